Context: an optimization exercise on an open-source flow, tuned for a short achievable clock period and few clock cycles. The choices shown serve that exercise and are no tape-out recipe. Function was checked by simulation only, so behaviour that the tests miss may differ from the original. Runs are listed by start time; runs that overlapped did not see each other's results, and the first one shown may already differ from the original design. Not every run is shown, and edits may drop behaviour that the tests do not exercise. The clock cells of runs 10 to 23 come from the design's own scripts or RTL, not from TritonCTS. The clock port is modelled as an ideal driver, which makes a skipped or thinned clock tree look cheaper than it is; a real chip needs a root buffer or a tree.

==> flow/design.v <==
module Register #(parameter DATA_WIDTH=32, parameter [(DATA_WIDTH-1):0] dafault_D={DATA_WIDTH{1'b0}})(
  input [(DATA_WIDTH-1):0] D,
  input rst,
  input en,
  input clk,
  output reg [(DATA_WIDTH-1):0]Q
);
always @ (posedge clk, posedge rst)
begin
  if(rst==1)begin
    Q<=dafault_D;
  end
  else if (en == 1) begin
    Q<=D;
  end
  else 
	 Q<=Q;
end
endmodule
module WriteControl (
  input [4:0] sel,
  input en,
  output out0,
  output out1,
  output out2,
  output out3,
  output out4,
  output out5,
  output out6,
  output out7,
  output out8,
  output out9,
  output out10,
  output out11,
  output out12,
  output out13,
  output out14,
  output out15,
  output out16,
  output out17,
  output out18,
  output out19,
  output out20,
  output out21,
  output out22,
  output out23,
  output out24,
  output out25,
  output out26,
  output out27,
  output out28,
  output out29,
  output out30,
  output out31
);
assign out0 = ((sel == 5'd0)&&(en ==1'b1))? 1'b1: 1'b0;
assign out1 = ((sel == 5'd1)&&(en ==1'b1))? 1'b1: 1'b0;
assign out2 = ((sel == 5'd2)&&(en ==1'b1))? 1'b1: 1'b0;
assign out3 = ((sel == 5'd3)&&(en ==1'b1))? 1'b1: 1'b0;
assign out4 = ((sel == 5'd4)&&(en ==1'b1))? 1'b1: 1'b0;
assign out5 = ((sel == 5'd5)&&(en ==1'b1))? 1'b1: 1'b0;
assign out6 = ((sel == 5'd6)&&(en ==1'b1))? 1'b1: 1'b0;
assign out7 = ((sel == 5'd7)&&(en ==1'b1))? 1'b1: 1'b0;
assign out8 = ((sel == 5'd8)&&(en ==1'b1))? 1'b1: 1'b0;
assign out9 = ((sel == 5'd9)&&(en ==1'b1))? 1'b1: 1'b0;
assign out10 = ((sel == 5'd10)&&(en==1'b1))? 1'b1: 1'b0;
assign out11 = ((sel == 5'd11)&&(en==1'b1))? 1'b1: 1'b0;
assign out12 = ((sel == 5'd12)&&(en==1'b1))? 1'b1: 1'b0;
assign out13 = ((sel == 5'd13)&&(en==1'b1))? 1'b1: 1'b0;
assign out14 = ((sel == 5'd14)&&(en==1'b1))? 1'b1: 1'b0;
assign out15 = ((sel == 5'd15)&&(en==1'b1))? 1'b1: 1'b0;
assign out16 = ((sel == 5'd16)&&(en==1'b1))? 1'b1: 1'b0;
assign out17 = ((sel == 5'd17)&&(en==1'b1))? 1'b1: 1'b0;
assign out18 = ((sel == 5'd18)&&(en==1'b1))? 1'b1: 1'b0;
assign out19 = ((sel == 5'd19)&&(en==1'b1))? 1'b1: 1'b0;
assign out20 = ((sel == 5'd20)&&(en==1'b1))? 1'b1: 1'b0;
assign out21 = ((sel == 5'd21)&&(en==1'b1))? 1'b1: 1'b0;
assign out22 = ((sel == 5'd22)&&(en==1'b1))? 1'b1: 1'b0;
assign out23 = ((sel == 5'd23)&&(en==1'b1))? 1'b1: 1'b0;
assign out24 = ((sel == 5'd24)&&(en==1'b1))? 1'b1: 1'b0;
assign out25 = ((sel == 5'd25)&&(en==1'b1))? 1'b1: 1'b0;
assign out26 = ((sel == 5'd26)&&(en==1'b1))? 1'b1: 1'b0;
assign out27 = ((sel == 5'd27)&&(en==1'b1))? 1'b1: 1'b0;
assign out28 = ((sel == 5'd28)&&(en==1'b1))? 1'b1: 1'b0;
assign out29 = ((sel == 5'd29)&&(en==1'b1))? 1'b1: 1'b0;
assign out30 = ((sel == 5'd30)&&(en==1'b1))? 1'b1: 1'b0;
assign out31 = ((sel == 5'd31)&&(en==1'b1))? 1'b1: 1'b0;
endmodule
module MUX32input (
  input [4:0]sel,
  input [31:0] Q0,
  input [31:0] Q1,
  input [31:0] Q2,
  input [31:0] Q3,
  input [31:0] Q4,
  input [31:0] Q5,
  input [31:0] Q6,
  input [31:0] Q7,
  input [31:0] Q8,
  input [31:0] Q9,
  input [31:0] Q10,
  input [31:0] Q11,
  input [31:0] Q12,
  input [31:0] Q13,
  input [31:0] Q14,
  input [31:0] Q15,
  input [31:0] Q16,
  input [31:0] Q17,
  input [31:0] Q18,
  input [31:0] Q19,
  input [31:0] Q20,
  input [31:0] Q21,
  input [31:0] Q22,
  input [31:0] Q23,
  input [31:0] Q24,
  input [31:0] Q25,
  input [31:0] Q26,
  input [31:0] Q27,
  input [31:0] Q28,
  input [31:0] Q29,
  input [31:0] Q30,
  input [31:0] Q31,
  output [31:0] data
);
reg [31:0] Dout;
assign data = Dout;
always @ * begin
  case (sel)
    5'd0: Dout = Q0;
    5'd1: Dout = Q1;
    5'd2: Dout = Q2;
    5'd3: Dout = Q3;
    5'd4: Dout = Q4;
    5'd5: Dout = Q5;
    5'd6: Dout = Q6;
    5'd7: Dout = Q7;
    5'd8: Dout = Q8;
    5'd9: Dout = Q9;
    5'd10: Dout = Q10;
    5'd11: Dout = Q11;
    5'd12: Dout = Q12;
    5'd13: Dout = Q13;
    5'd14: Dout = Q14;
    5'd15: Dout = Q15;
    5'd16: Dout = Q16;
    5'd17: Dout = Q17;
    5'd18: Dout = Q18;
    5'd19: Dout = Q19;
    5'd20: Dout = Q20;
    5'd21: Dout = Q21;
    5'd22: Dout = Q22;
    5'd23: Dout = Q23;
    5'd24: Dout = Q24;
    5'd25: Dout = Q25;
    5'd26: Dout = Q26;
    5'd27: Dout = Q27;
    5'd28: Dout = Q28;
    5'd29: Dout = Q29;
    5'd30: Dout = Q30;
    5'd31: Dout = Q31;
	 default: Dout = 32'b0;
  endcase
end
endmodule  
module Registers #(parameter DATA_WIDTH=32, parameter ADDR_WIDTH=5)(
 input [(DATA_WIDTH-1):0] D,
 input clk,
 input rst,
 input en0,
 input en1,
 input en2,
 input en3,
 input en4,
 input en5,
 input en6,
 input en7,
 input en8,
 input en9,
 input en10,
 input en11,
 input en12,
 input en13,
 input en14,
 input en15,
 input en16,
 input en17,
 input en18,
 input en19,
 input en20,
 input en21,
 input en22,
 input en23,
 input en24,
 input en25,
 input en26,
 input en27,
 input en28,
 input en29,
 input en30,
 input en31,
 output [(DATA_WIDTH-1):0] Q0,
 output [(DATA_WIDTH-1):0] Q1,
 output [(DATA_WIDTH-1):0] Q2,
 output [(DATA_WIDTH-1):0] Q3,
 output [(DATA_WIDTH-1):0] Q4,
 output [(DATA_WIDTH-1):0] Q5,
 output [(DATA_WIDTH-1):0] Q6,
 output [(DATA_WIDTH-1):0] Q7,
 output [(DATA_WIDTH-1):0] Q8,
 output [(DATA_WIDTH-1):0] Q9,
 output [(DATA_WIDTH-1):0] Q10,
 output [(DATA_WIDTH-1):0] Q11,
 output [(DATA_WIDTH-1):0] Q12,
 output [(DATA_WIDTH-1):0] Q13,
 output [(DATA_WIDTH-1):0] Q14,
 output [(DATA_WIDTH-1):0] Q15,
 output [(DATA_WIDTH-1):0] Q16,
 output [(DATA_WIDTH-1):0] Q17,
 output [(DATA_WIDTH-1):0] Q18,
 output [(DATA_WIDTH-1):0] Q19,
 output [(DATA_WIDTH-1):0] Q20,
 output [(DATA_WIDTH-1):0] Q21,
 output [(DATA_WIDTH-1):0] Q22,
 output [(DATA_WIDTH-1):0] Q23,
 output [(DATA_WIDTH-1):0] Q24,
 output [(DATA_WIDTH-1):0] Q25,
 output [(DATA_WIDTH-1):0] Q26,
 output [(DATA_WIDTH-1):0] Q27,
 output [(DATA_WIDTH-1):0] Q28,
 output [(DATA_WIDTH-1):0] Q29,
 output [(DATA_WIDTH-1):0] Q30,
 output [(DATA_WIDTH-1):0] Q31
);
wire enable [DATA_WIDTH-1:0];
wire [DATA_WIDTH-1:0] Qout [DATA_WIDTH-1:0];
assign enable[0] = en0;
assign enable[1] = en1;
assign enable[2] = en2;
assign enable[3] = en3;
assign enable[4] = en4;
assign enable[5] = en5;
assign enable[6] = en6;
assign enable[7] = en7;
assign enable[8] = en8;
assign enable[9] = en9;
assign enable[10] = en10;
assign enable[11] = en11;
assign enable[12] = en12;
assign enable[13] = en13;
assign enable[14] = en14;
assign enable[15] = en15;
assign enable[16] = en16;
assign enable[17] = en17;
assign enable[18] = en18;
assign enable[19] = en19;
assign enable[20] = en20;
assign enable[21] = en21;
assign enable[22] = en22;
assign enable[23] = en23;
assign enable[24] = en24;
assign enable[25] = en25;
assign enable[26] = en26;
assign enable[27] = en27;
assign enable[28] = en28;
assign enable[29] = en29;
assign enable[30] = en30;
assign enable[31] = en31;
assign Q0 = Qout[0];
assign Q1 = Qout[1];
assign Q2 = Qout[2];
assign Q3 = Qout[3];
assign Q4 = Qout[4];
assign Q5 = Qout[5];
assign Q6 = Qout[6];
assign Q7 = Qout[7];
assign Q8 = Qout[8];
assign Q9 = Qout[9];
assign Q10 = Qout[10];
assign Q11 = Qout[11];
assign Q12 = Qout[12];
assign Q13 = Qout[13];
assign Q14 = Qout[14];
assign Q15 = Qout[15];
assign Q16 = Qout[16];
assign Q17 = Qout[17];
assign Q18 = Qout[18];
assign Q19 = Qout[19];
assign Q20 = Qout[20];
assign Q21 = Qout[21];
assign Q22 = Qout[22];
assign Q23 = Qout[23];
assign Q24 = Qout[24];
assign Q25 = Qout[25];
assign Q26 = Qout[26];
assign Q27 = Qout[27];
assign Q28 = Qout[28];
assign Q29 = Qout[29];
assign Q30 = Qout[30];
assign Q31 = Qout[31];
genvar i;
generate
	for (i=0;i<2;i=i+1) begin: R0_1
		Register #(.dafault_D(32'h0000_0000)) R (
			.D(D),
			.rst(rst),
			.en(enable[i]),
			.clk(clk),
			.Q(Qout[i])
		);
	end
	for (i=3;i<32;i=i+1) begin: R3_31
		Register #(.dafault_D(32'h0000_0000)) R (
			.D(D),
			.rst(rst),
			.en(enable[i]),
			.clk(clk),
			.Q(Qout[i])
		);
	end
endgenerate
Register #(.dafault_D(32'h7FFF_EFFC)) SP (  
			.D(D),
			.rst(rst),
			.en(enable[2]),
			.clk(clk),
			.Q(Qout[2])
		);
endmodule
module RegisterFile #(parameter DATA_WIDTH=32, parameter ADDR_WIDTH=5)(
  input clk,
  input rst,
  input we3,
  input [(ADDR_WIDTH-1):0] A1,
  input [(ADDR_WIDTH-1):0] A2,
  input [(ADDR_WIDTH-1):0] A3,
  input [(DATA_WIDTH-1):0] wd3,
  output [(DATA_WIDTH-1):0] rd1,
  output [(DATA_WIDTH-1):0] rd2
);
wire [DATA_WIDTH-1:0] Q [2**ADDR_WIDTH-1:0];  
wire en [DATA_WIDTH-1:0];  
WriteControl WC_32_regs (
.sel(A3),
.en(we3),
.out0(en[0]),
.out1(en[1]),
.out2(en[2]),
.out3(en[3]),
.out4(en[4]),
.out5(en[5]),
.out6(en[6]),
.out7(en[7]),
.out8(en[8]),
.out9(en[9]),
.out10(en[10]),
.out11(en[11]),
.out12(en[12]),
.out13(en[13]),
.out14(en[14]),
.out15(en[15]),
.out16(en[16]),
.out17(en[17]),
.out18(en[18]),
.out19(en[19]),
.out20(en[20]),
.out21(en[21]),
.out22(en[22]),
.out23(en[23]),
.out24(en[24]),
.out25(en[25]),
.out26(en[26]),
.out27(en[27]),
.out28(en[28]),
.out29(en[29]),
.out30(en[30]),
.out31(en[31])
);
Registers Regs (
 .D(wd3),
 .clk(clk),
 .rst(rst),
 .en0(1'b0),
 .en1(en[1]),
 .en2(en[2]),
 .en3(en[3]),
 .en4(en[4]),
 .en5(en[5]),
 .en6(en[6]),
 .en7(en[7]),
 .en8(en[8]),
 .en9(en[9]),
 .en10(en[10]),
 .en11(en[11]),
 .en12(en[12]),
 .en13(en[13]),
 .en14(en[14]),
 .en15(en[15]),
 .en16(en[16]),
 .en17(en[17]),
 .en18(en[18]),
 .en19(en[19]),
 .en20(en[20]),
 .en21(en[21]),
 .en22(en[22]),
 .en23(en[23]),
 .en24(en[24]),
 .en25(en[25]),
 .en26(en[26]),
 .en27(en[27]),
 .en28(en[28]),
 .en29(en[29]),
 .en30(en[30]),
 .en31(en[31]),
 .Q0(Q[0]),
 .Q1(Q[1]),
 .Q2(Q[2]),
 .Q3(Q[3]),
 .Q4(Q[4]),
 .Q5(Q[5]),
 .Q6(Q[6]),
 .Q7(Q[7]),
 .Q8(Q[8]),
 .Q9(Q[9]),
 .Q10(Q[10]),
 .Q11(Q[11]),
 .Q12(Q[12]),
 .Q13(Q[13]),
 .Q14(Q[14]),
 .Q15(Q[15]),
 .Q16(Q[16]),
 .Q17(Q[17]),
 .Q18(Q[18]),
 .Q19(Q[19]),
 .Q20(Q[20]),
 .Q21(Q[21]),
 .Q22(Q[22]),
 .Q23(Q[23]),
 .Q24(Q[24]),
 .Q25(Q[25]),
 .Q26(Q[26]),
 .Q27(Q[27]),
 .Q28(Q[28]),
 .Q29(Q[29]),
 .Q30(Q[30]),
 .Q31(Q[31])
);
MUX32input rd1Out(
  .sel(A1),
  .Q0(Q[0]),
  .Q1(Q[1]),
  .Q2(Q[2]),
  .Q3(Q[3]),
  .Q4(Q[4]),
  .Q5(Q[5]),
  .Q6(Q[6]),
  .Q7(Q[7]),
  .Q8(Q[8]),
  .Q9(Q[9]),
  .Q10(Q[10]),
  .Q11(Q[11]),
  .Q12(Q[12]),
  .Q13(Q[13]),
  .Q14(Q[14]),
  .Q15(Q[15]),
  .Q16(Q[16]),
  .Q17(Q[17]),
  .Q18(Q[18]),
  .Q19(Q[19]),
  .Q20(Q[20]),
  .Q21(Q[21]),
  .Q22(Q[22]),
  .Q23(Q[23]),
  .Q24(Q[24]),
  .Q25(Q[25]),
  .Q26(Q[26]),
  .Q27(Q[27]),
  .Q28(Q[28]),
  .Q29(Q[29]),
  .Q30(Q[30]),
  .Q31(Q[31]),
  .data(rd1)
);
MUX32input rd2Out(
  .sel(A2),
  .Q0(Q[0]),
  .Q1(Q[1]),
  .Q2(Q[2]),
  .Q3(Q[3]),
  .Q4(Q[4]),
  .Q5(Q[5]),
  .Q6(Q[6]),
  .Q7(Q[7]),
  .Q8(Q[8]),
  .Q9(Q[9]),
  .Q10(Q[10]),
  .Q11(Q[11]),
  .Q12(Q[12]),
  .Q13(Q[13]),
  .Q14(Q[14]),
  .Q15(Q[15]),
  .Q16(Q[16]),
  .Q17(Q[17]),
  .Q18(Q[18]),
  .Q19(Q[19]),
  .Q20(Q[20]),
  .Q21(Q[21]),
  .Q22(Q[22]),
  .Q23(Q[23]),
  .Q24(Q[24]),
  .Q25(Q[25]),
  .Q26(Q[26]),
  .Q27(Q[27]),
  .Q28(Q[28]),
  .Q29(Q[29]),
  .Q30(Q[30]),
  .Q31(Q[31]),
  .data(rd2)
);
endmodule
module Mux_2to1 #(parameter InLength=32)(
input [InLength-1:0]A, B,
input Sel,
output [InLength-1:0]s
);
assign s = Sel==1'b0 ? A:B;
endmodule	
module Mux_4to1 #(parameter InLength=32)(
	input [InLength-1:0]A, B, C, D,
	input [1:0]Sel,
	output reg[InLength-1:0]s
);
always @*
begin
	case (Sel)
		2'b00:s=A;
		2'b01:s=B;
		2'b10:s=C;
		2'b11:s=D;
	endcase
end
endmodule	
module adder #(parameter LENGTH = 32)(
 input signed [LENGTH-1:0] A,
 input signed [LENGTH-1:0] B,
 output reg signed [LENGTH-1:0] Result
);
wire [LENGTH-1:0] Suma;
assign Suma = A+B;      
always @ * begin
	  Result= Suma;
end
endmodule
module ALU #(parameter LENGTH = 32)(
 input signed [LENGTH-1:0] A,
 input signed [LENGTH-1:0] B,
 input [4:0] control,
 output zeroflag,
 output negativeflag,
 output reg signed [LENGTH-1:0] Result
);
wire [LENGTH-1:0] suma,resta,Land,Lor,Lxor,Sleft,Sright,SrightU,SetLess,SetLessU, Mul;
wire [LENGTH-1:0] UA, UB;
assign UA = A;
assign UB = B;
assign suma = A+B;      
assign resta = A-B;      
assign Land = A&B;  
assign Lor = A|B;   
assign Sleft = A<<({27'b0,UB[4:0]});  
assign Sright = A>>({27'b0,UB[4:0]});
assign SrightU = UA>>>({27'b0,UB[4:0]});
assign Lxor = A^B;
assign SetLess = (A<B)?1:0;
assign SetLessU = (UA<UB)?1:0;
assign Mul = A*B;
always @ * begin
	case (control)
	  5'b00000:Result= suma;
	  5'b01000:Result= resta;
	  5'b00111:Result= Land; 
	  5'b00110:Result= Lor;
	  5'b00100:Result= Lxor;
	  5'b00001:Result= Sleft;
	  5'b00101:Result= Sright;
	  5'b01101:Result= SrightU;
	  5'b00010:Result= SetLess;
	  5'b00011:Result= SetLessU;
	  5'b10000:Result= Mul;	 
	  default:Result= {LENGTH{1'b0}};
	endcase
end
assign zeroflag = (Result == {LENGTH{1'b0}})?1'b1:1'b0;	 
assign negativeflag = Result[LENGTH-1];		 
endmodule
module imm(
  input [24:0]Datain,
  input [2:0]Ins_type,
  output reg [31:0]Imm,
  output [31:0]Doutm4
);
localparam I_type			= 3'b000;   
localparam S_type			= 3'b010;   
localparam B_type			= 3'b011;   
localparam J_type			= 3'b100;   
localparam U_type			= 3'b101;   
always @* begin
	case(Ins_type)
		I_type:		Imm= {{20{Datain[24]}},Datain[24:13]};
		S_type: 		Imm= {{20{Datain[24]}},Datain[24:18],Datain[4:0]};
		B_type: 		Imm= {{19{Datain[24]}},Datain[24],Datain[0],Datain[23:18],Datain[4:1],1'b0};
		J_type: 		Imm= {{11{Datain[24]}},Datain[24],Datain[12:5],Datain[13],Datain[23:14],1'b0};
		U_type: 		Imm= {Datain[24:5],{12{1'b0}}};
		default: 	Imm=32'h00000000;
	endcase
end
assign Doutm4 = Imm + 32'hFFFF_FFFC;
endmodule
module ALU_decoder(
	input [1:0]mod,
	input [2:0]funct,
	input [1:0]ALUop,
	output reg [4:0]ALUcontrol
);
always @*
	begin
	  if (ALUop==2'b00)
	  	ALUcontrol=5'b0000;
	  else if (ALUop==2'b01)
	  	ALUcontrol=5'b1000;
	  else if (ALUop==2'b10)
	  	ALUcontrol={mod,funct};	
	  else
	  	ALUcontrol=5'b0000;
	end	
endmodule
module Control (
	input [6:0]op_inst,
	output reg [2:0] InstType,
	output reg	Jump,
					JumpR,
					Branch,
					MemRead,
					MemWrite,
					ALUsrc,
					RegWrite,
					PCSave,
	output reg [1:0] 	ALU_Op,
							MemToReg
);
localparam R_Type = 7'h33;
localparam I_Logic_Type = 7'h13;
localparam I_Load_Type = 7'h03;
localparam S_Type = 7'h23;
localparam B_Type = 7'h63;
localparam J_Type = 7'h6F;
localparam I_Jump_Type = 7'h67;
localparam U_Load_Type = 7'h37;
localparam U_Add_Type = 7'h17;
always @ * begin
	case (op_inst)
		R_Type:
		begin
			InstType = 3'b111;
			ALU_Op = 2'b10;
			Jump = 1'b0;
			JumpR = 1'b0;
			Branch = 1'b0;
			MemRead = 1'b0;
			MemToReg = 2'b00;
			MemWrite = 1'b0;
			ALUsrc = 1'b0;
			RegWrite = 1'b1;
			PCSave = 1'b0;
		end
		I_Logic_Type:
		begin
			InstType = 3'b000;
			ALU_Op = 2'b10;
			Jump = 1'b0;
			JumpR = 1'b0;
			Branch = 1'b0;
			MemRead = 1'b0;
			MemToReg = 2'b00;
			MemWrite = 1'b0;
			ALUsrc = 1'b1;
			RegWrite = 1'b1;
			PCSave = 1'b0;
		end
		I_Load_Type:
		begin
			InstType = 3'b000;
			ALU_Op = 2'b00;
			Jump = 1'b0;
			JumpR = 1'b0;
			Branch = 1'b0;
			MemRead = 1'b1;
			MemToReg = 2'b01;
			MemWrite = 1'b0;
			ALUsrc = 1'b1;
			RegWrite = 1'b1;
			PCSave = 1'b0;
		end
		S_Type:
		begin
			InstType = 3'b010;
			ALU_Op = 2'b00;
			Jump = 1'b0;
			JumpR = 1'b0;
			Branch = 1'b0;
			MemRead = 1'b0;
			MemToReg = 2'b00;
			MemWrite = 1'b1;
			ALUsrc = 1'b1;
			RegWrite = 1'b0;
			PCSave = 1'b0;
		end
		B_Type:
		begin
			InstType = 3'b011;
			ALU_Op = 2'b01;
			Jump = 1'b0;
			JumpR = 1'b0;
			Branch = 1'b1;
			MemRead = 1'b0;
			MemToReg = 2'b00;
			MemWrite = 1'b0;
			ALUsrc = 1'b0;
			RegWrite = 1'b0;
			PCSave = 1'b0;
		end
		J_Type:
		begin
			InstType = 3'b100;
			ALU_Op = 2'b00;
			Jump = 1'b1;
			JumpR = 1'b0;
			Branch = 1'b0;
			MemRead = 1'b0;
			MemToReg = 2'b10;
			MemWrite = 1'b0;
			ALUsrc = 1'b0;
			RegWrite = 1'b1;
			PCSave = 1'b0;
		end
		I_Jump_Type:
		begin
			InstType = 3'b000;
			ALU_Op = 2'b00;
			Jump = 1'b0;
			JumpR = 1'b1;
			Branch = 1'b0;
			MemRead = 1'b0;
			MemToReg = 2'b10;
			MemWrite = 1'b0;
			ALUsrc = 1'b1;
			RegWrite = 1'b1;
			PCSave = 1'b0;
		end
		U_Load_Type:
		begin
			InstType = 3'b101;
			ALU_Op = 1'b00;
			Jump = 1'b0;
			JumpR = 1'b0;
			Branch = 1'b0;
			MemRead = 1'b0;
			MemToReg = 2'b11;
			MemWrite = 1'b0;
			ALUsrc = 1'b0;
			RegWrite = 1'b1;
			PCSave = 1'b0;
		end
		U_Add_Type:
		begin
			InstType = 3'b101;
			ALU_Op = 1'b00;
			Jump = 1'b0;
			JumpR = 1'b0;
			Branch = 1'b0;
			MemRead = 1'b0;
			MemToReg = 2'b10;
			MemWrite = 1'b0;
			ALUsrc = 1'b0;
			RegWrite = 1'b1;
			PCSave = 1'b1;
		end
		default:
		begin
			InstType = 3'b000;
			ALU_Op = 1'b00;
			Jump = 1'b0;
			JumpR = 1'b0;
			Branch = 1'b0;
			MemRead = 1'b0;
			MemToReg = 2'b00;
			MemWrite = 1'b0;
			ALUsrc = 1'b0;
			RegWrite = 1'b0;
			PCSave = 1'b0;
		end
	endcase
end
endmodule
module Control_unit_riscv(
		input [1:0] mod,
		input [6:0] opcode,
		input [2:0] funct3,
		output	Jump, 
					JumpR, 
					Branch, 
					MemRead, 
					MemWrite, 
					ALUsrc, 
					RegWrite, 
					PCSave,
					BNEinst, 
					BEQinst,
		output [1:0] MemToReg,
		output [4:0] ALUcontrol,
		output [2:0] InstType
);
wire [2:0] Inst_Type;
wire [1:0] mod2, ALUop;
assign BNEinst = (funct3 == 3'b001)? 1'b1: 1'b0;
assign BEQinst = (funct3 == 3'b000)? 1'b1: 1'b0;
assign InstType = Inst_Type;
assign mod2 = (Inst_Type ==  3'b111)? mod: 2'b0;
ALU_decoder ALUControl(
	.funct(funct3),
	.mod(mod2),
	.ALUop(ALUop),
	.ALUcontrol(ALUcontrol)
);
Control ControlModule(
	.op_inst(opcode),
	.InstType(Inst_Type),
	.Jump(Jump),
	.JumpR(JumpR),
	.Branch(Branch),
	.MemRead(MemRead),
	.MemWrite(MemWrite),
	.ALUsrc(ALUsrc),
	.RegWrite(RegWrite),
	.PCSave(PCSave),
	.ALU_Op(ALUop),
	.MemToReg(MemToReg)
);
endmodule
module core_risc_v #(parameter DATA_WIDTH = 32, parameter ADDR_WIDTH = 32)(
	input clk_O,
	input rst,
	output [(ADDR_WIDTH-1):0] PC,
	input [31:0] Instr_out,
	input [(DATA_WIDTH-1):0] data_o_map,
 	output MemWrite,
	output MemRead,
	output [(ADDR_WIDTH-1):0] Result,
	output [(DATA_WIDTH-1):0] rd2
);
wire JumpR,  PCWrite, RegWrite, zeroflag, PCen, bbeq, bbne, branch, srcB, PCSave;
wire [31:0] ToRegs, nxt_PC, Data_A, Imm, WD3_Out, ImmM4, pc_adder, pc_add_imm, PCadded, Data_B;
wire [1:0] MemToReg;
wire [4:0] ALUcontrol;
wire [2:0] Ins_type;
assign PCen = (zeroflag & bbeq & branch) | (~zeroflag & bbne & branch) | PCWrite;
Register #(.DATA_WIDTH(32), .dafault_D(32'h0040_0000)) PCReg(
.D(nxt_PC),
.rst(rst),
.en(1'b1),
.clk(clk_O),
.Q(PC)
);
adder PC_adder(
.A(PC),
.B(32'h0000_0004),
.Result(pc_adder)
);
adder PC_add_imm(
.A(PC),
.B(Imm),
.Result(pc_add_imm)
);
Mux_2to1 #(.InLength(32))pc_src(
.A(PCadded), 
.B(Result),
.Sel(JumpR), 
.s(nxt_PC)
); 
Mux_2to1 #(.InLength(32))pc_adders(
.A(pc_adder), 
.B(pc_add_imm),
.Sel(PCen), 
.s(PCadded)
);
Mux_2to1 #(.InLength(32))pc_save(
.A(pc_adder), 
.B(pc_add_imm),
.Sel(PCSave), 
.s(ToRegs)
);
Mux_4to1 #(.InLength(32))data_pc_rd(
.A(Result), 
.B(data_o_map),  
.C(ToRegs),
.D(Imm),
.Sel(MemToReg),
.s(WD3_Out)
);
RegisterFile RegFile(
.clk(clk_O),
.rst(rst),
.we3(RegWrite),
.A1(Instr_out[19:15]),
.A2(Instr_out[24:20]),
.A3(Instr_out[11:7]),
.wd3(WD3_Out),
.rd1(Data_A),
.rd2(rd2)
); 
imm GenImm(
  .Datain(Instr_out[31:7]),
  .Ins_type(Ins_type),
  .Imm(Imm),
  .Doutm4(ImmM4)
);
Mux_2to1 #(.InLength(32))src_B(
.A(rd2), 
.B(Imm),
.Sel(srcB),  
.s(Data_B)
);
ALU ALU_Block(
.A(Data_A),
.B(Data_B),
.control(ALUcontrol),
.zeroflag(zeroflag),
.negativeflag(),
.Result(Result)
);
Control_unit_riscv cu_riscV(
	.mod({Instr_out[25],Instr_out[30]}),
	.opcode(Instr_out[6:0]),
	.funct3(Instr_out[14:12]),
	.Jump(PCWrite), 
	.JumpR(JumpR), 
	.MemRead(MemRead), 
	.MemWrite(MemWrite), 
	.ALUsrc(srcB), 
	.RegWrite(RegWrite), 
	.PCSave(PCSave),
	.MemToReg(MemToReg),
	.ALUcontrol(ALUcontrol),
	.Branch(branch), 
	.BNEinst(bbne), 
	.BEQinst(bbeq),
	.InstType(Ins_type)
);
endmodule
==> flow/run.sh <==
#!/bin/bash
# synth_recipe.tcl (not shown) runs the flow's synth.tcl, then flattens the netlist and writes it again
# the make line also repeats each setting of config.mk as NAME=value (left out here)
make -C /OpenROAD-flow-scripts/flow DESIGN_CONFIG=/design/flow/config.mk WORK_HOME=/design/flow/orfs CLKGATE_MAP_FILE= SYNTH_SCRIPT=/design/flow/synth_recipe.tcl finish
==> flow/config.mk <==
export PLATFORM = sky130hd
export DESIGN_NAME = core_risc_v
export DESIGN_NICKNAME = core_risc_v
export VERILOG_FILES = /design/flow/design.v
export SDC_FILE = /design/flow/constraint.sdc
export NUM_CORES = 8
export LEC_CHECK = 0
export CAP_MARGIN = 20
export CORE_MARGIN = 2
export CORE_UTILIZATION = 40
export SLEW_MARGIN = 20
==> flow/constraint.sdc <==
create_clock -name core_clock -period 25.0 [get_ports {clk_O}]
set_input_delay 5.0000 -clock core_clock [delete_from_list [all_inputs] [get_ports {clk_O}]]
set_output_delay 5.0000 -clock core_clock [all_outputs]
set_load 0.01 [all_outputs]
==> metrics.yaml, run 1 <==
clock_network:
  root_buffer: "clkbuf_16"
  cts_tree: "built"
  post_cts_buffers: 0
  cts.sinks: 1024
  ctsHoldBuffers: 0
  htree_num_levels: 3
  worst_skew_pair.late_latency_ns: 0.82
  cts_resized: 0
  cts_buffer_depth: 3
  path_clk_slew_ns: 0.07
  numCtsBuffers: 105
setup_path:
  crit_arrival_ns: 18.85
  cp-start-kind: "input port"
  crit_type: "in -> out"
  worstSetupEndpointType: "primary output"
  critPathRequiredTime_ns: 20.00
  slowest_stage: "clkdlybuf4s50_1"
  crit_fanout: 20
  max_stage_delay_ns: 1.21
synth:
  ys_types: 102
  synthCells: 9225
  synth_seq_area_share_pct: 32.9
  synth_area_um2: 78100
  synth-seq-cells: 1024
  syn_area_per_cell_um2: 8.47
  yosys-top-cells-area: "dfrtp_1 (32%), fa_1 (11%), nand2_1 (7.0%), o21ai_0 (6.3%), a22oi_1 (5.2%)"
  yosys_warnings: 12
  async_flop_share_pct: 100
  synth_nets: 9981
  synth_edf_count: 0
  yosys-top-cells-count: "nand2_1 (1450), dfrtp_1 (995), o21ai_0 (988), nor2_1 (666), clkbuf_1 (642)"
  synth.top_cell.area_share_pct: 31.9
  synth_ff_type: "dfrtp_1"
  synth_top_area_cell: "dfrtp_1"
  synth_most_common_cell: "nand2_1"
timing:
  period_needed_ns: 23.85
  rsz0062_at_grt: "no"
  slew_viol_final: 0
  slew_headroom_pct: 16.4
  finalCritPeriodShare_pct: 95.4
  tightest_slew_ns: 1.25
  hold_viol: 0
  fin_tns_setup_ns: 0
  max_freq_ghz: 0.0419
  final-setup-viol-count: 0
  skew_ns: 0.0536
  fin_ws_ns: 1.15
status:
  status: "finished clean"
finish:
  drive_above_1_share_pct: 10.2
  multi_input_area_um2: 48300
  fin_nets: 9815
  fillers: 18902
  fin_cells: 11731
  final_cell_area_um2: 87200
  synthToLayoutAreaGrowth_pct: 11.7
  register_area_um2: 25700
drt:
  firstDrtPassIters: 13
  ant_nets: 0
  vias_per_cell: 7.06
  vias: 82774
  wirelength_um: 447000
  drc: 0
  routedWlPerCell_um: 38.1
  drtIter0Drc: 15746
floorplanning:
  die_h_um: 446
  initial_utilization_pct: 40.2
  core_area_um2: 194000
  row_count: 162
  chipWidth_um: 446
  ioPinCount: 164
  dieArea_um2: 199000
global_routing:
  track_usage_pct: 43.9
  gr-total-overflow: 0
  first_global_vias: 77599
  grt_pass1_wl_um: 617000
  grt_antenna_before_repair: 35
  grt_max_degree: 186
placement:
  post_dp_cell_area_um2: 83500
  dp_cells: 11491
  place.gp.congestion: 1.07
  io_buffers: 163
  pre_cts_ws_ns: 1.67
  place_hpwl_um: 305000
hold_path:
  hold_path_class: "reg -> reg"
run:
  maxCapViolCount: 0
[sequential cells by signal (all words and copies together) (netlist names)]
name / cells
PCReg.Q: 32
RegFile.Regs.R0_1.R.Q: 32
RegFile.Regs.R3_31.R.Q: 928
RegFile.Regs.SP.Q: 32
[layout by cell type, fill, tap and decap left out, types with 79 or more instances in the layout]
cell	n
buf_4	337
o21ai_0	967
nor3_1	108
a22oi_1	546
inv_1	548
a2111oi_0	81
xnor2_1	113
clkbuf_16	105
nand4_1	135
and3_1	328
a221oi_1	94
mux2_2	159
ha_1	279
nand3_1	227
a21oi_1	186
mux2i_1	84
dfrtp_1	995
a22o_1	81
nor2_1	600
o31ai_1	79
clkdlybuf4s50_1	157
fa_1	411
nand2_1	1426
[final timing paths]
kind | from | end | slack [ns] | depth (start not counted)
min in group asynchronous | rst | RegFile.Regs.R3_31[5].R.Q[0]$_DFFE_PP0P_ | 4.75 | 2
worst min register to register | RegFile.Regs.SP.Q[29]$_DFFE_PP1P_ | RegFile.Regs.SP.Q[29]$_DFFE_PP1P_ | 0.50 | 2
max in group asynchronous | rst | RegFile.Regs.R3_31[21].R.Q[23]$_DFFE_PP0P_ | 15.46 | 7
worst max-delay path | Instr_out[24] | Result[31] | 1.15 | 40
worst max register to register | RegFile.Regs.R3_31[18].R.Q[4]$_DFFE_PP0P_ | PCReg.Q[17]$_DFF_PP0_ | 11.40 | 41
worst min-delay path | RegFile.Regs.SP.Q[29]$_DFFE_PP1P_ | RegFile.Regs.SP.Q[29]$_DFFE_PP1P_ | 0.50 | 2
[layout make-up]
type	count	area share [%]
well taps	2542	3.65
inverters	568	2.45
diodes	42	0.121
repair buffers	506	4.93
clock inverters	37	0.488
multi-input cells	6854	55.4
clock buffers	158	3.52
flip-flops and latches	1024	29.4
[worst max-delay path, delay by kind of cell]
kind	cells	cell delay, ns
mux	1	0.18
compound gates	13	3.51
simple gates	7	3.03
buf+inv	8	2.98
fa+ha+maj	10	3.93
xor+xnor	1	0.18
[metrics by stage]
stage / hold WS (ns) / utilization (%)
after detailed placement: 0.484 / 42.9
after global routing: 0.512 / 44.8
after floorplan: 0.450 / -
after global placement: 0.467 / 42.9
final: 0.498 / 44.9
after CTS: 0.498 / 44.7
[routing by layer]
layer | GRT usage [%] | share of wire, % | vias to the layer above | wire, µm
li1 | - | - | 32271 | -
met3 | 19.7 | 16 | 2265 | 73100
met1 | 56.1 | 36 | 40351 | 163000
met2 | 58.4 | 38 | 7864 | 170000
met5 | 1.49 | 0.091 | - | 407
met4 | 30.2 | 9.1 | 23 | 40600
[cell families after synthesis]
logic type	after synthesis	synth area share (%)
and+or+nand+nor	3256	19.2
AOI/OAI and AO/OA	2517	21.2
buffers and inverters	1347	6.70
DFF	1024	32.9
adders and majority gates	690	15.0
muxes	247	3.44
xor gates and xnor gates	144	1.62
Testbench counts, summed over its fixed seeds: cycles 49,391.
Power of run 1 is not shown: the default activity estimate is doubtful for this run.
==> run 2: changes to the inputs <==
==> flow/design.v (replaced) <==
module mul_stage1(input [31:0] a, input [31:0] b, output [159:0] rows);
wire [1023:0] pp;
genvar gi, gj;
generate for (gj = 0; gj < 32; gj = gj + 1) begin : g_r
  for (gi = 0; gi < 32; gi = gi + 1) begin : g_c
    assign pp[gj*32+gi] = a[gi] & b[gj];
  end end endgenerate
wire w1 = pp[2] ^ pp[33] ^ pp[64];
wire w2 = (pp[2] & pp[33]) | (pp[2] & pp[64]) | (pp[33] & pp[64]);
wire w3 = pp[3] ^ pp[34] ^ pp[65];
wire w4 = (pp[3] & pp[34]) | (pp[3] & pp[65]) | (pp[34] & pp[65]);
wire w5 = pp[4] ^ pp[35] ^ pp[66];
wire w6 = (pp[4] & pp[35]) | (pp[4] & pp[66]) | (pp[35] & pp[66]);
wire w7 = pp[5] ^ pp[36] ^ pp[67];
wire w8 = (pp[5] & pp[36]) | (pp[5] & pp[67]) | (pp[36] & pp[67]);
wire w9 = pp[98] ^ pp[129] ^ pp[160];
wire w10 = (pp[98] & pp[129]) | (pp[98] & pp[160]) | (pp[129] & pp[160]);
wire w11 = pp[6] ^ pp[37] ^ pp[68];
wire w12 = (pp[6] & pp[37]) | (pp[6] & pp[68]) | (pp[37] & pp[68]);
wire w13 = pp[99] ^ pp[130] ^ pp[161];
wire w14 = (pp[99] & pp[130]) | (pp[99] & pp[161]) | (pp[130] & pp[161]);
wire w15 = pp[7] ^ pp[38] ^ pp[69];
wire w16 = (pp[7] & pp[38]) | (pp[7] & pp[69]) | (pp[38] & pp[69]);
wire w17 = pp[100] ^ pp[131] ^ pp[162];
wire w18 = (pp[100] & pp[131]) | (pp[100] & pp[162]) | (pp[131] & pp[162]);
wire w19 = pp[8] ^ pp[39] ^ pp[70];
wire w20 = (pp[8] & pp[39]) | (pp[8] & pp[70]) | (pp[39] & pp[70]);
wire w21 = pp[101] ^ pp[132] ^ pp[163];
wire w22 = (pp[101] & pp[132]) | (pp[101] & pp[163]) | (pp[132] & pp[163]);
wire w23 = pp[194] ^ pp[225] ^ pp[256];
wire w24 = (pp[194] & pp[225]) | (pp[194] & pp[256]) | (pp[225] & pp[256]);
wire w25 = pp[9] ^ pp[40] ^ pp[71];
wire w26 = (pp[9] & pp[40]) | (pp[9] & pp[71]) | (pp[40] & pp[71]);
wire w27 = pp[102] ^ pp[133] ^ pp[164];
wire w28 = (pp[102] & pp[133]) | (pp[102] & pp[164]) | (pp[133] & pp[164]);
wire w29 = pp[195] ^ pp[226] ^ pp[257];
wire w30 = (pp[195] & pp[226]) | (pp[195] & pp[257]) | (pp[226] & pp[257]);
wire w31 = pp[10] ^ pp[41] ^ pp[72];
wire w32 = (pp[10] & pp[41]) | (pp[10] & pp[72]) | (pp[41] & pp[72]);
wire w33 = pp[103] ^ pp[134] ^ pp[165];
wire w34 = (pp[103] & pp[134]) | (pp[103] & pp[165]) | (pp[134] & pp[165]);
wire w35 = pp[196] ^ pp[227] ^ pp[258];
wire w36 = (pp[196] & pp[227]) | (pp[196] & pp[258]) | (pp[227] & pp[258]);
wire w37 = pp[11] ^ pp[42] ^ pp[73];
wire w38 = (pp[11] & pp[42]) | (pp[11] & pp[73]) | (pp[42] & pp[73]);
wire w39 = pp[104] ^ pp[135] ^ pp[166];
wire w40 = (pp[104] & pp[135]) | (pp[104] & pp[166]) | (pp[135] & pp[166]);
wire w41 = pp[197] ^ pp[228] ^ pp[259];
wire w42 = (pp[197] & pp[228]) | (pp[197] & pp[259]) | (pp[228] & pp[259]);
wire w43 = pp[290] ^ pp[321] ^ pp[352];
wire w44 = (pp[290] & pp[321]) | (pp[290] & pp[352]) | (pp[321] & pp[352]);
wire w45 = pp[12] ^ pp[43] ^ pp[74];
wire w46 = (pp[12] & pp[43]) | (pp[12] & pp[74]) | (pp[43] & pp[74]);
wire w47 = pp[105] ^ pp[136] ^ pp[167];
wire w48 = (pp[105] & pp[136]) | (pp[105] & pp[167]) | (pp[136] & pp[167]);
wire w49 = pp[198] ^ pp[229] ^ pp[260];
wire w50 = (pp[198] & pp[229]) | (pp[198] & pp[260]) | (pp[229] & pp[260]);
wire w51 = pp[291] ^ pp[322] ^ pp[353];
wire w52 = (pp[291] & pp[322]) | (pp[291] & pp[353]) | (pp[322] & pp[353]);
wire w53 = pp[13] ^ pp[44] ^ pp[75];
wire w54 = (pp[13] & pp[44]) | (pp[13] & pp[75]) | (pp[44] & pp[75]);
wire w55 = pp[106] ^ pp[137] ^ pp[168];
wire w56 = (pp[106] & pp[137]) | (pp[106] & pp[168]) | (pp[137] & pp[168]);
wire w57 = pp[199] ^ pp[230] ^ pp[261];
wire w58 = (pp[199] & pp[230]) | (pp[199] & pp[261]) | (pp[230] & pp[261]);
wire w59 = pp[292] ^ pp[323] ^ pp[354];
wire w60 = (pp[292] & pp[323]) | (pp[292] & pp[354]) | (pp[323] & pp[354]);
wire w61 = pp[14] ^ pp[45] ^ pp[76];
wire w62 = (pp[14] & pp[45]) | (pp[14] & pp[76]) | (pp[45] & pp[76]);
wire w63 = pp[107] ^ pp[138] ^ pp[169];
wire w64 = (pp[107] & pp[138]) | (pp[107] & pp[169]) | (pp[138] & pp[169]);
wire w65 = pp[200] ^ pp[231] ^ pp[262];
wire w66 = (pp[200] & pp[231]) | (pp[200] & pp[262]) | (pp[231] & pp[262]);
wire w67 = pp[293] ^ pp[324] ^ pp[355];
wire w68 = (pp[293] & pp[324]) | (pp[293] & pp[355]) | (pp[324] & pp[355]);
wire w69 = pp[386] ^ pp[417] ^ pp[448];
wire w70 = (pp[386] & pp[417]) | (pp[386] & pp[448]) | (pp[417] & pp[448]);
wire w71 = pp[15] ^ pp[46] ^ pp[77];
wire w72 = (pp[15] & pp[46]) | (pp[15] & pp[77]) | (pp[46] & pp[77]);
wire w73 = pp[108] ^ pp[139] ^ pp[170];
wire w74 = (pp[108] & pp[139]) | (pp[108] & pp[170]) | (pp[139] & pp[170]);
wire w75 = pp[201] ^ pp[232] ^ pp[263];
wire w76 = (pp[201] & pp[232]) | (pp[201] & pp[263]) | (pp[232] & pp[263]);
wire w77 = pp[294] ^ pp[325] ^ pp[356];
wire w78 = (pp[294] & pp[325]) | (pp[294] & pp[356]) | (pp[325] & pp[356]);
wire w79 = pp[387] ^ pp[418] ^ pp[449];
wire w80 = (pp[387] & pp[418]) | (pp[387] & pp[449]) | (pp[418] & pp[449]);
wire w81 = pp[16] ^ pp[47] ^ pp[78];
wire w82 = (pp[16] & pp[47]) | (pp[16] & pp[78]) | (pp[47] & pp[78]);
wire w83 = pp[109] ^ pp[140] ^ pp[171];
wire w84 = (pp[109] & pp[140]) | (pp[109] & pp[171]) | (pp[140] & pp[171]);
wire w85 = pp[202] ^ pp[233] ^ pp[264];
wire w86 = (pp[202] & pp[233]) | (pp[202] & pp[264]) | (pp[233] & pp[264]);
wire w87 = pp[295] ^ pp[326] ^ pp[357];
wire w88 = (pp[295] & pp[326]) | (pp[295] & pp[357]) | (pp[326] & pp[357]);
wire w89 = pp[388] ^ pp[419] ^ pp[450];
wire w90 = (pp[388] & pp[419]) | (pp[388] & pp[450]) | (pp[419] & pp[450]);
wire w91 = pp[17] ^ pp[48] ^ pp[79];
wire w92 = (pp[17] & pp[48]) | (pp[17] & pp[79]) | (pp[48] & pp[79]);
wire w93 = pp[110] ^ pp[141] ^ pp[172];
wire w94 = (pp[110] & pp[141]) | (pp[110] & pp[172]) | (pp[141] & pp[172]);
wire w95 = pp[203] ^ pp[234] ^ pp[265];
wire w96 = (pp[203] & pp[234]) | (pp[203] & pp[265]) | (pp[234] & pp[265]);
wire w97 = pp[296] ^ pp[327] ^ pp[358];
wire w98 = (pp[296] & pp[327]) | (pp[296] & pp[358]) | (pp[327] & pp[358]);
wire w99 = pp[389] ^ pp[420] ^ pp[451];
wire w100 = (pp[389] & pp[420]) | (pp[389] & pp[451]) | (pp[420] & pp[451]);
wire w101 = pp[482] ^ pp[513] ^ pp[544];
wire w102 = (pp[482] & pp[513]) | (pp[482] & pp[544]) | (pp[513] & pp[544]);
wire w103 = pp[18] ^ pp[49] ^ pp[80];
wire w104 = (pp[18] & pp[49]) | (pp[18] & pp[80]) | (pp[49] & pp[80]);
wire w105 = pp[111] ^ pp[142] ^ pp[173];
wire w106 = (pp[111] & pp[142]) | (pp[111] & pp[173]) | (pp[142] & pp[173]);
wire w107 = pp[204] ^ pp[235] ^ pp[266];
wire w108 = (pp[204] & pp[235]) | (pp[204] & pp[266]) | (pp[235] & pp[266]);
wire w109 = pp[297] ^ pp[328] ^ pp[359];
wire w110 = (pp[297] & pp[328]) | (pp[297] & pp[359]) | (pp[328] & pp[359]);
wire w111 = pp[390] ^ pp[421] ^ pp[452];
wire w112 = (pp[390] & pp[421]) | (pp[390] & pp[452]) | (pp[421] & pp[452]);
wire w113 = pp[483] ^ pp[514] ^ pp[545];
wire w114 = (pp[483] & pp[514]) | (pp[483] & pp[545]) | (pp[514] & pp[545]);
wire w115 = pp[19] ^ pp[50] ^ pp[81];
wire w116 = (pp[19] & pp[50]) | (pp[19] & pp[81]) | (pp[50] & pp[81]);
wire w117 = pp[112] ^ pp[143] ^ pp[174];
wire w118 = (pp[112] & pp[143]) | (pp[112] & pp[174]) | (pp[143] & pp[174]);
wire w119 = pp[205] ^ pp[236] ^ pp[267];
wire w120 = (pp[205] & pp[236]) | (pp[205] & pp[267]) | (pp[236] & pp[267]);
wire w121 = pp[298] ^ pp[329] ^ pp[360];
wire w122 = (pp[298] & pp[329]) | (pp[298] & pp[360]) | (pp[329] & pp[360]);
wire w123 = pp[391] ^ pp[422] ^ pp[453];
wire w124 = (pp[391] & pp[422]) | (pp[391] & pp[453]) | (pp[422] & pp[453]);
wire w125 = pp[484] ^ pp[515] ^ pp[546];
wire w126 = (pp[484] & pp[515]) | (pp[484] & pp[546]) | (pp[515] & pp[546]);
wire w127 = pp[20] ^ pp[51] ^ pp[82];
wire w128 = (pp[20] & pp[51]) | (pp[20] & pp[82]) | (pp[51] & pp[82]);
wire w129 = pp[113] ^ pp[144] ^ pp[175];
wire w130 = (pp[113] & pp[144]) | (pp[113] & pp[175]) | (pp[144] & pp[175]);
wire w131 = pp[206] ^ pp[237] ^ pp[268];
wire w132 = (pp[206] & pp[237]) | (pp[206] & pp[268]) | (pp[237] & pp[268]);
wire w133 = pp[299] ^ pp[330] ^ pp[361];
wire w134 = (pp[299] & pp[330]) | (pp[299] & pp[361]) | (pp[330] & pp[361]);
wire w135 = pp[392] ^ pp[423] ^ pp[454];
wire w136 = (pp[392] & pp[423]) | (pp[392] & pp[454]) | (pp[423] & pp[454]);
wire w137 = pp[485] ^ pp[516] ^ pp[547];
wire w138 = (pp[485] & pp[516]) | (pp[485] & pp[547]) | (pp[516] & pp[547]);
wire w139 = pp[578] ^ pp[609] ^ pp[640];
wire w140 = (pp[578] & pp[609]) | (pp[578] & pp[640]) | (pp[609] & pp[640]);
wire w141 = pp[21] ^ pp[52] ^ pp[83];
wire w142 = (pp[21] & pp[52]) | (pp[21] & pp[83]) | (pp[52] & pp[83]);
wire w143 = pp[114] ^ pp[145] ^ pp[176];
wire w144 = (pp[114] & pp[145]) | (pp[114] & pp[176]) | (pp[145] & pp[176]);
wire w145 = pp[207] ^ pp[238] ^ pp[269];
wire w146 = (pp[207] & pp[238]) | (pp[207] & pp[269]) | (pp[238] & pp[269]);
wire w147 = pp[300] ^ pp[331] ^ pp[362];
wire w148 = (pp[300] & pp[331]) | (pp[300] & pp[362]) | (pp[331] & pp[362]);
wire w149 = pp[393] ^ pp[424] ^ pp[455];
wire w150 = (pp[393] & pp[424]) | (pp[393] & pp[455]) | (pp[424] & pp[455]);
wire w151 = pp[486] ^ pp[517] ^ pp[548];
wire w152 = (pp[486] & pp[517]) | (pp[486] & pp[548]) | (pp[517] & pp[548]);
wire w153 = pp[579] ^ pp[610] ^ pp[641];
wire w154 = (pp[579] & pp[610]) | (pp[579] & pp[641]) | (pp[610] & pp[641]);
wire w155 = pp[22] ^ pp[53] ^ pp[84];
wire w156 = (pp[22] & pp[53]) | (pp[22] & pp[84]) | (pp[53] & pp[84]);
wire w157 = pp[115] ^ pp[146] ^ pp[177];
wire w158 = (pp[115] & pp[146]) | (pp[115] & pp[177]) | (pp[146] & pp[177]);
wire w159 = pp[208] ^ pp[239] ^ pp[270];
wire w160 = (pp[208] & pp[239]) | (pp[208] & pp[270]) | (pp[239] & pp[270]);
wire w161 = pp[301] ^ pp[332] ^ pp[363];
wire w162 = (pp[301] & pp[332]) | (pp[301] & pp[363]) | (pp[332] & pp[363]);
wire w163 = pp[394] ^ pp[425] ^ pp[456];
wire w164 = (pp[394] & pp[425]) | (pp[394] & pp[456]) | (pp[425] & pp[456]);
wire w165 = pp[487] ^ pp[518] ^ pp[549];
wire w166 = (pp[487] & pp[518]) | (pp[487] & pp[549]) | (pp[518] & pp[549]);
wire w167 = pp[580] ^ pp[611] ^ pp[642];
wire w168 = (pp[580] & pp[611]) | (pp[580] & pp[642]) | (pp[611] & pp[642]);
wire w169 = pp[23] ^ pp[54] ^ pp[85];
wire w170 = (pp[23] & pp[54]) | (pp[23] & pp[85]) | (pp[54] & pp[85]);
wire w171 = pp[116] ^ pp[147] ^ pp[178];
wire w172 = (pp[116] & pp[147]) | (pp[116] & pp[178]) | (pp[147] & pp[178]);
wire w173 = pp[209] ^ pp[240] ^ pp[271];
wire w174 = (pp[209] & pp[240]) | (pp[209] & pp[271]) | (pp[240] & pp[271]);
wire w175 = pp[302] ^ pp[333] ^ pp[364];
wire w176 = (pp[302] & pp[333]) | (pp[302] & pp[364]) | (pp[333] & pp[364]);
wire w177 = pp[395] ^ pp[426] ^ pp[457];
wire w178 = (pp[395] & pp[426]) | (pp[395] & pp[457]) | (pp[426] & pp[457]);
wire w179 = pp[488] ^ pp[519] ^ pp[550];
wire w180 = (pp[488] & pp[519]) | (pp[488] & pp[550]) | (pp[519] & pp[550]);
wire w181 = pp[581] ^ pp[612] ^ pp[643];
wire w182 = (pp[581] & pp[612]) | (pp[581] & pp[643]) | (pp[612] & pp[643]);
wire w183 = pp[674] ^ pp[705] ^ pp[736];
wire w184 = (pp[674] & pp[705]) | (pp[674] & pp[736]) | (pp[705] & pp[736]);
wire w185 = pp[24] ^ pp[55] ^ pp[86];
wire w186 = (pp[24] & pp[55]) | (pp[24] & pp[86]) | (pp[55] & pp[86]);
wire w187 = pp[117] ^ pp[148] ^ pp[179];
wire w188 = (pp[117] & pp[148]) | (pp[117] & pp[179]) | (pp[148] & pp[179]);
wire w189 = pp[210] ^ pp[241] ^ pp[272];
wire w190 = (pp[210] & pp[241]) | (pp[210] & pp[272]) | (pp[241] & pp[272]);
wire w191 = pp[303] ^ pp[334] ^ pp[365];
wire w192 = (pp[303] & pp[334]) | (pp[303] & pp[365]) | (pp[334] & pp[365]);
wire w193 = pp[396] ^ pp[427] ^ pp[458];
wire w194 = (pp[396] & pp[427]) | (pp[396] & pp[458]) | (pp[427] & pp[458]);
wire w195 = pp[489] ^ pp[520] ^ pp[551];
wire w196 = (pp[489] & pp[520]) | (pp[489] & pp[551]) | (pp[520] & pp[551]);
wire w197 = pp[582] ^ pp[613] ^ pp[644];
wire w198 = (pp[582] & pp[613]) | (pp[582] & pp[644]) | (pp[613] & pp[644]);
wire w199 = pp[675] ^ pp[706] ^ pp[737];
wire w200 = (pp[675] & pp[706]) | (pp[675] & pp[737]) | (pp[706] & pp[737]);
wire w201 = pp[25] ^ pp[56] ^ pp[87];
wire w202 = (pp[25] & pp[56]) | (pp[25] & pp[87]) | (pp[56] & pp[87]);
wire w203 = pp[118] ^ pp[149] ^ pp[180];
wire w204 = (pp[118] & pp[149]) | (pp[118] & pp[180]) | (pp[149] & pp[180]);
wire w205 = pp[211] ^ pp[242] ^ pp[273];
wire w206 = (pp[211] & pp[242]) | (pp[211] & pp[273]) | (pp[242] & pp[273]);
wire w207 = pp[304] ^ pp[335] ^ pp[366];
wire w208 = (pp[304] & pp[335]) | (pp[304] & pp[366]) | (pp[335] & pp[366]);
wire w209 = pp[397] ^ pp[428] ^ pp[459];
wire w210 = (pp[397] & pp[428]) | (pp[397] & pp[459]) | (pp[428] & pp[459]);
wire w211 = pp[490] ^ pp[521] ^ pp[552];
wire w212 = (pp[490] & pp[521]) | (pp[490] & pp[552]) | (pp[521] & pp[552]);
wire w213 = pp[583] ^ pp[614] ^ pp[645];
wire w214 = (pp[583] & pp[614]) | (pp[583] & pp[645]) | (pp[614] & pp[645]);
wire w215 = pp[676] ^ pp[707] ^ pp[738];
wire w216 = (pp[676] & pp[707]) | (pp[676] & pp[738]) | (pp[707] & pp[738]);
wire w217 = pp[26] ^ pp[57] ^ pp[88];
wire w218 = (pp[26] & pp[57]) | (pp[26] & pp[88]) | (pp[57] & pp[88]);
wire w219 = pp[119] ^ pp[150] ^ pp[181];
wire w220 = (pp[119] & pp[150]) | (pp[119] & pp[181]) | (pp[150] & pp[181]);
wire w221 = pp[212] ^ pp[243] ^ pp[274];
wire w222 = (pp[212] & pp[243]) | (pp[212] & pp[274]) | (pp[243] & pp[274]);
wire w223 = pp[305] ^ pp[336] ^ pp[367];
wire w224 = (pp[305] & pp[336]) | (pp[305] & pp[367]) | (pp[336] & pp[367]);
wire w225 = pp[398] ^ pp[429] ^ pp[460];
wire w226 = (pp[398] & pp[429]) | (pp[398] & pp[460]) | (pp[429] & pp[460]);
wire w227 = pp[491] ^ pp[522] ^ pp[553];
wire w228 = (pp[491] & pp[522]) | (pp[491] & pp[553]) | (pp[522] & pp[553]);
wire w229 = pp[584] ^ pp[615] ^ pp[646];
wire w230 = (pp[584] & pp[615]) | (pp[584] & pp[646]) | (pp[615] & pp[646]);
wire w231 = pp[677] ^ pp[708] ^ pp[739];
wire w232 = (pp[677] & pp[708]) | (pp[677] & pp[739]) | (pp[708] & pp[739]);
wire w233 = pp[770] ^ pp[801] ^ pp[832];
wire w234 = (pp[770] & pp[801]) | (pp[770] & pp[832]) | (pp[801] & pp[832]);
wire w235 = pp[27] ^ pp[58] ^ pp[89];
wire w236 = (pp[27] & pp[58]) | (pp[27] & pp[89]) | (pp[58] & pp[89]);
wire w237 = pp[120] ^ pp[151] ^ pp[182];
wire w238 = (pp[120] & pp[151]) | (pp[120] & pp[182]) | (pp[151] & pp[182]);
wire w239 = pp[213] ^ pp[244] ^ pp[275];
wire w240 = (pp[213] & pp[244]) | (pp[213] & pp[275]) | (pp[244] & pp[275]);
wire w241 = pp[306] ^ pp[337] ^ pp[368];
wire w242 = (pp[306] & pp[337]) | (pp[306] & pp[368]) | (pp[337] & pp[368]);
wire w243 = pp[399] ^ pp[430] ^ pp[461];
wire w244 = (pp[399] & pp[430]) | (pp[399] & pp[461]) | (pp[430] & pp[461]);
wire w245 = pp[492] ^ pp[523] ^ pp[554];
wire w246 = (pp[492] & pp[523]) | (pp[492] & pp[554]) | (pp[523] & pp[554]);
wire w247 = pp[585] ^ pp[616] ^ pp[647];
wire w248 = (pp[585] & pp[616]) | (pp[585] & pp[647]) | (pp[616] & pp[647]);
wire w249 = pp[678] ^ pp[709] ^ pp[740];
wire w250 = (pp[678] & pp[709]) | (pp[678] & pp[740]) | (pp[709] & pp[740]);
wire w251 = pp[771] ^ pp[802] ^ pp[833];
wire w252 = (pp[771] & pp[802]) | (pp[771] & pp[833]) | (pp[802] & pp[833]);
wire w253 = pp[28] ^ pp[59] ^ pp[90];
wire w254 = (pp[28] & pp[59]) | (pp[28] & pp[90]) | (pp[59] & pp[90]);
wire w255 = pp[121] ^ pp[152] ^ pp[183];
wire w256 = (pp[121] & pp[152]) | (pp[121] & pp[183]) | (pp[152] & pp[183]);
wire w257 = pp[214] ^ pp[245] ^ pp[276];
wire w258 = (pp[214] & pp[245]) | (pp[214] & pp[276]) | (pp[245] & pp[276]);
wire w259 = pp[307] ^ pp[338] ^ pp[369];
wire w260 = (pp[307] & pp[338]) | (pp[307] & pp[369]) | (pp[338] & pp[369]);
wire w261 = pp[400] ^ pp[431] ^ pp[462];
wire w262 = (pp[400] & pp[431]) | (pp[400] & pp[462]) | (pp[431] & pp[462]);
wire w263 = pp[493] ^ pp[524] ^ pp[555];
wire w264 = (pp[493] & pp[524]) | (pp[493] & pp[555]) | (pp[524] & pp[555]);
wire w265 = pp[586] ^ pp[617] ^ pp[648];
wire w266 = (pp[586] & pp[617]) | (pp[586] & pp[648]) | (pp[617] & pp[648]);
wire w267 = pp[679] ^ pp[710] ^ pp[741];
wire w268 = (pp[679] & pp[710]) | (pp[679] & pp[741]) | (pp[710] & pp[741]);
wire w269 = pp[772] ^ pp[803] ^ pp[834];
wire w270 = (pp[772] & pp[803]) | (pp[772] & pp[834]) | (pp[803] & pp[834]);
wire w271 = pp[29] ^ pp[60] ^ pp[91];
wire w272 = (pp[29] & pp[60]) | (pp[29] & pp[91]) | (pp[60] & pp[91]);
wire w273 = pp[122] ^ pp[153] ^ pp[184];
wire w274 = (pp[122] & pp[153]) | (pp[122] & pp[184]) | (pp[153] & pp[184]);
wire w275 = pp[215] ^ pp[246] ^ pp[277];
wire w276 = (pp[215] & pp[246]) | (pp[215] & pp[277]) | (pp[246] & pp[277]);
wire w277 = pp[308] ^ pp[339] ^ pp[370];
wire w278 = (pp[308] & pp[339]) | (pp[308] & pp[370]) | (pp[339] & pp[370]);
wire w279 = pp[401] ^ pp[432] ^ pp[463];
wire w280 = (pp[401] & pp[432]) | (pp[401] & pp[463]) | (pp[432] & pp[463]);
wire w281 = pp[494] ^ pp[525] ^ pp[556];
wire w282 = (pp[494] & pp[525]) | (pp[494] & pp[556]) | (pp[525] & pp[556]);
wire w283 = pp[587] ^ pp[618] ^ pp[649];
wire w284 = (pp[587] & pp[618]) | (pp[587] & pp[649]) | (pp[618] & pp[649]);
wire w285 = pp[680] ^ pp[711] ^ pp[742];
wire w286 = (pp[680] & pp[711]) | (pp[680] & pp[742]) | (pp[711] & pp[742]);
wire w287 = pp[773] ^ pp[804] ^ pp[835];
wire w288 = (pp[773] & pp[804]) | (pp[773] & pp[835]) | (pp[804] & pp[835]);
wire w289 = pp[866] ^ pp[897] ^ pp[928];
wire w290 = (pp[866] & pp[897]) | (pp[866] & pp[928]) | (pp[897] & pp[928]);
wire w291 = pp[30] ^ pp[61] ^ pp[92];
wire w292 = (pp[30] & pp[61]) | (pp[30] & pp[92]) | (pp[61] & pp[92]);
wire w293 = pp[123] ^ pp[154] ^ pp[185];
wire w294 = (pp[123] & pp[154]) | (pp[123] & pp[185]) | (pp[154] & pp[185]);
wire w295 = pp[216] ^ pp[247] ^ pp[278];
wire w296 = (pp[216] & pp[247]) | (pp[216] & pp[278]) | (pp[247] & pp[278]);
wire w297 = pp[309] ^ pp[340] ^ pp[371];
wire w298 = (pp[309] & pp[340]) | (pp[309] & pp[371]) | (pp[340] & pp[371]);
wire w299 = pp[402] ^ pp[433] ^ pp[464];
wire w300 = (pp[402] & pp[433]) | (pp[402] & pp[464]) | (pp[433] & pp[464]);
wire w301 = pp[495] ^ pp[526] ^ pp[557];
wire w302 = (pp[495] & pp[526]) | (pp[495] & pp[557]) | (pp[526] & pp[557]);
wire w303 = pp[588] ^ pp[619] ^ pp[650];
wire w304 = (pp[588] & pp[619]) | (pp[588] & pp[650]) | (pp[619] & pp[650]);
wire w305 = pp[681] ^ pp[712] ^ pp[743];
wire w306 = (pp[681] & pp[712]) | (pp[681] & pp[743]) | (pp[712] & pp[743]);
wire w307 = pp[774] ^ pp[805] ^ pp[836];
wire w308 = (pp[774] & pp[805]) | (pp[774] & pp[836]) | (pp[805] & pp[836]);
wire w309 = pp[867] ^ pp[898] ^ pp[929];
wire w310 = (pp[867] & pp[898]) | (pp[867] & pp[929]) | (pp[898] & pp[929]);
wire w311 = pp[31] ^ pp[62] ^ pp[93];
wire w312 = pp[124] ^ pp[155] ^ pp[186];
wire w313 = pp[217] ^ pp[248] ^ pp[279];
wire w314 = pp[310] ^ pp[341] ^ pp[372];
wire w315 = pp[403] ^ pp[434] ^ pp[465];
wire w316 = pp[496] ^ pp[527] ^ pp[558];
wire w317 = pp[589] ^ pp[620] ^ pp[651];
wire w318 = pp[682] ^ pp[713] ^ pp[744];
wire w319 = pp[775] ^ pp[806] ^ pp[837];
wire w320 = pp[868] ^ pp[899] ^ pp[930];
wire w321 = w2 ^ w3 ^ pp[96];
wire w322 = (w2 & w3) | (w2 & pp[96]) | (w3 & pp[96]);
wire w323 = w4 ^ w5 ^ pp[97];
wire w324 = (w4 & w5) | (w4 & pp[97]) | (w5 & pp[97]);
wire w325 = w6 ^ w7 ^ w9;
wire w326 = (w6 & w7) | (w6 & w9) | (w7 & w9);
wire w327 = w8 ^ w10 ^ w11;
wire w328 = (w8 & w10) | (w8 & w11) | (w10 & w11);
wire w329 = w12 ^ w14 ^ w15;
wire w330 = (w12 & w14) | (w12 & w15) | (w14 & w15);
wire w331 = w17 ^ pp[193] ^ pp[224];
wire w332 = (w17 & pp[193]) | (w17 & pp[224]) | (pp[193] & pp[224]);
wire w333 = w16 ^ w18 ^ w19;
wire w334 = (w16 & w18) | (w16 & w19) | (w18 & w19);
wire w335 = w20 ^ w22 ^ w24;
wire w336 = (w20 & w22) | (w20 & w24) | (w22 & w24);
wire w337 = w25 ^ w27 ^ w29;
wire w338 = (w25 & w27) | (w25 & w29) | (w27 & w29);
wire w339 = w26 ^ w28 ^ w30;
wire w340 = (w26 & w28) | (w26 & w30) | (w28 & w30);
wire w341 = w31 ^ w33 ^ w35;
wire w342 = (w31 & w33) | (w31 & w35) | (w33 & w35);
wire w343 = w32 ^ w34 ^ w36;
wire w344 = (w32 & w34) | (w32 & w36) | (w34 & w36);
wire w345 = w37 ^ w39 ^ w41;
wire w346 = (w37 & w39) | (w37 & w41) | (w39 & w41);
wire w347 = w38 ^ w40 ^ w42;
wire w348 = (w38 & w40) | (w38 & w42) | (w40 & w42);
wire w349 = w44 ^ w45 ^ w47;
wire w350 = (w44 & w45) | (w44 & w47) | (w45 & w47);
wire w351 = w49 ^ w51 ^ pp[384];
wire w352 = (w49 & w51) | (w49 & pp[384]) | (w51 & pp[384]);
wire w353 = w46 ^ w48 ^ w50;
wire w354 = (w46 & w48) | (w46 & w50) | (w48 & w50);
wire w355 = w52 ^ w53 ^ w55;
wire w356 = (w52 & w53) | (w52 & w55) | (w53 & w55);
wire w357 = w57 ^ w59 ^ pp[385];
wire w358 = (w57 & w59) | (w57 & pp[385]) | (w59 & pp[385]);
wire w359 = w54 ^ w56 ^ w58;
wire w360 = (w54 & w56) | (w54 & w58) | (w56 & w58);
wire w361 = w60 ^ w61 ^ w63;
wire w362 = (w60 & w61) | (w60 & w63) | (w61 & w63);
wire w363 = w65 ^ w67 ^ w69;
wire w364 = (w65 & w67) | (w65 & w69) | (w67 & w69);
wire w365 = w62 ^ w64 ^ w66;
wire w366 = (w62 & w64) | (w62 & w66) | (w64 & w66);
wire w367 = w68 ^ w70 ^ w71;
wire w368 = (w68 & w70) | (w68 & w71) | (w70 & w71);
wire w369 = w73 ^ w75 ^ w77;
wire w370 = (w73 & w75) | (w73 & w77) | (w75 & w77);
wire w371 = w72 ^ w74 ^ w76;
wire w372 = (w72 & w74) | (w72 & w76) | (w74 & w76);
wire w373 = w78 ^ w80 ^ w81;
wire w374 = (w78 & w80) | (w78 & w81) | (w80 & w81);
wire w375 = w83 ^ w85 ^ w87;
wire w376 = (w83 & w85) | (w83 & w87) | (w85 & w87);
wire w377 = w89 ^ pp[481] ^ pp[512];
wire w378 = (w89 & pp[481]) | (w89 & pp[512]) | (pp[481] & pp[512]);
wire w379 = w82 ^ w84 ^ w86;
wire w380 = (w82 & w84) | (w82 & w86) | (w84 & w86);
wire w381 = w88 ^ w90 ^ w91;
wire w382 = (w88 & w90) | (w88 & w91) | (w90 & w91);
wire w383 = w93 ^ w95 ^ w97;
wire w384 = (w93 & w95) | (w93 & w97) | (w95 & w97);
wire w385 = w92 ^ w94 ^ w96;
wire w386 = (w92 & w94) | (w92 & w96) | (w94 & w96);
wire w387 = w98 ^ w100 ^ w102;
wire w388 = (w98 & w100) | (w98 & w102) | (w100 & w102);
wire w389 = w103 ^ w105 ^ w107;
wire w390 = (w103 & w105) | (w103 & w107) | (w105 & w107);
wire w391 = w109 ^ w111 ^ w113;
wire w392 = (w109 & w111) | (w109 & w113) | (w111 & w113);
wire w393 = w104 ^ w106 ^ w108;
wire w394 = (w104 & w106) | (w104 & w108) | (w106 & w108);
wire w395 = w110 ^ w112 ^ w114;
wire w396 = (w110 & w112) | (w110 & w114) | (w112 & w114);
wire w397 = w115 ^ w117 ^ w119;
wire w398 = (w115 & w117) | (w115 & w119) | (w117 & w119);
wire w399 = w121 ^ w123 ^ w125;
wire w400 = (w121 & w123) | (w121 & w125) | (w123 & w125);
wire w401 = w116 ^ w118 ^ w120;
wire w402 = (w116 & w118) | (w116 & w120) | (w118 & w120);
wire w403 = w122 ^ w124 ^ w126;
wire w404 = (w122 & w124) | (w122 & w126) | (w124 & w126);
wire w405 = w127 ^ w129 ^ w131;
wire w406 = (w127 & w129) | (w127 & w131) | (w129 & w131);
wire w407 = w133 ^ w135 ^ w137;
wire w408 = (w133 & w135) | (w133 & w137) | (w135 & w137);
wire w409 = w128 ^ w130 ^ w132;
wire w410 = (w128 & w130) | (w128 & w132) | (w130 & w132);
wire w411 = w134 ^ w136 ^ w138;
wire w412 = (w134 & w136) | (w134 & w138) | (w136 & w138);
wire w413 = w140 ^ w141 ^ w143;
wire w414 = (w140 & w141) | (w140 & w143) | (w141 & w143);
wire w415 = w145 ^ w147 ^ w149;
wire w416 = (w145 & w147) | (w145 & w149) | (w147 & w149);
wire w417 = w151 ^ w153 ^ pp[672];
wire w418 = (w151 & w153) | (w151 & pp[672]) | (w153 & pp[672]);
wire w419 = w142 ^ w144 ^ w146;
wire w420 = (w142 & w144) | (w142 & w146) | (w144 & w146);
wire w421 = w148 ^ w150 ^ w152;
wire w422 = (w148 & w150) | (w148 & w152) | (w150 & w152);
wire w423 = w154 ^ w155 ^ w157;
wire w424 = (w154 & w155) | (w154 & w157) | (w155 & w157);
wire w425 = w159 ^ w161 ^ w163;
wire w426 = (w159 & w161) | (w159 & w163) | (w161 & w163);
wire w427 = w165 ^ w167 ^ pp[673];
wire w428 = (w165 & w167) | (w165 & pp[673]) | (w167 & pp[673]);
wire w429 = w156 ^ w158 ^ w160;
wire w430 = (w156 & w158) | (w156 & w160) | (w158 & w160);
wire w431 = w162 ^ w164 ^ w166;
wire w432 = (w162 & w164) | (w162 & w166) | (w164 & w166);
wire w433 = w168 ^ w169 ^ w171;
wire w434 = (w168 & w169) | (w168 & w171) | (w169 & w171);
wire w435 = w173 ^ w175 ^ w177;
wire w436 = (w173 & w175) | (w173 & w177) | (w175 & w177);
wire w437 = w179 ^ w181 ^ w183;
wire w438 = (w179 & w181) | (w179 & w183) | (w181 & w183);
wire w439 = w170 ^ w172 ^ w174;
wire w440 = (w170 & w172) | (w170 & w174) | (w172 & w174);
wire w441 = w176 ^ w178 ^ w180;
wire w442 = (w176 & w178) | (w176 & w180) | (w178 & w180);
wire w443 = w182 ^ w184 ^ w185;
wire w444 = (w182 & w184) | (w182 & w185) | (w184 & w185);
wire w445 = w187 ^ w189 ^ w191;
wire w446 = (w187 & w189) | (w187 & w191) | (w189 & w191);
wire w447 = w193 ^ w195 ^ w197;
wire w448 = (w193 & w195) | (w193 & w197) | (w195 & w197);
wire w449 = w186 ^ w188 ^ w190;
wire w450 = (w186 & w188) | (w186 & w190) | (w188 & w190);
wire w451 = w192 ^ w194 ^ w196;
wire w452 = (w192 & w194) | (w192 & w196) | (w194 & w196);
wire w453 = w198 ^ w200 ^ w201;
wire w454 = (w198 & w200) | (w198 & w201) | (w200 & w201);
wire w455 = w203 ^ w205 ^ w207;
wire w456 = (w203 & w205) | (w203 & w207) | (w205 & w207);
wire w457 = w209 ^ w211 ^ w213;
wire w458 = (w209 & w211) | (w209 & w213) | (w211 & w213);
wire w459 = w215 ^ pp[769] ^ pp[800];
wire w460 = (w215 & pp[769]) | (w215 & pp[800]) | (pp[769] & pp[800]);
wire w461 = w202 ^ w204 ^ w206;
wire w462 = (w202 & w204) | (w202 & w206) | (w204 & w206);
wire w463 = w208 ^ w210 ^ w212;
wire w464 = (w208 & w210) | (w208 & w212) | (w210 & w212);
wire w465 = w214 ^ w216 ^ w217;
wire w466 = (w214 & w216) | (w214 & w217) | (w216 & w217);
wire w467 = w219 ^ w221 ^ w223;
wire w468 = (w219 & w221) | (w219 & w223) | (w221 & w223);
wire w469 = w225 ^ w227 ^ w229;
wire w470 = (w225 & w227) | (w225 & w229) | (w227 & w229);
wire w471 = w218 ^ w220 ^ w222;
wire w472 = (w218 & w220) | (w218 & w222) | (w220 & w222);
wire w473 = w224 ^ w226 ^ w228;
wire w474 = (w224 & w226) | (w224 & w228) | (w226 & w228);
wire w475 = w230 ^ w232 ^ w234;
wire w476 = (w230 & w232) | (w230 & w234) | (w232 & w234);
wire w477 = w235 ^ w237 ^ w239;
wire w478 = (w235 & w237) | (w235 & w239) | (w237 & w239);
wire w479 = w241 ^ w243 ^ w245;
wire w480 = (w241 & w243) | (w241 & w245) | (w243 & w245);
wire w481 = w247 ^ w249 ^ w251;
wire w482 = (w247 & w249) | (w247 & w251) | (w249 & w251);
wire w483 = w236 ^ w238 ^ w240;
wire w484 = (w236 & w238) | (w236 & w240) | (w238 & w240);
wire w485 = w242 ^ w244 ^ w246;
wire w486 = (w242 & w244) | (w242 & w246) | (w244 & w246);
wire w487 = w248 ^ w250 ^ w252;
wire w488 = (w248 & w250) | (w248 & w252) | (w250 & w252);
wire w489 = w253 ^ w255 ^ w257;
wire w490 = (w253 & w255) | (w253 & w257) | (w255 & w257);
wire w491 = w259 ^ w261 ^ w263;
wire w492 = (w259 & w261) | (w259 & w263) | (w261 & w263);
wire w493 = w265 ^ w267 ^ w269;
wire w494 = (w265 & w267) | (w265 & w269) | (w267 & w269);
wire w495 = w254 ^ w256 ^ w258;
wire w496 = (w254 & w256) | (w254 & w258) | (w256 & w258);
wire w497 = w260 ^ w262 ^ w264;
wire w498 = (w260 & w262) | (w260 & w264) | (w262 & w264);
wire w499 = w266 ^ w268 ^ w270;
wire w500 = (w266 & w268) | (w266 & w270) | (w268 & w270);
wire w501 = w271 ^ w273 ^ w275;
wire w502 = (w271 & w273) | (w271 & w275) | (w273 & w275);
wire w503 = w277 ^ w279 ^ w281;
wire w504 = (w277 & w279) | (w277 & w281) | (w279 & w281);
wire w505 = w283 ^ w285 ^ w287;
wire w506 = (w283 & w285) | (w283 & w287) | (w285 & w287);
wire w507 = w272 ^ w274 ^ w276;
wire w508 = (w272 & w274) | (w272 & w276) | (w274 & w276);
wire w509 = w278 ^ w280 ^ w282;
wire w510 = (w278 & w280) | (w278 & w282) | (w280 & w282);
wire w511 = w284 ^ w286 ^ w288;
wire w512 = (w284 & w286) | (w284 & w288) | (w286 & w288);
wire w513 = w290 ^ w291 ^ w293;
wire w514 = (w290 & w291) | (w290 & w293) | (w291 & w293);
wire w515 = w295 ^ w297 ^ w299;
wire w516 = (w295 & w297) | (w295 & w299) | (w297 & w299);
wire w517 = w301 ^ w303 ^ w305;
wire w518 = (w301 & w303) | (w301 & w305) | (w303 & w305);
wire w519 = w307 ^ w309 ^ pp[960];
wire w520 = (w307 & w309) | (w307 & pp[960]) | (w309 & pp[960]);
wire w521 = w292 ^ w294 ^ w296;
wire w522 = w298 ^ w300 ^ w302;
wire w523 = w304 ^ w306 ^ w308;
wire w524 = w310 ^ w311 ^ w312;
wire w525 = w313 ^ w314 ^ w315;
wire w526 = w316 ^ w317 ^ w318;
wire w527 = w319 ^ w320 ^ pp[961];
wire w528 = w322 ^ w323 ^ pp[128];
wire w529 = (w322 & w323) | (w322 & pp[128]) | (w323 & pp[128]);
wire w530 = w326 ^ w327 ^ w13;
wire w531 = (w326 & w327) | (w326 & w13) | (w327 & w13);
wire w532 = w328 ^ w329 ^ w331;
wire w533 = (w328 & w329) | (w328 & w331) | (w329 & w331);
wire w534 = w330 ^ w332 ^ w333;
wire w535 = (w330 & w332) | (w330 & w333) | (w332 & w333);
wire w536 = w334 ^ w335 ^ w337;
wire w537 = (w334 & w335) | (w334 & w337) | (w335 & w337);
wire w538 = w336 ^ w338 ^ w339;
wire w539 = (w336 & w338) | (w336 & w339) | (w338 & w339);
wire w540 = w341 ^ pp[289] ^ pp[320];
wire w541 = (w341 & pp[289]) | (w341 & pp[320]) | (pp[289] & pp[320]);
wire w542 = w340 ^ w342 ^ w343;
wire w543 = (w340 & w342) | (w340 & w343) | (w342 & w343);
wire w544 = w344 ^ w346 ^ w347;
wire w545 = (w344 & w346) | (w344 & w347) | (w346 & w347);
wire w546 = w348 ^ w350 ^ w352;
wire w547 = (w348 & w350) | (w348 & w352) | (w350 & w352);
wire w548 = w353 ^ w355 ^ w357;
wire w549 = (w353 & w355) | (w353 & w357) | (w355 & w357);
wire w550 = w354 ^ w356 ^ w358;
wire w551 = (w354 & w356) | (w354 & w358) | (w356 & w358);
wire w552 = w359 ^ w361 ^ w363;
wire w553 = (w359 & w361) | (w359 & w363) | (w361 & w363);
wire w554 = w360 ^ w362 ^ w364;
wire w555 = (w360 & w362) | (w360 & w364) | (w362 & w364);
wire w556 = w365 ^ w367 ^ w369;
wire w557 = (w365 & w367) | (w365 & w369) | (w367 & w369);
wire w558 = w366 ^ w368 ^ w370;
wire w559 = (w366 & w368) | (w366 & w370) | (w368 & w370);
wire w560 = w371 ^ w373 ^ w375;
wire w561 = (w371 & w373) | (w371 & w375) | (w373 & w375);
wire w562 = w372 ^ w374 ^ w376;
wire w563 = (w372 & w374) | (w372 & w376) | (w374 & w376);
wire w564 = w378 ^ w379 ^ w381;
wire w565 = (w378 & w379) | (w378 & w381) | (w379 & w381);
wire w566 = w383 ^ w99 ^ w101;
wire w567 = (w383 & w99) | (w383 & w101) | (w99 & w101);
wire w568 = w380 ^ w382 ^ w384;
wire w569 = (w380 & w382) | (w380 & w384) | (w382 & w384);
wire w570 = w385 ^ w387 ^ w389;
wire w571 = (w385 & w387) | (w385 & w389) | (w387 & w389);
wire w572 = w386 ^ w388 ^ w390;
wire w573 = (w386 & w388) | (w386 & w390) | (w388 & w390);
wire w574 = w392 ^ w393 ^ w395;
wire w575 = (w392 & w393) | (w392 & w395) | (w393 & w395);
wire w576 = w397 ^ w399 ^ pp[577];
wire w577 = (w397 & w399) | (w397 & pp[577]) | (w399 & pp[577]);
wire w578 = w394 ^ w396 ^ w398;
wire w579 = (w394 & w396) | (w394 & w398) | (w396 & w398);
wire w580 = w400 ^ w401 ^ w403;
wire w581 = (w400 & w401) | (w400 & w403) | (w401 & w403);
wire w582 = w405 ^ w407 ^ w139;
wire w583 = (w405 & w407) | (w405 & w139) | (w407 & w139);
wire w584 = w402 ^ w404 ^ w406;
wire w585 = (w402 & w404) | (w402 & w406) | (w404 & w406);
wire w586 = w408 ^ w409 ^ w411;
wire w587 = (w408 & w409) | (w408 & w411) | (w409 & w411);
wire w588 = w413 ^ w415 ^ w417;
wire w589 = (w413 & w415) | (w413 & w417) | (w415 & w417);
wire w590 = w410 ^ w412 ^ w414;
wire w591 = (w410 & w412) | (w410 & w414) | (w412 & w414);
wire w592 = w416 ^ w418 ^ w419;
wire w593 = (w416 & w418) | (w416 & w419) | (w418 & w419);
wire w594 = w421 ^ w423 ^ w425;
wire w595 = (w421 & w423) | (w421 & w425) | (w423 & w425);
wire w596 = w420 ^ w422 ^ w424;
wire w597 = (w420 & w422) | (w420 & w424) | (w422 & w424);
wire w598 = w426 ^ w428 ^ w429;
wire w599 = (w426 & w428) | (w426 & w429) | (w428 & w429);
wire w600 = w431 ^ w433 ^ w435;
wire w601 = (w431 & w433) | (w431 & w435) | (w433 & w435);
wire w602 = w430 ^ w432 ^ w434;
wire w603 = (w430 & w432) | (w430 & w434) | (w432 & w434);
wire w604 = w436 ^ w438 ^ w439;
wire w605 = (w436 & w438) | (w436 & w439) | (w438 & w439);
wire w606 = w441 ^ w443 ^ w445;
wire w607 = (w441 & w443) | (w441 & w445) | (w443 & w445);
wire w608 = w447 ^ w199 ^ pp[768];
wire w609 = (w447 & w199) | (w447 & pp[768]) | (w199 & pp[768]);
wire w610 = w440 ^ w442 ^ w444;
wire w611 = (w440 & w442) | (w440 & w444) | (w442 & w444);
wire w612 = w446 ^ w448 ^ w449;
wire w613 = (w446 & w448) | (w446 & w449) | (w448 & w449);
wire w614 = w451 ^ w453 ^ w455;
wire w615 = (w451 & w453) | (w451 & w455) | (w453 & w455);
wire w616 = w450 ^ w452 ^ w454;
wire w617 = (w450 & w452) | (w450 & w454) | (w452 & w454);
wire w618 = w456 ^ w458 ^ w460;
wire w619 = (w456 & w458) | (w456 & w460) | (w458 & w460);
wire w620 = w461 ^ w463 ^ w465;
wire w621 = (w461 & w463) | (w461 & w465) | (w463 & w465);
wire w622 = w467 ^ w469 ^ w231;
wire w623 = (w467 & w469) | (w467 & w231) | (w469 & w231);
wire w624 = w462 ^ w464 ^ w466;
wire w625 = (w462 & w464) | (w462 & w466) | (w464 & w466);
wire w626 = w468 ^ w470 ^ w471;
wire w627 = (w468 & w470) | (w468 & w471) | (w470 & w471);
wire w628 = w473 ^ w475 ^ w477;
wire w629 = (w473 & w475) | (w473 & w477) | (w475 & w477);
wire w630 = w479 ^ w481 ^ pp[864];
wire w631 = (w479 & w481) | (w479 & pp[864]) | (w481 & pp[864]);
wire w632 = w472 ^ w474 ^ w476;
wire w633 = (w472 & w474) | (w472 & w476) | (w474 & w476);
wire w634 = w478 ^ w480 ^ w482;
wire w635 = (w478 & w480) | (w478 & w482) | (w480 & w482);
wire w636 = w483 ^ w485 ^ w487;
wire w637 = (w483 & w485) | (w483 & w487) | (w485 & w487);
wire w638 = w489 ^ w491 ^ w493;
wire w639 = (w489 & w491) | (w489 & w493) | (w491 & w493);
wire w640 = w484 ^ w486 ^ w488;
wire w641 = (w484 & w486) | (w484 & w488) | (w486 & w488);
wire w642 = w490 ^ w492 ^ w494;
wire w643 = (w490 & w492) | (w490 & w494) | (w492 & w494);
wire w644 = w495 ^ w497 ^ w499;
wire w645 = (w495 & w497) | (w495 & w499) | (w497 & w499);
wire w646 = w501 ^ w503 ^ w505;
wire w647 = (w501 & w503) | (w501 & w505) | (w503 & w505);
wire w648 = w496 ^ w498 ^ w500;
wire w649 = (w496 & w498) | (w496 & w500) | (w498 & w500);
wire w650 = w502 ^ w504 ^ w506;
wire w651 = (w502 & w504) | (w502 & w506) | (w504 & w506);
wire w652 = w507 ^ w509 ^ w511;
wire w653 = (w507 & w509) | (w507 & w511) | (w509 & w511);
wire w654 = w513 ^ w515 ^ w517;
wire w655 = (w513 & w515) | (w513 & w517) | (w515 & w517);
wire w656 = w508 ^ w510 ^ w512;
wire w657 = w514 ^ w516 ^ w518;
wire w658 = w520 ^ w521 ^ w522;
wire w659 = w523 ^ w524 ^ w525;
wire w660 = w526 ^ w527 ^ pp[992];
wire w661 = w529 ^ w324 ^ w325;
wire w662 = (w529 & w324) | (w529 & w325) | (w324 & w325);
wire w663 = w533 ^ w534 ^ w21;
wire w664 = (w533 & w534) | (w533 & w21) | (w534 & w21);
wire w665 = w535 ^ w536 ^ pp[288];
wire w666 = (w535 & w536) | (w535 & pp[288]) | (w536 & pp[288]);
wire w667 = w537 ^ w538 ^ w540;
wire w668 = (w537 & w538) | (w537 & w540) | (w538 & w540);
wire w669 = w539 ^ w541 ^ w542;
wire w670 = (w539 & w541) | (w539 & w542) | (w541 & w542);
wire w671 = w543 ^ w544 ^ w349;
wire w672 = (w543 & w544) | (w543 & w349) | (w544 & w349);
wire w673 = w545 ^ w546 ^ w548;
wire w674 = (w545 & w546) | (w545 & w548) | (w546 & w548);
wire w675 = w547 ^ w549 ^ w550;
wire w676 = (w547 & w549) | (w547 & w550) | (w549 & w550);
wire w677 = w551 ^ w553 ^ w554;
wire w678 = (w551 & w553) | (w551 & w554) | (w553 & w554);
wire w679 = w556 ^ w79 ^ pp[480];
wire w680 = (w556 & w79) | (w556 & pp[480]) | (w79 & pp[480]);
wire w681 = w555 ^ w557 ^ w558;
wire w682 = (w555 & w557) | (w555 & w558) | (w557 & w558);
wire w683 = w559 ^ w561 ^ w562;
wire w684 = (w559 & w561) | (w559 & w562) | (w561 & w562);
wire w685 = w563 ^ w565 ^ w567;
wire w686 = (w563 & w565) | (w563 & w567) | (w565 & w567);
wire w687 = w568 ^ w570 ^ w391;
wire w688 = (w568 & w570) | (w568 & w391) | (w570 & w391);
wire w689 = w569 ^ w571 ^ w572;
wire w690 = (w569 & w571) | (w569 & w572) | (w571 & w572);
wire w691 = w574 ^ w576 ^ pp[608];
wire w692 = (w574 & w576) | (w574 & pp[608]) | (w576 & pp[608]);
wire w693 = w573 ^ w575 ^ w577;
wire w694 = (w573 & w575) | (w573 & w577) | (w575 & w577);
wire w695 = w578 ^ w580 ^ w582;
wire w696 = (w578 & w580) | (w578 & w582) | (w580 & w582);
wire w697 = w579 ^ w581 ^ w583;
wire w698 = (w579 & w581) | (w579 & w583) | (w581 & w583);
wire w699 = w584 ^ w586 ^ w588;
wire w700 = (w584 & w586) | (w584 & w588) | (w586 & w588);
wire w701 = w585 ^ w587 ^ w589;
wire w702 = (w585 & w587) | (w585 & w589) | (w587 & w589);
wire w703 = w590 ^ w592 ^ w594;
wire w704 = (w590 & w592) | (w590 & w594) | (w592 & w594);
wire w705 = w591 ^ w593 ^ w595;
wire w706 = (w591 & w593) | (w591 & w595) | (w593 & w595);
wire w707 = w596 ^ w598 ^ w600;
wire w708 = (w596 & w598) | (w596 & w600) | (w598 & w600);
wire w709 = w597 ^ w599 ^ w601;
wire w710 = (w597 & w599) | (w597 & w601) | (w599 & w601);
wire w711 = w602 ^ w604 ^ w606;
wire w712 = (w602 & w604) | (w602 & w606) | (w604 & w606);
wire w713 = w603 ^ w605 ^ w607;
wire w714 = (w603 & w605) | (w603 & w607) | (w605 & w607);
wire w715 = w609 ^ w610 ^ w612;
wire w716 = (w609 & w610) | (w609 & w612) | (w610 & w612);
wire w717 = w614 ^ w457 ^ w459;
wire w718 = (w614 & w457) | (w614 & w459) | (w457 & w459);
wire w719 = w611 ^ w613 ^ w615;
wire w720 = (w611 & w613) | (w611 & w615) | (w613 & w615);
wire w721 = w616 ^ w618 ^ w620;
wire w722 = (w616 & w618) | (w616 & w620) | (w618 & w620);
wire w723 = w617 ^ w619 ^ w621;
wire w724 = (w617 & w619) | (w617 & w621) | (w619 & w621);
wire w725 = w623 ^ w624 ^ w626;
wire w726 = (w623 & w624) | (w623 & w626) | (w624 & w626);
wire w727 = w625 ^ w627 ^ w629;
wire w728 = (w625 & w627) | (w625 & w629) | (w627 & w629);
wire w729 = w631 ^ w632 ^ w634;
wire w730 = (w631 & w632) | (w631 & w634) | (w632 & w634);
wire w731 = w636 ^ w638 ^ pp[865];
wire w732 = (w636 & w638) | (w636 & pp[865]) | (w638 & pp[865]);
wire w733 = w633 ^ w635 ^ w637;
wire w734 = (w633 & w635) | (w633 & w637) | (w635 & w637);
wire w735 = w639 ^ w640 ^ w642;
wire w736 = (w639 & w640) | (w639 & w642) | (w640 & w642);
wire w737 = w644 ^ w646 ^ w289;
wire w738 = (w644 & w646) | (w644 & w289) | (w646 & w289);
wire w739 = w641 ^ w643 ^ w645;
wire w740 = (w641 & w643) | (w641 & w645) | (w643 & w645);
wire w741 = w647 ^ w648 ^ w650;
wire w742 = (w647 & w648) | (w647 & w650) | (w648 & w650);
wire w743 = w652 ^ w654 ^ w519;
wire w744 = (w652 & w654) | (w652 & w519) | (w654 & w519);
wire w745 = w649 ^ w651 ^ w653;
wire w746 = w655 ^ w656 ^ w657;
wire w747 = w658 ^ w659 ^ w660;
wire w748 = w662 ^ w530 ^ pp[192];
wire w749 = (w662 & w530) | (w662 & pp[192]) | (w530 & pp[192]);
wire w750 = w668 ^ w669 ^ w345;
wire w751 = (w668 & w669) | (w668 & w345) | (w669 & w345);
wire w752 = w670 ^ w671 ^ w351;
wire w753 = (w670 & w671) | (w670 & w351) | (w671 & w351);
wire w754 = w672 ^ w673 ^ pp[416];
wire w755 = (w672 & w673) | (w672 & pp[416]) | (w673 & pp[416]);
wire w756 = w674 ^ w675 ^ w552;
wire w757 = (w674 & w675) | (w674 & w552) | (w675 & w552);
wire w758 = w676 ^ w677 ^ w679;
wire w759 = (w676 & w677) | (w676 & w679) | (w677 & w679);
wire w760 = w678 ^ w680 ^ w681;
wire w761 = (w678 & w680) | (w678 & w681) | (w680 & w681);
wire w762 = w682 ^ w683 ^ w564;
wire w763 = (w682 & w683) | (w682 & w564) | (w683 & w564);
wire w764 = w684 ^ w685 ^ w687;
wire w765 = (w684 & w685) | (w684 & w687) | (w685 & w687);
wire w766 = w686 ^ w688 ^ w689;
wire w767 = (w686 & w688) | (w686 & w689) | (w688 & w689);
wire w768 = w690 ^ w692 ^ w693;
wire w769 = (w690 & w692) | (w690 & w693) | (w692 & w693);
wire w770 = w694 ^ w696 ^ w697;
wire w771 = (w694 & w696) | (w694 & w697) | (w696 & w697);
wire w772 = w698 ^ w700 ^ w701;
wire w773 = (w698 & w700) | (w698 & w701) | (w700 & w701);
wire w774 = w703 ^ w427 ^ pp[704];
wire w775 = (w703 & w427) | (w703 & pp[704]) | (w427 & pp[704]);
wire w776 = w702 ^ w704 ^ w705;
wire w777 = (w702 & w704) | (w702 & w705) | (w704 & w705);
wire w778 = w706 ^ w708 ^ w709;
wire w779 = (w706 & w708) | (w706 & w709) | (w708 & w709);
wire w780 = w710 ^ w712 ^ w713;
wire w781 = (w710 & w712) | (w710 & w713) | (w712 & w713);
wire w782 = w714 ^ w716 ^ w718;
wire w783 = (w714 & w716) | (w714 & w718) | (w716 & w718);
wire w784 = w719 ^ w721 ^ w622;
wire w785 = (w719 & w721) | (w719 & w622) | (w721 & w622);
wire w786 = w720 ^ w722 ^ w723;
wire w787 = (w720 & w722) | (w720 & w723) | (w722 & w723);
wire w788 = w725 ^ w628 ^ w630;
wire w789 = (w725 & w628) | (w725 & w630) | (w628 & w630);
wire w790 = w724 ^ w726 ^ w727;
wire w791 = (w724 & w726) | (w724 & w727) | (w726 & w727);
wire w792 = w729 ^ w731 ^ pp[896];
wire w793 = (w729 & w731) | (w729 & pp[896]) | (w731 & pp[896]);
wire w794 = w728 ^ w730 ^ w732;
wire w795 = (w728 & w730) | (w728 & w732) | (w730 & w732);
wire w796 = w733 ^ w735 ^ w737;
wire w797 = (w733 & w735) | (w733 & w737) | (w735 & w737);
wire w798 = w734 ^ w736 ^ w738;
wire w799 = (w734 & w736) | (w734 & w738) | (w736 & w738);
wire w800 = w739 ^ w741 ^ w743;
wire w801 = (w739 & w741) | (w739 & w743) | (w741 & w743);
wire w802 = w740 ^ w742 ^ w744;
wire w803 = w745 ^ w746 ^ w747;
assign rows[0] = pp[0];
assign rows[1] = pp[1];
assign rows[2] = w1;
assign rows[3] = w321;
assign rows[4] = w528;
assign rows[5] = w661;
assign rows[6] = w748;
assign rows[7] = w749;
assign rows[8] = w663;
assign rows[9] = w664;
assign rows[10] = w666;
assign rows[11] = w750;
assign rows[12] = w751;
assign rows[13] = w753;
assign rows[14] = w755;
assign rows[15] = w757;
assign rows[16] = w759;
assign rows[17] = w761;
assign rows[18] = w763;
assign rows[19] = w765;
assign rows[20] = w767;
assign rows[21] = w769;
assign rows[22] = w771;
assign rows[23] = w773;
assign rows[24] = w777;
assign rows[25] = w779;
assign rows[26] = w781;
assign rows[27] = w783;
assign rows[28] = w787;
assign rows[29] = w791;
assign rows[30] = w795;
assign rows[31] = w799;
assign rows[32] = 1'b0;
assign rows[33] = pp[32];
assign rows[34] = 1'b0;
assign rows[35] = 1'b0;
assign rows[36] = 1'b0;
assign rows[37] = 1'b0;
assign rows[38] = 1'b0;
assign rows[39] = w531;
assign rows[40] = w23;
assign rows[41] = w665;
assign rows[42] = w667;
assign rows[43] = w43;
assign rows[44] = w752;
assign rows[45] = w754;
assign rows[46] = w756;
assign rows[47] = w758;
assign rows[48] = w760;
assign rows[49] = w762;
assign rows[50] = w764;
assign rows[51] = w766;
assign rows[52] = w768;
assign rows[53] = w770;
assign rows[54] = w772;
assign rows[55] = w775;
assign rows[56] = w778;
assign rows[57] = w780;
assign rows[58] = w782;
assign rows[59] = w785;
assign rows[60] = w789;
assign rows[61] = w793;
assign rows[62] = w797;
assign rows[63] = w801;
assign rows[64] = 1'b0;
assign rows[65] = 1'b0;
assign rows[66] = 1'b0;
assign rows[67] = 1'b0;
assign rows[68] = 1'b0;
assign rows[69] = 1'b0;
assign rows[70] = 1'b0;
assign rows[71] = w532;
assign rows[72] = 1'b0;
assign rows[73] = 1'b0;
assign rows[74] = 1'b0;
assign rows[75] = 1'b0;
assign rows[76] = 1'b0;
assign rows[77] = 1'b0;
assign rows[78] = 1'b0;
assign rows[79] = 1'b0;
assign rows[80] = w560;
assign rows[81] = w566;
assign rows[82] = pp[576];
assign rows[83] = w691;
assign rows[84] = w695;
assign rows[85] = w699;
assign rows[86] = w774;
assign rows[87] = w776;
assign rows[88] = w711;
assign rows[89] = w715;
assign rows[90] = w784;
assign rows[91] = w786;
assign rows[92] = w790;
assign rows[93] = w794;
assign rows[94] = w798;
assign rows[95] = w802;
assign rows[96] = 1'b0;
assign rows[97] = 1'b0;
assign rows[98] = 1'b0;
assign rows[99] = 1'b0;
assign rows[100] = 1'b0;
assign rows[101] = 1'b0;
assign rows[102] = 1'b0;
assign rows[103] = 1'b0;
assign rows[104] = 1'b0;
assign rows[105] = 1'b0;
assign rows[106] = 1'b0;
assign rows[107] = 1'b0;
assign rows[108] = 1'b0;
assign rows[109] = 1'b0;
assign rows[110] = 1'b0;
assign rows[111] = 1'b0;
assign rows[112] = w377;
assign rows[113] = 1'b0;
assign rows[114] = 1'b0;
assign rows[115] = 1'b0;
assign rows[116] = 1'b0;
assign rows[117] = 1'b0;
assign rows[118] = 1'b0;
assign rows[119] = w707;
assign rows[120] = w608;
assign rows[121] = w717;
assign rows[122] = w233;
assign rows[123] = w788;
assign rows[124] = w792;
assign rows[125] = w796;
assign rows[126] = w800;
assign rows[127] = w803;
assign rows[128] = 1'b0;
assign rows[129] = 1'b0;
assign rows[130] = 1'b0;
assign rows[131] = 1'b0;
assign rows[132] = 1'b0;
assign rows[133] = 1'b0;
assign rows[134] = 1'b0;
assign rows[135] = 1'b0;
assign rows[136] = 1'b0;
assign rows[137] = 1'b0;
assign rows[138] = 1'b0;
assign rows[139] = 1'b0;
assign rows[140] = 1'b0;
assign rows[141] = 1'b0;
assign rows[142] = 1'b0;
assign rows[143] = 1'b0;
assign rows[144] = 1'b0;
assign rows[145] = 1'b0;
assign rows[146] = 1'b0;
assign rows[147] = 1'b0;
assign rows[148] = 1'b0;
assign rows[149] = 1'b0;
assign rows[150] = 1'b0;
assign rows[151] = w437;
assign rows[152] = 1'b0;
assign rows[153] = 1'b0;
assign rows[154] = 1'b0;
assign rows[155] = 1'b0;
assign rows[156] = 1'b0;
assign rows[157] = 1'b0;
assign rows[158] = 1'b0;
assign rows[159] = 1'b0;
endmodule
module mul_stage2(input [159:0] rows, output [31:0] p);
wire w804 = rows[7] ^ rows[39] ^ rows[71];
wire w805 = (rows[7] & rows[39]) | (rows[7] & rows[71]) | (rows[39] & rows[71]);
wire w806 = rows[16] ^ rows[48] ^ rows[80];
wire w807 = (rows[16] & rows[48]) | (rows[16] & rows[80]) | (rows[48] & rows[80]);
wire w808 = rows[17] ^ rows[49] ^ rows[81];
wire w809 = (rows[17] & rows[49]) | (rows[17] & rows[81]) | (rows[49] & rows[81]);
wire w810 = rows[18] ^ rows[50] ^ rows[82];
wire w811 = (rows[18] & rows[50]) | (rows[18] & rows[82]) | (rows[50] & rows[82]);
wire w812 = rows[19] ^ rows[51] ^ rows[83];
wire w813 = (rows[19] & rows[51]) | (rows[19] & rows[83]) | (rows[51] & rows[83]);
wire w814 = rows[20] ^ rows[52] ^ rows[84];
wire w815 = (rows[20] & rows[52]) | (rows[20] & rows[84]) | (rows[52] & rows[84]);
wire w816 = rows[21] ^ rows[53] ^ rows[85];
wire w817 = (rows[21] & rows[53]) | (rows[21] & rows[85]) | (rows[53] & rows[85]);
wire w818 = rows[22] ^ rows[54] ^ rows[86];
wire w819 = (rows[22] & rows[54]) | (rows[22] & rows[86]) | (rows[54] & rows[86]);
wire w820 = rows[23] ^ rows[55] ^ rows[87];
wire w821 = (rows[23] & rows[55]) | (rows[23] & rows[87]) | (rows[55] & rows[87]);
wire w822 = rows[24] ^ rows[56] ^ rows[88];
wire w823 = (rows[24] & rows[56]) | (rows[24] & rows[88]) | (rows[56] & rows[88]);
wire w824 = rows[25] ^ rows[57] ^ rows[89];
wire w825 = (rows[25] & rows[57]) | (rows[25] & rows[89]) | (rows[57] & rows[89]);
wire w826 = rows[26] ^ rows[58] ^ rows[90];
wire w827 = (rows[26] & rows[58]) | (rows[26] & rows[90]) | (rows[58] & rows[90]);
wire w828 = rows[27] ^ rows[59] ^ rows[91];
wire w829 = (rows[27] & rows[59]) | (rows[27] & rows[91]) | (rows[59] & rows[91]);
wire w830 = rows[28] ^ rows[60] ^ rows[92];
wire w831 = (rows[28] & rows[60]) | (rows[28] & rows[92]) | (rows[60] & rows[92]);
wire w832 = rows[29] ^ rows[61] ^ rows[93];
wire w833 = (rows[29] & rows[61]) | (rows[29] & rows[93]) | (rows[61] & rows[93]);
wire w834 = rows[30] ^ rows[62] ^ rows[94];
wire w835 = (rows[30] & rows[62]) | (rows[30] & rows[94]) | (rows[62] & rows[94]);
wire w836 = rows[31] ^ rows[63] ^ rows[95];
wire w837 = w805 ^ rows[8] ^ rows[40];
wire w838 = (w805 & rows[8]) | (w805 & rows[40]) | (rows[8] & rows[40]);
wire w839 = w819 ^ w820 ^ rows[119];
wire w840 = (w819 & w820) | (w819 & rows[119]) | (w820 & rows[119]);
wire w841 = w821 ^ w822 ^ rows[120];
wire w842 = (w821 & w822) | (w821 & rows[120]) | (w822 & rows[120]);
wire w843 = w823 ^ w824 ^ rows[121];
wire w844 = (w823 & w824) | (w823 & rows[121]) | (w824 & rows[121]);
wire w845 = w825 ^ w826 ^ rows[122];
wire w846 = (w825 & w826) | (w825 & rows[122]) | (w826 & rows[122]);
wire w847 = w827 ^ w828 ^ rows[123];
wire w848 = (w827 & w828) | (w827 & rows[123]) | (w828 & rows[123]);
wire w849 = w829 ^ w830 ^ rows[124];
wire w850 = (w829 & w830) | (w829 & rows[124]) | (w830 & rows[124]);
wire w851 = w831 ^ w832 ^ rows[125];
wire w852 = (w831 & w832) | (w831 & rows[125]) | (w832 & rows[125]);
wire w853 = w833 ^ w834 ^ rows[126];
wire w854 = (w833 & w834) | (w833 & rows[126]) | (w834 & rows[126]);
wire w855 = w835 ^ w836 ^ rows[127];
wire w856 = w838 ^ rows[9] ^ rows[41];
wire w857 = (w838 & rows[9]) | (w838 & rows[41]) | (rows[9] & rows[41]);
wire w858 = w857 ^ rows[10] ^ rows[42];
wire w859 = (w857 & rows[10]) | (w857 & rows[42]) | (rows[10] & rows[42]);
wire w860 = w859 ^ rows[11] ^ rows[43];
wire w861 = (w859 & rows[11]) | (w859 & rows[43]) | (rows[11] & rows[43]);
wire w862 = w861 ^ rows[12] ^ rows[44];
wire w863 = (w861 & rows[12]) | (w861 & rows[44]) | (rows[12] & rows[44]);
wire w864 = w863 ^ rows[13] ^ rows[45];
wire w865 = (w863 & rows[13]) | (w863 & rows[45]) | (rows[13] & rows[45]);
wire w866 = w865 ^ rows[14] ^ rows[46];
wire w867 = (w865 & rows[14]) | (w865 & rows[46]) | (rows[14] & rows[46]);
wire w868 = w867 ^ rows[15] ^ rows[47];
wire w869 = (w867 & rows[15]) | (w867 & rows[47]) | (rows[15] & rows[47]);
wire w870 = w869 ^ w806 ^ rows[112];
wire w871 = (w869 & w806) | (w869 & rows[112]) | (w806 & rows[112]);
wire w872 = w871 ^ w807 ^ w808;
wire w873 = (w871 & w807) | (w871 & w808) | (w807 & w808);
wire w874 = w873 ^ w809 ^ w810;
wire w875 = (w873 & w809) | (w873 & w810) | (w809 & w810);
wire w876 = w875 ^ w811 ^ w812;
wire w877 = (w875 & w811) | (w875 & w812) | (w811 & w812);
wire w878 = w877 ^ w813 ^ w814;
wire w879 = (w877 & w813) | (w877 & w814) | (w813 & w814);
wire w880 = w879 ^ w815 ^ w816;
wire w881 = (w879 & w815) | (w879 & w816) | (w815 & w816);
wire w882 = w881 ^ w817 ^ w818;
wire w883 = (w881 & w817) | (w881 & w818) | (w817 & w818);
wire w884 = w883 ^ w839 ^ rows[151];
wire w885 = (w883 & w839) | (w883 & rows[151]) | (w839 & rows[151]);
wire w886 = w885 ^ w840 ^ w841;
wire w887 = (w885 & w840) | (w885 & w841) | (w840 & w841);
wire w888 = w887 ^ w842 ^ w843;
wire w889 = (w887 & w842) | (w887 & w843) | (w842 & w843);
wire w890 = w889 ^ w844 ^ w845;
wire w891 = (w889 & w844) | (w889 & w845) | (w844 & w845);
wire w892 = w891 ^ w846 ^ w847;
wire w893 = (w891 & w846) | (w891 & w847) | (w846 & w847);
wire w894 = w893 ^ w848 ^ w849;
wire w895 = (w893 & w848) | (w893 & w849) | (w848 & w849);
wire w896 = w895 ^ w850 ^ w851;
wire w897 = (w895 & w850) | (w895 & w851) | (w850 & w851);
wire w898 = w897 ^ w852 ^ w853;
wire w899 = (w897 & w852) | (w897 & w853) | (w852 & w853);
wire w900 = w899 ^ w854 ^ w855;
wire [31:0] x = {w900, w898, w896, w894, w892, w890, w888, w886, w884, w882, w880, w878, w876, w874, w872, w870, w868, w866, w864, w862, w860, w858, w856, w837, w804, rows[6], rows[5], rows[4], rows[3], rows[2], rows[1], rows[0]};
wire [31:0] y = {1'b0, 1'b0, 1'b0, 1'b0, 1'b0, 1'b0, 1'b0, 1'b0, 1'b0, 1'b0, 1'b0, 1'b0, 1'b0, 1'b0, 1'b0, 1'b0, 1'b0, 1'b0, 1'b0, 1'b0, 1'b0, 1'b0, 1'b0, 1'b0, 1'b0, 1'b0, 1'b0, 1'b0, 1'b0, 1'b0, rows[33], 1'b0};
assign p = x + y;
endmodule
module core_risc_v #(parameter DATA_WIDTH = 32, parameter ADDR_WIDTH = 32)(
	input clk_O,
	input rst,
	output [(ADDR_WIDTH-1):0] PC,
	input [31:0] Instr_out,
	input [(DATA_WIDTH-1):0] data_o_map,
	output MemWrite,
	output MemRead,
	output [(ADDR_WIDTH-1):0] Result,
	output [(DATA_WIDTH-1):0] rd2
);
localparam [31:0] RESET_PC = 32'h0040_0000;
localparam BTB_IW = 6;                  
localparam BTB_N  = 1 << BTB_IW;
localparam BTB_TW = 8;                  
reg [31:0] pc_f;
reg        v_d;
reg [31:0] ir_d, pc_d, pn_d;
reg        v_e;
reg [31:0] pc_e, pc4_e, tgt_e, pn_e, imm_e, idres_e, rs1v_e, rs2v_e;
reg [4:0]  rd_e;
reg        we_e, isB_e, isJAL_e, isJALR_e, isL_e, isS_e, isMul_e, srcB_e;
reg        f3eq_e, f3ne_e, pn_is_pc4_e, pn_is_tgt_e;
reg        fa_m_e, fa_w_e, fb_m_e, fb_w_e;
reg        op_add_e, op_sub_e, op_sll_e, op_slt_e, op_sltu_e, op_xor_e,
           op_srl_e, op_or_e, op_and_e, op_id_e;
reg        ctl_e;                       
reg [31:0] res_m, st_m;
reg        mw_m, mr_m, we_m, isMul_m;
reg [4:0]  rd_m;
reg [31:0] wb_val;
reg        we_w;
reg [4:0]  rd_w;
reg [31:0] rf [1:31];
reg              btb_v   [0:BTB_N-1];
reg [BTB_TW-1:0] btb_tag [0:BTB_N-1];
reg [31:0]       btb_tgt [0:BTB_N-1];
reg              bu_en, bu_v;
reg [BTB_IW-1:0] bu_idx;
reg [BTB_TW-1:0] bu_tag;
reg [31:0]       bu_tgt;
assign PC       = pc_f;
assign Result   = res_m;
assign rd2      = st_m;
assign MemWrite = mw_m;
assign MemRead  = mr_m;
wire [BTB_IW-1:0] f_idx = pc_f[2 +: BTB_IW];
wire [BTB_TW-1:0] f_tag = pc_f[2+BTB_IW +: BTB_TW];
wire              f_hit = btb_v[f_idx] && (btb_tag[f_idx] == f_tag);
wire [31:0]       pc4_f = pc_f + 32'd4;
wire [31:0]       pn_f  = f_hit ? btb_tgt[f_idx] : pc4_f;
wire [6:0] op_d  = ir_d[6:0];
wire [4:0] rd_d  = ir_d[11:7];
wire [2:0] f3_d  = ir_d[14:12];
wire [4:0] rs1_d = ir_d[19:15];
wire [4:0] rs2_d = ir_d[24:20];
wire       b25_d = ir_d[25];
wire       b30_d = ir_d[30];
wire isR_d     = (op_d == 7'h33);
wire isI_d     = (op_d == 7'h13);
wire isL_d     = (op_d == 7'h03);
wire isS_d     = (op_d == 7'h23);
wire isB_d     = (op_d == 7'h63);
wire isJAL_d   = (op_d == 7'h6F);
wire isJALR_d  = (op_d == 7'h67);
wire isLUI_d   = (op_d == 7'h37);
wire isAUIPC_d = (op_d == 7'h17);
wire [31:0] immI_d = {{20{ir_d[31]}}, ir_d[31:20]};
wire [31:0] immS_d = {{20{ir_d[31]}}, ir_d[31:25], ir_d[11:7]};
wire [31:0] immB_d = {{19{ir_d[31]}}, ir_d[31], ir_d[7], ir_d[30:25], ir_d[11:8], 1'b0};
wire [31:0] immJ_d = {{11{ir_d[31]}}, ir_d[31], ir_d[19:12], ir_d[20], ir_d[30:21], 1'b0};
wire [31:0] immU_d = {ir_d[31:12], 12'b0};
wire [31:0] imm_d = isS_d ? immS_d : immI_d;
wire [31:0] poff_d = isB_d ? immB_d : isJAL_d ? immJ_d : immU_d;
wire [31:0] tgt_d  = pc_d + poff_d;
wire [31:0] pc4_d  = pc_d + 32'd4;
wire we_d   = (isR_d | isI_d | isL_d | isJAL_d | isJALR_d | isLUI_d | isAUIPC_d) & (rd_d != 5'd0);
wire use1_d = isR_d | isI_d | isL_d | isS_d | isB_d | isJALR_d;
wire use2_d = isR_d | isS_d | isB_d;
wire [4:0] sel_d = isR_d ? {b25_d, b30_d, f3_d} : {2'b00, f3_d};
wire alu_d = isR_d | isI_d;
wire op_add_d  = (alu_d & (sel_d == 5'b00000)) | isL_d | isS_d;
wire op_sub_d  = alu_d & (sel_d == 5'b01000);
wire op_sll_d  = alu_d & (sel_d == 5'b00001);
wire op_slt_d  = alu_d & (sel_d == 5'b00010);
wire op_sltu_d = alu_d & (sel_d == 5'b00011);
wire op_xor_d  = alu_d & (sel_d == 5'b00100);
wire op_srl_d  = alu_d & ((sel_d == 5'b00101) | (sel_d == 5'b01101));
wire op_or_d   = alu_d & (sel_d == 5'b00110);
wire op_and_d  = alu_d & (sel_d == 5'b00111);
wire isMul_d   = isR_d & (sel_d == 5'b10000);
wire op_id_d   = isJAL_d | isJALR_d | isLUI_d | isAUIPC_d;
wire [31:0] idres_d = isLUI_d ? immU_d : isAUIPC_d ? tgt_d : pc4_d;
wire [31:0] rf1_d = (rs1_d == 5'd0) ? 32'd0 : (we_w && rd_w == rs1_d) ? wb_val : rf[rs1_d];
wire [31:0] rf2_d = (rs2_d == 5'd0) ? 32'd0 : (we_w && rd_w == rs2_d) ? wb_val : rf[rs2_d];
wire fa_m_d = we_e && v_e && (rd_e == rs1_d);
wire fb_m_d = we_e && v_e && (rd_e == rs2_d);
wire fa_w_d = we_m && (rd_m == rs1_d);
wire fb_w_d = we_m && (rd_m == rs2_d);
wire stall_d = v_d && v_e && we_e && (isL_e || isMul_e) &&
               ((use1_d && rd_e == rs1_d) || (use2_d && rd_e == rs2_d));
wire pn_is_pc4_d = (pn_d == pc4_d);
wire pn_is_tgt_d = (pn_d == tgt_d);
wire bcond_d     = isB_d & (f3_d[2:1] == 2'b00);           
wire redir_d     = v_d && !pn_is_tgt_d &&
                   (isJAL_d || (bcond_d && immB_d[31] && pn_is_pc4_d));
wire off4_d      = (poff_d == 32'd4);
wire [31:0] A   = fa_m_e ? res_m : fa_w_e ? wb_val : rs1v_e;
wire [31:0] B2  = fb_m_e ? res_m : fb_w_e ? wb_val : rs2v_e;
wire [31:0] B   = srcB_e ? imm_e : B2;
wire [31:0] sum   = A + B;
wire [31:0] diff  = A - B;
wire        lt_u  = (A < B);
wire        lt_s  = (A[31] ^ B[31]) ? A[31] : lt_u;
wire [31:0] shl   = A << B[4:0];
wire [31:0] shr   = A >> B[4:0];
wire [31:0] alu_res =
	({32{op_add_e}}  & sum)  |
	({32{op_sub_e}}  & diff) |
	({32{op_sll_e}}  & shl)  |
	({32{op_slt_e}}  & {31'd0, lt_s}) |
	({32{op_sltu_e}} & {31'd0, lt_u}) |
	({32{op_xor_e}}  & (A ^ B)) |
	({32{op_srl_e}}  & shr)  |
	({32{op_or_e}}   & (A | B)) |
	({32{op_and_e}}  & (A & B)) |
	({32{op_id_e}}   & idres_e);
wire eq_e    = (A == B2);
wire taken_e = isB_e & ((f3eq_e & eq_e) | (f3ne_e & ~eq_e));
wire jmis_e  = (sum != pn_e);
wire mis_e   = v_e && (isB_e    ? (taken_e ? ~pn_is_tgt_e : ~pn_is_pc4_e) :
                       isJALR_e ? jmis_e : ~pn_is_pc4_e);
wire [31:0] rtgt_e = (taken_e | isJAL_e) ? tgt_e : isJALR_e ? sum : pc4_e;
wire [159:0] mrows_e;
mul_stage1 MUL1(.a(A), .b(B2), .rows(mrows_e));
reg  [159:0] mrows_m;
wire [31:0]  mprod_m;
mul_stage2 MUL2(.rows(mrows_m), .p(mprod_m));
wire adv_d = !stall_d;      
always @(posedge clk_O or posedge rst) begin
	if (rst) begin
		pc_f <= RESET_PC;
		v_d  <= 1'b0;
		v_e  <= 1'b0;
		mw_m <= 1'b0;
		mr_m <= 1'b0;
		we_m <= 1'b0;
		isMul_m <= 1'b0;
		we_w <= 1'b0;
		bu_en <= 1'b0;
	end else begin
		if (mis_e) begin
			pc_f <= rtgt_e;
			v_d  <= 1'b0;
		end else if (stall_d) begin
			pc_f <= pc_f;
		end else if (redir_d) begin
			pc_f <= tgt_d;
			v_d  <= 1'b0;
		end else begin
			pc_f <= pn_f;
			v_d  <= 1'b1;
		end
		v_e <= v_d && !mis_e && !stall_d;
		mw_m    <= v_e && isS_e;
		mr_m    <= v_e && isL_e;
		we_m    <= v_e && we_e;
		isMul_m <= v_e && isMul_e;
		we_w <= we_m;
		bu_en <= v_e && (ctl_e || ~pn_is_pc4_e);
	end
end
always @(posedge clk_O) begin
	if (!mis_e && !stall_d) begin
		ir_d <= Instr_out;
		pc_d <= pc_f;
		pn_d <= pn_f;
	end
	if (adv_d) begin
		pc_e      <= pc_d;
		pc4_e     <= pc4_d;
		tgt_e     <= tgt_d;
		pn_e      <= redir_d ? tgt_d : pn_d;
		pn_is_pc4_e <= redir_d ? off4_d : pn_is_pc4_d;
		pn_is_tgt_e <= redir_d ? 1'b1 : pn_is_tgt_d;
		imm_e     <= imm_d;
		idres_e   <= idres_d;
		rs1v_e    <= rf1_d;
		rs2v_e    <= rf2_d;
		rd_e      <= rd_d;
		we_e      <= we_d;
		isB_e     <= isB_d;
		isJALR_e  <= isJALR_d;
		isJAL_e   <= isJAL_d;
		isL_e     <= isL_d;
		isS_e     <= isS_d;
		isMul_e   <= isMul_d;
		srcB_e    <= isI_d | isL_d | isS_d | isJALR_d;
		f3eq_e    <= (f3_d == 3'b000);
		f3ne_e    <= (f3_d == 3'b001);
		fa_m_e    <= fa_m_d;
		fa_w_e    <= fa_w_d;
		fb_m_e    <= fb_m_d;
		fb_w_e    <= fb_w_d;
		op_add_e  <= op_add_d;
		op_sub_e  <= op_sub_d;
		op_sll_e  <= op_sll_d;
		op_slt_e  <= op_slt_d;
		op_sltu_e <= op_sltu_d;
		op_xor_e  <= op_xor_d;
		op_srl_e  <= op_srl_d;
		op_or_e   <= op_or_d;
		op_and_e  <= op_and_d;
		op_id_e   <= op_id_d;
		ctl_e     <= isB_d | isJAL_d | isJALR_d;
	end
	res_m   <= alu_res;
	st_m    <= B2;
	rd_m    <= rd_e;
	mrows_m <= mrows_e;
	wb_val <= mr_m ? data_o_map : isMul_m ? mprod_m : res_m;
	rd_w   <= rd_m;
	bu_idx <= pc_e[2 +: BTB_IW];
	bu_tag <= pc_e[2+BTB_IW +: BTB_TW];
	bu_tgt <= rtgt_e;
	bu_v   <= ctl_e & (taken_e | isJALR_e | ~isB_e);
end
integer i;
always @(posedge clk_O or posedge rst) begin
	if (rst) begin
		for (i = 1; i < 32; i = i + 1)
			rf[i] <= (i == 2) ? 32'h7FFF_EFFC : 32'd0;
	end else if (we_w) begin
		rf[rd_w] <= wb_val;
	end
end
integer j;
always @(posedge clk_O or posedge rst) begin
	if (rst) begin
		for (j = 0; j < BTB_N; j = j + 1)
			btb_v[j] <= 1'b0;
	end else if (bu_en) begin
		btb_v[bu_idx] <= bu_v;
	end
end
always @(posedge clk_O) begin
	if (bu_en) begin
		btb_tag[bu_idx] <= bu_tag;
		btb_tgt[bu_idx] <= bu_tgt;
	end
end
endmodule
==> metrics.yaml, run 2 <==
setup_path:
  crit_path_start: "MUL2.rows[7]$_DFF_P_"
  reg2reg_slack_ns: 14.76
  r2r_end: "wb_val[31]$_DFF_P_"
  slowest_stage: "fa_1"
  crit_fanout: 1
  critPathRequiredTime_ns: 25.91
  ff2ff_path_depth: 38
  crit_arrival_ns: 11.15
  cp-start-kind: "flop"
  worstSetupEndpointType: "flop"
  crit_type: "reg -> reg"
  critPathMostFrequentCell: "fa_1"
  max_stage_delay_ns: 0.43
  timing.rr.start: "MUL2.rows[7]$_DFF_P_"
timing:
  hold_viol: 0
  max_freq_ghz: 0.0977
  finalCritPeriodShare_pct: 41.0
  tightest_slew_ns: 1.27
  period_needed_ns: 10.24
  final-setup-viol-count: 0
  slew_viol_final: 0
  fin_tns_setup_ns: 0
  rsz0062_at_grt: "no"
  skew_ns: 0.115
  slew_headroom_pct: 14.4
global_routing:
  grt_pass1_wl_um: 1020000
  grt_max_degree: 162
  grt_antenna_before_repair: 44
  gr-total-overflow: 0
  track_usage_pct: 28.9
  first_global_vias: 127119
hold_path:
  min_path_cells: 0
  hold_path_end: "bu_idx[3]$_DFF_P_"
  hold_path_class: "reg -> reg"
  min_from: "pc_e[5]$_DFFE_PN_"
synth:
  yosys-top-cells-count: "edfxtp_1 (2905), mux2_2 (1132), dfrtp_1 (1067), nor2_1 (955), mux4_2 (797)"
  synth.top_cell.area_share_pct: 43.8
  synth-seq-cells: 4240
  ys_types: 102
  syn_area_per_cell_um2: 14.8
  synth_ff_type: "edfxtp_1"
  synth_most_common_cell: "edfxtp_1"
  synth_seq_area_share_pct: 60.0
  synth_area_um2: 199000
  synthCells: 13449
  yosys-top-cells-area: "edfxtp_1 (44%), dfrtp_1 (13%), mux4_2 (9.0%), mux2_2 (6.4%), fa_1 (4.4%)"
  synth_top_area_cell: "edfxtp_1"
  synth_nets: 14104
  async_flop_share_pct: 25.8
  synth_edf_count: 2905
  yosys_warnings: 3
floorplanning:
  chipWidth_um: 710
  dieArea_um2: 503000
  ioPinCount: 164
  core_area_um2: 497000
  initial_utilization_pct: 40.1
  die_h_um: 710
  row_count: 259
clock_network:
  ctsHoldBuffers: 0
  numCtsBuffers: 437
  path_clk_slew_ns: 0.07
  worst_skew_pair.late_latency_ns: 1.07
  cts_tree: "built"
  cts_resized: 0
  cts.sinks: 4240
  post_cts_buffers: 0
  root_buffer: "clkbuf_16"
  cts_buffer_depth: 4
  htree_num_levels: 5
drt:
  wl_met2_um: 324000
  firstDrtPassIters: 10
  ant_nets: 0
  dr.max_layer_used: "met5"
  wl_met3_um: 88800
  routedWlPerCell_um: 36.2
  vias_per_cell: 6.42
  drtIter0Drc: 21572
  wirelength_um: 745000
  drc: 0
  drt-met1-wl_um: 285000
  vias: 132069
run:
  maxCapViolCount: 0
finish:
  final_common_cell: "edfxtp_1"
  mostFrequentLayoutCells: "edfxtp_1 (2905), mux2_2 (1132), dfrtp_1 (1059), nor2_1 (815), mux4_2 (797)"
  register_area_um2: 120000
  multi_input_area_um2: 74800
  fillers: 43472
  reg_top3: "btb_tgt x2048, rf x992, btb_tag x512"
  fin_nets: 14188
  regMostFlops: "btb_tgt"
  synthToLayoutAreaGrowth_pct: 13.0
  drive_above_1_share_pct: 24.4
  largest_reg_flops: 2048
placement:
  io_buffers: 163
  place.gp.congestion: 0.974
  place_hpwl_um: 442000
status:
  status: "finished clean"
[run 2: changes by cell type in the layout (fill, tap and decap cells not counted), moves of 139 or more]
cell       change
dfxtp_1      +193
nand2_1      -884
a221oi_1     +139
edfxtp_1    +2905
mux2_2       +973
mux4_2       +796
and3_1       -295
nor2_1       +215
clkbuf_16    +337
a21oi_1      +164
o21ai_0      -733
mux2i_1      +140
[run 2: cell families (layout without fill, tap and decap cells)]
logic type	count (synthesis)	in the layout	share of synthesized area, %
flops	4240	4240	60.0
simple gates	2365	2365	5.44
mux	2186	2186	16.8
compound gates	2141	2141	7.72
buf+inv	1577	2039	3.10
fa+ha+maj	589	589	5.35
xor+xnor	351	351	1.63
other cells	0	8	0
[run 2: worst max-delay path by stage]
stage	end	slack (ns)	cells after the start
after floorplan	btb_v[0]$_DFFE_PP0P_	4.90	1
after global placement	wb_val[31]$_DFF_P_	14.66	38
after detailed placement	wb_val[31]$_DFF_P_	14.87	38
after CTS	wb_val[31]$_DFF_P_	14.82	38
after global routing	wb_val[31]$_DFF_P_	14.33	38
final	wb_val[31]$_DFF_P_	14.76	38
[run 2: worst max-delay path, delay by kind of cell (launching register included)]
kind            cells  cell delay (ns)
buf+inv             7             0.46
fa+ha+maj          24             8.37
xor+xnor            4             0.71
simple gates        1             0.07
flops               1             0.33
compound gates      2             0.21
[run 2: through the flow]
stage / std cells / hold slack, ns / cell area (µm²) / worst slack, ns / util (%)
after floorplan: 13449 / 0.323 / 199000 / 4.90 / -
after global placement: 19741 / 0.328 / 210000 / 14.66 / 42.3
after detailed placement: 19746 / 0.330 / 210000 / 14.87 / 42.3
after CTS: 20563 / 0.349 / 225000 / 14.82 / 45.3
after global routing: 20568 / 0.362 / 225000 / 14.33 / 45.3
final: 20574 / 0.355 / 225000 / 14.76 / 45.3
[run 2: layout make-up]
| cell class | count | share of cell area (%) |
|---|---|---|
| clock inverter | 248 | 1.33 |
| tap | 6655 | 3.70 |
| antenna | 8 | 0.00889 |
| clock buffer | 569 | 5.27 |
| timing repair buffer | 599 | 2.27 |
| multi-input combinational | 7632 | 33.2 |
| inverter | 623 | 1.05 |
| sequential | 4240 | 53.1 |
[run 2: routing by layer]
metal / GRT usage [%] / vias to the layer above
li1: - / 51659
met2: 42.9 / 9129
met4: 14.9 / 20
met5: 0 / -
met3: 7.32 / 2161
met1: 39.3 / 69100
Testbench counts for the RTL of run 2, summed over its fixed seeds: cycles 52,735.
Power of run 2 is not shown: the default activity estimate is doubtful for this run.
==> run 3: changes to the inputs <==
==> flow/design.v (replaced) <==
module mul_stage1(input [31:0] a, input [31:0] b, output [31:0] s, output [31:0] c);
wire [1023:0] pp;
genvar gi, gj;
generate for (gj = 0; gj < 32; gj = gj + 1) begin : g_r
  for (gi = 0; gi < 32; gi = gi + 1) begin : g_c
    assign pp[gj*32+gi] = a[gi] & b[gj];
  end end endgenerate
wire w1, w2; mul_ha uw1(.a(pp[28]), .b(pp[59]), .s(w1), .co(w2));
wire w3, w4; mul_fa uw3(.a(pp[29]), .b(pp[60]), .c(pp[91]), .s(w3), .co(w4));
wire w5, w6; mul_ha uw5(.a(pp[122]), .b(pp[153]), .s(w5), .co(w6));
wire w7, w8; mul_fa uw7(.a(pp[30]), .b(pp[61]), .c(pp[92]), .s(w7), .co(w8));
wire w9, w10; mul_fa uw9(.a(pp[123]), .b(pp[154]), .c(pp[185]), .s(w9), .co(w10));
wire w11, w12; mul_ha uw11(.a(pp[216]), .b(pp[247]), .s(w11), .co(w12));
wire w13; mul_x3 uw13(.a(pp[31]), .b(pp[62]), .c(pp[93]), .s(w13));
wire w15; mul_x3 uw15(.a(pp[124]), .b(pp[155]), .c(pp[186]), .s(w15));
wire w17; mul_x3 uw17(.a(pp[217]), .b(pp[248]), .c(pp[279]), .s(w17));
wire w19 = pp[310] ^ pp[341];
wire w21, w22; mul_ha uw21(.a(pp[19]), .b(pp[50]), .s(w21), .co(w22));
wire w23, w24; mul_fa uw23(.a(pp[20]), .b(pp[51]), .c(pp[82]), .s(w23), .co(w24));
wire w25, w26; mul_ha uw25(.a(pp[113]), .b(pp[144]), .s(w25), .co(w26));
wire w27, w28; mul_fa uw27(.a(pp[21]), .b(pp[52]), .c(pp[83]), .s(w27), .co(w28));
wire w29, w30; mul_fa uw29(.a(pp[114]), .b(pp[145]), .c(pp[176]), .s(w29), .co(w30));
wire w31, w32; mul_ha uw31(.a(pp[207]), .b(pp[238]), .s(w31), .co(w32));
wire w33, w34; mul_fa uw33(.a(pp[22]), .b(pp[53]), .c(pp[84]), .s(w33), .co(w34));
wire w35, w36; mul_fa uw35(.a(pp[115]), .b(pp[146]), .c(pp[177]), .s(w35), .co(w36));
wire w37, w38; mul_fa uw37(.a(pp[208]), .b(pp[239]), .c(pp[270]), .s(w37), .co(w38));
wire w39, w40; mul_ha uw39(.a(pp[301]), .b(pp[332]), .s(w39), .co(w40));
wire w41, w42; mul_fa uw41(.a(pp[23]), .b(pp[54]), .c(pp[85]), .s(w41), .co(w42));
wire w43, w44; mul_fa uw43(.a(pp[116]), .b(pp[147]), .c(pp[178]), .s(w43), .co(w44));
wire w45, w46; mul_fa uw45(.a(pp[209]), .b(pp[240]), .c(pp[271]), .s(w45), .co(w46));
wire w47, w48; mul_fa uw47(.a(pp[302]), .b(pp[333]), .c(pp[364]), .s(w47), .co(w48));
wire w49, w50; mul_ha uw49(.a(pp[395]), .b(pp[426]), .s(w49), .co(w50));
wire w51, w52; mul_fa uw51(.a(pp[24]), .b(pp[55]), .c(pp[86]), .s(w51), .co(w52));
wire w53, w54; mul_fa uw53(.a(pp[117]), .b(pp[148]), .c(pp[179]), .s(w53), .co(w54));
wire w55, w56; mul_fa uw55(.a(pp[210]), .b(pp[241]), .c(pp[272]), .s(w55), .co(w56));
wire w57, w58; mul_fa uw57(.a(pp[303]), .b(pp[334]), .c(pp[365]), .s(w57), .co(w58));
wire w59, w60; mul_fa uw59(.a(pp[396]), .b(pp[427]), .c(pp[458]), .s(w59), .co(w60));
wire w61, w62; mul_ha uw61(.a(pp[489]), .b(pp[520]), .s(w61), .co(w62));
wire w63, w64; mul_fa uw63(.a(pp[25]), .b(pp[56]), .c(pp[87]), .s(w63), .co(w64));
wire w65, w66; mul_fa uw65(.a(pp[118]), .b(pp[149]), .c(pp[180]), .s(w65), .co(w66));
wire w67, w68; mul_fa uw67(.a(pp[211]), .b(pp[242]), .c(pp[273]), .s(w67), .co(w68));
wire w69, w70; mul_fa uw69(.a(pp[304]), .b(pp[335]), .c(pp[366]), .s(w69), .co(w70));
wire w71, w72; mul_fa uw71(.a(pp[397]), .b(pp[428]), .c(pp[459]), .s(w71), .co(w72));
wire w73, w74; mul_fa uw73(.a(pp[490]), .b(pp[521]), .c(pp[552]), .s(w73), .co(w74));
wire w75, w76; mul_ha uw75(.a(pp[583]), .b(pp[614]), .s(w75), .co(w76));
wire w77, w78; mul_fa uw77(.a(pp[26]), .b(pp[57]), .c(pp[88]), .s(w77), .co(w78));
wire w79, w80; mul_fa uw79(.a(pp[119]), .b(pp[150]), .c(pp[181]), .s(w79), .co(w80));
wire w81, w82; mul_fa uw81(.a(pp[212]), .b(pp[243]), .c(pp[274]), .s(w81), .co(w82));
wire w83, w84; mul_fa uw83(.a(pp[305]), .b(pp[336]), .c(pp[367]), .s(w83), .co(w84));
wire w85, w86; mul_fa uw85(.a(pp[398]), .b(pp[429]), .c(pp[460]), .s(w85), .co(w86));
wire w87, w88; mul_fa uw87(.a(pp[491]), .b(pp[522]), .c(pp[553]), .s(w87), .co(w88));
wire w89, w90; mul_fa uw89(.a(pp[584]), .b(pp[615]), .c(pp[646]), .s(w89), .co(w90));
wire w91, w92; mul_ha uw91(.a(pp[677]), .b(pp[708]), .s(w91), .co(w92));
wire w93, w94; mul_fa uw93(.a(pp[27]), .b(pp[58]), .c(pp[89]), .s(w93), .co(w94));
wire w95, w96; mul_fa uw95(.a(pp[120]), .b(pp[151]), .c(pp[182]), .s(w95), .co(w96));
wire w97, w98; mul_fa uw97(.a(pp[213]), .b(pp[244]), .c(pp[275]), .s(w97), .co(w98));
wire w99, w100; mul_fa uw99(.a(pp[306]), .b(pp[337]), .c(pp[368]), .s(w99), .co(w100));
wire w101, w102; mul_fa uw101(.a(pp[399]), .b(pp[430]), .c(pp[461]), .s(w101), .co(w102));
wire w103, w104; mul_fa uw103(.a(pp[492]), .b(pp[523]), .c(pp[554]), .s(w103), .co(w104));
wire w105, w106; mul_fa uw105(.a(pp[585]), .b(pp[616]), .c(pp[647]), .s(w105), .co(w106));
wire w107, w108; mul_fa uw107(.a(pp[678]), .b(pp[709]), .c(pp[740]), .s(w107), .co(w108));
wire w109, w110; mul_ha uw109(.a(pp[771]), .b(pp[802]), .s(w109), .co(w110));
wire w111, w112; mul_fa uw111(.a(w1), .b(pp[90]), .c(pp[121]), .s(w111), .co(w112));
wire w113, w114; mul_fa uw113(.a(pp[152]), .b(pp[183]), .c(pp[214]), .s(w113), .co(w114));
wire w115, w116; mul_fa uw115(.a(pp[245]), .b(pp[276]), .c(pp[307]), .s(w115), .co(w116));
wire w117, w118; mul_fa uw117(.a(pp[338]), .b(pp[369]), .c(pp[400]), .s(w117), .co(w118));
wire w119, w120; mul_fa uw119(.a(pp[431]), .b(pp[462]), .c(pp[493]), .s(w119), .co(w120));
wire w121, w122; mul_fa uw121(.a(pp[524]), .b(pp[555]), .c(pp[586]), .s(w121), .co(w122));
wire w123, w124; mul_fa uw123(.a(pp[617]), .b(pp[648]), .c(pp[679]), .s(w123), .co(w124));
wire w125, w126; mul_fa uw125(.a(pp[710]), .b(pp[741]), .c(pp[772]), .s(w125), .co(w126));
wire w127, w128; mul_fa uw127(.a(pp[803]), .b(pp[834]), .c(pp[865]), .s(w127), .co(w128));
wire w129, w130; mul_fa uw129(.a(w2), .b(w3), .c(w5), .s(w129), .co(w130));
wire w131, w132; mul_fa uw131(.a(pp[184]), .b(pp[215]), .c(pp[246]), .s(w131), .co(w132));
wire w133, w134; mul_fa uw133(.a(pp[277]), .b(pp[308]), .c(pp[339]), .s(w133), .co(w134));
wire w135, w136; mul_fa uw135(.a(pp[370]), .b(pp[401]), .c(pp[432]), .s(w135), .co(w136));
wire w137, w138; mul_fa uw137(.a(pp[463]), .b(pp[494]), .c(pp[525]), .s(w137), .co(w138));
wire w139, w140; mul_fa uw139(.a(pp[556]), .b(pp[587]), .c(pp[618]), .s(w139), .co(w140));
wire w141, w142; mul_fa uw141(.a(pp[649]), .b(pp[680]), .c(pp[711]), .s(w141), .co(w142));
wire w143, w144; mul_fa uw143(.a(pp[742]), .b(pp[773]), .c(pp[804]), .s(w143), .co(w144));
wire w145, w146; mul_fa uw145(.a(pp[835]), .b(pp[866]), .c(pp[897]), .s(w145), .co(w146));
wire w147, w148; mul_fa uw147(.a(w4), .b(w6), .c(w7), .s(w147), .co(w148));
wire w149, w150; mul_fa uw149(.a(w9), .b(w11), .c(pp[278]), .s(w149), .co(w150));
wire w151, w152; mul_fa uw151(.a(pp[309]), .b(pp[340]), .c(pp[371]), .s(w151), .co(w152));
wire w153, w154; mul_fa uw153(.a(pp[402]), .b(pp[433]), .c(pp[464]), .s(w153), .co(w154));
wire w155, w156; mul_fa uw155(.a(pp[495]), .b(pp[526]), .c(pp[557]), .s(w155), .co(w156));
wire w157, w158; mul_fa uw157(.a(pp[588]), .b(pp[619]), .c(pp[650]), .s(w157), .co(w158));
wire w159, w160; mul_fa uw159(.a(pp[681]), .b(pp[712]), .c(pp[743]), .s(w159), .co(w160));
wire w161, w162; mul_fa uw161(.a(pp[774]), .b(pp[805]), .c(pp[836]), .s(w161), .co(w162));
wire w163, w164; mul_fa uw163(.a(pp[867]), .b(pp[898]), .c(pp[929]), .s(w163), .co(w164));
wire w165; mul_x3 uw165(.a(w8), .b(w10), .c(w12), .s(w165));
wire w167; mul_x3 uw167(.a(w13), .b(w15), .c(w17), .s(w167));
wire w169; mul_x3 uw169(.a(w19), .b(pp[372]), .c(pp[403]), .s(w169));
wire w171; mul_x3 uw171(.a(pp[434]), .b(pp[465]), .c(pp[496]), .s(w171));
wire w173; mul_x3 uw173(.a(pp[527]), .b(pp[558]), .c(pp[589]), .s(w173));
wire w175; mul_x3 uw175(.a(pp[620]), .b(pp[651]), .c(pp[682]), .s(w175));
wire w177; mul_x3 uw177(.a(pp[713]), .b(pp[744]), .c(pp[775]), .s(w177));
wire w179; mul_x3 uw179(.a(pp[806]), .b(pp[837]), .c(pp[868]), .s(w179));
wire w181; mul_x3 uw181(.a(pp[899]), .b(pp[930]), .c(pp[961]), .s(w181));
wire w183, w184; mul_ha uw183(.a(pp[13]), .b(pp[44]), .s(w183), .co(w184));
wire w185, w186; mul_fa uw185(.a(pp[14]), .b(pp[45]), .c(pp[76]), .s(w185), .co(w186));
wire w187, w188; mul_ha uw187(.a(pp[107]), .b(pp[138]), .s(w187), .co(w188));
wire w189, w190; mul_fa uw189(.a(pp[15]), .b(pp[46]), .c(pp[77]), .s(w189), .co(w190));
wire w191, w192; mul_fa uw191(.a(pp[108]), .b(pp[139]), .c(pp[170]), .s(w191), .co(w192));
wire w193, w194; mul_ha uw193(.a(pp[201]), .b(pp[232]), .s(w193), .co(w194));
wire w195, w196; mul_fa uw195(.a(pp[16]), .b(pp[47]), .c(pp[78]), .s(w195), .co(w196));
wire w197, w198; mul_fa uw197(.a(pp[109]), .b(pp[140]), .c(pp[171]), .s(w197), .co(w198));
wire w199, w200; mul_fa uw199(.a(pp[202]), .b(pp[233]), .c(pp[264]), .s(w199), .co(w200));
wire w201, w202; mul_ha uw201(.a(pp[295]), .b(pp[326]), .s(w201), .co(w202));
wire w203, w204; mul_fa uw203(.a(pp[17]), .b(pp[48]), .c(pp[79]), .s(w203), .co(w204));
wire w205, w206; mul_fa uw205(.a(pp[110]), .b(pp[141]), .c(pp[172]), .s(w205), .co(w206));
wire w207, w208; mul_fa uw207(.a(pp[203]), .b(pp[234]), .c(pp[265]), .s(w207), .co(w208));
wire w209, w210; mul_fa uw209(.a(pp[296]), .b(pp[327]), .c(pp[358]), .s(w209), .co(w210));
wire w211, w212; mul_ha uw211(.a(pp[389]), .b(pp[420]), .s(w211), .co(w212));
wire w213, w214; mul_fa uw213(.a(pp[18]), .b(pp[49]), .c(pp[80]), .s(w213), .co(w214));
wire w215, w216; mul_fa uw215(.a(pp[111]), .b(pp[142]), .c(pp[173]), .s(w215), .co(w216));
wire w217, w218; mul_fa uw217(.a(pp[204]), .b(pp[235]), .c(pp[266]), .s(w217), .co(w218));
wire w219, w220; mul_fa uw219(.a(pp[297]), .b(pp[328]), .c(pp[359]), .s(w219), .co(w220));
wire w221, w222; mul_fa uw221(.a(pp[390]), .b(pp[421]), .c(pp[452]), .s(w221), .co(w222));
wire w223, w224; mul_ha uw223(.a(pp[483]), .b(pp[514]), .s(w223), .co(w224));
wire w225, w226; mul_fa uw225(.a(w21), .b(pp[81]), .c(pp[112]), .s(w225), .co(w226));
wire w227, w228; mul_fa uw227(.a(pp[143]), .b(pp[174]), .c(pp[205]), .s(w227), .co(w228));
wire w229, w230; mul_fa uw229(.a(pp[236]), .b(pp[267]), .c(pp[298]), .s(w229), .co(w230));
wire w231, w232; mul_fa uw231(.a(pp[329]), .b(pp[360]), .c(pp[391]), .s(w231), .co(w232));
wire w233, w234; mul_fa uw233(.a(pp[422]), .b(pp[453]), .c(pp[484]), .s(w233), .co(w234));
wire w235, w236; mul_fa uw235(.a(pp[515]), .b(pp[546]), .c(pp[577]), .s(w235), .co(w236));
wire w237, w238; mul_fa uw237(.a(w22), .b(w23), .c(w25), .s(w237), .co(w238));
wire w239, w240; mul_fa uw239(.a(pp[175]), .b(pp[206]), .c(pp[237]), .s(w239), .co(w240));
wire w241, w242; mul_fa uw241(.a(pp[268]), .b(pp[299]), .c(pp[330]), .s(w241), .co(w242));
wire w243, w244; mul_fa uw243(.a(pp[361]), .b(pp[392]), .c(pp[423]), .s(w243), .co(w244));
wire w245, w246; mul_fa uw245(.a(pp[454]), .b(pp[485]), .c(pp[516]), .s(w245), .co(w246));
wire w247, w248; mul_fa uw247(.a(pp[547]), .b(pp[578]), .c(pp[609]), .s(w247), .co(w248));
wire w249, w250; mul_fa uw249(.a(w24), .b(w26), .c(w27), .s(w249), .co(w250));
wire w251, w252; mul_fa uw251(.a(w29), .b(w31), .c(pp[269]), .s(w251), .co(w252));
wire w253, w254; mul_fa uw253(.a(pp[300]), .b(pp[331]), .c(pp[362]), .s(w253), .co(w254));
wire w255, w256; mul_fa uw255(.a(pp[393]), .b(pp[424]), .c(pp[455]), .s(w255), .co(w256));
wire w257, w258; mul_fa uw257(.a(pp[486]), .b(pp[517]), .c(pp[548]), .s(w257), .co(w258));
wire w259, w260; mul_fa uw259(.a(pp[579]), .b(pp[610]), .c(pp[641]), .s(w259), .co(w260));
wire w261, w262; mul_fa uw261(.a(w28), .b(w30), .c(w32), .s(w261), .co(w262));
wire w263, w264; mul_fa uw263(.a(w33), .b(w35), .c(w37), .s(w263), .co(w264));
wire w265, w266; mul_fa uw265(.a(w39), .b(pp[363]), .c(pp[394]), .s(w265), .co(w266));
wire w267, w268; mul_fa uw267(.a(pp[425]), .b(pp[456]), .c(pp[487]), .s(w267), .co(w268));
wire w269, w270; mul_fa uw269(.a(pp[518]), .b(pp[549]), .c(pp[580]), .s(w269), .co(w270));
wire w271, w272; mul_fa uw271(.a(pp[611]), .b(pp[642]), .c(pp[673]), .s(w271), .co(w272));
wire w273, w274; mul_fa uw273(.a(w34), .b(w36), .c(w38), .s(w273), .co(w274));
wire w275, w276; mul_fa uw275(.a(w40), .b(w41), .c(w43), .s(w275), .co(w276));
wire w277, w278; mul_fa uw277(.a(w45), .b(w47), .c(w49), .s(w277), .co(w278));
wire w279, w280; mul_fa uw279(.a(pp[457]), .b(pp[488]), .c(pp[519]), .s(w279), .co(w280));
wire w281, w282; mul_fa uw281(.a(pp[550]), .b(pp[581]), .c(pp[612]), .s(w281), .co(w282));
wire w283, w284; mul_fa uw283(.a(pp[643]), .b(pp[674]), .c(pp[705]), .s(w283), .co(w284));
wire w285, w286; mul_fa uw285(.a(w42), .b(w44), .c(w46), .s(w285), .co(w286));
wire w287, w288; mul_fa uw287(.a(w48), .b(w50), .c(w51), .s(w287), .co(w288));
wire w289, w290; mul_fa uw289(.a(w53), .b(w55), .c(w57), .s(w289), .co(w290));
wire w291, w292; mul_fa uw291(.a(w59), .b(w61), .c(pp[551]), .s(w291), .co(w292));
wire w293, w294; mul_fa uw293(.a(pp[582]), .b(pp[613]), .c(pp[644]), .s(w293), .co(w294));
wire w295, w296; mul_fa uw295(.a(pp[675]), .b(pp[706]), .c(pp[737]), .s(w295), .co(w296));
wire w297, w298; mul_fa uw297(.a(w52), .b(w54), .c(w56), .s(w297), .co(w298));
wire w299, w300; mul_fa uw299(.a(w58), .b(w60), .c(w62), .s(w299), .co(w300));
wire w301, w302; mul_fa uw301(.a(w63), .b(w65), .c(w67), .s(w301), .co(w302));
wire w303, w304; mul_fa uw303(.a(w69), .b(w71), .c(w73), .s(w303), .co(w304));
wire w305, w306; mul_fa uw305(.a(w75), .b(pp[645]), .c(pp[676]), .s(w305), .co(w306));
wire w307, w308; mul_fa uw307(.a(pp[707]), .b(pp[738]), .c(pp[769]), .s(w307), .co(w308));
wire w309, w310; mul_fa uw309(.a(w64), .b(w66), .c(w68), .s(w309), .co(w310));
wire w311, w312; mul_fa uw311(.a(w70), .b(w72), .c(w74), .s(w311), .co(w312));
wire w313, w314; mul_fa uw313(.a(w76), .b(w77), .c(w79), .s(w313), .co(w314));
wire w315, w316; mul_fa uw315(.a(w81), .b(w83), .c(w85), .s(w315), .co(w316));
wire w317, w318; mul_fa uw317(.a(w87), .b(w89), .c(w91), .s(w317), .co(w318));
wire w319, w320; mul_fa uw319(.a(pp[739]), .b(pp[770]), .c(pp[801]), .s(w319), .co(w320));
wire w321, w322; mul_fa uw321(.a(w78), .b(w80), .c(w82), .s(w321), .co(w322));
wire w323, w324; mul_fa uw323(.a(w84), .b(w86), .c(w88), .s(w323), .co(w324));
wire w325, w326; mul_fa uw325(.a(w90), .b(w92), .c(w93), .s(w325), .co(w326));
wire w327, w328; mul_fa uw327(.a(w95), .b(w97), .c(w99), .s(w327), .co(w328));
wire w329, w330; mul_fa uw329(.a(w101), .b(w103), .c(w105), .s(w329), .co(w330));
wire w331, w332; mul_fa uw331(.a(w107), .b(w109), .c(pp[833]), .s(w331), .co(w332));
wire w333, w334; mul_fa uw333(.a(w94), .b(w96), .c(w98), .s(w333), .co(w334));
wire w335, w336; mul_fa uw335(.a(w100), .b(w102), .c(w104), .s(w335), .co(w336));
wire w337, w338; mul_fa uw337(.a(w106), .b(w108), .c(w110), .s(w337), .co(w338));
wire w339, w340; mul_fa uw339(.a(w111), .b(w113), .c(w115), .s(w339), .co(w340));
wire w341, w342; mul_fa uw341(.a(w117), .b(w119), .c(w121), .s(w341), .co(w342));
wire w343, w344; mul_fa uw343(.a(w123), .b(w125), .c(w127), .s(w343), .co(w344));
wire w345, w346; mul_fa uw345(.a(w112), .b(w114), .c(w116), .s(w345), .co(w346));
wire w347, w348; mul_fa uw347(.a(w118), .b(w120), .c(w122), .s(w347), .co(w348));
wire w349, w350; mul_fa uw349(.a(w124), .b(w126), .c(w128), .s(w349), .co(w350));
wire w351, w352; mul_fa uw351(.a(w129), .b(w131), .c(w133), .s(w351), .co(w352));
wire w353, w354; mul_fa uw353(.a(w135), .b(w137), .c(w139), .s(w353), .co(w354));
wire w355, w356; mul_fa uw355(.a(w141), .b(w143), .c(w145), .s(w355), .co(w356));
wire w357, w358; mul_fa uw357(.a(w130), .b(w132), .c(w134), .s(w357), .co(w358));
wire w359, w360; mul_fa uw359(.a(w136), .b(w138), .c(w140), .s(w359), .co(w360));
wire w361, w362; mul_fa uw361(.a(w142), .b(w144), .c(w146), .s(w361), .co(w362));
wire w363, w364; mul_fa uw363(.a(w147), .b(w149), .c(w151), .s(w363), .co(w364));
wire w365, w366; mul_fa uw365(.a(w153), .b(w155), .c(w157), .s(w365), .co(w366));
wire w367, w368; mul_fa uw367(.a(w159), .b(w161), .c(w163), .s(w367), .co(w368));
wire w369; mul_x3 uw369(.a(w148), .b(w150), .c(w152), .s(w369));
wire w371; mul_x3 uw371(.a(w154), .b(w156), .c(w158), .s(w371));
wire w373; mul_x3 uw373(.a(w160), .b(w162), .c(w164), .s(w373));
wire w375; mul_x3 uw375(.a(w165), .b(w167), .c(w169), .s(w375));
wire w377; mul_x3 uw377(.a(w171), .b(w173), .c(w175), .s(w377));
wire w379; mul_x3 uw379(.a(w177), .b(w179), .c(w181), .s(w379));
wire w381, w382; mul_ha uw381(.a(pp[9]), .b(pp[40]), .s(w381), .co(w382));
wire w383, w384; mul_fa uw383(.a(pp[10]), .b(pp[41]), .c(pp[72]), .s(w383), .co(w384));
wire w385, w386; mul_ha uw385(.a(pp[103]), .b(pp[134]), .s(w385), .co(w386));
wire w387, w388; mul_fa uw387(.a(pp[11]), .b(pp[42]), .c(pp[73]), .s(w387), .co(w388));
wire w389, w390; mul_fa uw389(.a(pp[104]), .b(pp[135]), .c(pp[166]), .s(w389), .co(w390));
wire w391, w392; mul_ha uw391(.a(pp[197]), .b(pp[228]), .s(w391), .co(w392));
wire w393, w394; mul_fa uw393(.a(pp[12]), .b(pp[43]), .c(pp[74]), .s(w393), .co(w394));
wire w395, w396; mul_fa uw395(.a(pp[105]), .b(pp[136]), .c(pp[167]), .s(w395), .co(w396));
wire w397, w398; mul_fa uw397(.a(pp[198]), .b(pp[229]), .c(pp[260]), .s(w397), .co(w398));
wire w399, w400; mul_ha uw399(.a(pp[291]), .b(pp[322]), .s(w399), .co(w400));
wire w401, w402; mul_fa uw401(.a(w183), .b(pp[75]), .c(pp[106]), .s(w401), .co(w402));
wire w403, w404; mul_fa uw403(.a(pp[137]), .b(pp[168]), .c(pp[199]), .s(w403), .co(w404));
wire w405, w406; mul_fa uw405(.a(pp[230]), .b(pp[261]), .c(pp[292]), .s(w405), .co(w406));
wire w407, w408; mul_fa uw407(.a(pp[323]), .b(pp[354]), .c(pp[385]), .s(w407), .co(w408));
wire w409, w410; mul_fa uw409(.a(w184), .b(w185), .c(w187), .s(w409), .co(w410));
wire w411, w412; mul_fa uw411(.a(pp[169]), .b(pp[200]), .c(pp[231]), .s(w411), .co(w412));
wire w413, w414; mul_fa uw413(.a(pp[262]), .b(pp[293]), .c(pp[324]), .s(w413), .co(w414));
wire w415, w416; mul_fa uw415(.a(pp[355]), .b(pp[386]), .c(pp[417]), .s(w415), .co(w416));
wire w417, w418; mul_fa uw417(.a(w186), .b(w188), .c(w189), .s(w417), .co(w418));
wire w419, w420; mul_fa uw419(.a(w191), .b(w193), .c(pp[263]), .s(w419), .co(w420));
wire w421, w422; mul_fa uw421(.a(pp[294]), .b(pp[325]), .c(pp[356]), .s(w421), .co(w422));
wire w423, w424; mul_fa uw423(.a(pp[387]), .b(pp[418]), .c(pp[449]), .s(w423), .co(w424));
wire w425, w426; mul_fa uw425(.a(w190), .b(w192), .c(w194), .s(w425), .co(w426));
wire w427, w428; mul_fa uw427(.a(w195), .b(w197), .c(w199), .s(w427), .co(w428));
wire w429, w430; mul_fa uw429(.a(w201), .b(pp[357]), .c(pp[388]), .s(w429), .co(w430));
wire w431, w432; mul_fa uw431(.a(pp[419]), .b(pp[450]), .c(pp[481]), .s(w431), .co(w432));
wire w433, w434; mul_fa uw433(.a(w196), .b(w198), .c(w200), .s(w433), .co(w434));
wire w435, w436; mul_fa uw435(.a(w202), .b(w203), .c(w205), .s(w435), .co(w436));
wire w437, w438; mul_fa uw437(.a(w207), .b(w209), .c(w211), .s(w437), .co(w438));
wire w439, w440; mul_fa uw439(.a(pp[451]), .b(pp[482]), .c(pp[513]), .s(w439), .co(w440));
wire w441, w442; mul_fa uw441(.a(w204), .b(w206), .c(w208), .s(w441), .co(w442));
wire w443, w444; mul_fa uw443(.a(w210), .b(w212), .c(w213), .s(w443), .co(w444));
wire w445, w446; mul_fa uw445(.a(w215), .b(w217), .c(w219), .s(w445), .co(w446));
wire w447, w448; mul_fa uw447(.a(w221), .b(w223), .c(pp[545]), .s(w447), .co(w448));
wire w449, w450; mul_fa uw449(.a(w214), .b(w216), .c(w218), .s(w449), .co(w450));
wire w451, w452; mul_fa uw451(.a(w220), .b(w222), .c(w224), .s(w451), .co(w452));
wire w453, w454; mul_fa uw453(.a(w225), .b(w227), .c(w229), .s(w453), .co(w454));
wire w455, w456; mul_fa uw455(.a(w231), .b(w233), .c(w235), .s(w455), .co(w456));
wire w457, w458; mul_fa uw457(.a(w226), .b(w228), .c(w230), .s(w457), .co(w458));
wire w459, w460; mul_fa uw459(.a(w232), .b(w234), .c(w236), .s(w459), .co(w460));
wire w461, w462; mul_fa uw461(.a(w237), .b(w239), .c(w241), .s(w461), .co(w462));
wire w463, w464; mul_fa uw463(.a(w243), .b(w245), .c(w247), .s(w463), .co(w464));
wire w465, w466; mul_fa uw465(.a(w238), .b(w240), .c(w242), .s(w465), .co(w466));
wire w467, w468; mul_fa uw467(.a(w244), .b(w246), .c(w248), .s(w467), .co(w468));
wire w469, w470; mul_fa uw469(.a(w249), .b(w251), .c(w253), .s(w469), .co(w470));
wire w471, w472; mul_fa uw471(.a(w255), .b(w257), .c(w259), .s(w471), .co(w472));
wire w473, w474; mul_fa uw473(.a(w250), .b(w252), .c(w254), .s(w473), .co(w474));
wire w475, w476; mul_fa uw475(.a(w256), .b(w258), .c(w260), .s(w475), .co(w476));
wire w477, w478; mul_fa uw477(.a(w261), .b(w263), .c(w265), .s(w477), .co(w478));
wire w479, w480; mul_fa uw479(.a(w267), .b(w269), .c(w271), .s(w479), .co(w480));
wire w481, w482; mul_fa uw481(.a(w262), .b(w264), .c(w266), .s(w481), .co(w482));
wire w483, w484; mul_fa uw483(.a(w268), .b(w270), .c(w272), .s(w483), .co(w484));
wire w485, w486; mul_fa uw485(.a(w273), .b(w275), .c(w277), .s(w485), .co(w486));
wire w487, w488; mul_fa uw487(.a(w279), .b(w281), .c(w283), .s(w487), .co(w488));
wire w489, w490; mul_fa uw489(.a(w274), .b(w276), .c(w278), .s(w489), .co(w490));
wire w491, w492; mul_fa uw491(.a(w280), .b(w282), .c(w284), .s(w491), .co(w492));
wire w493, w494; mul_fa uw493(.a(w285), .b(w287), .c(w289), .s(w493), .co(w494));
wire w495, w496; mul_fa uw495(.a(w291), .b(w293), .c(w295), .s(w495), .co(w496));
wire w497, w498; mul_fa uw497(.a(w286), .b(w288), .c(w290), .s(w497), .co(w498));
wire w499, w500; mul_fa uw499(.a(w292), .b(w294), .c(w296), .s(w499), .co(w500));
wire w501, w502; mul_fa uw501(.a(w297), .b(w299), .c(w301), .s(w501), .co(w502));
wire w503, w504; mul_fa uw503(.a(w303), .b(w305), .c(w307), .s(w503), .co(w504));
wire w505, w506; mul_fa uw505(.a(w298), .b(w300), .c(w302), .s(w505), .co(w506));
wire w507, w508; mul_fa uw507(.a(w304), .b(w306), .c(w308), .s(w507), .co(w508));
wire w509, w510; mul_fa uw509(.a(w309), .b(w311), .c(w313), .s(w509), .co(w510));
wire w511, w512; mul_fa uw511(.a(w315), .b(w317), .c(w319), .s(w511), .co(w512));
wire w513, w514; mul_fa uw513(.a(w310), .b(w312), .c(w314), .s(w513), .co(w514));
wire w515, w516; mul_fa uw515(.a(w316), .b(w318), .c(w320), .s(w515), .co(w516));
wire w517, w518; mul_fa uw517(.a(w321), .b(w323), .c(w325), .s(w517), .co(w518));
wire w519, w520; mul_fa uw519(.a(w327), .b(w329), .c(w331), .s(w519), .co(w520));
wire w521, w522; mul_fa uw521(.a(w322), .b(w324), .c(w326), .s(w521), .co(w522));
wire w523, w524; mul_fa uw523(.a(w328), .b(w330), .c(w332), .s(w523), .co(w524));
wire w525, w526; mul_fa uw525(.a(w333), .b(w335), .c(w337), .s(w525), .co(w526));
wire w527, w528; mul_fa uw527(.a(w339), .b(w341), .c(w343), .s(w527), .co(w528));
wire w529, w530; mul_fa uw529(.a(w334), .b(w336), .c(w338), .s(w529), .co(w530));
wire w531, w532; mul_fa uw531(.a(w340), .b(w342), .c(w344), .s(w531), .co(w532));
wire w533, w534; mul_fa uw533(.a(w345), .b(w347), .c(w349), .s(w533), .co(w534));
wire w535, w536; mul_fa uw535(.a(w351), .b(w353), .c(w355), .s(w535), .co(w536));
wire w537, w538; mul_fa uw537(.a(w346), .b(w348), .c(w350), .s(w537), .co(w538));
wire w539, w540; mul_fa uw539(.a(w352), .b(w354), .c(w356), .s(w539), .co(w540));
wire w541, w542; mul_fa uw541(.a(w357), .b(w359), .c(w361), .s(w541), .co(w542));
wire w543, w544; mul_fa uw543(.a(w363), .b(w365), .c(w367), .s(w543), .co(w544));
wire w545; mul_x3 uw545(.a(w358), .b(w360), .c(w362), .s(w545));
wire w547; mul_x3 uw547(.a(w364), .b(w366), .c(w368), .s(w547));
wire w549; mul_x3 uw549(.a(w369), .b(w371), .c(w373), .s(w549));
wire w551; mul_x3 uw551(.a(w375), .b(w377), .c(w379), .s(w551));
wire w553, w554; mul_ha uw553(.a(pp[6]), .b(pp[37]), .s(w553), .co(w554));
wire w555, w556; mul_fa uw555(.a(pp[7]), .b(pp[38]), .c(pp[69]), .s(w555), .co(w556));
wire w557, w558; mul_ha uw557(.a(pp[100]), .b(pp[131]), .s(w557), .co(w558));
wire w559, w560; mul_fa uw559(.a(pp[8]), .b(pp[39]), .c(pp[70]), .s(w559), .co(w560));
wire w561, w562; mul_fa uw561(.a(pp[101]), .b(pp[132]), .c(pp[163]), .s(w561), .co(w562));
wire w563, w564; mul_ha uw563(.a(pp[194]), .b(pp[225]), .s(w563), .co(w564));
wire w565, w566; mul_fa uw565(.a(w381), .b(pp[71]), .c(pp[102]), .s(w565), .co(w566));
wire w567, w568; mul_fa uw567(.a(pp[133]), .b(pp[164]), .c(pp[195]), .s(w567), .co(w568));
wire w569, w570; mul_fa uw569(.a(pp[226]), .b(pp[257]), .c(pp[288]), .s(w569), .co(w570));
wire w571, w572; mul_fa uw571(.a(w382), .b(w383), .c(w385), .s(w571), .co(w572));
wire w573, w574; mul_fa uw573(.a(pp[165]), .b(pp[196]), .c(pp[227]), .s(w573), .co(w574));
wire w575, w576; mul_fa uw575(.a(pp[258]), .b(pp[289]), .c(pp[320]), .s(w575), .co(w576));
wire w577, w578; mul_fa uw577(.a(w384), .b(w386), .c(w387), .s(w577), .co(w578));
wire w579, w580; mul_fa uw579(.a(w389), .b(w391), .c(pp[259]), .s(w579), .co(w580));
wire w581, w582; mul_fa uw581(.a(pp[290]), .b(pp[321]), .c(pp[352]), .s(w581), .co(w582));
wire w583, w584; mul_fa uw583(.a(w388), .b(w390), .c(w392), .s(w583), .co(w584));
wire w585, w586; mul_fa uw585(.a(w393), .b(w395), .c(w397), .s(w585), .co(w586));
wire w587, w588; mul_fa uw587(.a(w399), .b(pp[353]), .c(pp[384]), .s(w587), .co(w588));
wire w589, w590; mul_fa uw589(.a(w394), .b(w396), .c(w398), .s(w589), .co(w590));
wire w591, w592; mul_fa uw591(.a(w400), .b(w401), .c(w403), .s(w591), .co(w592));
wire w593, w594; mul_fa uw593(.a(w405), .b(w407), .c(pp[416]), .s(w593), .co(w594));
wire w595, w596; mul_fa uw595(.a(w402), .b(w404), .c(w406), .s(w595), .co(w596));
wire w597, w598; mul_fa uw597(.a(w408), .b(w409), .c(w411), .s(w597), .co(w598));
wire w599, w600; mul_fa uw599(.a(w413), .b(w415), .c(pp[448]), .s(w599), .co(w600));
wire w601, w602; mul_fa uw601(.a(w410), .b(w412), .c(w414), .s(w601), .co(w602));
wire w603, w604; mul_fa uw603(.a(w416), .b(w417), .c(w419), .s(w603), .co(w604));
wire w605, w606; mul_fa uw605(.a(w421), .b(w423), .c(pp[480]), .s(w605), .co(w606));
wire w607, w608; mul_fa uw607(.a(w418), .b(w420), .c(w422), .s(w607), .co(w608));
wire w609, w610; mul_fa uw609(.a(w424), .b(w425), .c(w427), .s(w609), .co(w610));
wire w611, w612; mul_fa uw611(.a(w429), .b(w431), .c(pp[512]), .s(w611), .co(w612));
wire w613, w614; mul_fa uw613(.a(w426), .b(w428), .c(w430), .s(w613), .co(w614));
wire w615, w616; mul_fa uw615(.a(w432), .b(w433), .c(w435), .s(w615), .co(w616));
wire w617, w618; mul_fa uw617(.a(w437), .b(w439), .c(pp[544]), .s(w617), .co(w618));
wire w619, w620; mul_fa uw619(.a(w434), .b(w436), .c(w438), .s(w619), .co(w620));
wire w621, w622; mul_fa uw621(.a(w440), .b(w441), .c(w443), .s(w621), .co(w622));
wire w623, w624; mul_fa uw623(.a(w445), .b(w447), .c(pp[576]), .s(w623), .co(w624));
wire w625, w626; mul_fa uw625(.a(w442), .b(w444), .c(w446), .s(w625), .co(w626));
wire w627, w628; mul_fa uw627(.a(w448), .b(w449), .c(w451), .s(w627), .co(w628));
wire w629, w630; mul_fa uw629(.a(w453), .b(w455), .c(pp[608]), .s(w629), .co(w630));
wire w631, w632; mul_fa uw631(.a(w450), .b(w452), .c(w454), .s(w631), .co(w632));
wire w633, w634; mul_fa uw633(.a(w456), .b(w457), .c(w459), .s(w633), .co(w634));
wire w635, w636; mul_fa uw635(.a(w461), .b(w463), .c(pp[640]), .s(w635), .co(w636));
wire w637, w638; mul_fa uw637(.a(w458), .b(w460), .c(w462), .s(w637), .co(w638));
wire w639, w640; mul_fa uw639(.a(w464), .b(w465), .c(w467), .s(w639), .co(w640));
wire w641, w642; mul_fa uw641(.a(w469), .b(w471), .c(pp[672]), .s(w641), .co(w642));
wire w643, w644; mul_fa uw643(.a(w466), .b(w468), .c(w470), .s(w643), .co(w644));
wire w645, w646; mul_fa uw645(.a(w472), .b(w473), .c(w475), .s(w645), .co(w646));
wire w647, w648; mul_fa uw647(.a(w477), .b(w479), .c(pp[704]), .s(w647), .co(w648));
wire w649, w650; mul_fa uw649(.a(w474), .b(w476), .c(w478), .s(w649), .co(w650));
wire w651, w652; mul_fa uw651(.a(w480), .b(w481), .c(w483), .s(w651), .co(w652));
wire w653, w654; mul_fa uw653(.a(w485), .b(w487), .c(pp[736]), .s(w653), .co(w654));
wire w655, w656; mul_fa uw655(.a(w482), .b(w484), .c(w486), .s(w655), .co(w656));
wire w657, w658; mul_fa uw657(.a(w488), .b(w489), .c(w491), .s(w657), .co(w658));
wire w659, w660; mul_fa uw659(.a(w493), .b(w495), .c(pp[768]), .s(w659), .co(w660));
wire w661, w662; mul_fa uw661(.a(w490), .b(w492), .c(w494), .s(w661), .co(w662));
wire w663, w664; mul_fa uw663(.a(w496), .b(w497), .c(w499), .s(w663), .co(w664));
wire w665, w666; mul_fa uw665(.a(w501), .b(w503), .c(pp[800]), .s(w665), .co(w666));
wire w667, w668; mul_fa uw667(.a(w498), .b(w500), .c(w502), .s(w667), .co(w668));
wire w669, w670; mul_fa uw669(.a(w504), .b(w505), .c(w507), .s(w669), .co(w670));
wire w671, w672; mul_fa uw671(.a(w509), .b(w511), .c(pp[832]), .s(w671), .co(w672));
wire w673, w674; mul_fa uw673(.a(w506), .b(w508), .c(w510), .s(w673), .co(w674));
wire w675, w676; mul_fa uw675(.a(w512), .b(w513), .c(w515), .s(w675), .co(w676));
wire w677, w678; mul_fa uw677(.a(w517), .b(w519), .c(pp[864]), .s(w677), .co(w678));
wire w679, w680; mul_fa uw679(.a(w514), .b(w516), .c(w518), .s(w679), .co(w680));
wire w681, w682; mul_fa uw681(.a(w520), .b(w521), .c(w523), .s(w681), .co(w682));
wire w683, w684; mul_fa uw683(.a(w525), .b(w527), .c(pp[896]), .s(w683), .co(w684));
wire w685, w686; mul_fa uw685(.a(w522), .b(w524), .c(w526), .s(w685), .co(w686));
wire w687, w688; mul_fa uw687(.a(w528), .b(w529), .c(w531), .s(w687), .co(w688));
wire w689, w690; mul_fa uw689(.a(w533), .b(w535), .c(pp[928]), .s(w689), .co(w690));
wire w691, w692; mul_fa uw691(.a(w530), .b(w532), .c(w534), .s(w691), .co(w692));
wire w693, w694; mul_fa uw693(.a(w536), .b(w537), .c(w539), .s(w693), .co(w694));
wire w695, w696; mul_fa uw695(.a(w541), .b(w543), .c(pp[960]), .s(w695), .co(w696));
wire w697; mul_x3 uw697(.a(w538), .b(w540), .c(w542), .s(w697));
wire w699; mul_x3 uw699(.a(w544), .b(w545), .c(w547), .s(w699));
wire w701; mul_x3 uw701(.a(w549), .b(w551), .c(pp[992]), .s(w701));
wire w703, w704; mul_ha uw703(.a(pp[4]), .b(pp[35]), .s(w703), .co(w704));
wire w705, w706; mul_fa uw705(.a(pp[5]), .b(pp[36]), .c(pp[67]), .s(w705), .co(w706));
wire w707, w708; mul_ha uw707(.a(pp[98]), .b(pp[129]), .s(w707), .co(w708));
wire w709, w710; mul_fa uw709(.a(w553), .b(pp[68]), .c(pp[99]), .s(w709), .co(w710));
wire w711, w712; mul_fa uw711(.a(pp[130]), .b(pp[161]), .c(pp[192]), .s(w711), .co(w712));
wire w713, w714; mul_fa uw713(.a(w554), .b(w555), .c(w557), .s(w713), .co(w714));
wire w715, w716; mul_fa uw715(.a(pp[162]), .b(pp[193]), .c(pp[224]), .s(w715), .co(w716));
wire w717, w718; mul_fa uw717(.a(w556), .b(w558), .c(w559), .s(w717), .co(w718));
wire w719, w720; mul_fa uw719(.a(w561), .b(w563), .c(pp[256]), .s(w719), .co(w720));
wire w721, w722; mul_fa uw721(.a(w560), .b(w562), .c(w564), .s(w721), .co(w722));
wire w723, w724; mul_fa uw723(.a(w565), .b(w567), .c(w569), .s(w723), .co(w724));
wire w725, w726; mul_fa uw725(.a(w566), .b(w568), .c(w570), .s(w725), .co(w726));
wire w727, w728; mul_fa uw727(.a(w571), .b(w573), .c(w575), .s(w727), .co(w728));
wire w729, w730; mul_fa uw729(.a(w572), .b(w574), .c(w576), .s(w729), .co(w730));
wire w731, w732; mul_fa uw731(.a(w577), .b(w579), .c(w581), .s(w731), .co(w732));
wire w733, w734; mul_fa uw733(.a(w578), .b(w580), .c(w582), .s(w733), .co(w734));
wire w735, w736; mul_fa uw735(.a(w583), .b(w585), .c(w587), .s(w735), .co(w736));
wire w737, w738; mul_fa uw737(.a(w584), .b(w586), .c(w588), .s(w737), .co(w738));
wire w739, w740; mul_fa uw739(.a(w589), .b(w591), .c(w593), .s(w739), .co(w740));
wire w741, w742; mul_fa uw741(.a(w590), .b(w592), .c(w594), .s(w741), .co(w742));
wire w743, w744; mul_fa uw743(.a(w595), .b(w597), .c(w599), .s(w743), .co(w744));
wire w745, w746; mul_fa uw745(.a(w596), .b(w598), .c(w600), .s(w745), .co(w746));
wire w747, w748; mul_fa uw747(.a(w601), .b(w603), .c(w605), .s(w747), .co(w748));
wire w749, w750; mul_fa uw749(.a(w602), .b(w604), .c(w606), .s(w749), .co(w750));
wire w751, w752; mul_fa uw751(.a(w607), .b(w609), .c(w611), .s(w751), .co(w752));
wire w753, w754; mul_fa uw753(.a(w608), .b(w610), .c(w612), .s(w753), .co(w754));
wire w755, w756; mul_fa uw755(.a(w613), .b(w615), .c(w617), .s(w755), .co(w756));
wire w757, w758; mul_fa uw757(.a(w614), .b(w616), .c(w618), .s(w757), .co(w758));
wire w759, w760; mul_fa uw759(.a(w619), .b(w621), .c(w623), .s(w759), .co(w760));
wire w761, w762; mul_fa uw761(.a(w620), .b(w622), .c(w624), .s(w761), .co(w762));
wire w763, w764; mul_fa uw763(.a(w625), .b(w627), .c(w629), .s(w763), .co(w764));
wire w765, w766; mul_fa uw765(.a(w626), .b(w628), .c(w630), .s(w765), .co(w766));
wire w767, w768; mul_fa uw767(.a(w631), .b(w633), .c(w635), .s(w767), .co(w768));
wire w769, w770; mul_fa uw769(.a(w632), .b(w634), .c(w636), .s(w769), .co(w770));
wire w771, w772; mul_fa uw771(.a(w637), .b(w639), .c(w641), .s(w771), .co(w772));
wire w773, w774; mul_fa uw773(.a(w638), .b(w640), .c(w642), .s(w773), .co(w774));
wire w775, w776; mul_fa uw775(.a(w643), .b(w645), .c(w647), .s(w775), .co(w776));
wire w777, w778; mul_fa uw777(.a(w644), .b(w646), .c(w648), .s(w777), .co(w778));
wire w779, w780; mul_fa uw779(.a(w649), .b(w651), .c(w653), .s(w779), .co(w780));
wire w781, w782; mul_fa uw781(.a(w650), .b(w652), .c(w654), .s(w781), .co(w782));
wire w783, w784; mul_fa uw783(.a(w655), .b(w657), .c(w659), .s(w783), .co(w784));
wire w785, w786; mul_fa uw785(.a(w656), .b(w658), .c(w660), .s(w785), .co(w786));
wire w787, w788; mul_fa uw787(.a(w661), .b(w663), .c(w665), .s(w787), .co(w788));
wire w789, w790; mul_fa uw789(.a(w662), .b(w664), .c(w666), .s(w789), .co(w790));
wire w791, w792; mul_fa uw791(.a(w667), .b(w669), .c(w671), .s(w791), .co(w792));
wire w793, w794; mul_fa uw793(.a(w668), .b(w670), .c(w672), .s(w793), .co(w794));
wire w795, w796; mul_fa uw795(.a(w673), .b(w675), .c(w677), .s(w795), .co(w796));
wire w797, w798; mul_fa uw797(.a(w674), .b(w676), .c(w678), .s(w797), .co(w798));
wire w799, w800; mul_fa uw799(.a(w679), .b(w681), .c(w683), .s(w799), .co(w800));
wire w801, w802; mul_fa uw801(.a(w680), .b(w682), .c(w684), .s(w801), .co(w802));
wire w803, w804; mul_fa uw803(.a(w685), .b(w687), .c(w689), .s(w803), .co(w804));
wire w805, w806; mul_fa uw805(.a(w686), .b(w688), .c(w690), .s(w805), .co(w806));
wire w807, w808; mul_fa uw807(.a(w691), .b(w693), .c(w695), .s(w807), .co(w808));
wire w809; mul_x3 uw809(.a(w692), .b(w694), .c(w696), .s(w809));
wire w811; mul_x3 uw811(.a(w697), .b(w699), .c(w701), .s(w811));
wire w813, w814; mul_ha uw813(.a(pp[3]), .b(pp[34]), .s(w813), .co(w814));
wire w815, w816; mul_fa uw815(.a(w703), .b(pp[66]), .c(pp[97]), .s(w815), .co(w816));
wire w817, w818; mul_fa uw817(.a(w704), .b(w705), .c(w707), .s(w817), .co(w818));
wire w819, w820; mul_fa uw819(.a(w706), .b(w708), .c(w709), .s(w819), .co(w820));
wire w821, w822; mul_fa uw821(.a(w710), .b(w712), .c(w713), .s(w821), .co(w822));
wire w823, w824; mul_fa uw823(.a(w714), .b(w716), .c(w717), .s(w823), .co(w824));
wire w825, w826; mul_fa uw825(.a(w718), .b(w720), .c(w721), .s(w825), .co(w826));
wire w827, w828; mul_fa uw827(.a(w722), .b(w724), .c(w725), .s(w827), .co(w828));
wire w829, w830; mul_fa uw829(.a(w726), .b(w728), .c(w729), .s(w829), .co(w830));
wire w831, w832; mul_fa uw831(.a(w730), .b(w732), .c(w733), .s(w831), .co(w832));
wire w833, w834; mul_fa uw833(.a(w734), .b(w736), .c(w737), .s(w833), .co(w834));
wire w835, w836; mul_fa uw835(.a(w738), .b(w740), .c(w741), .s(w835), .co(w836));
wire w837, w838; mul_fa uw837(.a(w742), .b(w744), .c(w745), .s(w837), .co(w838));
wire w839, w840; mul_fa uw839(.a(w746), .b(w748), .c(w749), .s(w839), .co(w840));
wire w841, w842; mul_fa uw841(.a(w750), .b(w752), .c(w753), .s(w841), .co(w842));
wire w843, w844; mul_fa uw843(.a(w754), .b(w756), .c(w757), .s(w843), .co(w844));
wire w845, w846; mul_fa uw845(.a(w758), .b(w760), .c(w761), .s(w845), .co(w846));
wire w847, w848; mul_fa uw847(.a(w762), .b(w764), .c(w765), .s(w847), .co(w848));
wire w849, w850; mul_fa uw849(.a(w766), .b(w768), .c(w769), .s(w849), .co(w850));
wire w851, w852; mul_fa uw851(.a(w770), .b(w772), .c(w773), .s(w851), .co(w852));
wire w853, w854; mul_fa uw853(.a(w774), .b(w776), .c(w777), .s(w853), .co(w854));
wire w855, w856; mul_fa uw855(.a(w778), .b(w780), .c(w781), .s(w855), .co(w856));
wire w857, w858; mul_fa uw857(.a(w782), .b(w784), .c(w785), .s(w857), .co(w858));
wire w859, w860; mul_fa uw859(.a(w786), .b(w788), .c(w789), .s(w859), .co(w860));
wire w861, w862; mul_fa uw861(.a(w790), .b(w792), .c(w793), .s(w861), .co(w862));
wire w863, w864; mul_fa uw863(.a(w794), .b(w796), .c(w797), .s(w863), .co(w864));
wire w865, w866; mul_fa uw865(.a(w798), .b(w800), .c(w801), .s(w865), .co(w866));
wire w867, w868; mul_fa uw867(.a(w802), .b(w804), .c(w805), .s(w867), .co(w868));
wire w869; mul_x3 uw869(.a(w806), .b(w808), .c(w809), .s(w869));
wire w871, w872; mul_ha uw871(.a(pp[2]), .b(pp[33]), .s(w871), .co(w872));
wire w873, w874; mul_fa uw873(.a(w813), .b(pp[65]), .c(pp[96]), .s(w873), .co(w874));
wire w875, w876; mul_fa uw875(.a(w814), .b(w815), .c(pp[128]), .s(w875), .co(w876));
wire w877, w878; mul_fa uw877(.a(w816), .b(w817), .c(pp[160]), .s(w877), .co(w878));
wire w879, w880; mul_fa uw879(.a(w818), .b(w819), .c(w711), .s(w879), .co(w880));
wire w881, w882; mul_fa uw881(.a(w820), .b(w821), .c(w715), .s(w881), .co(w882));
wire w883, w884; mul_fa uw883(.a(w822), .b(w823), .c(w719), .s(w883), .co(w884));
wire w885, w886; mul_fa uw885(.a(w824), .b(w825), .c(w723), .s(w885), .co(w886));
wire w887, w888; mul_fa uw887(.a(w826), .b(w827), .c(w727), .s(w887), .co(w888));
wire w889, w890; mul_fa uw889(.a(w828), .b(w829), .c(w731), .s(w889), .co(w890));
wire w891, w892; mul_fa uw891(.a(w830), .b(w831), .c(w735), .s(w891), .co(w892));
wire w893, w894; mul_fa uw893(.a(w832), .b(w833), .c(w739), .s(w893), .co(w894));
wire w895, w896; mul_fa uw895(.a(w834), .b(w835), .c(w743), .s(w895), .co(w896));
wire w897, w898; mul_fa uw897(.a(w836), .b(w837), .c(w747), .s(w897), .co(w898));
wire w899, w900; mul_fa uw899(.a(w838), .b(w839), .c(w751), .s(w899), .co(w900));
wire w901, w902; mul_fa uw901(.a(w840), .b(w841), .c(w755), .s(w901), .co(w902));
wire w903, w904; mul_fa uw903(.a(w842), .b(w843), .c(w759), .s(w903), .co(w904));
wire w905, w906; mul_fa uw905(.a(w844), .b(w845), .c(w763), .s(w905), .co(w906));
wire w907, w908; mul_fa uw907(.a(w846), .b(w847), .c(w767), .s(w907), .co(w908));
wire w909, w910; mul_fa uw909(.a(w848), .b(w849), .c(w771), .s(w909), .co(w910));
wire w911, w912; mul_fa uw911(.a(w850), .b(w851), .c(w775), .s(w911), .co(w912));
wire w913, w914; mul_fa uw913(.a(w852), .b(w853), .c(w779), .s(w913), .co(w914));
wire w915, w916; mul_fa uw915(.a(w854), .b(w855), .c(w783), .s(w915), .co(w916));
wire w917, w918; mul_fa uw917(.a(w856), .b(w857), .c(w787), .s(w917), .co(w918));
wire w919, w920; mul_fa uw919(.a(w858), .b(w859), .c(w791), .s(w919), .co(w920));
wire w921, w922; mul_fa uw921(.a(w860), .b(w861), .c(w795), .s(w921), .co(w922));
wire w923, w924; mul_fa uw923(.a(w862), .b(w863), .c(w799), .s(w923), .co(w924));
wire w925, w926; mul_fa uw925(.a(w864), .b(w865), .c(w803), .s(w925), .co(w926));
wire w927, w928; mul_fa uw927(.a(w866), .b(w867), .c(w807), .s(w927), .co(w928));
wire w929; mul_x3 uw929(.a(w868), .b(w869), .c(w811), .s(w929));
assign s = {w928, w926, w924, w922, w920, w918, w916, w914, w912, w910, w908, w906, w904, w902, w900, w898, w896, w894, w892, w890, w888, w886, w884, w882, w880, w878, w876, w874, w872, w871, pp[1], pp[0]};
assign c = {w929, w927, w925, w923, w921, w919, w917, w915, w913, w911, w909, w907, w905, w903, w901, w899, w897, w895, w893, w891, w889, w887, w885, w883, w881, w879, w877, w875, w873, pp[64], pp[32], 1'b0};
endmodule
module mul_fa(input a, input b, input c, output s, output co);
assign s = a ^ b ^ c;
assign co = (a & b) | (a & c) | (b & c);
endmodule
module mul_ha(input a, input b, output s, output co);
assign s = a ^ b;
assign co = a & b;
endmodule
module mul_x3(input a, input b, input c, output s);
assign s = a ^ b ^ c;
endmodule
module mul_stage2(input [31:0] s, input [31:0] c, output [31:0] p);
assign p = s + c;
endmodule
module core_risc_v #(parameter DATA_WIDTH = 32, parameter ADDR_WIDTH = 32)(
	input clk_O,
	input rst,
	output [(ADDR_WIDTH-1):0] PC,
	input [31:0] Instr_out,
	input [(DATA_WIDTH-1):0] data_o_map,
	output MemWrite,
	output MemRead,
	output [(ADDR_WIDTH-1):0] Result,
	output [(DATA_WIDTH-1):0] rd2
);
localparam [31:0] RESET_PC = 32'h0040_0000;
localparam [31:0] RESET_SP = 32'h7FFF_EFFC;
localparam BTB_IW = 6;                  
localparam BTB_N  = 1 << BTB_IW;
localparam BTB_TW = 6;                  
localparam BTB_LB = 14;                 
reg [31:0] pc_f;
reg        v_d;
reg [31:0] ir_d, pc_d, pn_d;
reg        hit_d;
reg        v_e;
reg [31:0] pc4_e, tgt_e, jchk_e, imm_e, idres_e, op1_e, op2_e;
reg [4:0]  rd_e;
reg        we_e, isB_e, isJAL_e, isJALR_e, isL_e, isS_e, isMul_e, srcB_e;
reg        f3eq_e, f3ne_e, pn_is_pc4_e, pn_is_tgt_e;
reg        f1_e, f2_e;                  
reg [31:0] mop1_en, mop2_en;
reg        mf1_en, mf2_en;
reg [31:0] res_mx;                      
reg        op_add_e, op_sub_e, op_sll_e, op_slt_e, op_sltu_e, op_xor_e,
           op_srl_e, op_or_e, op_and_e, op_id_e;
reg        ctl_e;                       
reg [BTB_IW-1:0] bidx_e;
reg [BTB_TW-1:0] btag_e;
reg [31:0] res_mn, st_m, ms_m, mc_m;    
reg        mr_m, we_m, isMul_m;
wire [31:0] res_m = ~res_mn;
reg [31:0] pc_o, res_o;
reg        mw_o, mr_o;
reg [4:0]  rd_m;
reg [31:0] rf [1:31];
reg [31:1] rfv;
reg              btb_v   [0:BTB_N-1];
reg [BTB_TW-1:0] btb_tag [0:BTB_N-1];
reg [BTB_LB-1:0] btb_tgt [0:BTB_N-1];
reg              bu_en, bu_v;
reg [BTB_IW-1:0] bu_idx;
reg [BTB_TW-1:0] bu_tag;
reg [BTB_LB-1:0] bu_tgt;
assign PC       = pc_o;
assign Result   = res_o;
assign rd2      = st_m;
assign MemWrite = mw_o;
assign MemRead  = mr_o;
wire [BTB_IW-1:0] f_idx = pc_f[2 +: BTB_IW];
wire [BTB_TW-1:0] f_tag = pc_f[2+BTB_IW +: BTB_TW];
wire              f_hit = btb_v[f_idx] && (btb_tag[f_idx] == f_tag);
wire [31:0]       pc4_f = pc_f + 32'd4;
wire [31:0]       pn_f  = f_hit ? {pc_f[31:BTB_LB], btb_tgt[f_idx]} : pc4_f;
wire [31:0] mprod_m;
mul_stage2 MUL2(.s(ms_m), .c(mc_m), .p(mprod_m));
wire [31:0] mval = mr_m ? data_o_map : isMul_m ? mprod_m : res_m;
wire [6:0] op_d  = ir_d[6:0];
wire [4:0] rd_d  = ir_d[11:7];
wire [2:0] f3_d  = ir_d[14:12];
wire [4:0] rs1_d = ir_d[19:15];
wire [4:0] rs2_d = ir_d[24:20];
wire       b25_d = ir_d[25];
wire       b30_d = ir_d[30];
wire isR_d     = (op_d == 7'h33);
wire isI_d     = (op_d == 7'h13);
wire isL_d     = (op_d == 7'h03);
wire isS_d     = (op_d == 7'h23);
wire isB_d     = (op_d == 7'h63);
wire isJAL_d   = (op_d == 7'h6F);
wire isJALR_d  = (op_d == 7'h67);
wire isLUI_d   = (op_d == 7'h37);
wire isAUIPC_d = (op_d == 7'h17);
wire [31:0] immI_d = {{20{ir_d[31]}}, ir_d[31:20]};
wire [31:0] immS_d = {{20{ir_d[31]}}, ir_d[31:25], ir_d[11:7]};
wire [31:0] immB_d = {{19{ir_d[31]}}, ir_d[31], ir_d[7], ir_d[30:25], ir_d[11:8], 1'b0};
wire [31:0] immJ_d = {{11{ir_d[31]}}, ir_d[31], ir_d[19:12], ir_d[20], ir_d[30:21], 1'b0};
wire [31:0] immU_d = {ir_d[31:12], 12'b0};
wire [31:0] imm_d = isS_d ? immS_d : immI_d;
wire [31:0] poff_d = isB_d ? immB_d : isJAL_d ? immJ_d : immU_d;
wire [31:0] tgt_d  = pc_d + poff_d;
wire [31:0] pc4_d  = pc_d + 32'd4;
wire we_d   = (isR_d | isI_d | isL_d | isJAL_d | isJALR_d | isLUI_d | isAUIPC_d) & (rd_d != 5'd0);
wire use1_d = isR_d | isI_d | isL_d | isS_d | isB_d | isJALR_d;
wire use2_d = isR_d | isS_d | isB_d;
wire [4:0] sel_d = isR_d ? {b25_d, b30_d, f3_d} : {2'b00, f3_d};
wire alu_d = isR_d | isI_d;
wire op_add_d  = (alu_d & (sel_d == 5'b00000)) | isL_d | isS_d;
wire op_sub_d  = alu_d & (sel_d == 5'b01000);
wire op_sll_d  = alu_d & (sel_d == 5'b00001);
wire op_slt_d  = alu_d & (sel_d == 5'b00010);
wire op_sltu_d = alu_d & (sel_d == 5'b00011);
wire op_xor_d  = alu_d & (sel_d == 5'b00100);
wire op_srl_d  = alu_d & ((sel_d == 5'b00101) | (sel_d == 5'b01101));
wire op_or_d   = alu_d & (sel_d == 5'b00110);
wire op_and_d  = alu_d & (sel_d == 5'b00111);
wire isMul_d   = isR_d & (sel_d == 5'b10000);
wire op_id_d   = isJAL_d | isJALR_d | isLUI_d | isAUIPC_d;
wire [31:0] idres_d = isLUI_d ? immU_d : isAUIPC_d ? tgt_d : pc4_d;
wire [31:0] rr1_d = rfv[rs1_d] ? rf[rs1_d] : (rs1_d == 5'd2) ? RESET_SP : 32'd0;
wire [31:0] rr2_d = rfv[rs2_d] ? rf[rs2_d] : (rs2_d == 5'd2) ? RESET_SP : 32'd0;
wire        bp1_d = we_m && (rd_m == rs1_d);
wire        bp2_d = we_m && (rd_m == rs2_d);
wire [31:0] op1_d = (rs1_d == 5'd0) ? 32'd0 : bp1_d ? mval : rr1_d;
wire [31:0] op2_d = (rs2_d == 5'd0) ? 32'd0 : bp2_d ? mval : rr2_d;
wire        f1_d  = we_e && v_e && (rd_e == rs1_d);
wire        f2_d  = we_e && v_e && (rd_e == rs2_d);
wire stall_d = v_d && v_e && we_e && (isL_e || isMul_e) &&
               ((use1_d && rd_e == rs1_d) || (use2_d && rd_e == rs2_d));
wire [31:0] jchk_d = pn_d - imm_d;
wire pn_is_pc4_d = (pn_d == pc4_d);
wire pn_is_tgt_d = (pn_d == tgt_d);
wire bcond_d     = isB_d & (f3_d[2:1] == 2'b00);           
wire redir_d     = v_d && !hit_d && (isJAL_d || (bcond_d && immB_d[31]));
wire off4_d      = (poff_d == 32'd4);
wire [31:0] A   = f1_e ? res_m : op1_e;
wire [31:0] B2  = f2_e ? res_m : op2_e;
wire [31:0] B   = srcB_e ? imm_e : B2;
wire [31:0] sum   = A + B;
wire [31:0] diff  = A - B;
wire        lt_u  = (A < B);
wire        lt_s  = (A[31] ^ B[31]) ? A[31] : lt_u;
wire [31:0] shl   = A << B[4:0];
wire [31:0] shr   = A >> B[4:0];
wire [31:0] alu_res =
	({32{op_add_e}}  & sum)  |
	({32{op_sub_e}}  & diff) |
	({32{op_sll_e}}  & shl)  |
	({32{op_slt_e}}  & {31'd0, lt_s}) |
	({32{op_sltu_e}} & {31'd0, lt_u}) |
	({32{op_xor_e}}  & (A ^ B)) |
	({32{op_srl_e}}  & shr)  |
	({32{op_or_e}}   & (A | B)) |
	({32{op_and_e}}  & (A & B)) |
	({32{op_id_e}}   & idres_e);
wire eq_e    = (A == B2);
wire taken_e = isB_e & ((f3eq_e & eq_e) | (f3ne_e & ~eq_e));
wire jmis_e  = (A != jchk_e);
wire mis_e   = v_e && (isB_e    ? (taken_e ? ~pn_is_tgt_e : ~pn_is_pc4_e) :
                       isJALR_e ? jmis_e : isJAL_e ? ~pn_is_tgt_e : ~pn_is_pc4_e);
wire [31:0] rtgt_e = (taken_e | isJAL_e) ? tgt_e : isJALR_e ? sum : pc4_e;
wire [31:0] MA = ~mf1_en ? res_mx : ~mop1_en;
wire [31:0] MB = ~mf2_en ? res_mx : ~mop2_en;
wire [31:0] ms_e, mc_e;
mul_stage1 MUL1(.a(MA), .b(MB), .s(ms_e), .c(mc_e));
wire [31:0] pc_nx = mis_e ? rtgt_e : stall_d ? pc_f : redir_d ? tgt_d : pn_f;
always @(posedge clk_O or posedge rst) begin
	if (rst) begin
		pc_f    <= RESET_PC;
		v_d     <= 1'b0;
		v_e     <= 1'b0;
		mr_m    <= 1'b0;
		we_m    <= 1'b0;
		isMul_m <= 1'b0;
		bu_en   <= 1'b0;
	end else begin
		pc_f <= pc_nx;
		if (mis_e)
			v_d <= 1'b0;
		else if (!stall_d)
			v_d <= !redir_d;
		v_e <= v_d && !mis_e && !stall_d;
		mr_m    <= v_e && isL_e;
		we_m    <= v_e && we_e;
		isMul_m <= v_e && isMul_e;
		bu_en <= v_e && (ctl_e || ~pn_is_pc4_e);
	end
end
always @(posedge clk_O) begin
	if (!stall_d) begin
		ir_d  <= Instr_out;
		pc_d  <= pc_f;
		pn_d  <= pn_f;
		hit_d <= f_hit;
		pc4_e     <= pc4_d;
		tgt_e     <= tgt_d;
		jchk_e    <= jchk_d;
		pn_is_pc4_e <= redir_d ? off4_d : pn_is_pc4_d;
		pn_is_tgt_e <= redir_d ? 1'b1 : pn_is_tgt_d;
		imm_e     <= imm_d;
		idres_e   <= idres_d;
		op1_e     <= op1_d;
		op2_e     <= op2_d;
		f1_e      <= f1_d;
		f2_e      <= f2_d;
		mop1_en   <= ~op1_d;
		mop2_en   <= ~op2_d;
		mf1_en    <= ~f1_d;
		mf2_en    <= ~f2_d;
		rd_e      <= rd_d;
		we_e      <= we_d;
		isB_e     <= isB_d;
		isJAL_e   <= isJAL_d;
		isJALR_e  <= isJALR_d;
		isL_e     <= isL_d;
		isS_e     <= isS_d;
		isMul_e   <= isMul_d;
		srcB_e    <= isI_d | isL_d | isS_d | isJALR_d;
		f3eq_e    <= (f3_d == 3'b000);
		f3ne_e    <= (f3_d == 3'b001);
		op_add_e  <= op_add_d;
		op_sub_e  <= op_sub_d;
		op_sll_e  <= op_sll_d;
		op_slt_e  <= op_slt_d;
		op_sltu_e <= op_sltu_d;
		op_xor_e  <= op_xor_d;
		op_srl_e  <= op_srl_d;
		op_or_e   <= op_or_d;
		op_and_e  <= op_and_d;
		op_id_e   <= op_id_d;
		ctl_e     <= isB_d | isJAL_d | isJALR_d;
		bidx_e    <= pc_d[2 +: BTB_IW];
		btag_e    <= pc_d[2+BTB_IW +: BTB_TW];
	end
	res_mn <= ~alu_res;
	pc_o  <= rst ? RESET_PC : pc_nx;
	res_o <= alu_res;
	if (isMul_d)
		res_mx <= alu_res;
	mw_o  <= v_e && isS_e;
	mr_o  <= v_e && isL_e;
	st_m  <= B2;
	rd_m  <= rd_e;
	ms_m  <= ms_e;
	mc_m  <= mc_e;
	bu_idx <= bidx_e;
	bu_tag <= btag_e;
	bu_tgt <= rtgt_e[BTB_LB-1:0];
	bu_v   <= ctl_e & (taken_e | isJALR_e | ~isB_e);
end
always @(posedge clk_O or posedge rst) begin
	if (rst)
		rfv <= 31'd0;
	else if (we_m)
		rfv[rd_m] <= 1'b1;
end
always @(posedge clk_O) begin
	if (we_m)
		rf[rd_m] <= mval;
end
integer j;
always @(posedge clk_O or posedge rst) begin
	if (rst) begin
		for (j = 0; j < BTB_N; j = j + 1)
			btb_v[j] <= 1'b0;
	end else if (bu_en) begin
		btb_v[bu_idx] <= bu_v;
	end
end
always @(posedge clk_O) begin
	if (bu_en) begin
		btb_tag[bu_idx] <= bu_tag;
		btb_tgt[bu_idx] <= bu_tgt;
	end
end
endmodule
==> flow/flow/run.sh (new file) <==
#!/bin/bash
# Layout flow: the standard ORFS flow (standard synthesis unchanged), then the
# rest of the layout with a larger repair_timing setup margin so that the
# optimiser keeps improving paths that already meet the 25 ns constraint,
# unrestricted cell footprints for sizing, and buf_4 port buffers.
set -uo pipefail
bash standard.sh synth > synth.log 2>&1 || exit 1
bash standard.sh finish \
  SETUP_SLACK_MARGIN=19 \
  MATCH_CELL_FOOTPRINT=0 \
  "BUFFER_PORTS_ARGS=-buffer_cell sky130_fd_sc_hd__buf_4" > layout.log 2>&1
==> flow/standard.sh (new file) <==
#!/bin/bash
# synth_recipe.tcl (not shown) runs the flow's synth.tcl, then flattens the netlist and writes it again
# the make line also repeats each setting of config.mk as NAME=value (left out here)
make -C /OpenROAD-flow-scripts/flow DESIGN_CONFIG=/design/flow/config.mk WORK_HOME=/design/flow/orfs CLKGATE_MAP_FILE= SYNTH_SCRIPT=/design/flow/synth_recipe.tcl "${@:-finish}"
--- a/flow/config.mk
+++ b/flow/config.mk
@@ -7,5 +7,8 @@
 export LEC_CHECK = 0
+export ABC_CLOCK_PERIOD_IN_PS = 5000
 export CAP_MARGIN = 20
 export CORE_MARGIN = 2
-export CORE_UTILIZATION = 40
+export CORE_UTILIZATION = 60
+export PLACE_DENSITY = 0.7
 export SLEW_MARGIN = 20
+export SYNTH_HIERARCHICAL = 1
removed: flow/run.sh
==> metrics.yaml, run 3 <==
status:
  status: "finished clean"
timing:
  final-setup-viol-count: 0
  slew_headroom_pct: 14.1
  hold_viol: 0
  slew_viol_final: 0
  tightest_slew_ns: 1.27
  skew_ns: 0.0523
  finalCritPeriodShare_pct: 26.0
  rsz0062_at_grt: "yes"
  fin_tns_setup_ns: 0
  max_freq_ghz: 0.154
  period_needed_ns: 6.50
floorplanning:
  row_count: 188
  dieArea_um2: 267000
  core_area_um2: 262000
  initial_utilization_pct: 60.2
  die_h_um: 517
  ioPinCount: 164
  chipWidth_um: 517
synth:
  synth_most_common_cell: "edfxtp_1"
  synth_area_um2: 158000
  synth.top_cell.area_share_pct: 51.6
  yosys-top-cells-count: "edfxtp_1 (2712), mux4_2 (966), nor2_1 (625), and2_1 (553), nand2_1 (509)"
  yosys_warnings: 8
  synth_seq_area_share_pct: 56.8
  synth_nets: 11186
  synth-seq-cells: 3081
  synth_edf_count: 2712
  yosys-top-cells-area: "edfxtp_1 (52%), mux4_2 (14%), fa_1 (5.2%), dfxtp_1 (3.0%), and2_1 (2.2%)"
  synth_top_area_cell: "edfxtp_1"
  syn_area_per_cell_um2: 15.1
  synthCells: 10468
  async_flop_share_pct: 4.32
  synth_ff_type: "edfxtp_1"
  ys_types: 104
setup_path:
  ff2ff_path_depth: 16
  crit_type: "reg -> out"
  cp-start-kind: "flop"
  crit_path_cell_trace: "buf_6"
  max_stage_delay_ns: 0.46
  critPathRequiredTime_ns: 20.00
  path_depth: 1
  crit_family: "flip-flops"
  reg2reg_slack_ns: 19.11
  slowest_stage: "dfxtp_4"
  r2r_end: "res_mx[24]$_DFFE_PP_"
  path_buf_inv: 1
  crit_path_start: "res_o[29]$_DFF_P_"
  timing.rr.start: "res_mn[0]$_DFF_P_"
  crit_arrival_ns: 1.50
  worstSetupEndpointType: "primary output"
  crit_fanout: 1
  crit_end: "Result[29]"
drt:
  vias: 100796
  ant_nets: 0
  drc: 0
  firstDrtPassIters: 6
  vias_per_cell: 7.04
  wirelength_um: 542000
  drtIter0Drc: 14767
  routedWlPerCell_um: 37.8
clock_network:
  numCtsBuffers: 324
  cts_tree: "built"
  path_clk_slew_ns: 0.06
  worst_skew_pair.late_latency_ns: 0.94
  cts.sinks: 3081
  cts_buffer_depth: 4
  htree_num_levels: 5
  root_buffer: "clkbuf_16"
  ctsHoldBuffers: 0
global_routing:
  grt_max_degree: 132
  grt_pass1_wl_um: 757000
  grt_antenna_before_repair: 24
  track_usage_pct: 40.6
  first_global_vias: 100115
  gr-total-overflow: 0
finish:
  fin_nets: 11255
  mostFrequentLayoutCells: "edfxtp_1 (2712), mux4_2 (966), and2_1 (553), nor2_1 (531), nand2_1 (508)"
  final_cell_area_um2: 175000
  largest_reg_flops: 992
  synthToLayoutAreaGrowth_pct: 11.0
  drive_above_1_share_pct: 22.9
  reg_top3: "rf x992, btb_tgt x896, btb_tag x384"
  regMostFlops: "rf"
  final_common_cell: "edfxtp_1"
run:
  maxCapViolCount: 0
placement:
  io_buffers: 163
  post_dp_cell_area_um2: 163000
  place.gp.congestion: 1.04
  place_hpwl_um: 350000
hold_path:
  hold_path_class: "reg -> reg"
## run 3: cell count changes after synthesis, sizes merged, moves of 208 or more
cell    change
and2      +554
inv       -318
nor2      -330
clkbuf    -262
a221oi    -208
dfrtp     -935
a22oi     -480
mux2     -1006
## run 3: modules after synthesis, one instance, submodules excluded
module	flops+latches	copies in the design
mul_stage2	0	1
mul_ha	0	29
core_risc_v	3081	1
mul_stage1	0	1
mul_fa	0	406
mul_x3	0	29
## run 3: cell type report
cell class	instances	area, µm²
Antenna cell	9	22.5
Clock buffer	410	8770
Timing Repair Buffer	473	4200
Multi-Input combinational cell	6359	64700
Inverter	298	1140
Sequential cell	3081	89800
Clock inverter	176	2030
Tap cell	3515	4400
Fill cell	17735	86700
## run 3: worst min path at each step
stage | from | endpoint | slack, ns | cells past startpoint
5_1_grt | bidx_e[5]$_DFFE_PN_ | bu_idx[5]$_DFF_P_ | 0.35 | 0
6_report | bidx_e[0]$_DFFE_PN_ | bu_idx[0]$_DFF_P_ | 0.34 | 0
3_3_place_gp | bidx_e[3]$_DFFE_PN_ | bu_idx[3]$_DFF_P_ | 0.33 | 0
4_1_cts | bidx_e[5]$_DFFE_PN_ | bu_idx[5]$_DFF_P_ | 0.35 | 0
2_1_floorplan | bidx_e[0]$_DFFE_PN_ | bu_idx[0]$_DFF_P_ | 0.32 | 0
3_5_place_dp | btag_e[5]$_DFFE_PN_ | bu_tag[5]$_DFF_P_ | 0.33 | 0
## run 3: timing repair
| item | CTS | global route |
|---|---|---|
| gates cloned | 1 | 0 |
| pin swaps | 1 | 0 |
| setup buffers | 4 | 2 |
| resized for setup | 265 | 46 |
| setup endpoints to repair | 283 | 177 |
## run 3: cells by family after synthesis
group,Yosys count,synth area share [%]
multiplexers,1425,16.8
flip-flops,3081,56.8
buffers and inverters,1029,2.84
AO/OA/AOI/OAI,1533,6.41
other,1,0.00238
AND/OR/NAND/NOR,2355,7.52
adder cells (fa/ha/maj),652,7.13
XOR/XNOR,392,2.52
## run 3: per-layer routing
| metal | track usage [%] | share of wire (%) |
|---|---|---|
| met1 | 53.8 | 35 |
| met2 | 62.7 | 46 |
| met3 | 8.17 | 11 |
| met4 | 24.7 | 7.4 |
| met5 | 0 | 0.018 |
## run 3: stage by stage
step                      std cells  hold WS (ns)  utilization [%]  setup slack (ns)
final                         14321         0.344             66.9             18.50
after global routing          14315         0.347             66.9             18.48
after CTS                     14310         0.346             66.8             18.47
after detailed placement      13719         0.330             62.4             17.64
after global placement        13717         0.326             62.3             17.69
after floorplan               10468         0.323                -             19.00
Testbench counts for the RTL of run 3, summed over its fixed seeds: cycles 51,248.
Power of run 3 is not shown: the default activity estimate is doubtful for this run.
==> run 4: changes to the inputs <==
==> flow/flow/run.sh (replaced) <==
#!/bin/bash
# Layout flow: the standard ORFS flow (standard synthesis unchanged), with
#  - a larger repair_timing setup margin so that the optimiser keeps improving
#    paths that already meet the 25 ns constraint,
#  - unrestricted cell footprints for sizing and buf_4 port buffers,
#  - after global placement, each register that drives an output port moved
#    next to that port's buffer (legalised by the flow's detailed placement).
set -uo pipefail
VARS=(SETUP_SLACK_MARGIN=19 MATCH_CELL_FOOTPRINT=0 "BUFFER_PORTS_ARGS=-buffer_cell sky130_fd_sc_hd__buf_4")
RES=$PWD/orfs/results/sky130hd/core_risc_v/base
bash standard.sh synth > synth.log 2>&1 || exit 1
bash standard.sh 3_3_place_gp "${VARS[@]}" > place_gp.log 2>&1 || exit 1
MOVE_IN=$RES/3_3_place_gp.odb MOVE_OUT=$RES/3_3_place_gp.odb \
  openroad -no_init -exit flow/move_out_ffs.tcl > move.log 2>&1 || exit 1
bash standard.sh finish "${VARS[@]}" > layout.log 2>&1
==> flow/flow/move_out_ffs.tcl (new file) <==
# Move each register that drives an output-port buffer next to that buffer,
# so the register-to-port path has a short wire.  Legalised later by the
# flow's detailed placement.
read_db $::env(MOVE_IN)
set block [ord::get_db_block]
set n 0
foreach bterm [$block getBTerms] {
  if { [$bterm getIoType] != "OUTPUT" } { continue }
  set net [$bterm getNet]
  if { $net == "NULL" } { continue }
  set buf ""
  foreach it [$net getITerms] {
    if { [$it isOutputSignal] } { set buf [$it getInst] }
  }
  if { $buf == "" } { continue }
  set ff ""
  foreach it [$buf getITerms] {
    if { [$it isInputSignal] && [$it getNet] != "NULL" } {
      foreach it2 [[$it getNet] getITerms] {
        if { [$it2 isOutputSignal] } { set ff [$it2 getInst] }
      }
    }
  }
  if { $ff == "" } { continue }
  set m [[$ff getMaster] getName]
  if { ![string match "*df*" $m] } { continue }
  set loc [$buf getLocation]
  $ff setLocation [lindex $loc 0] [lindex $loc 1]
  incr n
}
puts "moved $n output registers"
write_db $::env(MOVE_OUT)
==> metrics.yaml, run 4 <==
setup_path:
  max_stage_delay_ns: 0.33
  slowest_stage: "dfxtp_2"
  crit_type: "reg -> out"
  reg2reg_slack_ns: 19.04
  crit_path_cell_trace: "buf_6"
  worstSetupEndpointType: "primary output"
  ff2ff_path_depth: 14
  crit_arrival_ns: 1.39
  r2r_end: "pc_o[14]$_SDFF_PP0_"
  timing.rr.start: "f1_e$_DFFE_PN_"
  critPathRequiredTime_ns: 20.00
  cp-start-kind: "flop"
  crit_family: "flip-flops"
  crit_fanout: 1
  path_buf_inv: 1
  crit_path_start: "pc_o[9]$_SDFF_PP0_"
clock_network:
  worst_skew_pair.late_latency_ns: 0.95
  cts_tree: "built"
  cts.sinks: 3081
  htree_num_levels: 5
  numCtsBuffers: 325
  path_clk_slew_ns: 0.07
  ctsHoldBuffers: 0
  root_buffer: "clkbuf_16"
  cts_buffer_depth: 4
synth:
  synthCells: 10468
  synth-seq-cells: 3081
  syn_area_per_cell_um2: 15.1
  yosys-top-cells-area: "edfxtp_1 (52%), mux4_2 (14%), fa_1 (5.2%), dfxtp_1 (3.0%), and2_1 (2.2%)"
  synth_ff_type: "edfxtp_1"
  synth_area_um2: 158000
  synth_top_area_cell: "edfxtp_1"
  yosys-top-cells-count: "edfxtp_1 (2712), mux4_2 (966), nor2_1 (625), and2_1 (553), nand2_1 (509)"
  yosys_warnings: 8
  ys_types: 104
  async_flop_share_pct: 4.32
  synth_nets: 11186
  synth_seq_area_share_pct: 56.8
  synth_edf_count: 2712
  synth.top_cell.area_share_pct: 51.6
  synth_most_common_cell: "edfxtp_1"
global_routing:
  grt_pass1_wl_um: 755000
  first_global_vias: 100323
  grt_max_degree: 132
  gr-total-overflow: 0
  grt_antenna_before_repair: 39
  track_usage_pct: 40.6
drt:
  vias: 101197
  drc: 0
  drtIter0Drc: 14069
  ant_nets: 0
  vias_per_cell: 7.05
  wirelength_um: 540000
  firstDrtPassIters: 8
  routedWlPerCell_um: 37.6
finish:
  multi_input_area_um2: 64700
  largest_reg_flops: 992
  final_common_cell: "edfxtp_1"
  final_cell_area_um2: 175000
  fin_cells: 14357
  reg_top3: "rf x992, btb_tgt x896, btb_tag x384"
  regMostFlops: "rf"
  fillers: 17761
  register_area_um2: 89700
  drive_above_1_share_pct: 23.3
  synthToLayoutAreaGrowth_pct: 10.9
  mostFrequentLayoutCells: "edfxtp_1 (2712), mux4_2 (966), and2_1 (553), nor2_1 (532), nand2_1 (507)"
  fin_nets: 11274
  utilization_pct: 66.8
placement:
  place_hpwl_um: 349000
  dp_cells: 13730
  place.gp.congestion: 1.04
  post_dp_cell_area_um2: 163000
  io_buffers: 163
hold_path:
  hold_path_class: "reg -> reg"
  hold_path_end: "bu_idx[0]$_DFF_P_"
  min_path_cells: 0
  min_from: "bidx_e[0]$_DFFE_PN_"
floorplanning:
  initial_utilization_pct: 60.2
  die_h_um: 517
  chipWidth_um: 517
  dieArea_um2: 267000
  ioPinCount: 164
  core_area_um2: 262000
  row_count: 188
timing:
  slew_headroom_pct: 10.8
  tightest_slew_ns: 1.34
  rsz0062_at_grt: "yes"
  max_freq_ghz: 0.157
  slew_viol_final: 0
  hold_viol: 0
  fin_tns_setup_ns: 0
  finalCritPeriodShare_pct: 25.5
  skew_ns: 0.0578
  period_needed_ns: 6.39
  final-setup-viol-count: 0
run:
  maxCapViolCount: 0
status:
  status: "finished clean"
run 4: changes by cell type in the layout (fill, tap and decap cells not counted), moves of 4 or more:
| cell | change |
|---|---|
| dfxtp_2 | +52 |
| buf_4 | +22 |
| diode_2 | +13 |
| o21ai_0 | -15 |
| clkbuf_1 | -9 |
| bufinv_16 | -14 |
| clkinv_4 | +6 |
| o21ai_1 | +14 |
| clkinv_2 | +5 |
| clkbuf_16 | -4 |
| dfxtp_4 | -52 |
| inv_6 | +7 |
run 4: final cells by class:
| cell class | instances | share of cell area (%) |
|---|---|---|
| antenna | 22 | 0.0315 |
| clock buffer | 400 | 4.96 |
| clock inverter | 191 | 1.07 |
| inverter | 298 | 0.654 |
| multi-input combinational | 6359 | 37.0 |
| sequential | 3081 | 51.3 |
| tap | 3515 | 2.51 |
| timing repair buffer | 491 | 2.47 |
run 4: logic make-up (layout without fill, tap and decap cells):
kind of cell	count (synthesis)	count (layout)	share of synthesized area, %
multiplexers	1425	1425	16.8
adder cells (fa/ha/maj)	652	652	7.13
AO/OA/AOI/OAI	1533	1533	6.41
XOR/XNOR	392	392	2.52
other	1	23	0.00238
buffers and inverters	1029	1380	2.84
AND/OR/NAND/NOR	2355	2356	7.52
flip-flops	3081	3081	56.8
run 4: layer usage:
metal	wire (µm)	GRT usage, %	up-vias
met5	152	0	-
li1	-	-	40374
met4	41000	25.3	22
met3	58500	8.74	1547
met1	193000	53.5	52161
met2	247000	62.1	7093
run 4: repair_timing:
action,4_1_cts,5_1_grt
hold endpoints to repair,0,0
pin swaps,2,0
endpoints found under the setup margin,284,175
resized for setup,220,47
setup buffers,8,5
cloned,1,0
run 4: how the worst max path moves through the flow:
stage                            end  cells past startpoint
2_1_floorplan  mop1_en[14]$_DFFE_PN_                      3
3_3_place_gp      pc_f[19]$_DFF_PP0_                     15
3_5_place_dp     pc_o[14]$_SDFF_PP0_                     14
4_1_cts                       PC[11]                      1
5_1_grt                        PC[5]                      1
6_report                       PC[9]                      1
run 4: metrics by stage:
stage          hold slack (ns)  setup slack, ns
2_1_floorplan            0.323            19.00
3_3_place_gp             0.326            17.69
3_5_place_dp             0.333            17.39
4_1_cts                  0.327            18.57
5_1_grt                  0.335            18.59
6_report                 0.325            18.61
run 4: Yosys stat by module, one instance, submodules excluded:
module | times used | flops+latches
core_risc_v | 1 | 3081
mul_stage2 | 1 | 0
mul_fa | 406 | 0
mul_stage1 | 1 | 0
mul_x3 | 29 | 0
mul_ha | 29 | 0
Power of run 4 is not shown: the default activity estimate is doubtful for this run.
==> run 5: changes to the inputs <==
--- a/flow/design.v
+++ b/flow/design.v
@@ -502,5 +502,5 @@
 localparam [31:0] RESET_SP = 32'h7FFF_EFFC;
-localparam BTB_IW = 6;                  
-localparam BTB_N  = 1 << BTB_IW;
-localparam BTB_TW = 6;                  
+localparam BTB_N  = 16;                 
+localparam BTB_PW = 4;                  
+localparam BTB_TW = 14;                 
 localparam BTB_LB = 14;                 
@@ -522,3 +522,2 @@
 reg        ctl_e;                       
-reg [BTB_IW-1:0] bidx_e;
 reg [BTB_TW-1:0] btag_e;
@@ -536,4 +535,4 @@
 reg              bu_en, bu_v;
-reg [BTB_IW-1:0] bu_idx;
 reg [BTB_TW-1:0] bu_tag;
+reg [BTB_PW-1:0] btb_ptr;               
 reg [BTB_LB-1:0] bu_tgt;
@@ -544,7 +543,16 @@
 assign MemRead  = mr_o;
-wire [BTB_IW-1:0] f_idx = pc_f[2 +: BTB_IW];
-wire [BTB_TW-1:0] f_tag = pc_f[2+BTB_IW +: BTB_TW];
-wire              f_hit = btb_v[f_idx] && (btb_tag[f_idx] == f_tag);
+wire [BTB_TW-1:0] f_tag = pc_f[2 +: BTB_TW];
+reg  [BTB_N-1:0]  f_way;
+reg  [BTB_LB-1:0] f_tgt;
+integer k;
+always @* begin
+	f_tgt = {BTB_LB{1'b0}};
+	for (k = 0; k < BTB_N; k = k + 1) begin
+		f_way[k] = btb_v[k] && (btb_tag[k] == f_tag);
+		f_tgt = f_tgt | ({BTB_LB{f_way[k]}} & btb_tgt[k]);
+	end
+end
+wire              f_hit = |f_way;
 wire [31:0]       pc4_f = pc_f + 32'd4;
-wire [31:0]       pn_f  = f_hit ? {pc_f[31:BTB_LB], btb_tgt[f_idx]} : pc4_f;
+wire [31:0]       pn_f  = f_hit ? {pc_f[31:BTB_LB], f_tgt} : pc4_f;
 wire [31:0] mprod_m;
@@ -706,4 +714,3 @@
 		ctl_e     <= isB_d | isJAL_d | isJALR_d;
-		bidx_e    <= pc_d[2 +: BTB_IW];
-		btag_e    <= pc_d[2+BTB_IW +: BTB_TW];
+		btag_e    <= pc_d[2 +: BTB_TW];
 	end
@@ -720,3 +727,2 @@
 	mc_m  <= mc_e;
-	bu_idx <= bidx_e;
 	bu_tag <= btag_e;
@@ -735,3 +741,10 @@
 end
+reg [BTB_N-1:0] u_way;
 integer j;
+always @* begin
+	for (j = 0; j < BTB_N; j = j + 1)
+		u_way[j] = btb_v[j] && (btb_tag[j] == bu_tag);
+end
+wire u_hit = |u_way;
+wire u_alloc = bu_en && !u_hit && bu_v;
 always @(posedge clk_O or posedge rst) begin
@@ -740,4 +753,12 @@
 			btb_v[j] <= 1'b0;
-	end else if (bu_en) begin
-		btb_v[bu_idx] <= bu_v;
+		btb_ptr <= {BTB_PW{1'b0}};
+	end else begin
+		for (j = 0; j < BTB_N; j = j + 1) begin
+			if (bu_en && u_way[j])
+				btb_v[j] <= bu_v;
+			else if (u_alloc && btb_ptr == j)
+				btb_v[j] <= 1'b1;
+		end
+		if (u_alloc)
+			btb_ptr <= btb_ptr + 1'b1;
 	end
@@ -745,5 +766,7 @@
 always @(posedge clk_O) begin
-	if (bu_en) begin
-		btb_tag[bu_idx] <= bu_tag;
-		btb_tgt[bu_idx] <= bu_tgt;
+	for (j = 0; j < BTB_N; j = j + 1) begin
+		if ((bu_en && u_way[j]) || (u_alloc && btb_ptr == j)) begin
+			btb_tag[j] <= bu_tag;
+			btb_tgt[j] <= bu_tgt;
+		end
 	end
==> metrics.yaml, run 5 <==
finish:
  largest_reg_flops: 992
  final_common_cell: "edfxtp_1"
  regMostFlops: "rf"
  final_cell_area_um2: 139000
  mostFrequentLayoutCells: "edfxtp_1 (1882), xnor2_1 (667), mux4_2 (589), and2_1 (586), nor2_1 (475)"
  synthToLayoutAreaGrowth_pct: 10.3
  fillers: 14870
  fin_nets: 10101
  utilization_pct: 66.5
  reg_top3: "rf x992, btb_tag x224, btb_tgt x224"
  drive_above_1_share_pct: 18.9
setup_path:
  ff2ff_path_depth: 19
  path_buf_inv: 1
  worstSetupEndpointType: "primary output"
  crit_fanout: 1
  crit_family: "flip-flops"
  crit_arrival_ns: 1.33
  path_depth: 1
  crit_type: "reg -> out"
  max_stage_delay_ns: 0.32
  crit_path_cell_trace: "buf_6"
  slowest_stage: "dfxtp_2"
  critPathRequiredTime_ns: 20.00
  cp-start-kind: "flop"
global_routing:
  grt_antenna_before_repair: 54
  grt_max_degree: 169
  grt_pass1_wl_um: 616000
  gr-total-overflow: 0
  first_global_vias: 84995
  track_usage_pct: 40.2
timing:
  final-setup-viol-count: 0
  hold_viol: 0
  rsz0062_at_grt: "yes"
  period_needed_ns: 6.33
  fin_tns_setup_ns: 0
  finalCritPeriodShare_pct: 25.3
  slew_viol_final: 0
  tightest_slew_ns: 1.25
  skew_ns: 0.104
  max_freq_ghz: 0.158
  slew_headroom_pct: 16.4
floorplanning:
  initial_utilization_pct: 60.3
  die_h_um: 462
  row_count: 168
  chipWidth_um: 462
  core_area_um2: 209000
  dieArea_um2: 214000
  ioPinCount: 164
drt:
  wirelength_um: 433000
  vias: 86014
  vias_per_cell: 6.94
  firstDrtPassIters: 6
  drtIter0Drc: 11795
  routedWlPerCell_um: 34.9
  ant_nets: 0
  drc: 0
synth:
  synth_ff_type: "edfxtp_1"
  yosys_warnings: 10
  syn_area_per_cell_um2: 13.4
  synth_top_area_cell: "edfxtp_1"
  synth_edf_count: 1882
  ys_types: 126
  synth-seq-cells: 2209
  synthCells: 9377
  synth.top_cell.area_share_pct: 44.8
  yosys-top-cells-area: "edfxtp_1 (45%), mux4_2 (11%), fa_1 (6.5%), xnor2_1 (4.6%), dfxtp_1 (3.8%)"
  synth_most_common_cell: "edfxtp_1"
  synth_seq_area_share_pct: 50.4
  async_flop_share_pct: 4.03
  synth_nets: 10096
  yosys-top-cells-count: "edfxtp_1 (1882), xnor2_1 (668), mux4_2 (589), and2_1 (586), nor2_1 (508)"
  synth_area_um2: 126000
run:
  maxCapViolCount: 0
placement:
  place_hpwl_um: 284000
  post_dp_cell_area_um2: 130000
  io_buffers: 163
  place.gp.congestion: 1.02
clock_network:
  htree_num_levels: 4
  worst_skew_pair.late_latency_ns: 0.92
  cts_buffer_depth: 3
  root_buffer: "clkbuf_16"
  numCtsBuffers: 226
  cts.sinks: 2209
  path_clk_slew_ns: 0.07
  cts_tree: "built"
hold_path:
  min_path_cells: 0
  hold_path_class: "reg -> reg"
status:
  status: "finished clean"
## run 5: cell count changes in the layout (fill, tap and decap cells not counted), moves of 57 or more
cell,before,now
nand4_1,44,152
edfxtp_1,2712,1882
nor2_1,532,475
clkbuf_16,331,229
xnor2_1,209,667
mux2_2,116,39
a21oi_1,439,381
mux4_2,966,589
nor2_2,62,3
## run 5: area by class of cell
cell class              instances  area, µm²  area share [%]
well taps                    2805       3510            2.52
repair buffers                421       3650            2.63
flip-flops and latches       2209      63700            45.8
inverters                     275       1040           0.750
clock inverters               147       1790            1.29
diodes                         17       42.5          0.0306
clock buffers                 277       6000            4.32
multi-input cells            6249      59300            42.7
## run 5: stage by stage
| step | hold WS [ns] | instances | setup WS, ns |
|---|---|---|---|
| after floorplan | 0.323 | 9377 | 19.01 |
| after global placement | 0.328 | 11950 | 17.97 |
| after detailed placement | 0.328 | 11950 | 17.89 |
| after CTS | 0.338 | 12375 | 18.63 |
| after global routing | 0.351 | 12388 | 18.63 |
| final | 0.340 | 12400 | 18.67 |
## run 5: path summary, 6_finish.rpt
path	from	to	slack [ns]
min in group asynchronous	rst	pc_f[27]$_DFF_PP0_	4.33
hold reg to reg	btag_e[3]$_DFFE_PN_	bu_tag[3]$_DFF_P_	0.34
setup reg to reg	ir_d[5]$_DFFE_PN_	pn_is_tgt_e$_SDFFCE_PP1N_	18.74
max in group asynchronous	rst	rfv[10]$_DFFE_PP0P_	19.56
setup / recovery	st_m[17]$_DFF_P_	rd2[17]	18.67
hold / removal	btag_e[3]$_DFFE_PN_	bu_tag[3]$_DFF_P_	0.34
## run 5: logic make-up after synthesis
| kind of cell | Yosys count | synth area share [%] |
|---|---|---|
| XOR/XNOR | 839 | 6.20 |
| AO/OA/AOI/OAI | 1480 | 7.96 |
| flip-flops | 2209 | 50.4 |
| adder cells (fa/ha/maj) | 653 | 8.93 |
| AND/OR/NAND/NOR | 2283 | 9.41 |
| multiplexers | 992 | 13.8 |
| other | 1 | 0.00298 |
| buffers and inverters | 920 | 3.26 |
## run 5: per-module statistics from Yosys, one instance, submodules excluded
module       cell area, µm²  copies in the design  flip-flops and latches  cells inside
mul_stage1             4240                     1                       0           672
mul_stage2             1750                     1                       0           243
mul_x3                 23.8                    29                       0             1
mul_ha                 12.5                    29                       0             1
mul_fa                 20.0                   406                       0             1
core_risc_v          111000                     1                    2209          7998
## run 5: per-layer routing
layer / up-vias / GRT usage (%) / wire length (µm)
met4: 20 / 20.3 / 25800
met1: 43741 / 55.4 / 162000
li1: 35029 / - / -
met2: 6020 / 60.0 / 193000
met5: - / 0 / 130
met3: 1204 / 9.91 / 52100
## run 5: what timing repair did
item | 4_1_cts | 5_1_grt
endpoints found under the setup margin | 116 | 143
gates resized for setup | 177 | 48
buffers inserted | 0 | 7
hold buffers | 0 | 0
cloned | 1 | 0
Testbench counts for the RTL of run 5, summed over its fixed seeds: cycles 51,191.
Power of run 5 is not shown: the default activity estimate is doubtful for this run.
==> run 6: changes to the inputs <==
--- a/flow/design.v
+++ b/flow/design.v
@@ -613,4 +613,5 @@
 wire [31:0] jchk_d = pn_d - imm_d;
-wire pn_is_pc4_d = (pn_d == pc4_d);
-wire pn_is_tgt_d = (pn_d == tgt_d);
+wire [31:0] dpn_d    = pn_d - pc_d;
+wire pn_is_pc4_d = (dpn_d == 32'd4);
+wire pn_is_tgt_d = (dpn_d == poff_d);
 wire bcond_d     = isB_d & (f3_d[2:1] == 2'b00);           
==> metrics.yaml, run 6 <==
setup_path:
  reg2reg_slack_ns: 19.13
  slowest_stage: "dfxtp_2"
  max_stage_delay_ns: 0.32
  crit_type: "reg -> out"
  path_buf_inv: 1
  ff2ff_path_depth: 16
  critPathRequiredTime_ns: 20.00
  crit_path_cell_trace: "buf_6"
  r2r_end: "res_mx[30]$_DFFE_PP_"
  crit_family: "flip-flops"
  crit_arrival_ns: 1.35
  worstSetupEndpointType: "primary output"
  crit_fanout: 1
  cp-start-kind: "flop"
  timing.rr.start: "f2_e$_DFFE_PN_"
finish:
  register_area_um2: 63700
  fin_nets: 10633
  drive_above_1_share_pct: 17.2
  final_common_cell: "edfxtp_1"
  reg_top3: "rf x992, btb_tag x224, btb_tgt x224"
  fillers: 15270
  multi_input_area_um2: 61300
  utilization_pct: 66.4
  regMostFlops: "rf"
  synthToLayoutAreaGrowth_pct: 9.95
  mostFrequentLayoutCells: "edfxtp_1 (1882), xnor2_1 (671), nor2_1 (581), and2_1 (561), mux4_2 (539)"
  largest_reg_flops: 992
run:
  maxCapViolCount: 0
drt:
  vias: 90848
  drtIter0Drc: 13455
  wirelength_um: 452000
  drc: 0
  routedWlPerCell_um: 35.0
  vias_per_cell: 7.04
  firstDrtPassIters: 7
  ant_nets: 0
floorplanning:
  core_area_um2: 212000
  row_count: 169
  initial_utilization_pct: 60.4
  dieArea_um2: 217000
  chipWidth_um: 466
  ioPinCount: 164
  die_h_um: 466
synth:
  yosys-top-cells-area: "edfxtp_1 (44%), mux4_2 (9.5%), fa_1 (6.4%), xnor2_1 (4.6%), dfxtp_1 (3.7%)"
  ys_types: 118
  synth_seq_area_share_pct: 49.5
  synth_nets: 10648
  synth_top_area_cell: "edfxtp_1"
  yosys-top-cells-count: "edfxtp_1 (1882), xnor2_1 (671), nor2_1 (615), and2_1 (561), mux4_2 (539)"
  synthCells: 9897
  syn_area_per_cell_um2: 13.0
  yosys_warnings: 10
  synth-seq-cells: 2209
  synth_most_common_cell: "edfxtp_1"
  synth_area_um2: 128000
  synth_ff_type: "edfxtp_1"
  synth.top_cell.area_share_pct: 44.1
  synth_edf_count: 1882
  async_flop_share_pct: 4.03
placement:
  place.gp.congestion: 1.05
  pre_cts_ws_ns: 17.95
  io_buffers: 163
  place_hpwl_um: 298000
timing:
  skew_ns: 0.0910
  period_needed_ns: 6.35
  finalCritPeriodShare_pct: 25.4
  hold_slack_ns: 0.342
  fin_tns_setup_ns: 0
  max_freq_ghz: 0.157
  rsz0062_at_grt: "yes"
  hold_viol: 0
  final-setup-viol-count: 0
  fin_ws_ns: 18.65
  tightest_slew_ns: 1.30
  slew_headroom_pct: 12.5
  slew_viol_final: 0
clock_network:
  htree_num_levels: 4
  ctsHoldBuffers: 0
  cts_tree: "built"
  root_buffer: "clkbuf_16"
  cts_buffer_depth: 3
  worst_skew_pair.late_latency_ns: 0.92
  cts.sinks: 2209
  numCtsBuffers: 223
  path_clk_slew_ns: 0.07
global_routing:
  grt_pass1_wl_um: 641000
  first_global_vias: 88921
  grt_antenna_before_repair: 46
  track_usage_pct: 41.3
  grt_max_degree: 129
  gr-total-overflow: 0
hold_path:
  min_from: "btag_e[7]$_DFFE_PN_"
  hold_path_end: "bu_tag[7]$_DFF_P_"
  min_path_cells: 0
  hold_path_class: "reg -> reg"
status:
  status: "finished clean"
## run 6: per-layer routing
| metal | track usage (%) | routed length, µm | up-vias |
|---|---|---|---|
| met3 | 10.5 | 56600 | 1258 |
| li1 | - | - | 37037 |
| met4 | 20.4 | 26300 | 24 |
| met2 | 61.1 | 199000 | 6483 |
| met1 | 57.4 | 169000 | 46046 |
| met5 | 0 | 207 | - |
## run 6: logic make-up after synthesis
group | Yosys count | synth area share, %
buffers and inverters | 969 | 3.30
adders and majority gates | 685 | 9.10
other | 1 | 0.00293
muxes | 1008 | 13.2
xor gates and xnor gates | 823 | 5.97
DFF | 2209 | 49.5
and+or+nand+nor | 2578 | 10.3
AOI/OAI and AO/OA | 1624 | 8.55
## run 6: worst max path at each step
stage | start | cells after the start | end
after detailed placement | data_o_map[25] | 3 | rf[17][25]$_DFFE_PP_
after CTS | pc_o[0]$_SDFF_PP0_ | 1 | PC[0]
after global routing | pc_o[3]$_SDFF_PP0_ | 1 | PC[3]
final | pc_o[3]$_SDFF_PP0_ | 1 | PC[3]
after floorplan | ir_d[15]$_DFFE_PN_ | 12 | pc_o[22]$_SDFF_PP1_
after global placement | data_o_map[25] | 3 | rf[24][25]$_DFFE_PP_
## run 6: worst register-to-register path, cell delays in order (launching register included)
cell and delay [ns]:
edfxtp_1 0.59, inv_1 0.14, buf_12 0.21, o21ai_1 0.91, mux2_2 0.33, ha_1 0.35
nor2b_1 0.18, o21ai_0 0.21, o221ai_2 0.21, nor3_2 0.31, o21ai_1 0.20, o41ai_4 0.37
a311o_1 0.29, o41ai_2 0.10, o21bai_1 0.17, mux2_2 0.36, a221o_1 0.53
## run 6: per-module statistics from Yosys (local to each module, per instance)
module / flip-flops and latches / area (µm²) / times used / cells
mul_x3: 0 / 23.8 / 29 / 1
core_risc_v: 2209 / 113000 / 1 / 8518
mul_stage2: 0 / 1750 / 1 / 243
mul_fa: 0 / 20.0 / 406 / 1
mul_ha: 0 / 12.5 / 29 / 1
mul_stage1: 0 / 4240 / 1 / 672
## run 6: repair_timing
action	in CTS	in global routing
setup buffers	0	5
pin swaps	0	1
resized for setup	196	28
cloned	0	0
endpoints found under the setup margin	240	222
## run 6: through the flow
step	cell area (µm²)	instances
after global placement	133000	12466
after CTS	141000	12885
after detailed placement	133000	12469
after floorplan	128000	9897
final	141000	12909
after global routing	141000	12896
## run 6: final cells by class
cell class | instances | share of cell area (%)
Clock buffer | 285 | 4.25
Tap cell | 2821 | 2.50
Sequential cell | 2209 | 45.2
Timing Repair Buffer | 425 | 2.65
Multi-Input combinational cell | 6719 | 43.5
Inverter | 304 | 0.813
Clock inverter | 131 | 1.08
Antenna cell | 15 | 0.0266
Testbench counts for the RTL of run 6, summed over its fixed seeds: cycles 51,191.
Power of run 6 is not shown: the default activity estimate is doubtful for this run.
==> run 7: changes to the inputs <==
--- a/flow/design.v
+++ b/flow/design.v
@@ -530,3 +530,3 @@
 reg [31:0] rf [1:31];
-reg [31:1] rfv;
+reg [31:0] rfv;
 reg              btb_v   [0:BTB_N-1];
@@ -617,4 +617,18 @@
 wire bcond_d     = isB_d & (f3_d[2:1] == 2'b00);           
-wire redir_d     = v_d && !hit_d && (isJAL_d || (bcond_d && immB_d[31]));
 wire off4_d      = (poff_d == 32'd4);
+wire raw1_d = !bp1_d && !f1_d;
+wire raw2_d = !bp2_d && !f2_d;
+wire eqr_d  = (rr1_d == rr2_d);
+wire brdy_d = bcond_d && raw1_d && raw2_d;
+wire btk_d  = f3_d[0] ? ~eqr_d : eqr_d;
+wire jrdy_d = isJALR_d && raw1_d;
+wire jok_d  = (rr1_d == jchk_d);
+wire [31:0] jt_d = rr1_d + imm_d;
+wire rjal_d  = isJAL_d && !pn_is_tgt_d;
+wire rbr_d   = brdy_d && (btk_d ? !pn_is_tgt_d : !pn_is_pc4_d);
+wire rbtfn_d = bcond_d && !brdy_d && !hit_d && immB_d[31];
+wire rjr_d   = jrdy_d && !jok_d;
+wire redir_d = v_d && (rjal_d || rbr_d || rbtfn_d || rjr_d);
+wire rnt_d   = rbr_d && !btk_d;             
+wire [31:0] rdt_d = rjr_d ? jt_d : rnt_d ? pc4_d : tgt_d;
 wire [31:0] A   = f1_e ? res_m : op1_e;
@@ -649,3 +663,3 @@
 mul_stage1 MUL1(.a(MA), .b(MB), .s(ms_e), .c(mc_e));
-wire [31:0] pc_nx = mis_e ? rtgt_e : stall_d ? pc_f : redir_d ? tgt_d : pn_f;
+wire [31:0] pc_nx = mis_e ? rtgt_e : stall_d ? pc_f : redir_d ? rdt_d : pn_f;
 always @(posedge clk_O or posedge rst) begin
@@ -680,5 +694,5 @@
 		tgt_e     <= tgt_d;
-		jchk_e    <= jchk_d;
-		pn_is_pc4_e <= redir_d ? off4_d : pn_is_pc4_d;
-		pn_is_tgt_e <= redir_d ? 1'b1 : pn_is_tgt_d;
+		jchk_e    <= (redir_d && rjr_d) ? rr1_d : jchk_d;
+		pn_is_pc4_e <= redir_d ? (rnt_d | off4_d) : pn_is_pc4_d;
+		pn_is_tgt_e <= redir_d ? (~rnt_d | off4_d) : pn_is_tgt_d;
 		imm_e     <= imm_d;
@@ -734,3 +748,3 @@
 	if (rst)
-		rfv <= 31'd0;
+		rfv <= 32'd0;
 	else if (we_m)
==> metrics.yaml, run 7 <==
floorplanning:
  die_h_um: 472
  core_area_um2: 217000
  dieArea_um2: 223000
  chipWidth_um: 472
  ioPinCount: 164
  row_count: 171
  initial_utilization_pct: 60.4
timing:
  final-setup-viol-count: 0
  skew_ns: 0.0937
  period_needed_ns: 6.46
  fin_tns_setup_ns: 0
  tightest_slew_ns: 1.32
  finalCritPeriodShare_pct: 25.8
  slew_viol_final: 0
  max_freq_ghz: 0.155
  hold_slack_ns: 0.346
  slew_headroom_pct: 11.6
  rsz0062_at_grt: "yes"
  hold_viol: 0
clock_network:
  cts.sinks: 2210
  worst_skew_pair.late_latency_ns: 0.94
  cts_tree: "built"
  numCtsBuffers: 222
  htree_num_levels: 4
  path_clk_slew_ns: 0.07
  root_buffer: "clkbuf_16"
  ctsHoldBuffers: 0
  cts_buffer_depth: 3
synth:
  syn_area_per_cell_um2: 12.2
  synthCells: 10814
  synth_most_common_cell: "edfxtp_1"
  synth-seq-cells: 2210
  synth_nets: 11585
  synth_area_um2: 131000
  synth_top_area_cell: "edfxtp_1"
  yosys-top-cells-count: "edfxtp_1 (1882), xnor2_1 (731), nand2_1 (633), nor2_1 (633), and2_1 (555)"
  synth_seq_area_share_pct: 48.4
  synth_ff_type: "edfxtp_1"
  ys_types: 115
  async_flop_share_pct: 4.07
  yosys_warnings: 10
  synth_edf_count: 1882
  yosys-top-cells-area: "edfxtp_1 (43%), mux4_2 (6.4%), fa_1 (6.3%), xnor2_1 (4.9%), mux2i_1 (3.6%)"
  synth.top_cell.area_share_pct: 43.0
setup_path:
  reg2reg_slack_ns: 18.54
  crit_fanout: 23
  r2r_end: "pc_o[26]$_SDFF_PP0_"
  crit_arrival_ns: 7.19
  critPathRequiredTime_ns: 25.73
  crit_type: "reg -> reg"
  worstSetupEndpointType: "flop"
  crit_end: "pc_o[26]$_SDFF_PP0_"
  ff2ff_path_depth: 18
  cp-start-kind: "flop"
finish:
  utilization_pct: 68.9
  drive_above_1_share_pct: 19.3
  reg_top3: "rf x992, btb_tag x224, btb_tgt x224"
  fin_nets: 11825
  largest_reg_flops: 992
  synthToLayoutAreaGrowth_pct: 13.9
  mostFrequentLayoutCells: "edfxtp_1 (1882), xnor2_1 (726), nand2_1 (625), nor2_1 (602), and2_1 (550)"
  regMostFlops: "rf"
  final_common_cell: "edfxtp_1"
hold_path:
  min_from: "btag_e[6]$_DFFE_PN_"
  hold_path_class: "reg -> reg"
global_routing:
  first_global_vias: 98600
  grt_max_degree: 75
  grt_antenna_before_repair: 50
  grt_pass1_wl_um: 741000
  gr-total-overflow: 0
  track_usage_pct: 47.2
drt:
  vias_per_cell: 7.26
  vias: 102694
  routedWlPerCell_um: 37.9
  ant_nets: 0
  firstDrtPassIters: 6
  drtIter0Drc: 16841
  drc: 0
  wirelength_um: 536000
run:
  maxCapViolCount: 0
placement:
  place.gp.congestion: 1.06
  io_buffers: 163
  place_hpwl_um: 349000
status:
  status: "finished clean"
==> run 7: cell types whose count changed after synthesis, moves of 35 or more <==
cell,before,now
mux4_2,539,376
nand4_1,223,167
a21oi_1,427,520
mux2i_1,393,478
nand2_1,480,633
a221oi_1,51,119
inv_1,296,441
nand3_1,179,243
o21ai_0,265,359
xnor2_1,671,731
a22oi_1,81,133
nor3_1,109,144
==> run 7: layer usage <==
layer | track usage (%) | routed length (µm) | part of all wire, % | vias to the layer above
met5 | 0 | 430 | 0.080 | -
li1 | - | - | - | 40613
met3 | 15.6 | 77100 | 14 | 2234
met2 | 68.2 | 228000 | 42 | 9140
met4 | 32.6 | 47000 | 8.8 | 44
met1 | 60.5 | 184000 | 34 | 50663
==> run 7: layout make-up <==
class	instances	area, µm²
fill	14952	67700
timing repair inverter	1	5.00
clock inverter	126	1520
clock buffer	294	6160
inverter	449	1710
tap	2854	3570
timing repair buffer	730	7320
antenna	33	82.6
multi-input combinational	7440	65600
sequential	2210	63700
==> run 7: critical path, stage by stage (launching register included) <==
cell and delay [ns]:
dfxtp_4 0.36, clkinv_2 0.63, nor3_1 1.32, a21oi_1 0.14
nand4_1 0.55, nor3b_1 0.30, o2bb2ai_1 0.16, o32a_1 0.23
o311a_1 0.23, nand4_4 0.23, nor4b_4 0.22, a2111oi_4 0.34
nand3_2 0.19, and3_4 0.22, buf_6 0.12, buf_6 0.12
clkbuf_16 0.18, o2bb2ai_4 0.14, a2111oi_4 0.56
==> run 7: repair_timing <==
| item | in CTS | in global routing |
|---|---|---|
| gates resized for setup | 582 | 213 |
| endpoints found under the hold margin | 0 | 0 |
| setup endpoints to repair | 297 | 279 |
| setup buffers | 103 | 96 |
| cloned | 25 | 10 |
| pin swaps | 61 | 103 |
==> run 7: metrics by stage <==
| step | area, µm² | setup slack (ns) | cells |
|---|---|---|---|
| finish | 150000 | 18.54 | 14137 |
| global route | 150000 | 18.61 | 14109 |
| CTS | 148000 | 18.61 | 13996 |
| detailed placement | 136000 | 15.52 | 13448 |
| global placement | 136000 | 16.31 | 13446 |
| floorplan | 131000 | 18.01 | 10814 |
==> run 7: worst min-delay path by stage <==
stage	end	slack, ns	depth (start not counted)
after detailed placement	bu_tag[5]$_DFF_P_	0.33	0
after global routing	bu_tag[2]$_DFF_P_	0.36	0
after global placement	bu_tag[2]$_DFF_P_	0.33	0
after floorplan	bu_tag[0]$_DFF_P_	0.32	0
final	bu_tag[6]$_DFF_P_	0.35	0
after CTS	bu_tag[6]$_DFF_P_	0.35	0
==> run 7: cells by family (layout without fill, tap and decap cells) <==
family                     Yosys count  in the layout  share of synthesized area (%)
other                                1             34                        0.00285
xor gates and xnor gates           875            875                           6.21
and+or+nand+nor                   2861           2861                           11.0
adders and majority gates          705            705                           9.07
AOI/OAI and AO/OA                 2051           2051                           10.5
DFF                               2210           2210                           48.4
buffers and inverters             1165           1600                           3.90
muxes                              946            947                           10.9
==> run 7: modules after synthesis, one instance, submodules excluded <==
module       flip-flops and latches  times used  cell area (µm²)  cells inside
mul_ha                            0          29             12.5             1
mul_fa                            0         406             20.0             1
mul_x3                            0          29             23.8             1
mul_stage1                        0           1             4240           672
core_risc_v                    2210           1           116000          9435
mul_stage2                        0           1             1750           243
Testbench counts for the RTL of run 7, summed over its fixed seeds: cycles 50,860.
Power of run 7 is not shown: the default activity estimate is doubtful for this run.
==> run 8: changes to the inputs <==
--- a/flow/design.v
+++ b/flow/design.v
@@ -530,3 +530,3 @@
 reg [31:0] rf [1:31];
-reg [31:0] rfv;
+reg [31:1] rfv;
 reg              btb_v   [0:BTB_N-1];
@@ -617,18 +617,4 @@
 wire bcond_d     = isB_d & (f3_d[2:1] == 2'b00);           
+wire redir_d     = v_d && !hit_d && (isJAL_d || (bcond_d && immB_d[31]));
 wire off4_d      = (poff_d == 32'd4);
-wire raw1_d = !bp1_d && !f1_d;
-wire raw2_d = !bp2_d && !f2_d;
-wire eqr_d  = (rr1_d == rr2_d);
-wire brdy_d = bcond_d && raw1_d && raw2_d;
-wire btk_d  = f3_d[0] ? ~eqr_d : eqr_d;
-wire jrdy_d = isJALR_d && raw1_d;
-wire jok_d  = (rr1_d == jchk_d);
-wire [31:0] jt_d = rr1_d + imm_d;
-wire rjal_d  = isJAL_d && !pn_is_tgt_d;
-wire rbr_d   = brdy_d && (btk_d ? !pn_is_tgt_d : !pn_is_pc4_d);
-wire rbtfn_d = bcond_d && !brdy_d && !hit_d && immB_d[31];
-wire rjr_d   = jrdy_d && !jok_d;
-wire redir_d = v_d && (rjal_d || rbr_d || rbtfn_d || rjr_d);
-wire rnt_d   = rbr_d && !btk_d;             
-wire [31:0] rdt_d = rjr_d ? jt_d : rnt_d ? pc4_d : tgt_d;
 wire [31:0] A   = f1_e ? res_m : op1_e;
@@ -663,3 +649,3 @@
 mul_stage1 MUL1(.a(MA), .b(MB), .s(ms_e), .c(mc_e));
-wire [31:0] pc_nx = mis_e ? rtgt_e : stall_d ? pc_f : redir_d ? rdt_d : pn_f;
+wire [31:0] pc_nx = mis_e ? rtgt_e : stall_d ? pc_f : redir_d ? tgt_d : pn_f;
 always @(posedge clk_O or posedge rst) begin
@@ -694,5 +680,5 @@
 		tgt_e     <= tgt_d;
-		jchk_e    <= (redir_d && rjr_d) ? rr1_d : jchk_d;
-		pn_is_pc4_e <= redir_d ? (rnt_d | off4_d) : pn_is_pc4_d;
-		pn_is_tgt_e <= redir_d ? (~rnt_d | off4_d) : pn_is_tgt_d;
+		jchk_e    <= jchk_d;
+		pn_is_pc4_e <= redir_d ? off4_d : pn_is_pc4_d;
+		pn_is_tgt_e <= redir_d ? 1'b1 : pn_is_tgt_d;
 		imm_e     <= imm_d;
@@ -748,3 +734,3 @@
 	if (rst)
-		rfv <= 32'd0;
+		rfv <= 31'd0;
 	else if (we_m)
--- a/flow/config.mk
+++ b/flow/config.mk
@@ -11,2 +11,4 @@
 export CORE_UTILIZATION = 60
+export CTS_CLUSTER_DIAMETER = 80
+export CTS_CLUSTER_SIZE = 30
 export PLACE_DENSITY = 0.7
==> metrics.yaml, run 8 <==
timing:
  slew_viol_final: 0
  period_needed_ns: 6.31
  slew_headroom_pct: 10.4
  skew_ns: 0.0801
  final-setup-viol-count: 0
  tightest_slew_ns: 1.33
  rsz0062_at_grt: "yes"
  max_freq_ghz: 0.158
  fin_tns_setup_ns: 0
  finalCritPeriodShare_pct: 25.2
  hold_viol: 0
finish:
  synthToLayoutAreaGrowth_pct: 7.34
  final_common_cell: "edfxtp_1"
  regMostFlops: "rf"
  fin_nets: 10526
  fin_cells: 12715
  drive_above_1_share_pct: 16.1
  mostFrequentLayoutCells: "edfxtp_1 (1882), xnor2_1 (671), nor2_1 (582), and2_1 (561), mux4_2 (539)"
  fillers: 15621
  largest_reg_flops: 992
  reg_top3: "rf x992, btb_tag x224, btb_tgt x224"
  final_cell_area_um2: 138000
setup_path:
  crit_path_cell_trace: "buf_6"
  crit_arrival_ns: 1.31
  path_buf_inv: 1
  crit_type: "reg -> out"
  cp-start-kind: "flop"
  path_depth: 1
  critPathRequiredTime_ns: 20.00
  crit_fanout: 1
  worstSetupEndpointType: "primary output"
  max_stage_delay_ns: 0.34
  slowest_stage: "dfxtp_2"
  crit_family: "flip-flops"
  ff2ff_path_depth: 17
floorplanning:
  row_count: 169
  die_h_um: 466
  chipWidth_um: 466
  ioPinCount: 164
  core_area_um2: 212000
  initial_utilization_pct: 60.4
  dieArea_um2: 217000
synth:
  synth_edf_count: 1882
  synth-seq-cells: 2209
  synth.top_cell.area_share_pct: 44.1
  synth_nets: 10648
  synthCells: 9897
  synth_most_common_cell: "edfxtp_1"
  synth_ff_type: "edfxtp_1"
  synth_top_area_cell: "edfxtp_1"
  yosys-top-cells-count: "edfxtp_1 (1882), xnor2_1 (671), nor2_1 (615), and2_1 (561), mux4_2 (539)"
  yosys-top-cells-area: "edfxtp_1 (44%), mux4_2 (9.5%), fa_1 (6.4%), xnor2_1 (4.6%), dfxtp_1 (3.7%)"
  synth_seq_area_share_pct: 49.5
  syn_area_per_cell_um2: 13.0
  async_flop_share_pct: 4.03
  ys_types: 118
  yosys_warnings: 10
  synth_area_um2: 128000
drt:
  drtIter0Drc: 13125
  wirelength_um: 446000
  firstDrtPassIters: 6
  drc: 0
  ant_nets: 0
  routedWlPerCell_um: 35.1
  vias: 89722
  vias_per_cell: 7.06
clock_network:
  worst_skew_pair.late_latency_ns: 0.87
  cts_tree: "built"
  numCtsBuffers: 116
  htree_num_levels: 3
  root_buffer: "clkbuf_16"
  cts_buffer_depth: 3
  path_clk_slew_ns: 0.11
  ctsHoldBuffers: 0
  cts.sinks: 2209
hold_path:
  hold_path_class: "reg -> reg"
  min_path_cells: 0
global_routing:
  grt_pass1_wl_um: 632000
  first_global_vias: 87144
  track_usage_pct: 40.7
  gr-total-overflow: 0
  grt_max_degree: 129
  grt_antenna_before_repair: 49
status:
  status: "finished clean"
placement:
  post_dp_cell_area_um2: 133000
  place.gp.congestion: 1.05
  dp_cells: 12469
  place_hpwl_um: 298000
  io_buffers: 163
run:
  maxCapViolCount: 0
-- run 8: changes by cell type after synthesis, sizes merged, moves of 81 or more --
cell   change
a21oi     -91
mux4     +163
o21ai     -81
nand2    -153
mux2i     -84
inv      -143
-- run 8: timing repair --
item | in CTS | in global routing
gates cloned | 0 | 0
gates resized for setup | 197 | 27
endpoints found under the setup margin | 170 | 216
setup buffers | 0 | 6
-- run 8: per-module statistics from Yosys, one instance, submodules excluded --
module / cells / area [µm²] / flip-flops and latches / copies in the design
core_risc_v: 8518 / 113000 / 2209 / 1
mul_stage1: 672 / 4240 / 0 / 1
mul_fa: 1 / 20.0 / 0 / 406
mul_ha: 1 / 12.5 / 0 / 29
mul_stage2: 243 / 1750 / 0 / 1
mul_x3: 1 / 23.8 / 0 / 29
-- run 8: layer usage --
metal	vias to the layer above	part of all wire (%)	global-route usage [%]
met2	6158	44	60.6
li1	36707	-	-
met4	32	5.5	18.9
met1	45632	38	57.1
met3	1193	12	9.77
met5	-	0.056	0
-- run 8: final timing paths --
| kind | slack (ns) | from | to |
|---|---|---|---|
| min in group asynchronous | 4.27 | rst | pc_f[21]$_DFF_PP0_ |
| setup reg to reg | 19.13 | f2_e$_DFFE_PN_ | res_mx[24]$_DFFE_PP_ |
| hold / removal | 0.35 | btag_e[7]$_DFFE_PN_ | bu_tag[7]$_DFF_P_ |
| setup / recovery | 18.69 | pc_o[6]$_SDFF_PP0_ | PC[6] |
| max in group asynchronous | 19.67 | rst | pc_f[15]$_DFF_PP0_ |
| hold reg to reg | 0.35 | btag_e[7]$_DFFE_PN_ | bu_tag[7]$_DFF_P_ |
-- run 8: layout make-up --
class	count	area (µm²)	share of cell area [%]
Multi-Input combinational cell	6719	61300	44.5
Clock inverter	81	1160	0.840
Inverter	304	1150	0.833
Tap cell	2821	3530	2.57
Sequential cell	2209	63700	46.3
Timing Repair Buffer	425	3720	2.70
Antenna cell	26	65.1	0.0473
Clock buffer	130	3010	2.19
-- run 8: stage by stage --
step / hold slack (ns) / setup slack, ns / util, %
6_report: 0.350 / 18.69 / 64.8
2_1_floorplan: 0.323 / 15.44 / -
3_5_place_dp: 0.327 / 17.95 / 62.5
3_3_place_gp: 0.329 / 17.99 / 62.4
5_1_grt: 0.362 / 18.65 / 64.8
4_1_cts: 0.352 / 18.65 / 64.7
-- run 8: worst register-to-register path, stage by stage (launching register included) --
cell and delay, ns:
edfxtp_1 0.56, inv_1 0.17, buf_12 0.25, o21ai_2 0.24, mux2i_2 0.35, buf_4 0.32, clkinv_1 0.10, buf_4 0.30
ha_1 0.34, a221o_1 0.33, a211oi_2 0.50, o21ai_1 0.28, a221oi_2 0.43, o31ai_1 0.20, a221o_1 0.41, nor2b_1 0.14
mux2_2 0.28, a221o_1 0.38
-- run 8: cell families after synthesis --
family                   after synthesis  synth area share (%)
other                                  1               0.00293
XOR/XNOR                             823                  5.97
AO/OA/AOI/OAI                       1624                  8.55
adder cells (fa/ha/maj)              685                  9.10
multiplexers                        1008                  13.2
flip-flops                          2209                  49.5
AND/OR/NAND/NOR                     2578                  10.3
buffers and inverters                969                  3.30
Testbench counts for the RTL of run 8, summed over its fixed seeds: cycles 51,191.
Power of run 8 is not shown: the default activity estimate is doubtful for this run.
==> run 9: changes to the inputs <==
--- a/flow/config.mk
+++ b/flow/config.mk
@@ -10,6 +10,6 @@
 export CORE_MARGIN = 2
-export CORE_UTILIZATION = 60
+export CORE_UTILIZATION = 72
 export CTS_CLUSTER_DIAMETER = 80
 export CTS_CLUSTER_SIZE = 30
-export PLACE_DENSITY = 0.7
+export PLACE_DENSITY = 0.8
 export SLEW_MARGIN = 20
==> metrics.yaml, run 9 <==
synth:
  synth_area_um2: 128000
  muxShareOfSynthArea_pct: 13.2
  synth_top_family_by_area: "multiplexers"
  synth_seq_area_share_pct: 49.5
  synth_nets: 10648
  yosys-top-cells-count: "edfxtp_1 (1882), xnor2_1 (671), nor2_1 (615), and2_1 (561), mux4_2 (539)"
  yosys-top-cells-area: "edfxtp_1 (44%), mux4_2 (9.5%), fa_1 (6.4%), xnor2_1 (4.6%), dfxtp_1 (3.7%)"
  synth.top_cell.area_share_pct: 44.1
  synth_simple_gate_area_share_pct: 10.3
  yosys_warnings: 10
  synthAdderAreaFrac_pct: 9.10
  synth-xor-area-share_pct: 5.97
  synth_most_common_cell: "edfxtp_1"
  async_flop_share_pct: 4.03
  synth_edf_count: 1882
  syn_area_per_cell_um2: 13.0
  synth_top_area_cell: "edfxtp_1"
  synth-seq-cells: 2209
  ys_types: 118
  synth_compound_area_share_pct: 8.55
  synth_ff_type: "edfxtp_1"
  synthCells: 9897
floorplanning:
  initial_utilization_pct: 72.6
  row_count: 154
  chipWidth_um: 426
  die_h_um: 426
  ioPinCount: 164
global_routing:
  track_usage_pct: 83.1
  gr-total-overflow: 1432
  grt_max_degree: 155
  grt_pass1_wl_um: 1040000
  first_global_vias: 117718
clock_network:
  ctsHoldBuffers: 0
  htree_num_levels: 3
  cts.sinks: 2209
  cts_buffer_depth: 3
  numCtsBuffers: 106
  root_buffer: "clkbuf_16"
status:
  error: "[ERROR GRT-0116] Global routing finished with congestion. Check the congestion regions in the DRC Viewer."
  status: "aborted with a tool error"
  haltStage: "global routing"
placement:
  place.gp.congestion: 1.06
  place_hpwl_um: 375000
  io_buffers: 163
-- run 9: timing repair --
item / CTS
resized for setup: 193
buffers inserted: 2
setup endpoints to repair: 206
-- run 9: routing by layer --
metal,GRT overflow,track usage (%)
met5,31,50.8
met3,209,74.4
met2,646,93.6
met4,353,74.4
met1,193,86.1
-- run 9: worst min path at each step --
stage / to / slack [ns]
floorplan: bu_tag[0]$_DFF_P_ / 0.32
global placement: bu_tag[2]$_DFF_P_ / 0.33
CTS: bu_tag[1]$_DFF_P_ / 0.36
detailed placement: bu_tag[5]$_DFF_P_ / 0.33
-- run 9: per-module statistics from Yosys, one instance, submodules excluded --
module       copies in the design  cell area (µm²)
core_risc_v                     1           113000
mul_stage1                      1             4240
mul_stage2                      1             1750
mul_x3                         29             23.8
mul_fa                        406             20.0
mul_ha                         29             12.5
-- run 9: kinds of logic after synthesis --
family          after synthesis
flops                      2209
compound gates             1624
simple gates               2578
mux                        1008
fa+ha+maj                   685
xor+xnor                    823
other cells                   1
buf+inv                     969
-- run 9: through the flow --
step	hold slack (ns)	std cells	instance area (µm²)	worst slack, ns
floorplan	0.323	9897	128000	15.44
global placement	0.328	11995	132000	18.09
detailed placement	0.330	11995	132000	17.95
CTS	0.356	12186	136000	18.67
==> run 10: changes to the inputs <==
--- a/flow/flow/run.sh
+++ b/flow/flow/run.sh
@@ -6,3 +6,6 @@
 #  - after global placement, each register that drives an output port moved
-#    next to that port's buffer (legalised by the flow's detailed placement).
+#    next to that port's buffer (legalised by the flow's detailed placement),
+#  - the clock tree built by flow/clock_tree.tcl (balanced 3-level tree,
+#    lower insertion delay than TritonCTS's H-tree) instead of ORFS's CTS;
+#    global routing, detailed routing and finishing are ORFS's.
 set -uo pipefail
@@ -10,2 +13,3 @@
 RES=$PWD/orfs/results/sky130hd/core_risc_v/base
+PLAT=$FLOW_HOME/platforms/sky130hd
 bash standard.sh synth > synth.log 2>&1 || exit 1
@@ -14,2 +18,11 @@
   openroad -no_init -exit flow/move_out_ffs.tcl > move.log 2>&1 || exit 1
+bash standard.sh place "${VARS[@]}" > place.log 2>&1 || exit 1
+DONT_USE=$(sed -n '/^export DONT_USE_CELLS/,/^$/p' $PLAT/config.mk | grep -o 'sky130_fd_sc_hd__[a-z0-9_]*' | sort -u | tr '\n' ' ')
+CTS_IN=$RES/3_place.odb CTS_SDC=$RES/3_place.sdc \
+CTS_OUT=$RES/4_1_cts.odb CTS_SDC_OUT=$RES/4_cts.sdc \
+LEAF_SIZE=17 MIDS=16 ROOTS=4 \
+LEAF_CELL=sky130_fd_sc_hd__clkbuf_16 MID_CELL=sky130_fd_sc_hd__clkbuf_16 \
+PLATFORM_DIR=$PLAT LIB=$PLAT/lib/sky130_fd_sc_hd__tt_025C_1v80.lib \
+DONT_USE="$DONT_USE" SETUP_MARGIN=19 \
+  openroad -no_init -exit flow/clock_tree.tcl > clock_tree.log 2>&1 || exit 1
 bash standard.sh finish "${VARS[@]}" > layout.log 2>&1
==> flow/flow/clock_tree.tcl (new file) <==
# Clock tree for the layout: a balanced three-level tree of clkbuf_16
# (4 root buffers driven by the clock port, MIDS mid buffers, leaf buffers
# each driving about LEAF_SIZE register clock pins).  Groups at every level
# are made by recursive bisection of the placement into equal-size parts,
# and each buffer sits at the centroid of the pins it drives.  Then the rest
# of ORFS's CTS step: legalisation and setup/hold repair.
read_liberty $::env(LIB)
read_db $::env(CTS_IN)
read_sdc $::env(CTS_SDC)
source $::env(PLATFORM_DIR)/setRC.tcl
set_dont_use $::env(DONT_USE)

set db [ord::get_db]
set block [ord::get_db_block]
set bufm [$db findMaster sky130_fd_sc_hd__clkbuf_16]
set leafm [$db findMaster $::env(LEAF_CELL)]
set midm [$db findMaster $::env(MID_CELL)]

set clknet [$block findNet clk_O]
set sinks {}
foreach it [$clknet getITerms] {
  lappend sinks $it
}
puts "clock sinks: [llength $sinks]"

proc centroid { pts } {
  set sx 0; set sy 0; set n [llength $pts]
  foreach p $pts { set sx [expr {$sx + [lindex $p 0]}]; set sy [expr {$sy + [lindex $p 1]}] }
  return [list [expr {$sx / $n}] [expr {$sy / $n}]]
}

# k-means on points {x y}; returns list of cluster index per point
proc kmeans { pts k iters } {
  set n [llength $pts]
  # init: evenly spaced points after sorting by x then y (deterministic)
  set idx [lsort -integer -indices [lmap p $pts { expr {[lindex $p 0] + [lindex $p 1]} }]]
  set cents {}
  for { set c 0 } { $c < $k } { incr c } {
    lappend cents [lindex $pts [lindex $idx [expr {int(($c + 0.5) * $n / $k)}]]]
  }
  set assign [lrepeat $n 0]
  for { set it 0 } { $it < $iters } { incr it } {
    set i 0
    foreach p $pts {
      set px [lindex $p 0]; set py [lindex $p 1]
      set best 0; set bd 1e30; set c 0
      foreach ce $cents {
        set d [expr {abs($px - [lindex $ce 0]) + abs($py - [lindex $ce 1])}]
        if { $d < $bd } { set bd $d; set best $c }
        incr c
      }
      lset assign $i $best
      incr i
    }
    set sums [lrepeat $k {0 0 0}]
    set i 0
    foreach p $pts {
      set c [lindex $assign $i]
      set s [lindex $sums $c]
      lset sums $c [list [expr {[lindex $s 0] + [lindex $p 0]}] [expr {[lindex $s 1] + [lindex $p 1]}] [expr {[lindex $s 2] + 1}]]
      incr i
    }
    set newc {}
    set c 0
    foreach s $sums {
      if { [lindex $s 2] > 0 } {
        lappend newc [list [expr {[lindex $s 0] / [lindex $s 2]}] [expr {[lindex $s 1] / [lindex $s 2]}]]
      } else {
        lappend newc [lindex $cents $c]
      }
      incr c
    }
    set cents $newc
  }
  return [list $assign $cents]
}


# recursive bisection into k groups of (nearly) equal size; pts is a list of
# {x y id}; returns a list of groups (lists of ids)
proc bisect { pts k } {
  if { $k <= 1 } { return [list [lmap p $pts { lindex $p 2 }]] }
  set xs [lmap p $pts { lindex $p 0 }]
  set ys [lmap p $pts { lindex $p 1 }]
  set w [expr {[tcl::mathfunc::max {*}$xs] - [tcl::mathfunc::min {*}$xs]}]
  set h [expr {[tcl::mathfunc::max {*}$ys] - [tcl::mathfunc::min {*}$ys]}]
  set ax [expr {$w >= $h ? 0 : 1}]
  set sorted [lsort -real -index $ax $pts]
  set k1 [expr {$k / 2}]
  set n1 [expr {int(round([llength $pts] * double($k1) / $k))}]
  return [concat [bisect [lrange $sorted 0 [expr {$n1 - 1}]] $k1] [bisect [lrange $sorted $n1 end] [expr {$k - $k1}]]]
}

set pts {}
foreach it $sinks {
  set inst [$it getInst]
  set b [$inst getBBox]
  lappend pts [list [expr {([$b xMin] + [$b xMax]) / 2}] [expr {([$b yMin] + [$b yMax]) / 2}]]
}
set nleaf [expr {int(ceil([llength $sinks] / double($::env(LEAF_SIZE))))}]
set ipts {}
set i 0
foreach p $pts { lappend ipts [list [lindex $p 0] [lindex $p 1] $i]; incr i }
set lassign [lrepeat [llength $pts] 0]
set lcents {}
set c 0
foreach g [bisect $ipts $nleaf] {
  set gp {}
  foreach id $g { lset lassign $id $c; lappend gp [lindex $pts $id] }
  lappend lcents [centroid $gp]
  incr c
}
puts "leaf clusters: $nleaf"

set bcount 0
proc new_buf { name x y {m ""} } {
  global block bufm
  if { $m == "" } { set m $bufm }
  set inst [odb::dbInst_create $block $m $name]
  $inst setLocation [expr {int($x)}] [expr {int($y)}]
  $inst setPlacementStatus PLACED
  return $inst
}
proc new_net { name } {
  global block
  set n [odb::dbNet_create $block $name]
  $n setSigType CLOCK
  return $n
}

# leaf buffers
set leafbufs {}
for { set c 0 } { $c < $nleaf } { incr c } {
  set ce [lindex $lcents $c]
  set b [new_buf "cts_leaf_$c" [lindex $ce 0] [lindex $ce 1] $leafm]
  set n [new_net "cts_leaf_net_$c"]
  [$b findITerm X] connect $n
  lappend leafbufs $b
  lappend leafnets $n
}
set i 0
foreach it $sinks {
  set c [lindex $lassign $i]
  $it disconnect
  $it connect [lindex $leafnets $c]
  incr i
}

# mid buffers: equal-size groups of leaves
proc group_pts { pts k } {
  set ipts {}
  set i 0
  foreach p $pts { lappend ipts [list [lindex $p 0] [lindex $p 1] $i]; incr i }
  set asg [lrepeat [llength $pts] 0]
  set cents {}
  set c 0
  foreach g [bisect $ipts $k] {
    set gp {}
    foreach id $g { lset asg $id $c; lappend gp [lindex $pts $id] }
    lappend cents [centroid $gp]
    incr c
  }
  return [list $asg $cents]
}
lassign [group_pts $lcents $::env(MIDS)] massign mcents
set midbufs {}
set midnets {}
for { set c 0 } { $c < $::env(MIDS) } { incr c } {
  set ce [lindex $mcents $c]
  set b [new_buf "cts_mid_$c" [lindex $ce 0] [lindex $ce 1] $midm]
  set n [new_net "cts_mid_net_$c"]
  [$b findITerm X] connect $n
  lappend midbufs $b
  lappend midnets $n
}
set i 0
foreach b $leafbufs {
  [$b findITerm A] connect [lindex $midnets [lindex $massign $i]]
  incr i
}
lassign [group_pts $mcents $::env(ROOTS)] rassign rcents
set rootnets {}
for { set c 0 } { $c < $::env(ROOTS) } { incr c } {
  set ce [lindex $rcents $c]
  set b [new_buf "cts_root_$c" [lindex $ce 0] [lindex $ce 1]]
  set n [new_net "cts_root_net_$c"]
  [$b findITerm X] connect $n
  [$b findITerm A] connect $clknet
  lappend rootnets $n
}
set i 0
foreach b $midbufs {
  [$b findITerm A] connect [lindex $rootnets [lindex $rassign $i]]
  incr i
}
$clknet setSigType CLOCK

set_propagated_clock [all_clocks]
estimate_parasitics -placement
report_clock_latency -include_internal_latency

set_placement_padding -global -left 0 -right 0
detailed_placement
estimate_parasitics -placement
report_worst_slack -max
report_worst_slack -min
repair_timing -setup_margin $::env(SETUP_MARGIN) -hold_margin 0 -repair_tns 100 -verbose
detailed_placement
check_placement -verbose
estimate_parasitics -placement
report_worst_slack -max
report_worst_slack -min
write_db $::env(CTS_OUT)
write_sdc -no_timestamp $::env(CTS_SDC_OUT)
--- a/flow/config.mk
+++ b/flow/config.mk
@@ -10,6 +10,6 @@
 export CORE_MARGIN = 2
-export CORE_UTILIZATION = 72
+export CORE_UTILIZATION = 60
 export CTS_CLUSTER_DIAMETER = 80
 export CTS_CLUSTER_SIZE = 30
-export PLACE_DENSITY = 0.8
+export PLACE_DENSITY = 0.7
 export SLEW_MARGIN = 20
==> metrics.yaml, run 10 <==
status:
  status: "finished clean"
floorplanning:
  dieArea_um2: 217000
  chipWidth_um: 466
  die_h_um: 466
  ioPinCount: 164
  initial_utilization_pct: 60.4
  row_count: 169
  core_area_um2: 212000
hold_path:
  min_from: "btag_e[7]$_DFFE_PN_"
  hold_path_class: "reg -> reg"
drt:
  ant_nets: 0
  routedWlPerCell_um: 35.4
  firstDrtPassIters: 6
  vias_per_cell: 7.10
  wirelength_um: 448000
  drc: 0
  vias: 89759
  drtIter0Drc: 13153
finish:
  final_common_cell: "edfxtp_1"
  largest_reg_flops: 992
  fin_nets: 10562
  mostFrequentLayoutCells: "edfxtp_1 (1882), xnor2_1 (671), nor2_1 (582), and2_1 (561), mux4_2 (539)"
  regMostFlops: "rf"
  drive_above_1_share_pct: 15.8
  reg_top3: "rf x992, btb_tag x224, btb_tgt x224"
  fillers: 15715
  synthToLayoutAreaGrowth_pct: 7.06
synth:
  synthCells: 9897
  yosys-top-cells-count: "edfxtp_1 (1882), xnor2_1 (671), nor2_1 (615), and2_1 (561), mux4_2 (539)"
  yosys_warnings: 10
  synth_top_area_cell: "edfxtp_1"
  synth_seq_area_share_pct: 49.5
  syn_area_per_cell_um2: 13.0
  ys_types: 118
  synth_area_um2: 128000
  synth_edf_count: 1882
  synth-seq-cells: 2209
  synth.top_cell.area_share_pct: 44.1
  synth_nets: 10648
  async_flop_share_pct: 4.03
  synth_ff_type: "edfxtp_1"
  yosys-top-cells-area: "edfxtp_1 (44%), mux4_2 (9.5%), fa_1 (6.4%), xnor2_1 (4.6%), dfxtp_1 (3.7%)"
  synth_most_common_cell: "edfxtp_1"
run:
  maxCapViolCount: 0
clock_network:
  path_clk_slew_ns: 0.10
  worst_skew_pair.late_latency_ns: 0.67
setup_path:
  worstSetupEndpointType: "primary output"
  timing.rr.start: "f2_e$_DFFE_PN_"
  cp-start-kind: "flop"
  crit_type: "reg -> out"
  slowest_stage: "dfxtp_2"
  crit_arrival_ns: 1.11
  crit_family: "flip-flops"
  crit_path_start: "st_m[5]$_DFF_P_"
  critPathRequiredTime_ns: 20.00
  max_stage_delay_ns: 0.33
  path_buf_inv: 1
  crit_path_cell_trace: "buf_6"
  crit_fanout: 1
global_routing:
  first_global_vias: 87467
  grt_max_degree: 129
  grt_antenna_before_repair: 44
  gr-total-overflow: 0
  track_usage_pct: 40.6
  grt_pass1_wl_um: 634000
timing:
  finalCritPeriodShare_pct: 24.4
  period_needed_ns: 6.11
  hold_viol: 0
  skew_ns: 0.112
  final-setup-viol-count: 0
  rsz0062_at_grt: "yes"
  fin_tns_setup_ns: 0
  max_freq_ghz: 0.164
  slew_headroom_pct: 6.39
  slew_viol_final: 0
  tightest_slew_ns: 1.39
placement:
  io_buffers: 163
  place_hpwl_um: 298000
  place.gp.congestion: 1.05
==> run 10: final timing paths <==
path	endpoint	slack, ns	cells after the start
setup / recovery	rd2[5]	18.89	1
hold / removal	bu_tag[7]$_DFF_P_	0.34	0
setup reg to reg	res_mx[30]$_DFFE_PP_	19.15	17
hold reg to reg	bu_tag[7]$_DFF_P_	0.34	0
max in group asynchronous	btb_v[6]$_DFFE_PP0P_	19.49	3
min in group asynchronous	pc_f[19]$_DFF_PP0_	4.47	2
==> run 10: layout make-up <==
class                      instances  area [µm²]  share of cell area, %
timing repair inverter             2        15.0                 0.0109
timing repair buffer             425        3740                   2.73
sequential                      2209       63700                   46.4
buffer                           150        3750                   2.74
inverter                         304        1150                  0.841
multi-input combinational       6719       61300                   44.7
tap                             2821        3530                   2.57
antenna                           17        42.5                 0.0310
==> run 10: through the flow <==
step | utilization [%] | hold slack, ns | std cells | setup WS (ns) | instance area [µm²]
final | 64.6 | 0.340 | 12647 | 18.89 | 137000
after floorplan | - | 0.323 | 9897 | 15.44 | 128000
after global placement | 62.4 | 0.329 | 12466 | 17.99 | 133000
after global routing | 64.6 | 0.344 | 12631 | 18.87 | 137000
after detailed placement | 62.5 | 0.327 | 12469 | 17.95 | 133000
==> run 10: cell families after synthesis <==
group	count (synthesis)	share of synthesized area, %
simple gates	2578	10.3
mux	1008	13.2
fa+ha+maj	685	9.10
compound gates	1624	8.55
buf+inv	969	3.30
flops	2209	49.5
xor+xnor	823	5.97
other cells	1	0.00293
==> run 10: routing by layer <==
metal / share of wire, % / up-vias / track usage (%)
met5: 0.042 / - / 0
met4: 5.8 / 26 / 19.3
met3: 12 / 1229 / 9.41
met2: 44 / 6111 / 60.2
met1: 38 / 45704 / 57.1
li1: - / 36689 / -
==> run 10: per-module statistics from Yosys, one instance, submodules excluded <==
module | cell area, µm² | times used | flip-flops and latches
mul_stage1 | 4240 | 1 | 0
core_risc_v | 113000 | 1 | 2209
mul_x3 | 23.8 | 29 | 0
mul_stage2 | 1750 | 1 | 0
mul_fa | 20.0 | 406 | 0
mul_ha | 12.5 | 29 | 0
Power of run 10 is not shown: the default activity estimate is doubtful for this run.
==> run 11: changes to the inputs <==
--- a/flow/design.v
+++ b/flow/design.v
@@ -525,2 +525,5 @@
 reg        mr_m, we_m, isMul_m;
+reg [31:0] wbv;
+reg [4:0]  rd_w;
+reg        we_w;
 wire [31:0] res_m = ~res_mn;
@@ -606,4 +609,6 @@
 wire        bp2_d = we_m && (rd_m == rs2_d);
-wire [31:0] op1_d = (rs1_d == 5'd0) ? 32'd0 : bp1_d ? mval : rr1_d;
-wire [31:0] op2_d = (rs2_d == 5'd0) ? 32'd0 : bp2_d ? mval : rr2_d;
+wire        bw1_d = we_w && (rd_w == rs1_d);
+wire        bw2_d = we_w && (rd_w == rs2_d);
+wire [31:0] op1_d = (rs1_d == 5'd0) ? 32'd0 : bp1_d ? mval : bw1_d ? wbv : rr1_d;
+wire [31:0] op2_d = (rs2_d == 5'd0) ? 32'd0 : bp2_d ? mval : bw2_d ? wbv : rr2_d;
 wire        f1_d  = we_e && v_e && (rd_e == rs1_d);
@@ -658,2 +663,3 @@
 		isMul_m <= 1'b0;
+		we_w    <= 1'b0;
 		bu_en   <= 1'b0;
@@ -669,2 +675,3 @@
 		isMul_m <= v_e && isMul_e;
+		we_w    <= we_m;
 		bu_en <= v_e && (ctl_e || ~pn_is_pc4_e);
@@ -727,2 +734,4 @@
 	ms_m  <= ms_e;
+	wbv   <= mval;
+	rd_w  <= rd_m;
 	mc_m  <= mc_e;
@@ -735,8 +744,8 @@
 		rfv <= 31'd0;
-	else if (we_m)
-		rfv[rd_m] <= 1'b1;
+	else if (we_w)
+		rfv[rd_w] <= 1'b1;
 end
 always @(posedge clk_O) begin
-	if (we_m)
-		rf[rd_m] <= mval;
+	if (we_w)
+		rf[rd_w] <= wbv;
 end
==> metrics.yaml, run 11 <==
timing:
  period_needed_ns: 6.14
  max_freq_ghz: 0.163
  skew_ns: 0.126
  slew_viol_final: 0
  fin_tns_setup_ns: 0
  rsz0062_at_grt: "yes"
  hold_viol: 0
  slew_headroom_pct: 15.0
  tightest_slew_ns: 1.24
  finalCritPeriodShare_pct: 24.5
  final-setup-viol-count: 0
setup_path:
  path_buf_inv: 1
  crit_arrival_ns: 1.14
  critPathRequiredTime_ns: 20.00
  worstSetupEndpointType: "primary output"
  crit_path_cell_trace: "buf_6"
  crit_family: "flip-flops"
  slowest_stage: "dfxtp_2"
  crit_type: "reg -> out"
  max_stage_delay_ns: 0.34
  crit_fanout: 1
  cp-start-kind: "flop"
finish:
  fin_nets: 10511
  synthToLayoutAreaGrowth_pct: 7.33
  largest_reg_flops: 992
  final_common_cell: "edfxtp_1"
  regMostFlops: "rf"
  fillers: 15568
  mostFrequentLayoutCells: "edfxtp_1 (1882), xnor2_1 (672), mux4_2 (591), and2_1 (552), nor2_1 (521)"
  drive_above_1_share_pct: 16.6
  reg_top3: "rf x992, btb_tag x224, btb_tgt x224"
synth:
  async_flop_share_pct: 4.01
  synth_nets: 10590
  synth.top_cell.area_share_pct: 44.0
  synth_edf_count: 1882
  synth_top_area_cell: "edfxtp_1"
  ys_types: 109
  synth_area_um2: 129000
  yosys-top-cells-area: "edfxtp_1 (44%), mux4_2 (10%), fa_1 (6.4%), xnor2_1 (4.6%), dfxtp_1 (4.3%)"
  synth_ff_type: "edfxtp_1"
  yosys-top-cells-count: "edfxtp_1 (1882), xnor2_1 (672), mux4_2 (591), nor2_1 (554), and2_1 (552)"
  synthCells: 9839
  synth-seq-cells: 2247
  syn_area_per_cell_um2: 13.1
  synth_seq_area_share_pct: 50.0
  synth_most_common_cell: "edfxtp_1"
  yosys_warnings: 10
floorplanning:
  ioPinCount: 164
  initial_utilization_pct: 60.5
  chipWidth_um: 467
  die_h_um: 467
  row_count: 169
  core_area_um2: 213000
  dieArea_um2: 218000
clock_network:
  worst_skew_pair.late_latency_ns: 0.68
  path_clk_slew_ns: 0.11
global_routing:
  grt_max_degree: 152
  grt_pass1_wl_um: 631000
  track_usage_pct: 40.4
  gr-total-overflow: 0
  grt_antenna_before_repair: 58
  first_global_vias: 87168
placement:
  place.gp.congestion: 1.02
  io_buffers: 163
  place_hpwl_um: 300000
drt:
  drc: 0
  drtIter0Drc: 13534
  firstDrtPassIters: 9
  ant_nets: 0
  wirelength_um: 446000
  vias: 89279
  vias_per_cell: 7.09
  routedWlPerCell_um: 35.4
hold_path:
  hold_path_class: "reg -> reg"
run:
  maxCapViolCount: 0
status:
  status: "finished clean"
## run 11: layer usage
metal / global-route usage [%] / part of all wire, % / vias up / wire [µm]
met2: 60.1 / 44 / 6202 / 197000
met5: 0 / 0.041 / - / 184
met3: 9.69 / 13 / 1140 / 55900
met4: 17.3 / 5.2 / 26 / 23200
met1: 57.3 / 38 / 45490 / 170000
li1: - / - / 36421 / -
## run 11: worst paths after layout
check / endpoint / startpoint / depth (start not counted) / slack (ns)
max: rd2[2] / st_m[2]$_DFF_P_ / 1 / 18.86
min: bu_tag[7]$_DFF_P_ / btag_e[7]$_DFFE_PN_ / 0 / 0.35
max reg2reg: res_mx[25]$_DFFE_PP_ / f2_e$_DFFE_PN_ / 16 / 19.08
min reg2reg: bu_tag[7]$_DFF_P_ / btag_e[7]$_DFFE_PN_ / 0 / 0.35
max in group asynchronous: btb_v[9]$_DFFE_PP0P_ / rst / 3 / 19.36
min in group asynchronous: pc_f[15]$_DFF_PP0_ / rst / 2 / 4.47
## run 11: final cells by class
type | count | area (µm²) | share of cell area, %
flip-flops and latches | 2247 | 64500 | 46.7
plain buffers | 153 | 3830 | 2.78
inverters | 311 | 1180 | 0.859
multi-input cells | 6611 | 61100 | 44.3
repair buffers | 436 | 3810 | 2.77
diodes | 18 | 45.0 | 0.0327
well taps | 2821 | 3530 | 2.56
## run 11: kinds of logic (layout without fill, tap and decap cells)
kind of cell	Yosys count	in the layout	share of synthesized area, %
adders and majority gates	685	685	9.07
xor gates and xnor gates	842	842	6.10
other	1	19	0.00292
buffers and inverters	981	900	3.20
and+or+nand+nor	2483	2483	9.90
AOI/OAI and AO/OA	1649	1649	8.49
muxes	951	951	13.2
DFF	2247	2247	50.0
## run 11: through the flow
| step | util, % | setup slack, ns | hold WS [ns] | instance area [µm²] | cells |
|---|---|---|---|---|---|
| after floorplan | - | 19.04 | 0.323 | 129000 | 9839 |
| after global placement | 62.7 | 18.35 | 0.329 | 133000 | 12413 |
| after detailed placement | 62.7 | 17.91 | 0.332 | 133000 | 12416 |
| after global routing | 64.9 | 18.83 | 0.358 | 138000 | 12584 |
| final | 64.9 | 18.86 | 0.347 | 138000 | 12597 |
## run 11: Yosys stat by module (local to each module, per instance)
module       copies in the design  cell area, µm²  flip-flops and latches
core_risc_v                     1          113000                    2247
mul_stage2                      1            1750                       0
mul_ha                         29            12.5                       0
mul_stage1                      1            4240                       0
mul_fa                        406            20.0                       0
mul_x3                         29            23.8                       0
Testbench counts for the RTL of run 11, summed over its fixed seeds: cycles 51,191.
Power of run 11 is not shown: the default activity estimate is doubtful for this run.
==> run 12: changes to the inputs <==
--- a/flow/design.v
+++ b/flow/design.v
@@ -1,2 +1,2 @@
-module mul_stage1(input [31:0] a, input [31:0] b, output [31:0] s, output [31:0] c);
+module mul_stage1(input [31:0] a, input [31:0] b, output [127:0] rows);
 wire [1023:0] pp;
@@ -413,63 +413,194 @@
 wire w811; mul_x3 uw811(.a(w697), .b(w699), .c(w701), .s(w811));
-wire w813, w814; mul_ha uw813(.a(pp[3]), .b(pp[34]), .s(w813), .co(w814));
-wire w815, w816; mul_fa uw815(.a(w703), .b(pp[66]), .c(pp[97]), .s(w815), .co(w816));
-wire w817, w818; mul_fa uw817(.a(w704), .b(w705), .c(w707), .s(w817), .co(w818));
-wire w819, w820; mul_fa uw819(.a(w706), .b(w708), .c(w709), .s(w819), .co(w820));
-wire w821, w822; mul_fa uw821(.a(w710), .b(w712), .c(w713), .s(w821), .co(w822));
-wire w823, w824; mul_fa uw823(.a(w714), .b(w716), .c(w717), .s(w823), .co(w824));
-wire w825, w826; mul_fa uw825(.a(w718), .b(w720), .c(w721), .s(w825), .co(w826));
-wire w827, w828; mul_fa uw827(.a(w722), .b(w724), .c(w725), .s(w827), .co(w828));
-wire w829, w830; mul_fa uw829(.a(w726), .b(w728), .c(w729), .s(w829), .co(w830));
-wire w831, w832; mul_fa uw831(.a(w730), .b(w732), .c(w733), .s(w831), .co(w832));
-wire w833, w834; mul_fa uw833(.a(w734), .b(w736), .c(w737), .s(w833), .co(w834));
-wire w835, w836; mul_fa uw835(.a(w738), .b(w740), .c(w741), .s(w835), .co(w836));
-wire w837, w838; mul_fa uw837(.a(w742), .b(w744), .c(w745), .s(w837), .co(w838));
-wire w839, w840; mul_fa uw839(.a(w746), .b(w748), .c(w749), .s(w839), .co(w840));
-wire w841, w842; mul_fa uw841(.a(w750), .b(w752), .c(w753), .s(w841), .co(w842));
-wire w843, w844; mul_fa uw843(.a(w754), .b(w756), .c(w757), .s(w843), .co(w844));
-wire w845, w846; mul_fa uw845(.a(w758), .b(w760), .c(w761), .s(w845), .co(w846));
-wire w847, w848; mul_fa uw847(.a(w762), .b(w764), .c(w765), .s(w847), .co(w848));
-wire w849, w850; mul_fa uw849(.a(w766), .b(w768), .c(w769), .s(w849), .co(w850));
-wire w851, w852; mul_fa uw851(.a(w770), .b(w772), .c(w773), .s(w851), .co(w852));
-wire w853, w854; mul_fa uw853(.a(w774), .b(w776), .c(w777), .s(w853), .co(w854));
-wire w855, w856; mul_fa uw855(.a(w778), .b(w780), .c(w781), .s(w855), .co(w856));
-wire w857, w858; mul_fa uw857(.a(w782), .b(w784), .c(w785), .s(w857), .co(w858));
-wire w859, w860; mul_fa uw859(.a(w786), .b(w788), .c(w789), .s(w859), .co(w860));
-wire w861, w862; mul_fa uw861(.a(w790), .b(w792), .c(w793), .s(w861), .co(w862));
-wire w863, w864; mul_fa uw863(.a(w794), .b(w796), .c(w797), .s(w863), .co(w864));
-wire w865, w866; mul_fa uw865(.a(w798), .b(w800), .c(w801), .s(w865), .co(w866));
-wire w867, w868; mul_fa uw867(.a(w802), .b(w804), .c(w805), .s(w867), .co(w868));
-wire w869; mul_x3 uw869(.a(w806), .b(w808), .c(w809), .s(w869));
-wire w871, w872; mul_ha uw871(.a(pp[2]), .b(pp[33]), .s(w871), .co(w872));
-wire w873, w874; mul_fa uw873(.a(w813), .b(pp[65]), .c(pp[96]), .s(w873), .co(w874));
-wire w875, w876; mul_fa uw875(.a(w814), .b(w815), .c(pp[128]), .s(w875), .co(w876));
-wire w877, w878; mul_fa uw877(.a(w816), .b(w817), .c(pp[160]), .s(w877), .co(w878));
-wire w879, w880; mul_fa uw879(.a(w818), .b(w819), .c(w711), .s(w879), .co(w880));
-wire w881, w882; mul_fa uw881(.a(w820), .b(w821), .c(w715), .s(w881), .co(w882));
-wire w883, w884; mul_fa uw883(.a(w822), .b(w823), .c(w719), .s(w883), .co(w884));
-wire w885, w886; mul_fa uw885(.a(w824), .b(w825), .c(w723), .s(w885), .co(w886));
-wire w887, w888; mul_fa uw887(.a(w826), .b(w827), .c(w727), .s(w887), .co(w888));
-wire w889, w890; mul_fa uw889(.a(w828), .b(w829), .c(w731), .s(w889), .co(w890));
-wire w891, w892; mul_fa uw891(.a(w830), .b(w831), .c(w735), .s(w891), .co(w892));
-wire w893, w894; mul_fa uw893(.a(w832), .b(w833), .c(w739), .s(w893), .co(w894));
-wire w895, w896; mul_fa uw895(.a(w834), .b(w835), .c(w743), .s(w895), .co(w896));
-wire w897, w898; mul_fa uw897(.a(w836), .b(w837), .c(w747), .s(w897), .co(w898));
-wire w899, w900; mul_fa uw899(.a(w838), .b(w839), .c(w751), .s(w899), .co(w900));
-wire w901, w902; mul_fa uw901(.a(w840), .b(w841), .c(w755), .s(w901), .co(w902));
-wire w903, w904; mul_fa uw903(.a(w842), .b(w843), .c(w759), .s(w903), .co(w904));
-wire w905, w906; mul_fa uw905(.a(w844), .b(w845), .c(w763), .s(w905), .co(w906));
-wire w907, w908; mul_fa uw907(.a(w846), .b(w847), .c(w767), .s(w907), .co(w908));
-wire w909, w910; mul_fa uw909(.a(w848), .b(w849), .c(w771), .s(w909), .co(w910));
-wire w911, w912; mul_fa uw911(.a(w850), .b(w851), .c(w775), .s(w911), .co(w912));
-wire w913, w914; mul_fa uw913(.a(w852), .b(w853), .c(w779), .s(w913), .co(w914));
-wire w915, w916; mul_fa uw915(.a(w854), .b(w855), .c(w783), .s(w915), .co(w916));
-wire w917, w918; mul_fa uw917(.a(w856), .b(w857), .c(w787), .s(w917), .co(w918));
-wire w919, w920; mul_fa uw919(.a(w858), .b(w859), .c(w791), .s(w919), .co(w920));
-wire w921, w922; mul_fa uw921(.a(w860), .b(w861), .c(w795), .s(w921), .co(w922));
-wire w923, w924; mul_fa uw923(.a(w862), .b(w863), .c(w799), .s(w923), .co(w924));
-wire w925, w926; mul_fa uw925(.a(w864), .b(w865), .c(w803), .s(w925), .co(w926));
-wire w927, w928; mul_fa uw927(.a(w866), .b(w867), .c(w807), .s(w927), .co(w928));
-wire w929; mul_x3 uw929(.a(w868), .b(w869), .c(w811), .s(w929));
-assign s = {w928, w926, w924, w922, w920, w918, w916, w914, w912, w910, w908, w906, w904, w902, w900, w898, w896, w894, w892, w890, w888, w886, w884, w882, w880, w878, w876, w874, w872, w871, pp[1], pp[0]};
-assign c = {w929, w927, w925, w923, w921, w919, w917, w915, w913, w911, w909, w907, w905, w903, w901, w899, w897, w895, w893, w891, w889, w887, w885, w883, w881, w879, w877, w875, w873, pp[64], pp[32], 1'b0};
+assign rows[0] = pp[0];
+assign rows[1] = pp[1];
+assign rows[2] = pp[2];
+assign rows[3] = pp[3];
+assign rows[4] = w703;
+assign rows[5] = w704;
+assign rows[6] = w706;
+assign rows[7] = w710;
+assign rows[8] = w714;
+assign rows[9] = w718;
+assign rows[10] = w722;
+assign rows[11] = w726;
+assign rows[12] = w730;
+assign rows[13] = w734;
+assign rows[14] = w738;
+assign rows[15] = w742;
+assign rows[16] = w746;
+assign rows[17] = w750;
+assign rows[18] = w754;
+assign rows[19] = w758;
+assign rows[20] = w762;
+assign rows[21] = w766;
+assign rows[22] = w770;
+assign rows[23] = w774;
+assign rows[24] = w778;
+assign rows[25] = w782;
+assign rows[26] = w786;
+assign rows[27] = w790;
+assign rows[28] = w794;
+assign rows[29] = w798;
+assign rows[30] = w802;
+assign rows[31] = w806;
+assign rows[32] = 1'b0;
+assign rows[33] = pp[32];
+assign rows[34] = pp[33];
+assign rows[35] = pp[34];
+assign rows[36] = pp[66];
+assign rows[37] = w705;
+assign rows[38] = w708;
+assign rows[39] = w712;
+assign rows[40] = w716;
+assign rows[41] = w720;
+assign rows[42] = w724;
+assign rows[43] = w728;
+assign rows[44] = w732;
+assign rows[45] = w736;
+assign rows[46] = w740;
+assign rows[47] = w744;
+assign rows[48] = w748;
+assign rows[49] = w752;
+assign rows[50] = w756;
+assign rows[51] = w760;
+assign rows[52] = w764;
+assign rows[53] = w768;
+assign rows[54] = w772;
+assign rows[55] = w776;
+assign rows[56] = w780;
+assign rows[57] = w784;
+assign rows[58] = w788;
+assign rows[59] = w792;
+assign rows[60] = w796;
+assign rows[61] = w800;
+assign rows[62] = w804;
+assign rows[63] = w808;
+assign rows[64] = 1'b0;
+assign rows[65] = 1'b0;
+assign rows[66] = pp[64];
+assign rows[67] = pp[65];
+assign rows[68] = pp[97];
+assign rows[69] = w707;
+assign rows[70] = w709;
+assign rows[71] = w713;
+assign rows[72] = w717;
+assign rows[73] = w721;
+assign rows[74] = w725;
+assign rows[75] = w729;
+assign rows[76] = w733;
+assign rows[77] = w737;
+assign rows[78] = w741;
+assign rows[79] = w745;
+assign rows[80] = w749;
+assign rows[81] = w753;
+assign rows[82] = w757;
+assign rows[83] = w761;
+assign rows[84] = w765;
+assign rows[85] = w769;
+assign rows[86] = w773;
+assign rows[87] = w777;
+assign rows[88] = w781;
+assign rows[89] = w785;
+assign rows[90] = w789;
+assign rows[91] = w793;
+assign rows[92] = w797;
+assign rows[93] = w801;
+assign rows[94] = w805;
+assign rows[95] = w809;
+assign rows[96] = 1'b0;
+assign rows[97] = 1'b0;
+assign rows[98] = 1'b0;
+assign rows[99] = pp[96];
+assign rows[100] = pp[128];
+assign rows[101] = pp[160];
+assign rows[102] = w711;
+assign rows[103] = w715;
+assign rows[104] = w719;
+assign rows[105] = w723;
+assign rows[106] = w727;
+assign rows[107] = w731;
+assign rows[108] = w735;
+assign rows[109] = w739;
+assign rows[110] = w743;
+assign rows[111] = w747;
+assign rows[112] = w751;
+assign rows[113] = w755;
+assign rows[114] = w759;
+assign rows[115] = w763;
+assign rows[116] = w767;
+assign rows[117] = w771;
+assign rows[118] = w775;
+assign rows[119] = w779;
+assign rows[120] = w783;
+assign rows[121] = w787;
+assign rows[122] = w791;
+assign rows[123] = w795;
+assign rows[124] = w799;
+assign rows[125] = w803;
+assign rows[126] = w807;
+assign rows[127] = w811;
+endmodule
+module mul_stage2(input [127:0] rows, output [31:0] p);
+wire w813, w814; mul_ha uw813(.a(rows[3]), .b(rows[35]), .s(w813), .co(w814));
+wire w815, w816; mul_fa uw815(.a(rows[4]), .b(rows[36]), .c(rows[68]), .s(w815), .co(w816));
+wire w817, w818; mul_fa uw817(.a(rows[5]), .b(rows[37]), .c(rows[69]), .s(w817), .co(w818));
+wire w819, w820; mul_fa uw819(.a(rows[6]), .b(rows[38]), .c(rows[70]), .s(w819), .co(w820));
+wire w821, w822; mul_fa uw821(.a(rows[7]), .b(rows[39]), .c(rows[71]), .s(w821), .co(w822));
+wire w823, w824; mul_fa uw823(.a(rows[8]), .b(rows[40]), .c(rows[72]), .s(w823), .co(w824));
+wire w825, w826; mul_fa uw825(.a(rows[9]), .b(rows[41]), .c(rows[73]), .s(w825), .co(w826));
+wire w827, w828; mul_fa uw827(.a(rows[10]), .b(rows[42]), .c(rows[74]), .s(w827), .co(w828));
+wire w829, w830; mul_fa uw829(.a(rows[11]), .b(rows[43]), .c(rows[75]), .s(w829), .co(w830));
+wire w831, w832; mul_fa uw831(.a(rows[12]), .b(rows[44]), .c(rows[76]), .s(w831), .co(w832));
+wire w833, w834; mul_fa uw833(.a(rows[13]), .b(rows[45]), .c(rows[77]), .s(w833), .co(w834));
+wire w835, w836; mul_fa uw835(.a(rows[14]), .b(rows[46]), .c(rows[78]), .s(w835), .co(w836));
+wire w837, w838; mul_fa uw837(.a(rows[15]), .b(rows[47]), .c(rows[79]), .s(w837), .co(w838));
+wire w839, w840; mul_fa uw839(.a(rows[16]), .b(rows[48]), .c(rows[80]), .s(w839), .co(w840));
+wire w841, w842; mul_fa uw841(.a(rows[17]), .b(rows[49]), .c(rows[81]), .s(w841), .co(w842));
+wire w843, w844; mul_fa uw843(.a(rows[18]), .b(rows[50]), .c(rows[82]), .s(w843), .co(w844));
+wire w845, w846; mul_fa uw845(.a(rows[19]), .b(rows[51]), .c(rows[83]), .s(w845), .co(w846));
+wire w847, w848; mul_fa uw847(.a(rows[20]), .b(rows[52]), .c(rows[84]), .s(w847), .co(w848));
+wire w849, w850; mul_fa uw849(.a(rows[21]), .b(rows[53]), .c(rows[85]), .s(w849), .co(w850));
+wire w851, w852; mul_fa uw851(.a(rows[22]), .b(rows[54]), .c(rows[86]), .s(w851), .co(w852));
+wire w853, w854; mul_fa uw853(.a(rows[23]), .b(rows[55]), .c(rows[87]), .s(w853), .co(w854));
+wire w855, w856; mul_fa uw855(.a(rows[24]), .b(rows[56]), .c(rows[88]), .s(w855), .co(w856));
+wire w857, w858; mul_fa uw857(.a(rows[25]), .b(rows[57]), .c(rows[89]), .s(w857), .co(w858));
+wire w859, w860; mul_fa uw859(.a(rows[26]), .b(rows[58]), .c(rows[90]), .s(w859), .co(w860));
+wire w861, w862; mul_fa uw861(.a(rows[27]), .b(rows[59]), .c(rows[91]), .s(w861), .co(w862));
+wire w863, w864; mul_fa uw863(.a(rows[28]), .b(rows[60]), .c(rows[92]), .s(w863), .co(w864));
+wire w865, w866; mul_fa uw865(.a(rows[29]), .b(rows[61]), .c(rows[93]), .s(w865), .co(w866));
+wire w867, w868; mul_fa uw867(.a(rows[30]), .b(rows[62]), .c(rows[94]), .s(w867), .co(w868));
+wire w869; mul_x3 uw869(.a(rows[31]), .b(rows[63]), .c(rows[95]), .s(w869));
+wire w871, w872; mul_ha uw871(.a(rows[2]), .b(rows[34]), .s(w871), .co(w872));
+wire w873, w874; mul_fa uw873(.a(w813), .b(rows[67]), .c(rows[99]), .s(w873), .co(w874));
+wire w875, w876; mul_fa uw875(.a(w814), .b(w815), .c(rows[100]), .s(w875), .co(w876));
+wire w877, w878; mul_fa uw877(.a(w816), .b(w817), .c(rows[101]), .s(w877), .co(w878));
+wire w879, w880; mul_fa uw879(.a(w818), .b(w819), .c(rows[102]), .s(w879), .co(w880));
+wire w881, w882; mul_fa uw881(.a(w820), .b(w821), .c(rows[103]), .s(w881), .co(w882));
+wire w883, w884; mul_fa uw883(.a(w822), .b(w823), .c(rows[104]), .s(w883), .co(w884));
+wire w885, w886; mul_fa uw885(.a(w824), .b(w825), .c(rows[105]), .s(w885), .co(w886));
+wire w887, w888; mul_fa uw887(.a(w826), .b(w827), .c(rows[106]), .s(w887), .co(w888));
+wire w889, w890; mul_fa uw889(.a(w828), .b(w829), .c(rows[107]), .s(w889), .co(w890));
+wire w891, w892; mul_fa uw891(.a(w830), .b(w831), .c(rows[108]), .s(w891), .co(w892));
+wire w893, w894; mul_fa uw893(.a(w832), .b(w833), .c(rows[109]), .s(w893), .co(w894));
+wire w895, w896; mul_fa uw895(.a(w834), .b(w835), .c(rows[110]), .s(w895), .co(w896));
+wire w897, w898; mul_fa uw897(.a(w836), .b(w837), .c(rows[111]), .s(w897), .co(w898));
+wire w899, w900; mul_fa uw899(.a(w838), .b(w839), .c(rows[112]), .s(w899), .co(w900));
+wire w901, w902; mul_fa uw901(.a(w840), .b(w841), .c(rows[113]), .s(w901), .co(w902));
+wire w903, w904; mul_fa uw903(.a(w842), .b(w843), .c(rows[114]), .s(w903), .co(w904));
+wire w905, w906; mul_fa uw905(.a(w844), .b(w845), .c(rows[115]), .s(w905), .co(w906));
+wire w907, w908; mul_fa uw907(.a(w846), .b(w847), .c(rows[116]), .s(w907), .co(w908));
+wire w909, w910; mul_fa uw909(.a(w848), .b(w849), .c(rows[117]), .s(w909), .co(w910));
+wire w911, w912; mul_fa uw911(.a(w850), .b(w851), .c(rows[118]), .s(w911), .co(w912));
+wire w913, w914; mul_fa uw913(.a(w852), .b(w853), .c(rows[119]), .s(w913), .co(w914));
+wire w915, w916; mul_fa uw915(.a(w854), .b(w855), .c(rows[120]), .s(w915), .co(w916));
+wire w917, w918; mul_fa uw917(.a(w856), .b(w857), .c(rows[121]), .s(w917), .co(w918));
+wire w919, w920; mul_fa uw919(.a(w858), .b(w859), .c(rows[122]), .s(w919), .co(w920));
+wire w921, w922; mul_fa uw921(.a(w860), .b(w861), .c(rows[123]), .s(w921), .co(w922));
+wire w923, w924; mul_fa uw923(.a(w862), .b(w863), .c(rows[124]), .s(w923), .co(w924));
+wire w925, w926; mul_fa uw925(.a(w864), .b(w865), .c(rows[125]), .s(w925), .co(w926));
+wire w927, w928; mul_fa uw927(.a(w866), .b(w867), .c(rows[126]), .s(w927), .co(w928));
+wire w929; mul_x3 uw929(.a(w868), .b(w869), .c(rows[127]), .s(w929));
+wire [31:0] x = {w928, w926, w924, w922, w920, w918, w916, w914, w912, w910, w908, w906, w904, w902, w900, w898, w896, w894, w892, w890, w888, w886, w884, w882, w880, w878, w876, w874, w872, w871, rows[1], rows[0]};
+wire [31:0] y = {w929, w927, w925, w923, w921, w919, w917, w915, w913, w911, w909, w907, w905, w903, w901, w899, w897, w895, w893, w891, w889, w887, w885, w883, w881, w879, w877, w875, w873, rows[66], rows[33], 1'b0};
+mul_add ADD(.s(x), .c(y), .p(p));
 endmodule
@@ -486,3 +617,3 @@
 endmodule
-module mul_stage2(input [31:0] s, input [31:0] c, output [31:0] p);
+module mul_add(input [31:0] s, input [31:0] c, output [31:0] p);
 assign p = s + c;
@@ -523,3 +654,4 @@
 reg [BTB_TW-1:0] btag_e;
-reg [31:0] res_mn, st_m, ms_m, mc_m;    
+reg [31:0] res_mn, st_m;                
+reg [127:0] mrows_m;                    
 reg        mr_m, we_m, isMul_m;
@@ -561,3 +693,3 @@
 wire [31:0] mprod_m;
-mul_stage2 MUL2(.s(ms_m), .c(mc_m), .p(mprod_m));
+mul_stage2 MUL2(.rows(mrows_m), .p(mprod_m));
 wire [31:0] mval = mr_m ? data_o_map : isMul_m ? mprod_m : res_m;
@@ -652,4 +784,4 @@
 wire [31:0] MB = ~mf2_en ? res_mx : ~mop2_en;
-wire [31:0] ms_e, mc_e;
-mul_stage1 MUL1(.a(MA), .b(MB), .s(ms_e), .c(mc_e));
+wire [127:0] mrows_e;
+mul_stage1 MUL1(.a(MA), .b(MB), .rows(mrows_e));
 wire [31:0] pc_nx = mis_e ? rtgt_e : stall_d ? pc_f : redir_d ? tgt_d : pn_f;
@@ -726,5 +858,5 @@
 	pc_o  <= rst ? RESET_PC : pc_nx;
-	res_o <= alu_res;
-	if (isMul_d)
-		res_mx <= alu_res;
+	if (v_e && (isL_e || isS_e))
+		res_o <= alu_res;
+	res_mx <= alu_res;
 	mw_o  <= v_e && isS_e;
@@ -733,6 +865,5 @@
 	rd_m  <= rd_e;
-	ms_m  <= ms_e;
+	mrows_m <= mrows_e;
 	wbv   <= mval;
 	rd_w  <= rd_m;
-	mc_m  <= mc_e;
 	bu_tag <= btag_e;
==> metrics.yaml, run 12 <==
status:
  status: "finished clean"
drt:
  routedWlPerCell_um: 35.3
  drc: 0
  drtIter0Drc: 12453
  wirelength_um: 444000
  vias_per_cell: 7.06
  vias: 88943
  ant_nets: 0
  firstDrtPassIters: 7
floorplanning:
  chipWidth_um: 470
  initial_utilization_pct: 60.5
  dieArea_um2: 221000
  ioPinCount: 164
  die_h_um: 470
  core_area_um2: 215000
  row_count: 170
finish:
  drive_above_1_share_pct: 16.7
  reg_top3: "rf x992, btb_tag x224, btb_tgt x224"
  mostFrequentLayoutCells: "edfxtp_1 (1882), xnor2_1 (693), mux4_2 (594), and2_1 (560), nor2_1 (479)"
  fin_nets: 10502
  regMostFlops: "rf"
  fillers: 15762
  synthToLayoutAreaGrowth_pct: 6.90
  largest_reg_flops: 992
  final_common_cell: "edfxtp_1"
  final_cell_area_um2: 139000
hold_path:
  hold_path_class: "reg -> reg"
setup_path:
  crit_fanout: 1
  max_stage_delay_ns: 0.41
  slowest_stage: "edfxtp_1"
  crit_path_cell_trace: "buf_6"
  crit_family: "flip-flops"
  worstSetupEndpointType: "primary output"
  critPathRequiredTime_ns: 20.00
  crit_arrival_ns: 1.19
  crit_type: "reg -> out"
  path_buf_inv: 1
  cp-start-kind: "flop"
timing:
  slew_headroom_pct: 15.9
  fin_tns_setup_ns: 0
  period_needed_ns: 6.19
  skew_ns: 0.0843
  final-setup-viol-count: 0
  max_freq_ghz: 0.162
  tightest_slew_ns: 1.26
  hold_viol: 0
  rsz0062_at_grt: "yes"
  slew_viol_final: 0
  finalCritPeriodShare_pct: 24.8
clock_network:
  path_clk_slew_ns: 0.07
  worst_skew_pair.late_latency_ns: 0.64
synth:
  synth_nets: 10610
  yosys_warnings: 10
  synthCells: 9859
  synth_area_um2: 130000
  syn_area_per_cell_um2: 13.2
placement:
  place_hpwl_um: 300000
  io_buffers: 163
  place.gp.congestion: 1.01
  post_dp_cell_area_um2: 134000
global_routing:
  track_usage_pct: 39.6
  grt_pass1_wl_um: 631000
  grt_antenna_before_repair: 57
  grt_max_degree: 141
  first_global_vias: 86616
  gr-total-overflow: 0
run:
  maxCapViolCount: 0
==> run 12: changes by cell type in the layout (fill, tap and decap cells not counted), moves of 31 or more <==
cell,delta
dfxtp_1,+94
nor2_1,-42
a22o_1,+49
a221oi_1,+42
dfxtp_2,-36
a22oi_1,-74
buf_4,+31
nand2_1,-49
==> run 12: through the flow <==
stage	utilization, %	hold slack [ns]	setup WS (ns)	std cells
after global routing	64.7	0.359	18.79	12588
final	64.7	0.348	18.81	12601
after floorplan	-	0.323	19.13	9859
after global placement	62.5	0.329	18.20	12421
after detailed placement	62.5	0.327	18.00	12422
==> run 12: worst register-to-register path, stage by stage, from the launching register on <==
cell and delay (ns):
dfxtp_2 0.56, nor2b_1 0.17, o31ai_4 0.28, buf_12 0.34, clkinv_1 0.15, buf_4 0.32, ha_1 0.39, fa_1 0.49
a21oi_1 0.22, nor3b_1 0.11, o21ai_1 0.44, a31oi_1 0.30, a311o_1 0.47, nor2b_1 0.16, o41a_1 0.35, mux2_2 0.27
mux2i_1 0.20, mux2i_1 0.13, and2_1 0.30
==> run 12: final timing paths <==
check / endpoint / cells after the start / slack, ns / from
max: Result[11] / 1 / 18.81 / res_o[11]$_DFFE_PP_
min: bu_tag[4]$_DFF_P_ / 0 / 0.35 / btag_e[4]$_DFFE_PN_
max reg2reg: pc_o[18]$_SDFF_PP0_ / 18 / 19.13 / res_mn[0]$_DFF_P_
min reg2reg: bu_tag[4]$_DFF_P_ / 0 / 0.35 / btag_e[4]$_DFFE_PN_
max in group asynchronous: btb_v[15]$_DFFE_PP0P_ / 3 / 19.60 / rst
min in group asynchronous: pc_f[25]$_DFF_PP0_ / 2 / 4.47 / rst
==> run 12: layout make-up <==
type	instances	area, µm²	share of cell area [%]
tap	2838	3550	2.55
antenna	14	35.0	0.0252
multi-input combinational	6518	60900	43.8
buffer	156	3900	2.81
sequential	2305	65600	47.1
timing repair buffer	461	3940	2.83
inverter	309	1170	0.844
==> run 12: metal layers <==
metal / global-route usage [%] / wire (µm) / vias up
met5: 0 / 192 / -
met4: 13.6 / 19500 / 28
met3: 9.19 / 55000 / 1022
met2: 59.7 / 197000 / 6030
met1: 57.1 / 172000 / 45559
li1: - / - / 36304
Testbench counts for the RTL of run 12, summed over its fixed seeds: cycles 51,191.
Power of run 12 is not shown: the default activity estimate is doubtful for this run.
==> run 13: changes to the inputs <==
--- a/flow/design.v
+++ b/flow/design.v
@@ -858,4 +858,3 @@
 	pc_o  <= rst ? RESET_PC : pc_nx;
-	if (v_e && (isL_e || isS_e))
-		res_o <= alu_res;
+	res_o  <= rst ? 32'd0 : alu_res;
 	res_mx <= alu_res;
==> metrics.yaml, run 13 <==
floorplanning:
  initial_utilization_pct: 60.2
  die_h_um: 470
  row_count: 171
  chipWidth_um: 470
  ioPinCount: 164
  core_area_um2: 217000
  dieArea_um2: 221000
setup_path:
  crit_arrival_ns: 1.11
  crit_fanout: 1
  worstSetupEndpointType: "primary output"
  max_stage_delay_ns: 0.35
  path_buf_inv: 1
  crit_family: "flip-flops"
  critPathRequiredTime_ns: 20.00
  crit_type: "reg -> out"
  cp-start-kind: "flop"
  slowest_stage: "dfxtp_2"
  crit_path_cell_trace: "buf_6"
clock_network:
  worst_skew_pair.late_latency_ns: 0.67
  path_clk_slew_ns: 0.07
finish:
  reg_top3: "rf x992, btb_tag x224, btb_tgt x224"
  largest_reg_flops: 992
  fillers: 16021
  drive_above_1_share_pct: 16.9
  mostFrequentLayoutCells: "edfxtp_1 (1850), xnor2_1 (691), mux4_2 (594), and2_1 (554), a21oi_1 (520)"
  utilization_pct: 64.3
  regMostFlops: "rf"
  fin_nets: 10594
  register_area_um2: 65300
  multi_input_area_um2: 61300
  synthToLayoutAreaGrowth_pct: 6.78
  final_common_cell: "edfxtp_1"
  fin_cells: 12704
synth:
  yosys_warnings: 10
  syn_area_per_cell_um2: 13.1
  synth_area_um2: 131000
  synth_nets: 10714
  synthCells: 9963
timing:
  tightest_slew_ns: 1.16
  finalCritPeriodShare_pct: 24.4
  period_needed_ns: 6.11
  final-setup-viol-count: 0
  hold_viol: 0
  fin_tns_setup_ns: 0
  skew_ns: 0.118
  slew_viol_final: 0
  slew_headroom_pct: 20.3
  max_freq_ghz: 0.164
  rsz0062_at_grt: "yes"
placement:
  dp_cells: 12534
  io_buffers: 163
  place.gp.congestion: 1.03
  place_hpwl_um: 295000
global_routing:
  gr-total-overflow: 0
  first_global_vias: 86647
  track_usage_pct: 38.9
  grt_pass1_wl_um: 621000
  grt_antenna_before_repair: 36
  grt_max_degree: 164
drt:
  drc: 0
  ant_nets: 0
  firstDrtPassIters: 8
  wirelength_um: 438000
  routedWlPerCell_um: 34.4
  vias_per_cell: 6.93
  vias: 88077
  drtIter0Drc: 12482
hold_path:
  hold_path_class: "reg -> reg"
status:
  status: "finished clean"
run:
  maxCapViolCount: 0
run 13: path summary, 6_finish.rpt:
| check | depth (start not counted) | slack [ns] | endpoint | from |
|---|---|---|---|---|
| setup / recovery | 1 | 18.89 | Result[11] | res_o[11]$_SDFF_PP0_ |
| hold / removal | 0 | 0.35 | bu_tag[10]$_DFF_P_ | btag_e[10]$_DFFE_PN_ |
| setup reg to reg | 15 | 18.99 | pc_o[16]$_SDFF_PP0_ | pc_f[2]$_DFF_PP0_ |
| hold reg to reg | 0 | 0.35 | bu_tag[10]$_DFF_P_ | btag_e[10]$_DFFE_PN_ |
| max in group asynchronous | 4 | 19.61 | btb_v[4]$_DFFE_PP0P_ | rst |
| min in group asynchronous | 2 | 4.42 | mr_m$_DFF_PP0_ | rst |
run 13: area by class of cell:
| class | instances | share of cell area, % |
|---|---|---|
| Buffer | 156 | 2.80 |
| Sequential cell | 2305 | 46.9 |
| Multi-Input combinational cell | 6566 | 44.0 |
| Timing Repair Buffer | 456 | 2.81 |
| Tap cell | 2854 | 2.56 |
| Antenna cell | 9 | 0.0162 |
| Inverter | 358 | 0.971 |
run 13: through the flow:
| step | worst slack [ns] | hold WS (ns) | area (µm²) |
|---|---|---|---|
| 2_1_floorplan | 19.10 | 0.323 | 131000 |
| 3_3_place_gp | 17.84 | 0.329 | 135000 |
| 3_5_place_dp | 17.69 | 0.328 | 135000 |
| 5_1_grt | 18.86 | 0.355 | 139000 |
| 6_report | 18.89 | 0.349 | 139000 |
run 13: routing by layer:
metal | track usage (%) | part of all wire, % | wire [µm] | vias to the layer above
met2 | 58.4 | 44 | 194000 | 5654
met3 | 9.27 | 12 | 52500 | 1054
met4 | 16.0 | 5.0 | 21800 | 28
li1 | - | - | - | 36504
met5 | 0 | 0.043 | 186 | -
met1 | 54.9 | 39 | 169000 | 44837
Testbench counts for the RTL of run 13, summed over its fixed seeds: cycles 51,191.
Power of run 13 is not shown: the default activity estimate is doubtful for this run.
==> run 14: changes to the inputs <==
--- a/flow/design.v
+++ b/flow/design.v
@@ -817,2 +817,4 @@
 		hit_d <= f_hit;
+	end
+	begin
 		pc4_e     <= pc4_d;
==> metrics.yaml, run 14 <==
setup_path:
  crit_family: "flip-flops"
  path_buf_inv: 1
  crit_arrival_ns: 1.09
  crit_fanout: 1
  cp-start-kind: "flop"
  ff2ff_path_depth: 18
  critPathRequiredTime_ns: 20.00
  max_stage_delay_ns: 0.33
  path_depth: 1
  crit_type: "reg -> out"
  crit_path_cell_trace: "buf_6"
  timing.rr.start: "srcB_e$_DFF_P_"
  r2r_end: "res_o[27]$_SDFF_PP0_"
  worstSetupEndpointType: "primary output"
  slowest_stage: "dfxtp_2"
  reg2reg_slack_ns: 19.16
run:
  maxCapViolCount: 0
placement:
  io_buffers: 163
  place.gp.congestion: 1.01
  place_hpwl_um: 282000
  dp_cells: 12370
finish:
  reg_top3: "rf x992, btb_tag x224, btb_tgt x224"
  mostFrequentLayoutCells: "edfxtp_1 (1537), xnor2_1 (700), mux4_2 (598), and2_1 (557), dfxtp_1 (540)"
  fin_nets: 10474
  synthToLayoutAreaGrowth_pct: 6.78
  largest_reg_flops: 992
  drive_above_1_share_pct: 16.9
  regMostFlops: "rf"
  final_common_cell: "edfxtp_1"
  fin_cells: 12545
timing:
  fin_tns_setup_ns: 0
  finalCritPeriodShare_pct: 24.3
  skew_ns: 0.106
  slew_viol_final: 0
  slew_headroom_pct: 15.5
  period_needed_ns: 6.09
  max_freq_ghz: 0.164
  tightest_slew_ns: 1.27
  final-setup-viol-count: 0
  hold_viol: 0
  rsz0062_at_grt: "yes"
floorplanning:
  initial_utilization_pct: 60.5
  ioPinCount: 164
  core_area_um2: 210000
  dieArea_um2: 215000
  die_h_um: 464
  chipWidth_um: 464
  row_count: 168
drt:
  drtIter0Drc: 11318
  wirelength_um: 419000
  firstDrtPassIters: 7
  vias: 86137
  ant_nets: 0
  routedWlPerCell_um: 33.4
  vias_per_cell: 6.87
  drc: 0
global_routing:
  track_usage_pct: 38.3
  first_global_vias: 85077
  grt_pass1_wl_um: 599000
  grt_antenna_before_repair: 36
  grt_max_degree: 120
  gr-total-overflow: 0
synth:
  synth_area_um2: 127000
  syn_area_per_cell_um2: 12.8
  synth_nets: 10624
  yosys_warnings: 10
  synthCells: 9873
clock_network:
  worst_skew_pair.late_latency_ns: 0.66
  path_clk_slew_ns: 0.08
hold_path:
  min_from: "btag_e[1]$_DFF_P_"
  hold_path_class: "reg -> reg"
  hold_path_end: "bu_tag[1]$_DFF_P_"
  min_path_cells: 0
status:
  status: "finished clean"
run 14: stage by stage:
stage	hold WS, ns	area [µm²]	utilization, %	setup slack (ns)
2_1_floorplan	0.310	127000	-	19.07
6_report	0.325	135000	64.6	18.91
5_1_grt	0.327	135000	64.5	18.89
3_3_place_gp	0.316	131000	62.4	17.99
3_5_place_dp	0.313	131000	62.4	17.95
run 14: how the worst max path moves through the flow:
stage	start	endpoint	slack, ns
floorplan	rst	pc_o[24]$_SDFF_PP0_	19.07
global placement	rst	pc_o[31]$_SDFF_PP0_	17.99
detailed placement	rst	pc_o[30]$_SDFF_PP0_	17.95
global route	st_m[27]$_DFF_P_	rd2[27]	18.89
finish	st_m[27]$_DFF_P_	rd2[27]	18.91
run 14: cell type report:
cell class              instances  area, µm²
diodes                         19       47.5
plain buffers                 156       3900
fillers                     15549      74300
inverters                     333       1270
multi-input cells            6507      60900
flip-flops and latches       2305      62200
well taps                    2805       3510
repair buffers                420       3600
run 14: routing by layer:
metal  part of all wire (%)  wire length [µm]  global-route usage [%]
met5                  0.013                54                       0
met4                    4.9             20500                    14.9
met3                     11             47000                    7.88
met2                     45            188000                    58.6
met1                     39            163000                    54.1
Testbench counts for the RTL of run 14, summed over its fixed seeds: cycles 51,191.
Power of run 14 is not shown: the default activity estimate is doubtful for this run.
==> run 15: changes to the inputs <==
--- a/flow/design.v
+++ b/flow/design.v
@@ -665,3 +665,2 @@
 reg [31:0] rf [1:31];
-reg [31:1] rfv;
 reg              btb_v   [0:BTB_N-1];
@@ -737,4 +736,4 @@
 wire [31:0] idres_d = isLUI_d ? immU_d : isAUIPC_d ? tgt_d : pc4_d;
-wire [31:0] rr1_d = rfv[rs1_d] ? rf[rs1_d] : (rs1_d == 5'd2) ? RESET_SP : 32'd0;
-wire [31:0] rr2_d = rfv[rs2_d] ? rf[rs2_d] : (rs2_d == 5'd2) ? RESET_SP : 32'd0;
+wire [31:0] rr1_d = rf[rs1_d];
+wire [31:0] rr2_d = rf[rs2_d];
 wire        bp1_d = we_m && (rd_m == rs1_d);
@@ -873,11 +872,10 @@
 end
+integer r;
 always @(posedge clk_O or posedge rst) begin
-	if (rst)
-		rfv <= 31'd0;
-	else if (we_w)
-		rfv[rd_w] <= 1'b1;
-end
-always @(posedge clk_O) begin
-	if (we_w)
+	if (rst) begin
+		for (r = 1; r < 32; r = r + 1)
+			rf[r] <= (r == 2) ? RESET_SP : 32'd0;
+	end else if (we_w) begin
 		rf[rd_w] <= wbv;
+	end
 end
==> metrics.yaml, run 15 <==
timing:
  slew_viol_final: 0
  max_freq_ghz: 0.164
  rsz0062_at_grt: "yes"
  finalCritPeriodShare_pct: 24.4
  hold_viol: 0
  slew_headroom_pct: 9.60
  fin_tns_setup_ns: 0
  tightest_slew_ns: 1.35
  period_needed_ns: 6.10
  final-setup-viol-count: 0
  skew_ns: 0.0989
synth:
  synthCells: 11551
  syn_area_per_cell_um2: 11.0
  yosys_warnings: 11
  synth_nets: 12286
  synth_area_um2: 127000
drt:
  firstDrtPassIters: 11
  wirelength_um: 531000
  vias: 104506
  drc: 0
  ant_nets: 0
  drtIter0Drc: 18495
  routedWlPerCell_um: 37.7
  vias_per_cell: 7.41
floorplanning:
  dieArea_um2: 215000
  initial_utilization_pct: 60.5
  ioPinCount: 164
  row_count: 168
  die_h_um: 464
  chipWidth_um: 464
  core_area_um2: 210000
finish:
  mostFrequentLayoutCells: "mux2_2 (1034), dfrtp_1 (1016), xnor2_1 (662), and2_1 (616), a22oi_1 (560)"
  largest_reg_flops: 992
  final_common_cell: "mux2_2"
  regMostFlops: "rf"
  reg_top3: "rf x992, btb_tag x224, btb_tgt x224"
  fin_cells: 14094
  synthToLayoutAreaGrowth_pct: 7.25
  fin_nets: 11999
  drive_above_1_share_pct: 19.0
setup_path:
  crit_arrival_ns: 1.10
  cp-start-kind: "flop"
  critPathRequiredTime_ns: 20.00
  crit_path_cell_trace: "buf_6"
  crit_type: "reg -> out"
  reg2reg_slack_ns: 19.06
  slowest_stage: "dfxtp_2"
  crit_family: "flip-flops"
  crit_fanout: 1
  worstSetupEndpointType: "primary output"
  path_buf_inv: 1
  max_stage_delay_ns: 0.35
clock_network:
  worst_skew_pair.late_latency_ns: 0.67
  path_clk_slew_ns: 0.07
placement:
  dp_cells: 13892
  place_hpwl_um: 339000
  io_buffers: 163
  place.gp.congestion: 1.04
global_routing:
  first_global_vias: 101628
  grt_max_degree: 92
  gr-total-overflow: 0
  grt_pass1_wl_um: 743000
  grt_antenna_before_repair: 35
  track_usage_pct: 47.8
status:
  status: "finished clean"
hold_path:
  hold_path_class: "reg -> reg"
run:
  maxCapViolCount: 0
[run 15: worst paths after layout]
check                             startpoint               endpoint  cells past startpoint
hold reg to reg            btag_e[1]$_DFF_P_      bu_tag[1]$_DFF_P_                      0
min in group asynchronous                rst  rf[7][15]$_DFFE_PP0P_                      4
setup reg to reg                f2_e$_DFF_P_   res_o[19]$_SDFF_PP0_                     18
setup / recovery            st_m[20]$_DFF_P_                rd2[20]                      1
hold / removal             btag_e[1]$_DFF_P_      bu_tag[1]$_DFF_P_                      0
max in group asynchronous                rst  rf[2][11]$_DFFE_PP1P_                      7
[run 15: metrics by stage]
| stage | area, µm² | worst slack [ns] | hold WS, ns | util [%] |
|---|---|---|---|---|
| after floorplan | 127000 | 16.41 | 0.310 | - |
| after global placement | 131000 | 15.79 | 0.314 | 62.4 |
| after detailed placement | 131000 | 15.60 | 0.314 | 62.4 |
| after global routing | 136000 | 18.90 | 0.332 | 64.8 |
| final | 136000 | 18.90 | 0.328 | 64.9 |
[run 15: layout make-up]
type | count | area, µm²
Antenna cell | 27 | 67.6
Sequential cell | 2264 | 56200
Timing Repair Buffer | 502 | 4630
Multi-Input combinational cell | 7978 | 66500
Tap cell | 2805 | 3510
Inverter | 364 | 1370
Buffer | 154 | 3850
Fill cell | 16279 | 73800
[run 15: layer usage]
layer | routed length (µm) | share of wire, % | track usage [%] | up-vias
li1 | - | - | - | 41179
met1 | 190000 | 36 | 61.0 | 51811
met2 | 218000 | 41 | 67.9 | 8767
met3 | 74200 | 14 | 16.7 | 2721
met4 | 48000 | 9.0 | 33.2 | 28
met5 | 494 | 0.093 | 0.869 | -
Testbench counts for the RTL of run 15, summed over its fixed seeds: cycles 51,191.
Power of run 15 is not shown: the default activity estimate is doubtful for this run.
==> run 16: changes to the inputs <==
--- a/flow/design.v
+++ b/flow/design.v
@@ -665,2 +665,3 @@
 reg [31:0] rf [1:31];
+reg [31:1] rfv;
 reg              btb_v   [0:BTB_N-1];
@@ -736,4 +737,10 @@
 wire [31:0] idres_d = isLUI_d ? immU_d : isAUIPC_d ? tgt_d : pc4_d;
-wire [31:0] rr1_d = rf[rs1_d];
-wire [31:0] rr2_d = rf[rs2_d];
+wire [31:0] rd1_d = rf[rs1_d];
+wire [31:0] rd2_d = rf[rs2_d];
+wire        rv1_d = (rs1_d != 5'd0) && rfv[rs1_d];
+wire        rv2_d = (rs2_d != 5'd0) && rfv[rs2_d];
+wire [31:0] rz1_d = (rs1_d == 5'd2) ? RESET_SP : 32'd0;
+wire [31:0] rz2_d = (rs2_d == 5'd2) ? RESET_SP : 32'd0;
+wire [31:0] rr1_d = rv1_d ? rd1_d : rz1_d;
+wire [31:0] rr2_d = rv2_d ? rd2_d : rz2_d;
 wire        bp1_d = we_m && (rd_m == rs1_d);
@@ -748,3 +755,3 @@
                ((use1_d && rd_e == rs1_d) || (use2_d && rd_e == rs2_d));
-wire [31:0] jchk_d = pn_d - imm_d;
+wire [31:0] jchk_d = pn_d - immI_d;
 wire [31:0] dpn_d    = pn_d - pc_d;
@@ -753,4 +760,18 @@
 wire bcond_d     = isB_d & (f3_d[2:1] == 2'b00);           
-wire redir_d     = v_d && !hit_d && (isJAL_d || (bcond_d && immB_d[31]));
 wire off4_d      = (poff_d == 32'd4);
+wire raw1_d = !bp1_d && !bw1_d && !f1_d;
+wire raw2_d = !bp2_d && !bw2_d && !f2_d;
+wire eq_dd  = (rd1_d == rd2_d);
+wire eq_1z  = (rd1_d == rz2_d);
+wire eq_z2  = (rz1_d == rd2_d);
+wire eq_zz  = (rs1_d == 5'd2) == (rs2_d == 5'd2);
+wire eqr_d  = rv1_d ? (rv2_d ? eq_dd : eq_1z) : (rv2_d ? eq_z2 : eq_zz);
+wire brdy_d = bcond_d && raw1_d && raw2_d;
+wire btk_d  = f3_d[0] ? ~eqr_d : eqr_d;
+wire rjal_d  = isJAL_d && !pn_is_tgt_d;
+wire rbr_d   = brdy_d && (btk_d ? !pn_is_tgt_d : !pn_is_pc4_d);
+wire rbtfn_d = bcond_d && !brdy_d && !hit_d && immB_d[31];
+wire redir_d = v_d && (rjal_d || rbr_d || rbtfn_d);
+wire rnt_d   = rbr_d && !btk_d;             
+wire [31:0] rdt_d = rnt_d ? pc4_d : tgt_d;
 wire [31:0] A   = f1_e ? res_m : op1_e;
@@ -785,3 +806,3 @@
 mul_stage1 MUL1(.a(MA), .b(MB), .rows(mrows_e));
-wire [31:0] pc_nx = mis_e ? rtgt_e : stall_d ? pc_f : redir_d ? tgt_d : pn_f;
+wire [31:0] pc_nx = mis_e ? rtgt_e : stall_d ? pc_f : redir_d ? rdt_d : pn_f;
 always @(posedge clk_O or posedge rst) begin
@@ -821,4 +842,4 @@
 		jchk_e    <= jchk_d;
-		pn_is_pc4_e <= redir_d ? off4_d : pn_is_pc4_d;
-		pn_is_tgt_e <= redir_d ? 1'b1 : pn_is_tgt_d;
+		pn_is_pc4_e <= redir_d ? (rnt_d | off4_d) : pn_is_pc4_d;
+		pn_is_tgt_e <= redir_d ? (~rnt_d | off4_d) : pn_is_tgt_d;
 		imm_e     <= imm_d;
@@ -872,10 +893,11 @@
 end
-integer r;
 always @(posedge clk_O or posedge rst) begin
-	if (rst) begin
-		for (r = 1; r < 32; r = r + 1)
-			rf[r] <= (r == 2) ? RESET_SP : 32'd0;
-	end else if (we_w) begin
+	if (rst)
+		rfv <= 31'd0;
+	else if (we_w)
+		rfv[rd_w] <= 1'b1;
+end
+always @(posedge clk_O) begin
+	if (we_w)
 		rf[rd_w] <= wbv;
-	end
 end
==> metrics.yaml, run 16 <==
finish:
  mostFrequentLayoutCells: "edfxtp_1 (1537), mux2i_1 (774), xnor2_1 (697), nor2_1 (625), nand2_1 (604)"
  regMostFlops: "rf"
  utilization_pct: 65.1
  largest_reg_flops: 992
  drive_above_1_share_pct: 12.6
  fillers: 16203
  synthToLayoutAreaGrowth_pct: 7.82
  fin_nets: 11908
  reg_top3: "rf x992, btb_tag x224, btb_tgt x224"
  final_common_cell: "edfxtp_1"
setup_path:
  crit_family: "flip-flops"
  crit_arrival_ns: 1.13
  slowest_stage: "dfxtp_2"
  path_buf_inv: 1
  max_stage_delay_ns: 0.33
  worstSetupEndpointType: "primary output"
  reg2reg_slack_ns: 18.90
  crit_fanout: 1
  crit_path_cell_trace: "buf_6"
  crit_type: "reg -> out"
  critPathRequiredTime_ns: 20.00
  cp-start-kind: "flop"
floorplanning:
  initial_utilization_pct: 60.4
  dieArea_um2: 219000
  core_area_um2: 214000
  ioPinCount: 164
  row_count: 170
  die_h_um: 468
  chipWidth_um: 468
timing:
  slew_headroom_pct: 14.2
  max_freq_ghz: 0.163
  period_needed_ns: 6.13
  fin_ws_ns: 18.87
  fin_tns_setup_ns: 0
  finalCritPeriodShare_pct: 24.5
  rsz0062_at_grt: "yes"
  tightest_slew_ns: 1.29
  slew_viol_final: 0
  skew_ns: 0.105
  hold_viol: 0
  final-setup-viol-count: 0
placement:
  place_hpwl_um: 321000
  pre_cts_ws_ns: 16.16
  place.gp.congestion: 1.02
  io_buffers: 163
clock_network:
  worst_skew_pair.late_latency_ns: 0.70
  path_clk_slew_ns: 0.09
synth:
  syn_area_per_cell_um2: 11.5
  yosys_warnings: 10
  synth_area_um2: 129000
  synth_nets: 12026
  synthCells: 11274
run:
  maxCapViolCount: 0
drt:
  vias: 98547
  routedWlPerCell_um: 34.7
  vias_per_cell: 7.03
  wirelength_um: 486000
  drc: 0
  ant_nets: 0
  drtIter0Drc: 14539
  firstDrtPassIters: 9
global_routing:
  gr-total-overflow: 0
  grt_pass1_wl_um: 682000
  grt_max_degree: 83
  track_usage_pct: 43.1
  first_global_vias: 95540
  grt_antenna_before_repair: 29
hold_path:
  hold_path_class: "reg -> reg"
status:
  status: "finished clean"
[run 16: final cells by class]
cell class / count / area [µm²] / area share, %
Antenna cell: 18 / 45.0 / 0.0323
Buffer: 156 / 3900 / 2.80
Inverter: 402 / 1540 / 1.10
Multi-Input combinational cell: 7744 / 63100 / 45.2
Sequential cell: 2305 / 62200 / 44.6
Tap cell: 2838 / 3550 / 2.54
Timing Repair Buffer: 547 / 5200 / 3.72
[run 16: through the flow]
step / hold WS [ns] / std cells / area [µm²]
2_1_floorplan: 0.310 / 11274 / 129000
6_report: 0.319 / 14010 / 140000
3_3_place_gp: 0.312 / 13751 / 133000
5_1_grt: 0.324 / 13995 / 140000
3_5_place_dp: 0.312 / 13752 / 133000
[run 16: worst paths after layout]
path,cells after the start,end,start
worst max-delay path,1,rd2[8],st_m[8]$_DFF_P_
worst min-delay path,0,bu_tag[5]$_DFF_P_,btag_e[5]$_DFF_P_
worst max register to register,19,pc_o[0]$_SDFF_PP0_,flop
worst min register to register,0,bu_tag[5]$_DFF_P_,btag_e[5]$_DFF_P_
max in group asynchronous,3,btb_v[10]$_DFFE_PP0P_,rst
min in group asynchronous,2,pc_f[14]$_DFF_PP0_,rst
[run 16: routing by layer]
metal / global-route usage [%] / share of wire, % / vias to the layer above
li1: - / - / 40721
met1: 57.1 / 37 / 48809
met2: 64.1 / 43 / 7331
met3: 10.9 / 13 / 1666
met4: 26.2 / 7.6 / 20
met5: 0 / 0.027 / -
Testbench counts for the RTL of run 16, summed over its fixed seeds: cycles 50,989.
Power of run 16 is not shown: the default activity estimate is doubtful for this run.
==> run 17: changes to the inputs <==
--- a/flow/design.v
+++ b/flow/design.v
@@ -770,2 +770,5 @@
 wire btk_d  = f3_d[0] ? ~eqr_d : eqr_d;
+wire jrdy_d = isJALR_d && raw1_d;
+wire jok_d  = rv1_d ? (rd1_d == jchk_d) : (rz1_d == jchk_d);
+wire [31:0] jt_d = rr1_d + immI_d;
 wire rjal_d  = isJAL_d && !pn_is_tgt_d;
@@ -773,5 +776,6 @@
 wire rbtfn_d = bcond_d && !brdy_d && !hit_d && immB_d[31];
-wire redir_d = v_d && (rjal_d || rbr_d || rbtfn_d);
+wire rjr_d   = jrdy_d && !jok_d;
+wire redir_d = v_d && (rjal_d || rbr_d || rbtfn_d || rjr_d);
 wire rnt_d   = rbr_d && !btk_d;             
-wire [31:0] rdt_d = rnt_d ? pc4_d : tgt_d;
+wire [31:0] rdt_d = rjr_d ? jt_d : rnt_d ? pc4_d : tgt_d;
 wire [31:0] A   = f1_e ? res_m : op1_e;
@@ -841,3 +845,3 @@
 		tgt_e     <= tgt_d;
-		jchk_e    <= jchk_d;
+		jchk_e    <= (redir_d && rjr_d) ? rr1_d : jchk_d;
 		pn_is_pc4_e <= redir_d ? (rnt_d | off4_d) : pn_is_pc4_d;
==> metrics.yaml, run 17 <==
setup_path:
  crit_type: "reg -> reg"
  critPathMostFrequentCell: "buf_4"
  max_stage_delay_ns: 0.85
  worstSetupEndpointType: "flop"
  crit_path_cell_trace: "buf_4 -> nor2b_1 -> and2_1 -> a22oi_1 -> nand4_1 -> nand2b_1 -> a31oi_1 -> a2111o_1 -> nor4_4 -> a31oi_4 -> buf_4 -> xnor2_4 -> nand3_2 -> and3_4 -> a21oi_4 -> buf_6 -> mux2i_1 -> a2111oi_4"
  ff2ff_path_depth: 18
  crit_fanout: 31
  cp-start-kind: "flop"
  critPathRequiredTime_ns: 25.47
  crit_arrival_ns: 6.63
  slowest_stage: "nor2b_1"
drt:
  routedWlPerCell_um: 36.2
  firstDrtPassIters: 7
  vias: 102799
  drtIter0Drc: 16209
  wirelength_um: 515000
  ant_nets: 0
  vias_per_cell: 7.22
  drc: 0
finish:
  largest_reg_flops: 992
  fillers: 16383
  fin_nets: 12131
  utilization_pct: 65.8
  final_common_cell: "edfxtp_1"
  drive_above_1_share_pct: 15.7
  synthToLayoutAreaGrowth_pct: 9.42
  regMostFlops: "rf"
  fin_cells: 14233
  reg_top3: "rf x992, btb_tag x224, btb_tgt x224"
  register_area_um2: 62200
  multi_input_area_um2: 66300
  mostFrequentLayoutCells: "edfxtp_1 (1537), xnor2_1 (709), nor2_1 (621), mux2i_1 (584), nand2_1 (575)"
timing:
  max_freq_ghz: 0.162
  slew_headroom_pct: 12.0
  final-setup-viol-count: 0
  tightest_slew_ns: 1.28
  fin_ws_ns: 18.84
  skew_ns: 0.138
  rsz0062_at_grt: "yes"
  hold_viol: 0
  fin_tns_setup_ns: 0
  slew_viol_final: 0
  period_needed_ns: 6.16
  finalCritPeriodShare_pct: 24.6
placement:
  io_buffers: 163
  place_hpwl_um: 348000
  pre_cts_ws_ns: 16.29
  dp_cells: 13875
  place.gp.congestion: 1.04
global_routing:
  track_usage_pct: 44.7
  grt_pass1_wl_um: 719000
  grt_antenna_before_repair: 39
  grt_max_degree: 73
  first_global_vias: 98738
  gr-total-overflow: 0
floorplanning:
  chipWidth_um: 473
  row_count: 172
  core_area_um2: 219000
  dieArea_um2: 223000
  initial_utilization_pct: 60.2
  die_h_um: 473
  ioPinCount: 164
hold_path:
  min_path_cells: 0
  hold_path_class: "reg -> reg"
run:
  maxCapViolCount: 0
clock_network:
  path_clk_slew_ns: 0.08
  worst_skew_pair.late_latency_ns: 0.68
synth:
  synth_area_um2: 132000
  synth_nets: 12118
  yosys_warnings: 10
  syn_area_per_cell_um2: 11.6
  synthCells: 11335
status:
  status: "finished clean"
[run 17: final cells by class]
| cell class | count | area share [%] |
|---|---|---|
| flip-flops and latches | 2305 | 43.1 |
| plain buffers | 156 | 2.71 |
| repair buffers | 676 | 4.43 |
| inverters | 466 | 1.24 |
| well taps | 2871 | 2.49 |
| multi-input cells | 7742 | 46.0 |
| repair inverters | 1 | 0.00347 |
| diodes | 16 | 0.0278 |
[run 17: metal layers]
layer,wire [µm],GRT usage (%),up-vias,share of wire (%)
met5,232,0,-,0.045
met4,42500,28.8,28,8.3
met3,68300,11.3,2010,13
met2,220000,65.9,8390,43
met1,184000,59.0,50931,36
li1,-,-,41440,-
[run 17: final timing paths]
check,start,to,slack [ns]
max reg2reg,flop,pc_o[21]$_SDFF_PP0_,18.84
max,flop,pc_o[21]$_SDFF_PP0_,18.84
min reg2reg,btag_e[11]$_DFF_P_,bu_tag[11]$_DFF_P_,0.33
min,btag_e[11]$_DFF_P_,bu_tag[11]$_DFF_P_,0.33
min in group asynchronous,rst,v_d$_DFFE_PP0P_,4.53
max in group asynchronous,rst,rfv[31]$_DFFE_PP0P_,19.55
[run 17: metrics by stage]
| step | cell area, µm² | hold WS [ns] |
|---|---|---|
| detailed placement | 136000 | 0.312 |
| global route | 144000 | 0.334 |
| floorplan | 132000 | 0.310 |
| global placement | 136000 | 0.311 |
| finish | 144000 | 0.327 |
[run 17: critical path, delay by kind of cell (launching register included)]
family                 cells  cell delay (ns)
AO/OA/AOI/OAI              6             1.70
flip-flops                 1             0.32
buffers and inverters      3             0.91
AND/OR/NAND/NOR            7             2.60
multiplexers               1             0.15
XOR/XNOR                   1             0.23
Testbench counts for the RTL of run 17, summed over its fixed seeds: cycles 50,867.
Power of run 17 is not shown: the default activity estimate is doubtful for this run.
==> run 18: changes to the inputs <==
==> flow/design.v: back to that of run 14 <==
--- a/flow/flow/run.sh
+++ b/flow/flow/run.sh
@@ -7,7 +7,8 @@
 #    next to that port's buffer (legalised by the flow's detailed placement),
-#  - the clock tree built by flow/clock_tree.tcl (balanced 3-level tree,
-#    lower insertion delay than TritonCTS's H-tree) instead of ORFS's CTS;
+#  - the clock tree built by flow/clock_tree.tcl (balanced 3-level tree of
+#    clock inverters, inverters and buffers: lower insertion delay than
+#    TritonCTS's H-tree) instead of ORFS's CTS;
 #    global routing, detailed routing and finishing are ORFS's.
 set -uo pipefail
-VARS=(SETUP_SLACK_MARGIN=19 MATCH_CELL_FOOTPRINT=0 "BUFFER_PORTS_ARGS=-buffer_cell sky130_fd_sc_hd__buf_4")
+VARS=(SETUP_SLACK_MARGIN=19.4 MATCH_CELL_FOOTPRINT=0 "BUFFER_PORTS_ARGS=-buffer_cell sky130_fd_sc_hd__buf_4")
 RES=$PWD/orfs/results/sky130hd/core_risc_v/base
@@ -23,5 +24,6 @@
 LEAF_SIZE=17 MIDS=16 ROOTS=4 \
-LEAF_CELL=sky130_fd_sc_hd__clkbuf_16 MID_CELL=sky130_fd_sc_hd__clkbuf_16 \
+ROOT_CELL=sky130_fd_sc_hd__clkinv_16 MID_CELL=sky130_fd_sc_hd__clkinv_16 \
+LEAF_CELL=sky130_fd_sc_hd__clkbuf_16 \
 PLATFORM_DIR=$PLAT LIB=$PLAT/lib/sky130_fd_sc_hd__tt_025C_1v80.lib \
-DONT_USE="$DONT_USE" SETUP_MARGIN=19 \
+DONT_USE="$DONT_USE" SETUP_MARGIN=19.4 \
   openroad -no_init -exit flow/clock_tree.tcl > clock_tree.log 2>&1 || exit 1
--- a/flow/flow/clock_tree.tcl
+++ b/flow/flow/clock_tree.tcl
@@ -1,7 +1 @@
-# Clock tree for the layout: a balanced three-level tree of clkbuf_16
-# (4 root buffers driven by the clock port, MIDS mid buffers, leaf buffers
-# each driving about LEAF_SIZE register clock pins).  Groups at every level
-# are made by recursive bisection of the placement into equal-size parts,
-# and each buffer sits at the centroid of the pins it drives.  Then the rest
-# of ORFS's CTS step: legalisation and setup/hold repair.
 read_liberty $::env(LIB)
@@ -16,2 +10,3 @@
 set leafm [$db findMaster $::env(LEAF_CELL)]
+set rootm [$db findMaster $::env(ROOT_CELL)]
 set midm [$db findMaster $::env(MID_CELL)]
@@ -123,2 +118,8 @@
 }
+# output pin of a clock buffer or inverter
+proc opin { inst } {
+  set it [$inst findITerm X]
+  if { $it == "NULL" } { set it [$inst findITerm Y] }
+  return $it
+}
 proc new_net { name } {
@@ -136,3 +137,3 @@
   set n [new_net "cts_leaf_net_$c"]
-  [$b findITerm X] connect $n
+  [opin $b] connect $n
   lappend leafbufs $b
@@ -171,3 +172,3 @@
   set n [new_net "cts_mid_net_$c"]
-  [$b findITerm X] connect $n
+  [opin $b] connect $n
   lappend midbufs $b
@@ -184,5 +185,5 @@
   set ce [lindex $rcents $c]
-  set b [new_buf "cts_root_$c" [lindex $ce 0] [lindex $ce 1]]
+  set b [new_buf "cts_root_$c" [lindex $ce 0] [lindex $ce 1] $rootm]
   set n [new_net "cts_root_net_$c"]
-  [$b findITerm X] connect $n
+  [opin $b] connect $n
   [$b findITerm A] connect $clknet
==> metrics.yaml, run 18 <==
finish:
  multi_input_area_um2: 61400
  largest_reg_flops: 992
  drive_above_1_share_pct: 17.5
  final_common_cell: "edfxtp_1"
  regMostFlops: "rf"
  fillers: 15497
  synthToLayoutAreaGrowth_pct: 7.37
  register_area_um2: 62200
  mostFrequentLayoutCells: "edfxtp_1 (1537), xnor2_1 (700), mux4_2 (598), and2_1 (557), dfxtp_1 (538)"
  reg_top3: "rf x992, btb_tag x224, btb_tgt x224"
  fin_nets: 10500
  utilization_pct: 64.9
floorplanning:
  row_count: 168
  core_area_um2: 210000
  initial_utilization_pct: 60.5
  dieArea_um2: 215000
  chipWidth_um: 464
  die_h_um: 464
  ioPinCount: 164
timing:
  skew_ns: 0.0983
  slew_viol_final: 0
  fin_tns_setup_ns: 0
  finalCritPeriodShare_pct: 23.7
  tightest_slew_ns: 1.29
  rsz0062_at_grt: "yes"
  period_needed_ns: 5.93
  hold_viol: 0
  max_freq_ghz: 0.169
  slew_headroom_pct: 11.5
  final-setup-viol-count: 0
setup_path:
  crit_family: "flip-flops"
  crit_arrival_ns: 0.93
  ff2ff_path_depth: 14
  crit_fanout: 1
  crit_path_start: "pc_o[29]$_SDFF_PP0_"
  reg2reg_slack_ns: 19.34
  slowest_stage: "dfxtp_2"
  path_buf_inv: 1
  cp-start-kind: "flop"
  crit_path_cell_trace: "buf_6"
  r2r_end: "pc_o[3]$_SDFF_PP0_"
  timing.rr.start: "f1_e$_DFF_P_"
  worstSetupEndpointType: "primary output"
  max_stage_delay_ns: 0.35
  critPathRequiredTime_ns: 20.00
  crit_type: "reg -> out"
synth:
  synthCells: 9873
  syn_area_per_cell_um2: 12.8
  synth_area_um2: 127000
  yosys_warnings: 10
  synth_nets: 10624
placement:
  place.gp.congestion: 1.02
  io_buffers: 163
  place_hpwl_um: 289000
status:
  status: "finished clean"
hold_path:
  min_from: "btag_e[2]$_DFF_P_"
  hold_path_class: "reg -> reg"
  min_path_cells: 0
  hold_path_end: "bu_tag[2]$_DFF_P_"
global_routing:
  gr-total-overflow: 0
  track_usage_pct: 39.3
  grt_max_degree: 101
  first_global_vias: 85857
  grt_pass1_wl_um: 612000
  grt_antenna_before_repair: 48
drt:
  ant_nets: 0
  vias_per_cell: 6.94
  firstDrtPassIters: 8
  drc: 0
  vias: 87188
  routedWlPerCell_um: 34.2
  drtIter0Drc: 11856
  wirelength_um: 430000
run:
  maxCapViolCount: 0
clock_network:
  worst_skew_pair.late_latency_ns: 0.50
  path_clk_slew_ns: 0.07
-- run 18: changes by cell type in the layout (fill, tap and decap cells not counted), moves of 143 or more --
cell | previous run | this run
mux4_2 | 281 | 598
mux2i_1 | 584 | 273
a22oi_1 | 255 | 40
buf_4 | 492 | 336
nand2_1 | 575 | 430
o21ai_0 | 378 | 235
-- run 18: area by class of cell --
cell class	count	share of cell area (%)
sequential	2305	45.6
multi-input combinational	6507	45.0
timing repair buffer	444	2.80
tap	2805	2.58
buffer	136	2.50
inverter	353	1.38
antenna	16	0.0294
timing repair inverter	2	0.0165
-- run 18: worst max path at each step --
stage          cells past startpoint                   to  slack [ns]
6_report                           1               PC[29]       19.07
3_5_place_dp                       4  pc_o[14]$_SDFF_PP0_       17.96
2_1_floorplan                      4  pc_o[24]$_SDFF_PP0_       19.23
5_1_grt                            1               PC[29]       19.04
3_3_place_gp                       4   pc_o[1]$_SDFF_PP0_       18.10
-- run 18: metal layers --
metal	GRT usage [%]	part of all wire [%]	wire length, µm
met1	55.3	38	165000
met2	59.6	45	192000
met3	8.75	12	50000
met4	16.4	5.2	22300
met5	0	0.022	95
-- run 18: through the flow --
step / hold WS [ns] / setup slack, ns / instance area (µm²) / std cells
floorplan: 0.310 / 19.23 / 127000 / 9873
global placement: 0.315 / 18.10 / 131000 / 12387
detailed placement: 0.312 / 17.96 / 131000 / 12387
global route: 0.331 / 19.04 / 136000 / 12557
finish: 0.325 / 19.07 / 136000 / 12568
Testbench counts for the RTL of run 18, summed over its fixed seeds: cycles 51,191.
Power of run 18 is not shown: the default activity estimate is doubtful for this run.
==> run 19: changes to the inputs <==
--- a/flow/design.v
+++ b/flow/design.v
@@ -642,5 +642,7 @@
 reg        v_e;
-reg [31:0] pc4_e, tgt_e, jchk_e, imm_e, idres_e, op1_e, op2_e;
+reg [31:0] pc4_e, tgt_e, jchk_e, idres_e, op1_e, op2_e;
+reg [31:0] opb_e;                       
+reg        fb_e;                        
 reg [4:0]  rd_e;
-reg        we_e, isB_e, isJAL_e, isJALR_e, isL_e, isS_e, isMul_e, srcB_e;
+reg        we_e, isB_e, isJAL_e, isJALR_e, isL_e, isS_e, isMul_e;
 reg        f3eq_e, f3ne_e, pn_is_pc4_e, pn_is_tgt_e;
@@ -736,2 +738,3 @@
 wire op_id_d   = isJAL_d | isJALR_d | isLUI_d | isAUIPC_d;
+wire srcB_d    = isI_d | isL_d | isS_d | isJALR_d;
 wire [31:0] idres_d = isLUI_d ? immU_d : isAUIPC_d ? tgt_d : pc4_d;
@@ -758,3 +761,3 @@
 wire [31:0] B2  = f2_e ? res_m : op2_e;
-wire [31:0] B   = srcB_e ? imm_e : B2;
+wire [31:0] B   = fb_e ? res_m : opb_e;
 wire [31:0] sum   = A + B;
@@ -776,5 +779,8 @@
 	({32{op_id_e}}   & idres_e);
-wire eq_e    = (A == B2);
+wire eq_oo   = (op1_e == op2_e);
+wire eq_ro   = (res_m == op2_e);
+wire eq_or   = (op1_e == res_m);
+wire eq_e    = f1_e ? (f2_e ? 1'b1 : eq_ro) : (f2_e ? eq_or : eq_oo);
 wire taken_e = isB_e & ((f3eq_e & eq_e) | (f3ne_e & ~eq_e));
-wire jmis_e  = (A != jchk_e);
+wire jmis_e  = f1_e ? (res_m != jchk_e) : (op1_e != jchk_e);
 wire mis_e   = v_e && (isB_e    ? (taken_e ? ~pn_is_tgt_e : ~pn_is_pc4_e) :
@@ -824,3 +830,2 @@
 		pn_is_tgt_e <= redir_d ? 1'b1 : pn_is_tgt_d;
-		imm_e     <= imm_d;
 		idres_e   <= idres_d;
@@ -842,3 +847,4 @@
 		isMul_e   <= isMul_d;
-		srcB_e    <= isI_d | isL_d | isS_d | isJALR_d;
+		opb_e     <= srcB_d ? imm_d : op2_d;
+		fb_e      <= f2_d & ~srcB_d;
 		f3eq_e    <= (f3_d == 3'b000);
--- a/flow/flow/run.sh
+++ b/flow/flow/run.sh
@@ -24,3 +24,3 @@
 LEAF_SIZE=17 MIDS=16 ROOTS=4 \
-ROOT_CELL=sky130_fd_sc_hd__clkinv_16 MID_CELL=sky130_fd_sc_hd__clkinv_16 \
+ROOT_CELL=sky130_fd_sc_hd__clkinv_16 MID_CELLS=sky130_fd_sc_hd__clkinv_16 \
 LEAF_CELL=sky130_fd_sc_hd__clkbuf_16 \
--- a/flow/flow/clock_tree.tcl
+++ b/flow/flow/clock_tree.tcl
@@ -11,3 +11,2 @@
 set rootm [$db findMaster $::env(ROOT_CELL)]
-set midm [$db findMaster $::env(MID_CELL)]
 
@@ -149,3 +148,5 @@
 
-# mid buffers: equal-size groups of leaves
+# intermediate levels (MIDS: cell counts from the top level down,
+# MID_CELLS: their cell types), each made of equal-size groups of the level
+# below, then the root cells driven by the clock port
 proc group_pts { pts k } {
@@ -165,19 +166,28 @@
 }
-lassign [group_pts $lcents $::env(MIDS)] massign mcents
-set midbufs {}
-set midnets {}
-for { set c 0 } { $c < $::env(MIDS) } { incr c } {
-  set ce [lindex $mcents $c]
-  set b [new_buf "cts_mid_$c" [lindex $ce 0] [lindex $ce 1] $midm]
-  set n [new_net "cts_mid_net_$c"]
-  [opin $b] connect $n
-  lappend midbufs $b
-  lappend midnets $n
-}
-set i 0
-foreach b $leafbufs {
-  [$b findITerm A] connect [lindex $midnets [lindex $massign $i]]
-  incr i
-}
-lassign [group_pts $mcents $::env(ROOTS)] rassign rcents
+set below $leafbufs
+set belowc $lcents
+set nl [llength $::env(MIDS)]
+for { set l [expr {$nl - 1}] } { $l >= 0 } { incr l -1 } {
+  set cnt [lindex $::env(MIDS) $l]
+  set m [$db findMaster [lindex $::env(MID_CELLS) $l]]
+  lassign [group_pts $belowc $cnt] asg cents
+  set cells {}
+  set nets {}
+  for { set c 0 } { $c < $cnt } { incr c } {
+    set ce [lindex $cents $c]
+    set b [new_buf "cts_l${l}_$c" [lindex $ce 0] [lindex $ce 1] $m]
+    set n [new_net "cts_l${l}_net_$c"]
+    [opin $b] connect $n
+    lappend cells $b
+    lappend nets $n
+  }
+  set i 0
+  foreach b $below {
+    [$b findITerm A] connect [lindex $nets [lindex $asg $i]]
+    incr i
+  }
+  set below $cells
+  set belowc $cents
+}
+lassign [group_pts $belowc $::env(ROOTS)] rassign rcents
 set rootnets {}
@@ -192,3 +202,3 @@
 set i 0
-foreach b $midbufs {
+foreach b $below {
   [$b findITerm A] connect [lindex $rootnets [lindex $rassign $i]]
==> metrics.yaml, run 19 <==
setup_path:
  crit_type: "reg -> out"
  crit_fanout: 1
  cp-start-kind: "flop"
  crit_arrival_ns: 0.92
  crit_family: "flip-flops"
  reg2reg_slack_ns: 19.54
  slowest_stage: "dfxtp_2"
  ff2ff_path_depth: 15
  path_depth: 1
  max_stage_delay_ns: 0.33
  path_buf_inv: 1
  worstSetupEndpointType: "primary output"
  timing.rr.start: "pn_d[0]$_DFFE_PN_"
  critPathRequiredTime_ns: 20.00
  r2r_end: "pn_is_pc4_e$_DFF_P_"
  crit_path_cell_trace: "buf_6"
drt:
  routedWlPerCell_um: 34.2
  vias_per_cell: 6.96
  wirelength_um: 435000
  vias: 88638
  drc: 0
  firstDrtPassIters: 8
  ant_nets: 0
  drtIter0Drc: 12768
floorplanning:
  row_count: 169
  dieArea_um2: 217000
  chipWidth_um: 466
  initial_utilization_pct: 60.4
  ioPinCount: 164
  core_area_um2: 212000
  die_h_um: 466
synth:
  syn_area_per_cell_um2: 12.8
  synth_area_um2: 128000
  yosys_warnings: 10
  synthCells: 10039
  synth_nets: 10790
placement:
  place_hpwl_um: 292000
  dp_cells: 12563
  io_buffers: 163
  post_dp_cell_area_um2: 133000
  place.gp.congestion: 1.04
timing:
  tightest_slew_ns: 1.17
  slew_headroom_pct: 19.7
  hold_viol: 0
  finalCritPeriodShare_pct: 23.7
  slew_viol_final: 0
  rsz0062_at_grt: "yes"
  skew_ns: 0.0677
  final-setup-viol-count: 0
  max_freq_ghz: 0.169
  hold_slack_ns: 0.317
  period_needed_ns: 5.92
  fin_tns_setup_ns: 0
global_routing:
  grt_pass1_wl_um: 620000
  grt_max_degree: 106
  grt_antenna_before_repair: 36
  track_usage_pct: 39.6
  gr-total-overflow: 0
  first_global_vias: 87712
finish:
  synthToLayoutAreaGrowth_pct: 7.21
  regMostFlops: "rf"
  fin_cells: 12732
  fin_nets: 10652
  mostFrequentLayoutCells: "edfxtp_1 (1537), xnor2_1 (673), mux4_2 (595), and2_1 (558), dfxtp_1 (556)"
  final_common_cell: "edfxtp_1"
  final_cell_area_um2: 137000
  largest_reg_flops: 992
  drive_above_1_share_pct: 17.2
  reg_top3: "rf x992, btb_tag x224, btb_tgt x224"
status:
  status: "finished clean"
clock_network:
  path_clk_slew_ns: 0.09
  worst_skew_pair.late_latency_ns: 0.49
hold_path:
  min_path_cells: 0
  hold_path_class: "reg -> reg"
  min_from: "btag_e[11]$_DFF_P_"
  hold_path_end: "bu_tag[11]$_DFF_P_"
run:
  maxCapViolCount: 0
[run 19: through the flow]
step	setup WS (ns)	utilization [%]
6_report	19.08	64.7
5_1_grt	19.06	64.7
3_5_place_dp	18.42	62.5
3_3_place_gp	18.47	62.5
2_1_floorplan	19.25	-
[run 19: cell type report]
class	count	area (µm²)
inverters	386	2000
flip-flops and latches	2325	62600
well taps	2821	3530
plain buffers	137	3430
multi-input cells	6619	62100
diodes	12	30.0
repair buffers	432	3700
fillers	15664	74900
[run 19: worst max path at each step]
stage,slack (ns),startpoint,endpoint
detailed placement,18.42,rst,btb_v[0]$_DFFE_PP0P_
finish,19.08,st_m[31]$_DFF_P_,rd2[31]
global route,19.06,st_m[26]$_DFF_P_,rd2[26]
floorplan,19.25,rst,pc_o[13]$_SDFF_PP0_
global placement,18.47,rst,btb_v[7]$_DFFE_PP0P_
[run 19: routing by layer]
layer  track usage, %  routed length, µm
met5                0                333
met4             19.5              26700
met3             9.56              53700
met2             59.2             191000
met1             54.6             164000
Testbench counts for the RTL of run 19, summed over its fixed seeds: cycles 51,191.
Power of run 19 is not shown: the default activity estimate is doubtful for this run.
==> run 20: changes to the inputs <==
--- a/flow/flow/run.sh
+++ b/flow/flow/run.sh
@@ -23,3 +23,3 @@
 CTS_OUT=$RES/4_1_cts.odb CTS_SDC_OUT=$RES/4_cts.sdc \
-LEAF_SIZE=17 MIDS=16 ROOTS=4 \
+LEAF_SIZE=14 MIDS=16 ROOTS=4 \
 ROOT_CELL=sky130_fd_sc_hd__clkinv_16 MID_CELLS=sky130_fd_sc_hd__clkinv_16 \
==> metrics.yaml, run 20 <==
setup_path:
  crit_path_start: "st_m[26]$_DFF_P_"
  cp-start-kind: "flop"
  crit_type: "reg -> out"
  critPathRequiredTime_ns: 20.00
  max_stage_delay_ns: 0.34
  crit_arrival_ns: 0.92
  path_depth: 1
  path_buf_inv: 1
  ff2ff_path_depth: 15
  crit_path_cell_trace: "buf_6"
  worstSetupEndpointType: "primary output"
  slowest_stage: "dfxtp_2"
  timing.rr.start: "pn_d[0]$_DFFE_PN_"
  crit_fanout: 1
  crit_family: "flip-flops"
timing:
  max_freq_ghz: 0.169
  skew_ns: 0.0717
  rsz0062_at_grt: "yes"
  hold_viol: 0
  finalCritPeriodShare_pct: 23.7
  fin_tns_setup_ns: 0
  slew_viol_final: 0
  final-setup-viol-count: 0
  period_needed_ns: 5.92
  tightest_slew_ns: 1.30
  slew_headroom_pct: 12.9
finish:
  mostFrequentLayoutCells: "edfxtp_1 (1537), xnor2_1 (673), mux4_2 (595), and2_1 (558), dfxtp_1 (556)"
  regMostFlops: "rf"
  fin_nets: 10683
  utilization_pct: 65.1
  synthToLayoutAreaGrowth_pct: 7.81
  reg_top3: "rf x992, btb_tag x224, btb_tgt x224"
  final_common_cell: "edfxtp_1"
  largest_reg_flops: 992
  fillers: 15583
  drive_above_1_share_pct: 17.5
  final_cell_area_um2: 138000
drt:
  routedWlPerCell_um: 34.2
  firstDrtPassIters: 6
  ant_nets: 0
  vias_per_cell: 6.97
  vias: 89005
  wirelength_um: 437000
  drc: 0
  drtIter0Drc: 12529
global_routing:
  gr-total-overflow: 0
  grt_antenna_before_repair: 31
  grt_pass1_wl_um: 622000
  grt_max_degree: 106
  track_usage_pct: 39.7
  first_global_vias: 88012
hold_path:
  hold_path_class: "reg -> reg"
  min_path_cells: 0
  min_from: "btag_e[11]$_DFF_P_"
status:
  status: "finished clean"
synth:
  synthCells: 10039
  synth_nets: 10790
  syn_area_per_cell_um2: 12.8
  yosys_warnings: 10
  synth_area_um2: 128000
placement:
  post_dp_cell_area_um2: 133000
  io_buffers: 163
  place.gp.congestion: 1.04
  place_hpwl_um: 292000
floorplanning:
  die_h_um: 466
  chipWidth_um: 466
  initial_utilization_pct: 60.4
  ioPinCount: 164
  core_area_um2: 212000
  dieArea_um2: 217000
  row_count: 169
clock_network:
  worst_skew_pair.late_latency_ns: 0.49
  path_clk_slew_ns: 0.07
run:
  maxCapViolCount: 0
## run 20: metrics by stage
stage | hold slack, ns | instances | worst slack [ns]
2_1_floorplan | 0.310 | 10039 | 19.25
3_3_place_gp | 0.314 | 12562 | 18.47
3_5_place_dp | 0.313 | 12563 | 18.42
5_1_grt | 0.336 | 12753 | 19.05
6_report | 0.324 | 12762 | 19.08
## run 20: path summary, 6_finish.rpt
check / to / slack, ns
setup / recovery: rd2[26] / 19.08
hold / removal: bu_tag[11]$_DFF_P_ / 0.32
setup reg to reg: pn_is_pc4_e$_DFF_P_ / 19.53
hold reg to reg: bu_tag[11]$_DFF_P_ / 0.32
max in group asynchronous: btb_v[5]$_DFFE_PP0P_ / 19.62
min in group asynchronous: mr_m$_DFF_PP0_ / 4.62
## run 20: cell type report
type,instances,area (µm²),share of cell area [%]
Antenna cell,11,27.5,0.0199
Buffer,167,4180,3.02
Inverter,386,2000,1.45
Multi-Input combinational cell,6619,62100,45.0
Sequential cell,2325,62600,45.3
Tap cell,2821,3530,2.55
Timing Repair Buffer,433,3720,2.69
## run 20: metal layers
| metal | vias up | routed length (µm) | GRT usage (%) |
|---|---|---|---|
| met4 | 22 | 27500 | 20.5 |
| met2 | 6213 | 191000 | 58.9 |
| met3 | 1217 | 54800 | 9.16 |
| li1 | 36632 | - | - |
| met1 | 44921 | 163000 | 55.0 |
| met5 | - | 166 | 0 |
Power of run 20 is not shown: the default activity estimate is doubtful for this run.
==> run 21: changes to the inputs <==
--- a/flow/flow/run.sh
+++ b/flow/flow/run.sh
@@ -23,3 +23,3 @@
 CTS_OUT=$RES/4_1_cts.odb CTS_SDC_OUT=$RES/4_cts.sdc \
-LEAF_SIZE=14 MIDS=16 ROOTS=4 \
+LEAF_SIZE=20 MIDS=12 ROOTS=4 \
 ROOT_CELL=sky130_fd_sc_hd__clkinv_16 MID_CELLS=sky130_fd_sc_hd__clkinv_16 \
==> metrics.yaml, run 21 <==
status:
  status: "finished clean"
clock_network:
  path_clk_slew_ns: 0.09
  worst_skew_pair.late_latency_ns: 0.47
timing:
  skew_ns: 0.0765
  rsz0062_at_grt: "yes"
  fin_ws_ns: 19.10
  period_needed_ns: 5.90
  slew_viol_final: 0
  tightest_slew_ns: 1.26
  final-setup-viol-count: 0
  slew_headroom_pct: 15.5
  fin_tns_setup_ns: 0
  finalCritPeriodShare_pct: 23.6
  max_freq_ghz: 0.169
  hold_viol: 0
global_routing:
  grt_max_degree: 106
  grt_antenna_before_repair: 35
  track_usage_pct: 39.4
  grt_pass1_wl_um: 618000
  first_global_vias: 87237
  gr-total-overflow: 0
finish:
  drive_above_1_share_pct: 17.1
  largest_reg_flops: 992
  mostFrequentLayoutCells: "edfxtp_1 (1537), xnor2_1 (673), mux4_2 (595), and2_1 (558), dfxtp_1 (555)"
  fin_nets: 10629
  final_common_cell: "edfxtp_1"
  regMostFlops: "rf"
  reg_top3: "rf x992, btb_tag x224, btb_tgt x224"
  final_cell_area_um2: 137000
  synthToLayoutAreaGrowth_pct: 6.73
  utilization_pct: 64.4
synth:
  yosys_warnings: 10
  synth_nets: 10790
  synthCells: 10039
  synth_area_um2: 128000
  syn_area_per_cell_um2: 12.8
drt:
  firstDrtPassIters: 7
  dr.max_layer_used: "met5"
  vias_per_cell: 6.96
  wl_met2_um: 191000
  ant_nets: 0
  wirelength_um: 434000
  vias: 88497
  drtIter0Drc: 12731
  drt-met1-wl_um: 162000
  drc: 0
  routedWlPerCell_um: 34.1
  wl_met3_um: 54800
hold_path:
  hold_path_class: "reg -> reg"
floorplanning:
  chipWidth_um: 466
  initial_utilization_pct: 60.4
  dieArea_um2: 217000
  ioPinCount: 164
  core_area_um2: 212000
  row_count: 169
  die_h_um: 466
placement:
  io_buffers: 163
  pre_cts_ws_ns: 18.42
  place.gp.congestion: 1.04
  post_dp_cell_area_um2: 133000
  place_hpwl_um: 292000
run:
  maxCapViolCount: 0
setup_path:
  critPathRequiredTime_ns: 20.00
  crit_path_cell_trace: "buf_6"
  path_buf_inv: 1
  crit_type: "reg -> out"
  crit_family: "flip-flops"
  cp-start-kind: "flop"
  worstSetupEndpointType: "primary output"
  slowest_stage: "dfxtp_2"
  crit_fanout: 1
  max_stage_delay_ns: 0.33
  crit_arrival_ns: 0.90
## run 21: path summary, 6_finish.rpt
kind | startpoint | endpoint | slack [ns] | cells past startpoint
setup / recovery | pc_o[16]$_SDFF_PP0_ | PC[16] | 19.10 | 1
hold / removal | btag_e[11]$_DFF_P_ | bu_tag[11]$_DFF_P_ | 0.30 | 0
setup reg to reg | ir_d[2]$_DFFE_PN_ | jchk_e[30]$_DFF_P_ | 19.53 | 16
hold reg to reg | btag_e[11]$_DFF_P_ | bu_tag[11]$_DFF_P_ | 0.30 | 0
max in group asynchronous | rst | btb_v[2]$_DFFE_PP0P_ | 19.59 | 3
min in group asynchronous | rst | isMul_m$_DFF_PP0_ | 4.62 | 2
## run 21: stage by stage
stage,cells,hold slack [ns]
global route,12699,0.296
detailed placement,12563,0.313
finish,12708,0.302
floorplan,10039,0.310
global placement,12562,0.314
## run 21: cell type report
type                    count  area (µm²)
repair buffers            433        3710
multi-input cells        6619       62100
flip-flops and latches   2325       62600
plain buffers             117        2930
fillers                 15726       75500
diodes                     11        27.5
inverters                 382        1880
well taps                2821        3530
## run 21: routing by layer
metal / global-route usage (%) / vias to the layer above
met1: 54.5 / 44586
met5: 0 / -
met2: 59.0 / 6182
met3: 9.46 / 1175
li1: - / 36532
met4: 18.9 / 22
Power of run 21 is not shown: the default activity estimate is doubtful for this run.
==> run 22: changes to the inputs <==
--- a/flow/design.v
+++ b/flow/design.v
@@ -637,3 +637,4 @@
 localparam BTB_LB = 14;                 
-reg [31:0] pc_f;
+reg [31:0] pc_fn;                       
+wire [31:0] pc_f = ~pc_fn;
 reg        v_d;
@@ -663,3 +664,3 @@
 wire [31:0] res_m = ~res_mn;
-reg [31:0] pc_o, res_o;
+reg [31:0] pc_ox, res_o;
 reg        mw_o, mr_o;
@@ -675,3 +676,3 @@
 reg [BTB_LB-1:0] bu_tgt;
-assign PC       = pc_o;
+assign PC       = pc_ox ^ RESET_PC;
 assign Result   = res_o;
@@ -795,3 +796,5 @@
 	if (rst) begin
-		pc_f    <= RESET_PC;
+		pc_fn   <= ~RESET_PC;
+		pc_ox   <= 32'd0;
+		mw_o    <= 1'b0;
 		v_d     <= 1'b0;
@@ -804,3 +807,5 @@
 	end else begin
-		pc_f <= pc_nx;
+		pc_fn <= ~pc_nx;
+		pc_ox <= pc_nx ^ RESET_PC;
+		mw_o  <= v_e && isS_e;
 		if (mis_e)
@@ -865,6 +870,4 @@
 	res_mn <= ~alu_res;
-	pc_o  <= rst ? RESET_PC : pc_nx;
 	res_o  <= rst ? 32'd0 : alu_res;
 	res_mx <= alu_res;
-	mw_o  <= v_e && isS_e;
 	mr_o  <= v_e && isL_e;
==> metrics.yaml, run 22 <==
setup_path:
  critPathRequiredTime_ns: 20.00
  reg2reg_slack_ns: 19.50
  ff2ff_path_depth: 12
  worstSetupEndpointType: "primary output"
  cp-start-kind: "flop"
  timing.rr.start: "f2_e$_DFF_P_"
  max_stage_delay_ns: 0.40
  r2r_end: "pc_ox[0]$_DFF_PP0_"
  crit_type: "reg -> out"
  crit_arrival_ns: 1.04
  path_buf_inv: 2
  slowest_stage: "dfrtp_1"
  crit_fanout: 3
  crit_path_cell_trace: "inv_2 -> buf_6"
  crit_family: "flip-flops"
timing:
  hold_viol: 0
  fin_tns_setup_ns: 0
  fin_ws_ns: 18.96
  slew_viol_final: 0
  max_freq_ghz: 0.166
  rsz0062_at_grt: "yes"
  period_needed_ns: 6.04
  finalCritPeriodShare_pct: 24.2
  skew_ns: 0.0784
  final-setup-viol-count: 0
  tightest_slew_ns: 1.24
  slew_headroom_pct: 16.5
run:
  maxCapViolCount: 0
global_routing:
  first_global_vias: 85319
  grt_pass1_wl_um: 624000
  track_usage_pct: 40.1
  gr-total-overflow: 0
  grt_antenna_before_repair: 50
  grt_max_degree: 102
finish:
  fillers: 15602
  utilization_pct: 64.2
  fin_nets: 10458
  synthToLayoutAreaGrowth_pct: 6.68
  reg_top3: "rf x992, btb_tag x224, btb_tgt x224"
  mostFrequentLayoutCells: "edfxtp_1 (1537), mux4_2 (597), dfxtp_1 (557), and2_1 (528), a21oi_1 (518)"
  drive_above_1_share_pct: 17.2
  fin_cells: 12543
  final_common_cell: "edfxtp_1"
  largest_reg_flops: 992
  regMostFlops: "rf"
synth:
  synth_area_um2: 127000
  synth_nets: 10603
  syn_area_per_cell_um2: 12.9
  synthCells: 9853
  yosys_warnings: 10
drt:
  firstDrtPassIters: 10
  wl_met2_um: 194000
  drtIter0Drc: 12148
  vias_per_cell: 6.92
  ant_nets: 0
  routedWlPerCell_um: 35.0
  wl_met3_um: 51600
  wirelength_um: 439000
  drt-met1-wl_um: 170000
  vias: 86805
  drc: 0
  dr.max_layer_used: "met5"
hold_path:
  min_path_cells: 0
  hold_path_end: "bu_tag[1]$_DFF_P_"
  min_from: "btag_e[1]$_DFF_P_"
  hold_path_class: "reg -> reg"
clock_network:
  worst_skew_pair.late_latency_ns: 0.47
  path_clk_slew_ns: 0.09
placement:
  dp_cells: 12386
  place.gp.congestion: 1.03
  io_buffers: 163
  place_hpwl_um: 299000
  pre_cts_ws_ns: 17.96
floorplanning:
  die_h_um: 465
  core_area_um2: 212000
  ioPinCount: 164
  dieArea_um2: 216000
  row_count: 169
  initial_utilization_pct: 60.2
  chipWidth_um: 465
status:
  status: "finished clean"
run 22: cell type report:
cell class | count | area, µm² | area share, %
antenna | 16 | 40.0 | 0.0295
buffer | 117 | 2930 | 2.15
inverter | 462 | 2170 | 1.60
multi-input combinational | 6356 | 60600 | 44.6
sequential | 2324 | 62700 | 46.2
tap | 2821 | 3530 | 2.60
timing repair buffer | 447 | 3870 | 2.85
run 22: worst reg2reg max path, delay by kind of cell, from the launching register on:
family | cells | cell delay (ns)
multiplexers | 3 | 1.75
buffers and inverters | 3 | 1.31
XOR/XNOR | 1 | 0.21
AND/OR/NAND/NOR | 3 | 0.73
AO/OA/AOI/OAI | 2 | 0.54
flip-flops | 1 | 0.79
run 22: how the worst max path moves through the flow:
stage | startpoint | end | slack [ns] | cells after the start
2_1_floorplan | rst | res_o[13]$_SDFF_PP0_ | 17.76 | 2
3_3_place_gp | rst | btb_v[0]$_DFFE_PP0P_ | 18.01 | 4
3_5_place_dp | rst | btb_v[14]$_DFFE_PP0P_ | 17.96 | 4
5_1_grt | flop | PC[22] | 18.91 | 2
6_report | flop | PC[22] | 18.96 | 2
run 22: per-layer routing:
| metal | GRT usage, % | vias to the layer above |
|---|---|---|
| li1 | - | 35671 |
| met1 | 57.3 | 44436 |
| met2 | 60.0 | 5683 |
| met3 | 8.67 | 1001 |
| met4 | 16.5 | 14 |
| met5 | 0.0891 | - |
run 22: through the flow:
stage | instance area, µm² | hold slack [ns]
finish | 136000 | 0.300
global route | 136000 | 0.301
detailed placement | 132000 | 0.315
global placement | 132000 | 0.314
floorplan | 127000 | 0.310
Testbench counts for the RTL of run 22, summed over its fixed seeds: cycles 51,191.
Power of run 22 is not shown: the default activity estimate is doubtful for this run.
==> run 23: changes to the inputs <==
--- a/flow/design.v
+++ b/flow/design.v
@@ -637,6 +637,6 @@
 localparam BTB_LB = 14;                 
-reg [31:0] pc_fn;                       
-wire [31:0] pc_f = ~pc_fn;
+reg [31:0] pc_f;
 reg        v_d;
 reg [31:0] ir_d, pc_d, pn_d;
+reg [31:1] s1_d, s2_d;                  
 reg        hit_d;
@@ -664,3 +664,3 @@
 wire [31:0] res_m = ~res_mn;
-reg [31:0] pc_ox, res_o;
+reg [31:0] pc_o, res_o;
 reg        mw_o, mr_o;
@@ -676,3 +676,3 @@
 reg [BTB_LB-1:0] bu_tgt;
-assign PC       = pc_ox ^ RESET_PC;
+assign PC       = pc_o;
 assign Result   = res_o;
@@ -695,2 +695,4 @@
 wire [31:0]       pn_f  = f_hit ? {pc_f[31:BTB_LB], f_tgt} : pc4_f;
+wire [31:0]       s1_f  = 32'd1 << Instr_out[19:15];
+wire [31:0]       s2_f  = 32'd1 << Instr_out[24:20];
 wire [31:0] mprod_m;
@@ -741,4 +743,12 @@
 wire [31:0] idres_d = isLUI_d ? immU_d : isAUIPC_d ? tgt_d : pc4_d;
-wire [31:0] rr1_d = rfv[rs1_d] ? rf[rs1_d] : (rs1_d == 5'd2) ? RESET_SP : 32'd0;
-wire [31:0] rr2_d = rfv[rs2_d] ? rf[rs2_d] : (rs2_d == 5'd2) ? RESET_SP : 32'd0;
+reg  [31:0] rr1_d, rr2_d;
+integer q;
+always @* begin
+	rr1_d = 32'd0;
+	rr2_d = 32'd0;
+	for (q = 1; q < 32; q = q + 1) begin
+		rr1_d = rr1_d | ({32{s1_d[q]}} & (rfv[q] ? rf[q] : (q == 2) ? RESET_SP : 32'd0));
+		rr2_d = rr2_d | ({32{s2_d[q]}} & (rfv[q] ? rf[q] : (q == 2) ? RESET_SP : 32'd0));
+	end
+end
 wire        bp1_d = we_m && (rd_m == rs1_d);
@@ -753,3 +763,3 @@
                ((use1_d && rd_e == rs1_d) || (use2_d && rd_e == rs2_d));
-wire [31:0] jchk_d = pn_d - imm_d;
+wire [31:0] jchk_d = pn_d - immI_d;
 wire [31:0] dpn_d    = pn_d - pc_d;
@@ -758,4 +768,18 @@
 wire bcond_d     = isB_d & (f3_d[2:1] == 2'b00);           
-wire redir_d     = v_d && !hit_d && (isJAL_d || (bcond_d && immB_d[31]));
 wire off4_d      = (poff_d == 32'd4);
+wire raw1_d = !bp1_d && !bw1_d && !f1_d;
+wire raw2_d = !bp2_d && !bw2_d && !f2_d;
+wire eqr_d  = (rr1_d == rr2_d);
+wire brdy_d = bcond_d && raw1_d && raw2_d;
+wire btk_d  = f3_d[0] ? ~eqr_d : eqr_d;
+wire jrdy_d = isJALR_d && raw1_d;
+wire jok_d  = (rr1_d == jchk_d);
+wire [31:0] jt_d = rr1_d + immI_d;
+wire rjal_d  = isJAL_d && !pn_is_tgt_d;
+wire rbr_d   = brdy_d && (btk_d ? !pn_is_tgt_d : !pn_is_pc4_d);
+wire rbtfn_d = bcond_d && !brdy_d && !hit_d && immB_d[31];
+wire rjr_d   = jrdy_d && !jok_d;
+wire redir_d = v_d && (rjal_d || rbr_d || rbtfn_d || rjr_d);
+wire rnt_d   = rbr_d && !btk_d;             
+wire [31:0] rdt_d = rjr_d ? jt_d : rnt_d ? pc4_d : tgt_d;
 wire [31:0] A   = f1_e ? res_m : op1_e;
@@ -793,8 +817,6 @@
 mul_stage1 MUL1(.a(MA), .b(MB), .rows(mrows_e));
-wire [31:0] pc_nx = mis_e ? rtgt_e : stall_d ? pc_f : redir_d ? tgt_d : pn_f;
+wire [31:0] pc_nx = mis_e ? rtgt_e : stall_d ? pc_f : redir_d ? rdt_d : pn_f;
 always @(posedge clk_O or posedge rst) begin
 	if (rst) begin
-		pc_fn   <= ~RESET_PC;
-		pc_ox   <= 32'd0;
-		mw_o    <= 1'b0;
+		pc_f    <= RESET_PC;
 		v_d     <= 1'b0;
@@ -807,5 +829,3 @@
 	end else begin
-		pc_fn <= ~pc_nx;
-		pc_ox <= pc_nx ^ RESET_PC;
-		mw_o  <= v_e && isS_e;
+		pc_f <= pc_nx;
 		if (mis_e)
@@ -825,2 +845,4 @@
 		ir_d  <= Instr_out;
+		s1_d  <= s1_f[31:1];
+		s2_d  <= s2_f[31:1];
 		pc_d  <= pc_f;
@@ -832,5 +854,5 @@
 		tgt_e     <= tgt_d;
-		jchk_e    <= jchk_d;
-		pn_is_pc4_e <= redir_d ? off4_d : pn_is_pc4_d;
-		pn_is_tgt_e <= redir_d ? 1'b1 : pn_is_tgt_d;
+		jchk_e    <= (redir_d && rjr_d) ? rr1_d : jchk_d;
+		pn_is_pc4_e <= redir_d ? (rnt_d | off4_d) : pn_is_pc4_d;
+		pn_is_tgt_e <= redir_d ? (~rnt_d | off4_d) : pn_is_tgt_d;
 		idres_e   <= idres_d;
@@ -870,4 +892,6 @@
 	res_mn <= ~alu_res;
+	pc_o  <= rst ? RESET_PC : pc_nx;
 	res_o  <= rst ? 32'd0 : alu_res;
 	res_mx <= alu_res;
+	mw_o  <= v_e && isS_e;
 	mr_o  <= v_e && isL_e;
==> metrics.yaml, run 23 <==
global_routing:
  grt_antenna_before_repair: 90
  first_global_vias: 107183
  grt_pass1_wl_um: 853000
  grt_max_degree: 77
  gr-total-overflow: 0
  track_usage_pct: 55.3
run:
  maxCapViolCount: 0
timing:
  period_needed_ns: 6.00
  slew_headroom_pct: 6.39
  hold_slack_ns: 0.328
  tightest_slew_ns: 1.39
  finalCritPeriodShare_pct: 24.0
  final-setup-viol-count: 0
  slew_viol_final: 0
  skew_ns: 0.0920
  fin_ws_ns: 19.00
  fin_tns_setup_ns: 0
  max_freq_ghz: 0.167
  rsz0062_at_grt: "yes"
  hold_viol: 0
setup_path:
  worstSetupEndpointType: "flop"
  crit_fanout: 22
  crit_type: "reg -> reg"
  critPathMostFrequentCell: "buf_4"
  max_stage_delay_ns: 0.62
  crit_path_cell_trace: "buf_4 -> and2_1 -> buf_4 -> a2111oi_0 -> nand3_1 -> or4_4 -> xor2_1 -> nor4_1 -> nand4_1 -> buf_4 -> o21a_1 -> nor4_1 -> o21bai_2 -> a211o_4 -> mux2i_1 -> a211oi_2"
  critPathRequiredTime_ns: 25.32
  crit_family: "compound AO/OA/AOI/OAI gates"
  cp-start-kind: "flop"
  slowest_stage: "or4_4"
  path_buf_inv: 3
  crit_arrival_ns: 6.31
floorplanning:
  core_area_um2: 215000
  row_count: 170
  die_h_um: 470
  initial_utilization_pct: 60.5
  dieArea_um2: 221000
  ioPinCount: 164
  chipWidth_um: 470
finish:
  mostFrequentLayoutCells: "edfxtp_1 (1599), xnor2_1 (696), nor2_1 (653), a22oi_1 (632), dfxtp_1 (566)"
  drive_above_1_share_pct: 13.5
  final_cell_area_um2: 143000
  final_common_cell: "edfxtp_1"
  largest_reg_flops: 992
  synthToLayoutAreaGrowth_pct: 9.98
  reg_top3: "rf x992, btb_tag x224, btb_tgt x224"
  regMostFlops: "rf"
  fillers: 15546
  fin_nets: 12517
synth:
  synthCells: 11778
  synth_area_um2: 130000
  synth_nets: 12556
  yosys_warnings: 10
  syn_area_per_cell_um2: 11.1
placement:
  post_dp_cell_area_um2: 135000
  place_hpwl_um: 411000
  io_buffers: 163
  pre_cts_ws_ns: 17.32
  place.gp.congestion: 1.11
drt:
  vias: 116810
  routedWlPerCell_um: 43.0
  drc: 0
  drtIter0Drc: 26760
  wirelength_um: 635000
  firstDrtPassIters: 28
  vias_per_cell: 7.91
  ant_nets: 0
clock_network:
  path_clk_slew_ns: 0.10
  worst_skew_pair.late_latency_ns: 0.51
status:
  status: "finished clean"
hold_path:
  hold_path_class: "reg -> reg"
==> run 23: cell count changes in the layout (fill, tap and decap cells not counted), moves of 168 or more <==
| cell | previous run | this run |
|---|---|---|
| xnor2_1 | 492 | 696 |
| nor2_1 | 481 | 653 |
| buf_4 | 336 | 514 |
| diode_2 | 16 | 184 |
| and3_1 | 24 | 513 |
| a22oi_1 | 44 | 632 |
| nand3_1 | 128 | 430 |
| mux4_2 | 597 | 0 |
==> run 23: worst paths after layout <==
path,start,cells past startpoint,slack [ns],to
worst max-delay path,rfv[7]$_DFFE_PP0P_,16,19.00,pc_o[7]$_SDFF_PP0_
worst min-delay path,btag_e[8]$_DFF_P_,0,0.33,bu_tag[8]$_DFF_P_
worst max register to register,rfv[7]$_DFFE_PP0P_,16,19.00,pc_o[7]$_SDFF_PP0_
worst min register to register,btag_e[8]$_DFF_P_,0,0.33,bu_tag[8]$_DFF_P_
max in group asynchronous,rst,4,19.54,btb_v[13]$_DFFE_PP0P_
min in group asynchronous,rst,3,4.58,we_m$_DFF_PP0_
==> run 23: area by class of cell <==
cell class                      instances  area (µm²)  area share, %
Sequential cell                      2377       64200           44.9
Buffer                                119        2980           2.08
Antenna cell                          184         460          0.322
Timing Repair Buffer                  684        6080           4.25
Timing Repair inverter                  4        41.3         0.0288
Inverter                              471        2240           1.57
Tap cell                             2838        3550           2.48
Multi-Input combinational cell       8082       63600           44.4
==> run 23: per-stage QoR <==
| step | util (%) | std cells |
|---|---|---|
| 2_1_floorplan | - | 11778 |
| 3_3_place_gp | 62.7 | 14297 |
| 3_5_place_dp | 62.8 | 14301 |
| 5_1_grt | 66.4 | 14632 |
| 6_report | 66.6 | 14759 |
==> run 23: metal layers <==
metal / up-vias / track usage (%) / wire (µm)
met2: 13863 / 73.9 / 243000
met4: 62 / 40.2 / 67900
met5: - / 5.91 / 1610
li1: 43105 / - / -
met1: 55536 / 67.6 / 205000
met3: 4244 / 28.6 / 117000
Testbench counts for the RTL of run 23, summed over its fixed seeds: cycles 50,867.
Power of run 23 is not shown: the default activity estimate is doubtful for this run.

static timing again, ports no longer ideal:
The flow's constraints put no driver on any port. The routed layouts listed below were extracted and timed again, unchanged, in two steps. Step 1 sets driving cells, clkbuf_16 on the clock port and buf_2 on the other inputs (assumed; they add their load-dependent delay and slew). Step 2 also shifts input and output timing later by t, the mid clock arrival at the registers, as if the neighbouring blocks saw the same clock. Three values: ideal ports, drivers, drivers and shift; two values: the first two.
| run | t, ns | slack for setup (ns) | slew at the worst register clock pin (ns) | pins driven straight from the clock port |
|---|---|---|---|---|
| run 1 | 0.885 | 1.146 / 1.084 / 1.084 | 0.08 / 0.08 | 1 |
| run 2 | 1.127 | 14.762 / 14.762 / 14.762 | 0.09 / 0.09 | 1 |
| run 3 | 1.021 | 18.498 / 18.388 / 18.271 | 0.07 / 0.07 | 1 |
| run 4 | 1.026 | 18.613 / 18.509 / 18.197 | 0.08 / 0.08 | 1 |
| run 5 | 0.958 | 18.673 / 18.580 / 18.309 | 0.07 / 0.07 | 1 |
| run 6 | 0.969 | 18.647 / 18.550 / 17.924 | 0.07 / 0.07 | 1 |
| run 7 | 1.007 | 18.538 / 18.517 / 18.010 | 0.07 / 0.07 | 1 |
| run 8 | 0.923 | 18.690 / 18.598 / 18.094 | 0.12 / 0.12 | 1 |
| run 10 | 0.794 | 18.889 / 18.707 / 18.382 | 0.10 / 0.10 | 4 |
| run 11 | 0.822 | 18.863 / 18.656 / 18.567 | 0.11 / 0.11 | 4 |
| run 12 | 0.808 | 18.809 / 18.610 / 18.478 | 0.11 / 0.11 | 4 |
| run 13 | 0.801 | 18.890 / 18.696 / 18.459 | 0.09 / 0.09 | 4 |
| run 14 | 0.799 | 18.915 / 18.722 / 18.520 | 0.09 / 0.09 | 4 |
| run 15 | 0.828 | 18.904 / 18.698 / 18.344 | 0.11 / 0.11 | 4 |
| run 16 | 0.827 | 18.869 / 18.685 / 18.284 | 0.10 / 0.10 | 4 |
| run 17 | 0.833 | 18.843 / 18.648 / 18.378 | 0.11 / 0.11 | 4 |
| run 18 | 0.790 | 19.073 / 18.733 / 18.794 | 0.12 / 0.12 | 4 |
| run 19 | 0.781 | 19.083 / 18.751 / 18.940 | 0.09 / 0.09 | 4 |
| run 20 | 0.790 | 19.077 / 18.750 / 18.958 | 0.09 / 0.09 | 4 |
| run 21 | 0.764 | 19.096 / 18.760 / 19.001 | 0.10 / 0.10 | 4 |
| run 22 | 0.764 | 18.958 / 18.625 / 18.969 | 0.12 / 0.12 | 4 |
| run 23 | 0.825 | 19.003 / 18.677 / 18.577 | 0.11 / 0.11 | 4 |
After both steps setup and hold are still met in every run listed. For run 6, which loses most, drivers alone change the setup slack by -0.097 ns; drivers and shift together by -0.723 ns. Setup slack includes reset recovery checks.
